From an optimization exercise on the open Yosys and OpenROAD flow, aimed at a short achievable clock period and few clock cycles; shortcuts taken in it are not production practice. RTL that was checked went through simulation tests only; none was proved equivalent to the original. Order is by start time. A run may have started before the one above it ended, and the first run may already hold edits. Some runs may be left out. An edit can pass the tests and still lose a function that they never use. The RTL of runs 2 to 4 and 11 to 14 was laid out without a check of its function. Power is estimated from default activity; no workload was simulated.

### design.v
`timescale 1ns/10ps
module regfile(clock,raddr1,rout1,raddr2,rout2,wen, waddr,win);
input           clock;
input           wen;
input   [15:0]  win;
input   [2:0]   raddr1,raddr2;
input   [2:0]   waddr;
output  [15:0]  rout1,rout2;
reg     [15:0]  ram[7:0];
assign rout1 = raddr1 ? ram[raddr1] : 16'd0;
assign rout2 = raddr2 ? ram[raddr2] : 16'd0;
always @(posedge clock)
begin
    ram[0]<=16'b0;
    if (wen)
    begin
        if(waddr!=0)
        begin
            ram[waddr]<= win;
        end
    end
end
endmodule
`timescale 1ns/10ps
module fetch_module(clock,resetn,brbus,inst,imem_addr,imem_rdata);
input           clock;
input           resetn;
input   [17:0]  brbus;
output  [15:0]  inst;
output  [11:0]  imem_addr;
input   [15:0]  imem_rdata;
reg  [15:0]     pc;
reg  [15:0]     inst_reg;
wire [15:0]     inst_;
wire            brbus_valid;
wire            brbus_taken;
wire [15:0]     brbus_offset;
assign brbus_valid = brbus[17];
assign brbus_taken = brbus[16];
assign brbus_offset= brbus[15:0];
assign inst = inst_reg;
assign imem_addr = pc[12:1];
assign inst_     = imem_rdata;
always@(posedge clock or negedge resetn)
if(!resetn)
    inst_reg <= 0;
else if(brbus_valid)
    inst_reg <= inst_;
always@(posedge clock or negedge resetn)
if(!resetn)
    pc <= 0;
else if(brbus_valid)
    pc <= brbus_taken? pc + brbus_offset : pc +2;
endmodule
`timescale 1ns/10ps
module decode_module(clock,resetn,inst,ex_dest,mem_dest,wb_dest,wbbus,brbus,idbus);
input           clock;
input           resetn;
input   [15:0]  inst;
input   [2:0]   ex_dest,mem_dest,wb_dest;
input   [19:0]  wbbus;
output  [55:0]  idbus;
output  [17:0]  brbus;
parameter NOP = 4'd0;
parameter ADD = 4'd1;
parameter SUB = 4'd2;
parameter AND = 4'd3;
parameter OR  = 4'd4;
parameter NOT = 4'd5;
parameter SL  = 4'd6;
parameter SR  = 4'd7;
parameter SRU = 4'd8;
parameter ADDI= 4'd9;
parameter LD  = 4'd10;
parameter ST  = 4'd11;
parameter BR  = 4'd12;
wire        wbbus_valid;
wire [2:0]  wbbus_dest;
wire [15:0] wbbus_value;
wire        idbus_valid;
wire [3:0]  idbus_op;
wire [2:0]  idbus_dest;
wire [15:0] idbus_value1;
wire [15:0] idbus_value2;
wire [15:0] idbus_stvalue;
wire        brbus_valid;
wire        brbus_taken;
wire [15:0] brbus_offset;
wire        valid;
wire [3:0]  op;
wire [2:0]  src1;
wire [2:0]  src2;
wire [2:0]  dep2;
wire [2:0]  dest;
wire [5:0]  imm;
wire [9:0]  eimm;
wire [15:0] rout1,rout2;
reg  [55:0] idbus_reg;
assign eimm             = {10{imm[5]}};
assign op               = inst[15:12];
assign dest             = inst[11:9];
assign src1             = inst[8:6];
assign src2             = inst[5:3];
assign dep2             = op == ST ? dest : src2;
assign imm              = inst[5:0];
assign valid            = !((ex_dest && ((ex_dest == src1) || (op != NOT && op<=SRU || op==ST) && (ex_dest == dep2))) ||
                          (mem_dest && ((mem_dest == src1) || (op != NOT && op<=SRU || op==ST) && (mem_dest == dep2))) ||
                          (wb_dest && ((wb_dest == src1) || (op != NOT && op<=SRU || op==ST) && (wb_dest == dep2))));
assign idbus_op         = valid ? op : 0;
assign idbus_dest       = valid ? ((op == BR || op == ST) ? 3'd0 : dest) : 0;
assign idbus_value1     = rout1;
assign idbus_value2     = (op[3] && (|op[2:0])) ? {eimm, imm} : rout2;
assign idbus_valid      = 1;
assign idbus_stvalue    = rout2;
assign wbbus_valid      = wbbus[19];
assign wbbus_dest       = wbbus[18:16];
assign wbbus_value      = wbbus[15:0];
always@(posedge clock or negedge resetn)
if(!resetn)
    idbus_reg <= 0;
else
    idbus_reg <= {idbus_valid, idbus_op, idbus_dest, idbus_value1, idbus_value2, rout2};
assign brbus_valid = valid;
assign brbus_taken = (idbus_op == BR) & ((dest == 3'b0 ) ? (rout1 == 16'd0) : (dest == 3'b11 ) ? (|rout1) : ((dest == 3'b1 ) ^ rout1[15]));
assign brbus_offset = {eimm, imm};
regfile regs(
.clock(clock),
.wen(wbbus_valid),
.win(wbbus_value),
.raddr1(src1),
.raddr2(dep2),
.waddr(wbbus_dest),
.rout1(rout1),
.rout2(rout2)
);
assign brbus[17]=brbus_valid;
assign brbus[16]=brbus_taken;
assign brbus[15:0]=brbus_offset;
assign idbus = idbus_reg;
endmodule
`timescale 1ns/10ps
module alu_module(clock,resetn,idbus,exbus,ex_dest);
input           clock;
input           resetn;
input   [55:0]  idbus;
output  [39:0]  exbus;
output  [2:0]   ex_dest;
wire            idbus_valid;
wire [3:0]      idbus_op;
wire [2:0]      idbus_dest;
wire [15:0]     idbus_value1;
wire [15:0]     idbus_value2;
wire [15:0]     idbus_stvalue;
reg  [15:0]     exbus_exresult;
reg  [39:0]     exbus_reg;
parameter NOP = 4'd0;
parameter ADD = 4'd1;
parameter SUB = 4'd2;
parameter AND = 4'd3;
parameter OR  = 4'd4;
parameter NOT = 4'd5;
parameter SL  = 4'd6;
parameter SR  = 4'd7;
parameter SRU = 4'd8;
parameter ADDI= 4'd9;
parameter LD  = 4'd10;
parameter ST  = 4'd11;
parameter BR  = 4'd12;
assign idbus_valid      = idbus[55];
assign idbus_op         = idbus[54:51];
assign idbus_dest       = idbus[50:48];
assign idbus_value1     = idbus[47:32];
assign idbus_value2     = idbus[31:16];
assign idbus_stvalue    = idbus[15:0];
assign ex_dest          = idbus_dest;
always@(posedge clock or negedge resetn)
if(!resetn)
    exbus_reg <= 0;
else
    exbus_reg <= {idbus_valid, idbus_op, idbus_dest, exbus_exresult, idbus_stvalue};
always@( * )
begin
    case(idbus_op)
        ADD, ADDI, LD, ST:
              exbus_exresult = idbus_value1 + idbus_value2;
        SUB : exbus_exresult = idbus_value1 - idbus_value2;
        AND : exbus_exresult = idbus_value1 & idbus_value2;
        OR  : exbus_exresult = idbus_value1 | idbus_value2;
        NOT : exbus_exresult = ~idbus_value1;
        SL  : exbus_exresult = idbus_value1 << idbus_value2;
        SR  : exbus_exresult = idbus_value1 >> idbus_value2;
        SRU : exbus_exresult = idbus_value2>=16 ? {16{idbus_value1[15]}} : ({{15{idbus_value1[15]}}, idbus_value1} >> idbus_value2);
        default: exbus_exresult = 16'd0;
    endcase
end
assign exbus = exbus_reg;
endmodule
`timescale 1ns/10ps
module mem_module(clock,resetn,exbus,membus,mem_dest,dmem_addr,dmem_we,dmem_wdata,dmem_rdata);
input           clock;
input           resetn;
input   [39:0]  exbus;
output  [39:0]  membus;
output  [2:0]   mem_dest;
output  [11:0]  dmem_addr;
output          dmem_we;
output  [15:0]  dmem_wdata;
input   [15:0]  dmem_rdata;
wire            exbus_valid;
wire    [3:0]   exbus_op;
wire    [2:0]   exbus_dest;
wire    [15:0]  exbus_exresult;
wire    [15:0]  exbus_stvalue;
wire    [15:0]  membus_memresult;
reg     [39:0]  membus_reg;
always@(posedge clock or negedge resetn)
if(!resetn)
    membus_reg <= 0;
else
    membus_reg <= {exbus_valid, exbus_op, exbus_dest, exbus_exresult, membus_memresult};
assign dmem_we          = (exbus_op == 4'b1011);
assign dmem_wdata       = exbus_stvalue;
assign dmem_addr        = exbus_exresult[12:1];
assign membus_memresult = dmem_rdata;
assign exbus_valid=exbus[39];
assign exbus_op=exbus[38:35];
assign exbus_dest=exbus[34:32];
assign exbus_exresult=exbus[31:16];
assign exbus_stvalue=exbus[15:0];
assign membus = membus_reg;
assign mem_dest = exbus_dest;
endmodule
`timescale 1ns/10ps
module wb_module(clock,resetn,membus,wbbus,wb_dest);
input           clock;
input           resetn;
input   [39:0]  membus;
output  [19:0]  wbbus;
output  [2:0]   wb_dest;
wire            membus_valid;
wire [3:0]      membus_op;
wire [2:0]      membus_dest;
wire [15:0]     membus_exresult;
wire [15:0]     membus_memresult;
wire            wbbus_valid;
wire [2:0]      wbbus_dest;
wire [15:0]     wbbus_value;
assign membus_valid     = membus[39];
assign membus_op        = membus[38:35];
assign membus_dest      = membus[34:32];
assign membus_exresult  = membus[31:16];
assign membus_memresult = membus[15:0];
assign wbbus_valid = !membus_op[3] && (|membus_op[2:0]) || membus_op[3] &&!membus_op[2]&&!membus_op[1] || !membus_op[2]&&membus_op[1]&&~membus_op[0];
assign wbbus_dest = membus_dest;         
assign wbbus_value = membus_op[3]&membus_op[1] ? membus_memresult: membus_exresult;
assign wb_dest = wbbus_dest;
assign wbbus[19]        = wbbus_valid;
assign wbbus[18:16]     = wbbus_dest;
assign wbbus[15:0]      = wbbus_value;
endmodule
`timescale 1ns/10ps
module cpu(clock,resetn,imem_addr,imem_rdata,dmem_addr,dmem_we,dmem_wdata,dmem_rdata,
           rf_we,rf_waddr,rf_wdata);
input       clock;
input       resetn;
output [11:0] imem_addr;
input  [15:0] imem_rdata;
output [11:0] dmem_addr;
output        dmem_we;
output [15:0] dmem_wdata;
input  [15:0] dmem_rdata;
output        rf_we;
output [2:0]  rf_waddr;
output [15:0] rf_wdata;
wire [17:0] brbus;
wire [15:0] inst;
wire [2:0]  ex_dest,mem_dest,wb_dest;
wire [19:0] wbbus;
wire [55:0] idbus;
wire [39:0] exbus;
wire [39:0] membus;
fetch_module fetch(.clock(clock),.resetn(resetn),.brbus(brbus),.inst(inst),
                   .imem_addr(imem_addr),.imem_rdata(imem_rdata));
decode_module decode(.clock(clock),.resetn(resetn),.inst(inst),
                     .ex_dest(ex_dest),.mem_dest(mem_dest),.wb_dest(wb_dest),
                     .wbbus(wbbus),.brbus(brbus),.idbus(idbus));
alu_module alu(.clock(clock),.resetn(resetn),
               .idbus(idbus),.exbus(exbus),.ex_dest(ex_dest));
mem_module mem(.clock(clock),.resetn(resetn),
               .exbus(exbus),.membus(membus),.mem_dest(mem_dest),
               .dmem_addr(dmem_addr),.dmem_we(dmem_we),.dmem_wdata(dmem_wdata),
               .dmem_rdata(dmem_rdata));
wb_module wb(.clock(clock),.resetn(resetn),
             .membus(membus),.wbbus(wbbus),.wb_dest(wb_dest));
assign rf_we    = wbbus[19];
assign rf_waddr = wbbus[18:16];
assign rf_wdata = wbbus[15:0];
endmodule
### run.sh
#!/bin/bash
# synth_recipe.tcl (not shown) runs the flow's synth.tcl, then flattens the netlist and writes it again
# the make line also repeats each setting of config.mk as NAME=value (left out here)
make -C /OpenROAD-flow-scripts/flow DESIGN_CONFIG=/design/flow/config.mk WORK_HOME=/design/flow/orfs CLKGATE_MAP_FILE= SYNTH_SCRIPT=/design/flow/synth_recipe.tcl finish
### config.mk
export PLATFORM = sky130hd
export DESIGN_NAME = cpu
export DESIGN_NICKNAME = cpu
export VERILOG_FILES = /design/flow/design.v
export SDC_FILE = /design/flow/constraint.sdc
export NUM_CORES = 4
export LEC_CHECK = 0
export CAP_MARGIN = 20
export CORE_MARGIN = 2
export CORE_UTILIZATION = 40
export SLEW_MARGIN = 20
### constraint.sdc
create_clock -name core_clock -period 5.0 [get_ports {clock}]
set_input_delay 1.0000 -clock core_clock [delete_from_list [all_inputs] [get_ports {clock}]]
set_output_delay 1.0000 -clock core_clock [all_outputs]
set_load 0.01 [all_outputs]
==> out/metrics.yaml, run 1 <==
global_route:
  overflow: 0
  grtUsageTotal_pct: 23.2
  grt_pass1_vias: 11100
  antenna_violations_before_repair: 1
  wire_length_of_the_first_global_routing_pass_um: 68700
  grt_max_degree: 87
synthesis:
  sequential_cell_area_fraction_in_the_yosys_report_pct: 49.0
  postSynth.asyncResetShare_pct: 58.7
  synth_warnings: 5
  synth_top_cells_by_count: "162 x dfrtp_1, 131 x nor2_1, 112 x a21oi_1, 112 x edfxtp_1, 92 x nand2_1"
  post_synth_inst_count: 1391
  synth_largest_area_cell: "dfrtp_1"
  syn-cell-area_um2: 15200
  synth_cell_type_count: 77
  yosys-top-cells-area: "dfrtp_1 27%, edfxtp_1 22%, mux2_2 5.3%"
  top_count_cell_post_synth: "dfrtp_1"
  synth-edff-count: 112
  fraction_of_post_synthesis_cell_area_in_the_top_cell_type_by_area_pct: 26.6
  ys.flop_type: "dfrtp_1"
  post_synthesis_register_bit_count: 276
  synth_area_per_cell_um2: 10.9
hold_path:
  timing.hold.worst.class: "reg -> reg"
timing:
  slew_violations: 0
  max_clock_freq_ghz: 0.252
  final_hold_vios: 0
  timing.max_slew.rel_slack_pct: 24.9
  setup_repair_after_global_routing_missed_its_margin: "no"
  final_setup_viols: 0
  fin_setup_tns_ns: 0
  timing.final.crit_period_ns: 3.97
  timing.final.crit_share_pct: 79.4
  skew_ns: 0.0136
  tightest_pin_transition_ns: 1.13
clocking:
  clock_slew_at_the_register_clock_pins_of_the_worst_setup_and_hold_paths_ns: 0.06
  cts_post_setup_buffers_inserted: 0
  numCtsBuffers: 29
  cts_hold_buf: 0
  numClockSinks: 276
  maximum_root_to_sink_buffer_count: 3
  cts_htree_levels: 1
  clk_root_buffer_cell: "clkbuf_16"
  clock_latency_ns: 0.56
  cts_tree: "built"
  ctsResizeCount: 0
finish:
  area.growth.synth_to_final_pct: 14.5
  largest_register_ffs: 114
  n_antenna_cell: 0
  finish.net_count: 1489
  drive_above_1_share_pct: 14.2
  fin_util_pct: 46.4
route:
  pre_antenna_drt_iters: 6
  drc_violation_count_after_routing: 0
  detailedRoute.firstIterationViolations: 895
  route.final.wire_length_um: 45700
  ant_nets: 0
  routed-via-count: 11200
  post_drt_wl_per_cell_um: 23.4
  avgViaCountPerCell: 5.73
place:
  routabilityCongestion: 0.971
  detailed_place_hpwl_um: 32300
  portBuffers: 94
floorplan:
  design.die.area_um2: 39600
  placement_rows: 71
  core_area_um2: 37600
  top_level_ports: 95
  fp.dieW_um: 199
  floorplan.die.height_um: 199
  floorplan.initialDensity_pct: 40.5
setup_path:
  crit_required_ns: 5.44
  timing.critical_path.to_type: "flop"
  setup.worst_path.class: "reg -> reg"
  setup.worst_path.start_class: "flop"
  crit_fanout: 38
  worst-endpoint-arrival_ns: 4.41
status:
  run_status: "no timing/DRC/antenna violations"
run:
  max_cap_violations: 0
## per-layer routing
layer | track usage (%) | wire [um] | vias up
li1 | - | - | 5160
met1 | 32.4 | 20200 | 5553
met2 | 36.7 | 21100 | 404
met3 | 3.48 | 2840 | 97
met4 | 8.18 | 1570 | 0
met5 | 0 | 0 | -
## layout make-up
| type | count | area, um^2 |
|---|---|---|
| Fill cell | 3434 | 20100 |
| Sequential cell | 276 | 7460 |
| Multi-Input combinational cell | 951 | 7010 |
| Timing Repair Buffer | 127 | 1200 |
| Clock buffer | 46 | 897 |
| Tap cell | 511 | 639 |
| Inverter | 37 | 139 |
| Clock inverter | 8 | 81.3 |
## worst paths after layout
check / start / cells past startpoint / slack, ns / to
max in group asynchronous: resetn / 2 / 3.57 / alu.exbus_reg[14]
min in group asynchronous: resetn / 1 / 0.51 / alu.exbus_reg[20]
hold / removal: decode.idbus_reg[9] / 0 / 0.35 / alu.exbus_reg[9]
setup / recovery: fetch.inst_reg[7] / 8 / 1.03 / fetch.pc[0]
hold reg to reg: decode.idbus_reg[9] / 0 / 0.35 / alu.exbus_reg[9]
setup reg to reg: fetch.inst_reg[7] / 8 / 1.03 / fetch.pc[0]
## layout by cell type, fill, tap and decap left out, types with 14 or more instances in the layout
cell type          n
o21ai_0           71
clkdlybuf4s50_1   93
inv_1             35
dfrtp_1          160
clkbuf_16         32
mux4_2            31
nor3_1            28
nor2_1           130
xnor2_1           36
mux2i_1           74
a21oi_1          112
buf_4             32
nand2_1           92
mux2_2            72
a211oi_1          14
ha_1              31
o22ai_1           19
a221oi_1          14
edfxtp_1         112
## kinds of logic (layout without fill, tap and decap cells)
family / Yosys count / after routing / synth area share (%)
and+or+nand+nor: 348 / 348 / 10.7
AOI/OAI and AO/OA: 333 / 333 / 13.7
DFF: 276 / 276 / 49.0
muxes: 188 / 188 / 15.6
buffers and inverters: 165 / 218 / 5.46
xor gates and xnor gates: 47 / 47 / 2.70
adders and majority gates: 33 / 33 / 2.81
other: 1 / 2 / 0.0246
## stage by stage
stage	hold WS [ns]	cells	setup slack (ns)	cell area [um^2]
after floorplan	0.331	1392	0.848	15200
after global placement	0.335	1902	1.06	16500
after detailed placement	0.336	1902	1.01	16500
after CTS	0.346	1956	1.00	17400
after global routing	0.356	1956	0.746	17400
final	0.347	1956	1.03	17400
## worst max-delay path, stage by stage, from the launching register on
cell and delay, ns:
dfrtp_2 0.93, mux2_2 0.41, mux4_2 0.50, o21bai_1 0.19, or3_1 0.46, a221o_1 0.45
nor2_4 0.48, nand2_1 0.12, mux2_2 0.28
Testbench counts, summed over its fixed seeds: cycles 72,787.
Power of run 1 is not shown: the default activity estimate is doubtful for this run.
==> inputs of run 2 (changes only) <==
==> design.v (replaced) <==
`timescale 1ns/10ps
module reg_file(clock,raddr1,rout1,raddr2,rout2,raddr3,rout3,wen,waddr,win);
input           clock;
input   [2:0]   raddr1,raddr2,raddr3;
output  [15:0]  rout1,rout2,rout3;
input           wen;
input   [2:0]   waddr;
input   [15:0]  win;
reg     [15:0]  ram[7:1];
assign rout1 = raddr1 ? ram[raddr1] : 16'd0;
assign rout2 = raddr2 ? ram[raddr2] : 16'd0;
assign rout3 = raddr3 ? ram[raddr3] : 16'd0;
always @(posedge clock)
    if (wen && waddr != 3'd0)
        ram[waddr] <= win;
endmodule
`timescale 1ns/10ps
module fetch_module(clock,resetn,br,cond,a,off,pc,imem_addr);
input           clock;
input           resetn;
input           br;
input   [2:0]   cond;
input   [15:0]  a;
input   [15:0]  off;
output  [15:0]  pc;
output  [11:0]  imem_addr;
reg  [15:0] pc;
wire taken = br & ((cond == 3'd0) ? (a == 16'd0) :
                   (cond == 3'd3) ? (a != 16'd0) :
                   (cond == 3'd1) ? !a[15] : a[15]);
assign imem_addr = pc[12:1];
always @(posedge clock or negedge resetn)
if (!resetn)
    pc <= 16'd0;
else
    pc <= taken ? pc + off : pc + 16'd2;
endmodule
`timescale 1ns/10ps
module decode_module(op,rd,sel,wen,imm);
input  [3:0]  op;
input  [2:0]  rd;
output [10:0] sel;
output        wen;
output        imm;
parameter NOP = 4'd0;
parameter ADD = 4'd1;
parameter SUB = 4'd2;
parameter AND = 4'd3;
parameter OR  = 4'd4;
parameter NOT = 4'd5;
parameter SL  = 4'd6;
parameter SR  = 4'd7;
parameter SRU = 4'd8;
parameter ADDI= 4'd9;
parameter LD  = 4'd10;
parameter ST  = 4'd11;
parameter BR  = 4'd12;
assign sel[0]  = (op == ADD) || (op == ADDI);
assign sel[1]  = (op == SUB);
assign sel[2]  = (op == AND);
assign sel[3]  = (op == OR);
assign sel[4]  = (op == NOT);
assign sel[5]  = (op == SL);
assign sel[6]  = (op == SR);
assign sel[7]  = (op == SRU);
assign sel[8]  = (op == LD);
assign sel[9]  = (op == ST);
assign sel[10] = (op == BR);
assign wen     = (op >= ADD) && (op <= LD) && (rd != 3'd0);
assign imm     = (op == ADDI) || (op == LD) || (op == ST);
endmodule
`timescale 1ns/10ps
module alu_module(sel,a,b,res);
input  [7:0]  sel;
input  [15:0] a;
input  [15:0] b;
output [15:0] res;
wire        big  = |b[15:4];
wire [3:0]  sh   = b[3:0];
wire [15:0] add  = a + b;
wire [15:0] sub  = a - b;
wire [15:0] shl  = big ? 16'd0 : (a << sh);
wire [15:0] shr  = big ? 16'd0 : (a >> sh);
wire signed [15:0] sa = a;
wire [15:0] asr  = sa >>> sh;
wire [15:0] sra  = big ? {16{a[15]}} : asr;
assign res = ({16{sel[0]}} & add)
           | ({16{sel[1]}} & sub)
           | ({16{sel[2]}} & (a & b))
           | ({16{sel[3]}} & (a | b))
           | ({16{sel[4]}} & ~a)
           | ({16{sel[5]}} & shl)
           | ({16{sel[6]}} & shr)
           | ({16{sel[7]}} & sra);
endmodule
`timescale 1ns/10ps
module mem_module(ld,st,base,off,sdata,alu_res,res,dmem_addr,dmem_we,dmem_wdata,dmem_rdata);
input         ld;
input         st;
input  [15:0] base;
input  [15:0] off;
input  [15:0] sdata;
input  [15:0] alu_res;
output [15:0] res;
output [11:0] dmem_addr;
output        dmem_we;
output [15:0] dmem_wdata;
input  [15:0] dmem_rdata;
wire [12:0] ea = base[12:0] + off[12:0];
assign dmem_addr  = ea[12:1];
assign dmem_we    = st;
assign dmem_wdata = sdata;
assign res        = ld ? dmem_rdata : alu_res;
endmodule
`timescale 1ns/10ps
module wb_module(clock,resetn,wen,waddr,wdata,rf_we,rf_waddr,rf_wdata);
input           clock;
input           resetn;
input           wen;
input   [2:0]   waddr;
input   [15:0]  wdata;
output          rf_we;
output  [2:0]   rf_waddr;
output  [15:0]  rf_wdata;
reg         rf_we;
reg  [2:0]  rf_waddr;
reg  [15:0] rf_wdata;
always @(posedge clock or negedge resetn)
if (!resetn)
    rf_we <= 1'b0;
else
    rf_we <= wen;
always @(posedge clock) begin
    rf_waddr <= waddr;
    rf_wdata <= wdata;
end
endmodule
`timescale 1ns/10ps
module cpu(clock,resetn,imem_addr,imem_rdata,dmem_addr,dmem_we,dmem_wdata,dmem_rdata,
           rf_we,rf_waddr,rf_wdata);
input       clock;
input       resetn;
output [11:0] imem_addr;
input  [15:0] imem_rdata;
output [11:0] dmem_addr;
output        dmem_we;
output [15:0] dmem_wdata;
input  [15:0] dmem_rdata;
output        rf_we;
output [2:0]  rf_waddr;
output [15:0] rf_wdata;
wire [15:0] pc;
wire [15:0] inst = imem_rdata;
wire [3:0]  op   = inst[15:12];
wire [2:0]  rd   = inst[11:9];
wire [2:0]  rs1  = inst[8:6];
wire [2:0]  rs2  = inst[5:3];
wire [15:0] sx   = {{10{inst[5]}}, inst[5:0]};
wire [10:0] dec_sel;
wire        dec_wen;
wire        dec_imm;
decode_module decode(.op(op), .rd(rd), .sel(dec_sel), .wen(dec_wen), .imm(dec_imm));
wire [15:0] rf1, rf2, rfd;
wire [15:0] ex_res;
reg         ex_wen;
reg  [2:0]  ex_rd;
reg_file regs(.clock(clock),
              .raddr1(rs1), .rout1(rf1),
              .raddr2(rs2), .rout2(rf2),
              .raddr3(rd),  .rout3(rfd),
              .wen(ex_wen), .waddr(ex_rd), .win(ex_res));
wire fwd1 = ex_wen && (ex_rd == rs1);
wire fwd2 = ex_wen && (ex_rd == rs2);
wire fwdd = ex_wen && (ex_rd == rd);
wire [15:0] v1 = fwd1 ? ex_res : rf1;
wire [15:0] v2 = fwd2 ? ex_res : rf2;
wire [15:0] vd = fwdd ? ex_res : rfd;
reg  [15:0] ex_a, ex_b, ex_s, ex_sx;
reg  [10:0] ex_sel;
reg  [2:0]  ex_cond;
always @(posedge clock or negedge resetn)
if (!resetn) begin
    ex_sel  <= 11'd0;
    ex_wen  <= 1'b0;
    ex_rd   <= 3'd0;
    ex_cond <= 3'd0;
end else begin
    ex_sel  <= dec_sel;
    ex_wen  <= dec_wen;
    ex_rd   <= rd;
    ex_cond <= rd;
end
always @(posedge clock) begin
    ex_a  <= v1;
    ex_b  <= dec_imm ? sx : v2;
    ex_s  <= vd;
    ex_sx <= sx;
end
wire [15:0] alu_res;
alu_module alu(.sel(ex_sel[7:0]), .a(ex_a), .b(ex_b), .res(alu_res));
wire ex_ld = ex_sel[8];
wire ex_st = ex_sel[9];
wire ex_br = ex_sel[10];
mem_module mem(.ld(ex_ld), .st(ex_st), .base(ex_a), .off(ex_sx), .sdata(ex_s),
               .alu_res(alu_res), .res(ex_res),
               .dmem_addr(dmem_addr), .dmem_we(dmem_we), .dmem_wdata(dmem_wdata),
               .dmem_rdata(dmem_rdata));
fetch_module fetch(.clock(clock), .resetn(resetn), .br(ex_br), .cond(ex_cond),
                   .a(ex_a), .off(ex_sx), .pc(pc), .imem_addr(imem_addr));
wb_module wb(.clock(clock), .resetn(resetn), .wen(ex_wen), .waddr(ex_rd), .wdata(ex_res),
             .rf_we(rf_we), .rf_waddr(rf_waddr), .rf_wdata(rf_wdata));
endmodule
==> run 2 against run 1 <==
Net effect: still clean on timing, DRC and antenna; critical path depth rose by 2; count of clock-buffer cells in the layout shrank 20; worst setup slack got worse by 0.63 ns; synthesized cell count grew 5.9%; global-route usage rose by 1.8 points; critical path type is now reg -> out; critical endpoint is now dmem_addr[11]; largest cell class is now multi-input gates.
==> out/metrics.yaml, run 2 <==
setup_path:
  rr_endpoint: "regs.ram[1][13]"
  worstSetupEndpoint: "dmem_addr[11]"
  worst-endpoint-arrival_ns: 3.60  # -0.81 ns
  crit_fanout: 11  # -71%
  r2r_start: "ex_a[4]"
  timing.critical_path.to_type: "primary output"
  crit_required_ns: 4.00  # -1.44 ns
  timing.reg2reg.worst_path_depth: 9  # +1
  timing.critical_path.from: "ex_a[1]"
  setup.worst_path.start_class: "flop"
  setup.worst_path.class: "reg -> out"
  ff2ff_setup_slack_ns: 1.19  # +0.16 ns
floorplan:
  fp.dieW_um: 198  # -0.71%
  floorplan.die.height_um: 198  # -0.71%
  floorplan.initialDensity_pct: 40.8  # +0.28 points
  core_area_um2: 36800  # -2.1%
  top_level_ports: 95  # unchanged
  placement_rows: 70  # -1.4%
  design.die.area_um2: 39100  # -1.4%
power_and_ir_drop:
  peakVddDrop_uv: 309
  power.leakage_nw: 6.39
  seq_power_share_pct: 37.1
  clockPowerShare_pct: 23.8
  total_power_mw: 6.38
  net-switching-power_mw: 2.31
  switching_share_pct: 36.2
  p_per_area_nw_per_um2: 378
  power_frac_comb_pct: 39.1
  cell_internal_pwr_mw: 4.07
clocking:
  cts_htree_levels: 1  # unchanged
  cts_post_setup_buffers_inserted: 0  # unchanged
  maximum_root_to_sink_buffer_count: 3  # unchanged
  numCtsBuffers: 21  # -28%
  cts_tree: "built"
  clock_latency_ns: 0.52  # -0.04 ns
  clk_root_buffer_cell: "clkbuf_16"
  numClockSinks: 214  # -22%
  clock_slew_at_the_register_clock_pins_of_the_worst_setup_and_hold_paths_ns: 0.07  # about the same
  cts_hold_buf: 0  # unchanged
  ctsResizeCount: 0  # unchanged
route:
  routed-via-count: 12500  # +12%
  avgViaCountPerCell: 6.29  # +9.6%
  post_drt_wl_per_cell_um: 24.5  # +4.9%
  ant_nets: 0  # unchanged
  detailedRoute.firstIterationViolations: 1386  # +55%
  route.final.wire_length_um: 48900  # +7.0%
  drc_violation_count_after_routing: 0  # unchanged
  pre_antenna_drt_iters: 5  # -1
synthesis:
  yosys-top-cells-area: "edfxtp_1 22%, mux4_2 10%, dfxtp_1 9.7%"
  fraction_of_post_synthesis_cell_area_in_the_top_cell_type_by_area_pct: 22.4  # -4.2 points
  top_count_cell_post_synth: "nor2_1"
  sequential_cell_area_fraction_in_the_yosys_report_pct: 37.0  # -12 points
  post_synthesis_register_bit_count: 214  # -22%
  synth_warnings: 4  # -1
  synth_largest_area_cell: "edfxtp_1"
  synth_top_cells_by_count: "117 x nor2_1, 112 x edfxtp_1, 100 x a21oi_1"
  syn-cell-area_um2: 15000  # -1.4%
  ys.flop_type: "edfxtp_1"
  synth_area_per_cell_um2: 10.2  # -6.9%
  post_synth_inst_count: 1473  # +5.9%
  postSynth.asyncResetShare_pct: 13.6  # -45 points
  synth_cell_type_count: 87  # +13%
  synth-edff-count: 112  # unchanged
place:
  portBuffers: 94  # unchanged
  detailed_place_hpwl_um: 34700  # +7.4%
  post_dp_cell_area_um2: 16200  # -1.3%
  routabilityCongestion: 0.976  # +0.55%
finish:
  final_cell_area_um2: 16900  # -3.1%
  area_used_by_multi_input_combinational_logic_um2: 8590  # +22%
  n_antenna_cell: 0  # unchanged
  finish.net_count: 1622  # +8.9%
  area.growth.synth_to_final_pct: 12.6
  registers.top_by_ff_count: "regs.ram"
  sequential_standard_cell_area_um2: 5550  # -26%
  fin_util_pct: 45.9  # -0.46 points
  largest_register_ffs: 112  # -1.8%
  drive_above_1_share_pct: 13.4  # -0.76 points
  most_frequent_cells_in_the_layout: "117 x nor2_1, 112 x edfxtp_1, 100 x a21oi_1"
  layout_commonest_cell: "nor2_1"
  fill_cells: 3441  # +0.20%
global_route:
  grtUsageTotal_pct: 24.9  # +1.8 points
  antenna_violations_before_repair: 0  # -1
  overflow: 0  # unchanged
  grt_max_degree: 43  # -51%
  wire_length_of_the_first_global_routing_pass_um: 74500  # +8.4%
  grt_pass1_vias: 12300  # +10%
status:
  run_status: "no timing/DRC/antenna violations"
run:
  max_cap_violations: 0  # unchanged
timing:
  slew_violations: 0  # unchanged
  timing.final.crit_period_ns: 4.60  # +0.627 ns
  tightest_pin_transition_ns: 0.841  # -0.285 ns
  fin_setup_tns_ns: 0  # unchanged
  final_hold_vios: 0  # unchanged
  final_setup_viols: 0  # unchanged
  setup_repair_after_global_routing_missed_its_margin: "no"
  skew_ns: 0.0236  # +0.00999 ns
  timing.max_slew.rel_slack_pct: 43.9  # +19 points
  timing.final.crit_share_pct: 92.0  # +13 points
  max_clock_freq_ghz: 0.217  # -14%
hold_path:
  timing.hold.worst.class: "reg -> reg"
==> run 2: changes by cell type after synthesis, sizes merged, moves of 22 or more <==
| cell | delta |
|---|---|
| ha | +41 |
| mux4 | +44 |
| dfxtp | +71 |
| mux2 | -58 |
| dfrtp | -133 |
| inv | +44 |
| a211oi | +22 |
==> run 2: kinds of logic after synthesis <==
logic type	share of synthesized area (%)
DFF	37.0
AOI/OAI and AO/OA	19.6
adders and majority gates	6.54
muxes	17.2
xor gates and xnor gates	2.57
and+or+nand+nor	11.2
buffers and inverters	5.89
==> run 2: worst min-delay path by stage <==
stage	slack, ns	startpoint	cells past startpoint	to
finish	0.49	fetch.pc[12]	1	fetch.pc[12]
detailed placement	0.49	fetch.pc[12]	1	fetch.pc[12]
floorplan	0.35	ex_cond[0]	0	wb.rf_waddr[0]
global placement	0.49	fetch.pc[12]	1	fetch.pc[12]
global route	0.51	fetch.pc[12]	1	fetch.pc[12]
CTS	0.50	fetch.pc[12]	1	fetch.pc[12]
==> run 2: through the flow <==
step                hold slack (ns)  setup WS (ns)  cells
global route                  0.509          0.140   1995
CTS                           0.500          0.406   1995
global placement              0.492          0.953   1957
finish                        0.495          0.402   1995
floorplan                     0.345           1.68   1473
detailed placement            0.491          0.948   1957
==> run 2: cell type report <==
cell class,instances,area share [%]
multi-input cells,1059,50.8
repair buffers,135,7.21
flip-flops and latches,214,32.9
well taps,468,3.47
clock buffers,26,3.34
inverters,81,1.80
clock inverters,12,0.504
==> run 2: power groups by stage <==
stage          sequential [mW]  combinational (mW)  clock (mW)
2_1_floorplan             2.29                1.74           0
4_1_cts                   2.36                2.48        1.54
5_1_grt                   2.39                2.72        1.62
6_report                  2.37                2.50        1.52
3_3_place_gp              2.39                2.45           0
3_5_place_dp              2.40                2.46           0
==> run 2: critical path: stages, from the launching register on <==
cell and delay (ns):
dfxtp_1 0.62, inv_1 0.28, fa_1 0.49, nor2b_1 0.12, o21ai_0 0.10, a21boi_0 0.34, o211ai_1 0.15, a21oi_1 0.20
o31ai_1 0.12, xnor2_1 0.14, clkdlybuf4s50_1 0.55
==> run 2: layer usage <==
layer,vias to the layer above,part of all wire (%),GRT usage [%]
li1,5677,-,-
met1,6178,42,33.6
met2,601,47,41.1
met3,85,7.9,3.85
met4,0,2.8,8.33
met5,-,0,0
==> inputs of run 3 (changes only) <==
--- a/config.mk
+++ b/config.mk
@@ -7,2 +7,3 @@
 export LEC_CHECK = 0
+export ABC_CLOCK_PERIOD_IN_PS = 2000
 export CAP_MARGIN = 20
@@ -10,2 +11,3 @@
 export CORE_UTILIZATION = 40
+export SETUP_SLACK_MARGIN = 3.0
 export SLEW_MARGIN = 20
==> run 3 against run 2 <==
Net effect: still clean on timing, DRC and antenna; sequential power barely moved; routed wire length increased by 13%; first-iteration DRC count grew 3.0%; synthesized cell count is the same; combinational power grew 49%; worst setup slack gained 1.0 ns; register-to-register slack improved by 0.75 ns; worst hold slack improved by 0.041 ns; non-clock buffer count rose by 170; largest cell class unchanged.
==> out/metrics.yaml, run 3 <==
status:
  run_status: "no timing/DRC/antenna violations"
setup_path:
  crit_required_ns: 4.00  # about the same
  r2r_start: "ex_a[5]"
  rr_endpoint: "regs.ram[5][13]"
  crit_fanout: 4  # -7
  worst-endpoint-arrival_ns: 2.57  # -1.03 ns
  ff2ff_setup_slack_ns: 1.94  # +0.75 ns
  setup.worst_path.start_class: "flop"
  timing.reg2reg.worst_path_depth: 13  # +4
  timing.critical_path.to_type: "primary output"
  setup.worst_path.class: "reg -> out"
route:
  detailedRoute.firstIterationViolations: 1427  # +3.0%
  dr_wl_met3_um: 4210  # +9.5%
  pre_antenna_drt_iters: 6  # +1
  drc_violation_count_after_routing: 0  # unchanged
  route.final.wire_length_um: 55300  # +13%
  avgViaCountPerCell: 6.25  # -0.51%
  detail_route.wirelength.met1_um: 22400  # +8.4%
  routed.top_layer: "met4"
  ant_nets: 0  # unchanged
  post_drt_wl_per_cell_um: 25.5  # +3.8%
  routed-via-count: 13600  # +8.2%
  dr_wl_met2_um: 26600  # +15%
place:
  routabilityCongestion: 0.980  # +0.43%
  dp_worst_setup_slack_ns: 1.25  # +0.303 ns
  post_dp_cell_area_um2: 16700  # +2.6%
  detailed_place_hpwl_um: 35700  # +3.0%
  portBuffers: 94  # unchanged
finish:
  layout_commonest_cell: "buf_4"
  area.growth.synth_to_final_pct: 36.1
  finish.net_count: 1796  # +11%
  drive_above_1_share_pct: 42.8  # +29 points
  fin_util_pct: 55.5  # +9.6 points
  n_antenna_cell: 0  # unchanged
  final_cell_area_um2: 20400  # +21%
  largest_register_ffs: 112  # unchanged
  most_frequent_cells_in_the_layout: "137 x buf_4, 112 x edfxtp_1, 97 x nor2_1"
  registers.top_by_ff_count: "regs.ram"
timing:
  timing.max_slew.rel_slack_pct: 31.8  # -12 points
  final_setup_viols: 0  # unchanged
  fin_setup_tns_ns: 0  # unchanged
  slew_violations: 0  # unchanged
  final_hold_vios: 0  # unchanged
  max_clock_freq_ghz: 0.280  # +29%
  tightest_pin_transition_ns: 1.02  # +0.182 ns
  skew_ns: 0.0133  # -0.0103 ns
  setup_repair_after_global_routing_missed_its_margin: "yes"
  timing.final.ws_setup_ns: 1.43  # +1.03 ns
  timing.final.crit_share_pct: 71.4  # -21 points
  timing.final.crit_period_ns: 3.57  # -1.03 ns
synthesis:
  yosys-top-cells-area: "edfxtp_1 22%, mux4_2 10%, dfxtp_1 9.7%"
  compound_cell_area_share_of_the_yosys_netlist_pct: 19.6  # unchanged
  synth_warnings: 4  # unchanged
  top_count_cell_post_synth: "nor2_1"
  synth_top_family_by_area: "compound AO/OA/AOI/OAI gates"
  synth_largest_area_cell: "edfxtp_1"
  area_share_of_xor_xnor_cells_in_the_synthesized_design_pct: 2.57  # unchanged
  synth_top_cells_by_count: "117 x nor2_1, 112 x edfxtp_1, 100 x a21oi_1"
  sequential_cell_area_fraction_in_the_yosys_report_pct: 37.0  # unchanged
  post_synth_mux_area_share_pct: 17.2  # unchanged
  postSynth.asyncResetShare_pct: 13.6  # unchanged
  post_synthesis_register_bit_count: 214  # unchanged
  synth_cell_type_count: 87  # unchanged
  fraction_of_post_synthesis_cell_area_in_the_top_cell_type_by_area_pct: 22.4  # unchanged
  synth-edff-count: 112  # unchanged
  synth_area_per_cell_um2: 10.2  # unchanged
  simple_gate_share_of_the_synthesized_area_pct: 11.2  # unchanged
  post_synth_inst_count: 1473  # unchanged
  synth_adder_area_share_pct: 6.54  # unchanged
  ys.flop_type: "edfxtp_1"
  syn-cell-area_um2: 15000  # unchanged
global_route:
  wire_length_of_the_first_global_routing_pass_um: 81700  # +9.7%
  grt_pass1_vias: 13200  # +7.6%
  antenna_violations_before_repair: 0  # unchanged
  grt_max_degree: 36  # -16%
  overflow: 0  # unchanged
  grtUsageTotal_pct: 27.5  # +2.5 points
clocking:
  cts_tree: "built"
  clock_latency_ns: 0.52  # about the same
  clk_root_buffer_cell: "clkbuf_16"
  numCtsBuffers: 22  # +4.8%
  maximum_root_to_sink_buffer_count: 3  # unchanged
  numClockSinks: 214  # unchanged
  cts_htree_levels: 1  # unchanged
  clock_slew_at_the_register_clock_pins_of_the_worst_setup_and_hold_paths_ns: 0.06  # about the same
floorplan:
  floorplan.die.height_um: 198  # unchanged
  floorplan.initialDensity_pct: 40.8  # unchanged
  core_area_um2: 36800  # unchanged
  design.die.area_um2: 39100  # unchanged
  top_level_ports: 95  # unchanged
  fp.dieW_um: 198  # unchanged
  placement_rows: 70  # unchanged
power_and_ir_drop:
  total_power_mw: 7.79  # +22%
  p_per_area_nw_per_um2: 381  # +0.87%
  power.leakage_nw: 7.73  # +21%
  peakVddDrop_uv: 255  # -17%
hold_path:
  worst_hold_startpoint: "fetch.pc[0]"
  hold-path-endpoint: "fetch.pc[0]"
  timing.hold.worst_path_depth: 1  # unchanged
  timing.hold.worst.class: "reg -> reg"
run:
  max_cap_violations: 0  # unchanged
-- run 3: cell counts after synthesis --
No cell type changed its count.
-- run 3: worst max-delay path by stage --
stage / slack (ns) / startpoint / endpoint
after floorplan: 2.01 / ex_b[1] / regs.ram[1][13]
after global placement: 1.29 / ex_a[2] / dmem_addr[11]
after detailed placement: 1.25 / ex_a[6] / dmem_addr[10]
after CTS: 1.36 / ex_a[1] / dmem_addr[10]
after global routing: 1.30 / ex_a[1] / dmem_addr[11]
final: 1.43 / ex_a[1] / dmem_addr[11]
-- run 3: final cells by class --
| class | count | area (um^2) |
|---|---|---|
| inverters | 81 | 350 |
| multi-input cells | 1061 | 10300 |
| fillers | 3112 | 16400 |
| flip-flops and latches | 214 | 5660 |
| repair buffers | 305 | 2750 |
| clock buffers | 28 | 636 |
| repair inverters | 1 | 8.76 |
| well taps | 468 | 586 |
| clock inverters | 12 | 124 |
-- run 3: cell families (layout without fill, tap and decap cells) --
| kind of cell | count (synthesis) | after routing |
|---|---|---|
| compound gates | 422 | 424 |
| simple gates | 358 | 358 |
| flops | 214 | 214 |
| buf+inv | 200 | 427 |
| mux | 159 | 159 |
| fa+ha+maj | 76 | 76 |
| xor+xnor | 44 | 44 |
-- run 3: per-layer routing --
metal	global-route usage, %	vias to the layer above
met5	0	-
met4	9.86	0
met3	4.04	112
met2	45.5	650
met1	36.7	6762
li1	-	6048
-- run 3: where the power goes --
group / internal [mW] / switching, mW / total (mW) / leakage (nW)
logic: 1.77 / 1.96 / 3.73 / 5.34
registers: 2.12 / 0.214 / 2.34 / 2.01
clock network: 1.01 / 0.708 / 1.72 / 0.382
total: 4.90 / 2.88 / 7.79 / 7.73
-- run 3: stage by stage --
stage / hold slack [ns] / std cells
after global routing: 0.549 / 2170
final: 0.536 / 2170
after floorplan: 0.345 / 1473
after CTS: 0.527 / 2123
after global placement: 0.488 / 1953
after detailed placement: 0.493 / 1953
-- run 3: worst max-delay path, cell delays in order, from the launching register on --
cell	delay, ns
dfxtp_4	0.40
buf_12	0.13
inv_8	0.04
fa_2	0.35
nor2b_2	0.15
o21ai_2	0.08
a21boi_2	0.16
o211ai_1	0.16
a21oi_2	0.22
o31ai_2	0.08
xnor2_1	0.15
buf_2	0.15
-- run 3: what timing repair did --
| action | 4_1_cts | 5_1_grt |
|---|---|---|
| setup endpoints to repair | 259 | 229 |
| buffers inserted | 125 | 47 |
| resized for setup | 516 | 165 |
| cloned | 5 | 0 |
| pin swaps | 81 | 71 |
| hold buffers | 0 | 0 |
==> inputs of run 4 (changes only) <==
--- a/config.mk
+++ b/config.mk
@@ -7,3 +7,3 @@
 export LEC_CHECK = 0
-export ABC_CLOCK_PERIOD_IN_PS = 2000
+export ABC_CLOCK_PERIOD_IN_PS = 2500
 export CAP_MARGIN = 20
@@ -11,3 +11,3 @@
 export CORE_UTILIZATION = 40
-export SETUP_SLACK_MARGIN = 3.0
+export SETUP_SLACK_MARGIN = 2.5
 export SLEW_MARGIN = 20
==> run 4 against run 3 <==
Net effect: cell area down 3.6%; worst setup slack worse by 0.016 ns; count of clock-buffer cells in the layout shrank 5; combinational power is 8.3% lower; die area stayed put; total power is 5.3% lower; largest power group unchanged; highest routed layer unchanged; via count down 1.4%; critical endpoint unchanged; first-iteration DRC count is 6.4% higher.
==> out/metrics.yaml, run 4 <==
synthesis:
  synth_area_per_cell_um2: 10.2  # unchanged
  synth_cell_type_count: 87  # unchanged
  post_synth_mux_area_share_pct: 17.2  # unchanged
  synth_top_cells_by_count: "117 x nor2_1, 112 x edfxtp_1, 100 x a21oi_1"
  syn-cell-area_um2: 15000  # unchanged
  post_synth_inst_count: 1473  # unchanged
  synth_warnings: 4  # unchanged
  post_synthesis_register_bit_count: 214  # unchanged
  area_share_of_xor_xnor_cells_in_the_synthesized_design_pct: 2.57  # unchanged
  synth_adder_area_share_pct: 6.54  # unchanged
  yosys-top-cells-area: "edfxtp_1 22%, mux4_2 10%, dfxtp_1 9.7%"
  synth-edff-count: 112  # unchanged
  simple_gate_share_of_the_synthesized_area_pct: 11.2  # unchanged
  top_count_cell_post_synth: "nor2_1"
  postSynth.asyncResetShare_pct: 13.6  # unchanged
  compound_cell_area_share_of_the_yosys_netlist_pct: 19.6  # unchanged
  synth_largest_area_cell: "edfxtp_1"
  sequential_cell_area_fraction_in_the_yosys_report_pct: 37.0  # unchanged
  fraction_of_post_synthesis_cell_area_in_the_top_cell_type_by_area_pct: 22.4  # unchanged
  synth_top_family_by_area: "compound AO/OA/AOI/OAI gates"
  ys.flop_type: "edfxtp_1"
power_and_ir_drop:
  power.leakage_nw: 7.37  # -4.6%
  p_per_area_nw_per_um2: 375  # -1.7%
  cell_internal_pwr_mw: 4.61  # -5.9%
  seq_power_share_pct: 31.9  # +1.9 points
  clockPowerShare_pct: 21.8  # -0.3 points
  power_frac_comb_pct: 46.4  # -1.5 points
  peakVddDrop_uv: 237  # -7.0%
  net-switching-power_mw: 2.76  # -4.1%
  switching_share_pct: 37.5  # +0.44 points
setup_path:
  path_common_cell: "buf_6"
  crit_fanout: 3  # -1
  critical_path.slowest_cell: "dfxtp_2"
  setup.worst_path.class: "reg -> out"
  crit_path_cell_trace: "buf_6 > ha_4 > nor2b_4 > o21ai_2 > a21boi_2 > o211ai_1 > buf_4 > a21oi_4 > buf_6 > o31ai_4 > xnor2_1 > buf_2"
  worst-endpoint-arrival_ns: 2.58  # about the same
  timing.critical_path.to_type: "primary output"
  crit_required_ns: 4.00  # about the same
  setup.worst_path.start_class: "flop"
  r2r_start: "ex_a[0]"
  timing.critical_path.from: "ex_a[2]"
  slowest_delay_ns: 0.32  # -0.08 ns
floorplan:
  floorplan.initialDensity_pct: 40.8  # unchanged
  core_area_um2: 36800  # unchanged
  design.die.area_um2: 39100  # unchanged
  fp.dieW_um: 198  # unchanged
  placement_rows: 70  # unchanged
  top_level_ports: 95  # unchanged
  floorplan.die.height_um: 198  # unchanged
route:
  post_drt_wl_per_cell_um: 25.5  # +0.31%
  routed-via-count: 13400  # -1.4%
  ant_nets: 0  # unchanged
  pre_antenna_drt_iters: 8  # +2
  avgViaCountPerCell: 6.30  # +0.78%
  detailedRoute.firstIterationViolations: 1519  # +6.4%
  route.final.wire_length_um: 54300  # -1.8%
  drc_violation_count_after_routing: 0  # unchanged
timing:
  timing.final.crit_share_pct: 71.7  # +0.32 points
  setup_repair_after_global_routing_missed_its_margin: "yes"
  timing.max_slew.rel_slack_pct: 31.6  # -0.21 points
  fin_setup_tns_ns: 0  # unchanged
  slew_violations: 0  # unchanged
  final_setup_viols: 0  # unchanged
  final_hold_vios: 0  # unchanged
  timing.final.crit_period_ns: 3.58  # +0.0161 ns
  skew_ns: 0.0153  # +0.00198 ns
  tightest_pin_transition_ns: 1.02  # -0.000634 ns
  max_clock_freq_ghz: 0.279  # -0.45%
hold_path:
  worst_hold_startpoint: "fetch.pc[12]"
  timing.hold.worst.class: "reg -> reg"
finish:
  layout_commonest_cell: "buf_4"
  area.growth.synth_to_final_pct: 31.2
  most_frequent_cells_in_the_layout: "119 x buf_4, 112 x edfxtp_1, 102 x nor2_1"
  registers.top_by_ff_count: "regs.ram"
  fin_util_pct: 53.5  # -2.0 points
  largest_register_ffs: 112  # unchanged
  drive_above_1_share_pct: 34.2  # -8.6 points
  finish.net_count: 1749  # -2.6%
global_route:
  grt_max_degree: 34  # -5.6%
  overflow: 0  # unchanged
  antenna_violations_before_repair: 3  # +3
  wire_length_of_the_first_global_routing_pass_um: 79800  # -2.3%
  grt_pass1_vias: 13100  # -0.52%
  grtUsageTotal_pct: 26.9  # -0.53 points
place:
  portBuffers: 94  # unchanged
  routabilityCongestion: 0.932  # -4.9%
  detailed_place_hpwl_um: 34900  # -2.3%
clocking:
  clock_slew_at_the_register_clock_pins_of_the_worst_setup_and_hold_paths_ns: 0.07  # about the same
  cts_tree: "built"
  numClockSinks: 214  # unchanged
  numCtsBuffers: 21  # -4.5%
  maximum_root_to_sink_buffer_count: 3  # unchanged
  clock_latency_ns: 0.51  # about the same
  clk_root_buffer_cell: "clkbuf_16"
  cts_htree_levels: 1  # unchanged
run:
  max_cap_violations: 0  # unchanged
status:
  run_status: "no timing/DRC/antenna violations"
## run 4: cell counts after synthesis
No cell type changed its count.
## run 4: power by group through the flow
| stage | clock network [mW] | registers [mW] | logic [mW] |
|---|---|---|---|
| finish | 1.61 | 2.35 | 3.42 |
| global route | 1.70 | 2.37 | 3.63 |
| CTS | 1.63 | 2.34 | 3.06 |
| detailed placement | 0 | 2.41 | 2.55 |
| global placement | 0 | 2.41 | 2.54 |
| floorplan | 0 | 2.30 | 1.85 |
## run 4: area by class of cell
class | count | area, um^2
antenna | 3 | 7.51
clock buffer | 23 | 543
clock inverter | 14 | 150
fill | 3173 | 17100
inverter | 81 | 370
multi-input combinational | 1061 | 10000
sequential | 214 | 5630
tap | 468 | 586
timing repair buffer | 259 | 2400
timing repair inverter | 1 | 8.76
## run 4: timing repair
action | CTS | global route
buffers inserted | 87 | 36
resized for setup | 262 | 133
cloned | 2 | 3
hold endpoints to repair | 0 | 0
hold buffers | 0 | 0
endpoints found under the setup margin | 213 | 197
pin swaps | 58 | 62
## run 4: worst paths after layout
kind,end,slack (ns),cells past startpoint
max,dmem_addr[11],1.42,12
min,fetch.pc[12],0.51,1
max reg2reg,ex_a[10],1.95,15
min reg2reg,fetch.pc[12],0.51,1
max in group asynchronous,fetch.pc[3],3.79,2
min in group asynchronous,fetch.pc[9],0.89,2
## run 4: kinds of logic after synthesis
group                    Yosys count
AO/OA/AOI/OAI                    422
AND/OR/NAND/NOR                  358
flip-flops                       214
buffers and inverters            200
multiplexers                     159
adder cells (fa/ha/maj)           76
XOR/XNOR                          44
## run 4: stage by stage
stage	hold slack, ns	cells	power [mW]	setup slack [ns]	area (um^2)
5_1_grt	0.531	2124	7.70	1.31	19700
3_5_place_dp	0.498	1956	4.96	1.25	16600
2_1_floorplan	0.345	1473	4.15	2.01	15400
6_report	0.514	2124	7.38	1.42	19700
4_1_cts	0.507	2082	7.02	1.42	18800
3_3_place_gp	0.488	1956	4.94	1.30	16600
## run 4: per-layer routing
| metal | vias to the layer above | GRT usage (%) | part of all wire [%] |
|---|---|---|---|
| met2 | 659 | 44.3 | 47 |
| met4 | 0 | 10.8 | 3.6 |
| met1 | 6663 | 36.2 | 41 |
| met5 | - | 0 | 0 |
| li1 | 5942 | - | - |
| met3 | 124 | 3.32 | 8.1 |
## run 4: worst max-delay path, delay by kind of cell (launching register included)
family / cells / cell delay [ns]
and+or+nand+nor: 1 / 0.13
DFF: 1 / 0.32
adders and majority gates: 1 / 0.24
AOI/OAI and AO/OA: 5 / 0.70
buffers and inverters: 4 / 0.56
xor gates and xnor gates: 1 / 0.14
==> inputs of run 5 (changes only) <==
--- a/design.v
+++ b/design.v
@@ -17,5 +17,6 @@
 `timescale 1ns/10ps
-module fetch_module(clock,resetn,br,cond,a,off,pc,imem_addr);
+module fetch_module(clock,resetn,hold,br,cond,a,off,imem_addr);
 input           clock;
 input           resetn;
+input           hold;
 input           br;
@@ -24,3 +25,2 @@
 input   [15:0]  off;
-output  [15:0]  pc;
 output  [11:0]  imem_addr;
@@ -34,4 +34,6 @@
     pc <= 16'd0;
-else
-    pc <= taken ? pc + off : pc + 16'd2;
+else if (taken)
+    pc <= pc + off;
+else if (!hold)
+    pc <= pc + 16'd2;
 endmodule
@@ -72,28 +74,64 @@
 `timescale 1ns/10ps
-module alu_module(sel,a,b,res);
-input  [7:0]  sel;
+module alu_module(cin,lsel,ssel,a,b,sum,lg,sh);
+input         cin;
+input  [1:0]  lsel;
+input  [1:0]  ssel;
 input  [15:0] a;
 input  [15:0] b;
-output [15:0] res;
+output [15:0] sum;
+output [15:0] lg;
+output [15:0] sh;
+wire [15:0] g0 = a & b;
+wire [15:0] p0 = a ^ b;
+wire [15:0] g1, p1, g2, p2, g3, p3, g4;
+wire [15:0] gi = {g0[15:1], g0[0] | (p0[0] & cin)};
+genvar i;
+generate
+for (i = 0; i < 16; i = i + 1) begin : ks
+    if (i >= 1) begin
+        assign g1[i] = gi[i] | (p0[i] & gi[i-1]);
+        assign p1[i] = p0[i] & p0[i-1];
+    end else begin
+        assign g1[i] = gi[i];
+        assign p1[i] = p0[i];
+    end
+    if (i >= 2) begin
+        assign g2[i] = g1[i] | (p1[i] & g1[i-2]);
+        assign p2[i] = p1[i] & p1[i-2];
+    end else begin
+        assign g2[i] = g1[i];
+        assign p2[i] = p1[i];
+    end
+    if (i >= 4) begin
+        assign g3[i] = g2[i] | (p2[i] & g2[i-4]);
+        assign p3[i] = p2[i] & p2[i-4];
+    end else begin
+        assign g3[i] = g2[i];
+        assign p3[i] = p2[i];
+    end
+    if (i >= 8)
+        assign g4[i] = g3[i] | (p3[i] & g3[i-8]);
+    else
+        assign g4[i] = g3[i];
+end
+endgenerate
+assign sum = p0 ^ {g4[14:0], cin};
+assign lg = lsel[1] ? (lsel[0] ? ~a : (a | b)) : (a & b);
 wire        big  = |b[15:4];
-wire [3:0]  sh   = b[3:0];
-wire [15:0] add  = a + b;
-wire [15:0] sub  = a - b;
-wire [15:0] shl  = big ? 16'd0 : (a << sh);
-wire [15:0] shr  = big ? 16'd0 : (a >> sh);
-wire signed [15:0] sa = a;
-wire [15:0] asr  = sa >>> sh;
-wire [15:0] sra  = big ? {16{a[15]}} : asr;
-assign res = ({16{sel[0]}} & add)
-           | ({16{sel[1]}} & sub)
-           | ({16{sel[2]}} & (a & b))
-           | ({16{sel[3]}} & (a | b))
-           | ({16{sel[4]}} & ~a)
-           | ({16{sel[5]}} & shl)
-           | ({16{sel[6]}} & shr)
-           | ({16{sel[7]}} & sra);
-endmodule
-`timescale 1ns/10ps
-module mem_module(ld,st,base,off,sdata,alu_res,res,dmem_addr,dmem_we,dmem_wdata,dmem_rdata);
-input         ld;
+wire [3:0]  s    = b[3:0];
+wire        fill = ssel[1] & ssel[0] & a[15];
+wire [15:0] l1 = s[0] ? {a[14:0], 1'b0}  : a;
+wire [15:0] l2 = s[1] ? {l1[13:0], 2'b0} : l1;
+wire [15:0] l3 = s[2] ? {l2[11:0], 4'b0} : l2;
+wire [15:0] l4 = s[3] ? {l3[7:0], 8'b0}  : l3;
+wire [15:0] r1 = s[0] ? {fill, a[15:1]}         : a;
+wire [15:0] r2 = s[1] ? {{2{fill}}, r1[15:2]}   : r1;
+wire [15:0] r3 = s[2] ? {{4{fill}}, r2[15:4]}   : r2;
+wire [15:0] r4 = s[3] ? {{8{fill}}, r3[15:8]}   : r3;
+assign sh = big ? {16{fill}} : (ssel[1] ? r4 : l4);
+endmodule
+`timescale 1ns/10ps
+module mem_module(clock,resetn,st,base,off,sdata,dmem_addr,dmem_we,dmem_wdata);
+input         clock;
+input         resetn;
 input         st;
@@ -102,4 +140,2 @@
 input  [15:0] sdata;
-input  [15:0] alu_res;
-output [15:0] res;
 output [11:0] dmem_addr;
@@ -107,8 +143,15 @@
 output [15:0] dmem_wdata;
-input  [15:0] dmem_rdata;
-wire [12:0] ea = base[12:0] + off[12:0];
-assign dmem_addr  = ea[12:1];
-assign dmem_we    = st;
-assign dmem_wdata = sdata;
-assign res        = ld ? dmem_rdata : alu_res;
+reg    [11:0] dmem_addr;
+reg           dmem_we;
+reg    [15:0] dmem_wdata;
+wire   [12:0] ea = base[12:0] + off[12:0];
+always @(posedge clock or negedge resetn)
+if (!resetn)
+    dmem_we <= 1'b0;
+else
+    dmem_we <= st;
+always @(posedge clock) begin
+    dmem_addr  <= ea[12:1];
+    dmem_wdata <= sdata;
+end
 endmodule
@@ -151,3 +194,2 @@
 output [15:0] rf_wdata;
-wire [15:0] pc;
 wire [15:0] inst = imem_rdata;
@@ -162,6 +204,13 @@
 decode_module decode(.op(op), .rd(rd), .sel(dec_sel), .wen(dec_wen), .imm(dec_imm));
+wire use1     = (op != 4'd0);                                   
+wire use2     = (op != 4'd0) && (op <= 4'd8) && (op != 4'd5);   
+reg         ex_wen, ex_ld;
+reg  [2:0]  ex_rd;
+reg  [2:0]  ex_unit;             
+wire [15:0] ex_sum, ex_lg, ex_sh;
+reg         mem_wen, mem_ld;
+reg  [2:0]  mem_rd;
+reg  [15:0] mem_alu;
+wire [15:0] mem_res = mem_ld ? dmem_rdata : mem_alu;
 wire [15:0] rf1, rf2, rfd;
-wire [15:0] ex_res;
-reg         ex_wen;
-reg  [2:0]  ex_rd;
 reg_file regs(.clock(clock),
@@ -170,42 +219,84 @@
               .raddr3(rd),  .rout3(rfd),
-              .wen(ex_wen), .waddr(ex_rd), .win(ex_res));
-wire fwd1 = ex_wen && (ex_rd == rs1);
-wire fwd2 = ex_wen && (ex_rd == rs2);
-wire fwdd = ex_wen && (ex_rd == rd);
-wire [15:0] v1 = fwd1 ? ex_res : rf1;
-wire [15:0] v2 = fwd2 ? ex_res : rf2;
-wire [15:0] vd = fwdd ? ex_res : rfd;
+              .wen(mem_wen), .waddr(mem_rd), .win(mem_res));
+wire e1 = ex_wen && (ex_rd == rs1);
+wire e2 = ex_wen && (ex_rd == rs2);
+wire ed = ex_wen && (ex_rd == rd);
+wire m1 = mem_wen && (mem_rd == rs1);
+wire m2 = mem_wen && (mem_rd == rs2);
+wire md = mem_wen && (mem_rd == rd);
+wire stall = ex_ld && ((e1 && use1) || (e2 && use2));
+function [15:0] pick;
+    input        e, m;
+    input [2:0]  unit;
+    input [15:0] sum, lg, sh, mr, rf;
+    begin
+        pick = ({16{e & unit[0]}} & sum)
+             | ({16{e & unit[1]}} & lg)
+             | ({16{e & unit[2]}} & sh)
+             | ({16{~e & m}}      & mr)
+             | ({16{~e & ~m}}     & rf);
+    end
+endfunction
+wire [15:0] v1 = pick(e1, m1, ex_unit, ex_sum, ex_lg, ex_sh, mem_res, rf1);
+wire [15:0] v2 = pick(e2, m2, ex_unit, ex_sum, ex_lg, ex_sh, mem_res, rf2);
+wire [15:0] vd = pick(ed, md, ex_unit, ex_sum, ex_lg, ex_sh, mem_res, rfd);
 reg  [15:0] ex_a, ex_b, ex_s, ex_sx;
-reg  [10:0] ex_sel;
 reg  [2:0]  ex_cond;
+reg  [1:0]  ex_lsel, ex_ssel;
+reg         ex_st, ex_br, ex_cin, ex_sfwd;
+wire [2:0] dec_unit = {dec_sel[7] | dec_sel[6] | dec_sel[5],
+                       dec_sel[4] | dec_sel[3] | dec_sel[2],
+                       dec_sel[1] | dec_sel[0]};
 always @(posedge clock or negedge resetn)
 if (!resetn) begin
-    ex_sel  <= 11'd0;
+    ex_unit <= 3'd0;
+    ex_st   <= 1'b0;
+    ex_br   <= 1'b0;
     ex_wen  <= 1'b0;
+    ex_ld   <= 1'b0;
     ex_rd   <= 3'd0;
     ex_cond <= 3'd0;
+    ex_sfwd <= 1'b0;
 end else begin
-    ex_sel  <= dec_sel;
-    ex_wen  <= dec_wen;
+    ex_unit <= stall ? 3'd0 : dec_unit;
+    ex_st   <= !stall && dec_sel[9];
+    ex_br   <= !stall && dec_sel[10];
+    ex_wen  <= !stall && dec_wen;
+    ex_ld   <= !stall && dec_sel[8];
     ex_rd   <= rd;
     ex_cond <= rd;
+    ex_sfwd <= ex_ld && ed;      
 end
 always @(posedge clock) begin
-    ex_a  <= v1;
-    ex_b  <= dec_imm ? sx : v2;
-    ex_s  <= vd;
-    ex_sx <= sx;
-end
-wire [15:0] alu_res;
-alu_module alu(.sel(ex_sel[7:0]), .a(ex_a), .b(ex_b), .res(alu_res));
-wire ex_ld = ex_sel[8];
-wire ex_st = ex_sel[9];
-wire ex_br = ex_sel[10];
-mem_module mem(.ld(ex_ld), .st(ex_st), .base(ex_a), .off(ex_sx), .sdata(ex_s),
-               .alu_res(alu_res), .res(ex_res),
-               .dmem_addr(dmem_addr), .dmem_we(dmem_we), .dmem_wdata(dmem_wdata),
-               .dmem_rdata(dmem_rdata));
-fetch_module fetch(.clock(clock), .resetn(resetn), .br(ex_br), .cond(ex_cond),
-                   .a(ex_a), .off(ex_sx), .pc(pc), .imem_addr(imem_addr));
-wb_module wb(.clock(clock), .resetn(resetn), .wen(ex_wen), .waddr(ex_rd), .wdata(ex_res),
+    ex_a    <= v1;
+    ex_b    <= dec_imm ? sx : dec_sel[1] ? ~v2 : v2;
+    ex_cin  <= dec_sel[1];
+    ex_s    <= vd;
+    ex_sx   <= sx;
+    ex_lsel <= {dec_sel[3] | dec_sel[4], dec_sel[4]};
+    ex_ssel <= {dec_sel[6] | dec_sel[7], dec_sel[7]};
+end
+alu_module alu(.cin(ex_cin), .lsel(ex_lsel), .ssel(ex_ssel), .a(ex_a), .b(ex_b),
+               .sum(ex_sum), .lg(ex_lg), .sh(ex_sh));
+wire [15:0] alu_res = ({16{ex_unit[0]}} & ex_sum)
+                    | ({16{ex_unit[1]}} & ex_lg)
+                    | ({16{ex_unit[2]}} & ex_sh);
+mem_module mem(.clock(clock), .resetn(resetn), .st(ex_st), .base(ex_a), .off(ex_sx),
+               .sdata(ex_sfwd ? mem_res : ex_s),
+               .dmem_addr(dmem_addr), .dmem_we(dmem_we), .dmem_wdata(dmem_wdata));
+fetch_module fetch(.clock(clock), .resetn(resetn), .hold(stall), .br(ex_br), .cond(ex_cond),
+                   .a(ex_a), .off(ex_sx), .imem_addr(imem_addr));
+always @(posedge clock or negedge resetn)
+if (!resetn) begin
+    mem_wen <= 1'b0;
+    mem_ld  <= 1'b0;
+    mem_rd  <= 3'd0;
+end else begin
+    mem_wen <= ex_wen;
+    mem_ld  <= ex_ld;
+    mem_rd  <= ex_rd;
+end
+always @(posedge clock)
+    mem_alu <= alu_res;
+wb_module wb(.clock(clock), .resetn(resetn), .wen(mem_wen), .waddr(mem_rd), .wdata(mem_res),
              .rf_we(rf_we), .rf_waddr(rf_waddr), .rf_wdata(rf_wdata));
--- a/config.mk
+++ b/config.mk
@@ -7,3 +7,2 @@
 export LEC_CHECK = 0
-export ABC_CLOCK_PERIOD_IN_PS = 2500
 export CAP_MARGIN = 20
@@ -11,3 +10,3 @@
 export CORE_UTILIZATION = 40
-export SETUP_SLACK_MARGIN = 2.5
+export SETUP_SLACK_MARGIN = 3.0
 export SLEW_MARGIN = 20
==> run 5 against run 4 <==
Net effect: still clean on timing, DRC and antenna; non-clock buffer count up 17; critical path depth decreased by 1; worst hold slack worse by 0.16 ns; count of clock-buffer cells in the layout up 20; via count grew 1.5%; clock power is 37% higher; clock skew up 0.020 ns; cell area rose by 8.9%; die area increased by 8.2%; sequential power increased by 22%; largest cell class unchanged.
==> out/metrics.yaml, run 5 <==
hold_path:
  timing.hold.worst.class: "reg -> reg"
  worst_hold_startpoint: "ex_st"
clocking:
  clk_root_buffer_cell: "clkbuf_16"
  clock_latency_ns: 0.59  # +0.08 ns
  clock_slew_at_the_register_clock_pins_of_the_worst_setup_and_hold_paths_ns: 0.06  # about the same
  cts_hold_buf: 0  # unchanged
  maximum_root_to_sink_buffer_count: 3  # unchanged
  numClockSinks: 265  # +24%
  cts_tree: "built"
  cts_htree_levels: 1  # unchanged
  numCtsBuffers: 29  # +38%
synthesis:
  postSynth.asyncResetShare_pct: 11.7  # -1.9 points
  post_synthesis_register_bit_count: 265  # +24%
  post_synth_inst_count: 1550  # +5.2%
  synth_area_per_cell_um2: 10.5  # +3.0%
  synth_largest_area_cell: "edfxtp_1"
  synth_cell_type_count: 96  # +10%
  syn-cell-area_um2: 16300  # +8.4%
  synth-edff-count: 112  # unchanged
  yosys-top-cells-area: "edfxtp_1 21%, dfxtp_1 15%, mux4_2 9.6%"
  top_count_cell_post_synth: "nor2_1"
  sequential_cell_area_fraction_in_the_yosys_report_pct: 40.4  # +3.5 points
  synth_top_cells_by_count: "145 x nor2_1, 135 x a21oi_1, 122 x dfxtp_1"
  ys.flop_type: "dfxtp_1"
  fraction_of_post_synthesis_cell_area_in_the_top_cell_type_by_area_pct: 20.7  # -1.7 points
  synth_warnings: 5  # +1
timing:
  skew_ns: 0.0349  # +0.0196 ns
  setup_repair_after_global_routing_missed_its_margin: "yes"
  worst_hold_slack_ns: 0.351  # -0.164 ns
  slew_violations: 0  # unchanged
  final_setup_viols: 0  # unchanged
  timing.final.ws_setup_ns: 2.19  # +0.775 ns
  final_hold_vios: 0  # unchanged
  tightest_pin_transition_ns: 1.06  # +0.0371 ns
  fin_setup_tns_ns: 0  # unchanged
  max_clock_freq_ghz: 0.356  # +28%
  timing.final.crit_period_ns: 2.81  # -0.775 ns
  timing.max_slew.rel_slack_pct: 29.3  # -2.2 points
  timing.final.crit_share_pct: 56.2  # -16 points
route:
  avgViaCountPerCell: 5.97  # -5.3%
  routed-via-count: 13600  # +1.5%
  pre_antenna_drt_iters: 5  # -3
  route.final.wire_length_um: 53100  # -2.1%
  post_drt_wl_per_cell_um: 23.3  # -8.6%
  ant_nets: 0  # unchanged
  detailedRoute.firstIterationViolations: 1116  # -27%
  drc_violation_count_after_routing: 0  # unchanged
finish:
  drive_above_1_share_pct: 40.1  # +5.9 points
  fin_util_pct: 53.7  # +0.18 points
  area.growth.synth_to_final_pct: 31.8
  n_antenna_cell: 0  # -3
  largest_register_ffs: 112  # unchanged
  most_frequent_cells_in_the_layout: "132 x nor2_1, 120 x buf_4, 112 x edfxtp_1"
  registers.top_by_ff_count: "regs.ram"
  layout_commonest_cell: "nor2_1"
  finish.net_count: 1824  # +4.3%
  final_cell_area_um2: 21400  # +8.9%
place:
  portBuffers: 94  # unchanged
  dp_worst_setup_slack_ns: 1.35  # +0.0976 ns
  detailed_place_hpwl_um: 33600  # -3.7%
  post_dp_cell_area_um2: 17700  # +6.9%
  routabilityCongestion: 0.931  # -0.18%
setup_path:
  crit_required_ns: 5.51  # +1.51 ns
  timing.critical_path.from: "ex_b[0]"
  r2r_start: "ex_b[0]"
  timing.critical_path.to_type: "flop"
  setup.worst_path.class: "reg -> reg"
  worst-endpoint-arrival_ns: 3.32  # +0.74 ns
  crit_fanout: 4  # +1
  setup.worst_path.start_class: "flop"
global_route:
  grtUsageTotal_pct: 24.8  # -2.2 points
  wire_length_of_the_first_global_routing_pass_um: 80300  # +0.62%
  overflow: 0  # unchanged
  antenna_violations_before_repair: 0  # -3
  grt_pass1_vias: 13300  # +0.94%
  grt_max_degree: 52  # +53%
floorplan:
  floorplan.initialDensity_pct: 40.8  # about the same
  fp.dieW_um: 206  # +4.0%
  design.die.area_um2: 42300  # +8.2%
  floorplan.die.height_um: 206  # +4.0%
  placement_rows: 73  # +4.3%
  core_area_um2: 39900  # +8.5%
  top_level_ports: 95  # unchanged
status:
  run_status: "no timing/DRC/antenna violations"
power_and_ir_drop:
  peakVddDrop_uv: 257  # +8.6%
  power.leakage_nw: 8.33  # +13%
  p_per_area_nw_per_um2: 392  # +4.7%
run:
  max_cap_violations: 0  # unchanged
-- run 5: changes by cell type in the layout (fill, tap and decap cells not counted), sizes merged, moves of 17 or more --
cell	change
o31ai	-21
xor2	+18
clkbuf	+17
o21ai	-26
a21oi	+39
mux2	+23
nor2	+29
buf	+68
clkdlybuf4s50	-47
o211ai	-19
dfxtp	+49
mux2i	+33
-- run 5: final cells by class --
| type | instances | area, um^2 |
|---|---|---|
| clock buffers | 43 | 862 |
| clock inverters | 11 | 143 |
| fillers | 3287 | 18500 |
| inverters | 71 | 304 |
| multi-input cells | 1086 | 9970 |
| flip-flops and latches | 265 | 6710 |
| well taps | 525 | 657 |
| repair buffers | 276 | 2790 |
-- run 5: final timing paths --
kind	to	slack (ns)	cells after the start
setup / recovery	ex_b[12]	2.19	11
hold / removal	mem.dmem_we	0.35	0
setup reg to reg	ex_b[12]	2.19	11
hold reg to reg	mem.dmem_we	0.35	0
max in group asynchronous	fetch.pc[8]	3.81	2
min in group asynchronous	mem_rd[1]	0.85	2
-- run 5: power breakdown --
| group | switching, mW | internal [mW] |
|---|---|---|
| clock network | 0.904 | 1.31 |
| registers | 0.269 | 2.59 |
| logic | 1.71 | 1.63 |
| total | 2.88 | 5.53 |
-- run 5: metrics by stage --
stage / total power, mW / instances
after floorplan: 4.63 / 1550
after global placement: 5.27 / 2071
after detailed placement: 5.31 / 2071
after CTS: 8.08 / 2232
after global routing: 8.81 / 2277
final: 8.41 / 2277
-- run 5: routing by layer --
layer	part of all wire, %	track usage [%]	vias to the layer above
met1	41	32.4	6718
met3	7.5	3.98	110
met5	0	0	-
met4	2.9	7.61	0
met2	49	42.0	606
li1	-	-	6156
-- run 5: worst max-delay path: stages (launching register included) --
cell	delay [ns]
dfxtp_4	0.39
fa_2	0.22
inv_2	0.04
fa_2	0.39
nor2b_4	0.15
o31ai_4	0.11
a21oi_2	0.15
and3b_2	0.23
o311a_1	0.28
or3b_4	0.44
a21oi_2	0.15
mux2i_1	0.20
-- run 5: timing repair --
| item | in CTS | in global routing |
|---|---|---|
| pin swaps | 78 | 59 |
| resized for setup | 571 | 107 |
| setup endpoints to repair | 268 | 174 |
| gates cloned | 9 | 1 |
| setup buffers | 98 | 44 |
-- run 5: cells by family after synthesis --
| family | synth area share [%] |
|---|---|
| muxes | 19.2 |
| xor gates and xnor gates | 3.50 |
| buffers and inverters | 6.46 |
| adders and majority gates | 4.88 |
| and+or+nand+nor | 10.7 |
| DFF | 40.4 |
| AOI/OAI and AO/OA | 14.8 |
Testbench counts for the RTL of run 5, summed over its fixed seeds: cycles 41,155.
==> inputs of run 6 (changes only) <==
==> design.v (replaced) <==
`timescale 1ns/10ps
module reg_file(clock,raddr1,rout1,raddr2,rout2,raddr3,rout3,wen,waddr,win);
input           clock;
input   [2:0]   raddr1,raddr2,raddr3;
output  [15:0]  rout1,rout2,rout3;
input           wen;
input   [2:0]   waddr;
input   [15:0]  win;
reg     [15:0]  ram[7:1];
assign rout1 = raddr1 ? ram[raddr1] : 16'd0;
assign rout2 = raddr2 ? ram[raddr2] : 16'd0;
assign rout3 = raddr3 ? ram[raddr3] : 16'd0;
always @(posedge clock)
    if (wen && waddr != 3'd0)
        ram[waddr] <= win;
endmodule
`timescale 1ns/10ps
module fetch_module(clock,resetn,hold,bc,a,off,imem_addr);
input           clock;
input           resetn;
input           hold;
input   [3:0]   bc;
input   [15:0]  a;
input   [15:0]  off;
output  [11:0]  imem_addr;
reg  [12:0] pc;
reg  [12:0] pc2;
wire z     = (a == 16'd0);
wire taken = (bc[0] & z) | (bc[1] & !z) | (bc[2] & !a[15]) | (bc[3] & a[15]);
wire [15:0] tgt, tgt2, pc4, unused0, unused1, unused2;
ks_adder add_t (.a({3'd0, pc}),  .b(off),   .cin(1'b0), .sum(tgt),  .sumn(unused0));
ks_adder add_t2(.a({3'd0, pc2}), .b(off),   .cin(1'b0), .sum(tgt2), .sumn(unused1));
ks_adder add_4 (.a({3'd0, pc2}), .b(16'd2), .cin(1'b0), .sum(pc4),  .sumn(unused2));
assign imem_addr = pc[12:1];
always @(posedge clock or negedge resetn)
if (!resetn) begin
    pc  <= 13'd0;
    pc2 <= 13'd2;
end else begin
    pc  <= taken ? tgt[12:0]  : hold ? pc  : pc2;
    pc2 <= taken ? tgt2[12:0] : hold ? pc2 : pc4[12:0];
end
endmodule
`timescale 1ns/10ps
module decode_module(op,rd,sel,wen,imm);
input  [3:0]  op;
input  [2:0]  rd;
output [10:0] sel;
output        wen;
output        imm;
parameter NOP = 4'd0;
parameter ADD = 4'd1;
parameter SUB = 4'd2;
parameter AND = 4'd3;
parameter OR  = 4'd4;
parameter NOT = 4'd5;
parameter SL  = 4'd6;
parameter SR  = 4'd7;
parameter SRU = 4'd8;
parameter ADDI= 4'd9;
parameter LD  = 4'd10;
parameter ST  = 4'd11;
parameter BR  = 4'd12;
assign sel[0]  = (op == ADD) || (op == ADDI);
assign sel[1]  = (op == SUB);
assign sel[2]  = (op == AND);
assign sel[3]  = (op == OR);
assign sel[4]  = (op == NOT);
assign sel[5]  = (op == SL);
assign sel[6]  = (op == SR);
assign sel[7]  = (op == SRU);
assign sel[8]  = (op == LD);
assign sel[9]  = (op == ST);
assign sel[10] = (op == BR);
assign wen     = (op >= ADD) && (op <= LD) && (rd != 3'd0);
assign imm     = (op == ADDI) || (op == LD) || (op == ST);
endmodule
`timescale 1ns/10ps
module and16(a,b,y);
input  [15:0] a, b;
output [15:0] y;
assign y = a & b;
endmodule
module xor16(a,b,y);
input  [15:0] a, b;
output [15:0] y;
assign y = a ^ b;
endmodule
module xnor16(a,b,y);
input  [15:0] a, b;
output [15:0] y;
assign y = ~(a ^ b);
endmodule
module pfx17(g,p,gl,pl,go,po);
input  [16:0] g, p, gl, pl;
output [16:0] go, po;
assign go = g | (p & gl);
assign po = p & pl;
endmodule
module mux16(s,a,b,y);
input         s;
input  [15:0] a, b;
output [15:0] y;
assign y = s ? b : a;
endmodule
module mux16n(s,a,b,y);
input         s;
input  [15:0] a, b;
output [15:0] y;
assign y = ~(s ? b : a);
endmodule
module ks_adder(a,b,cin,sum,sumn);
input  [15:0] a, b;
input         cin;
output [15:0] sum, sumn;
wire [15:0] g, p;
and16 u_g(.a(a), .b(b), .y(g));
xor16 u_p(.a(a), .b(b), .y(p));
wire [16:0] g0 = {g, cin};
wire [16:0] p0 = {p, 1'b0};
wire [16:0] g1, p1, g2, p2, g3, p3, g4, p4;
pfx17 l1(.g(g0), .p(p0), .gl({g0[15:0], 1'b0}),  .pl({p0[15:0], 1'b1}),  .go(g1), .po(p1));
pfx17 l2(.g(g1), .p(p1), .gl({g1[14:0], 2'b0}),  .pl({p1[14:0], 2'b11}), .go(g2), .po(p2));
pfx17 l3(.g(g2), .p(p2), .gl({g2[12:0], 4'b0}),  .pl({p2[12:0], 4'hf}),  .go(g3), .po(p3));
pfx17 l4(.g(g3), .p(p3), .gl({g3[8:0], 8'b0}),   .pl({p3[8:0], 8'hff}),  .go(g4), .po(p4));
xor16  u_s (.a(p), .b(g4[15:0]), .y(sum));
xnor16 u_sn(.a(p), .b(g4[15:0]), .y(sumn));
endmodule
module shifter(x,s,fill,l,r,ln,rn);
input  [15:0] x;
input  [3:0]  s;
input         fill;
output [15:0] l, r, ln, rn;
wire [15:0] l1, l2, l3, r1, r2, r3;
mux16 ul1(.s(s[0]), .a(x),  .b({x[14:0], 1'b0}),  .y(l1));
mux16 ul2(.s(s[1]), .a(l1), .b({l1[13:0], 2'b0}), .y(l2));
mux16 ul3(.s(s[2]), .a(l2), .b({l2[11:0], 4'b0}), .y(l3));
mux16 ul4(.s(s[3]), .a(l3), .b({l3[7:0], 8'b0}),  .y(l));
mux16n ul4n(.s(s[3]), .a(l3), .b({l3[7:0], 8'b0}), .y(ln));
mux16 ur1(.s(s[0]), .a(x),  .b({fill, x[15:1]}),        .y(r1));
mux16 ur2(.s(s[1]), .a(r1), .b({{2{fill}}, r1[15:2]}),  .y(r2));
mux16 ur3(.s(s[2]), .a(r2), .b({{4{fill}}, r2[15:4]}),  .y(r3));
mux16 ur4(.s(s[3]), .a(r3), .b({{8{fill}}, r3[15:8]}),  .y(r));
mux16n ur4n(.s(s[3]), .a(r3), .b({{8{fill}}, r3[15:8]}), .y(rn));
endmodule
module alu_module(cin,lsel,sra,a,b,xa,xb,sum,sumn,lg,shl,shr,shln,shrn,big,fill);
input         cin;
input  [1:0]  lsel;
input         sra;
input  [15:0] a, b, xa, xb;
output [15:0] sum, sumn, lg, shl, shr, shln, shrn;
output        big, fill;
ks_adder add(.a(a), .b(b), .cin(cin), .sum(sum), .sumn(sumn));
assign lg   = lsel[1] ? (lsel[0] ? ~xa : (xa | xb)) : (xa & xb);
assign big  = |xb[15:4];
assign fill = sra & xa[15];
shifter sh(.x(xa), .s(xb[3:0]), .fill(fill), .l(shl), .r(shr), .ln(shln), .rn(shrn));
endmodule
`timescale 1ns/10ps
module mem_module(clock,resetn,st,base,off,sdata,dmem_addr,dmem_we,dmem_wdata);
input         clock;
input         resetn;
input         st;
input  [15:0] base;
input  [15:0] off;
input  [15:0] sdata;
output [11:0] dmem_addr;
output        dmem_we;
output [15:0] dmem_wdata;
reg    [11:0] dmem_addr;
reg           dmem_we;
reg    [15:0] dmem_wdata;
wire   [12:0] ea = base[12:0] + off[12:0];
always @(posedge clock or negedge resetn)
if (!resetn)
    dmem_we <= 1'b0;
else
    dmem_we <= st;
always @(posedge clock) begin
    dmem_addr  <= ea[12:1];
    dmem_wdata <= sdata;
end
endmodule
`timescale 1ns/10ps
module wb_module(clock,resetn,wen,waddr,wdata,rf_we,rf_waddr,rf_wdata);
input           clock;
input           resetn;
input           wen;
input   [2:0]   waddr;
input   [15:0]  wdata;
output          rf_we;
output  [2:0]   rf_waddr;
output  [15:0]  rf_wdata;
reg         rf_we;
reg  [2:0]  rf_waddr;
reg  [15:0] rf_wdata;
always @(posedge clock or negedge resetn)
if (!resetn)
    rf_we <= 1'b0;
else
    rf_we <= wen;
always @(posedge clock) begin
    rf_waddr <= waddr;
    rf_wdata <= wdata;
end
endmodule
`timescale 1ns/10ps
module fsel3(s0,s1,s2,d0,d1,d2,o,y);
input         s0, s1, s2;
input  [15:0] d0, d1, d2, o;
output [15:0] y;
assign y = ({16{s0}} & d0) | ({16{s1}} & d1) | ({16{s2}} & d2) | o;
endmodule
module fsel6(s0,s1,s2,s3,s4,s5,d0,d1,d2,d3,d4,d5,o,y);
input         s0, s1, s2, s3, s4, s5;
input  [15:0] d0, d1, d2, d3, d4, d5, o;
output [15:0] y;
assign y = ({16{s0}} & d0) | ({16{s1}} & d1) | ({16{s2}} & d2)
         | ({16{s3}} & d3) | ({16{s4}} & d4) | ({16{s5}} & d5) | o;
endmodule
module fwd_detect(rs1,rs2,rd,ex_wen,ex_rd,mem_wen,mem_rd,e1,e2,ed,m1,m2,md);
input  [2:0] rs1, rs2, rd, ex_rd, mem_rd;
input        ex_wen, mem_wen;
output       e1, e2, ed, m1, m2, md;
assign e1 = ex_wen && (ex_rd == rs1);
assign e2 = ex_wen && (ex_rd == rs2);
assign ed = ex_wen && (ex_rd == rd);
assign m1 = mem_wen && (mem_rd == rs1);
assign m2 = mem_wen && (mem_rd == rs2);
assign md = mem_wen && (mem_rd == rd);
endmodule
module cpu(clock,resetn,imem_addr,imem_rdata,dmem_addr,dmem_we,dmem_wdata,dmem_rdata,
           rf_we,rf_waddr,rf_wdata);
input       clock;
input       resetn;
output [11:0] imem_addr;
input  [15:0] imem_rdata;
output [11:0] dmem_addr;
output        dmem_we;
output [15:0] dmem_wdata;
input  [15:0] dmem_rdata;
output        rf_we;
output [2:0]  rf_waddr;
output [15:0] rf_wdata;
wire [15:0] inst = imem_rdata;
wire [3:0]  op   = inst[15:12];
wire [2:0]  rd   = inst[11:9];
wire [2:0]  rs1  = inst[8:6];
wire [2:0]  rs2  = inst[5:3];
wire [15:0] sx   = {{10{inst[5]}}, inst[5:0]};
wire [10:0] dec_sel;
wire        dec_wen;
wire        dec_imm;
decode_module decode(.op(op), .rd(rd), .sel(dec_sel), .wen(dec_wen), .imm(dec_imm));
wire use1     = (op != 4'd0);                                   
wire use2     = (op != 4'd0) && (op <= 4'd8) && (op != 4'd5);   
wire dec_add  = dec_sel[0] | dec_sel[1];                        
wire dec_xa   = |dec_sel[10:2];                                 
wire dec_xb   = |dec_sel[7:2];                                  
wire dec_sub  = dec_sel[1];
wire dec_bpos = dec_sel[0] & !dec_imm;                          
reg         ex_wen, ex_ld;
reg  [2:0]  ex_rd;
reg         ex_usum, ex_ulg, ex_ush, ex_shr;    
wire [15:0] ex_sum, ex_sumn, ex_lg, ex_shl, ex_shrv, ex_shln, ex_shrn;
wire        ex_big, ex_fill;
reg         mem_wen, mem_ld;
reg  [2:0]  mem_rd;
reg  [15:0] mem_alu;
wire [15:0] mem_res = mem_ld ? dmem_rdata : mem_alu;
wire [15:0] rf1, rf2, rfd;
reg_file regs(.clock(clock),
              .raddr1(rs1), .rout1(rf1),
              .raddr2(rs2), .rout2(rf2),
              .raddr3(rd),  .rout3(rfd),
              .wen(mem_wen), .waddr(mem_rd), .win(mem_res));
wire e1, e2, ed, m1, m2, md;
fwd_detect fwd(.rs1(rs1), .rs2(rs2), .rd(rd), .ex_wen(ex_wen), .ex_rd(ex_rd),
               .mem_wen(mem_wen), .mem_rd(mem_rd),
               .e1(e1), .e2(e2), .ed(ed), .m1(m1), .m2(m2), .md(md));
wire stall = ex_ld && ((e1 && use1) || (e2 && use2));
wire ex_sl  = ex_ush & !ex_big & !ex_shr;
wire ex_sr  = ex_ush & !ex_big & ex_shr;
wire [15:0] ex_early = ({16{ex_ulg}} & ex_lg) | ({16{ex_ush & ex_big}} & {16{ex_fill}});
wire [15:0] o1 = e1 ? ex_early : m1 ? mem_res : rf1;
wire [15:0] o2 = e2 ? ex_early : m2 ? mem_res : rf2;
wire late2 = e2 & (ex_usum | ex_sl | ex_sr);
wire [15:0] vd = md ? mem_res : rfd;
wire [15:0] ex_a_n, ex_b_n, ex_xa_n, ex_xb_n;
fsel3 sel_a (.s0(dec_add & e1 & ex_usum), .s1(dec_add & e1 & ex_sl), .s2(dec_add & e1 & ex_sr),
             .d0(ex_sum), .d1(ex_shl), .d2(ex_shrv),
             .o({16{dec_add}} & o1), .y(ex_a_n));
fsel3 sel_xa(.s0(dec_xa & e1 & ex_usum), .s1(dec_xa & e1 & ex_sl), .s2(dec_xa & e1 & ex_sr),
             .d0(ex_sum), .d1(ex_shl), .d2(ex_shrv),
             .o({16{dec_xa}} & o1), .y(ex_xa_n));
fsel3 sel_xb(.s0(dec_xb & e2 & ex_usum), .s1(dec_xb & e2 & ex_sl), .s2(dec_xb & e2 & ex_sr),
             .d0(ex_sum), .d1(ex_shl), .d2(ex_shrv),
             .o({16{dec_xb}} & o2), .y(ex_xb_n));
fsel6 sel_b (.s0(dec_bpos & e2 & ex_usum), .s1(dec_bpos & e2 & ex_sl), .s2(dec_bpos & e2 & ex_sr),
             .s3(dec_sub & e2 & ex_usum),  .s4(dec_sub & e2 & ex_sl),  .s5(dec_sub & e2 & ex_sr),
             .d0(ex_sum), .d1(ex_shl), .d2(ex_shrv), .d3(ex_sumn), .d4(ex_shln), .d5(ex_shrn),
             .o(dec_imm ? sx : dec_sub ? (late2 ? 16'd0 : ~o2) : dec_bpos ? o2 : 16'd0), .y(ex_b_n));
reg  [15:0] ex_a, ex_b, ex_xa, ex_xb, ex_s, ex_sx;
reg  [3:0]  ex_bc;
reg  [1:0]  ex_lsel;
reg         ex_st, ex_cin, ex_sra, ex_sfwd;
always @(posedge clock or negedge resetn)
if (!resetn) begin
    ex_usum <= 1'b0;
    ex_ulg  <= 1'b0;
    ex_ush  <= 1'b0;
    ex_st   <= 1'b0;
    ex_wen  <= 1'b0;
    ex_ld   <= 1'b0;
    ex_rd   <= 3'd0;
    ex_bc   <= 4'd0;
    ex_sfwd <= 1'b0;
end else begin
    ex_usum <= !stall && dec_add;
    ex_ulg  <= !stall && (dec_sel[2] | dec_sel[3] | dec_sel[4]);
    ex_ush  <= !stall && (dec_sel[5] | dec_sel[6] | dec_sel[7]);
    ex_st   <= !stall && dec_sel[9];
    ex_wen  <= !stall && dec_wen;
    ex_ld   <= !stall && dec_sel[8];
    ex_rd   <= rd;
    ex_bc   <= (stall || !dec_sel[10]) ? 4'd0 :
               {rd != 3'd0 && rd != 3'd1 && rd != 3'd3, rd == 3'd1, rd == 3'd3, rd == 3'd0};
    ex_sfwd <= ed;
end
always @(posedge clock) begin
    ex_a    <= ex_a_n;
    ex_b    <= ex_b_n;
    ex_xa   <= ex_xa_n;
    ex_xb   <= ex_xb_n;
    ex_cin  <= dec_sub;
    ex_s    <= vd;
    ex_sx   <= sx;
    ex_lsel <= {dec_sel[3] | dec_sel[4], dec_sel[4]};
    ex_shr  <= dec_sel[6] | dec_sel[7];
    ex_sra  <= dec_sel[7];
end
alu_module alu(.cin(ex_cin), .lsel(ex_lsel), .sra(ex_sra), .a(ex_a), .b(ex_b),
               .xa(ex_xa), .xb(ex_xb), .sum(ex_sum), .sumn(ex_sumn), .lg(ex_lg),
               .shl(ex_shl), .shr(ex_shrv), .shln(ex_shln), .shrn(ex_shrn),
               .big(ex_big), .fill(ex_fill));
wire [15:0] alu_res = ({16{ex_usum}} & ex_sum)
                    | ({16{ex_sl}}   & ex_shl)
                    | ({16{ex_sr}}   & ex_shrv)
                    | ex_early;
mem_module mem(.clock(clock), .resetn(resetn), .st(ex_st), .base(ex_xa), .off(ex_sx),
               .sdata(ex_sfwd ? mem_res : ex_s),
               .dmem_addr(dmem_addr), .dmem_we(dmem_we), .dmem_wdata(dmem_wdata));
fetch_module fetch(.clock(clock), .resetn(resetn), .hold(stall), .bc(ex_bc),
                   .a(ex_xa), .off(ex_sx), .imem_addr(imem_addr));
always @(posedge clock or negedge resetn)
if (!resetn) begin
    mem_wen <= 1'b0;
    mem_ld  <= 1'b0;
    mem_rd  <= 3'd0;
end else begin
    mem_wen <= ex_wen;
    mem_ld  <= ex_ld;
    mem_rd  <= ex_rd;
end
always @(posedge clock)
    mem_alu <= alu_res;
wb_module wb(.clock(clock), .resetn(resetn), .wen(mem_wen), .waddr(mem_rd), .wdata(mem_res),
             .rf_we(rf_we), .rf_waddr(rf_waddr), .rf_wdata(rf_wdata));
endmodule
--- a/config.mk
+++ b/config.mk
@@ -10,3 +10,4 @@
 export CORE_UTILIZATION = 40
-export SETUP_SLACK_MARGIN = 3.0
+export SETUP_SLACK_MARGIN = 2.7
 export SLEW_MARGIN = 20
+export SYNTH_HIERARCHICAL = 1
==> run 6 against run 5 <==
Net effect: still clean; synthesized area rose by 48%; die area is 47% higher; routed wire length is 59% higher; count of clock-buffer cells in the layout increased by 15; non-clock buffer count down 16; cell area up 41%; fmax grew 15%; synthesized cell count increased by 51%; critical path type is now in -> reg; largest cell class unchanged; highest routed layer unchanged.
==> out/metrics.yaml, run 6 <==
status:
  run_status: "no timing/DRC/antenna violations"
timing:
  timing.final.crit_period_ns: 2.45  # -0.357 ns
  slew_violations: 0  # unchanged
  tightest_pin_transition_ns: 0.793  # -0.267 ns
  setup_repair_after_global_routing_missed_its_margin: "yes"
  timing.final.ws_setup_ns: 2.55  # +0.357 ns
  max_clock_freq_ghz: 0.408  # +15%
  worst_hold_slack_ns: 0.430  # +0.0794 ns
  timing.final.crit_share_pct: 49.0  # -7.1 points
  final_hold_vios: 0  # unchanged
  timing.max_slew.rel_slack_pct: 47.1  # +18 points
  skew_ns: 0.0224  # -0.0125 ns
  fin_setup_tns_ns: 0  # unchanged
  final_setup_viols: 0  # unchanged
finish:
  drive_above_1_share_pct: 32.2  # -7.9 points
  largest_register_ffs: 112  # unchanged
  layout_commonest_cell: "a21o_1"
  registers.top_by_ff_count: "regs.ram"
  fin_util_pct: 51.0  # -2.7 points
  final_cell_area_um2: 30200  # +41%
  area.growth.synth_to_final_pct: 25.7
  fill_cells: 5344  # +63%
  n_antenna_cell: 0  # unchanged
  finish.net_count: 2681  # +47%
  most_frequent_cells_in_the_layout: "221 x a21o_1, 211 x and2_1, 199 x mux2_4"
  layout.cells.non_filler: 3440  # +51%
setup_path:
  slowest_delay_ns: 0.32  # -0.12 ns
  crit_path_cell_trace: "buf_16 > buf_6 > xnor2_2 > and4_4 > o21ai_4 > nor3_4 > buf_6 > clkbuf_16 > mux2_4 > mux2_4"
  worst-path-buf-inv: 4  # +3
  gate_family_responsible_for_the_most_delay_along_the_worst_path: "buffers and inverters"
  critical_path.slowest_cell: "nor3_4"
  setup.worst_path.start_class: "input port"
  crit_fanout: 6  # +2
  crit_required_ns: 5.44  # -0.07 ns
  timing.critical_path.to_type: "flop"
  setup.worst_path.class: "in -> reg"
  worst-endpoint-arrival_ns: 2.90  # -0.42 ns
route:
  route.final.wire_length_um: 84700  # +59%
  routed-via-count: 20000  # +47%
  post_drt_wl_per_cell_um: 24.6  # +5.5%
  detailedRoute.firstIterationViolations: 1711  # +53%
  avgViaCountPerCell: 5.80  # -2.8%
  pre_antenna_drt_iters: 8  # +3
  ant_nets: 0  # unchanged
  drc_violation_count_after_routing: 0  # unchanged
clocking:
  clock_slew_at_the_register_clock_pins_of_the_worst_setup_and_hold_paths_ns: 0.06  # about the same
  cts_tree: "built"
  clk_root_buffer_cell: "clkbuf_16"
  maximum_root_to_sink_buffer_count: 3  # unchanged
  cts_htree_levels: 2  # +1
  clock_latency_ns: 0.57  # -0.02 ns
  numClockSinks: 313  # +18%
  cts_hold_buf: 0  # unchanged
  numCtsBuffers: 40  # +38%
global_route:
  overflow: 0  # unchanged
  wire_length_of_the_first_global_routing_pass_um: 126000  # +57%
  grt_pass1_vias: 20100  # +52%
  grt_max_degree: 71  # +37%
  grtUsageTotal_pct: 26.2  # +1.4 points
  antenna_violations_before_repair: 0  # unchanged
place:
  portBuffers: 94  # unchanged
  routabilityCongestion: 0.911  # -2.1%
  post_dp_cell_area_um2: 25800  # +46%
  numPlacedInstances: 3248  # +57%
  detailed_place_hpwl_um: 56200  # +67%
  dp_worst_setup_slack_ns: 0.862  # -0.488 ns
power_and_ir_drop:
  power.leakage_nw: 13.8  # +66%
  clockPowerShare_pct: 26.7  # +0.4 points
  power_frac_comb_pct: 43.2  # +3.5 points
  total_power_mw: 11.4  # +35%
  net-switching-power_mw: 4.09  # +42%
  seq_power_share_pct: 30.1  # -3.9 points
  cell_internal_pwr_mw: 7.30  # +32%
  peakVddDrop_uv: 299  # +16%
  switching_share_pct: 35.9  # +1.6 points
  p_per_area_nw_per_um2: 377  # -3.9%
floorplan:
  fp.dieW_um: 249  # +21%
  floorplan.initialDensity_pct: 40.6  # -0.17 points
  core_area_um2: 59200  # +48%
  top_level_ports: 95  # unchanged
  placement_rows: 89  # +22%
  design.die.area_um2: 62100  # +47%
  floorplan.die.height_um: 249  # +21%
hold_path:
  timing.hold.worst.class: "reg -> reg"
synthesis:
  synth_warnings: 11  # +6
  post_synth_inst_count: 2346  # +51%
  syn-cell-area_um2: 24000  # +48%
  synth_area_per_cell_um2: 10.3  # -2.3%
run:
  max_cap_violations: 0  # unchanged
==> run 6: final timing paths <==
check | cells after the start | startpoint | endpoint | slack [ns]
min in group asynchronous | 2 | resetn | fetch.pc2[12] | 0.54
setup reg to reg | 10 | ex_xb[11] | ex_b[2] | 2.57
max in group asynchronous | 2 | resetn | mem_ld | 3.93
hold reg to reg | 0 | ex_wen | mem_wen | 0.43
setup / recovery | 10 | imem_rdata[3] | fetch.pc[8] | 2.55
hold / removal | 0 | ex_wen | mem_wen | 0.43
==> run 6: what timing repair did <==
item / in CTS / in global routing
resized for setup: 369 / 132
endpoints found under the setup margin: 227 / 122
pin swaps: 68 / 66
gates cloned: 13 / 4
buffers inserted: 80 / 20
==> run 6: worst register-to-register path: cells and delay by family, from the launching register on <==
family	cells	cell delay, ns
AND/OR/NAND/NOR	7	1.49
buffers and inverters	2	0.44
flip-flops	1	0.34
AO/OA/AOI/OAI	1	0.09
==> run 6: per-layer routing <==
metal / up-vias / routed length [um] / global-route usage, %
li1: 9090 / - / -
met1: 9869 / 36700 / 34.1
met5: - / 0 / 0
met3: 227 / 5200 / 3.99
met2: 768 / 39000 / 43.2
met4: 0 / 3770 / 11.2
==> run 6: layout make-up <==
type,count,area (um^2),share of cell area [%]
Clock buffer,58,1150,3.81
Sequential cell,313,7660,25.3
Multi-Input combinational cell,1996,17200,57.0
Clock inverter,16,219,0.724
Tap cell,773,967,3.20
Inverter,24,90.1,0.298
Timing Repair Buffer,260,2910,9.64
==> run 6: power groups by stage <==
stage	Clock (mW)	Sequential [mW]	Combinational (mW)
after floorplan	0	3.29	3.38
after global placement	0	3.49	4.25
after detailed placement	0	3.50	4.29
after CTS	3.08	3.41	4.66
after global routing	3.19	3.45	5.28
final	3.04	3.42	4.93
Testbench counts for the RTL of run 6, summed over its fixed seeds: cycles 41,155.
==> inputs of run 7 (changes only) <==
--- a/design.v
+++ b/design.v
@@ -30,6 +30,15 @@
 wire [15:0] tgt, tgt2, pc4, unused0, unused1, unused2;
-ks_adder add_t (.a({3'd0, pc}),  .b(off),   .cin(1'b0), .sum(tgt),  .sumn(unused0));
-ks_adder add_t2(.a({3'd0, pc2}), .b(off),   .cin(1'b0), .sum(tgt2), .sumn(unused1));
-ks_adder add_4 (.a({3'd0, pc2}), .b(16'd2), .cin(1'b0), .sum(pc4),  .sumn(unused2));
+ks_adder add_t (.a({3'd0, pc}),  .b(off),   .cin(1'b0), .inv(1'b0), .sum(tgt),  .sumx(unused0));
+ks_adder add_t2(.a({3'd0, pc2}), .b(off),   .cin(1'b0), .inv(1'b0), .sum(tgt2), .sumx(unused1));
+ks_adder add_4 (.a({3'd0, pc2}), .b(16'd2), .cin(1'b0), .inv(1'b0), .sum(pc4),  .sumx(unused2));
 assign imem_addr = pc[12:1];
+wire [25:0] nh = {pc4[12:0], pc2};
+wire [25:0] tk = {tgt2[12:0], tgt[12:0]};
+wire [25:0] cur = {pc2, pc};
+wire [31:0] nxt_t, nxt;
+mux16 m_t0(.s(taken), .a(nh[15:0]), .b(tk[15:0]), .y(nxt_t[15:0]));
+mux16 m_t1(.s(taken), .a({6'd0, nh[25:16]}), .b({6'd0, tk[25:16]}), .y(nxt_t[31:16]));
+wire [25:0] nxt_nh = {nxt_t[25:16], nxt_t[15:0]};
+mux16 m_h0(.s(hold), .a(nxt_nh[15:0]), .b(cur[15:0]), .y(nxt[15:0]));
+mux16 m_h1(.s(hold), .a({6'd0, nxt_nh[25:16]}), .b({6'd0, cur[25:16]}), .y(nxt[31:16]));
 always @(posedge clock or negedge resetn)
@@ -39,4 +48,4 @@
 end else begin
-    pc  <= taken ? tgt[12:0]  : hold ? pc  : pc2;
-    pc2 <= taken ? tgt2[12:0] : hold ? pc2 : pc4[12:0];
+    pc  <= nxt[12:0];
+    pc2 <= nxt[25:13];
 end
@@ -88,7 +97,2 @@
 endmodule
-module xnor16(a,b,y);
-input  [15:0] a, b;
-output [15:0] y;
-assign y = ~(a ^ b);
-endmodule
 module pfx17(g,p,gl,pl,go,po);
@@ -105,12 +109,7 @@
 endmodule
-module mux16n(s,a,b,y);
-input         s;
-input  [15:0] a, b;
-output [15:0] y;
-assign y = ~(s ? b : a);
-endmodule
-module ks_adder(a,b,cin,sum,sumn);
+module ks_adder(a,b,cin,inv,sum,sumx);
 input  [15:0] a, b;
 input         cin;
-output [15:0] sum, sumn;
+input         inv;
+output [15:0] sum, sumx;
 wire [15:0] g, p;
@@ -126,22 +125,35 @@
 xor16  u_s (.a(p), .b(g4[15:0]), .y(sum));
-xnor16 u_sn(.a(p), .b(g4[15:0]), .y(sumn));
+wire [15:0] px;
+xor16 u_px(.a(p), .b({16{inv}}), .y(px));
+xor16 u_sx(.a(px), .b(g4[15:0]), .y(sumx));
 endmodule
-module shifter(x,s,fill,l,r,ln,rn);
-input  [15:0] x;
-input  [3:0]  s;
+module or16(a,b,y);
+input  [15:0] a, b;
+output [15:0] y;
+assign y = a | b;
+endmodule
+module shifter(xl,xr,sl,sr,fill,inv,sh,shx);
+input  [15:0] xl, xr;
+input  [3:0]  sl, sr;
 input         fill;
-output [15:0] l, r, ln, rn;
+input         inv;
+output [15:0] sh, shx;
 wire [15:0] l1, l2, l3, r1, r2, r3;
-mux16 ul1(.s(s[0]), .a(x),  .b({x[14:0], 1'b0}),  .y(l1));
-mux16 ul2(.s(s[1]), .a(l1), .b({l1[13:0], 2'b0}), .y(l2));
-mux16 ul3(.s(s[2]), .a(l2), .b({l2[11:0], 4'b0}), .y(l3));
-mux16 ul4(.s(s[3]), .a(l3), .b({l3[7:0], 8'b0}),  .y(l));
-mux16n ul4n(.s(s[3]), .a(l3), .b({l3[7:0], 8'b0}), .y(ln));
-mux16 ur1(.s(s[0]), .a(x),  .b({fill, x[15:1]}),        .y(r1));
-mux16 ur2(.s(s[1]), .a(r1), .b({{2{fill}}, r1[15:2]}),  .y(r2));
-mux16 ur3(.s(s[2]), .a(r2), .b({{4{fill}}, r2[15:4]}),  .y(r3));
-mux16 ur4(.s(s[3]), .a(r3), .b({{8{fill}}, r3[15:8]}),  .y(r));
-mux16n ur4n(.s(s[3]), .a(r3), .b({{8{fill}}, r3[15:8]}), .y(rn));
+mux16 ul1(.s(sl[0]), .a(xl), .b({xl[14:0], 1'b0}), .y(l1));
+mux16 ul2(.s(sl[1]), .a(l1), .b({l1[13:0], 2'b0}), .y(l2));
+mux16 ul3(.s(sl[2]), .a(l2), .b({l2[11:0], 4'b0}), .y(l3));
+mux16 ur1(.s(sr[0]), .a(xr), .b({fill, xr[15:1]}),       .y(r1));
+mux16 ur2(.s(sr[1]), .a(r1), .b({{2{fill}}, r1[15:2]}),  .y(r2));
+mux16 ur3(.s(sr[2]), .a(r2), .b({{4{fill}}, r2[15:4]}),  .y(r3));
+wire [15:0] n8, s8;            
+or16 o_n(.a(l3), .b(r3), .y(n8));
+or16 o_s(.a({l3[7:0], 8'b0}), .b({{8{fill}}, r3[15:8]}), .y(s8));
+wire s3 = sl[3] | sr[3];
+mux16 u4(.s(s3), .a(n8), .b(s8), .y(sh));
+wire [15:0] n8x, s8x;
+xor16 x_n(.a(n8), .b({16{inv}}), .y(n8x));
+xor16 x_s(.a(s8), .b({16{inv}}), .y(s8x));
+mux16 u4x(.s(s3), .a(n8x), .b(s8x), .y(shx));
 endmodule
-module alu_module(cin,lsel,sra,a,b,xa,xb,sum,sumn,lg,shl,shr,shln,shrn,big,fill);
+module alu_module(cin,lsel,sra,inv,a,b,xa,xb,xl,xr,sl,sr,sum,sumx,lg,sh,shx,big,fill);
 input         cin;
@@ -149,10 +161,12 @@
 input         sra;
-input  [15:0] a, b, xa, xb;
-output [15:0] sum, sumn, lg, shl, shr, shln, shrn;
+input         inv;
+input  [15:0] a, b, xa, xb, xl, xr;
+input  [3:0]  sl, sr;
+output [15:0] sum, sumx, lg, sh, shx;
 output        big, fill;
-ks_adder add(.a(a), .b(b), .cin(cin), .sum(sum), .sumn(sumn));
+ks_adder add(.a(a), .b(b), .cin(cin), .inv(inv), .sum(sum), .sumx(sumx));
 assign lg   = lsel[1] ? (lsel[0] ? ~xa : (xa | xb)) : (xa & xb);
 assign big  = |xb[15:4];
-assign fill = sra & xa[15];
-shifter sh(.x(xa), .s(xb[3:0]), .fill(fill), .l(shl), .r(shr), .ln(shln), .rn(shrn));
+assign fill = sra & xr[15];
+shifter sh_u(.xl(xl), .xr(xr), .sl(sl), .sr(sr), .fill(fill), .inv(inv), .sh(sh), .shx(shx));
 endmodule
@@ -207,14 +221,27 @@
 `timescale 1ns/10ps
-module fsel3(s0,s1,s2,d0,d1,d2,o,y);
-input         s0, s1, s2;
-input  [15:0] d0, d1, d2, o;
+module fsel2(s0,s1,d0,d1,o,y);
+input         s0, s1;
+input  [15:0] d0, d1, o;
 output [15:0] y;
-assign y = ({16{s0}} & d0) | ({16{s1}} & d1) | ({16{s2}} & d2) | o;
+assign y = ({16{s0}} & d0) | ({16{s1}} & d1) | o;
 endmodule
-module fsel6(s0,s1,s2,s3,s4,s5,d0,d1,d2,d3,d4,d5,o,y);
-input         s0, s1, s2, s3, s4, s5;
-input  [15:0] d0, d1, d2, d3, d4, d5, o;
+module opmux(g,e,m,early,mres,rf,y);
+input         g, e, m;
+input  [15:0] early, mres, rf;
 output [15:0] y;
-assign y = ({16{s0}} & d0) | ({16{s1}} & d1) | ({16{s2}} & d2)
-         | ({16{s3}} & d3) | ({16{s4}} & d4) | ({16{s5}} & d5) | o;
+assign y = g ? (e ? early : m ? mres : rf) : 16'd0;
+endmodule
+module opmux_b(imm,sub,bpos,late,e,m,sx,early,mres,rf,y);
+input         imm, sub, bpos, late, e, m;
+input  [15:0] sx, early, mres, rf;
+output [15:0] y;
+wire   [15:0] v = e ? early : m ? mres : rf;
+assign y = imm ? sx : sub ? (late ? 16'd0 : ~v) : bpos ? v : 16'd0;
+endmodule
+module stall_detect(ldoh,rs1,rs2,use1,use2,stall);
+input  [7:0] ldoh;
+input  [2:0] rs1, rs2;
+input        use1, use2;
+output       stall;
+assign stall = (use1 && ldoh[rs1]) || (use2 && ldoh[rs2]);
 endmodule
@@ -257,4 +284,7 @@
 wire dec_add  = dec_sel[0] | dec_sel[1];                        
-wire dec_xa   = |dec_sel[10:2];                                 
-wire dec_xb   = |dec_sel[7:2];                                  
+wire dec_lg   = dec_sel[2] | dec_sel[3] | dec_sel[4];
+wire dec_shl  = dec_sel[5];
+wire dec_shr  = dec_sel[6] | dec_sel[7];
+wire dec_xa   = dec_lg | (|dec_sel[10:8]);                      
+wire dec_xb   = dec_lg | dec_shl | dec_shr;                     
 wire dec_sub  = dec_sel[1];
@@ -263,4 +293,5 @@
 reg  [2:0]  ex_rd;
-reg         ex_usum, ex_ulg, ex_ush, ex_shr;    
-wire [15:0] ex_sum, ex_sumn, ex_lg, ex_shl, ex_shrv, ex_shln, ex_shrn;
+reg  [7:0]  ex_ldoh;             
+reg         ex_usum, ex_ulg, ex_ush;    
+wire [15:0] ex_sum, ex_sumx, ex_lg, ex_sh, ex_shx;
 wire        ex_big, ex_fill;
@@ -280,25 +311,39 @@
                .e1(e1), .e2(e2), .ed(ed), .m1(m1), .m2(m2), .md(md));
-wire stall = ex_ld && ((e1 && use1) || (e2 && use2));
-wire ex_sl  = ex_ush & !ex_big & !ex_shr;
-wire ex_sr  = ex_ush & !ex_big & ex_shr;
+wire stall;
+stall_detect stl(.ldoh(ex_ldoh), .rs1(rs1), .rs2(rs2), .use1(use1), .use2(use2), .stall(stall));
+wire ex_ssh = ex_ush & !ex_big;
 wire [15:0] ex_early = ({16{ex_ulg}} & ex_lg) | ({16{ex_ush & ex_big}} & {16{ex_fill}});
-wire [15:0] o1 = e1 ? ex_early : m1 ? mem_res : rf1;
-wire [15:0] o2 = e2 ? ex_early : m2 ? mem_res : rf2;
-wire late2 = e2 & (ex_usum | ex_sl | ex_sr);
+wire late2 = e2 & (ex_usum | ex_ssh);
+wire [15:0] o_a, o_xa, o_xl, o_xr, o_xb, o_sl, o_sr, o_b;
+opmux om_a (.g(dec_add), .e(e1), .m(m1), .early(ex_early), .mres(mem_res), .rf(rf1), .y(o_a));
+opmux om_xa(.g(dec_xa),  .e(e1), .m(m1), .early(ex_early), .mres(mem_res), .rf(rf1), .y(o_xa));
+opmux om_xl(.g(dec_shl), .e(e1), .m(m1), .early(ex_early), .mres(mem_res), .rf(rf1), .y(o_xl));
+opmux om_xr(.g(dec_shr), .e(e1), .m(m1), .early(ex_early), .mres(mem_res), .rf(rf1), .y(o_xr));
+opmux om_xb(.g(dec_xb),  .e(e2), .m(m2), .early(ex_early), .mres(mem_res), .rf(rf2), .y(o_xb));
+opmux om_sl(.g(dec_shl), .e(e2), .m(m2), .early(ex_early), .mres(mem_res), .rf(rf2), .y(o_sl));
+opmux om_sr(.g(dec_shr), .e(e2), .m(m2), .early(ex_early), .mres(mem_res), .rf(rf2), .y(o_sr));
+opmux_b om_b(.imm(dec_imm), .sub(dec_sub), .bpos(dec_bpos), .late(late2), .e(e2), .m(m2),
+             .sx(sx), .early(ex_early), .mres(mem_res), .rf(rf2), .y(o_b));
 wire [15:0] vd = md ? mem_res : rfd;
-wire [15:0] ex_a_n, ex_b_n, ex_xa_n, ex_xb_n;
-fsel3 sel_a (.s0(dec_add & e1 & ex_usum), .s1(dec_add & e1 & ex_sl), .s2(dec_add & e1 & ex_sr),
-             .d0(ex_sum), .d1(ex_shl), .d2(ex_shrv),
-             .o({16{dec_add}} & o1), .y(ex_a_n));
-fsel3 sel_xa(.s0(dec_xa & e1 & ex_usum), .s1(dec_xa & e1 & ex_sl), .s2(dec_xa & e1 & ex_sr),
-             .d0(ex_sum), .d1(ex_shl), .d2(ex_shrv),
-             .o({16{dec_xa}} & o1), .y(ex_xa_n));
-fsel3 sel_xb(.s0(dec_xb & e2 & ex_usum), .s1(dec_xb & e2 & ex_sl), .s2(dec_xb & e2 & ex_sr),
-             .d0(ex_sum), .d1(ex_shl), .d2(ex_shrv),
-             .o({16{dec_xb}} & o2), .y(ex_xb_n));
-fsel6 sel_b (.s0(dec_bpos & e2 & ex_usum), .s1(dec_bpos & e2 & ex_sl), .s2(dec_bpos & e2 & ex_sr),
-             .s3(dec_sub & e2 & ex_usum),  .s4(dec_sub & e2 & ex_sl),  .s5(dec_sub & e2 & ex_sr),
-             .d0(ex_sum), .d1(ex_shl), .d2(ex_shrv), .d3(ex_sumn), .d4(ex_shln), .d5(ex_shrn),
-             .o(dec_imm ? sx : dec_sub ? (late2 ? 16'd0 : ~o2) : dec_bpos ? o2 : 16'd0), .y(ex_b_n));
-reg  [15:0] ex_a, ex_b, ex_xa, ex_xb, ex_s, ex_sx;
+wire [15:0] ex_a_n, ex_b_n, ex_xa_n, ex_xb_n, ex_xl_n, ex_xr_n, ex_sl_n, ex_sr_n;
+fsel2 sel_a (.s0(dec_add & e1 & ex_usum), .s1(dec_add & e1 & ex_ssh), .d0(ex_sum), .d1(ex_sh),
+             .o(o_a), .y(ex_a_n));
+fsel2 sel_xa(.s0(dec_xa & e1 & ex_usum),  .s1(dec_xa & e1 & ex_ssh),  .d0(ex_sum), .d1(ex_sh),
+             .o(o_xa), .y(ex_xa_n));
+fsel2 sel_xl(.s0(dec_shl & e1 & ex_usum), .s1(dec_shl & e1 & ex_ssh), .d0(ex_sum), .d1(ex_sh),
+             .o(o_xl), .y(ex_xl_n));
+fsel2 sel_xr(.s0(dec_shr & e1 & ex_usum), .s1(dec_shr & e1 & ex_ssh), .d0(ex_sum), .d1(ex_sh),
+             .o(o_xr), .y(ex_xr_n));
+fsel2 sel_xb(.s0(dec_xb & e2 & ex_usum),  .s1(dec_xb & e2 & ex_ssh),  .d0(ex_sum), .d1(ex_sh),
+             .o(o_xb), .y(ex_xb_n));
+fsel2 sel_sl(.s0(dec_shl & e2 & ex_usum), .s1(dec_shl & e2 & ex_ssh), .d0(ex_sum), .d1(ex_sh),
+             .o(o_sl), .y(ex_sl_n));
+fsel2 sel_sr(.s0(dec_shr & e2 & ex_usum), .s1(dec_shr & e2 & ex_ssh), .d0(ex_sum), .d1(ex_sh),
+             .o(o_sr), .y(ex_sr_n));
+fsel2 sel_b (.s0((dec_bpos | dec_sub) & e2 & ex_usum), .s1((dec_bpos | dec_sub) & e2 & ex_ssh),
+             .d0(ex_sumx), .d1(ex_shx),
+             .o(o_b),
+             .y(ex_b_n));
+reg  [15:0] ex_a, ex_b, ex_xa, ex_xb, ex_xl, ex_xr, ex_s, ex_sx;
+reg  [3:0]  ex_sl, ex_sr;
 reg  [3:0]  ex_bc;
@@ -314,2 +359,3 @@
     ex_ld   <= 1'b0;
+    ex_ldoh <= 8'd0;
     ex_rd   <= 3'd0;
@@ -319,4 +365,4 @@
     ex_usum <= !stall && dec_add;
-    ex_ulg  <= !stall && (dec_sel[2] | dec_sel[3] | dec_sel[4]);
-    ex_ush  <= !stall && (dec_sel[5] | dec_sel[6] | dec_sel[7]);
+    ex_ulg  <= !stall && dec_lg;
+    ex_ush  <= !stall && (dec_shl | dec_shr);
     ex_st   <= !stall && dec_sel[9];
@@ -324,2 +370,3 @@
     ex_ld   <= !stall && dec_sel[8];
+    ex_ldoh <= (stall || !dec_sel[8] || !dec_wen) ? 8'd0 : (8'd1 << rd);
     ex_rd   <= rd;
@@ -334,2 +381,6 @@
     ex_xb   <= ex_xb_n;
+    ex_xl   <= ex_xl_n;
+    ex_xr   <= ex_xr_n;
+    ex_sl   <= ex_sl_n[3:0];
+    ex_sr   <= ex_sr_n[3:0];
     ex_cin  <= dec_sub;
@@ -338,12 +389,11 @@
     ex_lsel <= {dec_sel[3] | dec_sel[4], dec_sel[4]};
-    ex_shr  <= dec_sel[6] | dec_sel[7];
     ex_sra  <= dec_sel[7];
 end
-alu_module alu(.cin(ex_cin), .lsel(ex_lsel), .sra(ex_sra), .a(ex_a), .b(ex_b),
-               .xa(ex_xa), .xb(ex_xb), .sum(ex_sum), .sumn(ex_sumn), .lg(ex_lg),
-               .shl(ex_shl), .shr(ex_shrv), .shln(ex_shln), .shrn(ex_shrn),
+alu_module alu(.cin(ex_cin), .lsel(ex_lsel), .sra(ex_sra), .inv(dec_sub),
+               .a(ex_a), .b(ex_b), .xa(ex_xa), .xb(ex_xb), .xl(ex_xl), .xr(ex_xr),
+               .sl(ex_sl), .sr(ex_sr),
+               .sum(ex_sum), .sumx(ex_sumx), .lg(ex_lg), .sh(ex_sh), .shx(ex_shx),
                .big(ex_big), .fill(ex_fill));
 wire [15:0] alu_res = ({16{ex_usum}} & ex_sum)
-                    | ({16{ex_sl}}   & ex_shl)
-                    | ({16{ex_sr}}   & ex_shrv)
+                    | ({16{ex_ssh}}  & ex_sh)
                     | ex_early;
==> run 7 against run 6 <==
Net effect: sequential share of layout area is 0.33 points higher; fmax fell by 7.1%; global-route usage down 0.16 points; critical path depth decreased by 3; critical endpoint is now ex_sl[1]; combinational power is 0.8% higher; count of clock-buffer cells in the layout shrank 1; clock skew increased by 0.0038 ns.
==> out/metrics.yaml, run 7 <==
route:
  route.final.wire_length_um: 96500  # +14%
  post_drt_wl_per_cell_um: 25.5  # +3.6%
  drc_violation_count_after_routing: 0  # unchanged
  routed-via-count: 21900  # +9.6%
  detailedRoute.firstIterationViolations: 1985  # +16%
  avgViaCountPerCell: 5.78  # -0.34%
  ant_nets: 0  # unchanged
  pre_antenna_drt_iters: 6  # -2
timing:
  fin_setup_tns_ns: 0  # unchanged
  timing.max_slew.rel_slack_pct: 29.4  # -18 points
  timing.final.crit_period_ns: 2.64  # +0.188 ns
  setup_repair_after_global_routing_missed_its_margin: "yes"
  final_hold_vios: 0  # unchanged
  timing.final.crit_share_pct: 52.8  # +3.8 points
  final_setup_viols: 0  # unchanged
  slew_violations: 0  # unchanged
  tightest_pin_transition_ns: 1.06  # +0.262 ns
  max_clock_freq_ghz: 0.379  # -7.1%
  skew_ns: 0.0263  # +0.00384 ns
clocking:
  clk_root_buffer_cell: "clkbuf_16"
  numClockSinks: 360  # +15%
  cts_htree_levels: 2  # unchanged
  clock_slew_at_the_register_clock_pins_of_the_worst_setup_and_hold_paths_ns: 0.06  # about the same
  numCtsBuffers: 43  # +7.5%
  cts_tree: "built"
  maximum_root_to_sink_buffer_count: 3  # unchanged
  clock_latency_ns: 0.61  # +0.04 ns
setup_path:
  worst-endpoint-arrival_ns: 3.08  # +0.18 ns
  rr_endpoint: "ex_sl[1]"
  r2r_start: "ex_sr[0]"
  timing.reg2reg.worst_path_depth: 7  # -3
  timing.critical_path.from: "ex_sr[0]"
  timing.critical_path.to_type: "flop"
  setup.worst_path.start_class: "flop"
  setup.worst_path.class: "reg -> reg"
  ff2ff_setup_slack_ns: 2.36  # -0.21 ns
  crit_fanout: 8  # +2
  crit_required_ns: 5.44  # about the same
power_and_ir_drop:
  net-switching-power_mw: 4.29  # +4.9%
  seq_power_share_pct: 31.1  # +1.0 points
  clockPowerShare_pct: 27.6  # +0.9 points
  p_per_area_nw_per_um2: 356  # -5.5%
  power_frac_comb_pct: 41.3  # -1.9 points
  power.leakage_nw: 16.1  # +16%
  switching_share_pct: 35.7  # -0.22 points
  peakVddDrop_uv: 294  # -1.8%
  cell_internal_pwr_mw: 7.74  # +5.9%
global_route:
  grt_pass1_vias: 21700  # +7.7%
  met2_usage_pct: 42.7  # -0.52 points
  antenna_violations_before_repair: 0  # unchanged
  overflow: 0  # unchanged
  grt_max_degree: 56  # -21%
  grt_use_met1_pct: 33.2  # -0.91 points
  top_usage_layer_grt: "met2"
  grtUsageTotal_pct: 26.0  # -0.16 points
  wire_length_of_the_first_global_routing_pass_um: 140000  # +11%
  grt_util_met3_pct: 4.75  # +0.76 points
floorplan:
  floorplan.initialDensity_pct: 40.2  # -0.39 points
  top_level_ports: 95  # unchanged
  floorplan.die.height_um: 269  # +7.8%
  placement_rows: 97  # +9.0%
  core_area_um2: 69700  # +18%
  design.die.area_um2: 72200  # +16%
  fp.dieW_um: 269  # +7.8%
hold_path:
  worst_hold_startpoint: "ex_ld"
  timing.hold.worst_path_depth: 0  # unchanged
  timing.hold.worst.class: "reg -> reg"
  hold-path-endpoint: "mem_ld"
synthesis:
  syn-cell-area_um2: 28000  # +16%
  post_synth_inst_count: 2577  # +9.8%
  synth_warnings: 11  # unchanged
  synth_area_per_cell_um2: 10.9  # +6.0%
place:
  detailed_place_hpwl_um: 65900  # +17%
  routabilityCongestion: 0.982  # +7.8%
  portBuffers: 94  # unchanged
finish:
  largest_register_ffs: 112  # unchanged
  most_frequent_cells_in_the_layout: "234 x mux2_4, 224 x a21o_1, 198 x and2_1"
  layout_commonest_cell: "mux2_4"
  drive_above_1_share_pct: 33.2  # +0.96 points
  finish.net_count: 2854  # +6.5%
  area.growth.synth_to_final_pct: 20.5
  registers.top_by_ff_count: "regs.ram"
  fin_util_pct: 48.5  # -2.6 points
run:
  max_cap_violations: 0  # unchanged
status:
  run_status: "no timing/DRC/antenna violations"
-- run 7: power by group through the flow --
| stage | combinational [mW] | clock [mW] | sequential [mW] |
|---|---|---|---|
| after global routing | 5.30 | 3.48 | 3.78 |
| after global placement | 4.21 | 0 | 3.76 |
| after detailed placement | 4.25 | 0 | 3.77 |
| after floorplan | 3.26 | 0 | 3.64 |
| final | 4.97 | 3.32 | 3.74 |
| after CTS | 4.55 | 3.37 | 3.69 |
-- run 7: routing by layer --
metal / up-vias / wire length [um]
li1: 9902 / -
met1: 10800 / 40600
met2: 904 / 44100
met3: 251 / 6760
met4: 0 / 5000
met5: - / 0
-- run 7: repair_timing --
action / CTS / global route
setup endpoints to repair: 256 / 173
gates resized for setup: 298 / 154
pin swaps: 23 / 39
buffers inserted: 61 / 21
gates cloned: 14 / 3
hold buffers: 0 / 0
-- run 7: layout make-up --
class	count	area [um^2]
timing repair buffer	229	2460
timing repair inverter	1	7.51
clock buffer	57	1210
clock inverter	23	279
inverter	31	135
sequential	360	8670
antenna	1	2.50
multi-input combinational	2142	19800
fill	6331	35900
tap	940	1180
-- run 7: how the worst max path moves through the flow --
stage	to	cells after the start
floorplan	ex_b[10]	9
CTS	ex_sl[1]	7
global placement	ex_b[14]	11
finish	ex_sl[1]	7
detailed placement	ex_b[14]	11
global route	ex_b[2]	10
-- run 7: per-stage QoR --
step           cells  hold WS (ns)  setup WS, ns  total power [mW]  area [um^2]
5_1_grt         3783         0.371          2.39              12.6        33800
3_5_place_dp    3604         0.340          1.00              8.03        29600
3_3_place_gp    3604         0.343          1.09              7.97        29600
4_1_cts         3759         0.363          2.38              11.6        32800
6_report        3784         0.358          2.36              12.0        33800
2_1_floorplan   2712         0.331          1.06              6.89        29100
-- run 7: worst max-delay path: stages (launching register included) --
cell and delay (ns):
dfxtp_4 0.43, buf_8 0.16, mux2_4 0.31, mux2_4 0.29, mux2_4 0.26, or2_4 0.24, mux2_4 0.36, a221o_1 0.43
Testbench counts for the RTL of run 7, summed over its fixed seeds: cycles 41,155.
==> inputs of run 8 (changes only) <==
--- a/design.v
+++ b/design.v
@@ -34,11 +34,2 @@
 assign imem_addr = pc[12:1];
-wire [25:0] nh = {pc4[12:0], pc2};
-wire [25:0] tk = {tgt2[12:0], tgt[12:0]};
-wire [25:0] cur = {pc2, pc};
-wire [31:0] nxt_t, nxt;
-mux16 m_t0(.s(taken), .a(nh[15:0]), .b(tk[15:0]), .y(nxt_t[15:0]));
-mux16 m_t1(.s(taken), .a({6'd0, nh[25:16]}), .b({6'd0, tk[25:16]}), .y(nxt_t[31:16]));
-wire [25:0] nxt_nh = {nxt_t[25:16], nxt_t[15:0]};
-mux16 m_h0(.s(hold), .a(nxt_nh[15:0]), .b(cur[15:0]), .y(nxt[15:0]));
-mux16 m_h1(.s(hold), .a({6'd0, nxt_nh[25:16]}), .b({6'd0, cur[25:16]}), .y(nxt[31:16]));
 always @(posedge clock or negedge resetn)
@@ -48,4 +39,4 @@
 end else begin
-    pc  <= nxt[12:0];
-    pc2 <= nxt[25:13];
+    pc  <= hold ? pc  : taken ? tgt[12:0]  : pc2;
+    pc2 <= hold ? pc2 : taken ? tgt2[12:0] : pc4[12:0];
 end
@@ -227,22 +218,2 @@
 endmodule
-module opmux(g,e,m,early,mres,rf,y);
-input         g, e, m;
-input  [15:0] early, mres, rf;
-output [15:0] y;
-assign y = g ? (e ? early : m ? mres : rf) : 16'd0;
-endmodule
-module opmux_b(imm,sub,bpos,late,e,m,sx,early,mres,rf,y);
-input         imm, sub, bpos, late, e, m;
-input  [15:0] sx, early, mres, rf;
-output [15:0] y;
-wire   [15:0] v = e ? early : m ? mres : rf;
-assign y = imm ? sx : sub ? (late ? 16'd0 : ~v) : bpos ? v : 16'd0;
-endmodule
-module stall_detect(ldoh,rs1,rs2,use1,use2,stall);
-input  [7:0] ldoh;
-input  [2:0] rs1, rs2;
-input        use1, use2;
-output       stall;
-assign stall = (use1 && ldoh[rs1]) || (use2 && ldoh[rs2]);
-endmodule
 module fwd_detect(rs1,rs2,rd,ex_wen,ex_rd,mem_wen,mem_rd,e1,e2,ed,m1,m2,md);
@@ -311,17 +282,8 @@
                .e1(e1), .e2(e2), .ed(ed), .m1(m1), .m2(m2), .md(md));
-wire stall;
-stall_detect stl(.ldoh(ex_ldoh), .rs1(rs1), .rs2(rs2), .use1(use1), .use2(use2), .stall(stall));
+wire stall = (use1 && ex_ldoh[rs1]) || (use2 && ex_ldoh[rs2]);
 wire ex_ssh = ex_ush & !ex_big;
 wire [15:0] ex_early = ({16{ex_ulg}} & ex_lg) | ({16{ex_ush & ex_big}} & {16{ex_fill}});
+wire [15:0] o1 = e1 ? ex_early : m1 ? mem_res : rf1;
+wire [15:0] o2 = e2 ? ex_early : m2 ? mem_res : rf2;
 wire late2 = e2 & (ex_usum | ex_ssh);
-wire [15:0] o_a, o_xa, o_xl, o_xr, o_xb, o_sl, o_sr, o_b;
-opmux om_a (.g(dec_add), .e(e1), .m(m1), .early(ex_early), .mres(mem_res), .rf(rf1), .y(o_a));
-opmux om_xa(.g(dec_xa),  .e(e1), .m(m1), .early(ex_early), .mres(mem_res), .rf(rf1), .y(o_xa));
-opmux om_xl(.g(dec_shl), .e(e1), .m(m1), .early(ex_early), .mres(mem_res), .rf(rf1), .y(o_xl));
-opmux om_xr(.g(dec_shr), .e(e1), .m(m1), .early(ex_early), .mres(mem_res), .rf(rf1), .y(o_xr));
-opmux om_xb(.g(dec_xb),  .e(e2), .m(m2), .early(ex_early), .mres(mem_res), .rf(rf2), .y(o_xb));
-opmux om_sl(.g(dec_shl), .e(e2), .m(m2), .early(ex_early), .mres(mem_res), .rf(rf2), .y(o_sl));
-opmux om_sr(.g(dec_shr), .e(e2), .m(m2), .early(ex_early), .mres(mem_res), .rf(rf2), .y(o_sr));
-opmux_b om_b(.imm(dec_imm), .sub(dec_sub), .bpos(dec_bpos), .late(late2), .e(e2), .m(m2),
-             .sx(sx), .early(ex_early), .mres(mem_res), .rf(rf2), .y(o_b));
 wire [15:0] vd = md ? mem_res : rfd;
@@ -329,18 +291,18 @@
 fsel2 sel_a (.s0(dec_add & e1 & ex_usum), .s1(dec_add & e1 & ex_ssh), .d0(ex_sum), .d1(ex_sh),
-             .o(o_a), .y(ex_a_n));
+             .o({16{dec_add}} & o1), .y(ex_a_n));
 fsel2 sel_xa(.s0(dec_xa & e1 & ex_usum),  .s1(dec_xa & e1 & ex_ssh),  .d0(ex_sum), .d1(ex_sh),
-             .o(o_xa), .y(ex_xa_n));
+             .o({16{dec_xa}} & o1), .y(ex_xa_n));
 fsel2 sel_xl(.s0(dec_shl & e1 & ex_usum), .s1(dec_shl & e1 & ex_ssh), .d0(ex_sum), .d1(ex_sh),
-             .o(o_xl), .y(ex_xl_n));
+             .o({16{dec_shl}} & o1), .y(ex_xl_n));
 fsel2 sel_xr(.s0(dec_shr & e1 & ex_usum), .s1(dec_shr & e1 & ex_ssh), .d0(ex_sum), .d1(ex_sh),
-             .o(o_xr), .y(ex_xr_n));
+             .o({16{dec_shr}} & o1), .y(ex_xr_n));
 fsel2 sel_xb(.s0(dec_xb & e2 & ex_usum),  .s1(dec_xb & e2 & ex_ssh),  .d0(ex_sum), .d1(ex_sh),
-             .o(o_xb), .y(ex_xb_n));
+             .o({16{dec_xb}} & o2), .y(ex_xb_n));
 fsel2 sel_sl(.s0(dec_shl & e2 & ex_usum), .s1(dec_shl & e2 & ex_ssh), .d0(ex_sum), .d1(ex_sh),
-             .o(o_sl), .y(ex_sl_n));
+             .o({16{dec_shl}} & o2), .y(ex_sl_n));
 fsel2 sel_sr(.s0(dec_shr & e2 & ex_usum), .s1(dec_shr & e2 & ex_ssh), .d0(ex_sum), .d1(ex_sh),
-             .o(o_sr), .y(ex_sr_n));
+             .o({16{dec_shr}} & o2), .y(ex_sr_n));
 fsel2 sel_b (.s0((dec_bpos | dec_sub) & e2 & ex_usum), .s1((dec_bpos | dec_sub) & e2 & ex_ssh),
              .d0(ex_sumx), .d1(ex_shx),
-             .o(o_b),
+             .o(dec_imm ? sx : dec_sub ? (late2 ? 16'd0 : ~o2) : dec_bpos ? o2 : 16'd0),
              .y(ex_b_n));
==> run 8 against run 7 <==
Net effect: still clean on timing, DRC and antenna; cell area decreased by 8.4%; routed wire length is 12% lower; synthesized cell count decreased by 2.6%; via count decreased by 4.7%; critical path type unchanged.
==> out/metrics.yaml, run 8 <==
floorplan:
  placement_rows: 92  # -5.2%
  top_level_ports: 95  # unchanged
  fp.dieW_um: 258  # -4.1%
  design.die.area_um2: 66300  # -8.1%
  floorplan.die.height_um: 258  # -4.1%
  floorplan.initialDensity_pct: 40.6  # +0.41 points
  core_area_um2: 63300  # -9.1%
timing:
  final_hold_vios: 0  # unchanged
  worst_hold_slack_ns: 0.348  # -0.00909 ns
  timing.final.crit_share_pct: 51.5  # -1.3 points
  fin_setup_tns_ns: 0  # unchanged
  max_clock_freq_ghz: 0.388  # +2.5%
  final_setup_viols: 0  # unchanged
  setup_repair_after_global_routing_missed_its_margin: "yes"
  timing.max_slew.rel_slack_pct: 27.2  # -2.2 points
  slew_violations: 0  # unchanged
  skew_ns: 0.0246  # -0.00169 ns
  timing.final.crit_period_ns: 2.58  # -0.0644 ns
  tightest_pin_transition_ns: 1.09  # +0.0366 ns
place:
  portBuffers: 94  # unchanged
  numPlacedInstances: 3463  # -3.9%
  detailed_place_hpwl_um: 58800  # -11%
  post_dp_cell_area_um2: 27500  # -7.3%
  routabilityCongestion: 0.943  # -4.0%
synthesis:
  synth_warnings: 11  # unchanged
  post_synth_inst_count: 2509  # -2.6%
  synth_area_per_cell_um2: 10.2  # -5.7%
  syn-cell-area_um2: 25700  # -8.2%
route:
  post_drt_wl_per_cell_um: 23.3  # -8.5%
  drc_violation_count_after_routing: 0  # unchanged
  pre_antenna_drt_iters: 6  # unchanged
  route.final.wire_length_um: 84800  # -12%
  routed-via-count: 20800  # -4.7%
  routed.top_layer: "met4"
  dr_wl_met2_um: 40000  # -9.4%
  detail_route.wirelength.met1_um: 36400  # -10%
  dr_wl_met3_um: 4900  # -27%
  ant_nets: 0  # unchanged
  detailedRoute.firstIterationViolations: 1593  # -20%
  avgViaCountPerCell: 5.74  # -0.78%
clocking:
  cts_htree_levels: 2  # unchanged
  clock_slew_at_the_register_clock_pins_of_the_worst_setup_and_hold_paths_ns: 0.06  # about the same
  cts_hold_buf: 0  # unchanged
  numCtsBuffers: 44  # +2.3%
  cts_tree: "built"
  clk_root_buffer_cell: "clkbuf_16"
  numClockSinks: 360  # unchanged
  maximum_root_to_sink_buffer_count: 3  # unchanged
  clock_latency_ns: 0.59  # -0.02 ns
setup_path:
  crit_path_cell_trace: "buf_6 > mux2_4 > mux2_4 > mux2_4 > or2_4 > xor2_1 > mux2_4 > a221o_1"
  crit_fanout: 8  # unchanged
  setup.worst_path.class: "reg -> reg"
  timing.critical_path.to_type: "flop"
  critical_path.slowest_cell: "dfxtp_4"
  slowest_delay_ns: 0.45  # +0.02 ns
  path_common_cell: "mux2_4"
  worst-endpoint-arrival_ns: 3.03  # -0.05 ns
  setup.worst_path.start_class: "flop"
  crit_required_ns: 5.45  # about the same
finish:
  area_used_by_multi_input_combinational_logic_um2: 17100  # -14%
  sequential_standard_cell_area_um2: 8640  # -0.27%
  finish.net_count: 2800  # -1.9%
  largest_register_ffs: 112  # unchanged
  drive_above_1_share_pct: 26.8  # -6.3 points
  n_antenna_cell: 0  # -1
  layout.cells.non_filler: 3634  # -4.0%
  most_frequent_cells_in_the_layout: "224 x a21o_1, 213 x and2_1, 184 x dfxtp_1"
  registers.top_by_ff_count: "regs.ram"
  layout_commonest_cell: "a21o_1"
  area.growth.synth_to_final_pct: 20.3
  fill_cells: 5777  # -8.8%
  final_cell_area_um2: 30900  # -8.4%
global_route:
  grtUsageTotal_pct: 24.6  # -1.4 points
  overflow: 0  # unchanged
  wire_length_of_the_first_global_routing_pass_um: 127000  # -9.6%
  grt_max_degree: 57  # +1.8%
  antenna_violations_before_repair: 1  # +1
  grt_pass1_vias: 20600  # -5.0%
power_and_ir_drop:
  clockPowerShare_pct: 30.5  # +2.9 points
  power.leakage_nw: 14.2  # -11%
  power_frac_comb_pct: 38.6  # -2.7 points
  cell_internal_pwr_mw: 7.59  # -2.0%
  peakVddDrop_uv: 234  # -20%
  switching_share_pct: 35.2  # -0.41 points
  seq_power_share_pct: 30.8  # -0.3 points
  p_per_area_nw_per_um2: 379  # +6.3%
  net-switching-power_mw: 4.13  # -3.7%
hold_path:
  timing.hold.worst.class: "reg -> reg"
status:
  run_status: "no timing/DRC/antenna violations"
run:
  max_cap_violations: 0  # unchanged
-- run 8: metal layers --
layer / vias up / GRT usage (%)
li1: 9651 / -
met1: 10300 / 32.3
met2: 747 / 41.0
met3: 166 / 3.12
met4: 0 / 10.1
met5: - / 0
-- run 8: power groups by stage --
stage	sequential, mW	combinational, mW	clock (mW)
global route	3.65	4.87	3.75
CTS	3.60	4.21	3.63
detailed placement	3.70	3.93	0
global placement	3.69	3.92	0
floorplan	3.59	2.97	0
finish	3.61	4.53	3.58
-- run 8: area by class of cell --
class                   count  area share [%]
inverters                  37           0.449
well taps                 846            3.42
flip-flops and latches    360            27.9
repair buffers            236            7.59
clock inverters            31            1.39
clock buffers              49            3.86
multi-input cells        2075            55.4
-- run 8: critical path, delay by kind of cell (launching register included) --
kind,cells,cell delay (ns)
buf+inv,1,0.15
compound gates,1,0.30
flops,1,0.45
mux,4,1.17
xor+xnor,1,0.14
simple gates,1,0.24
-- run 8: final timing paths --
kind	start	to	slack [ns]	cells past startpoint
setup / recovery	ex_sl[0]	ex_b[7]	2.42	8
hold / removal	ex_st	mem.dmem_we	0.35	0
setup reg to reg	ex_sl[0]	ex_b[7]	2.42	8
hold reg to reg	ex_st	mem.dmem_we	0.35	0
max in group asynchronous	resetn	fetch.pc2[4]	3.85	2
min in group asynchronous	resetn	fetch.pc2[12]	0.58	2
-- run 8: what timing repair did --
| item | in CTS | in global routing |
|---|---|---|
| setup endpoints to repair | 245 | 159 |
| setup buffers | 66 | 15 |
| pin swaps | 56 | 33 |
| cloned | 7 | 2 |
| gates resized for setup | 271 | 91 |
-- run 8: metrics by stage --
stage	power, mW	setup WS, ns	util (%)
2_1_floorplan	6.56	1.02	-
3_3_place_gp	7.61	0.833	43.3
3_5_place_dp	7.63	0.804	43.4
4_1_cts	11.4	2.42	47.9
5_1_grt	12.3	2.38	48.9
6_report	11.7	2.42	48.9
Testbench counts for the RTL of run 8, summed over its fixed seeds: cycles 41,155.
==> inputs of run 9 (changes only) <==
==> design.v: back to that of run 6 <==
--- a/config.mk
+++ b/config.mk
@@ -9,3 +9,4 @@
 export CORE_MARGIN = 2
-export CORE_UTILIZATION = 40
+export CORE_UTILIZATION = 55
+export PLACE_DENSITY = 0.7
 export SETUP_SLACK_MARGIN = 2.7
==> run 9 against run 8 <==
Net effect: synthesized cell count fell by 6.5%; sequential power decreased by 4%; count of clock-buffer cells in the layout is 2 lower; worst setup slack lost 0.023 ns; combinational power is 9.5% higher; die area down 32%; total power is 3.1% lower; critical path type is now in -> reg; largest power group unchanged.
==> out/metrics.yaml, run 9 <==
setup_path:
  worst-endpoint-arrival_ns: 3.03  # about the same
  critical_path.slowest_cell: "and4_4"
  setup.worst_path.class: "in -> reg"
  timing.reg2reg.worst_path_depth: 11  # +3
  timing.critical_path.to_type: "flop"
  crit_path_cell_trace: "buf_12 > buf_12 > xnor2_1 > and4_4 > buf_12 > buf_4 > buf_4 > nor2_1 > a211oi_2 > a21oi_2 > mux2i_1 > a21oi_2 > nand3_1"
  rr_endpoint: "ex_b[3]"
  crit_fanout: 6  # -2
  ff2ff_setup_slack_ns: 2.43  # about the same
  r2r_start: "mem_rd[1]"
  crit_required_ns: 5.43  # -0.02 ns
  slowest_delay_ns: 0.32  # -0.13 ns
  setup.worst_path.start_class: "input port"
  path_common_cell: "buf_12"
timing:
  skew_ns: 0.0302  # +0.00561 ns
  tightest_pin_transition_ns: 1.14  # +0.0486 ns
  setup_repair_after_global_routing_missed_its_margin: "yes"
  max_clock_freq_ghz: 0.385  # -0.88%
  timing.final.ws_setup_ns: 2.40  # -0.0229 ns
  timing.final.crit_share_pct: 52.0  # +0.46 points
  timing.max_slew.rel_slack_pct: 23.7  # -3.5 points
  final_setup_viols: 0  # unchanged
  slew_violations: 0  # unchanged
  final_hold_vios: 0  # unchanged
  fin_setup_tns_ns: 0  # unchanged
  timing.final.crit_period_ns: 2.60  # +0.0229 ns
power_and_ir_drop:
  cell_internal_pwr_mw: 7.21  # -5.0%
  net-switching-power_mw: 4.14  # +0.39%
  total_power_mw: 11.4  # -3.1%
  switching_share_pct: 36.5  # +1.3 points
  seq_power_share_pct: 30.4  # -0.4 points
  power_frac_comb_pct: 43.7  # +5.1 points
  power.leakage_nw: 14.2  # -0.41%
  clockPowerShare_pct: 25.8  # -4.7 points
  peakVddDrop_uv: 354  # +51%
  p_per_area_nw_per_um2: 368  # -2.8%
finish:
  layout_commonest_cell: "a21o_1"
  layout.cells.non_filler: 3283  # -9.7%
  area.growth.synth_to_final_pct: 28.3
  largest_register_ffs: 112  # unchanged
  registers.top_by_ff_count: "regs.ram"
  most_frequent_cells_in_the_layout: "223 x a21o_1, 215 x and2_1, 200 x mux2_4"
  n_antenna_cell: 0  # unchanged
  finish.net_count: 2716  # -3.0%
  fin_util_pct: 71.6  # +23 points
  drive_above_1_share_pct: 33.4  # +6.6 points
  fill_cells: 2946  # -49%
floorplan:
  placement_rows: 76  # -17%
  fp.dieW_um: 213  # -17%
  floorplan.die.height_um: 213  # -17%
  design.die.area_um2: 45400  # -32%
  floorplan.initialDensity_pct: 55.8  # +15 points
  core_area_um2: 43100  # -32%
  top_level_ports: 95  # unchanged
clocking:
  maximum_root_to_sink_buffer_count: 3  # unchanged
  clock_slew_at_the_register_clock_pins_of_the_worst_setup_and_hold_paths_ns: 0.06  # about the same
  cts_tree: "built"
  numClockSinks: 313  # -13%
  cts_htree_levels: 2  # unchanged
  cts_hold_buf: 0  # unchanged
  clk_root_buffer_cell: "clkbuf_16"
  clock_latency_ns: 0.58  # about the same
  numCtsBuffers: 37  # -16%
hold_path:
  worst_hold_startpoint: "ex_s[9]"
  timing.hold.worst_path_depth: 2  # +2
  timing.hold.worst.class: "reg -> reg"
  hold-path-endpoint: "mem.dmem_wdata[9]"
global_route:
  top_usage_layer_grt: "met2"
  grtUsageTotal_pct: 37.5  # +13 points
  grt_util_met3_pct: 6.43  # +3.3 points
  grt_use_met1_pct: 46.1  # +14 points
  wire_length_of_the_first_global_routing_pass_um: 128000  # +1.0%
  antenna_violations_before_repair: 2  # +1
  overflow: 0  # unchanged
  met2_usage_pct: 60.4  # +19 points
  grt_max_degree: 66  # +16%
  grt_pass1_vias: 21000  # +1.8%
route:
  post_drt_wl_per_cell_um: 26.9  # +15%
  routed-via-count: 21000  # +0.87%
  avgViaCountPerCell: 6.40  # +12%
  pre_antenna_drt_iters: 6  # unchanged
  detailedRoute.firstIterationViolations: 2547  # +60%
  ant_nets: 0  # unchanged
  route.final.wire_length_um: 88400  # +4.2%
  drc_violation_count_after_routing: 0  # unchanged
synthesis:
  synth_area_per_cell_um2: 10.3  # about the same
  post_synth_inst_count: 2346  # -6.5%
  syn-cell-area_um2: 24000  # -6.5%
  synth_warnings: 11  # unchanged
place:
  portBuffers: 94  # unchanged
  detailed_place_hpwl_um: 53300  # -9.4%
  routabilityCongestion: 0.950  # +0.81%
  dp_worst_setup_slack_ns: 1.03  # +0.229 ns
  numPlacedInstances: 3061  # -12%
run:
  max_cap_violations: 0  # unchanged
status:
  run_status: "no timing/DRC/antenna violations"
-- run 9: power groups by stage --
stage,clock (mW),combinational [mW],sequential [mW]
finish,2.93,4.96,3.45
floorplan,0,3.38,3.29
global route,3.05,5.30,3.48
CTS,2.93,4.62,3.42
detailed placement,0,4.23,3.49
global placement,0,4.19,3.48
-- run 9: per-stage QoR --
step	cell area [um^2]	hold WS (ns)
3_3_place_gp	25600	0.405
5_1_grt	30800	0.471
3_5_place_dp	25600	0.410
6_report	30800	0.453
4_1_cts	29600	0.458
2_1_floorplan	25100	0.331
-- run 9: worst max-delay path, delay by kind of cell --
family,cells,cell delay (ns)
AO/OA/AOI/OAI,3,0.49
XOR/XNOR,1,0.29
multiplexers,1,0.14
AND/OR/NAND/NOR,3,0.49
buffers and inverters,5,0.60
-- run 9: how the worst max path moves through the flow --
| stage | startpoint | end | slack (ns) | cells after the start |
|---|---|---|---|---|
| final | imem_rdata[4] | ex_b[3] | 2.40 | 13 |
| after floorplan | imem_rdata[3] | fetch.pc2[10] | 2.24 | 9 |
| after global routing | imem_rdata[3] | ex_b[5] | 2.37 | 13 |
| after global placement | imem_rdata[3] | ex_b[1] | 1.12 | 11 |
| after detailed placement | imem_rdata[14] | ex_xa[0] | 1.03 | 10 |
| after CTS | imem_rdata[3] | ex_b[8] | 2.55 | 12 |
-- run 9: routing by layer --
metal / vias to the layer above / share of wire [%]
met5: - / 0.031
met4: 4 / 7.8
met3: 430 / 8.7
met2: 1283 / 45
met1: 10200 / 39
li1: 9157 / -
-- run 9: layout make-up --
class	instances	area, um^2	share of cell area [%]
multi-input combinational	1996	17500	56.8
sequential	313	7660	24.8
timing repair buffer	298	3560	11.5
clock buffer	47	1030	3.35
tap	585	732	2.37
clock inverter	20	268	0.868
inverter	24	90.1	0.292
-- run 9: what timing repair did --
| action | 4_1_cts | 5_1_grt |
|---|---|---|
| setup buffers | 98 | 33 |
| endpoints found under the setup margin | 198 | 124 |
| pin swaps | 71 | 109 |
| gates cloned | 21 | 3 |
| gates resized for setup | 366 | 177 |
Testbench counts for the RTL of run 9, summed over its fixed seeds: cycles 41,155.
==> inputs of run 10 (changes only) <==
--- a/config.mk
+++ b/config.mk
@@ -9,5 +9,4 @@
 export CORE_MARGIN = 2
-export CORE_UTILIZATION = 55
-export PLACE_DENSITY = 0.7
-export SETUP_SLACK_MARGIN = 2.7
+export CORE_UTILIZATION = 40
+export SETUP_SLACK_MARGIN = 3.0
 export SLEW_MARGIN = 20
==> run 10 against run 9 <==
Net effect: worst hold slack got worse by 0.11 ns; critical path depth down 6; register-to-register slack worse by 0.13 ns; largest power group unchanged; fmax shrank 3.7%; final cell count up 4.7%; count of clock-buffer cells in the layout rose by 7; flip-flop and latch count unchanged; total power rose by 1.2%; routed wire length fell by 2.0%; worst setup slack worse by 0.10 ns.
==> out/metrics.yaml, run 10 <==
status:
  run_status: "no timing/DRC/antenna violations"
place:
  detailed_place_hpwl_um: 59000  # +11%
  portBuffers: 94  # unchanged
  routabilityCongestion: 1.00  # +5.5%
  post_dp_cell_area_um2: 25900  # +1.0%
global_route:
  grt_pass1_vias: 20000  # -4.8%
  grtUsageTotal_pct: 27.0  # -10 points
  antenna_violations_before_repair: 2  # unchanged
  overflow: 0  # unchanged
  grt_max_degree: 73  # +11%
  wire_length_of_the_first_global_routing_pass_um: 129000  # +0.56%
setup_path:
  timing.reg2reg.worst_path_depth: 7  # -4
  timing.critical_path.to_type: "flop"
  crit_fanout: 5  # -1
  worst-endpoint-arrival_ns: 3.13  # +0.10 ns
  setup.worst_path.start_class: "flop"
  crit_required_ns: 5.43  # about the same
  setup.worst_path.class: "reg -> reg"
finish:
  registers.top_by_ff_count: "regs.ram"
  largest_register_ffs: 112  # unchanged
  layout_commonest_cell: "a21o_1"
  n_antenna_cell: 0  # unchanged
  final_cell_area_um2: 30100  # -2.3%
  finish.net_count: 2678  # -1.4%
  drive_above_1_share_pct: 36.3  # +2.9 points
  area.growth.synth_to_final_pct: 25.3
  most_frequent_cells_in_the_layout: "224 x a21o_1, 214 x and2_1, 208 x mux2_4"
timing:
  max_clock_freq_ghz: 0.370  # -3.7%
  timing.final.crit_share_pct: 54.0  # +2.0 points
  final_setup_viols: 0  # unchanged
  tightest_pin_transition_ns: 1.04  # -0.102 ns
  fin_setup_tns_ns: 0  # unchanged
  timing.max_slew.rel_slack_pct: 30.8  # +7.1 points
  worst_hold_slack_ns: 0.347  # -0.106 ns
  setup_repair_after_global_routing_missed_its_margin: "yes"
  final_hold_vios: 0  # unchanged
  skew_ns: 0.0343  # +0.00414 ns
  slew_violations: 0  # unchanged
  timing.final.crit_period_ns: 2.70  # +0.101 ns
clocking:
  numCtsBuffers: 40  # +8.1%
  clock_latency_ns: 0.59  # about the same
  cts_tree: "built"
  cts_htree_levels: 2  # unchanged
  numClockSinks: 313  # unchanged
  maximum_root_to_sink_buffer_count: 3  # unchanged
  clk_root_buffer_cell: "clkbuf_16"
  clock_slew_at_the_register_clock_pins_of_the_worst_setup_and_hold_paths_ns: 0.06  # about the same
power_and_ir_drop:
  power.leakage_nw: 13.8  # -2.7%
  switching_share_pct: 36.4  # -0.090 points
  p_per_area_nw_per_um2: 381  # +3.6%
  power_frac_comb_pct: 44.8  # +1.1 points
  total_power_mw: 11.5  # +1.2%
  peakVddDrop_uv: 284  # -20%
  seq_power_share_pct: 29.5  # -0.9 points
  cell_internal_pwr_mw: 7.31  # +1.4%
  net-switching-power_mw: 4.18  # +0.96%
  clockPowerShare_pct: 25.7  # about the same
floorplan:
  core_area_um2: 59200  # +38%
  floorplan.initialDensity_pct: 40.6  # -15 points
  top_level_ports: 95  # unchanged
  design.die.area_um2: 62100  # +37%
  placement_rows: 89  # +17%
  fp.dieW_um: 249  # +17%
  floorplan.die.height_um: 249  # +17%
run:
  max_cap_violations: 0  # unchanged
route:
  ant_nets: 0  # unchanged
  post_drt_wl_per_cell_um: 25.2  # -6.3%
  detailedRoute.firstIterationViolations: 2141  # -16%
  route.final.wire_length_um: 86700  # -2.0%
  drc_violation_count_after_routing: 0  # unchanged
  pre_antenna_drt_iters: 8  # +2
  routed-via-count: 19900  # -5.4%
  avgViaCountPerCell: 5.79  # -9.6%
synthesis:
  synth_warnings: 11  # unchanged
  syn-cell-area_um2: 24000  # unchanged
  post_synth_inst_count: 2346  # unchanged
  synth_area_per_cell_um2: 10.3  # unchanged
hold_path:
  timing.hold.worst_path_depth: 0  # -2
  timing.hold.worst.class: "reg -> reg"
run 10: path summary, 6_finish.rpt:
path	from	to	slack (ns)
hold / removal	ex_st	mem.dmem_we	0.35
max in group asynchronous	resetn	fetch.pc[5]	4.00
min in group asynchronous	resetn	fetch.pc2[12]	0.54
hold reg to reg	ex_st	mem.dmem_we	0.35
setup / recovery	ex_xb[0]	ex_b[4]	2.30
setup reg to reg	ex_xb[0]	ex_b[4]	2.30
run 10: per-stage QoR:
step	instances	setup WS [ns]	util [%]
finish	3436	2.30	50.9
global route	3436	2.31	50.9
CTS	3416	2.37	49.5
detailed placement	3247	0.812	43.7
global placement	3247	0.846	43.7
floorplan	2489	2.24	-
run 10: routing by layer:
metal | share of wire (%) | vias up | track usage (%)
li1 | - | 9099 | -
met1 | 44 | 9801 | 36.1
met2 | 46 | 808 | 43.5
met3 | 6.5 | 183 | 4.18
met4 | 3.9 | 0 | 11.2
met5 | 0 | - | 0
run 10: timing repair:
action,CTS,global route
gates cloned,13,3
hold buffers,0,0
setup endpoints to repair,221,208
resized for setup,609,130
pin swaps,90,23
setup buffers,83,17
run 10: area by class of cell:
class,count,area [um^2]
sequential,313,7720
clock buffer,54,1110
inverter,24,90.1
multi-input combinational,1999,17200
fill,5317,29100
tap,773,967
timing repair buffer,254,2840
clock inverter,19,225
run 10: power groups by stage:
stage          Combinational, mW  Clock [mW]  Sequential, mW
2_1_floorplan               3.39           0            3.29
3_3_place_gp                4.33           0            3.46
3_5_place_dp                4.35           0            3.48
4_1_cts                     4.93        2.99            3.36
5_1_grt                     5.50        3.10            3.42
6_report                    5.15        2.95            3.39
run 10: critical path, stage by stage, from the launching register on:
cell and delay [ns]:
dfxtp_4 0.36, buf_6 0.14, mux2_4 0.31, mux2_4 0.27, mux2_4 0.29, mux2_4 0.29
a222oi_1 0.75, nand3_1 0.14
==> inputs of run 11 (changes only) <==
--- a/design.v
+++ b/design.v
@@ -105,8 +105,2 @@
 endmodule
-module mux16n(s,a,b,y);
-input         s;
-input  [15:0] a, b;
-output [15:0] y;
-assign y = ~(s ? b : a);
-endmodule
 module ks_adder(a,b,cin,sum,sumn);
@@ -128,5 +122,18 @@
 endmodule
-module shifter(x,s,fill,l,r,ln,rn);
+module ao16(sa,sb,c,a,b,y);
+input         sa, sb, c;
+input  [15:0] a, b;
+output [15:0] y;
+assign y = ({16{sa}} & a) | ({16{sb}} & b) | {16{c}};
+endmodule
+module ao16n(sa,sb,c,a,b,y);
+input         sa, sb, c;
+input  [15:0] a, b;
+output [15:0] y;
+assign y = ~(({16{sa}} & a) | ({16{sb}} & b) | {16{c}});
+endmodule
+module shifter(x,s,big,fill,l,r,ln,rn);
 input  [15:0] x;
 input  [3:0]  s;
+input         big;
 input         fill;
@@ -137,4 +144,2 @@
 mux16 ul3(.s(s[2]), .a(l2), .b({l2[11:0], 4'b0}), .y(l3));
-mux16 ul4(.s(s[3]), .a(l3), .b({l3[7:0], 8'b0}),  .y(l));
-mux16n ul4n(.s(s[3]), .a(l3), .b({l3[7:0], 8'b0}), .y(ln));
 mux16 ur1(.s(s[0]), .a(x),  .b({fill, x[15:1]}),        .y(r1));
@@ -142,4 +147,9 @@
 mux16 ur3(.s(s[2]), .a(r2), .b({{4{fill}}, r2[15:4]}),  .y(r3));
-mux16 ur4(.s(s[3]), .a(r3), .b({{8{fill}}, r3[15:8]}),  .y(r));
-mux16n ur4n(.s(s[3]), .a(r3), .b({{8{fill}}, r3[15:8]}), .y(rn));
+wire sa = !s[3] & !big;
+wire sb = s[3] & !big;
+wire bf = big & fill;
+ao16  ul4 (.sa(sa), .sb(sb), .c(1'b0), .a(l3), .b({l3[7:0], 8'b0}), .y(l));
+ao16n ul4n(.sa(sa), .sb(sb), .c(1'b0), .a(l3), .b({l3[7:0], 8'b0}), .y(ln));
+ao16  ur4 (.sa(sa), .sb(sb), .c(bf), .a(r3), .b({{8{fill}}, r3[15:8]}), .y(r));
+ao16n ur4n(.sa(sa), .sb(sb), .c(bf), .a(r3), .b({{8{fill}}, r3[15:8]}), .y(rn));
 endmodule
@@ -156,3 +166,3 @@
 assign fill = sra & xa[15];
-shifter sh(.x(xa), .s(xb[3:0]), .fill(fill), .l(shl), .r(shr), .ln(shln), .rn(shrn));
+shifter sh(.x(xa), .s(xb[3:0]), .big(big), .fill(fill), .l(shl), .r(shr), .ln(shln), .rn(shrn));
 endmodule
@@ -281,5 +291,5 @@
 wire stall = ex_ld && ((e1 && use1) || (e2 && use2));
-wire ex_sl  = ex_ush & !ex_big & !ex_shr;
-wire ex_sr  = ex_ush & !ex_big & ex_shr;
-wire [15:0] ex_early = ({16{ex_ulg}} & ex_lg) | ({16{ex_ush & ex_big}} & {16{ex_fill}});
+wire ex_sl  = ex_ush & !ex_shr;
+wire ex_sr  = ex_ush & ex_shr;
+wire [15:0] ex_early = {16{ex_ulg}} & ex_lg;
 wire [15:0] o1 = e1 ? ex_early : m1 ? mem_res : rf1;
--- a/config.mk
+++ b/config.mk
@@ -10,3 +10,3 @@
 export CORE_UTILIZATION = 40
-export SETUP_SLACK_MARGIN = 3.0
+export SETUP_SLACK_MARGIN = 2.7
 export SLEW_MARGIN = 20
==> run 11 against run 10 <==
Net effect: synthesized cell count shrank 2.2%; register-to-register slack is essentially flat; worst hold slack better by 0.026 ns; core utilization down 2.0 points; first-iteration DRC count down 2.4%; largest cell class unchanged; largest power group unchanged; worst setup slack got worse by 0.0078 ns; count of clock-buffer cells in the layout is 2 higher; combinational power decreased by 9.7%; sequential share of layout area increased by 0.52 points.
==> out/metrics.yaml, run 11 <==
synthesis:
  post_synth_inst_count: 2295  # -2.2%
  synth_warnings: 11  # unchanged
  synth_area_per_cell_um2: 10.5  # +2.6%
  syn-cell-area_um2: 24100  # +0.39%
power_and_ir_drop:
  cell_internal_pwr_mw: 6.86  # -6.2%
  seq_power_share_pct: 31.7  # +2.2 points
  p_per_area_nw_per_um2: 369  # -3.3%
  power_frac_comb_pct: 42.9  # -1.9 points
  power.leakage_nw: 13.5  # -2.3%
  peakVddDrop_uv: 286  # +0.76%
  switching_share_pct: 36.7  # +0.27 points
  clockPowerShare_pct: 25.4  # -0.3 points
  net-switching-power_mw: 3.97  # -5.0%
timing:
  timing.final.crit_period_ns: 2.71  # +0.00778 ns
  skew_ns: 0.0388  # +0.00447 ns
  final_setup_viols: 0  # unchanged
  final_hold_vios: 0  # unchanged
  tightest_pin_transition_ns: 0.894  # -0.144 ns
  timing.max_slew.rel_slack_pct: 40.4  # +9.6 points
  worst_hold_slack_ns: 0.373  # +0.0261 ns
  fin_setup_tns_ns: 0  # unchanged
  timing.final.crit_share_pct: 54.2  # +0.16 points
  max_clock_freq_ghz: 0.369  # -0.29%
  setup_repair_after_global_routing_missed_its_margin: "yes"
  slew_violations: 0  # unchanged
  timing.final.ws_setup_ns: 2.29  # -0.00778 ns
setup_path:
  timing.critical_path.to_type: "flop"
  ff2ff_setup_slack_ns: 2.29  # about the same
  crit_path_cell_trace: "mux2_4 > mux2_4 > mux2_4 > a221o_2 > mux2_4 > a221o_1"
  critical_path.slowest_cell: "dfxtp_1"
  r2r_start: "ex_xa[9]"
  setup.worst_path.class: "reg -> reg"
  timing.reg2reg.worst_path_depth: 6  # -1
  crit_required_ns: 5.45  # +0.02 ns
  gate_family_responsible_for_the_most_delay_along_the_worst_path: "multiplexers"
  path_common_cell: "mux2_4"
  crit_fanout: 9  # +4
  setup.worst_path.start_class: "flop"
  slowest_delay_ns: 0.51  # -0.24 ns
  worst-path-buf-inv: 0  # -1
  rr_endpoint: "mem_alu[8]"
  worst-endpoint-arrival_ns: 3.16  # +0.03 ns
global_route:
  overflow: 0  # unchanged
  antenna_violations_before_repair: 0  # -2
  grt_pass1_vias: 20400  # +2.0%
  grtUsageTotal_pct: 26.1  # -0.91 points
  wire_length_of_the_first_global_routing_pass_um: 126000  # -2.3%
  grt_max_degree: 53  # -27%
finish:
  registers.top_by_ff_count: "regs.ram"
  finish.net_count: 2675  # -0.11%
  drive_above_1_share_pct: 31.9  # -4.5 points
  fin_util_pct: 48.9  # -2.0 points
  area.growth.synth_to_final_pct: 21.6
  fill_cells: 5494  # +3.3%
  layout_commonest_cell: "and2_1"
  sequential_standard_cell_area_um2: 7680  # -0.60%
  most_frequent_cells_in_the_layout: "231 x and2_1, 223 x a21o_1, 168 x conb_1"
  largest_register_ffs: 112  # unchanged
  area_used_by_multi_input_combinational_logic_um2: 16600  # -3.1%
route:
  avgViaCountPerCell: 5.98  # +3.4%
  dr_wl_met3_um: 6150  # +8.7%
  post_drt_wl_per_cell_um: 25.0  # -0.91%
  detailedRoute.firstIterationViolations: 2089  # -2.4%
  detail_route.wirelength.met1_um: 36000  # -5.6%
  pre_antenna_drt_iters: 7  # -1
  routed-via-count: 20600  # +3.6%
  routed.top_layer: "met4"
  ant_nets: 0  # unchanged
  dr_wl_met2_um: 40000  # +0.96%
  route.final.wire_length_um: 86000  # -0.74%
  drc_violation_count_after_routing: 0  # unchanged
clocking:
  numClockSinks: 313  # unchanged
  numCtsBuffers: 38  # -5.0%
  maximum_root_to_sink_buffer_count: 3  # unchanged
  cts_tree: "built"
  clk_root_buffer_cell: "clkbuf_16"
  clock_latency_ns: 0.60  # about the same
  cts_hold_buf: 0  # unchanged
  clock_slew_at_the_register_clock_pins_of_the_worst_setup_and_hold_paths_ns: 0.06  # about the same
  cts_htree_levels: 2  # unchanged
hold_path:
  timing.hold.worst_path_depth: 0  # unchanged
  hold-path-endpoint: "mem.dmem_we"
  worst_hold_startpoint: "ex_st"
  timing.hold.worst.class: "reg -> reg"
place:
  routabilityCongestion: 0.908  # -9.4%
  portBuffers: 94  # unchanged
  detailed_place_hpwl_um: 56700  # -3.9%
  dp_worst_setup_slack_ns: 0.808  # -0.00352 ns
floorplan:
  core_area_um2: 60000  # +1.3%
  floorplan.die.height_um: 250  # +0.19%
  floorplan.initialDensity_pct: 40.2  # -0.37 points
  top_level_ports: 95  # unchanged
  fp.dieW_um: 250  # +0.19%
  placement_rows: 90  # +1.1%
  design.die.area_um2: 62300  # +0.39%
status:
  run_status: "no timing/DRC/antenna violations"
run:
  max_cap_violations: 0  # unchanged
## run 11: stage by stage
step	power [mW]	std cells	area, um^2
floorplan	6.58	2452	25300
detailed placement	7.66	3213	25900
global placement	7.63	3213	25900
finish	10.8	3442	29400
CTS	10.6	3384	28500
global route	11.3	3440	29400
## run 11: repair_timing
item,in CTS,in global routing
cloned,8,5
pin swaps,54,53
setup buffers,94,51
endpoints found under the setup margin,198,121
resized for setup,238,99
## run 11: area by class of cell
type                    count  area share [%]
diodes                      2          0.0170
clock buffers              56            3.60
clock inverters            13           0.558
inverters                  25           0.345
multi-input cells        1959            56.7
flip-flops and latches    313            26.2
well taps                 782            3.33
repair buffers            292            9.30
## run 11: how the worst max path moves through the flow
stage                        startpoint       endpoint  slack (ns)  depth (start not counted)
after floorplan           imem_rdata[6]  fetch.pc2[10]        2.08                         10
after global placement    imem_rdata[5]        ex_b[4]        0.71                          8
after detailed placement  imem_rdata[8]   fetch.pc2[4]        0.81                          7
after CTS                      ex_xb[0]     mem_alu[7]        2.33                          7
after global routing           ex_xb[0]     mem_alu[7]        2.28                          7
final                          ex_xa[9]     mem_alu[8]        2.29                          6
## run 11: power by group through the flow
stage               Clock (mW)  Sequential, mW  Combinational (mW)
floorplan                    0            3.31                3.27
global placement             0            3.49                4.14
detailed placement           0            3.50                4.16
CTS                       2.78            3.43                4.38
global route              2.88            3.47                4.99
finish                    2.75            3.44                4.65
## run 11: routing by layer
layer | vias to the layer above | global-route usage, %
met4 | 0 | 11.9
met5 | - | 0
met3 | 234 | 3.90
li1 | 9209 | -
met1 | 10200 | 33.4
met2 | 985 | 43.5
==> inputs of run 12 (changes only) <==
--- a/config.mk
+++ b/config.mk
@@ -10,3 +10,3 @@
 export CORE_UTILIZATION = 40
-export SETUP_SLACK_MARGIN = 2.7
+export SETUP_SLACK_MARGIN = 2.5
 export SLEW_MARGIN = 20
==> run 12 against run 11 <==
Net effect: still clean on timing, DRC and antenna; count of clock-buffer cells in the layout increased by 6; global-route usage increased by 0.34 points; worst hold slack got worse by 0.025 ns; first-iteration DRC count increased by 2.3%; synthesized cell count unchanged; fmax decreased by 2.5%; sequential share of layout area increased by 0.13 points; critical path type unchanged.
==> out/metrics.yaml, run 12 <==
global_route:
  grt_max_degree: 65  # +23%
  grtUsageTotal_pct: 26.5  # +0.34 points
  wire_length_of_the_first_global_routing_pass_um: 126000  # +0.39%
  antenna_violations_before_repair: 4  # +4
  overflow: 0  # unchanged
  grt_pass1_vias: 20000  # -1.7%
timing:
  skew_ns: 0.0207  # -0.0181 ns
  final_hold_vios: 0  # unchanged
  tightest_pin_transition_ns: 0.992  # +0.0981 ns
  max_clock_freq_ghz: 0.360  # -2.5%
  fin_setup_tns_ns: 0  # unchanged
  timing.max_slew.rel_slack_pct: 33.9  # -6.5 points
  timing.final.crit_share_pct: 55.5  # +1.4 points
  final_setup_viols: 0  # unchanged
  worst_hold_slack_ns: 0.349  # -0.0247 ns
  timing.final.ws_setup_ns: 2.22  # -0.0683 ns
  timing.final.crit_period_ns: 2.78  # +0.0683 ns
  slew_violations: 0  # unchanged
  setup_repair_after_global_routing_missed_its_margin: "yes"
setup_path:
  ff2ff_setup_slack_ns: 2.22  # -0.07 ns
  crit_required_ns: 5.44  # about the same
  timing.reg2reg.worst_path_depth: 6  # unchanged
  timing.critical_path.to_type: "flop"
  slowest_delay_ns: 0.56  # +0.05 ns
  critical_path.slowest_cell: "dfxtp_1"
  setup.worst_path.class: "reg -> reg"
  crit_path_cell_trace: "mux2_4 > mux2_4 > mux2_4 > a221o_2 > mux2_4 > a221o_1"
  crit_fanout: 9  # unchanged
  r2r_start: "ex_xa[8]"
  path_common_cell: "mux2_4"
  setup.worst_path.start_class: "flop"
  worst-endpoint-arrival_ns: 3.22  # +0.06 ns
  rr_endpoint: "mem_alu[6]"
synthesis:
  synth_area_per_cell_um2: 10.5  # unchanged
  post_synth_inst_count: 2295  # unchanged
  synth_warnings: 11  # unchanged
  syn-cell-area_um2: 24100  # unchanged
run:
  max_cap_violations: 0  # unchanged
floorplan:
  design.die.area_um2: 62300  # unchanged
  top_level_ports: 95  # unchanged
  floorplan.die.height_um: 250  # unchanged
  fp.dieW_um: 250  # unchanged
  floorplan.initialDensity_pct: 40.2  # unchanged
  placement_rows: 90  # unchanged
  core_area_um2: 60000  # unchanged
hold_path:
  timing.hold.worst_path_depth: 0  # unchanged
  worst_hold_startpoint: "ex_st"
  timing.hold.worst.class: "reg -> reg"
  hold-path-endpoint: "mem.dmem_we"
route:
  post_drt_wl_per_cell_um: 25.1  # +0.48%
  detailedRoute.firstIterationViolations: 2137  # +2.3%
  drc_violation_count_after_routing: 0  # unchanged
  pre_antenna_drt_iters: 8  # +1
  avgViaCountPerCell: 6.00  # +0.23%
  routed-via-count: 20500  # -0.30%
  route.final.wire_length_um: 86000  # about the same
  ant_nets: 0  # unchanged
finish:
  drive_above_1_share_pct: 30.2  # -1.6 points
  largest_register_ffs: 112  # unchanged
  finish.net_count: 2655  # -0.75%
  fin_util_pct: 48.5  # -0.40 points
  area.growth.synth_to_final_pct: 20.6
  layout_commonest_cell: "and2_1"
  layout.cells.non_filler: 3424  # -0.52%
  registers.top_by_ff_count: "regs.ram"
  final_cell_area_um2: 29100  # -0.82%
  most_frequent_cells_in_the_layout: "230 x and2_1, 224 x a21o_1, 168 x conb_1"
clocking:
  numCtsBuffers: 38  # unchanged
  cts_htree_levels: 2  # unchanged
  cts_hold_buf: 0  # unchanged
  numClockSinks: 313  # unchanged
  clock_latency_ns: 0.58  # -0.02 ns
  clk_root_buffer_cell: "clkbuf_16"
  maximum_root_to_sink_buffer_count: 3  # unchanged
  clock_slew_at_the_register_clock_pins_of_the_worst_setup_and_hold_paths_ns: 0.06  # about the same
  cts_tree: "built"
power_and_ir_drop:
  total_power_mw: 10.8  # about the same
  power.leakage_nw: 13.3  # -1.6%
  p_per_area_nw_per_um2: 372  # +0.87%
  cell_internal_pwr_mw: 6.88  # +0.31%
  net-switching-power_mw: 3.96  # -0.41%
  switching_share_pct: 36.5  # -0.17 points
  clockPowerShare_pct: 25.7  # +0.3 points
  peakVddDrop_uv: 317  # +11%
  seq_power_share_pct: 31.7  # about the same
  power_frac_comb_pct: 42.7  # -0.2 points
place:
  routabilityCongestion: 0.915  # +0.72%
  portBuffers: 94  # unchanged
  detailed_place_hpwl_um: 57100  # +0.85%
  post_dp_cell_area_um2: 25900  # -0.17%
  numPlacedInstances: 3219  # +0.19%
  dp_worst_setup_slack_ns: 0.885  # +0.0763 ns
status:
  run_status: "no timing/DRC/antenna violations"
## run 12: power groups by stage
| stage | Clock (mW) | Combinational, mW | Sequential, mW |
|---|---|---|---|
| floorplan | 0 | 3.25 | 3.31 |
| CTS | 2.81 | 4.42 | 3.43 |
| finish | 2.78 | 4.62 | 3.43 |
| global route | 2.92 | 4.94 | 3.47 |
| detailed placement | 0 | 4.18 | 3.49 |
| global placement | 0 | 4.15 | 3.48 |
## run 12: how the worst max path moves through the flow
stage | cells after the start | start | to | slack [ns]
2_1_floorplan | 10 | imem_rdata[6] | fetch.pc2[10] | 2.07
3_3_place_gp | 8 | imem_rdata[12] | ex_b[11] | 0.81
3_5_place_dp | 7 | imem_rdata[6] | fetch.pc2[4] | 0.88
4_1_cts | 7 | ex_xb[0] | mem_alu[7] | 2.30
5_1_grt | 6 | ex_xa[8] | mem_alu[6] | 2.22
6_report | 6 | ex_xa[8] | mem_alu[6] | 2.22
## run 12: final cells by class
class                           instances  area, um^2
Clock inverter                          8        91.3
Fill cell                            5464       30900
Antenna cell                            3        7.51
Timing Repair Buffer                  274        2650
Inverter                               25        93.8
Multi-Input combinational cell       1957       16500
Sequential cell                       313        7650
Tap cell                              782         978
Clock buffer                           62        1160
## run 12: routing by layer
metal,routed length [um],global-route usage [%],vias to the layer above
li1,-,-,9186
met1,35500,33.9,10000
met4,4400,12.3,2
met3,6560,4.51,262
met5,13,0,-
met2,39500,43.5,1056
## run 12: repair_timing
item,in CTS,in global routing
cloned,8,3
resized for setup,166,90
setup endpoints to repair,132,111
pin swaps,57,50
setup buffers,87,34
## run 12: critical path: cells and delay by family, from the launching register on
family | cells | cell delay [ns]
muxes | 4 | 1.26
AOI/OAI and AO/OA | 2 | 0.82
DFF | 1 | 0.56
==> inputs of run 13 (changes only) <==
--- a/design.v
+++ b/design.v
@@ -355,6 +355,5 @@
                .big(ex_big), .fill(ex_fill));
-wire [15:0] alu_res = ({16{ex_usum}} & ex_sum)
-                    | ({16{ex_sl}}   & ex_shl)
-                    | ({16{ex_sr}}   & ex_shrv)
-                    | ex_early;
+wire [15:0] alu_res;
+fsel3 sel_m(.s0(ex_usum), .s1(ex_sl), .s2(ex_sr), .d0(ex_sum), .d1(ex_shl), .d2(ex_shrv),
+            .o(ex_early), .y(alu_res));
 mem_module mem(.clock(clock), .resetn(resetn), .st(ex_st), .base(ex_xa), .off(ex_sx),
--- a/config.mk
+++ b/config.mk
@@ -10,3 +10,3 @@
 export CORE_UTILIZATION = 40
-export SETUP_SLACK_MARGIN = 2.5
+export SETUP_SLACK_MARGIN = 2.7
 export SLEW_MARGIN = 20
==> run 13 against run 12 <==
Net effect: combinational power fell by 0.9%; still clean on timing, DRC and antenna; clock power rose by 7.2%; largest power group unchanged; count of clock-buffer cells in the layout fell by 14; highest routed layer unchanged; total power rose by 1.1%.
==> out/metrics.yaml, run 13 <==
status:
  run_status: "no timing/DRC/antenna violations"
setup_path:
  timing.critical_path.to_type: "flop"
  path_common_cell: "mux2_4"
  r2r_start: "ex_xb[0]"
  slowest_delay_ns: 0.53  # -0.03 ns
  timing.reg2reg.worst_path_depth: 8  # +2
  crit_fanout: 8  # -1
  setup.worst_path.class: "reg -> reg"
  crit_required_ns: 5.43  # about the same
  critical_path.slowest_cell: "a222oi_1"
  rr_endpoint: "ex_b[1]"
  crit_path_cell_trace: "buf_12 > buf_12 > mux2_4 > mux2_4 > mux2_4 > a221o_2 > a222oi_1 > nand3_1"
  setup.worst_path.start_class: "flop"
  worst-endpoint-arrival_ns: 3.15  # -0.07 ns
  ff2ff_setup_slack_ns: 2.29  # +0.06 ns
place:
  routabilityCongestion: 0.942  # +3.0%
  numPlacedInstances: 3234  # +0.47%
  post_dp_cell_area_um2: 25800  # -0.47%
  portBuffers: 94  # unchanged
  dp_worst_setup_slack_ns: 1.10  # +0.220 ns
  detailed_place_hpwl_um: 56400  # -1.3%
clocking:
  cts_tree: "built"
  cts_hold_buf: 0  # unchanged
  cts_htree_levels: 2  # unchanged
  numCtsBuffers: 39  # +2.6%
  maximum_root_to_sink_buffer_count: 3  # unchanged
  clock_slew_at_the_register_clock_pins_of_the_worst_setup_and_hold_paths_ns: 0.06  # about the same
  numClockSinks: 313  # unchanged
  clock_latency_ns: 0.60  # +0.02 ns
  clk_root_buffer_cell: "clkbuf_16"
timing:
  final_setup_viols: 0  # unchanged
  skew_ns: 0.0454  # +0.0248 ns
  tightest_pin_transition_ns: 1.03  # +0.0344 ns
  max_clock_freq_ghz: 0.368  # +2.3%
  timing.final.ws_setup_ns: 2.29  # +0.0613 ns
  timing.max_slew.rel_slack_pct: 31.5  # -2.4 points
  worst_hold_slack_ns: 0.360  # +0.0111 ns
  fin_setup_tns_ns: 0  # unchanged
  timing.final.crit_share_pct: 54.3  # -1.2 points
  setup_repair_after_global_routing_missed_its_margin: "yes"
  slew_violations: 0  # unchanged
  timing.final.crit_period_ns: 2.71  # -0.0613 ns
  final_hold_vios: 0  # unchanged
power_and_ir_drop:
  p_per_area_nw_per_um2: 377  # +1.4%
  peakVddDrop_uv: 232  # -27%
  power.leakage_nw: 13.4  # +0.79%
  total_power_mw: 10.9  # +1.1%
route:
  post_drt_wl_per_cell_um: 24.6  # -2.2%
  avgViaCountPerCell: 6.00  # about the same
  pre_antenna_drt_iters: 7  # -1
  detailedRoute.firstIterationViolations: 2100  # -1.7%
  drc_violation_count_after_routing: 0  # unchanged
  route.final.wire_length_um: 84100  # -2.1%
  routed-via-count: 20500  # -0.0049%
  ant_nets: 0  # unchanged
finish:
  finish.net_count: 2659  # +0.15%
  most_frequent_cells_in_the_layout: "232 x and2_1, 224 x a21o_1, 176 x a21oi_1"
  largest_register_ffs: 112  # unchanged
  layout_commonest_cell: "and2_1"
  n_antenna_cell: 0  # -3
  registers.top_by_ff_count: "regs.ram"
  fin_util_pct: 48.4  # -0.17 points
  layout.cells.non_filler: 3425  # +0.029%
  area.growth.synth_to_final_pct: 20.1
  drive_above_1_share_pct: 29.0  # -1.2 points
  final_cell_area_um2: 29000  # -0.34%
global_route:
  wire_length_of_the_first_global_routing_pass_um: 123000  # -2.1%
  antenna_violations_before_repair: 1  # -3
  grt_max_degree: 51  # -22%
  overflow: 0  # unchanged
  grtUsageTotal_pct: 25.6  # -0.85 points
  grt_pass1_vias: 20200  # +0.62%
synthesis:
  synth_warnings: 11  # unchanged
  syn-cell-area_um2: 24200  # +0.11%
  post_synth_inst_count: 2317  # +0.96%
  synth_area_per_cell_um2: 10.4  # -0.84%
floorplan:
  fp.dieW_um: 250  # about the same
  core_area_um2: 60000  # unchanged
  top_level_ports: 95  # unchanged
  floorplan.die.height_um: 250  # about the same
  floorplan.initialDensity_pct: 40.3  # +0.044 points
  placement_rows: 90  # unchanged
  design.die.area_um2: 62400  # +0.10%
hold_path:
  timing.hold.worst.class: "reg -> reg"
  timing.hold.worst_path_depth: 0  # unchanged
  worst_hold_startpoint: "ex_st"
  hold-path-endpoint: "mem.dmem_we"
run:
  max_cap_violations: 0  # unchanged
[run 13: final cells by class]
type	count	area, um^2
timing repair buffer	257	2590
fill	5540	31000
clock inverter	23	309
inverter	28	105
multi-input combinational	1974	16400
tap	782	978
sequential	313	7660
clock buffer	48	1030
[run 13: critical path, delay by kind of cell (launching register included)]
family          cells  cell delay [ns]
simple gates        1             0.13
compound gates      2             0.88
mux                 3             0.91
flops               1             0.36
buf+inv             2             0.28
[run 13: how the worst max path moves through the flow]
stage              startpoint            end  slack [ns]  depth (start not counted)
2_1_floorplan  imem_rdata[12]  fetch.pc2[10]        2.15                          8
3_3_place_gp    imem_rdata[5]       ex_b[14]        0.99                          8
3_5_place_dp    imem_rdata[6]    fetch.pc[7]        1.10                          8
4_1_cts              ex_xb[0]        ex_b[7]        2.37                          7
5_1_grt              ex_xb[0]        ex_b[1]        2.28                          8
6_report             ex_xb[0]        ex_b[1]        2.29                          8
[run 13: routing by layer]
layer	vias up	routed length [um]	track usage (%)
li1	9196	-	-
met1	10100	35600	33.7
met2	950	38700	42.2
met3	243	6020	3.38
met4	2	3770	11.0
met5	-	11	0
[run 13: where the power goes]
part	total (mW)	internal (mW)	switching (mW)
sequential	3.39	3.00	0.388
clock	2.98	1.75	1.23
combinational	4.58	2.26	2.32
total	10.9	7.01	3.94
[run 13: timing repair]
item / in CTS / in global routing
resized for setup: 227 / 74
pin swaps: 116 / 49
cloned: 12 / 4
hold endpoints to repair: 0 / 0
setup endpoints to repair: 197 / 117
buffers inserted: 83 / 21
==> inputs of run 14 (changes only) <==
--- a/design.v
+++ b/design.v
@@ -155,3 +155,3 @@
 endmodule
-module alu_module(cin,lsel,sra,a,b,xa,xb,sum,sumn,lg,shl,shr,shln,shrn,big,fill);
+module alu_module(cin,lsel,sra,a,b,xa,xb,xs,sa,sum,sumn,lg,shl,shr,shln,shrn,big,fill);
 input         cin;
@@ -159,3 +159,4 @@
 input         sra;
-input  [15:0] a, b, xa, xb;
+input  [15:0] a, b, xa, xb, xs;
+input  [3:0]  sa;
 output [15:0] sum, sumn, lg, shl, shr, shln, shrn;
@@ -165,4 +166,4 @@
 assign big  = |xb[15:4];
-assign fill = sra & xa[15];
-shifter sh(.x(xa), .s(xb[3:0]), .big(big), .fill(fill), .l(shl), .r(shr), .ln(shln), .rn(shrn));
+assign fill = sra & xs[15];
+shifter sh(.x(xs), .s(sa), .big(big), .fill(fill), .l(shl), .r(shr), .ln(shln), .rn(shrn));
 endmodule
@@ -267,3 +268,4 @@
 wire dec_add  = dec_sel[0] | dec_sel[1];                        
-wire dec_xa   = |dec_sel[10:2];                                 
+wire dec_sh   = |dec_sel[7:5];                                  
+wire dec_xa   = (|dec_sel[10:8]) | (|dec_sel[4:2]);              
 wire dec_xb   = |dec_sel[7:2];                                  
@@ -298,3 +300,3 @@
 wire [15:0] vd = md ? mem_res : rfd;
-wire [15:0] ex_a_n, ex_b_n, ex_xa_n, ex_xb_n;
+wire [15:0] ex_a_n, ex_b_n, ex_xa_n, ex_xb_n, ex_xs_n, ex_sa_n;
 fsel3 sel_a (.s0(dec_add & e1 & ex_usum), .s1(dec_add & e1 & ex_sl), .s2(dec_add & e1 & ex_sr),
@@ -308,2 +310,8 @@
              .o({16{dec_xb}} & o2), .y(ex_xb_n));
+fsel3 sel_xs(.s0(dec_sh & e1 & ex_usum), .s1(dec_sh & e1 & ex_sl), .s2(dec_sh & e1 & ex_sr),
+             .d0(ex_sum), .d1(ex_shl), .d2(ex_shrv),
+             .o({16{dec_sh}} & o1), .y(ex_xs_n));
+fsel3 sel_sa(.s0(dec_sh & e2 & ex_usum), .s1(dec_sh & e2 & ex_sl), .s2(dec_sh & e2 & ex_sr),
+             .d0(ex_sum), .d1(ex_shl), .d2(ex_shrv),
+             .o({16{dec_sh}} & o2), .y(ex_sa_n));
 fsel6 sel_b (.s0(dec_bpos & e2 & ex_usum), .s1(dec_bpos & e2 & ex_sl), .s2(dec_bpos & e2 & ex_sr),
@@ -312,3 +320,4 @@
              .o(dec_imm ? sx : dec_sub ? (late2 ? 16'd0 : ~o2) : dec_bpos ? o2 : 16'd0), .y(ex_b_n));
-reg  [15:0] ex_a, ex_b, ex_xa, ex_xb, ex_s, ex_sx;
+reg  [15:0] ex_a, ex_b, ex_xa, ex_xb, ex_xs, ex_s, ex_sx;
+reg  [3:0]  ex_sa;
 reg  [3:0]  ex_bc;
@@ -344,2 +353,4 @@
     ex_xb   <= ex_xb_n;
+    ex_xs   <= ex_xs_n;
+    ex_sa   <= ex_sa_n[3:0];
     ex_cin  <= dec_sub;
@@ -351,3 +362,3 @@
 end
-alu_module alu(.cin(ex_cin), .lsel(ex_lsel), .sra(ex_sra), .a(ex_a), .b(ex_b),
+alu_module alu(.cin(ex_cin), .lsel(ex_lsel), .sra(ex_sra), .a(ex_a), .b(ex_b), .xs(ex_xs), .sa(ex_sa),
                .xa(ex_xa), .xb(ex_xb), .sum(ex_sum), .sumn(ex_sumn), .lg(ex_lg),
==> run 14 against run 13 <==
Net effect: still clean; synthesized area rose by 4.1%; worst setup slack improved by 0.075 ns; worst hold slack got worse by 0.011 ns; die area rose by 4.0%; register-to-register slack improved by 0.08 ns; largest cell class unchanged; highest routed layer is now met4.
==> out/metrics.yaml, run 14 <==
floorplan:
  core_area_um2: 61900  # +3.2%
  fp.dieW_um: 255  # +2.0%
  design.die.area_um2: 64900  # +4.0%
  top_level_ports: 95  # unchanged
  floorplan.die.height_um: 255  # +2.0%
  placement_rows: 91  # +1.1%
  floorplan.initialDensity_pct: 40.6  # +0.35 points
synthesis:
  syn-cell-area_um2: 25200  # +4.1%
  synth_warnings: 11  # unchanged
  post_synth_inst_count: 2430  # +4.9%
  synth_area_per_cell_um2: 10.4  # -0.74%
setup_path:
  rr_endpoint: "ex_b[7]"
  crit_fanout: 5  # -3
  worst-endpoint-arrival_ns: 3.09  # -0.06 ns
  setup.worst_path.start_class: "flop"
  worstSetupEndpoint: "ex_b[7]"
  r2r_start: "ex_sa[0]"
  timing.critical_path.from: "ex_sa[0]"
  setup.worst_path.class: "reg -> reg"
  crit_required_ns: 5.45  # +0.02 ns
  ff2ff_setup_slack_ns: 2.36  # +0.08 ns
  timing.reg2reg.worst_path_depth: 7  # -1
  timing.critical_path.to_type: "flop"
hold_path:
  timing.hold.worst.class: "reg -> reg"
finish:
  layout_commonest_cell: "and2_1"
  fin_util_pct: 48.7  # +0.33 points
  n_antenna_cell: 0  # unchanged
  registers.top_by_ff_count: "regs.ram"
  finish.net_count: 2764  # +3.9%
  area.growth.synth_to_final_pct: 19.9
  largest_register_ffs: 112  # unchanged
  fill_cells: 5756  # +3.9%
  most_frequent_cells_in_the_layout: "231 x and2_1, 223 x a21o_1, 208 x a21oi_1"
  drive_above_1_share_pct: 29.3  # +0.33 points
power_and_ir_drop:
  net-switching-power_mw: 3.87  # -1.9%
  p_per_area_nw_per_um2: 362  # -3.9%
  power_frac_comb_pct: 38.9  # -2.9 points
  seq_power_share_pct: 32.2  # +1.3 points
  switching_share_pct: 35.4  # -0.62 points
  power.leakage_nw: 13.7  # +2.8%
  clockPowerShare_pct: 28.9  # +1.6 points
  cell_internal_pwr_mw: 7.07  # +0.81%
  peakVddDrop_uv: 206  # -11%
route:
  pre_antenna_drt_iters: 7  # unchanged
  routed-via-count: 21300  # +3.8%
  post_drt_wl_per_cell_um: 24.8  # +0.85%
  ant_nets: 0  # unchanged
  detailedRoute.firstIterationViolations: 2405  # +15%
  avgViaCountPerCell: 5.94  # -0.88%
  drc_violation_count_after_routing: 0  # unchanged
  route.final.wire_length_um: 88900  # +5.6%
timing:
  max_clock_freq_ghz: 0.379  # +2.9%
  final_setup_viols: 0  # unchanged
  fin_setup_tns_ns: 0  # unchanged
  timing.final.ws_setup_ns: 2.36  # +0.0754 ns
  final_hold_vios: 0  # unchanged
  worst_hold_slack_ns: 0.349  # -0.0108 ns
  timing.max_slew.rel_slack_pct: 40.3  # +8.8 points
  timing.final.crit_period_ns: 2.64  # -0.0754 ns
  tightest_pin_transition_ns: 0.896  # -0.131 ns
  slew_violations: 0  # unchanged
  setup_repair_after_global_routing_missed_its_margin: "yes"
  skew_ns: 0.0495  # +0.00411 ns
  timing.final.crit_share_pct: 52.8  # -1.5 points
global_route:
  antenna_violations_before_repair: 0  # -1
  grtUsageTotal_pct: 26.9  # +1.3 points
  grt_max_degree: 55  # +7.8%
  grt_use_met1_pct: 36.2  # +2.6 points
  grt_util_met3_pct: 4.25  # +0.87 points
  wire_length_of_the_first_global_routing_pass_um: 132000  # +7.2%
  top_usage_layer_grt: "met2"
  overflow: 0  # unchanged
  grt_pass1_vias: 21100  # +4.6%
  met2_usage_pct: 42.8  # +0.61 points
place:
  routabilityCongestion: 0.947  # +0.58%
  detailed_place_hpwl_um: 62900  # +12%
  dp_worst_setup_slack_ns: 0.818  # -0.287 ns
  portBuffers: 94  # unchanged
clocking:
  cts_htree_levels: 2  # unchanged
  numCtsBuffers: 41  # +5.1%
  maximum_root_to_sink_buffer_count: 3  # unchanged
  clock_latency_ns: 0.59  # about the same
  numClockSinks: 333  # +6.4%
  cts_hold_buf: 0  # unchanged
  clk_root_buffer_cell: "clkbuf_16"
  clock_slew_at_the_register_clock_pins_of_the_worst_setup_and_hold_paths_ns: 0.06  # about the same
  cts_tree: "built"
run:
  max_cap_violations: 0  # unchanged
status:
  run_status: "no timing/DRC/antenna violations"
[run 14: worst max-delay path, stage by stage, from the launching register on]
cell and delay [ns]:
dfxtp_4 0.45, buf_6 0.15, mux2_4 0.30, mux2_2 0.28
mux2_4 0.30, a221o_2 0.39, a222oi_1 0.53, nand3_1 0.14
[run 14: worst min path at each step]
| stage | startpoint | to | cells past startpoint |
|---|---|---|---|
| 2_1_floorplan | ex_st | mem.dmem_we | 0 |
| 3_3_place_gp | ex_st | mem.dmem_we | 0 |
| 3_5_place_dp | ex_st | mem.dmem_we | 0 |
| 4_1_cts | ex_st | mem.dmem_we | 0 |
| 5_1_grt | ex_st | mem.dmem_we | 0 |
| 6_report | ex_st | mem.dmem_we | 0 |
[run 14: layout make-up]
type	count	area [um^2]	share of cell area, %
multi-input combinational	2061	17000	56.4
sequential	333	8050	26.7
inverter	24	90.1	0.299
tap	837	1050	3.47
clock buffer	56	1220	4.04
timing repair buffer	257	2510	8.32
clock inverter	19	224	0.743
[run 14: power groups by stage]
stage          combinational (mW)  sequential [mW]  clock (mW)
2_1_floorplan                3.01             3.44           0
3_3_place_gp                 3.85             3.59           0
3_5_place_dp                 3.91             3.60           0
4_1_cts                      4.12             3.52        3.20
5_1_grt                      4.59             3.55        3.32
6_report                     4.25             3.52        3.16
[run 14: repair_timing]
action / CTS / global route
buffers inserted: 87 / 11
endpoints found under the setup margin: 242 / 133
pin swaps: 69 / 37
cloned: 10 / 0
resized for setup: 267 / 64
[run 14: routing by layer]
layer	share of wire, %	wire length (um)
met1	43	38000
met2	45	40000
met5	0	0
met4	4.5	4000
met3	7.7	6820
[run 14: per-stage QoR]
step / std cells / power, mW / area [um^2]
6_report: 3587 / 10.9 / 30200
4_1_cts: 3576 / 10.8 / 29800
2_1_floorplan: 2587 / 6.46 / 26200
3_3_place_gp: 3404 / 7.45 / 26800
3_5_place_dp: 3404 / 7.50 / 26900
5_1_grt: 3587 / 11.5 / 30200
==> inputs of run 15 (changes only) <==
--- a/design.v
+++ b/design.v
@@ -134,5 +134,5 @@
 endmodule
-module shifter(x,s,big,fill,l,r,ln,rn);
-input  [15:0] x;
-input  [3:0]  s;
+module shifter(xl,xr,sl,sr,big,fill,l,r,ln,rn);
+input  [15:0] xl, xr;
+input  [3:0]  sl, sr;
 input         big;
@@ -141,17 +141,19 @@
 wire [15:0] l1, l2, l3, r1, r2, r3;
-mux16 ul1(.s(s[0]), .a(x),  .b({x[14:0], 1'b0}),  .y(l1));
-mux16 ul2(.s(s[1]), .a(l1), .b({l1[13:0], 2'b0}), .y(l2));
-mux16 ul3(.s(s[2]), .a(l2), .b({l2[11:0], 4'b0}), .y(l3));
-mux16 ur1(.s(s[0]), .a(x),  .b({fill, x[15:1]}),        .y(r1));
-mux16 ur2(.s(s[1]), .a(r1), .b({{2{fill}}, r1[15:2]}),  .y(r2));
-mux16 ur3(.s(s[2]), .a(r2), .b({{4{fill}}, r2[15:4]}),  .y(r3));
-wire sa = !s[3] & !big;
-wire sb = s[3] & !big;
+mux16 ul1(.s(sl[0]), .a(xl), .b({xl[14:0], 1'b0}), .y(l1));
+mux16 ul2(.s(sl[1]), .a(l1), .b({l1[13:0], 2'b0}), .y(l2));
+mux16 ul3(.s(sl[2]), .a(l2), .b({l2[11:0], 4'b0}), .y(l3));
+mux16 ur1(.s(sr[0]), .a(xr), .b({fill, xr[15:1]}),       .y(r1));
+mux16 ur2(.s(sr[1]), .a(r1), .b({{2{fill}}, r1[15:2]}),  .y(r2));
+mux16 ur3(.s(sr[2]), .a(r2), .b({{4{fill}}, r2[15:4]}),  .y(r3));
+wire la = !sl[3] & !big;
+wire lb = sl[3] & !big;
+wire ra = !sr[3] & !big;
+wire rb = sr[3] & !big;
 wire bf = big & fill;
-ao16  ul4 (.sa(sa), .sb(sb), .c(1'b0), .a(l3), .b({l3[7:0], 8'b0}), .y(l));
-ao16n ul4n(.sa(sa), .sb(sb), .c(1'b0), .a(l3), .b({l3[7:0], 8'b0}), .y(ln));
-ao16  ur4 (.sa(sa), .sb(sb), .c(bf), .a(r3), .b({{8{fill}}, r3[15:8]}), .y(r));
-ao16n ur4n(.sa(sa), .sb(sb), .c(bf), .a(r3), .b({{8{fill}}, r3[15:8]}), .y(rn));
+ao16  ul4 (.sa(la), .sb(lb), .c(1'b0), .a(l3), .b({l3[7:0], 8'b0}), .y(l));
+ao16n ul4n(.sa(la), .sb(lb), .c(1'b0), .a(l3), .b({l3[7:0], 8'b0}), .y(ln));
+ao16  ur4 (.sa(ra), .sb(rb), .c(bf), .a(r3), .b({{8{fill}}, r3[15:8]}), .y(r));
+ao16n ur4n(.sa(ra), .sb(rb), .c(bf), .a(r3), .b({{8{fill}}, r3[15:8]}), .y(rn));
 endmodule
-module alu_module(cin,lsel,sra,a,b,xa,xb,xs,sa,sum,sumn,lg,shl,shr,shln,shrn,big,fill);
+module alu_module(cin,lsel,sra,a,b,xa,xb,xl,xr,sal,sar,sum,sumn,lg,shl,shr,shln,shrn,big,fill);
 input         cin;
@@ -159,4 +161,4 @@
 input         sra;
-input  [15:0] a, b, xa, xb, xs;
-input  [3:0]  sa;
+input  [15:0] a, b, xa, xb, xl, xr;
+input  [3:0]  sal, sar;
 output [15:0] sum, sumn, lg, shl, shr, shln, shrn;
@@ -166,4 +168,4 @@
 assign big  = |xb[15:4];
-assign fill = sra & xs[15];
-shifter sh(.x(xs), .s(sa), .big(big), .fill(fill), .l(shl), .r(shr), .ln(shln), .rn(shrn));
+assign fill = sra & xr[15];
+shifter sh(.xl(xl), .xr(xr), .sl(sal), .sr(sar), .big(big), .fill(fill), .l(shl), .r(shr), .ln(shln), .rn(shrn));
 endmodule
@@ -218,2 +220,29 @@
 `timescale 1ns/10ps
+module aoi22_16(s0,s1,d0,d1,y);
+input         s0, s1;
+input  [15:0] d0, d1;
+output [15:0] y;
+assign y = ~(({16{s0}} & d0) | ({16{s1}} & d1));
+endmodule
+module aoi21_16(s,d,o,y);
+input         s;
+input  [15:0] d, o;
+output [15:0] y;
+assign y = ~(({16{s}} & d) | o);
+endmodule
+module nand2_16(a,b,y);
+input  [15:0] a, b;
+output [15:0] y;
+assign y = ~(a & b);
+endmodule
+module nand4_16(a,b,c,d,y);
+input  [15:0] a, b, c, d;
+output [15:0] y;
+assign y = ~(a & b & c & d);
+endmodule
+module inv16(a,y);
+input  [15:0] a;
+output [15:0] y;
+assign y = ~a;
+endmodule
 module fsel3(s0,s1,s2,d0,d1,d2,o,y);
@@ -222,3 +251,6 @@
 output [15:0] y;
-assign y = ({16{s0}} & d0) | ({16{s1}} & d1) | ({16{s2}} & d2) | o;
+wire   [15:0] n1, n2;
+aoi22_16 u1(.s0(s0), .s1(s1), .d0(d0), .d1(d1), .y(n1));
+aoi21_16 u2(.s(s2), .d(d2), .o(o), .y(n2));
+nand2_16 u3(.a(n1), .b(n2), .y(y));
 endmodule
@@ -228,4 +260,8 @@
 output [15:0] y;
-assign y = ({16{s0}} & d0) | ({16{s1}} & d1) | ({16{s2}} & d2)
-         | ({16{s3}} & d3) | ({16{s4}} & d4) | ({16{s5}} & d5) | o;
+wire   [15:0] n1, n2, n3, n4;
+aoi22_16 u1(.s0(s0), .s1(s1), .d0(d0), .d1(d1), .y(n1));
+aoi22_16 u2(.s0(s2), .s1(s3), .d0(d2), .d1(d3), .y(n2));
+aoi22_16 u3(.s0(s4), .s1(s5), .d0(d4), .d1(d5), .y(n3));
+inv16    u4(.a(o), .y(n4));
+nand4_16 u5(.a(n1), .b(n2), .c(n3), .d(n4), .y(y));
 endmodule
@@ -268,3 +304,4 @@
 wire dec_add  = dec_sel[0] | dec_sel[1];                        
-wire dec_sh   = |dec_sel[7:5];                                  
+wire dec_shl  = dec_sel[5];                                     
+wire dec_shr  = dec_sel[6] | dec_sel[7];                        
 wire dec_xa   = (|dec_sel[10:8]) | (|dec_sel[4:2]);              
@@ -300,3 +337,3 @@
 wire [15:0] vd = md ? mem_res : rfd;
-wire [15:0] ex_a_n, ex_b_n, ex_xa_n, ex_xb_n, ex_xs_n, ex_sa_n;
+wire [15:0] ex_a_n, ex_b_n, ex_xa_n, ex_xb_n, ex_xl_n, ex_xr_n, ex_sl_n, ex_sr_n;
 fsel3 sel_a (.s0(dec_add & e1 & ex_usum), .s1(dec_add & e1 & ex_sl), .s2(dec_add & e1 & ex_sr),
@@ -310,8 +347,14 @@
              .o({16{dec_xb}} & o2), .y(ex_xb_n));
-fsel3 sel_xs(.s0(dec_sh & e1 & ex_usum), .s1(dec_sh & e1 & ex_sl), .s2(dec_sh & e1 & ex_sr),
+fsel3 sel_xl(.s0(dec_shl & e1 & ex_usum), .s1(dec_shl & e1 & ex_sl), .s2(dec_shl & e1 & ex_sr),
+             .d0(ex_sum), .d1(ex_shl), .d2(ex_shrv),
+             .o({16{dec_shl}} & o1), .y(ex_xl_n));
+fsel3 sel_xr(.s0(dec_shr & e1 & ex_usum), .s1(dec_shr & e1 & ex_sl), .s2(dec_shr & e1 & ex_sr),
+             .d0(ex_sum), .d1(ex_shl), .d2(ex_shrv),
+             .o({16{dec_shr}} & o1), .y(ex_xr_n));
+fsel3 sel_sl(.s0(dec_shl & e2 & ex_usum), .s1(dec_shl & e2 & ex_sl), .s2(dec_shl & e2 & ex_sr),
              .d0(ex_sum), .d1(ex_shl), .d2(ex_shrv),
-             .o({16{dec_sh}} & o1), .y(ex_xs_n));
-fsel3 sel_sa(.s0(dec_sh & e2 & ex_usum), .s1(dec_sh & e2 & ex_sl), .s2(dec_sh & e2 & ex_sr),
+             .o({16{dec_shl}} & o2), .y(ex_sl_n));
+fsel3 sel_sr(.s0(dec_shr & e2 & ex_usum), .s1(dec_shr & e2 & ex_sl), .s2(dec_shr & e2 & ex_sr),
              .d0(ex_sum), .d1(ex_shl), .d2(ex_shrv),
-             .o({16{dec_sh}} & o2), .y(ex_sa_n));
+             .o({16{dec_shr}} & o2), .y(ex_sr_n));
 fsel6 sel_b (.s0(dec_bpos & e2 & ex_usum), .s1(dec_bpos & e2 & ex_sl), .s2(dec_bpos & e2 & ex_sr),
@@ -320,4 +363,4 @@
              .o(dec_imm ? sx : dec_sub ? (late2 ? 16'd0 : ~o2) : dec_bpos ? o2 : 16'd0), .y(ex_b_n));
-reg  [15:0] ex_a, ex_b, ex_xa, ex_xb, ex_xs, ex_s, ex_sx;
-reg  [3:0]  ex_sa;
+reg  [15:0] ex_a, ex_b, ex_xa, ex_xb, ex_xl, ex_xr, ex_s, ex_sx;
+reg  [3:0]  ex_sal, ex_sar;
 reg  [3:0]  ex_bc;
@@ -353,4 +396,6 @@
     ex_xb   <= ex_xb_n;
-    ex_xs   <= ex_xs_n;
-    ex_sa   <= ex_sa_n[3:0];
+    ex_xl   <= ex_xl_n;
+    ex_xr   <= ex_xr_n;
+    ex_sal  <= ex_sl_n[3:0];
+    ex_sar  <= ex_sr_n[3:0];
     ex_cin  <= dec_sub;
@@ -362,3 +407,3 @@
 end
-alu_module alu(.cin(ex_cin), .lsel(ex_lsel), .sra(ex_sra), .a(ex_a), .b(ex_b), .xs(ex_xs), .sa(ex_sa),
+alu_module alu(.cin(ex_cin), .lsel(ex_lsel), .sra(ex_sra), .a(ex_a), .b(ex_b), .xl(ex_xl), .xr(ex_xr), .sal(ex_sal), .sar(ex_sar),
                .xa(ex_xa), .xb(ex_xb), .sum(ex_sum), .sumn(ex_sumn), .lg(ex_lg),
==> run 15 against run 14 <==
Net effect: register-to-register slack better by 0.19 ns; core utilization up 3.3 points; critical path depth up 5; sequential share of layout area down 2.5 points; combinational power up 9.6%; total power up 9.4%; non-clock buffer count up 87; flip-flop and latch count up 20; global-route usage up 0.12 points; synthesized area up 8.6%; clock power up 14%.
==> out/metrics.yaml, run 15 <==
clocking:
  clk_root_buffer_cell: "clkbuf_16"
  clock_slew_at_the_register_clock_pins_of_the_worst_setup_and_hold_paths_ns: 0.06  # about the same
  numCtsBuffers: 44  # +7.3%
  numClockSinks: 353  # +6.0%
  cts_htree_levels: 2  # unchanged
  cts_hold_buf: 0  # unchanged
  clock_latency_ns: 0.62  # +0.03 ns
  cts_tree: "built"
  maximum_root_to_sink_buffer_count: 3  # unchanged
global_route:
  grt_max_degree: 73  # +33%
  overflow: 0  # unchanged
  wire_length_of_the_first_global_routing_pass_um: 145000  # +9.6%
  antenna_violations_before_repair: 2  # +2
  grt_pass1_vias: 23100  # +9.5%
  grtUsageTotal_pct: 27.0  # +0.12 points
floorplan:
  top_level_ports: 95  # unchanged
  placement_rows: 95  # +4.4%
  floorplan.die.height_um: 265  # +4.1%
  design.die.area_um2: 70400  # +8.4%
  fp.dieW_um: 265  # +4.1%
  core_area_um2: 67400  # +8.8%
  floorplan.initialDensity_pct: 40.5  # -0.096 points
setup_path:
  crit_fanout: 5  # unchanged
  crit_required_ns: 5.52  # +0.07 ns
  timing.critical_path.to_type: "flop"
  crit_path_cell_trace: "buf_16 > buf_16 > nor2b_4 > buf_12 > buf_4 > a221oi_4 > a221oi_2 > a222oi_1 > buf_4 > mux2i_4 > inv_1 > nand4_1"
  setup.worst_path.class: "in -> reg"
  setup.worst_path.start_class: "input port"
  worst-path-buf-inv: 6  # +5
  critical_path.slowest_cell: "a221oi_4"
  gate_family_responsible_for_the_most_delay_along_the_worst_path: "buffers and inverters"
  slowest_delay_ns: 0.32  # -0.21 ns
  worst-endpoint-arrival_ns: 3.07  # -0.02 ns
timing:
  fin_setup_tns_ns: 0  # unchanged
  timing.final.crit_period_ns: 2.55  # -0.0877 ns
  timing.final.crit_share_pct: 51.0  # -1.8 points
  tightest_pin_transition_ns: 0.790  # -0.106 ns
  final_hold_vios: 0  # unchanged
  max_clock_freq_ghz: 0.392  # +3.4%
  skew_ns: 0.0465  # -0.00304 ns
  slew_violations: 0  # unchanged
  timing.max_slew.rel_slack_pct: 47.3  # +7.1 points
  final_setup_viols: 0  # unchanged
  setup_repair_after_global_routing_missed_its_margin: "yes"
power_and_ir_drop:
  net-switching-power_mw: 4.18  # +8.0%
  peakVddDrop_uv: 293  # +43%
  switching_share_pct: 34.9  # -0.44 points
  clockPowerShare_pct: 30.1  # +1.2 points
  power_frac_comb_pct: 39.0  # about the same
  power.leakage_nw: 15.3  # +11%
  seq_power_share_pct: 30.9  # -1.3 points
  p_per_area_nw_per_um2: 341  # -5.9%
  cell_internal_pwr_mw: 7.78  # +10%
place:
  detailed_place_hpwl_um: 64900  # +3.1%
  routabilityCongestion: 0.944  # -0.29%
  portBuffers: 94  # unchanged
finish:
  most_frequent_cells_in_the_layout: "234 x and2_1, 222 x a21o_1, 178 x dfxtp_1"
  layout_commonest_cell: "and2_1"
  largest_register_ffs: 112  # unchanged
  finish.net_count: 2982  # +7.9%
  drive_above_1_share_pct: 38.5  # +9.2 points
  area.growth.synth_to_final_pct: 28.3
  registers.top_by_ff_count: "regs.ram"
  fin_util_pct: 52.0  # +3.3 points
  n_antenna_cell: 0  # unchanged
  fill_cells: 5809  # +0.92%
route:
  pre_antenna_drt_iters: 9  # +2
  post_drt_wl_per_cell_um: 25.4  # +2.6%
  drc_violation_count_after_routing: 0  # unchanged
  avgViaCountPerCell: 5.95  # +0.15%
  route.final.wire_length_um: 97700  # +9.9%
  routed-via-count: 22900  # +7.4%
  detailedRoute.firstIterationViolations: 2192  # -8.9%
  ant_nets: 0  # unchanged
synthesis:
  syn-cell-area_um2: 27300  # +8.6%
  synth_warnings: 11  # unchanged
  synth_area_per_cell_um2: 10.6  # +2.6%
  post_synth_inst_count: 2572  # +5.8%
status:
  run_status: "no timing/DRC/antenna violations"
hold_path:
  timing.hold.worst.class: "reg -> reg"
run:
  max_cap_violations: 0  # unchanged
run 15: cell type report:
cell class | instances | area [um^2] | share of cell area [%]
Tap cell | 873 | 1090 | 3.12
Clock buffer | 63 | 1260 | 3.61
Sequential cell | 353 | 8470 | 24.2
Clock inverter | 19 | 367 | 1.05
Inverter | 41 | 158 | 0.450
Timing Repair Buffer | 344 | 3860 | 11.0
Multi-Input combinational cell | 2152 | 19800 | 56.6
run 15: metal layers:
layer  GRT usage (%)  share of wire (%)  vias to the layer above  routed length, um
li1                -                  -                    10200                  -
met1            34.6                 41                    11300              40300
met2            44.4                 46                     1102              45300
met3            5.41                8.0                      266               7820
met4            11.4                4.3                        0               4250
met5               0                  0                        -                  0
run 15: path summary, 6_finish.rpt:
check	cells after the start	to	slack (ns)	from
worst min-delay path	0	mem.dmem_we	0.36	ex_st
worst min register to register	0	mem.dmem_we	0.36	ex_st
worst max-delay path	12	ex_b[12]	2.45	imem_rdata[3]
worst max register to register	9	ex_xl[14]	2.55	ex_sal[0]
max in group asynchronous	2	fetch.pc2[2]	3.98	resetn
min in group asynchronous	2	fetch.pc[8]	0.51	resetn
run 15: through the flow:
step           hold WS [ns]  total power, mW  instance area, um^2  instances  worst slack [ns]
3_5_place_dp          0.350             7.69                29000       3564             0.750
3_3_place_gp          0.338             7.63                29000       3564             0.792
4_1_cts               0.363             11.8                34000       3807              2.49
2_1_floorplan         0.331             6.62                28600       2729              2.14
5_1_grt               0.361             12.5                35000       3845              2.41
6_report              0.357             12.0                35000       3845              2.45
run 15: repair_timing:
action                     in CTS  in global routing
pin swaps                     147                103
setup endpoints to repair     231                150
gates cloned                   24                  3
gates resized for setup       448                131
buffers inserted              137                 35
run 15: power groups by stage:
stage / combinational, mW / sequential, mW / clock [mW]
3_3_place_gp: 3.88 / 3.75 / 0
4_1_cts: 4.48 / 3.68 / 3.65
5_1_grt: 5.00 / 3.73 / 3.76
2_1_floorplan: 3.02 / 3.60 / 0
6_report: 4.66 / 3.70 / 3.60
3_5_place_dp: 3.92 / 3.77 / 0
Testbench counts for the RTL of run 15, summed over its fixed seeds: cycles 41,155.
==> inputs of run 16 (changes only) <==
--- a/design.v
+++ b/design.v
@@ -122,3 +122,9 @@
 endmodule
-module ao16(sa,sb,c,a,b,y);
+module mux16i(s,a,b,y);
+input         s;
+input  [15:0] a, b;
+output [15:0] y;
+assign y = ~(s ? b : a);
+endmodule
+module ao16i(sa,sb,c,a,b,y);
 input         sa, sb, c;
@@ -126,5 +132,5 @@
 output [15:0] y;
-assign y = ({16{sa}} & a) | ({16{sb}} & b) | {16{c}};
+assign y = ({16{sa}} & ~a) | ({16{sb}} & ~b) | {16{c}};
 endmodule
-module ao16n(sa,sb,c,a,b,y);
+module ao16in(sa,sb,c,a,b,y);
 input         sa, sb, c;
@@ -132,3 +138,3 @@
 output [15:0] y;
-assign y = ~(({16{sa}} & a) | ({16{sb}} & b) | {16{c}});
+assign y = ~(({16{sa}} & ~a) | ({16{sb}} & ~b) | {16{c}});
 endmodule
@@ -140,9 +146,9 @@
 output [15:0] l, r, ln, rn;
-wire [15:0] l1, l2, l3, r1, r2, r3;
-mux16 ul1(.s(sl[0]), .a(xl), .b({xl[14:0], 1'b0}), .y(l1));
-mux16 ul2(.s(sl[1]), .a(l1), .b({l1[13:0], 2'b0}), .y(l2));
-mux16 ul3(.s(sl[2]), .a(l2), .b({l2[11:0], 4'b0}), .y(l3));
-mux16 ur1(.s(sr[0]), .a(xr), .b({fill, xr[15:1]}),       .y(r1));
-mux16 ur2(.s(sr[1]), .a(r1), .b({{2{fill}}, r1[15:2]}),  .y(r2));
-mux16 ur3(.s(sr[2]), .a(r2), .b({{4{fill}}, r2[15:4]}),  .y(r3));
+wire [15:0] l1n, l2, l3n, r1n, r2, r3n;
+mux16i ul1(.s(sl[0]), .a(xl),  .b({xl[14:0], 1'b0}),   .y(l1n));
+mux16i ul2(.s(sl[1]), .a(l1n), .b({l1n[13:0], 2'b11}), .y(l2));
+mux16i ul3(.s(sl[2]), .a(l2),  .b({l2[11:0], 4'b0}),   .y(l3n));
+mux16i ur1(.s(sr[0]), .a(xr),  .b({fill, xr[15:1]}),         .y(r1n));
+mux16i ur2(.s(sr[1]), .a(r1n), .b({{2{!fill}}, r1n[15:2]}),  .y(r2));
+mux16i ur3(.s(sr[2]), .a(r2),  .b({{4{fill}}, r2[15:4]}),    .y(r3n));
 wire la = !sl[3] & !big;
@@ -152,6 +158,6 @@
 wire bf = big & fill;
-ao16  ul4 (.sa(la), .sb(lb), .c(1'b0), .a(l3), .b({l3[7:0], 8'b0}), .y(l));
-ao16n ul4n(.sa(la), .sb(lb), .c(1'b0), .a(l3), .b({l3[7:0], 8'b0}), .y(ln));
-ao16  ur4 (.sa(ra), .sb(rb), .c(bf), .a(r3), .b({{8{fill}}, r3[15:8]}), .y(r));
-ao16n ur4n(.sa(ra), .sb(rb), .c(bf), .a(r3), .b({{8{fill}}, r3[15:8]}), .y(rn));
+ao16i  ul4 (.sa(la), .sb(lb), .c(1'b0), .a(l3n), .b({l3n[7:0], 8'hff}), .y(l));
+ao16in ul4n(.sa(la), .sb(lb), .c(1'b0), .a(l3n), .b({l3n[7:0], 8'hff}), .y(ln));
+ao16i  ur4 (.sa(ra), .sb(rb), .c(bf), .a(r3n), .b({{8{!fill}}, r3n[15:8]}), .y(r));
+ao16in ur4n(.sa(ra), .sb(rb), .c(bf), .a(r3n), .b({{8{!fill}}, r3n[15:8]}), .y(rn));
 endmodule
--- a/config.mk
+++ b/config.mk
@@ -10,3 +10,3 @@
 export CORE_UTILIZATION = 40
-export SETUP_SLACK_MARGIN = 2.7
+export SETUP_SLACK_MARGIN = 2.9
 export SLEW_MARGIN = 20
==> run 16 against run 15 <==
Net effect: critical path type unchanged; flip-flop and latch count unchanged; critical path depth down 2; cell area up 4.8%; final cell count up 6.1%; first-iteration DRC count rose by 27%; still clean on timing, DRC and antenna; non-clock buffer count increased by 94; register-to-register slack better by 0.03 ns; highest routed layer unchanged.
==> out/metrics.yaml, run 16 <==
status:
  run_status: "no timing/DRC/antenna violations"
setup_path:
  gate_family_responsible_for_the_most_delay_along_the_worst_path: "compound AO/OA/AOI/OAI gates"
  slowest_delay_ns: 0.34  # +0.02 ns
  rr_endpoint: "ex_b[15]"
  setup.worst_path.class: "in -> reg"
  crit_path_cell_trace: "buf_16 > buf_12 > mux2_4 > a221oi_4 > a221oi_2 > a222oi_1 > buf_4 > mux2i_4 > inv_1 > nand4_1"
  worst-path-buf-inv: 4  # -2
  timing.critical_path.to_type: "flop"
  critical_path.slowest_cell: "a222oi_1"
  crit_fanout: 6  # +1
  ff2ff_setup_slack_ns: 2.58  # +0.03 ns
  r2r_start: "ex_sal[0]"
  worst-endpoint-arrival_ns: 3.01  # -0.06 ns
  crit_required_ns: 5.53  # about the same
  setup.worst_path.start_class: "input port"
  timing.reg2reg.worst_path_depth: 10  # +1
place:
  detailed_place_hpwl_um: 67600  # +4.2%
  numPlacedInstances: 3714  # +4.2%
  routabilityCongestion: 0.954  # +1.0%
  portBuffers: 94  # unchanged
  post_dp_cell_area_um2: 29200  # +0.86%
timing:
  fin_setup_tns_ns: 0  # unchanged
  tightest_pin_transition_ns: 0.709  # -0.0808 ns
  setup_repair_after_global_routing_missed_its_margin: "yes"
  final_hold_vios: 0  # unchanged
  timing.max_slew.rel_slack_pct: 52.7  # +5.4 points
  skew_ns: 0.0231  # -0.0234 ns
  slew_violations: 0  # unchanged
  max_clock_freq_ghz: 0.404  # +3.0%
  timing.final.crit_period_ns: 2.48  # -0.0738 ns
  final_setup_viols: 0  # unchanged
  timing.final.crit_share_pct: 49.6  # -1.5 points
  worst_hold_slack_ns: 0.374  # +0.0174 ns
global_route:
  wire_length_of_the_first_global_routing_pass_um: 154000  # +6.4%
  antenna_violations_before_repair: 3  # +1
  grtUsageTotal_pct: 29.0  # +2.0 points
  grt_max_degree: 59  # -19%
  overflow: 0  # unchanged
  grt_pass1_vias: 24100  # +4.3%
synthesis:
  synth_warnings: 11  # unchanged
  synth_area_per_cell_um2: 10.2  # -4.3%
  post_synth_inst_count: 2702  # +5.1%
  syn-cell-area_um2: 27500  # +0.51%
finish:
  layout_commonest_cell: "and2_1"
  area.growth.synth_to_final_pct: 33.8
  largest_register_ffs: 112  # unchanged
  registers.top_by_ff_count: "regs.ram"
  area_used_by_multi_input_combinational_logic_um2: 20300  # +2.3%
  finish.net_count: 3209  # +7.6%
  final_cell_area_um2: 36700  # +4.8%
  drive_above_1_share_pct: 41.8  # +3.2 points
  layout.cells.non_filler: 4081  # +6.1%
  fill_cells: 5771  # -0.65%
  sequential_standard_cell_area_um2: 8520  # +0.61%
  most_frequent_cells_in_the_layout: "230 x and2_1, 218 x a21o_1, 218 x buf_4"
floorplan:
  floorplan.initialDensity_pct: 40.2  # -0.29 points
  design.die.area_um2: 70700  # +0.51%
  placement_rows: 96  # +1.1%
  top_level_ports: 95  # unchanged
  fp.dieW_um: 266  # +0.25%
  floorplan.die.height_um: 266  # +0.25%
  core_area_um2: 68200  # +1.2%
clocking:
  numClockSinks: 353  # unchanged
  numCtsBuffers: 44  # unchanged
  cts_htree_levels: 2  # unchanged
  cts_tree: "built"
  maximum_root_to_sink_buffer_count: 3  # unchanged
  cts_hold_buf: 0  # unchanged
  clock_latency_ns: 0.60  # -0.02 ns
  clock_slew_at_the_register_clock_pins_of_the_worst_setup_and_hold_paths_ns: 0.06  # about the same
  clk_root_buffer_cell: "clkbuf_16"
hold_path:
  hold-path-endpoint: "mem.dmem_we"
  worst_hold_startpoint: "ex_st"
  timing.hold.worst_path_depth: 0  # unchanged
  timing.hold.worst.class: "reg -> reg"
power_and_ir_drop:
  p_per_area_nw_per_um2: 332  # -2.8%
  peakVddDrop_uv: 235  # -20%
  power.leakage_nw: 16.7  # +9.2%
route:
  ant_nets: 0  # unchanged
  route.final.wire_length_um: 108000  # +10%
  avgViaCountPerCell: 6.00  # +0.72%
  detailedRoute.firstIterationViolations: 2775  # +27%
  drc_violation_count_after_routing: 0  # unchanged
  routed-via-count: 24500  # +6.9%
  pre_antenna_drt_iters: 8  # -1
  post_drt_wl_per_cell_um: 26.4  # +3.9%
run:
  max_cap_violations: 0  # unchanged
[run 16: area by class of cell]
class                      instances  share of cell area [%]
tap                              882                    3.00
antenna                            1                 0.00681
clock buffer                      60                    3.46
sequential                       353                    23.2
clock inverter                    21                   0.736
inverter                         170                    1.80
multi-input combinational       2156                    55.3
timing repair buffer             438                    12.5
[run 16: timing repair]
action | 4_1_cts | 5_1_grt
resized for setup | 759 | 210
pin swaps | 141 | 110
setup endpoints to repair | 246 | 178
setup buffers | 202 | 53
cloned | 27 | 3
[run 16: worst max path at each step]
stage | start | endpoint | slack [ns] | cells after the start
finish | imem_rdata[3] | ex_b[3] | 2.52 | 10
global route | imem_rdata[3] | ex_b[3] | 2.47 | 10
CTS | imem_rdata[3] | ex_b[1] | 2.69 | 10
detailed placement | imem_rdata[12] | ex_b[15] | 1.11 | 6
global placement | imem_rdata[5] | ex_b[5] | 0.89 | 8
floorplan | imem_rdata[12] | fetch.pc2[10] | 2.14 | 8
[run 16: worst reg2reg max path, cell delays in order, from the launching register on]
cell and delay, ns:
dfxtp_4 0.37, buf_12 0.17, buf_12 0.15, mux2i_4 0.26, mux2i_2 0.13, mux2i_2 0.26
buf_4 0.17, inv_1 0.04, a221oi_2 0.42, a22oi_1 0.24, nand4_1 0.16
[run 16: metrics by stage]
step	utilization (%)	power, mW	worst slack, ns
after floorplan	-	6.62	2.14
after global routing	53.8	12.7	2.47
final	53.8	12.2	2.52
after CTS	51.5	11.8	2.69
after detailed placement	42.9	7.72	1.11
after global placement	42.8	7.67	0.892
[run 16: power breakdown]
part | internal, mW | leakage, nW | switching (mW)
Clock | 2.05 | 0.761 | 1.38
Combinational | 2.47 | 12.7 | 2.62
Sequential | 3.32 | 3.21 | 0.341
[run 16: per-layer routing]
layer  routed length, um  vias to the layer above  global-route usage [%]
met4                6670                        0                    14.9
met2               48100                     1416                    46.0
met3               10400                      405                    5.51
met1               42600                    11900                    37.7
li1                    -                    10700                       -
met5                   0                        -                       0
Testbench counts for the RTL of run 16, summed over its fixed seeds: cycles 41,155.
==> inputs of run 17 (changes only) <==
--- a/config.mk
+++ b/config.mk
@@ -10,3 +10,3 @@
 export CORE_UTILIZATION = 40
-export SETUP_SLACK_MARGIN = 2.9
+export SETUP_SLACK_MARGIN = 3.1
 export SLEW_MARGIN = 20
==> run 17 against run 16 <==
Net effect: core utilization up 1.5 points; global-route usage grew 1.0 points; via count rose by 1.3%; worst setup slack better by 0.038 ns.
==> out/metrics.yaml, run 17 <==
timing:
  final_hold_vios: 0  # unchanged
  skew_ns: 0.0234  # +0.000303 ns
  tightest_pin_transition_ns: 0.834  # +0.125 ns
  worst_hold_slack_ns: 0.360  # -0.0143 ns
  timing.final.crit_period_ns: 2.44  # -0.0381 ns
  fin_setup_tns_ns: 0  # unchanged
  timing.final.crit_share_pct: 48.8  # -0.76 points
  slew_violations: 0  # unchanged
  final_setup_viols: 0  # unchanged
  timing.max_slew.rel_slack_pct: 44.1  # -8.6 points
  setup_repair_after_global_routing_missed_its_margin: "yes"
  max_clock_freq_ghz: 0.410  # +1.6%
  timing.final.ws_setup_ns: 2.56  # +0.0381 ns
status:
  run_status: "no timing/DRC/antenna violations"
finish:
  most_frequent_cells_in_the_layout: "247 x buf_4, 226 x and2_1, 215 x a21o_1"
  fin_util_pct: 55.4  # +1.5 points
  drive_above_1_share_pct: 45.4  # +3.7 points
  n_antenna_cell: 0  # -1
  layout.cells.non_filler: 4110  # +0.71%
  finish.net_count: 3239  # +0.93%
  registers.top_by_ff_count: "regs.ram"
  layout_commonest_cell: "buf_4"
  final_cell_area_um2: 37800  # +2.8%
  largest_register_ffs: 112  # unchanged
  fill_cells: 5632  # -2.4%
  area.growth.synth_to_final_pct: 37.6
clocking:
  clock_slew_at_the_register_clock_pins_of_the_worst_setup_and_hold_paths_ns: 0.06  # about the same
  maximum_root_to_sink_buffer_count: 3  # unchanged
  numClockSinks: 353  # unchanged
  cts_htree_levels: 2  # unchanged
  cts_tree: "built"
  clk_root_buffer_cell: "clkbuf_16"
  numCtsBuffers: 43  # -2.3%
  cts_hold_buf: 0  # unchanged
  clock_latency_ns: 0.61  # about the same
global_route:
  overflow: 0  # unchanged
  antenna_violations_before_repair: 1  # -2
  grtUsageTotal_pct: 30.1  # +1.0 points
  wire_length_of_the_first_global_routing_pass_um: 160000  # +3.5%
  grt_pass1_vias: 24500  # +1.6%
  grt_max_degree: 56  # -5.1%
place:
  portBuffers: 94  # unchanged
  post_dp_cell_area_um2: 29300  # +0.18%
  routabilityCongestion: 0.965  # +1.2%
  detailed_place_hpwl_um: 68500  # +1.4%
  numPlacedInstances: 3700  # -0.38%
  dp_worst_setup_slack_ns: 0.786  # -0.329 ns
power_and_ir_drop:
  peakVddDrop_uv: 246  # +5.0%
  power.leakage_nw: 17.0  # +1.7%
  p_per_area_nw_per_um2: 326  # -1.7%
  total_power_mw: 12.3  # +1.1%
route:
  routed-via-count: 24800  # +1.3%
  avgViaCountPerCell: 6.03  # +0.56%
  ant_nets: 0  # unchanged
  detailedRoute.firstIterationViolations: 2780  # +0.18%
  post_drt_wl_per_cell_um: 26.8  # +1.6%
  drc_violation_count_after_routing: 0  # unchanged
  dr_wl_met2_um: 50700  # +5.5%
  pre_antenna_drt_iters: 9  # +1
  dr_wl_met3_um: 9370  # -10%
  routed.top_layer: "met4"
  route.final.wire_length_um: 110000  # +2.3%
  detail_route.wirelength.met1_um: 43700  # +2.5%
setup_path:
  crit_fanout: 7  # +1
  setup.worst_path.class: "reg -> reg"
  crit_path_cell_trace: "buf_12 > mux2i_4 > mux2i_4 > mux2i_2 > buf_4 > buf_6 > inv_4 > a221o_2 > a22oi_1 > nand4_1"
  gate_family_responsible_for_the_most_delay_along_the_worst_path: "multiplexers"
  critical_path.slowest_cell: "a221o_2"
  path_common_cell: "mux2i_4"
  slowest_delay_ns: 0.44  # +0.10 ns
  worst-endpoint-arrival_ns: 2.91  # -0.10 ns
  worst-path-buf-inv: 4  # unchanged
  setup.worst_path.start_class: "flop"
  crit_required_ns: 5.47  # -0.06 ns
  timing.critical_path.to_type: "flop"
run:
  max_cap_violations: 0  # unchanged
floorplan:
  floorplan.initialDensity_pct: 40.2  # unchanged
  design.die.area_um2: 70700  # unchanged
  core_area_um2: 68200  # unchanged
  floorplan.die.height_um: 266  # unchanged
  fp.dieW_um: 266  # unchanged
  top_level_ports: 95  # unchanged
  placement_rows: 96  # unchanged
hold_path:
  timing.hold.worst.class: "in -> async"
synthesis:
  synth_area_per_cell_um2: 10.2  # unchanged
  post_synth_inst_count: 2702  # unchanged
  syn-cell-area_um2: 27500  # unchanged
  synth_warnings: 11  # unchanged
[run 17: path summary, 6_finish.rpt]
| path | from | to | slack (ns) | cells after the start |
|---|---|---|---|---|
| worst min register to register | ex_st | mem.dmem_we | 0.38 | 0 |
| worst max register to register | ex_sar[0] | ex_b[2] | 2.56 | 10 |
| max in group asynchronous | resetn | mem_ld | 3.85 | 2 |
| worst min-delay path | resetn | fetch.pc[11] | 0.36 | 1 |
| min in group core_clock | ex_st | mem.dmem_we | 0.38 | 0 |
| worst max-delay path | ex_sar[0] | ex_b[2] | 2.56 | 10 |
[run 17: layout make-up]
type / count / area [um^2] / share of cell area, %
multi-input cells: 2156 / 20900 / 55.4
flip-flops and latches: 353 / 8540 / 22.6
repair buffers: 469 / 5020 / 13.3
clock buffers: 55 / 1160 / 3.07
well taps: 882 / 1100 / 2.92
inverters: 170 / 653 / 1.73
clock inverters: 25 / 342 / 0.904
[run 17: worst register-to-register path, cell delays in order (launching register included)]
cell and delay [ns]:
dfxtp_4 0.37, buf_12 0.16, mux2i_4 0.36, mux2i_4 0.12
mux2i_2 0.21, buf_4 0.17, buf_6 0.11, inv_4 0.04
a221o_2 0.44, a22oi_1 0.24, nand4_1 0.10
[run 17: report_power, final]
part / switching (mW) / total (mW) / internal [mW]
clock network: 1.40 / 3.38 / 1.98
registers: 0.329 / 3.65 / 3.32
logic: 2.71 / 5.28 / 2.58
total: 4.44 / 12.3 / 7.88
[run 17: repair_timing]
action	4_1_cts	5_1_grt
setup endpoints to repair	338	218
endpoints found under the hold margin	0	0
buffers inserted	252	43
pin swaps	215	119
cloned	32	3
resized for setup	972	185
[run 17: routing by layer]
layer	global-route usage, %	up-vias
met3	4.28	356
met2	49.0	1425
li1	-	10800
met4	15.7	0
met1	38.7	12200
met5	0	-
==> inputs of run 18 (changes only) <==
--- a/design.v
+++ b/design.v
@@ -105,6 +105,6 @@
 endmodule
-module ks_adder(a,b,cin,sum,sumn);
+module ks_adder(a,b,cin,sum,sum2,sumn);
 input  [15:0] a, b;
 input         cin;
-output [15:0] sum, sumn;
+output [15:0] sum, sum2, sumn;
 wire [15:0] g, p;
@@ -120,2 +120,3 @@
 xor16  u_s (.a(p), .b(g4[15:0]), .y(sum));
+xor16  u_s2(.a(p), .b(g4[15:0]), .y(sum2));
 xnor16 u_sn(.a(p), .b(g4[15:0]), .y(sumn));
@@ -140,3 +141,3 @@
 endmodule
-module shifter(xl,xr,sl,sr,big,fill,l,r,ln,rn);
+module shifter(xl,xr,sl,sr,big,fill,l,r,lc,rc,ln,rn);
 input  [15:0] xl, xr;
@@ -145,3 +146,3 @@
 input         fill;
-output [15:0] l, r, ln, rn;
+output [15:0] l, r, lc, rc, ln, rn;
 wire [15:0] l1n, l2, l3n, r1n, r2, r3n;
@@ -159,7 +160,9 @@
 ao16i  ul4 (.sa(la), .sb(lb), .c(1'b0), .a(l3n), .b({l3n[7:0], 8'hff}), .y(l));
+ao16i  ul4b(.sa(la), .sb(lb), .c(1'b0), .a(l3n), .b({l3n[7:0], 8'hff}), .y(lc));
 ao16in ul4n(.sa(la), .sb(lb), .c(1'b0), .a(l3n), .b({l3n[7:0], 8'hff}), .y(ln));
 ao16i  ur4 (.sa(ra), .sb(rb), .c(bf), .a(r3n), .b({{8{!fill}}, r3n[15:8]}), .y(r));
+ao16i  ur4b(.sa(ra), .sb(rb), .c(bf), .a(r3n), .b({{8{!fill}}, r3n[15:8]}), .y(rc));
 ao16in ur4n(.sa(ra), .sb(rb), .c(bf), .a(r3n), .b({{8{!fill}}, r3n[15:8]}), .y(rn));
 endmodule
-module alu_module(cin,lsel,sra,a,b,xa,xb,xl,xr,sal,sar,sum,sumn,lg,shl,shr,shln,shrn,big,fill);
+module alu_module(cin,lsel,sra,a,b,xa,xb,xl,xr,sal,sar,sum,sum2,sumn,lg,shl,shr,shl2,shr2,shln,shrn,big,fill);
 input         cin;
@@ -169,5 +172,5 @@
 input  [3:0]  sal, sar;
-output [15:0] sum, sumn, lg, shl, shr, shln, shrn;
+output [15:0] sum, sum2, sumn, lg, shl, shr, shl2, shr2, shln, shrn;
 output        big, fill;
-ks_adder add(.a(a), .b(b), .cin(cin), .sum(sum), .sumn(sumn));
+ks_adder add(.a(a), .b(b), .cin(cin), .sum(sum), .sum2(sum2), .sumn(sumn));
 assign lg   = lsel[1] ? (lsel[0] ? ~xa : (xa | xb)) : (xa & xb);
@@ -175,3 +178,3 @@
 assign fill = sra & xr[15];
-shifter sh(.xl(xl), .xr(xr), .sl(sal), .sr(sar), .big(big), .fill(fill), .l(shl), .r(shr), .ln(shln), .rn(shrn));
+shifter sh(.xl(xl), .xr(xr), .sl(sal), .sr(sar), .big(big), .fill(fill), .l(shl), .r(shr), .lc(shl2), .rc(shr2), .ln(shln), .rn(shrn));
 endmodule
@@ -319,2 +322,3 @@
 reg         ex_usum, ex_ulg, ex_ush, ex_shr;    
+wire [15:0] ex_sum2, ex_shl2, ex_shrv2;
 wire [15:0] ex_sum, ex_sumn, ex_lg, ex_shl, ex_shrv, ex_shln, ex_shrn;
@@ -354,12 +358,12 @@
 fsel3 sel_xl(.s0(dec_shl & e1 & ex_usum), .s1(dec_shl & e1 & ex_sl), .s2(dec_shl & e1 & ex_sr),
-             .d0(ex_sum), .d1(ex_shl), .d2(ex_shrv),
+             .d0(ex_sum2), .d1(ex_shl2), .d2(ex_shrv2),
              .o({16{dec_shl}} & o1), .y(ex_xl_n));
 fsel3 sel_xr(.s0(dec_shr & e1 & ex_usum), .s1(dec_shr & e1 & ex_sl), .s2(dec_shr & e1 & ex_sr),
-             .d0(ex_sum), .d1(ex_shl), .d2(ex_shrv),
+             .d0(ex_sum2), .d1(ex_shl2), .d2(ex_shrv2),
              .o({16{dec_shr}} & o1), .y(ex_xr_n));
 fsel3 sel_sl(.s0(dec_shl & e2 & ex_usum), .s1(dec_shl & e2 & ex_sl), .s2(dec_shl & e2 & ex_sr),
-             .d0(ex_sum), .d1(ex_shl), .d2(ex_shrv),
+             .d0(ex_sum2), .d1(ex_shl2), .d2(ex_shrv2),
              .o({16{dec_shl}} & o2), .y(ex_sl_n));
 fsel3 sel_sr(.s0(dec_shr & e2 & ex_usum), .s1(dec_shr & e2 & ex_sl), .s2(dec_shr & e2 & ex_sr),
-             .d0(ex_sum), .d1(ex_shl), .d2(ex_shrv),
+             .d0(ex_sum2), .d1(ex_shl2), .d2(ex_shrv2),
              .o({16{dec_shr}} & o2), .y(ex_sr_n));
@@ -414,4 +418,4 @@
 alu_module alu(.cin(ex_cin), .lsel(ex_lsel), .sra(ex_sra), .a(ex_a), .b(ex_b), .xl(ex_xl), .xr(ex_xr), .sal(ex_sal), .sar(ex_sar),
-               .xa(ex_xa), .xb(ex_xb), .sum(ex_sum), .sumn(ex_sumn), .lg(ex_lg),
-               .shl(ex_shl), .shr(ex_shrv), .shln(ex_shln), .shrn(ex_shrn),
+               .xa(ex_xa), .xb(ex_xb), .sum(ex_sum), .sum2(ex_sum2), .sumn(ex_sumn), .lg(ex_lg),
+               .shl(ex_shl), .shr(ex_shrv), .shl2(ex_shl2), .shr2(ex_shrv2), .shln(ex_shln), .shrn(ex_shrn),
                .big(ex_big), .fill(ex_fill));
--- a/config.mk
+++ b/config.mk
@@ -10,3 +10,3 @@
 export CORE_UTILIZATION = 40
-export SETUP_SLACK_MARGIN = 3.1
+export SETUP_SLACK_MARGIN = 2.9
 export SLEW_MARGIN = 20
==> run 18 against run 17 <==
Net effect: worst setup slack worse by 0.099 ns; cell area up 1.9%; synthesized area up 3.0%; combinational power down 2%; clock skew up 0.051 ns; final cell count up 3.8%; flip-flop and latch count unchanged; critical path depth down 1; clock power about the same; sequential power about the same; worst hold slack worse by 0.076 ns; global-route usage up 0.46 points.
==> out/metrics.yaml, run 18 <==
timing:
  setup_repair_after_global_routing_missed_its_margin: "yes"
  fin_setup_tns_ns: 0  # unchanged
  timing.final.ws_setup_ns: 2.46  # -0.0995 ns
  final_setup_viols: 0  # unchanged
  timing.final.crit_period_ns: 2.54  # +0.0995 ns
  timing.max_slew.rel_slack_pct: 54.8  # +11 points
  max_clock_freq_ghz: 0.394  # -3.9%
  skew_ns: 0.0742  # +0.0509 ns
  timing.final.crit_share_pct: 50.8  # +2.0 points
  slew_violations: 0  # unchanged
  tightest_pin_transition_ns: 0.676  # -0.158 ns
  final_hold_vios: 0  # unchanged
place:
  detailed_place_hpwl_um: 77100  # +13%
  routabilityCongestion: 1.00  # +3.9%
  portBuffers: 94  # unchanged
  dp_worst_setup_slack_ns: 0.721  # -0.0643 ns
route:
  pre_antenna_drt_iters: 8  # -1
  routed.top_layer: "met4"
  ant_nets: 0  # unchanged
  avgViaCountPerCell: 5.88  # -2.5%
  route.final.wire_length_um: 115000  # +4.1%
  routed-via-count: 25100  # +1.2%
  detail_route.wirelength.met1_um: 47100  # +7.9%
  detailedRoute.firstIterationViolations: 2561  # -7.9%
  post_drt_wl_per_cell_um: 26.9  # +0.36%
  dr_wl_met3_um: 9290  # -0.89%
  dr_wl_met2_um: 51600  # +1.8%
  drc_violation_count_after_routing: 0  # unchanged
global_route:
  antenna_violations_before_repair: 4  # +3
  overflow: 0  # unchanged
  grt_pass1_vias: 24800  # +1.2%
  grtUsageTotal_pct: 30.5  # +0.46 points
  grt_max_degree: 65  # +16%
  wire_length_of_the_first_global_routing_pass_um: 167000  # +4.6%
finish:
  drive_above_1_share_pct: 43.7  # -1.8 points
  largest_register_ffs: 112  # unchanged
  layout_commonest_cell: "and2_1"
  area.growth.synth_to_final_pct: 36.1
  finish.net_count: 3336  # +3.0%
  most_frequent_cells_in_the_layout: "230 x and2_1, 227 x buf_4, 210 x a21o_1"
  registers.top_by_ff_count: "regs.ram"
  fill_cells: 6014  # +6.8%
setup_path:
  rr_endpoint: "mem_alu[13]"
  crit_path_cell_trace: "buf_12 > buf_6 > mux2i_4 > mux2i_1 > mux2i_2 > inv_1 > a221o_2 > a22oi_2 > nand2_2"
  crit_required_ns: 5.49  # +0.02 ns
  worst-path-buf-inv: 3  # -1
  crit_fanout: 8  # +1
  worst-endpoint-arrival_ns: 3.03  # +0.12 ns
  setup.worst_path.class: "reg -> reg"
  r2r_start: "ex_sal[0]"
  timing.critical_path.to_type: "flop"
  critical_path_cell_count: 9  # -1
  timing.reg2reg.worst_path_depth: 9  # -1
  critical_path.slowest_cell: "dfxtp_4"
  setup.worst_path.start_class: "flop"
  slowest_delay_ns: 0.48  # +0.04 ns
  gate_family_responsible_for_the_most_delay_along_the_worst_path: "compound AO/OA/AOI/OAI gates"
  ff2ff_setup_slack_ns: 2.46  # -0.10 ns
clocking:
  clock_latency_ns: 0.63  # +0.02 ns
  cts_tree: "built"
  cts_hold_buf: 0  # unchanged
  numCtsBuffers: 44  # +2.3%
  maximum_root_to_sink_buffer_count: 3  # unchanged
  numClockSinks: 353  # unchanged
  cts_htree_levels: 2  # unchanged
  clk_root_buffer_cell: "clkbuf_16"
  clock_slew_at_the_register_clock_pins_of_the_worst_setup_and_hold_paths_ns: 0.06  # about the same
status:
  run_status: "no timing/DRC/antenna violations"
floorplan:
  floorplan.die.height_um: 270  # +1.5%
  floorplan.initialDensity_pct: 40.4  # +0.13 points
  core_area_um2: 70000  # +2.6%
  design.die.area_um2: 72800  # +2.9%
  placement_rows: 97  # +1.0%
  fp.dieW_um: 270  # +1.5%
  top_level_ports: 95  # unchanged
power_and_ir_drop:
  power.leakage_nw: 17.6  # +3.6%
  peakVddDrop_uv: 235  # -4.7%
  p_per_area_nw_per_um2: 317  # -2.8%
run:
  max_cap_violations: 0  # unchanged
synthesis:
  post_synth_inst_count: 2824  # +4.5%
  synth_warnings: 11  # unchanged
  synth_area_per_cell_um2: 10.0  # -1.5%
  syn-cell-area_um2: 28300  # +3.0%
hold_path:
  timing.hold.worst.class: "in -> async"
-- run 18: cell count changes in the layout (fill, tap and decap cells not counted), moves of 13 or more --
| cell | delta |
|---|---|
| dfxtp_2 | -30 |
| buf_4 | -20 |
| inv_1 | +66 |
| mux2i_1 | -14 |
| buf_2 | +15 |
| a221oi_4 | +22 |
| a221o_1 | +24 |
| conb_1 | +15 |
| a221oi_2 | -21 |
| nand2_1 | -13 |
| dfxtp_1 | +31 |
-- run 18: worst max-delay path by stage --
stage	startpoint	end	slack [ns]
6_report	ex_sal[0]	mem_alu[13]	2.46
5_1_grt	ex_sal[0]	ex_b[3]	2.44
4_1_cts	imem_rdata[3]	ex_b[8]	2.55
3_5_place_dp	imem_rdata[15]	ex_xa[12]	0.72
3_3_place_gp	imem_rdata[15]	ex_xa[12]	0.78
2_1_floorplan	imem_rdata[12]	fetch.pc2[10]	2.14
-- run 18: per-layer routing --
layer / track usage [%] / vias up
met3: 5.97 / 337
met1: 39.6 / 12400
met2: 48.3 / 1280
li1: - / 11100
met4: 15.6 / 0
met5: 0 / -
-- run 18: worst register-to-register path: stages, from the launching register on --
cell and delay (ns):
dfxtp_4 0.48, buf_12 0.21, buf_6 0.13, mux2i_4 0.25
mux2i_1 0.12, mux2i_2 0.32, inv_1 0.08, a221o_2 0.47
a22oi_2 0.25, nand2_2 0.15
-- run 18: layout make-up --
cell class                 count  area (um^2)  share of cell area [%]
tap                          940         1180                    3.06
antenna                        1         2.50                 0.00650
clock buffer                  62         1280                    3.33
timing repair buffer         443         4460                    11.6
timing repair inverter         1         5.00                  0.0130
sequential                   353         8500                    22.1
multi-input combinational   2213        21900                    56.9
inverter                     234          908                    2.36
clock inverter                18          236                   0.614
-- run 18: power breakdown --
group	total, mW	leakage (nW)	internal (mW)	switching, mW
Combinational	5.17	13.6	2.47	2.70
Clock	3.35	0.737	1.97	1.39
Sequential	3.68	3.21	3.31	0.364
Total	12.2	17.6	7.75	4.45
-- run 18: metrics by stage --
step / instances / power (mW) / cell area [um^2] / hold WS (ns) / utilization (%)
6_report: 4265 / 12.2 / 38500 / 0.284 / 55.0
5_1_grt: 4264 / 12.7 / 38500 / 0.297 / 55.0
4_1_cts: 4221 / 12.0 / 37500 / 0.281 / 53.5
3_5_place_dp: 3909 / 7.84 / 30200 / 0.336 / 43.1
3_3_place_gp: 3909 / 7.80 / 30200 / 0.335 / 43.1
2_1_floorplan: 2995 / 6.69 / 29700 / 0.331 / -
-- run 18: what timing repair did --
item,4_1_cts,5_1_grt
cloned,19,0
buffers inserted,213,43
setup endpoints to repair,254,181
resized for setup,1061,132
pin swaps,186,103
Testbench counts for the RTL of run 18, summed over its fixed seeds: cycles 41,155.
==> inputs of run 19 (changes only) <==
--- a/design.v
+++ b/design.v
@@ -129,13 +129,13 @@
 endmodule
-module ao16i(sa,sb,c,a,b,y);
-input         sa, sb, c;
+module oai16(san,sbn,cn,a,b,y);
+input         san, sbn, cn;
 input  [15:0] a, b;
 output [15:0] y;
-assign y = ({16{sa}} & ~a) | ({16{sb}} & ~b) | {16{c}};
+assign y = ~(({16{san}} | a) & ({16{sbn}} | b) & {16{cn}});
 endmodule
-module ao16in(sa,sb,c,a,b,y);
-input         sa, sb, c;
+module oa16(san,sbn,cn,a,b,y);
+input         san, sbn, cn;
 input  [15:0] a, b;
 output [15:0] y;
-assign y = ~(({16{sa}} & ~a) | ({16{sb}} & ~b) | {16{c}});
+assign y = ({16{san}} | a) & ({16{sbn}} | b) & {16{cn}};
 endmodule
@@ -154,13 +154,13 @@
 mux16i ur3(.s(sr[2]), .a(r2),  .b({{4{fill}}, r2[15:4]}),    .y(r3n));
-wire la = !sl[3] & !big;
-wire lb = sl[3] & !big;
-wire ra = !sr[3] & !big;
-wire rb = sr[3] & !big;
-wire bf = big & fill;
-ao16i  ul4 (.sa(la), .sb(lb), .c(1'b0), .a(l3n), .b({l3n[7:0], 8'hff}), .y(l));
-ao16i  ul4b(.sa(la), .sb(lb), .c(1'b0), .a(l3n), .b({l3n[7:0], 8'hff}), .y(lc));
-ao16in ul4n(.sa(la), .sb(lb), .c(1'b0), .a(l3n), .b({l3n[7:0], 8'hff}), .y(ln));
-ao16i  ur4 (.sa(ra), .sb(rb), .c(bf), .a(r3n), .b({{8{!fill}}, r3n[15:8]}), .y(r));
-ao16i  ur4b(.sa(ra), .sb(rb), .c(bf), .a(r3n), .b({{8{!fill}}, r3n[15:8]}), .y(rc));
-ao16in ur4n(.sa(ra), .sb(rb), .c(bf), .a(r3n), .b({{8{!fill}}, r3n[15:8]}), .y(rn));
+wire lan = sl[3] | big;
+wire lbn = !sl[3] | big;
+wire ran = sr[3] | big;
+wire rbn = !sr[3] | big;
+wire bfn = !(big & fill);
+oai16 ul4 (.san(lan), .sbn(lbn), .cn(1'b1), .a(l3n), .b({l3n[7:0], 8'hff}), .y(l));
+oai16 ul4b(.san(lan), .sbn(lbn), .cn(1'b1), .a(l3n), .b({l3n[7:0], 8'hff}), .y(lc));
+oa16  ul4n(.san(lan), .sbn(lbn), .cn(1'b1), .a(l3n), .b({l3n[7:0], 8'hff}), .y(ln));
+oai16 ur4 (.san(ran), .sbn(rbn), .cn(bfn), .a(r3n), .b({{8{!fill}}, r3n[15:8]}), .y(r));
+oai16 ur4b(.san(ran), .sbn(rbn), .cn(bfn), .a(r3n), .b({{8{!fill}}, r3n[15:8]}), .y(rc));
+oa16  ur4n(.san(ran), .sbn(rbn), .cn(bfn), .a(r3n), .b({{8{!fill}}, r3n[15:8]}), .y(rn));
 endmodule
==> run 19 against run 18 <==
Net effect: total power increased by 2.6%; worst hold slack improved by 0.062 ns; non-clock buffer count decreased by 12; clock skew decreased by 0.038 ns; via count decreased by 1.1%; routed wire length decreased by 2.8%; cell area decreased by 0.55%; final cell count decreased by 5.0%; critical path type is now in -> reg.
==> out/metrics.yaml, run 19 <==
status:
  run_status: "no timing/DRC/antenna violations"
finish:
  finish.net_count: 3128  # -6.2%
  drive_above_1_share_pct: 44.1  # +0.50 points
  fin_util_pct: 55.8  # +0.85 points
  layout.cells.non_filler: 4050  # -5.0%
  final_cell_area_um2: 38300  # -0.55%
  area.growth.synth_to_final_pct: 38.2
  layout_commonest_cell: "and2_1"
  largest_register_ffs: 112  # unchanged
  most_frequent_cells_in_the_layout: "228 x and2_1, 211 x a21o_1, 193 x buf_4"
  n_antenna_cell: 0  # -1
  registers.top_by_ff_count: "regs.ram"
  fill_cells: 5596  # -7.0%
floorplan:
  design.die.area_um2: 71400  # -2.0%
  fp.dieW_um: 267  # -1.0%
  placement_rows: 96  # -1.0%
  top_level_ports: 95  # unchanged
  floorplan.initialDensity_pct: 40.4  # about the same
  core_area_um2: 68600  # -2.1%
  floorplan.die.height_um: 267  # -1.0%
global_route:
  wire_length_of_the_first_global_routing_pass_um: 159000  # -4.7%
  grtUsageTotal_pct: 29.7  # -0.78 points
  overflow: 0  # unchanged
  grt_pass1_vias: 24400  # -1.4%
  grt_max_degree: 48  # -26%
  antenna_violations_before_repair: 0  # -4
synthesis:
  synth_area_per_cell_um2: 10.5  # +5.0%
  synth_warnings: 11  # unchanged
  post_synth_inst_count: 2634  # -6.7%
  syn-cell-area_um2: 27700  # -2.0%
timing:
  final_hold_vios: 0  # unchanged
  slew_violations: 0  # unchanged
  timing.final.crit_share_pct: 49.1  # -1.7 points
  timing.max_slew.rel_slack_pct: 42.2  # -13 points
  setup_repair_after_global_routing_missed_its_margin: "yes"
  tightest_pin_transition_ns: 0.867  # +0.191 ns
  fin_setup_tns_ns: 0  # unchanged
  timing.final.crit_period_ns: 2.46  # -0.0832 ns
  max_clock_freq_ghz: 0.407  # +3.4%
  worst_hold_slack_ns: 0.346  # +0.0616 ns
  skew_ns: 0.0358  # -0.0384 ns
  final_setup_viols: 0  # unchanged
clocking:
  clock_slew_at_the_register_clock_pins_of_the_worst_setup_and_hold_paths_ns: 0.06  # about the same
  numCtsBuffers: 45  # +2.3%
  clock_latency_ns: 0.61  # -0.02 ns
  numClockSinks: 353  # unchanged
  cts_htree_levels: 2  # unchanged
  cts_tree: "built"
  maximum_root_to_sink_buffer_count: 3  # unchanged
  clk_root_buffer_cell: "clkbuf_16"
setup_path:
  worst-endpoint-arrival_ns: 2.97  # -0.06 ns
  slowest_delay_ns: 0.37  # -0.11 ns
  crit_fanout: 6  # -2
  setup.worst_path.start_class: "input port"
  ff2ff_setup_slack_ns: 2.64  # +0.18 ns
  crit_path_cell_trace: "buf_16 > buf_12 > mux2_4 > a221oi_4 > a221oi_2 > a222oi_1 > buf_4 > mux2i_1 > inv_1 > nand4_1"
  critical_path.slowest_cell: "a221oi_4"
  timing.critical_path.to_type: "flop"
  crit_required_ns: 5.52  # +0.03 ns
  setup.worst_path.class: "in -> reg"
place:
  detailed_place_hpwl_um: 69800  # -9.5%
  numPlacedInstances: 3693  # -5.5%
  portBuffers: 94  # unchanged
  routabilityCongestion: 0.956  # -4.7%
  post_dp_cell_area_um2: 29500  # -2.4%
power_and_ir_drop:
  peakVddDrop_uv: 273  # +16%
  power.leakage_nw: 15.8  # -10%
  p_per_area_nw_per_um2: 327  # +3.2%
route:
  drc_violation_count_after_routing: 0  # unchanged
  post_drt_wl_per_cell_um: 27.5  # +2.3%
  routed-via-count: 24800  # -1.1%
  detailedRoute.firstIterationViolations: 2661  # +3.9%
  ant_nets: 0  # unchanged
  avgViaCountPerCell: 6.12  # +4.1%
  route.final.wire_length_um: 112000  # -2.8%
  pre_antenna_drt_iters: 6  # -2
run:
  max_cap_violations: 0  # unchanged
hold_path:
  timing.hold.worst.class: "reg -> reg"
run 19: final timing paths:
kind                               startpoint     endpoint  depth (start not counted)
max in group asynchronous              resetn       mem_ld                          1
min in group asynchronous              resetn  fetch.pc[9]                          1
worst max-delay path            imem_rdata[3]      ex_b[1]                         10
worst min-delay path                    ex_st  mem.dmem_we                          0
worst max register to register         mem_ld      ex_b[3]                          9
worst min register to register          ex_st  mem.dmem_we                          0
run 19: stage by stage:
stage / total power [mW] / setup slack, ns
final: 12.5 / 2.54
after global routing: 13.0 / 2.53
after CTS: 12.2 / 2.66
after detailed placement: 7.75 / 1.01
after global placement: 7.69 / 1.05
after floorplan: 6.70 / 2.14
run 19: timing repair:
| item | 4_1_cts | 5_1_grt |
|---|---|---|
| buffers inserted | 149 | 85 |
| cloned | 30 | 9 |
| setup endpoints to repair | 322 | 172 |
| hold buffers | 0 | 0 |
| gates resized for setup | 881 | 267 |
| pin swaps | 163 | 129 |
run 19: final cells by class:
cell class              instances  area (um^2)  share of cell area, %
multi-input cells            2208        22000                   57.4
flip-flops and latches        353         8500                   22.2
repair buffers                431         4800                   12.5
clock buffers                  56         1260                   3.31
well taps                     931         1160                   3.04
clock inverters                28          392                   1.02
inverters                      42          171                  0.448
repair inverters                1         7.51                 0.0196
run 19: routing by layer:
| layer | global-route usage, % | wire (um) | part of all wire, % |
|---|---|---|---|
| met2 | 49.2 | 52100 | 47 |
| met3 | 4.76 | 9600 | 8.6 |
| met1 | 37.6 | 43300 | 39 |
| met5 | 0 | 0 | 0 |
| met4 | 14.8 | 6560 | 5.9 |
run 19: worst max-delay path: cells and delay by family:
| family | cells | cell delay (ns) |
|---|---|---|
| AOI/OAI and AO/OA | 3 | 0.73 |
| buffers and inverters | 4 | 0.58 |
| muxes | 2 | 0.56 |
| and+or+nand+nor | 1 | 0.10 |
run 19: power breakdown:
part / total [mW] / leakage [nW] / switching, mW / internal [mW]
clock: 3.64 / 0.815 / 1.45 / 2.19
combinational: 5.17 / 11.8 / 2.68 / 2.49
sequential: 3.71 / 3.22 / 0.401 / 3.31
total: 12.5 / 15.8 / 4.53 / 7.99
Testbench counts for the RTL of run 19, summed over its fixed seeds: cycles 41,155.
==> inputs of run 20 (changes only) <==
--- a/design.v
+++ b/design.v
@@ -29,7 +29,16 @@
 wire taken = (bc[0] & z) | (bc[1] & !z) | (bc[2] & !a[15]) | (bc[3] & a[15]);
-wire [15:0] tgt, tgt2, pc4, unused0, unused1, unused2;
-ks_adder add_t (.a({3'd0, pc}),  .b(off),   .cin(1'b0), .sum(tgt),  .sumn(unused0));
-ks_adder add_t2(.a({3'd0, pc2}), .b(off),   .cin(1'b0), .sum(tgt2), .sumn(unused1));
-ks_adder add_4 (.a({3'd0, pc2}), .b(16'd2), .cin(1'b0), .sum(pc4),  .sumn(unused2));
+wire [15:0] tgt, tgt2, pc4, unused0, unused1, unused2, unused3, unused4, unused5;
+ks_adder add_t (.a({3'd0, pc}),  .b(off),   .cin(1'b0), .sum(tgt),  .sum2(unused3), .sumn(unused0));
+ks_adder add_t2(.a({3'd0, pc2}), .b(off),   .cin(1'b0), .sum(tgt2), .sum2(unused4), .sumn(unused1));
+ks_adder add_4 (.a({3'd0, pc2}), .b(16'd2), .cin(1'b0), .sum(pc4),  .sum2(unused5), .sumn(unused2));
 assign imem_addr = pc[12:1];
+wire [25:0] nh = {pc4[12:0], pc2};
+wire [25:0] tk = {tgt2[12:0], tgt[12:0]};
+wire [25:0] cur = {pc2, pc};
+wire [31:0] nxt_t, nxt;
+mux16 m_t0(.s(taken), .a(nh[15:0]), .b(tk[15:0]), .y(nxt_t[15:0]));
+mux16 m_t1(.s(taken), .a({6'd0, nh[25:16]}), .b({6'd0, tk[25:16]}), .y(nxt_t[31:16]));
+wire [25:0] nxt_nh = {nxt_t[25:16], nxt_t[15:0]};
+mux16 m_h0(.s(hold), .a(nxt_nh[15:0]), .b(cur[15:0]), .y(nxt[15:0]));
+mux16 m_h1(.s(hold), .a({6'd0, nxt_nh[25:16]}), .b({6'd0, cur[25:16]}), .y(nxt[31:16]));
 always @(posedge clock or negedge resetn)
@@ -39,4 +48,4 @@
 end else begin
-    pc  <= taken ? tgt[12:0]  : hold ? pc  : pc2;
-    pc2 <= taken ? tgt2[12:0] : hold ? pc2 : pc4[12:0];
+    pc  <= nxt[12:0];
+    pc2 <= nxt[25:13];
 end
@@ -276,2 +285,9 @@
 endmodule
+module stall_detect(ldoh,rs1,rs2,use1,use2,stall);
+input  [7:0] ldoh;
+input  [2:0] rs1, rs2;
+input        use1, use2;
+output       stall;
+assign stall = (use1 && ldoh[rs1]) || (use2 && ldoh[rs2]);
+endmodule
 module fwd_detect(rs1,rs2,rd,ex_wen,ex_rd,mem_wen,mem_rd,e1,e2,ed,m1,m2,md);
@@ -320,2 +336,3 @@
 reg         ex_wen, ex_ld;
+reg  [7:0]  ex_ldoh;             
 reg  [2:0]  ex_rd;
@@ -339,3 +356,4 @@
                .e1(e1), .e2(e2), .ed(ed), .m1(m1), .m2(m2), .md(md));
-wire stall = ex_ld && ((e1 && use1) || (e2 && use2));
+wire stall;
+stall_detect stl(.ldoh(ex_ldoh), .rs1(rs1), .rs2(rs2), .use1(use1), .use2(use2), .stall(stall));
 wire ex_sl  = ex_ush & !ex_shr;
@@ -386,2 +404,3 @@
     ex_ld   <= 1'b0;
+    ex_ldoh <= 8'd0;
     ex_rd   <= 3'd0;
@@ -396,2 +415,3 @@
     ex_ld   <= !stall && dec_sel[8];
+    ex_ldoh <= (stall || !dec_sel[8] || !dec_wen) ? 8'd0 : (8'd1 << rd);
     ex_rd   <= rd;
==> run 20 against run 19 <==
Net effect: critical path type is now reg -> reg; combinational power increased by 9.9%; synthesized cell count increased by 1.3%; count of clock-buffer cells in the layout increased by 9; routed wire length increased by 0.95%; global-route usage decreased by 1.3 points; cell area increased by 3.9%; core utilization increased by 1.2 points; sequential share of layout area decreased by 0.23 points; fmax decreased by 3.8%.
==> out/metrics.yaml, run 20 <==
status:
  run_status: "no timing/DRC/antenna violations"
setup_path:
  crit_fanout: 13  # +7
  critical_path.slowest_cell: "clkinvlp_4"
  worst-endpoint-arrival_ns: 3.00  # +0.03 ns
  r2r_start: "ex_xr[15]"
  slowest_delay_ns: 0.52  # +0.15 ns
  timing.critical_path.from: "ex_xr[15]"
  setup.worst_path.start_class: "flop"
  timing.critical_path.to_type: "flop"
  crit_path_cell_trace: "and2_4 > buf_4 > clkinvlp_4 > o221a_1 > a22oi_2 > nand4_1"
  crit_required_ns: 5.44  # -0.08 ns
  setup.worst_path.class: "reg -> reg"
floorplan:
  fp.dieW_um: 269  # +0.76%
  top_level_ports: 95  # unchanged
  floorplan.initialDensity_pct: 40.3  # -0.083 points
  design.die.area_um2: 72400  # +1.5%
  placement_rows: 97  # +1.0%
  core_area_um2: 69800  # +1.7%
  floorplan.die.height_um: 269  # +0.76%
global_route:
  grt_use_met1_pct: 36.7  # -0.95 points
  grt_util_met3_pct: 5.47  # +0.71 points
  grt_max_degree: 47  # -2.1%
  wire_length_of_the_first_global_routing_pass_um: 158000  # -1.0%
  grt_pass1_vias: 24800  # +1.4%
  overflow: 0  # unchanged
  top_usage_layer_grt: "met2"
  antenna_violations_before_repair: 4  # +4
  met2_usage_pct: 45.2  # -4.0 points
  grtUsageTotal_pct: 28.4  # -1.3 points
finish:
  most_frequent_cells_in_the_layout: "234 x buf_4, 209 x a21o_1, 198 x and2_1"
  sequential_standard_cell_area_um2: 8740  # +2.8%
  finish.net_count: 3234  # +3.4%
  area_used_by_multi_input_combinational_logic_um2: 22600  # +2.7%
  fill_cells: 5535  # -1.1%
  drive_above_1_share_pct: 48.1  # +3.9 points
  layout_commonest_cell: "buf_4"
  area.growth.synth_to_final_pct: 41.4
  fin_util_pct: 57.0  # +1.2 points
  registers.top_by_ff_count: "regs.ram"
  largest_register_ffs: 112  # unchanged
route:
  post_drt_wl_per_cell_um: 27.0  # -1.8%
  route.final.wire_length_um: 113000  # +0.95%
  routed-via-count: 25400  # +2.5%
  drc_violation_count_after_routing: 0  # unchanged
  detailedRoute.firstIterationViolations: 2731  # +2.6%
  pre_antenna_drt_iters: 10  # +4
  ant_nets: 0  # unchanged
  avgViaCountPerCell: 6.10  # -0.33%
synthesis:
  syn-cell-area_um2: 28100  # +1.5%
  synth_area_per_cell_um2: 10.5  # +0.21%
  post_synth_inst_count: 2669  # +1.3%
  synth_warnings: 11  # unchanged
clocking:
  clk_root_buffer_cell: "clkbuf_16"
  numCtsBuffers: 45  # unchanged
  cts_hold_buf: 0  # unchanged
  numClockSinks: 361  # +2.3%
  clock_slew_at_the_register_clock_pins_of_the_worst_setup_and_hold_paths_ns: 0.06  # about the same
  maximum_root_to_sink_buffer_count: 3  # unchanged
  cts_htree_levels: 2  # unchanged
  cts_tree: "built"
  clock_latency_ns: 0.62  # about the same
timing:
  fin_setup_tns_ns: 0  # unchanged
  skew_ns: 0.0381  # +0.00233 ns
  max_clock_freq_ghz: 0.392  # -3.8%
  slew_violations: 0  # unchanged
  tightest_pin_transition_ns: 0.737  # -0.131 ns
  timing.final.crit_share_pct: 51.1  # +2.0 points
  final_hold_vios: 0  # unchanged
  timing.max_slew.rel_slack_pct: 50.9  # +8.7 points
  final_setup_viols: 0  # unchanged
  setup_repair_after_global_routing_missed_its_margin: "yes"
  timing.final.crit_period_ns: 2.55  # +0.0979 ns
hold_path:
  timing.hold.worst.class: "reg -> reg"
  worst_hold_startpoint: "ex_st"
power_and_ir_drop:
  peakVddDrop_uv: 289  # +5.8%
  p_per_area_nw_per_um2: 320  # -2.3%
  power.leakage_nw: 16.3  # +3.3%
place:
  portBuffers: 94  # unchanged
  routabilityCongestion: 0.927  # -3.0%
  detailed_place_hpwl_um: 69100  # -1.1%
run:
  max_cap_violations: 0  # unchanged
-- run 20: path summary, 6_finish.rpt --
| path | endpoint | slack [ns] | cells after the start |
|---|---|---|---|
| max | ex_b[14] | 2.45 | 6 |
| min | mem.dmem_we | 0.36 | 0 |
| max reg2reg | ex_b[14] | 2.45 | 6 |
| min reg2reg | mem.dmem_we | 0.36 | 0 |
| max in group asynchronous | fetch.pc2[1] | 3.65 | 2 |
| min in group asynchronous | ex_ush | 0.45 | 1 |
-- run 20: critical path, delay by kind of cell (launching register included) --
kind	cells	cell delay, ns
AOI/OAI and AO/OA	2	0.77
buffers and inverters	2	0.75
DFF	1	0.46
and+or+nand+nor	2	0.41
-- run 20: layout make-up --
class,instances,area share (%)
Sequential cell,361,22.0
Clock buffer,65,3.30
Multi-Input combinational cell,2229,56.8
Inverter,47,0.466
Antenna cell,2,0.0126
Clock inverter,16,0.368
Tap cell,940,2.96
Timing Repair Buffer,503,14.1
Timing Repair inverter,1,0.0189
-- run 20: power breakdown --
group	internal, mW	switching (mW)	leakage, nW
logic	2.84	2.84	12.3
registers	3.35	0.379	3.33
clock network	1.89	1.42	0.722
total	8.08	4.63	16.3
-- run 20: metal layers --
layer	vias to the layer above	wire length, um	part of all wire (%)
li1	10900	-	-
met1	12600	43700	39
met2	1469	50700	45
met3	462	10700	9.5
met4	8	7430	6.6
met5	-	53	0.047
-- run 20: stage by stage --
stage | worst slack, ns | power [mW] | hold WS [ns] | cells | area [um^2]
final | 2.45 | 12.7 | 0.358 | 4164 | 39800
after global routing | 2.47 | 13.2 | 0.373 | 4162 | 39800
after CTS | 2.66 | 11.9 | 0.361 | 4032 | 36700
after detailed placement | 0.834 | 7.73 | 0.342 | 3737 | 29800
after global placement | 0.884 | 7.66 | 0.343 | 3737 | 29800
after floorplan | 2.24 | 6.71 | 0.331 | 2834 | 29400
-- run 20: repair_timing --
item | 4_1_cts | 5_1_grt
gates resized for setup | 962 | 327
endpoints found under the hold margin | 0 | 0
setup buffers | 183 | 119
setup endpoints to repair | 248 | 188
cloned | 31 | 11
pin swaps | 135 | 198
Testbench counts for the RTL of run 20, summed over its fixed seeds: cycles 41,155.
==> inputs of run 21 (changes only) <==
==> design.v: back to that of run 19 <==
--- a/config.mk
+++ b/config.mk
@@ -10,3 +10,3 @@
 export CORE_UTILIZATION = 40
-export SETUP_SLACK_MARGIN = 2.9
+export SETUP_SLACK_MARGIN = 3.1
 export SLEW_MARGIN = 20
==> run 21 against run 20 <==
Net effect: highest routed layer unchanged; clock skew fell by 0.012 ns; synthesized area fell by 1.5%; still clean on timing, DRC and antenna; critical path type is now in -> reg; fmax rose by 1.7%.
==> out/metrics.yaml, run 21 <==
synthesis:
  synth_warnings: 11  # unchanged
  syn-cell-area_um2: 27700  # -1.5%
  synth_area_per_cell_um2: 10.5  # -0.21%
  post_synth_inst_count: 2634  # -1.3%
route:
  pre_antenna_drt_iters: 8  # -2
  ant_nets: 0  # unchanged
  post_drt_wl_per_cell_um: 27.6  # +2.1%
  avgViaCountPerCell: 6.13  # +0.55%
  drc_violation_count_after_routing: 0  # unchanged
  routed-via-count: 25000  # -1.8%
  route.final.wire_length_um: 112000  # -0.21%
  detailedRoute.firstIterationViolations: 3040  # +11%
timing:
  skew_ns: 0.0257  # -0.0124 ns
  slew_violations: 0  # unchanged
  final_hold_vios: 0  # unchanged
  timing.max_slew.rel_slack_pct: 55.5  # +4.6 points
  fin_setup_tns_ns: 0  # unchanged
  tightest_pin_transition_ns: 0.668  # -0.0692 ns
  timing.final.crit_share_pct: 50.2  # -0.85 points
  setup_repair_after_global_routing_missed_its_margin: "yes"
  final_setup_viols: 0  # unchanged
  timing.final.crit_period_ns: 2.51  # -0.0424 ns
  max_clock_freq_ghz: 0.398  # +1.7%
setup_path:
  setup.worst_path.start_class: "input port"
  timing.critical_path.to_type: "flop"
  worst-endpoint-arrival_ns: 3.06  # +0.06 ns
  crit_required_ns: 5.55  # +0.11 ns
  setup.worst_path.class: "in -> reg"
  crit_fanout: 6  # -7
power_and_ir_drop:
  seq_power_share_pct: 30.1  # +0.7 points
  power_frac_comb_pct: 44.8  # about the same
  p_per_area_nw_per_um2: 313  # -2.0%
  cell_internal_pwr_mw: 7.64  # -5.3%
  switching_share_pct: 37.1  # +0.63 points
  net-switching-power_mw: 4.51  # -2.8%
  clockPowerShare_pct: 25.1  # -0.9 points
  power.leakage_nw: 15.9  # -2.3%
  peakVddDrop_uv: 275  # -4.9%
clocking:
  clk_root_buffer_cell: "clkbuf_16"
  cts_hold_buf: 0  # unchanged
  cts_htree_levels: 2  # unchanged
  cts_tree: "built"
  numCtsBuffers: 42  # -6.7%
  maximum_root_to_sink_buffer_count: 3  # unchanged
  numClockSinks: 353  # -2.2%
  clock_slew_at_the_register_clock_pins_of_the_worst_setup_and_hold_paths_ns: 0.07  # about the same
  clock_latency_ns: 0.61  # about the same
floorplan:
  fp.dieW_um: 267  # -0.75%
  design.die.area_um2: 71400  # -1.5%
  top_level_ports: 95  # unchanged
  placement_rows: 96  # -1.0%
  floorplan.die.height_um: 267  # -0.75%
  floorplan.initialDensity_pct: 40.4  # +0.083 points
  core_area_um2: 68600  # -1.7%
status:
  run_status: "no timing/DRC/antenna violations"
finish:
  layout.cells.non_filler: 4068  # -2.3%
  most_frequent_cells_in_the_layout: "223 x and2_1, 209 x a21o_1, 208 x buf_4"
  area.growth.synth_to_final_pct: 40.1
  n_antenna_cell: 0  # -2
  largest_register_ffs: 112  # unchanged
  drive_above_1_share_pct: 46.1  # -2.0 points
  layout_commonest_cell: "and2_1"
  finish.net_count: 3151  # -2.6%
  registers.top_by_ff_count: "regs.ram"
place:
  routabilityCongestion: 0.934  # +0.77%
  numPlacedInstances: 3689  # -1.3%
  portBuffers: 94  # unchanged
  detailed_place_hpwl_um: 68600  # -0.74%
hold_path:
  timing.hold.worst.class: "in -> async"
global_route:
  grt_max_degree: 49  # +4.3%
  grtUsageTotal_pct: 30.6  # +2.1 points
  grt_pass1_vias: 25000  # +0.78%
  antenna_violations_before_repair: 1  # -3
  overflow: 0  # unchanged
  wire_length_of_the_first_global_routing_pass_um: 163000  # +3.4%
run:
  max_cap_violations: 0  # unchanged
[run 21: cell types whose count changed in the layout (fill, tap and decap cells not counted), sizes merged, moves of 6 or more]
| cell | before | now |
|---|---|---|
| buf | 473 | 433 |
| clkinv | 13 | 7 |
| a21boi | 1 | 21 |
| a21oi | 235 | 218 |
| and3 | 6 | 12 |
| nor2 | 134 | 113 |
| dfrtp | 54 | 46 |
[run 21: path summary, 6_finish.rpt]
kind,startpoint,endpoint,slack (ns),cells past startpoint
min reg2reg,ex_st,mem.dmem_we,0.36,0
max in group asynchronous,resetn,mem_ld,3.94,2
min,resetn,fetch.pc[8],0.17,1
max reg2reg,mem_ld,ex_b[10],2.63,9
max,imem_rdata[3],ex_b[9],2.49,12
min in group core_clock,ex_st,mem.dmem_we,0.36,0
[run 21: power groups by stage]
stage	Combinational, mW	Clock [mW]	Sequential [mW]
floorplan	3.13	0	3.61
global placement	3.97	0	3.76
detailed placement	4.01	0	3.77
CTS	5.15	3.08	3.62
global route	5.76	3.18	3.68
finish	5.45	3.05	3.65
[run 21: routing by layer]
| layer | vias up | routed length [um] | part of all wire (%) | GRT usage, % |
|---|---|---|---|---|
| li1 | 10700 | - | - | - |
| met3 | 418 | 11500 | 10 | 6.74 |
| met2 | 1514 | 50000 | 44 | 48.4 |
| met5 | - | 11 | 0.0098 | 0 |
| met1 | 12300 | 44300 | 39 | 39.5 |
| met4 | 2 | 6590 | 5.9 | 14.5 |
[run 21: stage by stage]
stage	worst slack [ns]	power [mW]	area [um^2]	hold slack [ns]	util, %
2_1_floorplan	2.14	6.74	29500	0.331	-
3_3_place_gp	0.794	7.74	29800	0.334	43.4
3_5_place_dp	0.925	7.79	29800	0.336	43.4
4_1_cts	2.69	11.8	37400	0.152	54.5
5_1_grt	2.44	12.6	38800	0.161	56.6
6_report	2.49	12.2	38800	0.168	56.6
[run 21: what timing repair did]
action                                  4_1_cts  5_1_grt
setup buffers                               205       52
pin swaps                                   200      100
gates resized for setup                    1001      203
endpoints found under the setup margin      353      229
cloned                                       42        4
[run 21: layout make-up]
| cell class | instances | area, um^2 |
|---|---|---|
| clock buffers | 66 | 1210 |
| clock inverters | 10 | 97.6 |
| fillers | 5513 | 29800 |
| inverters | 42 | 161 |
| multi-input cells | 2203 | 22000 |
| flip-flops and latches | 353 | 8540 |
| well taps | 931 | 1160 |
| repair buffers | 462 | 5580 |
| repair inverters | 1 | 7.51 |
[run 21: worst max-delay path, stage by stage]
cell      delay (ns)
buf_16          0.12
buf_12          0.13
buf_16          0.13
buf_4           0.14
mux2_4          0.30
a221oi_4        0.24
a221oi_2        0.08
a222oi_1        0.32
buf_4           0.19
mux2i_1         0.20
inv_1           0.08
nand4_1         0.09
Testbench counts for the RTL of run 21, summed over its fixed seeds: cycles 41,155.
==> inputs of run 22 (changes only) <==
==> design.v: back to that of run 15 <==
--- a/config.mk
+++ b/config.mk
@@ -10,3 +10,3 @@
 export CORE_UTILIZATION = 40
-export SETUP_SLACK_MARGIN = 3.1
+export SETUP_SLACK_MARGIN = 2.9
 export SLEW_MARGIN = 20
==> run 22 against run 21 <==
Net effect: non-clock buffer count fell by 119; sequential power barely moved; critical path depth fell by 4; core utilization fell by 5.9 points; die area fell by 1.4%; worst setup slack improved by 0.068 ns; cell area fell by 12%; still clean.
==> out/metrics.yaml, run 22 <==
status:
  run_status: "no timing/DRC/antenna violations"
finish:
  layout.cells.non_filler: 3840  # -5.6%
  final_cell_area_um2: 34100  # -12%
  largest_register_ffs: 112  # unchanged
  fill_cells: 5958  # +8.1%
  most_frequent_cells_in_the_layout: "232 x and2_1, 222 x a21o_1, 178 x buf_4"
  registers.top_by_ff_count: "regs.ram"
  finish.net_count: 2978  # -5.5%
  layout_commonest_cell: "and2_1"
  drive_above_1_share_pct: 40.3  # -5.8 points
  area.growth.synth_to_final_pct: 24.9
timing:
  skew_ns: 0.0139  # -0.0118 ns
  final_hold_vios: 0  # unchanged
  timing.max_slew.rel_slack_pct: 52.7  # -2.8 points
  fin_setup_tns_ns: 0  # unchanged
  tightest_pin_transition_ns: 0.709  # +0.0419 ns
  max_clock_freq_ghz: 0.409  # +2.8%
  slew_violations: 0  # unchanged
  final_setup_viols: 0  # unchanged
  timing.final.crit_period_ns: 2.44  # -0.0682 ns
  worst_hold_slack_ns: 0.359  # +0.191 ns
  setup_repair_after_global_routing_missed_its_margin: "yes"
  timing.final.crit_share_pct: 48.9  # -1.4 points
route:
  detailedRoute.firstIterationViolations: 2177  # -28%
  avgViaCountPerCell: 5.92  # -3.5%
  routed-via-count: 22700  # -8.9%
  ant_nets: 0  # unchanged
  drc_violation_count_after_routing: 0  # unchanged
  route.final.wire_length_um: 95800  # -15%
  pre_antenna_drt_iters: 8  # unchanged
  post_drt_wl_per_cell_um: 25.0  # -9.7%
floorplan:
  design.die.area_um2: 70400  # -1.4%
  fp.dieW_um: 265  # -0.68%
  placement_rows: 95  # -1.0%
  floorplan.die.height_um: 265  # -0.68%
  floorplan.initialDensity_pct: 40.5  # +0.14 points
  top_level_ports: 95  # unchanged
  core_area_um2: 67400  # -1.7%
clocking:
  numCtsBuffers: 42  # unchanged
  cts_tree: "built"
  clock_slew_at_the_register_clock_pins_of_the_worst_setup_and_hold_paths_ns: 0.06  # about the same
  cts_htree_levels: 2  # unchanged
  clk_root_buffer_cell: "clkbuf_16"
  clock_latency_ns: 0.60  # about the same
  numClockSinks: 353  # unchanged
  maximum_root_to_sink_buffer_count: 3  # unchanged
power_and_ir_drop:
  total_power_mw: 11.7  # -3.9%
  peakVddDrop_uv: 253  # -7.8%
  p_per_area_nw_per_um2: 342  # +9.3%
  power.leakage_nw: 15.0  # -5.9%
global_route:
  overflow: 0  # unchanged
  grt_pass1_vias: 23000  # -7.9%
  grtUsageTotal_pct: 26.4  # -4.2 points
  wire_length_of_the_first_global_routing_pass_um: 142000  # -13%
  antenna_violations_before_repair: 2  # +1
  grt_max_degree: 49  # unchanged
setup_path:
  setup.worst_path.class: "reg -> reg"
  timing.reg2reg.worst_path_depth: 8  # -1
  timing.critical_path.to_type: "flop"
  crit_required_ns: 5.48  # -0.07 ns
  worst-endpoint-arrival_ns: 2.92  # -0.14 ns
  crit_fanout: 8  # +2
  setup.worst_path.start_class: "flop"
place:
  numPlacedInstances: 3573  # -3.1%
  routabilityCongestion: 0.936  # +0.25%
  detailed_place_hpwl_um: 65100  # -5.0%
  post_dp_cell_area_um2: 29200  # -2.1%
  portBuffers: 94  # unchanged
run:
  max_cap_violations: 0  # unchanged
synthesis:
  syn-cell-area_um2: 27300  # -1.4%
  synth_area_per_cell_um2: 10.6  # +0.99%
  synth_warnings: 11  # unchanged
  post_synth_inst_count: 2572  # -2.4%
hold_path:
  timing.hold.worst.class: "reg -> reg"
  timing.hold.worst_path_depth: 0
[run 22: final timing paths]
path / from / endpoint / slack, ns
min reg2reg: ex_st / mem.dmem_we / 0.36
max: ex_sal[0] / mem_alu[4] / 2.56
min in group asynchronous: resetn / fetch.pc[11] / 0.43
max reg2reg: ex_sal[0] / mem_alu[4] / 2.56
min: ex_st / mem.dmem_we / 0.36
max in group asynchronous: resetn / ex_rd[0] / 4.11
[run 22: area by class of cell]
class / instances / area [um^2] / area share [%]
timing repair buffer: 343 / 3380 / 9.91
clock inverter: 16 / 198 / 0.579
tap: 873 / 1090 / 3.20
inverter: 41 / 154 / 0.451
multi-input combinational: 2151 / 19600 / 57.4
sequential: 353 / 8480 / 24.9
antenna: 2 / 5.00 / 0.0147
clock buffer: 61 / 1240 / 3.62
[run 22: report_power, final]
part	switching [mW]	leakage (nW)	total, mW	internal (mW)
logic	2.49	11.1	4.82	2.33
clock network	1.34	0.688	3.23	1.89
registers	0.313	3.20	3.63	3.31
[run 22: per-stage QoR]
step | worst slack [ns] | utilization [%]
2_1_floorplan | 2.14 | -
3_3_place_gp | 0.926 | 43.3
6_report | 2.56 | 50.6
4_1_cts | 2.60 | 49.2
5_1_grt | 2.52 | 50.6
3_5_place_dp | 0.864 | 43.3
[run 22: worst max-delay path, cell delays in order, from the launching register on]
cell,delay (ns)
dfxtp_4,0.42
buf_6,0.14
mux2_4,0.31
mux2_4,0.28
mux2_4,0.32
a221o_2,0.47
buf_12,0.17
a22oi_2,0.13
nand2_1,0.08
[run 22: repair_timing]
action / 4_1_cts / 5_1_grt
endpoints found under the setup margin: 240 / 168
hold buffers: 0 / 0
setup buffers: 133 / 39
pin swaps: 138 / 80
cloned: 14 / 2
endpoints found under the hold margin: 0 / 0
gates resized for setup: 590 / 102
[run 22: per-layer routing]
| layer | global-route usage (%) | wire length [um] |
|---|---|---|
| met3 | 5.32 | 7330 |
| met1 | 32.4 | 38600 |
| met5 | 0 | 13 |
| met4 | 11.6 | 4520 |
| met2 | 44.6 | 45400 |
Testbench counts for the RTL of run 22, summed over its fixed seeds: cycles 41,155.
==> inputs of run 23 (changes only) <==
==> design.v: back to that of run 19 <==
--- a/config.mk
+++ b/config.mk
@@ -9,4 +9,4 @@
 export CORE_MARGIN = 2
-export CORE_UTILIZATION = 40
-export SETUP_SLACK_MARGIN = 2.9
+export CORE_UTILIZATION = 45
+export SETUP_SLACK_MARGIN = 3.0
 export SLEW_MARGIN = 20
==> run 23 against run 22 <==
Net effect: worst setup slack worse by 0.019 ns; synthesized area is 1.4% higher; count of clock-buffer cells in the layout is 2 higher; cell area is 11% higher; fmax is 0.76% lower; critical path type is now in -> reg; core utilization is 12 points higher; sequential power hardly changed; register-to-register slack better by 0.05 ns; largest cell class unchanged.
==> out/metrics.yaml, run 23 <==
route:
  routed-via-count: 24500  # +7.7%
  post_drt_wl_per_cell_um: 27.1  # +8.6%
  pre_antenna_drt_iters: 8  # unchanged
  route.final.wire_length_um: 106000  # +10%
  drc_violation_count_after_routing: 0  # unchanged
  detailedRoute.firstIterationViolations: 2618  # +20%
  avgViaCountPerCell: 6.27  # +6.0%
  ant_nets: 0  # unchanged
place:
  detailed_place_hpwl_um: 66900  # +2.7%
  portBuffers: 94  # unchanged
  routabilityCongestion: 0.971  # +3.7%
  numPlacedInstances: 3542  # -0.87%
finish:
  area.growth.synth_to_final_pct: 37.1
  finish.net_count: 3130  # +5.1%
  layout_commonest_cell: "and2_1"
  most_frequent_cells_in_the_layout: "221 x and2_1, 209 x a21o_1, 201 x buf_4"
  n_antenna_cell: 0  # -2
  registers.top_by_ff_count: "regs.ram"
  drive_above_1_share_pct: 45.5  # +5.3 points
  layout.cells.non_filler: 3901  # +1.6%
  largest_register_ffs: 112  # unchanged
setup_path:
  ff2ff_setup_slack_ns: 2.61  # +0.05 ns
  worst-endpoint-arrival_ns: 2.92  # about the same
  crit_fanout: 5  # -3
  timing.critical_path.to_type: "flop"
  r2r_start: "ex_xb[9]"
  timing.reg2reg.worst_path_depth: 9  # +1
  worstSetupEndpoint: "ex_xl[2]"
  setup.worst_path.start_class: "input port"
  crit_required_ns: 5.46  # -0.02 ns
  setup.worst_path.class: "in -> reg"
  timing.critical_path.from: "imem_rdata[7]"
  rr_endpoint: "ex_b[15]"
global_route:
  top_usage_layer_grt: "met2"
  wire_length_of_the_first_global_routing_pass_um: 153000  # +7.4%
  grt_max_degree: 72  # +47%
  grt_use_met1_pct: 41.3  # +8.9 points
  grtUsageTotal_pct: 31.8  # +5.4 points
  grt_util_met3_pct: 7.12  # +1.8 points
  overflow: 0  # unchanged
  met2_usage_pct: 50.1  # +5.5 points
  grt_pass1_vias: 24300  # +5.6%
  antenna_violations_before_repair: 1  # -1
timing:
  max_clock_freq_ghz: 0.406  # -0.76%
  timing.max_slew.rel_slack_pct: 55.0  # +2.4 points
  timing.final.crit_period_ns: 2.46  # +0.0187 ns
  worst_hold_slack_ns: 0.359  # -0.000307 ns
  final_hold_vios: 0  # unchanged
  setup_repair_after_global_routing_missed_its_margin: "yes"
  tightest_pin_transition_ns: 0.675  # -0.0349 ns
  slew_violations: 0  # unchanged
  timing.final.crit_share_pct: 49.2  # +0.37 points
  final_setup_viols: 0  # unchanged
  skew_ns: 0.0188  # +0.00488 ns
  fin_setup_tns_ns: 0  # unchanged
clocking:
  cts_htree_levels: 2  # unchanged
  clk_root_buffer_cell: "clkbuf_16"
  clock_latency_ns: 0.60  # about the same
  maximum_root_to_sink_buffer_count: 3  # unchanged
  clock_slew_at_the_register_clock_pins_of_the_worst_setup_and_hold_paths_ns: 0.06  # about the same
  numClockSinks: 353  # unchanged
  numCtsBuffers: 43  # +2.4%
  cts_tree: "built"
floorplan:
  floorplan.die.height_um: 252  # -5.0%
  placement_rows: 90  # -5.3%
  floorplan.initialDensity_pct: 45.7  # +5.2 points
  fp.dieW_um: 252  # -5.0%
  top_level_ports: 95  # unchanged
  design.die.area_um2: 63500  # -9.7%
  core_area_um2: 60600  # -10%
power_and_ir_drop:
  peakVddDrop_uv: 248  # -2.0%
  power.leakage_nw: 15.7  # +4.6%
  p_per_area_nw_per_um2: 328  # -4.1%
synthesis:
  synth_area_per_cell_um2: 10.5  # -0.99%
  syn-cell-area_um2: 27700  # +1.4%
  synth_warnings: 11  # unchanged
  post_synth_inst_count: 2634  # +2.4%
hold_path:
  timing.hold.worst.class: "reg -> reg"
run:
  max_cap_violations: 0  # unchanged
status:
  run_status: "no timing/DRC/antenna violations"
[run 23: cell type report]
cell class | count | area (um^2)
multi-input cells | 2203 | 21800
fillers | 4646 | 22600
inverters | 42 | 171
repair buffers | 440 | 4940
well taps | 782 | 978
repair inverters | 1 | 7.51
flip-flops and latches | 353 | 8550
clock inverters | 17 | 226
clock buffers | 63 | 1300
[run 23: how the worst min path moves through the flow]
stage	startpoint	end	slack [ns]	cells past startpoint
finish	ex_st	mem.dmem_we	0.36	0
floorplan	ex_st	mem.dmem_we	0.33	0
CTS	ex_st	mem.dmem_we	0.35	0
global placement	ex_st	mem.dmem_we	0.34	0
detailed placement	ex_st	mem.dmem_we	0.34	0
global route	ex_st	mem.dmem_we	0.37	0
[run 23: metal layers]
metal,vias to the layer above,part of all wire (%),wire (um)
li1,10700,-,-
met1,12100,41,43100
met2,1273,45,47500
met3,358,9.0,9550
met4,2,5.2,5540
met5,-,0.012,13
[run 23: per-stage QoR]
stage               power, mW  cell area, um^2  setup slack, ns  util, %
floorplan                6.72            29300             2.14        -
global placement         7.64            29400             1.00     48.6
detailed placement       7.70            29400            0.918     48.6
CTS                      12.0            36200             2.71     59.7
global route             13.0            38000             2.51     62.7
finish                   12.5            38000             2.54     62.7
[run 23: repair_timing]
action	in CTS	in global routing
cloned	27	3
gates resized for setup	936	244
buffers inserted	196	53
hold buffers	0	0
pin swaps	170	166
setup endpoints to repair	358	230
[run 23: worst max-delay path: stages]
cell and delay [ns]:
buf_12 0.08, buf_12 0.10, buf_6 0.09, nor2b_4 0.04
buf_6 0.11, buf_12 0.13, buf_12 0.13, a221oi_4 0.27
a221oi_2 0.05, nor2_1 0.13, a211o_1 0.32, a21boi_1 0.13
a21oi_1 0.22, nand2_1 0.10
[run 23: power by group]
part / internal [mW] / switching [mW] / total, mW
Clock: 2.03 / 1.38 / 3.41
Sequential: 3.32 / 0.335 / 3.66
Combinational: 2.69 / 2.71 / 5.40
Testbench counts for the RTL of run 23, summed over its fixed seeds: cycles 41,155.
==> inputs of run 24 (changes only) <==
==> design.v: back to that of run 15 <==
--- a/config.mk
+++ b/config.mk
@@ -9,4 +9,4 @@
 export CORE_MARGIN = 2
-export CORE_UTILIZATION = 45
-export SETUP_SLACK_MARGIN = 3.0
+export CORE_UTILIZATION = 40
+export SETUP_SLACK_MARGIN = 3.1
 export SLEW_MARGIN = 20
==> run 24 against run 23 <==
Net effect: routed wire length is 6.9% lower; synthesized cell count is 2.4% lower; sequential power hardly changed; first-iteration DRC count is 13% lower; still clean; non-clock buffer count is 78 lower; largest power group unchanged; synthesized area is 1.4% lower; critical endpoint is now ex_xr[3]; sequential share of layout area is 2.0 points higher; clock power is 7.6% lower; count of clock-buffer cells in the layout is 5 lower; die area is 11% higher; worst hold slack better by 0.0019 ns; core utilization is 11 points lower.
==> out/metrics.yaml, run 24 <==
synthesis:
  syn-cell-area_um2: 27300  # -1.4%
  post_synth_inst_count: 2572  # -2.4%
  synth_area_per_cell_um2: 10.6  # +0.99%
  synth_warnings: 11  # unchanged
setup_path:
  crit_fanout: 7  # +2
  crit_required_ns: 5.46  # about the same
  worst-path-buf-inv: 2  # -4
  gate_family_responsible_for_the_most_delay_along_the_worst_path: "multiplexers"
  rr_endpoint: "ex_xr[3]"
  r2r_start: "ex_sal[0]"
  timing.reg2reg.worst_path_depth: 8  # -1
  slowest_delay_ns: 0.46  # +0.14 ns
  setup.worst_path.class: "reg -> reg"
  timing.critical_path.from: "ex_sal[0]"
  setup.worst_path.start_class: "flop"
  worst-endpoint-arrival_ns: 2.94  # +0.02 ns
  path_common_cell: "mux2_4"
  ff2ff_setup_slack_ns: 2.52  # -0.09 ns
  crit_path_cell_trace: "buf_4 > mux2_4 > mux2_4 > mux2_4 > a221o_2 > buf_4 > a22oi_1 > nand2_1"
  timing.critical_path.to_type: "flop"
  critical_path.slowest_cell: "dfxtp_4"
finish:
  final_cell_area_um2: 34800  # -8.2%
  finish.net_count: 2993  # -4.4%
  drive_above_1_share_pct: 43.2  # -2.3 points
  fill_cells: 5823  # +25%
  largest_register_ffs: 112  # unchanged
  most_frequent_cells_in_the_layout: "231 x and2_1, 223 x a21o_1, 183 x buf_4"
  registers.top_by_ff_count: "regs.ram"
  layout_commonest_cell: "and2_1"
  area.growth.synth_to_final_pct: 27.5
timing:
  fin_setup_tns_ns: 0  # unchanged
  max_clock_freq_ghz: 0.403  # -0.71%
  timing.final.ws_setup_ns: 2.52  # -0.0175 ns
  timing.final.crit_period_ns: 2.48  # +0.0175 ns
  timing.final.crit_share_pct: 49.6  # +0.35 points
  final_hold_vios: 0  # unchanged
  slew_violations: 0  # unchanged
  worst_hold_slack_ns: 0.361  # +0.00191 ns
  setup_repair_after_global_routing_missed_its_margin: "yes"
  timing.max_slew.rel_slack_pct: 23.4  # -32 points
  final_setup_viols: 0  # unchanged
  tightest_pin_transition_ns: 1.15  # +0.471 ns
  skew_ns: 0.0403  # +0.0215 ns
hold_path:
  hold-path-endpoint: "mem.dmem_we"
  timing.hold.worst.class: "reg -> reg"
  timing.hold.worst_path_depth: 0  # unchanged
  worst_hold_startpoint: "ex_st"
route:
  detailedRoute.firstIterationViolations: 2267  # -13%
  routed-via-count: 23100  # -5.7%
  ant_nets: 0  # unchanged
  pre_antenna_drt_iters: 8  # unchanged
  drc_violation_count_after_routing: 0  # unchanged
  route.final.wire_length_um: 98300  # -6.9%
  avgViaCountPerCell: 5.99  # -4.6%
  post_drt_wl_per_cell_um: 25.5  # -5.8%
floorplan:
  floorplan.initialDensity_pct: 40.5  # -5.2 points
  design.die.area_um2: 70400  # +11%
  placement_rows: 95  # +5.6%
  floorplan.die.height_um: 265  # +5.2%
  top_level_ports: 95  # unchanged
  fp.dieW_um: 265  # +5.2%
  core_area_um2: 67400  # +11%
global_route:
  overflow: 0  # unchanged
  grtUsageTotal_pct: 26.9  # -4.8 points
  grt_max_degree: 48  # -33%
  grt_pass1_vias: 23100  # -4.9%
  wire_length_of_the_first_global_routing_pass_um: 145000  # -5.2%
  antenna_violations_before_repair: 4  # +3
power_and_ir_drop:
  peakVddDrop_uv: 230  # -7.3%
  power.leakage_nw: 15.2  # -3.2%
  p_per_area_nw_per_um2: 335  # +2.0%
clocking:
  numCtsBuffers: 42  # -2.3%
  cts_htree_levels: 2  # unchanged
  cts_tree: "built"
  clk_root_buffer_cell: "clkbuf_16"
  cts_hold_buf: 0  # unchanged
  clock_slew_at_the_register_clock_pins_of_the_worst_setup_and_hold_paths_ns: 0.06  # about the same
  clock_latency_ns: 0.61  # about the same
  maximum_root_to_sink_buffer_count: 3  # unchanged
  numClockSinks: 353  # unchanged
run:
  max_cap_violations: 0  # unchanged
place:
  post_dp_cell_area_um2: 29100  # -1.0%
  dp_worst_setup_slack_ns: 1.01  # +0.0918 ns
  detailed_place_hpwl_um: 66800  # -0.15%
  routabilityCongestion: 0.923  # -4.9%
  portBuffers: 94  # unchanged
status:
  run_status: "no timing/DRC/antenna violations"
[run 24: what timing repair did]
| item | 4_1_cts | 5_1_grt |
|---|---|---|
| buffers inserted | 146 | 50 |
| cloned | 13 | 2 |
| pin swaps | 147 | 107 |
| resized for setup | 658 | 174 |
| endpoints found under the setup margin | 256 | 223 |
[run 24: final cells by class]
cell class | count | area (um^2) | area share [%]
clock buffer | 58 | 1190 | 3.42
tap | 873 | 1090 | 3.14
timing repair buffer | 362 | 3720 | 10.7
multi-input combinational | 2147 | 19900 | 57.2
sequential | 353 | 8530 | 24.5
antenna | 1 | 2.50 | 0.00718
clock inverter | 19 | 214 | 0.614
inverter | 41 | 158 | 0.453
[run 24: worst max-delay path by stage]
stage                    endpoint  slack, ns  cells after the start
detailed placement        ex_b[1]       1.01                      9
CTS                       ex_b[1]       2.58                      7
global placement          ex_a[0]       1.09                      7
global route              ex_b[1]       2.50                      7
finish                   ex_xr[3]       2.52                      8
floorplan           fetch.pc2[10]       2.14                      8
[run 24: through the flow]
stage               utilization [%]  std cells  power [mW]
finish                         51.7       3854        11.7
global route                   51.7       3853        12.2
CTS                            49.8       3801        11.4
detailed placement             43.2       3565        7.71
global placement               43.2       3565        7.65
floorplan                         -       2729        6.64
[run 24: routing by layer]
metal	up-vias	track usage, %	wire (um)
met1	11500	34.2	40700
met4	2	11.6	4580
met3	283	5.01	7170
met5	-	0	15
met2	1074	44.8	45900
li1	10200	-	-
[run 24: power by group]
part / switching, mW / internal (mW)
combinational: 2.48 / 2.38
clock: 1.36 / 1.79
sequential: 0.328 / 3.32
total: 4.16 / 7.50
Testbench counts for the RTL of run 24, summed over its fixed seeds: cycles 41,155.
==> inputs of run 25 (changes only) <==
--- a/config.mk
+++ b/config.mk
@@ -10,3 +10,3 @@
 export CORE_UTILIZATION = 40
-export SETUP_SLACK_MARGIN = 3.1
+export SETUP_SLACK_MARGIN = 3.0
 export SLEW_MARGIN = 20
==> run 25 against run 24 <==
Net effect: worst setup slack worse by 0.052 ns; count of clock-buffer cells in the layout increased by 1; synthesized cell count unchanged; total power increased by 0.68%; fmax decreased by 2.0%; sequential share of layout area is 0.15 points lower; sequential power rose by 1%; flip-flop and latch count did not move; largest cell class unchanged.
==> out/metrics.yaml, run 25 <==
timing:
  fin_setup_tns_ns: 0  # unchanged
  final_setup_viols: 0  # unchanged
  skew_ns: 0.0341  # -0.00616 ns
  timing.final.crit_share_pct: 50.6  # +1.0 points
  final_hold_vios: 0  # unchanged
  max_clock_freq_ghz: 0.395  # -2.0%
  tightest_pin_transition_ns: 0.632  # -0.513 ns
  setup_repair_after_global_routing_missed_its_margin: "yes"
  timing.final.crit_period_ns: 2.53  # +0.0517 ns
  slew_violations: 0  # unchanged
  timing.max_slew.rel_slack_pct: 57.8  # +34 points
setup_path:
  timing.critical_path.to_type: "flop"
  setup.worst_path.start_class: "input port"
  slowest_delay_ns: 0.32  # -0.14 ns
  timing.reg2reg.worst_path_depth: 7  # -1
  worst-endpoint-arrival_ns: 3.05  # +0.11 ns
  timing.critical_path.from: "imem_rdata[3]"
  critical_path.slowest_cell: "a222oi_1"
  crit_path_cell_trace: "buf_16 > buf_12 > buf_12 > buf_4 > mux2_4 > a221oi_2 > a221oi_2 > a222oi_1 > buf_4 > mux2i_1 > inv_1 > nand4_1"
  setup.worst_path.class: "in -> reg"
  r2r_start: "ex_sar[0]"
  crit_required_ns: 5.52  # +0.06 ns
  critical_path_cell_count: 12  # +4
  rr_endpoint: "ex_b[2]"
  worst-path-buf-inv: 6  # +4
  crit_fanout: 6  # -1
  ff2ff_setup_slack_ns: 2.52  # about the same
  gate_family_responsible_for_the_most_delay_along_the_worst_path: "buffers and inverters"
finish:
  largest_register_ffs: 112  # unchanged
  drive_above_1_share_pct: 43.1  # -0.12 points
  finish.net_count: 2995  # +0.067%
  area.growth.synth_to_final_pct: 28.0
  registers.top_by_ff_count: "regs.ram"
  most_frequent_cells_in_the_layout: "233 x and2_1, 223 x a21o_1, 183 x buf_4"
  fill_cells: 5815  # -0.14%
  layout.cells.non_filler: 3859  # +0.13%
  layout_commonest_cell: "and2_1"
route:
  detailedRoute.firstIterationViolations: 2178  # -3.9%
  avgViaCountPerCell: 5.97  # -0.20%
  ant_nets: 0  # unchanged
  post_drt_wl_per_cell_um: 25.9  # +1.4%
  pre_antenna_drt_iters: 8  # unchanged
  drc_violation_count_after_routing: 0  # unchanged
  routed-via-count: 23100  # -0.074%
  route.final.wire_length_um: 99900  # +1.5%
synthesis:
  syn-cell-area_um2: 27300  # unchanged
  synth_area_per_cell_um2: 10.6  # unchanged
  post_synth_inst_count: 2572  # unchanged
  synth_warnings: 11  # unchanged
power_and_ir_drop:
  p_per_area_nw_per_um2: 336  # +0.28%
  power.leakage_nw: 15.3  # +0.55%
  peakVddDrop_uv: 310  # +35%
floorplan:
  placement_rows: 95  # unchanged
  floorplan.initialDensity_pct: 40.5  # unchanged
  top_level_ports: 95  # unchanged
  fp.dieW_um: 265  # unchanged
  core_area_um2: 67400  # unchanged
  design.die.area_um2: 70400  # unchanged
  floorplan.die.height_um: 265  # unchanged
place:
  detailed_place_hpwl_um: 66600  # -0.38%
  routabilityCongestion: 0.956  # +3.5%
  numPlacedInstances: 3571  # +0.17%
  portBuffers: 94  # unchanged
global_route:
  grt_max_degree: 48  # unchanged
  wire_length_of_the_first_global_routing_pass_um: 146000  # +1.1%
  overflow: 0  # unchanged
  grtUsageTotal_pct: 27.3  # +0.36 points
  grt_pass1_vias: 23000  # -0.27%
  antenna_violations_before_repair: 6  # +2
clocking:
  cts_tree: "built"
  cts_htree_levels: 2  # unchanged
  numClockSinks: 353  # unchanged
  clock_slew_at_the_register_clock_pins_of_the_worst_setup_and_hold_paths_ns: 0.06  # about the same
  clock_latency_ns: 0.59  # -0.02 ns
  cts_hold_buf: 0  # unchanged
  maximum_root_to_sink_buffer_count: 3  # unchanged
  clk_root_buffer_cell: "clkbuf_16"
  numCtsBuffers: 43  # +2.4%
run:
  max_cap_violations: 0  # unchanged
hold_path:
  timing.hold.worst.class: "reg -> reg"
  timing.hold.worst_path_depth: 0  # unchanged
  worst_hold_startpoint: "ex_st"
  hold-path-endpoint: "mem.dmem_we"
status:
  run_status: "no timing/DRC/antenna violations"
==> run 25: worst max path at each step <==
stage,endpoint,slack (ns)
final,ex_b[8],2.47
after global routing,ex_b[10],2.42
after CTS,ex_b[10],2.58
after detailed placement,ex_b[11],0.96
after global placement,ex_b[11],1.00
after floorplan,fetch.pc2[10],2.14
==> run 25: per-layer routing <==
metal | wire length, um | share of wire (%) | vias to the layer above | global-route usage, %
li1 | - | - | 10300 | -
met1 | 40300 | 40 | 11400 | 34.3
met2 | 46500 | 47 | 1089 | 45.1
met3 | 7960 | 8.0 | 280 | 5.31
met4 | 5100 | 5.1 | 4 | 12.9
met5 | 18 | 0.018 | - | 0
==> run 25: report_power, final <==
part | internal [mW] | switching (mW) | leakage, nW
clock network | 1.91 | 1.36 | 0.738
registers | 3.32 | 0.370 | 3.21
logic | 2.34 | 2.44 | 11.3
==> run 25: cell type report <==
cell class	instances	area (um^2)	share of cell area, %
multi-input cells	2150	20000	57.1
flip-flops and latches	353	8510	24.3
repair buffers	360	3750	10.7
clock buffers	59	1280	3.66
well taps	873	1090	3.12
clock inverters	21	211	0.605
inverters	41	165	0.472
diodes	2	5.00	0.0143
==> run 25: timing repair <==
action                     CTS  global route
resized for setup          677           149
pin swaps                  152            66
cloned                      21             3
setup endpoints to repair  261           230
setup buffers              152            30
==> run 25: metrics by stage <==
step                      area (um^2)  hold slack, ns  power (mW)  utilization (%)  setup slack (ns)
after floorplan                 28800           0.331        6.64                -              2.14
after global placement          29200           0.341        7.66             43.3              1.00
after detailed placement        29200           0.346        7.72             43.3             0.959
after CTS                       33900           0.360        11.5             50.3              2.58
after global routing            35000           0.368        12.3             51.9              2.42
final                           35000           0.360        11.7             51.9              2.47

port drivers added, routing unchanged:
How much do the figures lean on ideal ports? The routed layouts below were timed once more, with nothing changed but the port constraints.
Step 1: set_driving_cell puts a clkbuf_16 on clock and a buf_2 on each other input, an assumption about the parent block.
Step 2 times the ports against the registers' clock, not the clock port: input delays grow and output delays shrink by t, the midpoint of the rising clock arrivals with the driver on.
Three values: ideal, step 1, step 2; two values: the first two.
run	shift t [ns]	slack for setup (ns)	worst setup path at the end	slew at the worst register clock pin (ns)
run 1	0.597	1.029 / 1.029 / 1.029	register to register	0.07 / 0.07
run 2	0.554	0.402 / 0.353 / 0.907	register to output	0.07 / 0.07
run 3	0.560	1.432 / 1.385 / 1.521	input to register	0.07 / 0.07
run 4	0.550	1.415 / 1.366 / 1.631	input to register	0.07 / 0.07
run 5	0.627	2.191 / 2.191 / 2.124	input to register	0.07 / 0.07
run 6	0.623	2.548 / 2.544 / 1.921	input to register	0.06 / 0.06
run 7	0.661	2.360 / 2.360 / 1.783	input to register	0.06 / 0.06
run 8	0.635	2.424 / 2.368 / 1.733	input to register	0.07 / 0.07
run 9	0.629	2.401 / 2.397 / 1.768	input to register	0.07 / 0.07
run 10	0.631	2.300 / 2.300 / 1.825	input to register	0.07 / 0.07
run 11	0.640	2.292 / 2.292 / 1.804	input to register	0.07 / 0.07
run 12	0.631	2.224 / 2.224 / 1.825	input to register	0.06 / 0.06
run 13	0.644	2.285 / 2.285 / 1.838	input to register	0.06 / 0.06
run 14	0.629	2.361 / 2.361 / 1.897	input to register	0.07 / 0.07
run 15	0.660	2.448 / 2.449 / 1.789	input to register	0.07 / 0.07
run 16	0.655	2.522 / 2.408 / 1.753	input to register	0.07 / 0.07
run 17	0.665	2.560 / 2.494 / 1.828	input to register	0.06 / 0.06
run 18	0.657	2.461 / 2.461 / 1.851	input to register	0.07 / 0.07
run 19	0.657	2.544 / 2.515 / 1.858	input to register	0.07 / 0.07
run 20	0.664	2.446 / 2.446 / 1.859	input to register	0.07 / 0.07
run 21	0.670	2.488 / 2.415 / 1.745	input to register	0.07 / 0.07
run 22	0.651	2.557 / 2.530 / 1.879	input to register	0.06 / 0.06
run 23	0.653	2.538 / 2.541 / 1.887	input to register	0.07 / 0.07
run 24	0.651	2.520 / 2.520 / 1.883	input to register	0.06 / 0.06
run 25	0.641	2.469 / 2.430 / 1.790	input to register	0.07 / 0.07
After both steps every run listed still meets setup and hold. For run 16, which loses most, drivers alone change the setup slack by -0.114 ns; drivers and shift together by -0.769 ns.
